Source: an optimization exercise on an open RTL-to-GDS flow (aim: small area, a short achievable clock period and few clock cycles). Production flows keep margins and buffers that such runs may drop.
At most, simulation tests tie the RTL to the original design; equivalence was not proved.
Order is by start time. A run may have started before the one above it ended, and the first run may already hold edits.
The series may have gaps, and a smaller design here may also do less where the tests do not look.
No functional check of the RTL was part of runs 3 to 16.
No activity file was given, so power comes from the tool's default toggle rates.

$ cat flow/design.v
`timescale 1ns/100ps
`default_nettype none
module milestone(
	input logic Clock,
	input logic resetn,
	input logic [15:0] SRAM_read_data,
	input logic m1start,
	output logic [17:0] SRAM_address,
	output logic [15:0] SRAM_write_data,
	output logic SRAM_we_n,
	output logic m1end); 
typedef enum logic [6:0] {
	M1S_IDLE,
	li0, 
	li1,
	li2,
	li3,
	li4,
	li5,
	li6,
	li7,
	li8,
	li9,
	li10,
	li11,
	li12,
	li13,
	li14,
	li15,
	li16,
	li17,
	li18,
	li19,
	li20,
	li21,
	li22,
	li23,
	li24,
	li25,
	li26,
	li27,
	li28,
	li29,
	li30,
	li31,
	li32,
	li33,
	cc1,
	cc2,
	cc3,
	cc4,
	cc5,
	cc6,
	cc7,
	cc8,
	cc9,
	cc10,
	cc11,
	cc12,
	cc13,
	cc14,
	cc15,
	cc16,
	cc17,
	cc18,
	lo0,
	lo1,
	lo2,
	lo3,
	lo4,
	lo5,
	lo6,
	lo7,
	lo8,
	lo9,
	lo10,
	lo11,
	lo12,
	lo13,
	lo14,
	lo15,
	lo16,
	lo17,
	lo18,
	lo19,
	lo20,
	lo21,
	lo22,
	lo23,
	lo24,
	lo25,
	lo26,
	lo27,
	lo28,
	lo29,
	lo30
} milestone1_state_type;
milestone1_state_type m1state;
parameter uaddy= 18'd38400;
parameter yaddy=18'd0;
parameter vaddy=18'd57600;
parameter RGBaddy=18'd146944;
logic[31:0] upeven;
logic[31:0] upodd;
logic[31:0] ubufferodd;
logic[31:0] ubuffereven;
logic[31:0] vpeven;
logic[31:0] vpodd;
logic[31:0] vbufferodd;
logic[31:0] vbuffereven;
logic [7:0] un5;
logic [7:0] un3;
logic [7:0] un1;
logic [7:0] up1;
logic [7:0] up3;
logic [7:0] up5;
logic [7:0] vn5;
logic [7:0] vn3;
logic [7:0] vn1;
logic [7:0] vp1;
logic [7:0] vp3;
logic [7:0] vp5;
logic [31:0]ybuff[1:0];
logic [7:0]ubuff;
logic [7:0]vbuff;
logic [31:0] R; 
logic [31:0] G;
logic [31:0] B;
logic [31:0] Rbuff[0:1];  
logic [31:0] Gbuff[0:1];
logic [31:0] Bbuff[0:1];
logic [7:0] Rc[1:0]; 
logic [7:0] Bc[1:0];
logic [7:0] Gc[1:0];
logic [7:0] Rout[0:1];
logic [7:0] Bout[0:1];
logic [7:0] Gout[0:1];
logic signed [31:0] op1,op2,op3,op4,op5,op6;
logic signed [31:0] mult1,mult2,mult3;
logic signed [63:0] multlong1, multlong2, multlong3;
logic [17:0] ucounter;
logic [17:0] vcounter;
logic [17:0] ycounter;
logic [17:0] rgbcounter;
logic[17:0] colcounter;
logic [17:0] pixCount;
parameter signed jn5= 32'h15; 
parameter signed jn3= 32'hFFFFFFCC; 
parameter signed jn1= 32'h9F; 
parameter signed jp1= 32'h9F; 
parameter signed jp3= 32'hFFFFFFCC; 
parameter signed jp5= 32'h15; 
parameter signed a00=32'h129FC; 
parameter signed a02=32'h19893; 
parameter signed a11=32'hFFFF9BE8; 
parameter signed a12=32'hFFFF2FDF; 
parameter signed a21=32'h2049B; 
assign multlong1=$signed(op1)*$signed(op2);
assign mult1=multlong1[31:0];
assign multlong2=$signed(op3)*$signed(op4);
assign mult2=multlong2[31:0];
assign multlong3=$signed(op5)*$signed(op6);
assign mult3=multlong3[31:0];
always_comb begin
 Rc[0]=(Rbuff[0][31]==1'b1)?8'd0:((Rbuff[0][31:24]>=8'd1)?8'd255:Rbuff[0][23:16]);
 Bc[0]=(Bbuff[0][31]==1'b1)?8'd0:((Bbuff[0][31:24]>=8'd1)?8'd255:Bbuff[0][23:16]);
Gc[0]=(Gbuff[0][31]==1'b1)?8'd0:((Gbuff[0][31:24]>=8'd1)?8'd255:Gbuff[0][23:16]);
 Rc[1]=(Rbuff[1][31]==1'b1)?8'd0:((Rbuff[1][31:24]>=8'd1)?8'd255:Rbuff[1][23:16]);
 Bc[1]=(Bbuff[1][31]==1'b1)?8'd0:((Bbuff[1][31:24]>=8'd1)?8'd255:Bbuff[1][23:16]);
 Gc[1]=(Gbuff[1][31]==1'b1)?8'd0:((Gbuff[1][31:24]>=8'd1)?8'd255:Gbuff[1][23:16]);
end
always @(posedge Clock or negedge resetn) begin
	if(~resetn)begin
		SRAM_address<=18'd0;
		SRAM_write_data<=18'd0;
		SRAM_we_n<=1'b1;
		m1end<=1'b0;
		upeven<=32'd0;
		upodd<=32'd0;
      ubufferodd<=32'd0;
		ubuffereven<=32'd0;
		ucounter<=18'd0;
		vcounter<=18'd0;
		ycounter<=18'd0;
		vpeven<=32'd0;
		vpodd<=32'd0;
		vbufferodd<=32'd0;
		vbuffereven<=32'd0;
		pixCount<=18'd0;
		un5<=8'd0;
		un3<=8'd0;
		un1<=8'd0;
		up1<=8'd0;
		up3<=8'd0;
		up5<=8'd0;
		vn5<=8'd0;
		vn3<=8'd0;
		vn1<=8'd0;
		vp1<=8'd0;
		vp3<=8'd0;
		vp5<=8'd0;
		ybuff[0]<=32'd0;
		ybuff[1]<=32'd0;
		ubuff<=8'd0;
		vbuff<=8'd0;
		R<=32'd0;
		G<=32'd0;
		B<=32'd0;
		Rbuff[0]<=32'd0;
		Gbuff[0]<=32'd0;
		Bbuff[0]<=32'd0;
		Rbuff[1]<=32'd0;
		Gbuff[1]<=32'd0;
		Bbuff[1]<=32'd0;
		Rout[0]<=8'd0;
		Bout[0]<=8'd0;
		Gout[0]<=8'd0;
		Rout[1]<=8'd0;
		Bout[1]<=8'd0;
		Gout[1]<=8'd0;
		op1<=32'd0;
		op2<=32'd0;
		op3<=32'd0;
		op4<=32'd0;
		op5<=32'd0;
		op6<=32'd0;
		rgbcounter<=18'd0;
		colcounter<=18'd0;
		m1state<=M1S_IDLE;
	end else begin
		case(m1state)
			M1S_IDLE:begin
					if (m1start==1'b1) begin
					SRAM_address <= uaddy;
					ucounter<= 18'd0;
					m1state <= li0;
					SRAM_write_data<=18'd0;
					SRAM_we_n<=1'b1;
					m1end<=1'b0;
					upeven<=32'd0;
					upodd<=32'd0;
					ucounter<=18'd0;
					vcounter<=18'd0;
					ycounter<=18'd0;
					ubufferodd<=32'd0;
					ubuffereven<=32'd0;
					pixCount<=18'd0;
					vpeven<=32'd0;
					vpodd<=32'd0;
					vbufferodd<=32'd0;
					vbuffereven<=32'd0;
					un5<=8'd0;
					un3<=8'd0;
					un1<=8'd0;
					up1<=8'd0;
					up3<=8'd0;
					up5<=8'd0;
					vn5<=8'd0;
					vn3<=8'd0;
					vn1<=8'd0;
					vp1<=8'd0;
					vp3<=8'd0;
					vp5<=8'd0;
					ybuff[0]<=32'd0;
					ybuff[1]<=32'd0;
					ubuff<=8'd0;
					vbuff<=8'd0;
					R<=32'd0;
					G<=32'd0;
					B<=32'd0;
		Rbuff[0]<=32'd0;
		Gbuff[0]<=32'd0;
		Bbuff[0]<=32'd0;
		Rbuff[1]<=32'd0;
		Gbuff[1]<=32'd0;
		Bbuff[1]<=32'd0;
		Rout[0]<=8'd0;
		Bout[0]<=8'd0;
		Gout[0]<=8'd0;
		Rout[1]<=8'd0;
		Bout[1]<=8'd0;
		Gout[1]<=8'd0;					
					colcounter<=18'd0;
					op1<=32'd0;
					op2<=32'd0;
					op3<=32'd0;
					op4<=32'd0;
					op5<=32'd0;
					op6<=32'd0;
					rgbcounter<=18'd0;
					m1state <= li0;
					end
			end
			li0:begin
				SRAM_we_n <= 1'b1;
				SRAM_address <= vaddy+vcounter; 
				vcounter <= vcounter + 18'd1;
				ucounter<= ucounter + 18'd1;
				m1state <= li1;
			end
			li1:begin 
				SRAM_address <= uaddy + ucounter;  
				m1state <= li2;
			end 
			li2:begin
				un5<=SRAM_read_data[15:8]; 
				un3<=SRAM_read_data[15:8];
				un1<=SRAM_read_data[15:8];
				up1<=SRAM_read_data[15:8];
				up3<=SRAM_read_data[15:8];
				up5<=SRAM_read_data[7:0]; 
				upeven <= {24'd0,SRAM_read_data[15:8]};
				op1<= {24'd0,SRAM_read_data[15:8]}; 
				op2 <= jn5;
				SRAM_address <= vaddy + vcounter;
				vcounter <= vcounter + 18'd1;
				ucounter<= ucounter + 18'd1;
				m1state <= li3;
			end
			li3:begin
				vn5<=SRAM_read_data[15:8]; 
				vn3<=SRAM_read_data[15:8]; 
				vn1<=SRAM_read_data[15:8]; 
				vp1<=SRAM_read_data[15:8]; 
				vp3<=SRAM_read_data[15:8]; 
				vp5<=SRAM_read_data[7:0];
				vpeven <= {24'd0,SRAM_read_data[15:8]};
				ubuffereven <= upeven-32'd128;
				upodd <= mult1;  
				op1<= {24'd0,un3};
				op2 <= jn3;
				op3<= {24'd0,SRAM_read_data[15:8]}; 
				op4<=jn5;
				SRAM_address <= yaddy+ycounter;
				ycounter<= ycounter + 18'd1;
				m1state <= li4;				
			end
			li4:begin	
				upodd <= upodd+mult1;  
				vpodd<=mult2;  
				up1<=up5; 
				up3<=SRAM_read_data[15:8]; 
				up5<=SRAM_read_data[7:0]; 
				op1<= {24'd0,un1}; 
				op2 <= jn1;
				op3 <= {24'd0,vn3};
				op4 <= jn3;
				vbuffereven<=vpeven-32'd128;
				m1state <= li5;
			end
			li5:begin
				upodd <= upodd + mult1;  
				vpodd <= vpodd + mult2;  
				vp1<=vp5;
				vp3<=SRAM_read_data[15:8];
				vp5<=SRAM_read_data[7:0];
				op1<={24'd0,up1};
				op2<=jp1;
				op3<={24'd0,vn1};
				op4<=jn1;
				m1state <= li6;
			end
			li6:begin
				upodd <= upodd + mult1;  
				vpodd <= vpodd + mult2;  
				ybuff[0]<={24'd0,SRAM_read_data[15:8]} - 32'd16;
				ybuff[1]<={24'd0,SRAM_read_data[7:0]} - 32'd16;
				op1<={24'd0,up3};
				op2<=jp3;
				op3<={24'd0,vp1};
				op4<=jp1;
				m1state <= li7;
			end
			li7:begin
				upodd <= upodd + mult1;  
				vpodd <= vpodd + mult2;  
				op1<={24'd0,up5};
				op2<=jp5;
				op3<={24'd0,vp3};
				op4<=jp3;
				m1state <= li8;
			end
			li8:begin
				upodd <= ((upodd + mult1 + 32'd128)>>>8) - 32'd128;  
				vpodd <= vpodd + mult2;  
				op3<={24'd0,vp5};
				op4<=jp5;
				m1state <= li9;
			end
			li9:begin
				vpodd <= ((vpodd + mult2 + 32'd128)>>>8) - 32'd128;  
				ubufferodd <= upodd; 
				op1<=a00;
				op2<=ybuff[0];			
				op3<=a02; 
				op4<=vbuffereven;		
				op5<=a21; 
				op6<=ubuffereven;
				m1state <= li10;
			end
			li10:begin
			Rbuff[0]<=mult1+mult2;
			Bbuff[0]<=mult1+mult3;
			G<=mult1;
			op1<=a11;
			op2<=ubuffereven;				
			op3<=a12;
			op4<=vbuffereven;
			vbufferodd <= vpodd;
			SRAM_address <= uaddy + ucounter;  
			m1state <= li11;
			end
			li11:begin
				SRAM_address <= vaddy + vcounter;  
				vcounter<= vcounter + 18'd1;
				ucounter<= ucounter + 18'd1;
				Gbuff[0]<=G+mult1+mult2;
				Rout[0]<=Rc[0];
				Bout[0]<=Bc[0];
				un5 <= un3;
				un3 <= un1;
				un1 <= up1;
				up1<=up3;
				up3 <= up5;
				vn5 <= vn3;
				vn3 <= vn1;
				vn1 <= vp1;
				vp1 <= vp3;
				vp3<=vp5;
				op1<=a00;
		op2<=ybuff[1];
		op3<=a02; 
		op4<=vbufferodd;
		op5<=a21; 
		op6<=ubufferodd;
				m1state <= li12;
			end
			li12:begin
			Rbuff[1]<=mult1+mult2;
			Bbuff[1]<=mult1+mult3;
			G<=mult1;
			op1<=a11;
			op2<=ubufferodd;	
			op3<=a12;
			op4<=vbufferodd;
			Gout[0]<=Gc[0];
			SRAM_address <= yaddy + ycounter;
			ycounter <= ycounter + 18'd1;
			m1state <= li13;
			end
			li13:begin
				SRAM_we_n <= 18'b0;
			SRAM_address <= RGBaddy + rgbcounter;
			rgbcounter <= rgbcounter + 18'd1;
			SRAM_write_data <= {Rout[0],Gout[0]};
			op1 <= {24'd0,un5};
			op2 <= jn5;
			op3 <= {24'd0,un3};
			op4 <= jn3;
			op5 <= {24'd0,un1};
			op6 <= jn1;
			Rout[1]<=Rc[1];
			Bout[1]<=Bc[1];
			Gbuff[1]<=G+mult1+mult2;
			up5 <= SRAM_read_data[15:8];
			ubuff <= SRAM_read_data[7:0];
				m1state <= li14;				
			end
			li14:begin
			SRAM_we_n <= 18'b1;
			Gout[1]<=Gc[1];
			upodd<=mult1+mult2+mult3;
			ubuffereven<={24'd0,un1}-32'd128;
			vp5 <= SRAM_read_data[15:8];
			vbuff <= SRAM_read_data[7:0];
			op1 <= {24'd0,up5};
			op2 <= jp5;
			op3 <= {24'd0,up3};
			op4 <= jp3;
			op5 <= {24'd0,up1};
			op6 <= jp1;
				m1state <= li15;
			end
			li15:begin
			pixCount<=pixCount+18'd1;
			SRAM_we_n <= 18'b0;
			SRAM_address <= RGBaddy + rgbcounter; 
			rgbcounter <= rgbcounter + 18'd1;
			SRAM_write_data <= {Bout[0],Rout[1]};
			ubufferodd<=((upodd+mult1+mult2+mult3+ 32'd128)>>>8)-32'd128;
			ubuffereven<={24'd0,un1}-32'd128;
			ybuff[0] <= {24'd0,SRAM_read_data[15:8]}-32'd16;
			ybuff[1] <= {24'd0,SRAM_read_data[7:0]}-32'd16;
			op1 <= {24'd0,vn5};
			op2 <= jn5;
			op3 <= {24'd0,vn3};
			op4 <= jn3;
			op5 <= {24'd0,vn1};
			op6 <= jn1;
			vbuffereven<={24'd0,vn1}-32'd128;
			m1state <= li16;
			end
			li16:begin
			pixCount<=pixCount+18'd1;
			SRAM_address <= RGBaddy + rgbcounter; 
			rgbcounter <= rgbcounter + 18'd1;
			SRAM_write_data <= {Gout[1],Bout[1]};
				vpodd<=mult1+mult2+mult3;
			op1 <= {24'd0,vp5};
			op2 <= jp5;
			op3 <= {24'd0,vp3};
			op4 <= jp3;
			op5 <= {24'd0,vp1};
			op6 <= jp1;	
				m1state <= li17;
			end
			li17:begin
			SRAM_we_n <= 18'b1;
				vbufferodd<=((vpodd+mult1+mult2+mult3+ 32'd128)>>>8)-32'd128;
		op1<=a00;
		op2<=ybuff[0];			
		op3<=a02; 
		op4<=vbuffereven;		
		op5<=a21; 
		op6<=ubuffereven;	
				m1state <= li18;
			end
			li18:begin
				Rbuff[0]<=mult1+mult2;
		Bbuff[0]<=mult1+mult3;
		G<=mult1;
		op1<=a11;
		op2<=ubuffereven;				
		op3<=a12;
		op4<=vbuffereven;
				m1state <= li19;
			end
			li19:begin
				Gbuff[0]<=G+mult1+mult2;
		Rout[0]<=Rc[0];
		Bout[0]<=Bc[0];
		op1<=a00;
		op2<=ybuff[1];
		op3<=a02; 
		op4<=vbufferodd;
		op5<=a21; 
		op6<=ubufferodd;
				m1state <= li20;
			end
			li20:begin
				Rbuff[1]<=mult1+mult2;
			Bbuff[1]<=mult1+mult3;
			G<=mult1;
			op1<=a11;
				op2<=ubufferodd;
				op3<=a12;
				op4<=vbufferodd;
				Gout[0]<=Gc[0];
				m1state <= li21;
			end
			li21:begin
				SRAM_address <= yaddy + ycounter;
			ycounter <= ycounter + 18'd1;
			Rout[1]<=Rc[1];
			Bout[1]<=Bc[1];
			Gbuff[1]<=G+mult1+mult2;
			un5 <= un3;
				un3 <= un1;
				un1 <= up1;
				up1<=up3;
				up3 <= up5;
				up5<=ubuff;
				vn5 <= vn3;
				vn3 <= vn1;
				vn1 <= vp1;
				vp1 <= vp3;
				vp3<=vp5;
				vp5<=vbuff;
			m1state <= li22;		
			end
			li22:begin
					Gout[1]<=Gc[1];
		SRAM_we_n <= 18'b0;
			SRAM_address <= RGBaddy + rgbcounter;
			rgbcounter <= rgbcounter + 18'd1;
			SRAM_write_data <= {Rout[0],Gout[0]};
			op1 <= {24'd0,un5};
			op2 <= jn5;
			op3 <= {24'd0,un3};
			op4 <= jn3;
			op5 <= {24'd0,un1};
			op6 <= jn1;
			m1state <= li23;				
			end
			li23:begin
SRAM_address <= RGBaddy + rgbcounter; 
				rgbcounter <= rgbcounter + 18'd1;
			SRAM_write_data <= {Bout[0],Rout[1]};
			upodd<=mult1+mult2+mult3;
			op1 <= {24'd0,up5};
			op2 <= jp5;
			op3 <= {24'd0,up3};
			op4 <= jp3;
			op5 <= {24'd0,up1};
			op6 <= jp1;
			pixCount<=pixCount+18'd1;	
			m1state <= li24;				
			end
			li24:begin				
				SRAM_address <= RGBaddy + rgbcounter; 
				rgbcounter <= rgbcounter + 18'd1;
			SRAM_write_data <= {Gout[1],Bout[1]};
			ubufferodd<=((upodd+mult1+mult2+mult3+ 32'd128)>>>8)-32'd128;
			ubuffereven<={24'd0,un1}-32'd128;
			ybuff[0] <= {24'd0,SRAM_read_data[15:8]}-32'd16;
			ybuff[1] <= {24'd0,SRAM_read_data[7:0]}-32'd16;
			op1 <= {24'd0,vn5};
			op2 <= jn5;
			op3 <= {24'd0,vn3};
			op4 <= jn3;
			op5 <= {24'd0,vn1};
			op6 <= jn1;	
		vbuffereven<={24'd0,vn1}-32'd128;	
		pixCount<=pixCount+18'd1;
			m1state <= li25;			
			end	
			li25:begin
				SRAM_we_n <= 18'b1;
			vpodd<=mult1+mult2+mult3;
			op1 <= {24'd0,vp5};
			op2 <= jp5;
			op3 <= {24'd0,vp3};
			op4 <= jp3;
			op5 <= {24'd0,vp1};
			op6 <= jp1;			
			m1state <= li26;				
			end
			li26:begin
			op1<=a00;
		op2<=ybuff[0];			
		op3<=a02; 
		op4<=vbuffereven;		
		op5<=a21; 
		op6<=ubuffereven;
		vbufferodd<=((vpodd+mult1+mult2+mult3+ 32'd128)>>>8)-32'd128;
				m1state<=li27;
			end
			li27: begin
						un5 <= un3;
				un3 <= un1;
				un1 <= up1;
				up1<=up3;
				up3 <= up5;
				vn5 <= vn3;
				vn3 <= vn1;
				vn1 <= vp1;
				vp1 <= vp3;
				vp3<=vp5;
				Rbuff[0]<=mult1+mult2;
				Bbuff[0]<=mult1+mult3;
				G<=mult1;
				op1<=a11;
				op2<=ubuffereven;
				op3<=a12;
				op4<=vbuffereven;
				m1state<=li28;
			end
			li28: begin
			SRAM_we_n <= 1'b1;
			Gbuff[0]<=G+mult1+mult2;
			Rout[0]<=Rc[0];
			Bout[0]<=Bc[0];
			op1<=a00;
				op2<=ybuff[1];
				op3<=a02; 
				op4<=vbufferodd;
				op5<=a21; 
				op6<=ubufferodd;
			m1state<=li29;
			end
			li29: begin
								SRAM_address <= uaddy + ucounter;
			Rbuff[1]<=mult1+mult2;
			Bbuff[1]<=mult1+mult3;
			Gout[0]<=Gc[0];
			G<=mult1;
			op1<=a11;
				op2<=ubufferodd;
				op3<=a12;
				op4<=vbufferodd;
			m1state<=li30;
			end
			li30: begin
			SRAM_address <= vaddy + vcounter;
			vcounter <= vcounter + 18'd1;
			ucounter <= ucounter + 18'd1;
			Rout[1]<=Rc[1];
			Bout[1]<=Bc[1];
			Gbuff[1]<=G+mult1+mult2;
			m1state<=li31;
			end
			li31: begin
			SRAM_address <= yaddy + ycounter;
			ycounter <= ycounter + 18'd1;	
			Gout[1]<=Gc[1];
			m1state<=cc1;
			end
		cc1:begin
		SRAM_we_n <= 18'b0;
			SRAM_address <= RGBaddy + rgbcounter;
			rgbcounter <= rgbcounter + 18'd1;
			SRAM_write_data <= {Rout[0],Gout[0]};
			Gout[1]<=Gc[1];
			op1 <= {24'd0,un5};
			op2 <= jn5;
			op3 <= {24'd0,un3};
			op4 <= jn3;
			op5 <= {24'd0,un1};
			op6 <= jn1;
			up5 <= SRAM_read_data[15:8];
			ubuff <= SRAM_read_data[7:0];
			m1state<=cc2;
			end
		cc2:begin
				SRAM_address <= RGBaddy + rgbcounter; 
				rgbcounter <= rgbcounter + 18'd1;
			SRAM_write_data <= {Bout[0],Rout[1]};
			upodd<=mult1+mult2+mult3;
			ubuffereven<={24'd0,un1}-32'd128;
			vp5 <= SRAM_read_data[15:8];
			vbuff <= SRAM_read_data[7:0];
			op1 <= {24'd0,up5};
			pixCount<=pixCount+18'd1;
			op2 <= jp5;
			op3 <= {24'd0,up3};
			op4 <= jp3;
			op5 <= {24'd0,up1};
			op6 <= jp1;
			m1state<=cc3;
			end
		cc3:begin
		pixCount<=pixCount+18'd1;
				SRAM_address <= RGBaddy + rgbcounter; 
				rgbcounter <= rgbcounter + 18'd1;
			SRAM_write_data <= {Gout[1],Bout[1]};
			ubufferodd<=((upodd+mult1+mult2+mult3+ 32'd128)>>>8)-32'd128;
			ubuffereven<={24'd0,un1}-32'd128;
			ybuff[0] <= {24'd0,SRAM_read_data[15:8]}-32'd16;
			ybuff[1] <= {24'd0,SRAM_read_data[7:0]}-32'd16;
			op1 <= {24'd0,vn5};
			op2 <= jn5;
			op3 <= {24'd0,vn3};
			op4 <= jn3;
			op5 <= {24'd0,vn1};
			op6 <= jn1;
			vbuffereven<={24'd0,vn1}-32'd128;
		m1state<=cc4;
			end
		cc4:begin
		vpodd<=mult1+mult2+mult3;
		SRAM_we_n <= 18'b1;
			op1 <= {24'd0,vp5};
			op2 <= jp5;
			op3 <= {24'd0,vp3};
			op4 <= jp3;
			op5 <= {24'd0,vp1};
			op6 <= jp1;
		m1state<=cc5;	
				end
		cc5:begin
		vbufferodd<=((vpodd+mult1+mult2+mult3+ 32'd128)>>>8)-32'd128;
		op1<=a00;
		op2<=ybuff[0];			
		op3<=a02; 
		op4<=vbuffereven;		
		op5<=a21; 
		op6<=ubuffereven;
		m1state<=cc6;
			end
		cc6:begin
		Rbuff[0]<=mult1+mult2;
		Bbuff[0]<=mult1+mult3;
		G<=mult1;
		op1<=a11;
		op2<=ubuffereven;				
		op3<=a12;
		op4<=vbuffereven;
		m1state<=cc7;
				end
		cc7:begin
		Gbuff[0]<=G+mult1+mult2;
		Rout[0]<=Rc[0];
		Bout[0]<=Bc[0];
		op1<=a00;
		op2<=ybuff[1];
		op3<=a02; 
		op4<=vbufferodd;
		op5<=a21; 
		op6<=ubufferodd;
		m1state<=cc8;
			end
		cc8:begin
				SRAM_address <= yaddy + ycounter;
			ycounter <= ycounter + 18'd1;
			Rbuff[1]<=mult1+mult2;
			Bbuff[1]<=mult1+mult3;
			G<=mult1;
			op1<=a11;
				op2<=ubufferodd;
				op3<=a12;
				op4<=vbufferodd;
				Gout[0]<=Gc[0];
		m1state<=cc9;
			end
		cc9:begin
			Rout[1]<=Rc[1];
			Bout[1]<=Bc[1];
			Gbuff[1]<=G+mult1+mult2;
			un5 <= un3;
				un3 <= un1;
				un1 <= up1;
				up1<=up3;
				up3 <= up5;
				up5<=ubuff;
				vn5 <= vn3;
				vn3 <= vn1;
				vn1 <= vp1;
				vp1 <= vp3;
				vp3<=vp5;
				vp5<=vbuff;
		m1state<=cc10;
			end
		cc10:begin
		Gout[1]<=Gc[1];
		SRAM_we_n <= 18'b0;
			SRAM_address <= RGBaddy + rgbcounter;
			rgbcounter <= rgbcounter + 18'd1;
			SRAM_write_data <= {Rout[0],Gout[0]};
			op1 <= {24'd0,un5};
			op2 <= jn5;
			op3 <= {24'd0,un3};
			op4 <= jn3;
			op5 <= {24'd0,un1};
			op6 <= jn1;
		m1state<=cc11;
			end
		cc11:begin
		ybuff[0] <= {24'd0,SRAM_read_data[15:8]}-32'd16;
			ybuff[1] <= {24'd0,SRAM_read_data[7:0]}-32'd16;
		SRAM_address <= RGBaddy + rgbcounter; 
				rgbcounter <= rgbcounter + 18'd1;
			SRAM_write_data <= {Bout[0],Rout[1]};
			upodd<=mult1+mult2+mult3;
			op1 <= {24'd0,up5};
			op2 <= jp5;
			op3 <= {24'd0,up3};
			op4 <= jp3;
			op5 <= {24'd0,up1};
			op6 <= jp1;
			pixCount<=pixCount+18'd1;
		m1state<=cc12;
			end
		cc12:begin
		SRAM_address <= RGBaddy + rgbcounter; 
				rgbcounter <= rgbcounter + 18'd1;
			SRAM_write_data <= {Gout[1],Bout[1]};
			ubufferodd<=((upodd+mult1+mult2+mult3+ 32'd128)>>>8)-32'd128;
			ubuffereven<={24'd0,un1}-32'd128;
			op1 <= {24'd0,vn5};
			op2 <= jn5;
			op3 <= {24'd0,vn3};
			op4 <= jn3;
			op5 <= {24'd0,vn1};
			op6 <= jn1;	
		vbuffereven<={24'd0,vn1}-32'd128;	
		pixCount<=pixCount+18'd1;
		m1state<=cc13;
			end
		cc13:begin
			SRAM_we_n <= 18'b1;
			vpodd<=mult1+mult2+mult3;
			op1 <= {24'd0,vp5};
			op2 <= jp5;
			op3 <= {24'd0,vp3};
			op4 <= jp3;
			op5 <= {24'd0,vp1};
			op6 <= jp1;	
		m1state<=cc14;
			end
		cc14:begin
		op1<=a00;
		op2<=ybuff[0];			
		op3<=a02; 
		op4<=vbuffereven;		
		op5<=a21; 
		op6<=ubuffereven;
		vbufferodd<=((vpodd+mult1+mult2+mult3+ 32'd128)>>>8)-32'd128;
		m1state<=cc15;
			end
		cc15:begin
		Rbuff[0]<=mult1+mult2;
		Bbuff[0]<=mult1+mult3;
		G<=mult1;
		op1<=a11;
		op2<=ubuffereven;				
		op3<=a12;
		op4<=vbuffereven;
		m1state<=cc16;
			end
		cc16:begin
		if (pixCount!=312) begin
		SRAM_address <= uaddy + ucounter;
		end
		Gbuff[0]<=G+mult1+mult2;
		Rout[0]<=Rc[0];
		Bout[0]<=Bc[0];
		op1<=a00;
		op2<=ybuff[1];
		op3<=a02; 
		op4<=vbufferodd;
		op5<=a21; 
		op6<=ubufferodd;
		m1state<=cc17;
			end
		cc17:begin
		if (pixCount!=312) begin
		SRAM_address <= vaddy + vcounter;
		vcounter <= vcounter + 18'd1;	
		ucounter <= ucounter + 18'd1;	
		end
		Rbuff[1]<=mult1+mult2;
		Bbuff[1]<=mult1+mult3;
		Gout[0]<=Gc[0];
		G<=mult1;
		op1<=a11;
		op2<=ubufferodd;				
				op3<=a12;
				op4<=vbufferodd;
				un5 <= un3;
				un3 <= un1;
				un1 <= up1;
				up1<=up3;
				up3 <= up5;
				vn5 <= vn3;
				vn3 <= vn1;
				vn1 <= vp1;
				vp1 <= vp3;
				vp3<=vp5;
		m1state<=cc18;
			end
		cc18:begin
		SRAM_address <= yaddy + ycounter;
			ycounter <= ycounter + 18'd1;
			Rout[1]<=Rc[1];
			Bout[1]<=Bc[1];
			Gbuff[1]<=G+mult1+mult2;
		if (pixCount<312) begin
			m1state<=cc1;
		end else begin
		m1state<=lo0;
		end
			end		
		lo0:begin
			SRAM_we_n <= 18'b0;
			SRAM_address <= RGBaddy + rgbcounter;
			rgbcounter <= rgbcounter + 18'd1;
			SRAM_write_data <= {Rout[0],Gout[0]};
			Gout[1]<=Gc[1];
			op1 <= {24'd0,un5};
			op2 <= jn5;
			op3 <= {24'd0,un3};
			op4 <= jn3;
			op5 <= {24'd0,un1};
			op6 <= jn1;
			m1state<=lo1;
			end
		lo1:begin
			SRAM_address <= RGBaddy + rgbcounter; 
			rgbcounter <= rgbcounter + 18'd1;
			SRAM_write_data <= {Bout[0],Rout[1]};
			pixCount <= pixCount + 32'd1;
			upodd<=mult1+mult2+mult3;
			ubuffereven<={24'd0,un1}-32'd128;
			op1 <= {24'd0,up5};
			op2 <= jp5;
			op3 <= {24'd0,up3};
			op4 <= jp3;
			op5 <= {24'd0,up1};
			op6 <= jp1;
			m1state<=lo2;
			end
		lo2:begin
				SRAM_address <= RGBaddy + rgbcounter; 
				rgbcounter <= rgbcounter + 18'd1;
			SRAM_write_data <= {Gout[1],Bout[1]};
			pixCount <= pixCount + 32'd1;
			ubufferodd<=((upodd+mult1+mult2+mult3+ 32'd128)>>>8)-32'd128;
			ubuffereven<={24'd0,un1}-32'd128;
			ybuff[0] <= {24'd0,SRAM_read_data[15:8]}-32'd16;
			ybuff[1] <= {24'd0,SRAM_read_data[7:0]}-32'd16;
			op1 <= {24'd0,vn5};
			op2 <= jn5;
			op3 <= {24'd0,vn3};
			op4 <= jn3;
			op5 <= {24'd0,vn1};
			op6 <= jn1;
			vbuffereven<={24'd0,vn1}-32'd128;
		m1state<=lo3;
			end
		lo3:begin
		vpodd<=mult1+mult2+mult3;
		SRAM_we_n <= 18'b1;
			op1 <= {24'd0,vp5};
			op2 <= jp5;
			op3 <= {24'd0,vp3};
			op4 <= jp3;
			op5 <= {24'd0,vp1};
			op6 <= jp1;	
		m1state<=lo4;
				end
		lo4:begin
		vbufferodd<=((vpodd+mult1+mult2+mult3+ 32'd128)>>>8)-32'd128;
		op1<=a00;
		op2<=ybuff[0];			
		op3<=a02; 
		op4<=vbuffereven;		
		op5<=a21; 
		op6<=ubuffereven;
		m1state<=lo5;
			end
		lo5:begin
		Rbuff[0]<=mult1+mult2;
		Bbuff[0]<=mult1+mult3;
		G<=mult1;
		op1<=a11;
		op2<=ubuffereven;				
		op3<=a12;
		op4<=vbuffereven;
		m1state<=lo6;
				end
		lo6:begin
		Gbuff[0]<=G+mult1+mult2;
		Rout[0]<=Rc[0];
		Bout[0]<=Bc[0];
		op1<=a00;
		op2<=ybuff[1];
		op3<=a02; 
		op4<=vbufferodd;
		op5<=a21; 
		op6<=ubufferodd;
		m1state<=lo7;
			end
		lo7:begin
			Rbuff[1]<=mult1+mult2;
			Bbuff[1]<=mult1+mult3;
			Gout[0]<=Gc[0];
			G<=mult1;
			op1<=a11;
			op2<=ubufferodd;
			op3<=a12;
			op4<=vbufferodd;
			un5 <= un3;
			un3 <= un1;
			un1 <= up1;
			up1<=up3;
			up3 <= up5;
		m1state<=lo8;
			end
		lo8:begin
		SRAM_address <= yaddy + ycounter;
		ycounter <= ycounter + 18'd1;
			Rout[1]<=Rc[1];
			Bout[1]<=Bc[1];
			Gbuff[1]<=G+mult1+mult2; 
		m1state<=lo9;
			end
		lo9:begin
		Gout[1]<=Gc[1];
		SRAM_we_n <= 18'b0;
			SRAM_address <= RGBaddy + rgbcounter;
			rgbcounter <= rgbcounter + 18'd1;
			SRAM_write_data <= {Rout[0],Gout[0]};
			op1 <= {24'd0,un5};
			op2 <= jn5;
			op3 <= {24'd0,un3};
			op4 <= jn3;
			op5 <= {24'd0,un1};
			op6 <= jn1;
			vn5 <= vn3;
			vn3 <= vn1;
			vn1 <= vp1;
			vp1 <= vp3;
			vp3<=vp5;
		m1state<=lo10;
			end
		lo10:begin
		SRAM_address <= RGBaddy + rgbcounter; 
				rgbcounter <= rgbcounter + 18'd1;
			SRAM_write_data <= {Bout[0],Rout[1]};
			pixCount <= pixCount + 32'd1;
			upodd<=mult1+mult2+mult3;
			op1 <= {24'd0,up5};
			op2 <= jp5;
			op3 <= {24'd0,up3};
			op4 <= jp3;
			op5 <= {24'd0,up1};
			op6 <= jp1;
		m1state<=lo11;
			end
		lo11:begin
		SRAM_address <= RGBaddy + rgbcounter; 
				rgbcounter <= rgbcounter + 18'd1;
			SRAM_write_data <= {Gout[1],Bout[1]};
			pixCount <= pixCount + 32'd1;
			ubufferodd<=((upodd+mult1+mult2+mult3+ 32'd128)>>>8)-32'd128;
			ubuffereven<={24'd0,un1}-32'd128;
			ybuff[0] <= {24'd0,SRAM_read_data[15:8]}-32'd16;
			ybuff[1] <= {24'd0,SRAM_read_data[7:0]}-32'd16;
			op1 <= {24'd0,vn5};
			op2 <= jn5;
			op3 <= {24'd0,vn3};
			op4 <= jn3;
			op5 <= {24'd0,vn1};
			op6 <= jn1;	
		vbuffereven<={24'd0,vn1}-32'd128;	
		m1state<=lo12;
			end
		lo12:begin
				SRAM_we_n <= 18'b1;
			op1 <= {24'd0,vp5};
			op2 <= jp5;
			op3 <= {24'd0,vp3};
			op4 <= jp3;
			op5 <= {24'd0,vp1};
			op6 <= jp1;
			vpodd<=mult1+mult2+mult3;
		m1state<=lo13;
			end
		lo13:begin
				op1<=a00;
		op2<=ybuff[0];			
		op3<=a02; 
		op4<=vbuffereven;		
		op5<=a21; 
		op6<=ubuffereven;
		vbufferodd<=((vpodd+mult1+mult2+mult3+ 32'd128)>>>8)-32'd128;
		m1state<=lo14;
			end
		lo14:begin
		Rbuff[0]<=mult1+mult2;
		Bbuff[0]<=mult1+mult3;
		G<=mult1;
		op1<=a11;
		op2<=ubuffereven;				
		op3<=a12;
		op4<=vbuffereven;
		m1state<=lo15;
			end
		lo15:begin
		Gbuff[0]<=G+mult1+mult2;
		Rout[0]<=Rc[0];
		Bout[0]<=Bc[0];
		op1<=a00;
		op2<=ybuff[1];
		op3<=a02; 
		op4<=vbufferodd;
		op5<=a21; 
		op6<=ubufferodd;
		m1state<=lo16;
			end
		lo16:begin		
			Rbuff[1]<=mult1+mult2;
			Bbuff[1]<=mult1+mult3;
			Gout[0]<=Gc[0];
			G<=mult1;
			op1<=a11;
				op2<=ubufferodd;
				op3<=a12;
				op4<=vbufferodd;
		m1state<=lo17;
			end
		lo17:begin
		SRAM_address <= yaddy + ycounter;
			ycounter <= ycounter + 18'd1;
			Rout[1]<=Rc[1];
			Bout[1]<=Bc[1];
			Gbuff[1]<=G+mult1+mult2;
			un5 <= un3;
			un3 <= un1;
			un1 <= up1;
			up1 <= up3;
			up3 <= up5;
					vn5 <= vn3;
			vn3 <= vn1;
			vn1 <= vp1;
			vp1 <= vp3;
			vp3 <= vp5;
			m1state <= lo18;
			end
		lo18:begin
			SRAM_we_n <= 18'b0;
			SRAM_address <= RGBaddy + rgbcounter;
			rgbcounter <= rgbcounter + 18'd1;
			SRAM_write_data <= {Rout[0],Gout[0]};
			Gout[1]<=Gc[1];
			op1 <= {24'd0,un5};
			op2 <= jn5;
			op3 <= {24'd0,un3};
			op4 <= jn3;
			op5 <= {24'd0,un1};
			op6 <= jn1;
			m1state<=lo19;
			end
		lo19:begin
			SRAM_address <= RGBaddy + rgbcounter; 
			rgbcounter <= rgbcounter + 18'd1;
			SRAM_write_data <= {Bout[0],Rout[1]};
			pixCount <= pixCount + 32'd1;
			upodd<=mult1+mult2+mult3;
			ubuffereven<={24'd0,un1}-32'd128;
			op1 <= {24'd0,up5};
			op2 <= jp5;
			op3 <= {24'd0,up3};
			op4 <= jp3;
			op5 <= {24'd0,up1};
			op6 <= jp1;
			m1state<=lo20;
			end
		lo20:begin
				SRAM_address <= RGBaddy + rgbcounter; 
				rgbcounter <= rgbcounter + 18'd1;
			SRAM_write_data <= {Gout[1],Bout[1]};
			pixCount <= pixCount + 32'd1;
			ubufferodd<=((upodd+mult1+mult2+mult3+ 32'd128)>>>8)-32'd128;
			ubuffereven<={24'd0,un1}-32'd128;
			ybuff[0] <= {24'd0,SRAM_read_data[15:8]}-32'd16;
			ybuff[1] <= {24'd0,SRAM_read_data[7:0]}-32'd16;
			op1 <= {24'd0,vn5};
			op2 <= jn5;
			op3 <= {24'd0,vn3};
			op4 <= jn3;
			op5 <= {24'd0,vn1};
			op6 <= jn1;
			vbuffereven<={24'd0,vn1}-32'd128;
		m1state<=lo21;
			end
		lo21:begin
		vpodd<=mult1+mult2+mult3;
		SRAM_we_n <= 18'b1;
			op1 <= {24'd0,vp5};
			op2 <= jp5;
			op3 <= {24'd0,vp3};
			op4 <= jp3;
			op5 <= {24'd0,vp1};
			op6 <= jp1;
		m1state<=lo22;
				end
		lo22:begin
		vbufferodd<=((vpodd+mult1+mult2+mult3+ 32'd128)>>>8)-32'd128;
		op1<=a00;
		op2<=ybuff[0];			
		op3<=a02; 
		op4<=vbuffereven;		
		op5<=a21; 
		op6<=ubuffereven;
		m1state<=lo23;
			end
		lo23:begin
		Rbuff[0]<=mult1+mult2;
		Bbuff[0]<=mult1+mult3;
		G<=mult1;
		op1<=a11;
		op2<=ubuffereven;				
		op3<=a12;
		op4<=vbuffereven;
		m1state<=lo24;
				end
		lo24:begin
		Gbuff[0]<=G+mult1+mult2;
		Rout[0]<=Rc[0];
		Bout[0]<=Bc[0];
		op1<=a00;
		op2<=ybuff[1];
		op3<=a02; 
		op4<=vbufferodd;
		op5<=a21; 
		op6<=ubufferodd;
		m1state<=lo25;
			end
		lo25:begin
			Rbuff[1]<=mult1+mult2;
			Bbuff[1]<=mult1+mult3;
			Gout[0]<=Gc[0];
			G<=mult1;
			op1<=a11;
				op2<=ubufferodd;
				op3<=a12;
				op4<=vbufferodd;
		m1state<=lo26;
			end
		lo26:begin
			Rout[1]<=Rc[1];
			Bout[1]<=Bc[1];
			Gbuff[1]<=G+mult1+mult2;
			m1state<=lo27;	
			end
		lo27: begin
		Gout[1]<=Gc[1];
			SRAM_we_n <= 18'b0;
			SRAM_address <= RGBaddy + rgbcounter;
			rgbcounter <= rgbcounter + 18'd1;
			SRAM_write_data <= {Rout[0],Gout[0]};
			m1state<=lo28;
		end
		lo28:begin
		SRAM_address <= RGBaddy + rgbcounter;
			rgbcounter <= rgbcounter + 18'd1;
			SRAM_write_data <= {Bout[0],Rout[1]};
			pixCount <= pixCount + 32'd1;
			m1state<=lo29;
		end
				lo29:begin
		SRAM_address <= RGBaddy + rgbcounter;
			rgbcounter <= rgbcounter + 18'd1;
			SRAM_write_data <= {Gout[1],Bout[1]};
			pixCount <= pixCount + 32'd1;
			colcounter <= colcounter + 18'd1;
			m1state<=lo30;
		end
		lo30:begin
		SRAM_we_n <= 18'b1;
		if (colcounter<240) begin
			pixCount<=18'd0;
			SRAM_address <= uaddy+ucounter;
			vpodd<=32'd0;
			upodd<=32'd0;
				vpeven<=32'd0;
			upeven<=32'd0;
			ubuffereven<=32'd0;
			ubufferodd<=32'd0;
				vbuffereven<=32'd0;
			vbufferodd<=32'd0;
			G<=32'd0;
			m1state<=li0;
		end else begin
		m1state<=M1S_IDLE;
		m1end<=1'b1;
		end
		end
		endcase
end
end
endmodule
$ cat flow/run.sh
#!/bin/bash
# synth_recipe.tcl (not shown) runs the flow's synth.tcl, then flattens the netlist and writes it again
# the make line also repeats each setting of config.mk as NAME=value (left out here)
make -C /OpenROAD-flow-scripts/flow DESIGN_CONFIG=/design/flow/config.mk WORK_HOME=/design/flow/orfs CLKGATE_MAP_FILE= SYNTH_SCRIPT=/design/flow/synth_recipe.tcl finish
$ cat flow/config.mk
export PLATFORM = sky130hd
export DESIGN_NAME = milestone
export DESIGN_NICKNAME = milestone
export VERILOG_FILES = /design/flow/design.v
export SDC_FILE = /design/flow/constraint.sdc
export NUM_CORES = 4
export LEC_CHECK = 0
export CAP_MARGIN = 20
export CORE_MARGIN = 2
export CORE_UTILIZATION = 40
export SLEW_MARGIN = 20
$ cat flow/constraint.sdc
create_clock -name core_clock -period 13.0 [get_ports {Clock}]
set_input_delay 2.6000 -clock core_clock [delete_from_list [all_inputs] [get_ports {Clock}]]
set_output_delay 2.6000 -clock core_clock [all_outputs]
set_load 0.01 [all_outputs]
==> results of run 1 <==
==> registers in the layout, indices dropped and copies added, names as in the netlist, 32 cells and up <==
name        count
Rbuff          32
op4            32
vbufferodd     32
ubufferodd     32
op2            32
vpodd          32
op6            32
Bbuff          32
Gbuff          32
G              32
upodd          32
==> cells by family after synthesis <==
group / Yosys count / share of synthesized area, %
compound gates: 1813 / 14.4
buf+inv: 2010 / 8.57
flops: 744 / 21.1
fa+ha+maj: 1820 / 34.3
xor+xnor: 576 / 5.76
simple gates: 2874 / 15.5
mux: 23 / 0.284
==> worst max path at each step <==
stage	endpoint	slack (ns)	start
2_1_floorplan	ubufferodd[24]	1.59	op1[6]
5_1_grt	ubufferodd[24]	0.03	op1[6]
3_5_place_dp	ubufferodd[29]	0.48	op1[30]
3_3_place_gp	ubufferodd[29]	0.57	op1[6]
6_report	ubufferodd[24]	0.70	op2[2]
4_1_cts	ubufferodd[24]	0.44	op1[30]
==> final cells by class <==
cell class                 instances  area, um2  share of cell area [%]
multi-input combinational       7106      62200                    64.9
antenna                            2       5.00                 0.00522
clock inverter                    43        671                   0.699
tap                             2871       3590                    3.74
sequential                       744      18600                    19.4
timing repair buffer             297       2470                    2.57
clock buffer                     122       2560                    2.67
inverter                        1542       5790                    6.03
==> placed cells by master (no fill, tap or decap), drive strengths merged, types with 163 or more instances in the layout <==
cell type  synthesis  final
inv             1541   1542
nand2           1166   1166
fa               994    994
ha               826    826
dfrtp            743    743
nor2             453    453
and2             447    447
o21ai            411    411
a21oi            368    368
xnor2            345    345
nand3            278    278
buf               47    244
xor2             229    229
a221o            163    163
==> cell usage after synthesis (all sizes together), types with 42 or more instances <==
library cell | n | area, um2
nand4 | 63 | 409
o211ai | 47 | 363
inv | 1541 | 5780
nor2 | 453 | 1700
nor4 | 42 | 284
a221o | 163 | 1630
xnor2 | 345 | 3020
or3 | 60 | 380
and2 | 447 | 2800
a21o | 113 | 848
nand2 | 1166 | 4380
a21oi | 368 | 1850
and3 | 52 | 325
ha | 826 | 10300
nor2b | 62 | 388
nand2b | 55 | 344
a222oi | 115 | 1150
o31ai | 45 | 338
dfrtp | 743 | 18600
a22oi | 94 | 706
nor3 | 106 | 536
xor2 | 229 | 2010
nand3 | 278 | 1410
o21ai | 411 | 2060
buf | 47 | 189
fa | 994 | 19900
o21a | 64 | 480
a221oi | 66 | 578
clkbuf | 421 | 1580
==> per-layer routing <==
layer / up-vias / global-route usage (%) / part of all wire (%)
met5: - / 0 / 0.0043
met4: 2 / 10.6 / 4.5
met3: 623 / 5.10 / 8.0
met2: 2833 / 43.6 / 46
met1: 36600 / 36.7 / 42
li1: 32600 / - / -
==> critical path, delay by kind of cell, from the launching register on <==
family	cells	cell delay [ns]
adder cells (fa/ha/maj)	12	5.32
buffers and inverters	6	1.26
flip-flops	1	0.60
AO/OA/AOI/OAI	10	2.59
XOR/XNOR	5	1.53
AND/OR/NAND/NOR	3	0.94
==> metrics by stage <==
stage | worst slack (ns) | hold WS [ns] | util (%) | cell area (um2) | instances
final | 0.701 | 0.461 | 43.7 | 95900 | 12700
after global routing | 0.0289 | 0.484 | 43.7 | 95900 | 12700
after CTS | 0.443 | 0.456 | 43.7 | 95800 | 12700
after detailed placement | 0.475 | 0.458 | 42.2 | 92600 | 12600
after global placement | 0.573 | 0.450 | 42.2 | 92600 | 12600
after floorplan | 1.59 | 0.438 | - | 88100 | 9860
==> results.py, run 1 <==
metrics = {
    "critical_path": {
        "cp_common_cell": "fa_1",
        "rr_startpoint": "op2[2]",
        "required_ns": 13.66,
        "rr_worst_depth": 36,
        "r2r-end": "ubufferodd[24]",
        "r2r_slack_ns": 0.70,
        "worst-path-max-fanout": 12,
        "path_class": "flip-flop to flip-flop",
        "endpoint_kind": "flip-flop",
        "startpoint_type": "flip-flop",
        "cp_slowest_cell": "a2111oi_0",
        "crit_path_max_incr_delay_ns": 0.81,
        "arrival_ns": 12.96,
    },
    "timing": {
        "fin_crit_sh_pct": 94.6,
        "timing.slew.headroom_pct": 16.1,
        "setup_viol": 0,
        "fmax_ghz": 0.0813,
        "fin_skew_ns": 0.0947,
        "finalHoldViolations": 0,
        "grt_setup_unrepaired": "false",
        "finalWorstPathRequiredPeriod_ns": 12.30,
        "slew_viol_final": 0,
        "fin_setup_tns_ns": 0,
        "worst_slew_pin_slew_ns": 1.25,
    },
    "global_route": {
        "grt_pass1_wl_mm": 468,
        "grt_pass1_vias": 74000,
        "grt_max_degree": 178,
        "grt_usage_pct": 27.3,
        "grt_antenna_before_repair": 9,
        "grt_overflow": 0,
    },
    "floorplanning": {
        "coreArea_um2": 219000,
        "start_util_pct": 40.2,
        "core.rowCount": 172,
        "ioPinCount": 55,
        "die_x_um": 473,
        "die-area_um2": 224000,
        "die_h_um": 473,
    },
    "place": {
        "dp_hpwl_mm": 243,
        "place_congestion": 0.993,
        "portBuffers": 54,
    },
    "clocking": {
        "clk_latency_ns": 0.80,
        "cts_tree": "built",
        "cts-root-buf": "clkbuf_16",
        "cts_hold_buffers": 0,
        "path_clk_slew_ns": 0.08,
        "cts_max_level": 3,
        "cts_made_buffers": 91,
        "cts_sinks": 744,
        "cts.path.max_buffers": 3,
        "cts-resized-gates": 0,
        "post_cts_buffers": 0,
    },
    "detailed_routing": {
        "vias_per_cell": 5.71,
        "dr.first_iter.drc_count": 7054,
        "drtAntennaViolNets": 0,
        "firstDrtPassIters": 10,
        "dr_total_vias": 72600,
        "drc": 0,
        "drt_wl_total_mm": 305,
        "post_drt_wl_per_cell_um": 24.0,
    },
    "logic_synthesis": {
        "ys.flop_type": "dfrtp_1",
        "yosysSeqAreaShare_pct": 21.1,
        "synth_area_um2": 88100,
        "ys_warn_count": 11,
        "synthDistinctLibCells": 105,
        "synthArstFlopShare_pct": 100,
        "avgSynthCellArea_um2": 8.94,
        "synth_edf_count": 0,
        "synth_cells": 9860,
        "yosys_register_bits": 744,
    },
    "hold_path": {
        "hold_end": "vp5[4]",
        "hold_path_startpoint": "vbuff[4]",
        "holdPathStages": 2,
        "hold_class": "flip-flop to flip-flop",
    },
    "finish": {
        "num-fill-cells": 21300,
        "drive_gt1_share_pct": 5.16,
        "syn2layout_area_growth_pct": 8.84,
        "nets": 11600,
    },
    "run": {
        "cap_viol_max_count": 0,
    },
    "outcome": {
        "status": "no timing/DRC/antenna violations",
    },
}
Testbench counts, summed over its fixed seeds: cycles 1,043,283.
Power of run 1 is not shown: default switching activity piles up to over one toggle a cycle in this logic, so the estimate is an artifact.
==> run 2, diff against run 1 <==
==> flow/design.v (replaced) <==
`timescale 1ns/100ps
`default_nettype none
module milestone(
	input logic Clock,
	input logic resetn,
	input logic [15:0] SRAM_read_data,
	input logic m1start,
	output logic [17:0] SRAM_address,
	output logic [15:0] SRAM_write_data,
	output logic SRAM_we_n,
	output logic m1end);
localparam logic [17:0] RGB_BASE = 18'd146944;
logic        run;
logic [2:0]  ph;
logic signed [16:0] ycnt;    
logic [7:0]  col;            
logic [17:0] rgb_next;
logic [7:0]  wu [0:6];       
logic [7:0]  wv [0:6];       
logic [15:0] yw;             
logic signed [9:0] uo, vo;   
logic        uq, vq;         
logic signed [11:0] rs, gs, bs;  
logic        sqv, squ;        
logic [7:0]  b0h;            
logic [7:0] t0, t1, t2, t3, t4, t5;
logic [7:0] f [0:5];
always_comb begin
	for (int i = 0; i < 6; i++) f[i] = (ph == 3'd0) ? wu[i] : wv[i];
	t0 = f[0]; t1 = f[1]; t2 = f[2]; t3 = f[3]; t4 = f[4]; t5 = f[5];
	if (col == 8'd0) begin t0 = f[2]; t1 = f[2]; end
	if (col == 8'd1) t0 = f[1];
	if (col == 8'd157) t5 = f[4];
	if (col == 8'd158) begin t4 = f[3]; t5 = f[3]; end
	if (col == 8'd159) begin t3 = f[2]; t4 = f[2]; t5 = f[2]; end
end
logic [8:0] fa, fb, fc;
logic signed [17:0] fs;
assign fa = t0 + t5;
assign fb = t1 + t4;
assign fc = t2 + t3;
assign fs = $signed({9'd0, fa}) * 18'sd21 - $signed({9'd0, fb}) * 18'sd52
          + $signed({9'd0, fc}) * 18'sd159 + 18'sd128;
logic [7:0] cy;
logic signed [9:0] cu, cv;
logic cqu, cqv;
always_comb begin
	if (ph == 3'd1) begin
		cy = yw[15:8]; cu = {2'b00, wu[2]}; cv = {2'b00, wv[1]}; cqu = 1'b0; cqv = 1'b0;
	end else begin
		cy = yw[7:0]; cu = uo; cv = vo; cqu = uq; cqv = vq;
	end
end
logic signed [27:0] rsum, gsum, bsum;
logic signed [27:0] py;
assign py   = $signed({20'd0, cy}) * 28'sd76284;
assign rsum = py + cv * 28'sd104595 - 28'sd14608704;
assign gsum = py - cu * 28'sd25624 - cv * 28'sd53281 + 28'sd8879296;
assign bsum = py + cu * 28'sd132251 - 28'sd18148672;
function automatic logic [7:0] clip(input logic signed [11:0] s, input logic [7:0] k);
	logic [7:0] top;
	top = {{4{s[11]}}, s[11:8]} + k;
	if (top[7]) clip = 8'd0;
	else if (top[6:0] != 7'd0) clip = 8'd255;
	else clip = s[7:0];
endfunction
logic [7:0] cr, cg, cb;
assign cr = clip(rs, sqv ? 8'h93 : 8'h00);
assign cg = clip(gs, (squ ? 8'hE8 : 8'h00) + (sqv ? 8'hDF : 8'h00));
assign cb = clip(bs, squ ? 8'h9B : 8'h00);
always_ff @(posedge Clock or negedge resetn) begin
	if (~resetn) begin
		run <= 1'b0;
		SRAM_we_n <= 1'b1;
		m1end <= 1'b0;
	end else if (!run) begin
		if (m1start) begin
			run <= 1'b1;
			m1end <= 1'b0;
		end
	end else begin
		if (ph == 3'd2) SRAM_we_n <= (ycnt <= 17'sd0);
		if (ph == 3'd0) begin
			SRAM_we_n <= 1'b1;
			if (!SRAM_we_n && (&SRAM_address)) begin
				run <= 1'b0;
				m1end <= 1'b1;
			end
		end
	end
end
always_ff @(posedge Clock) begin
	if (!run) begin
		if (m1start) begin
			ph <= 3'd2;
			ycnt <= -17'sd4;
			col <= 8'd156;
			rgb_next <= RGB_BASE;
			SRAM_address <= 18'd57600;
		end
	end else begin
		ph <= (ph == 3'd4) ? 3'd0 : ph + 3'd1;
		case (ph)
			3'd0: begin
				SRAM_address <= {ycnt[16], ycnt};
				if (!SRAM_we_n) rgb_next <= SRAM_address + 18'd1;
				col <= (col == 8'd159) ? 8'd0 : col + 8'd1;
			end
			3'd1: SRAM_address <= {{2{ycnt[16]}}, ycnt[16:1]} + (ycnt[0] ? 18'd38402 : 18'd57602);
			3'd2: begin
				SRAM_address <= rgb_next;
				ycnt <= ycnt + 17'sd1;
			end
			default: SRAM_address <= SRAM_address + 18'd1;
		endcase
	end
end
always_ff @(posedge Clock) begin
	if (ph == 3'd0) begin
		uo <= fs[17:8];
		uq <= fs[17];
	end
	if (ph == 3'd2) begin
		vo <= fs[17:8];
		vq <= fs[17];
	end
	if (ph == 3'd3) yw <= SRAM_read_data;
	if (ph == 3'd4) begin
		if (!ycnt[0]) begin
			for (int i = 0; i < 5; i++) wu[i] <= wu[i+1];
			wu[5] <= SRAM_read_data[15:8];
			wu[6] <= SRAM_read_data[7:0];
			for (int i = 0; i < 6; i++) wv[i] <= wv[i+1];
		end else begin
			for (int i = 0; i < 6; i++) wu[i] <= wu[i+1];
			for (int i = 0; i < 5; i++) wv[i] <= wv[i+1];
			wv[5] <= SRAM_read_data[15:8];
			wv[6] <= SRAM_read_data[7:0];
		end
	end
	if (ph == 3'd1 || ph == 3'd2) begin
		rs <= rsum[27:16]; gs <= gsum[27:16]; bs <= bsum[27:16];
		sqv <= cqv; squ <= cqu;
	end
	case (ph)
		3'd2: begin SRAM_write_data <= {cr, cg}; b0h <= cb; end
		3'd3: SRAM_write_data <= {b0h, cr};
		3'd4: SRAM_write_data <= {cg, cb};
		default: ;
	endcase
end
endmodule
==> results.py, run 2 <==
metrics = {
    "outcome": {
        "status": "no timing/DRC/antenna violations",
    },
    "floorplanning": {
        "start_util_pct": 40.3,
        "core.rowCount": 102,
        "ioPinCount": 55,
        "coreArea_um2": 77300,
        "die-area_um2": 80100,
        "die_x_um": 283,
        "die_h_um": 283,
    },
    "critical_path": {
        "rr_startpoint": "ph[1]",
        "required_ns": 13.32,
        "arrival_ns": 10.73,
        "startpoint_type": "flip-flop",
        "worst-path-max-fanout": 21,
        "rr_worst_depth": 36,
        "r2r_slack_ns": 2.59,
        "path_class": "flip-flop to flip-flop",
        "crit_path_max_incr_delay_ns": 0.67,
        "crit_path_start": "ph[1]",
        "r2r-end": "rs[11]",
        "endpoint_kind": "flip-flop",
        "cp_common_cell": "inv_1",
        "cp_slowest_cell": "fa_1",
    },
    "finish": {
        "final_common_cell": "ha_1",
        "final_core_util_pct": 43.8,
        "drive_gt1_share_pct": 4.16,
        "syn2layout_area_growth_pct": 8.80,
        "layout_common_cells": "603 x ha_1, 598 x inv_1, 274 x edfxtp_1",
        "reg.largest.list": "wu: 56 flops, wv: 56 flops",
        "nets": 3930,
    },
    "logic_synthesis": {
        "synth_cells": 2992,
        "ys.flop_type": "edfxtp_1",
        "yosysTopAreaCell": "edfxtp_1",
        "synthTopCellsByArea": "edfxtp_1 26%, ha_1 24%, fa_1 16%",
        "yosysSeqAreaShare_pct": 26.7,
        "synth_edf_count": 274,
        "yosys-top-cells-count": "603 x ha_1, 600 x inv_1, 274 x edfxtp_1, 253 x fa_1, 196 x nand2_1",
        "ys_warn_count": 4,
        "yosys.area.top_type_share_pct": 26.4,
        "synth_area_um2": 31200,
        "synthArstFlopShare_pct": 1.08,
        "post-synth-top-count-cell": "ha_1",
        "avgSynthCellArea_um2": 10.4,
        "synthDistinctLibCells": 80,
        "yosys_register_bits": 277,
    },
    "timing": {
        "fin_setup_tns_ns": 0,
        "slew_viol_final": 0,
        "timing.slew.headroom_pct": 32.6,
        "finalWorstPathRequiredPeriod_ns": 10.41,
        "fmax_ghz": 0.0961,
        "fin_crit_sh_pct": 80.1,
        "fin_skew_ns": 0.0211,
        "setup_viol": 0,
        "worst_slew_pin_slew_ns": 1.01,
        "finalHoldViolations": 0,
        "grt_setup_unrepaired": "false",
    },
    "clocking": {
        "post_cts_buffers": 0,
        "path_clk_slew_ns": 0.07,
        "clk_latency_ns": 0.60,
        "cts_sinks": 277,
        "cts_made_buffers": 29,
        "cts_hold_buffers": 0,
        "cts_max_level": 1,
        "cts-root-buf": "clkbuf_16",
        "cts_tree": "built",
        "cts-resized-gates": 0,
        "cts.path.max_buffers": 3,
    },
    "global_route": {
        "grt_usage_pct": 18.7,
        "grt_max_degree": 52,
        "grt_antenna_before_repair": 4,
        "grt_pass1_wl_mm": 118,
        "grt_pass1_vias": 21200,
        "grt_overflow": 0,
    },
    "hold_path": {
        "hold_end": "wv[1][6]",
        "holdPathStages": 0,
        "hold_path_startpoint": "wv[2][6]",
        "hold_class": "flip-flop to flip-flop",
    },
    "detailed_routing": {
        "dr_total_vias": 20800,
        "drtAntennaViolNets": 0,
        "drc": 0,
        "drt_wl_total_mm": 74.4,
        "firstDrtPassIters": 5,
        "vias_per_cell": 5.06,
        "post_drt_wl_per_cell_um": 18.1,
        "dr.first_iter.drc_count": 1366,
    },
    "place": {
        "dp_hpwl_mm": 61.7,
        "place_congestion": 0.940,
        "portBuffers": 54,
    },
    "run": {
        "cap_viol_max_count": 0,
    },
}
run 2: cell count changes after synthesis, moves of 274 or more:
cell / previous run / this run
and2_1: 438 / 9
clkbuf_1: 421 / 34
dfrtp_1: 743 / 2
edfxtp_1: 0 / 274
fa_1: 994 / 253
inv_1: 1541 / 600
nand2_1: 1166 / 196
nor2_1: 453 / 141
o21ai_0: 382 / 52
run 2: kinds of logic after synthesis:
family | count (synthesis) | share of synthesized area [%]
adder cells (fa/ha/maj) | 856 | 40.5
flip-flops | 277 | 26.7
XOR/XNOR | 182 | 5.12
multiplexers | 74 | 3.08
buffers and inverters | 647 | 7.83
AND/OR/NAND/NOR | 524 | 7.59
AO/OA/AOI/OAI | 432 | 9.26
run 2: cell type report:
cell class              instances  area, um2
well taps                    1040       1300
fillers                      7438      43400
flip-flops and latches        277       8300
clock inverters                18        131
clock buffers                  35        748
inverters                     600       2250
repair buffers                 79        728
diodes                          1       2.50
multi-input cells            2068      20400
run 2: worst max path at each step:
| stage | slack, ns | depth (start not counted) | end |
|---|---|---|---|
| after floorplan | 3.44 | 38 | rs[11] |
| after global placement | 2.80 | 36 | rs[11] |
| after detailed placement | 2.60 | 36 | rs[11] |
| after CTS | 2.56 | 36 | rs[11] |
| after global routing | 1.87 | 36 | rs[11] |
| final | 2.59 | 36 | rs[11] |
run 2: metrics by stage:
| stage | hold slack (ns) | setup WS, ns | area, um2 | instances |
|---|---|---|---|---|
| CTS | 0.443 | 2.56 | 33900 | 4117 |
| global placement | 0.429 | 2.80 | 33000 | 4064 |
| floorplan | 0.421 | 3.44 | 31200 | 2992 |
| detailed placement | 0.433 | 2.60 | 33000 | 4064 |
| global route | 0.454 | 1.87 | 33900 | 4117 |
| finish | 0.442 | 2.59 | 33900 | 4118 |
run 2: metal layers:
layer / vias up / routed length (um) / part of all wire, % / track usage, %
met1: 10000 / 34300 / 46 / 25.4
met2: 381 / 34600 / 47 / 31.2
li1: 10300 / - / - / -
met4: 4 / 2350 / 3.2 / 5.45
met5: - / 26 / 0.035 / 0
met3: 120 / 3070 / 4.1 / 2.38
run 2: worst max-delay path: cells and delay by family, from the launching register on:
kind                     cells  cell delay (ns)
AO/OA/AOI/OAI                8             1.56
XOR/XNOR                     2             0.76
adder cells (fa/ha/maj)     12             5.13
buffers and inverters        9             0.79
flip-flops                   1             0.41
multiplexers                 1             0.31
AND/OR/NAND/NOR              4             1.15
Testbench counts for the RTL of run 2, summed over its fixed seeds: cycles 576,075.
Power of run 2 is left out for the same reason.
==> run 3, diff against run 2 <==
==> flow/design.v (replaced) <==
`timescale 1ns/100ps
`default_nettype none
module milestone(
	input logic Clock,
	input logic resetn,
	input logic [15:0] SRAM_read_data,
	input logic m1start,
	output logic [17:0] SRAM_address,
	output logic [15:0] SRAM_write_data,
	output logic SRAM_we_n,
	output logic m1end);
localparam logic [17:0] RGB_BASE = 18'd146944;
logic        run;
logic [4:0]  ph;             
logic signed [16:0] ycnt;    
logic [7:0]  col;            
logic [17:0] wa;             
logic        wr_ok;          
assign wr_ok = !ycnt[16] && (ycnt[15:1] != 15'd0);
logic [7:0]  wu [0:6];       
logic [7:0]  wv [0:6];       
logic [15:0] yw;             
logic [7:0] f [0:5];
logic [7:0] t0, t1, t2, t3, t4, t5;
logic e0, e1, e157, e158, e159;
assign e0 = (col == 8'd0);
assign e1 = (col == 8'd1);
assign e157 = (col == 8'd157);
assign e158 = (col == 8'd158);
assign e159 = (col == 8'd159);
always_comb begin
	for (int i = 0; i < 6; i++) f[i] = ph[0] ? wu[i] : wv[i];
	t0 = e0 ? f[2] : (e1 ? f[1] : f[0]);
	t1 = e0 ? f[2] : f[1];
	t2 = f[2];
	t3 = e159 ? f[2] : f[3];
	t4 = e159 ? f[2] : (e158 ? f[3] : f[4]);
	t5 = e159 ? f[2] : (e158 ? f[3] : (e157 ? f[4] : f[5]));
end
logic [8:0] fa, fb, fc;      
always_ff @(posedge Clock) begin
	fa <= t0 + t5;
	fb <= t1 + t4;
	fc <= t2 + t3;
end
logic [17:0] fsum;
wire f_1 = fa[7] ^ fa[5];
wire f_2 = fa[7] & fa[5];
wire f_3 = fa[8] ^ fa[6];
wire f_4 = fa[8] & fa[6];
wire f_5 = fa[5] ^ fa[3];
wire f_6 = fa[5] & fa[3];
wire f_7 = fa[6] ^ fa[4] ^ fa[2];
wire f_8 = (fa[6] & fa[4]) | (fa[6] & fa[2]) | (fa[4] & fa[2]);
wire f_9 = ~fb[4] ^ fb[2] ^ ~fb[0];
wire f_10 = (~fb[4] & fb[2]) | (~fb[4] & ~fb[0]) | (fb[2] & ~fb[0]);
wire f_11 = fa[3] ^ ~fb[5] ^ fb[3];
wire f_12 = (fa[3] & ~fb[5]) | (fa[3] & fb[3]) | (~fb[5] & fb[3]);
wire f_13 = ~fb[1] ^ ~fc[7] ^ fc[2];
wire f_14 = (~fb[1] & ~fc[7]) | (~fb[1] & fc[2]) | (~fc[7] & fc[2]);
wire f_15 = fc[0] ^ 1'b1;
wire f_16 = fc[0] & 1'b1;
wire f_17 = fa[4] ^ ~fb[6] ^ fb[4];
wire f_18 = (fa[4] & ~fb[6]) | (fa[4] & fb[4]) | (~fb[6] & fb[4]);
wire f_19 = ~fb[2] ^ ~fc[8] ^ fc[3];
wire f_20 = (~fb[2] & ~fc[8]) | (~fb[2] & fc[3]) | (~fc[8] & fc[3]);
wire f_21 = fc[1] ^ f_2 ^ f_3;
wire f_22 = (fc[1] & f_2) | (fc[1] & f_3) | (f_2 & f_3);
wire f_23 = fa[7] ^ fa[5] ^ ~fb[7];
wire f_24 = (fa[7] & fa[5]) | (fa[7] & ~fb[7]) | (fa[5] & ~fb[7]);
wire f_25 = fb[5] ^ ~fb[3] ^ fc[4];
wire f_26 = (fb[5] & ~fb[3]) | (fb[5] & fc[4]) | (~fb[3] & fc[4]);
wire f_27 = fc[2] ^ 1'b1 ^ f_4;
wire f_28 = (fc[2] & 1'b1) | (fc[2] & f_4) | (1'b1 & f_4);
wire f_29 = fa[8] ^ fa[6] ^ ~fb[8];
wire f_30 = (fa[8] & fa[6]) | (fa[8] & ~fb[8]) | (fa[6] & ~fb[8]);
wire f_31 = fb[6] ^ ~fb[4] ^ fc[5];
wire f_32 = (fb[6] & ~fb[4]) | (fb[6] & fc[5]) | (~fb[4] & fc[5]);
wire f_33 = fc[3] ^ 1'b1;
wire f_34 = fc[3] & 1'b1;
wire f_35 = fa[7] ^ fb[7] ^ ~fb[5];
wire f_36 = (fa[7] & fb[7]) | (fa[7] & ~fb[5]) | (fb[7] & ~fb[5]);
wire f_37 = fa[8] ^ fb[8];
wire f_38 = fa[8] & fb[8];
wire f_39 = fa[2] ^ fa[0];
wire f_40 = fa[2] & fa[0];
wire f_41 = fa[3] ^ fa[1];
wire f_42 = fa[3] & fa[1];
wire f_43 = fa[4] ^ fa[2] ^ fa[0];
wire f_44 = (fa[4] & fa[2]) | (fa[4] & fa[0]) | (fa[2] & fa[0]);
wire f_45 = ~fb[2] ^ fb[0];
wire f_46 = ~fb[2] & fb[0];
wire f_47 = fa[1] ^ ~fb[3] ^ fb[1];
wire f_48 = (fa[1] & ~fb[3]) | (fa[1] & fb[1]) | (~fb[3] & fb[1]);
wire f_49 = ~fc[5] ^ fc[0] ^ f_5;
wire f_50 = (~fc[5] & fc[0]) | (~fc[5] & f_5) | (fc[0] & f_5);
wire f_51 = ~fc[6] ^ fc[1] ^ 1'b1;
wire f_52 = (~fc[6] & fc[1]) | (~fc[6] & 1'b1) | (fc[1] & 1'b1);
wire f_53 = f_6 ^ f_7 ^ f_9;
wire f_54 = (f_6 & f_7) | (f_6 & f_9) | (f_7 & f_9);
wire f_55 = f_1 ^ f_8 ^ f_10;
wire f_56 = (f_1 & f_8) | (f_1 & f_10) | (f_8 & f_10);
wire f_57 = f_11 ^ f_13 ^ f_15;
wire f_58 = (f_11 & f_13) | (f_11 & f_15) | (f_13 & f_15);
wire f_59 = f_12 ^ f_14 ^ f_16;
wire f_60 = (f_12 & f_14) | (f_12 & f_16) | (f_14 & f_16);
wire f_61 = f_17 ^ f_19 ^ f_21;
wire f_62 = (f_17 & f_19) | (f_17 & f_21) | (f_19 & f_21);
wire f_63 = f_18 ^ f_20 ^ f_22;
wire f_64 = (f_18 & f_20) | (f_18 & f_22) | (f_20 & f_22);
wire f_65 = f_23 ^ f_25 ^ f_27;
wire f_66 = (f_23 & f_25) | (f_23 & f_27) | (f_25 & f_27);
wire f_67 = f_24 ^ f_26 ^ f_28;
wire f_68 = (f_24 & f_26) | (f_24 & f_28) | (f_26 & f_28);
wire f_69 = f_29 ^ f_31 ^ f_33;
wire f_70 = (f_29 & f_31) | (f_29 & f_33) | (f_31 & f_33);
wire f_71 = fc[6] ^ fc[4] ^ f_30;
wire f_72 = (fc[6] & fc[4]) | (fc[6] & f_30) | (fc[4] & f_30);
wire f_73 = f_32 ^ f_34 ^ f_35;
wire f_74 = (f_32 & f_34) | (f_32 & f_35) | (f_34 & f_35);
wire f_75 = ~fb[6] ^ fc[7] ^ fc[5];
wire f_76 = (~fb[6] & fc[7]) | (~fb[6] & fc[5]) | (fc[7] & fc[5]);
wire f_77 = 1'b1 ^ f_36 ^ f_37;
wire f_78 = (1'b1 & f_36) | (1'b1 & f_37) | (f_36 & f_37);
wire f_79 = ~fb[7] ^ fc[8] ^ fc[6];
wire f_80 = (~fb[7] & fc[8]) | (~fb[7] & fc[6]) | (fc[8] & fc[6]);
wire f_81 = 1'b1 ^ f_38;
wire f_82 = 1'b1 & f_38;
wire f_83 = ~fb[8] ^ fc[7];
wire f_84 = ~fb[8] & fc[7];
wire f_85 = ~fb[0] ^ ~fc[2];
wire f_86 = ~fb[0] & ~fc[2];
wire f_87 = ~fb[1] ^ ~fc[3] ^ f_40;
wire f_88 = (~fb[1] & ~fc[3]) | (~fb[1] & f_40) | (~fc[3] & f_40);
wire f_89 = ~fc[4] ^ f_42 ^ f_43;
wire f_90 = (~fc[4] & f_42) | (~fc[4] & f_43) | (f_42 & f_43);
wire f_91 = f_44 ^ f_46 ^ f_47;
wire f_92 = (f_44 & f_46) | (f_44 & f_47) | (f_46 & f_47);
wire f_93 = f_48 ^ f_50 ^ f_51;
wire f_94 = (f_48 & f_50) | (f_48 & f_51) | (f_50 & f_51);
wire f_95 = f_52 ^ f_54 ^ f_55;
wire f_96 = (f_52 & f_54) | (f_52 & f_55) | (f_54 & f_55);
wire f_97 = f_56 ^ f_58 ^ f_59;
wire f_98 = (f_56 & f_58) | (f_56 & f_59) | (f_58 & f_59);
wire f_99 = f_60 ^ f_62 ^ f_63;
wire f_100 = (f_60 & f_62) | (f_60 & f_63) | (f_62 & f_63);
wire f_101 = f_64 ^ f_66 ^ f_67;
wire f_102 = (f_64 & f_66) | (f_64 & f_67) | (f_66 & f_67);
wire f_103 = f_68 ^ f_70 ^ f_71;
wire f_104 = (f_68 & f_70) | (f_68 & f_71) | (f_70 & f_71);
wire f_105 = f_72 ^ f_74 ^ f_75;
wire f_106 = (f_72 & f_74) | (f_72 & f_75) | (f_74 & f_75);
wire f_107 = f_76 ^ f_78 ^ f_79;
wire f_108 = (f_76 & f_78) | (f_76 & f_79) | (f_78 & f_79);
wire f_109 = 1'b1 ^ f_80 ^ f_82;
wire f_110 = (1'b1 & f_80) | (1'b1 & f_82) | (f_80 & f_82);
wire f_111 = fa[0] ^ ~fc[0];
wire f_112 = fa[0] & ~fc[0];
wire f_113 = fa[1] ^ ~fc[1];
wire f_114 = fa[1] & ~fc[1];
wire f_115 = 1'b1 ^ f_39 ^ f_85;
wire f_116 = (1'b1 & f_39) | (1'b1 & f_85) | (f_39 & f_85);
wire f_117 = f_41 ^ f_86 ^ f_87;
wire f_118 = (f_41 & f_86) | (f_41 & f_87) | (f_86 & f_87);
wire f_119 = f_45 ^ f_88 ^ f_89;
wire f_120 = (f_45 & f_88) | (f_45 & f_89) | (f_88 & f_89);
wire f_121 = f_49 ^ f_90 ^ f_91;
wire f_122 = (f_49 & f_90) | (f_49 & f_91) | (f_90 & f_91);
wire f_123 = f_53 ^ f_92 ^ f_93;
wire f_124 = (f_53 & f_92) | (f_53 & f_93) | (f_92 & f_93);
wire f_125 = f_57 ^ f_94 ^ f_95;
wire f_126 = (f_57 & f_94) | (f_57 & f_95) | (f_94 & f_95);
wire f_127 = f_61 ^ f_96 ^ f_97;
wire f_128 = (f_61 & f_96) | (f_61 & f_97) | (f_96 & f_97);
wire f_129 = f_65 ^ f_98 ^ f_99;
wire f_130 = (f_65 & f_98) | (f_65 & f_99) | (f_98 & f_99);
wire f_131 = f_69 ^ f_100 ^ f_101;
wire f_132 = (f_69 & f_100) | (f_69 & f_101) | (f_100 & f_101);
wire f_133 = f_73 ^ f_102 ^ f_103;
wire f_134 = (f_73 & f_102) | (f_73 & f_103) | (f_102 & f_103);
wire f_135 = f_77 ^ f_104 ^ f_105;
wire f_136 = (f_77 & f_104) | (f_77 & f_105) | (f_104 & f_105);
wire f_137 = f_81 ^ f_106 ^ f_107;
wire f_138 = (f_81 & f_106) | (f_81 & f_107) | (f_106 & f_107);
wire f_139 = f_83 ^ f_108 ^ f_109;
wire f_140 = (f_83 & f_108) | (f_83 & f_109) | (f_108 & f_109);
wire f_141 = fc[8] ^ f_84 ^ f_110;
wire f_142 = (fc[8] & f_84) | (fc[8] & f_110) | (f_84 & f_110);
assign fsum = {1'b0, f_142, f_140, f_138, f_136, f_134, f_132, f_130, f_128, f_126, f_124, f_122, f_120, f_118, f_116, f_114, f_112, 1'b1} + {1'b0, 1'b0, f_141, f_139, f_137, f_135, f_133, f_131, f_129, f_127, f_125, f_123, f_121, f_119, f_117, f_115, f_113, f_111};
logic [9:0] fx;
logic       fq;
assign fx = fsum[17:8];
assign fq = ~(fsum[17] | fsum[16]);
logic [9:0] vo;
logic       vq;
logic [7:0] cy;              
logic [9:0] cu, cv;          
logic       cqu, cqv;        
logic [16+3:0] r_lo, g_lo, b_lo;
wire rl_1 = ~cy[7] ^ cy[0];
wire rl_2 = ~cy[7] & cy[0];
wire rl_3 = cy[4] ^ cy[2];
wire rl_4 = cy[4] & cy[2];
wire rl_5 = cy[5] ^ cy[3];
wire rl_6 = cy[5] & cy[3];
wire rl_7 = cy[6] ^ cy[4] ^ cy[2];
wire rl_8 = (cy[6] & cy[4]) | (cy[6] & cy[2]) | (cy[4] & cy[2]);
wire rl_9 = ~cy[4] ^ ~cv[6];
wire rl_10 = ~cy[4] & ~cv[6];
wire rl_11 = ~cy[5] ^ ~cv[7] ^ cv[5];
wire rl_12 = (~cy[5] & ~cv[7]) | (~cy[5] & cv[5]) | (~cv[7] & cv[5]);
wire rl_13 = cv[3] ^ cv[0];
wire rl_14 = cv[3] & cv[0];
wire rl_15 = ~cy[6] ^ ~cv[8] ^ cv[6];
wire rl_16 = (~cy[6] & ~cv[8]) | (~cy[6] & cv[6]) | (~cv[8] & cv[6]);
wire rl_17 = cv[4] ^ cv[1] ^ 1'b1;
wire rl_18 = (cv[4] & cv[1]) | (cv[4] & 1'b1) | (cv[1] & 1'b1);
wire rl_19 = ~cv[9] ^ cv[7] ^ cv[5];
wire rl_20 = (~cv[9] & cv[7]) | (~cv[9] & cv[5]) | (cv[7] & cv[5]);
wire rl_21 = cv[2] ^ 1'b1 ^ rl_1;
wire rl_22 = (cv[2] & 1'b1) | (cv[2] & rl_1) | (1'b1 & rl_1);
wire rl_23 = cy[1] ^ cv[8] ^ cv[6];
wire rl_24 = (cy[1] & cv[8]) | (cy[1] & cv[6]) | (cv[8] & cv[6]);
wire rl_25 = cv[3] ^ rl_2;
wire rl_26 = cv[3] & rl_2;
wire rl_27 = cy[2] ^ cy[0] ^ cv[9];
wire rl_28 = (cy[2] & cy[0]) | (cy[2] & cv[9]) | (cy[0] & cv[9]);
wire rl_29 = cv[7] ^ cv[4] ^ ~cv[0];
wire rl_30 = (cv[7] & cv[4]) | (cv[7] & ~cv[0]) | (cv[4] & ~cv[0]);
wire rl_31 = cy[3] ^ cy[1] ^ cv[8];
wire rl_32 = (cy[3] & cy[1]) | (cy[3] & cv[8]) | (cy[1] & cv[8]);
wire rl_33 = cv[5] ^ ~cv[1];
wire rl_34 = cv[5] & ~cv[1];
wire rl_35 = cy[0] ^ cv[9] ^ cv[6];
wire rl_36 = (cy[0] & cv[9]) | (cy[0] & cv[6]) | (cv[9] & cv[6]);
wire rl_37 = ~cv[2] ^ cv[0] ^ rl_3;
wire rl_38 = (~cv[2] & cv[0]) | (~cv[2] & rl_3) | (cv[0] & rl_3);
wire rl_39 = cy[1] ^ cv[7] ^ ~cv[3];
wire rl_40 = (cy[1] & cv[7]) | (cy[1] & ~cv[3]) | (cv[7] & ~cv[3]);
wire rl_41 = cv[1] ^ rl_4 ^ rl_5;
wire rl_42 = (cv[1] & rl_4) | (cv[1] & rl_5) | (rl_4 & rl_5);
wire rl_43 = cv[8] ^ ~cv[4] ^ cv[2];
wire rl_44 = (cv[8] & ~cv[4]) | (cv[8] & cv[2]) | (~cv[4] & cv[2]);
wire rl_45 = ~cv[0] ^ rl_6 ^ rl_7;
wire rl_46 = (~cv[0] & rl_6) | (~cv[0] & rl_7) | (rl_6 & rl_7);
wire rl_47 = ~cy[0] ^ ~cv[2];
wire rl_48 = ~cy[0] & ~cv[2];
wire rl_49 = ~cy[1] ^ ~cv[3];
wire rl_50 = ~cy[1] & ~cv[3];
wire rl_51 = ~cy[2] ^ ~cv[4] ^ cv[2];
wire rl_52 = (~cy[2] & ~cv[4]) | (~cy[2] & cv[2]) | (~cv[4] & cv[2]);
wire rl_53 = ~cy[3] ^ ~cv[5] ^ cv[3];
wire rl_54 = (~cy[3] & ~cv[5]) | (~cy[3] & cv[3]) | (~cv[5] & cv[3]);
wire rl_55 = cv[4] ^ cv[2] ^ 1'b1;
wire rl_56 = (cv[4] & cv[2]) | (cv[4] & 1'b1) | (cv[2] & 1'b1);
wire rl_57 = 1'b1 ^ rl_10 ^ rl_11;
wire rl_58 = (1'b1 & rl_10) | (1'b1 & rl_11) | (rl_10 & rl_11);
wire rl_59 = rl_12 ^ rl_14 ^ rl_15;
wire rl_60 = (rl_12 & rl_14) | (rl_12 & rl_15) | (rl_14 & rl_15);
wire rl_61 = rl_16 ^ rl_18 ^ rl_19;
wire rl_62 = (rl_16 & rl_18) | (rl_16 & rl_19) | (rl_18 & rl_19);
wire rl_63 = rl_20 ^ rl_22 ^ rl_23;
wire rl_64 = (rl_20 & rl_22) | (rl_20 & rl_23) | (rl_22 & rl_23);
wire rl_65 = rl_24 ^ rl_26 ^ rl_27;
wire rl_66 = (rl_24 & rl_26) | (rl_24 & rl_27) | (rl_26 & rl_27);
wire rl_67 = rl_28 ^ rl_30 ^ rl_31;
wire rl_68 = (rl_28 & rl_30) | (rl_28 & rl_31) | (rl_30 & rl_31);
wire rl_69 = rl_32 ^ rl_34 ^ rl_35;
wire rl_70 = (rl_32 & rl_34) | (rl_32 & rl_35) | (rl_34 & rl_35);
wire rl_71 = rl_36 ^ rl_38 ^ rl_39;
wire rl_72 = (rl_36 & rl_38) | (rl_36 & rl_39) | (rl_38 & rl_39);
wire rl_73 = rl_40 ^ rl_42 ^ rl_43;
wire rl_74 = (rl_40 & rl_42) | (rl_40 & rl_43) | (rl_42 & rl_43);
wire rl_75 = rl_8 ^ rl_44;
wire rl_76 = rl_8 & rl_44;
wire rl_77 = cv[0] ^ 1'b1;
wire rl_78 = cv[0] & 1'b1;
wire rl_79 = cv[1] ^ rl_48 ^ rl_49;
wire rl_80 = (cv[1] & rl_48) | (cv[1] & rl_49) | (rl_48 & rl_49);
wire rl_81 = cv[0] ^ rl_50 ^ rl_51;
wire rl_82 = (cv[0] & rl_50) | (cv[0] & rl_51) | (rl_50 & rl_51);
wire rl_83 = cv[1] ^ rl_52 ^ rl_53;
wire rl_84 = (cv[1] & rl_52) | (cv[1] & rl_53) | (rl_52 & rl_53);
wire rl_85 = rl_9 ^ rl_54 ^ rl_55;
wire rl_86 = (rl_9 & rl_54) | (rl_9 & rl_55) | (rl_54 & rl_55);
wire rl_87 = rl_13 ^ rl_56 ^ rl_57;
wire rl_88 = (rl_13 & rl_56) | (rl_13 & rl_57) | (rl_56 & rl_57);
wire rl_89 = rl_17 ^ rl_58 ^ rl_59;
wire rl_90 = (rl_17 & rl_58) | (rl_17 & rl_59) | (rl_58 & rl_59);
wire rl_91 = rl_21 ^ rl_60 ^ rl_61;
wire rl_92 = (rl_21 & rl_60) | (rl_21 & rl_61) | (rl_60 & rl_61);
wire rl_93 = rl_25 ^ rl_62 ^ rl_63;
wire rl_94 = (rl_25 & rl_62) | (rl_25 & rl_63) | (rl_62 & rl_63);
wire rl_95 = rl_29 ^ rl_64 ^ rl_65;
wire rl_96 = (rl_29 & rl_64) | (rl_29 & rl_65) | (rl_64 & rl_65);
wire rl_97 = rl_33 ^ rl_66 ^ rl_67;
wire rl_98 = (rl_33 & rl_66) | (rl_33 & rl_67) | (rl_66 & rl_67);
wire rl_99 = rl_37 ^ rl_68 ^ rl_69;
wire rl_100 = (rl_37 & rl_68) | (rl_37 & rl_69) | (rl_68 & rl_69);
wire rl_101 = rl_41 ^ rl_70 ^ rl_71;
wire rl_102 = (rl_41 & rl_70) | (rl_41 & rl_71) | (rl_70 & rl_71);
wire rl_103 = rl_45 ^ rl_72 ^ rl_73;
wire rl_104 = (rl_45 & rl_72) | (rl_45 & rl_73) | (rl_72 & rl_73);
wire rl_105 = rl_46 ^ rl_74 ^ rl_75;
wire rl_106 = (rl_46 & rl_74) | (rl_46 & rl_75) | (rl_74 & rl_75);
assign r_lo = {1'b0, 1'b0, rl_76, rl_104, rl_102, rl_100, rl_98, rl_96, rl_94, rl_92, rl_90, rl_88, rl_86, rl_84, rl_82, rl_80, rl_78, rl_47, ~cv[1], ~cv[0]} + {1'b0, 1'b0, rl_106, rl_105, rl_103, rl_101, rl_99, rl_97, rl_95, rl_93, rl_91, rl_89, rl_87, rl_85, rl_83, rl_81, rl_79, rl_77, 1'b0, 1'b1};
wire gl_1 = cy[5] ^ cy[3];
wire gl_2 = cy[5] & cy[3];
wire gl_3 = ~cy[7] ^ cy[0];
wire gl_4 = ~cy[7] & cy[0];
wire gl_5 = cy[3] ^ cy[1];
wire gl_6 = cy[3] & cy[1];
wire gl_7 = cy[4] ^ cy[2] ^ cy[0];
wire gl_8 = (cy[4] & cy[2]) | (cy[4] & cy[0]) | (cy[2] & cy[0]);
wire gl_9 = ~cu[8] ^ ~cu[3];
wire gl_10 = ~cu[8] & ~cu[3];
wire gl_11 = cy[1] ^ ~cu[9] ^ ~cu[4];
wire gl_12 = (cy[1] & ~cu[9]) | (cy[1] & ~cu[4]) | (~cu[9] & ~cu[4]);
wire gl_13 = cu[1] ^ ~cv[9] ^ ~cv[2];
wire gl_14 = (cu[1] & ~cv[9]) | (cu[1] & ~cv[2]) | (~cv[9] & ~cv[2]);
wire gl_15 = cv[0] ^ 1'b1;
wire gl_16 = cv[0] & 1'b1;
wire gl_17 = cy[6] ^ cy[4] ^ cy[2];
wire gl_18 = (cy[6] & cy[4]) | (cy[6] & cy[2]) | (cy[4] & cy[2]);
wire gl_19 = ~cu[5] ^ cu[2] ^ ~cu[0];
wire gl_20 = (~cu[5] & cu[2]) | (~cu[5] & ~cu[0]) | (cu[2] & ~cu[0]);
wire gl_21 = ~cv[3] ^ cv[1] ^ gl_2;
wire gl_22 = (~cv[3] & cv[1]) | (~cv[3] & gl_2) | (cv[1] & gl_2);
wire gl_23 = ~cy[3] ^ cu[2];
wire gl_24 = ~cy[3] & cu[2];
wire gl_25 = ~cy[4] ^ cu[3] ^ ~cu[1];
wire gl_26 = (~cy[4] & cu[3]) | (~cy[4] & ~cu[1]) | (cu[3] & ~cu[1]);
wire gl_27 = ~cy[5] ^ cu[4] ^ ~cu[2];
wire gl_28 = (~cy[5] & cu[4]) | (~cy[5] & ~cu[2]) | (cu[4] & ~cu[2]);
wire gl_29 = ~cy[6] ^ cu[5] ^ ~cu[3];
wire gl_30 = (~cy[6] & cu[5]) | (~cy[6] & ~cu[3]) | (cu[5] & ~cu[3]);
wire gl_31 = cu[6] ^ ~cu[4] ^ ~cv[9];
wire gl_32 = (cu[6] & ~cu[4]) | (cu[6] & ~cv[9]) | (~cu[4] & ~cv[9]);
wire gl_33 = ~cv[4] ^ 1'b1;
wire gl_34 = ~cv[4] & 1'b1;
wire gl_35 = cy[1] ^ cu[7] ^ ~cu[5];
wire gl_36 = (cy[1] & cu[7]) | (cy[1] & ~cu[5]) | (cu[7] & ~cu[5]);
wire gl_37 = ~cu[0] ^ ~cv[5] ^ gl_4;
wire gl_38 = (~cu[0] & ~cv[5]) | (~cu[0] & gl_4) | (~cv[5] & gl_4);
wire gl_39 = cy[2] ^ cy[0] ^ cu[8];
wire gl_40 = (cy[2] & cy[0]) | (cy[2] & cu[8]) | (cy[0] & cu[8]);
wire gl_41 = ~cu[6] ^ ~cu[1] ^ ~cv[6];
wire gl_42 = (~cu[6] & ~cu[1]) | (~cu[6] & ~cv[6]) | (~cu[1] & ~cv[6]);
wire gl_43 = cu[9] ^ ~cu[7] ^ ~cu[2];
wire gl_44 = (cu[9] & ~cu[7]) | (cu[9] & ~cu[2]) | (~cu[7] & ~cu[2]);
wire gl_45 = ~cv[7] ^ ~cv[0] ^ gl_5;
wire gl_46 = (~cv[7] & ~cv[0]) | (~cv[7] & gl_5) | (~cv[0] & gl_5);
wire gl_47 = cu[0] ^ ~cv[8] ^ ~cv[1];
wire gl_48 = (cu[0] & ~cv[8]) | (cu[0] & ~cv[1]) | (~cv[8] & ~cv[1]);
wire gl_49 = gl_6 ^ gl_7 ^ gl_9;
wire gl_50 = (gl_6 & gl_7) | (gl_6 & gl_9) | (gl_7 & gl_9);
wire gl_51 = gl_1 ^ gl_8 ^ gl_10;
wire gl_52 = (gl_1 & gl_8) | (gl_1 & gl_10) | (gl_8 & gl_10);
wire gl_53 = gl_11 ^ gl_13 ^ gl_15;
wire gl_54 = (gl_11 & gl_13) | (gl_11 & gl_15) | (gl_13 & gl_15);
wire gl_55 = gl_12 ^ gl_14 ^ gl_16;
wire gl_56 = (gl_12 & gl_14) | (gl_12 & gl_16) | (gl_14 & gl_16);
wire gl_57 = gl_17 ^ gl_19 ^ gl_21;
wire gl_58 = (gl_17 & gl_19) | (gl_17 & gl_21) | (gl_19 & gl_21);
wire gl_59 = gl_18 ^ gl_20;
wire gl_60 = gl_18 & gl_20;
wire gl_61 = ~cu[0] ^ ~cv[5];
wire gl_62 = ~cu[0] & ~cv[5];
wire gl_63 = ~cv[6] ^ ~cv[1] ^ gl_24;
wire gl_64 = (~cv[6] & ~cv[1]) | (~cv[6] & gl_24) | (~cv[1] & gl_24);
wire gl_65 = ~cv[7] ^ ~cv[2] ^ gl_26;
wire gl_66 = (~cv[7] & ~cv[2]) | (~cv[7] & gl_26) | (~cv[2] & gl_26);
wire gl_67 = ~cv[8] ^ ~cv[3] ^ gl_28;
wire gl_68 = (~cv[8] & ~cv[3]) | (~cv[8] & gl_28) | (~cv[3] & gl_28);
wire gl_69 = gl_3 ^ gl_30 ^ gl_31;
wire gl_70 = (gl_3 & gl_30) | (gl_3 & gl_31) | (gl_30 & gl_31);
wire gl_71 = gl_32 ^ gl_34 ^ gl_35;
wire gl_72 = (gl_32 & gl_34) | (gl_32 & gl_35) | (gl_34 & gl_35);
wire gl_73 = gl_36 ^ gl_38 ^ gl_39;
wire gl_74 = (gl_36 & gl_38) | (gl_36 & gl_39) | (gl_38 & gl_39);
wire gl_75 = gl_40 ^ gl_42 ^ gl_43;
wire gl_76 = (gl_40 & gl_42) | (gl_40 & gl_43) | (gl_42 & gl_43);
wire gl_77 = gl_44 ^ gl_46 ^ gl_47;
wire gl_78 = (gl_44 & gl_46) | (gl_44 & gl_47) | (gl_46 & gl_47);
wire gl_79 = gl_48 ^ gl_50 ^ gl_51;
wire gl_80 = (gl_48 & gl_50) | (gl_48 & gl_51) | (gl_50 & gl_51);
wire gl_81 = gl_52 ^ gl_54 ^ gl_55;
wire gl_82 = (gl_52 & gl_54) | (gl_52 & gl_55) | (gl_54 & gl_55);
wire gl_83 = gl_22 ^ gl_56 ^ gl_58;
wire gl_84 = (gl_22 & gl_56) | (gl_22 & gl_58) | (gl_56 & gl_58);
wire gl_85 = ~cy[0] ^ ~cv[2];
wire gl_86 = ~cy[0] & ~cv[2];
wire gl_87 = ~cy[1] ^ cu[0] ^ ~cv[3];
wire gl_88 = (~cy[1] & cu[0]) | (~cy[1] & ~cv[3]) | (cu[0] & ~cv[3]);
wire gl_89 = ~cy[2] ^ cu[1] ^ ~cv[4];
wire gl_90 = (~cy[2] & cu[1]) | (~cy[2] & ~cv[4]) | (cu[1] & ~cv[4]);
wire gl_91 = ~cv[0] ^ gl_23 ^ gl_61;
wire gl_92 = (~cv[0] & gl_23) | (~cv[0] & gl_61) | (gl_23 & gl_61);
wire gl_93 = gl_25 ^ gl_62 ^ gl_63;
wire gl_94 = (gl_25 & gl_62) | (gl_25 & gl_63) | (gl_62 & gl_63);
wire gl_95 = gl_27 ^ gl_64 ^ gl_65;
wire gl_96 = (gl_27 & gl_64) | (gl_27 & gl_65) | (gl_64 & gl_65);
wire gl_97 = gl_29 ^ gl_66 ^ gl_67;
wire gl_98 = (gl_29 & gl_66) | (gl_29 & gl_67) | (gl_66 & gl_67);
wire gl_99 = gl_33 ^ gl_68 ^ gl_69;
wire gl_100 = (gl_33 & gl_68) | (gl_33 & gl_69) | (gl_68 & gl_69);
wire gl_101 = gl_37 ^ gl_70 ^ gl_71;
wire gl_102 = (gl_37 & gl_70) | (gl_37 & gl_71) | (gl_70 & gl_71);
wire gl_103 = gl_41 ^ gl_72 ^ gl_73;
wire gl_104 = (gl_41 & gl_72) | (gl_41 & gl_73) | (gl_72 & gl_73);
wire gl_105 = gl_45 ^ gl_74 ^ gl_75;
wire gl_106 = (gl_45 & gl_74) | (gl_45 & gl_75) | (gl_74 & gl_75);
wire gl_107 = gl_49 ^ gl_76 ^ gl_77;
wire gl_108 = (gl_49 & gl_76) | (gl_49 & gl_77) | (gl_76 & gl_77);
wire gl_109 = gl_53 ^ gl_78 ^ gl_79;
wire gl_110 = (gl_53 & gl_78) | (gl_53 & gl_79) | (gl_78 & gl_79);
wire gl_111 = gl_57 ^ gl_80 ^ gl_81;
wire gl_112 = (gl_57 & gl_80) | (gl_57 & gl_81) | (gl_80 & gl_81);
wire gl_113 = gl_59 ^ gl_82 ^ gl_83;
wire gl_114 = (gl_59 & gl_82) | (gl_59 & gl_83) | (gl_82 & gl_83);
wire gl_115 = gl_60 ^ gl_84;
wire gl_116 = gl_60 & gl_84;
assign g_lo = {1'b0, gl_116, gl_114, gl_112, gl_110, gl_108, gl_106, gl_104, gl_102, gl_100, gl_98, gl_96, gl_94, gl_92, gl_90, gl_88, gl_86, 1'b1, ~cv[1], ~cv[0]} + {1'b0, 1'b0, gl_115, gl_113, gl_111, gl_109, gl_107, gl_105, gl_103, gl_101, gl_99, gl_97, gl_95, gl_93, gl_91, gl_89, gl_87, gl_85, 1'b0, 1'b1};
wire bl_1 = ~cy[7] ^ cy[0];
wire bl_2 = ~cy[7] & cy[0];
wire bl_3 = cy[1] ^ ~cu[8];
wire bl_4 = cy[1] & ~cu[8];
wire bl_5 = cy[2] ^ cy[0] ^ ~cu[9];
wire bl_6 = (cy[2] & cy[0]) | (cy[2] & ~cu[9]) | (cy[0] & ~cu[9]);
wire bl_7 = cy[3] ^ cy[1];
wire bl_8 = cy[3] & cy[1];
wire bl_9 = cy[4] ^ cy[2];
wire bl_10 = cy[4] & cy[2];
wire bl_11 = cy[5] ^ cy[3] ^ cy[1];
wire bl_12 = (cy[5] & cy[3]) | (cy[5] & cy[1]) | (cy[3] & cy[1]);
wire bl_13 = ~cy[4] ^ ~cu[6];
wire bl_14 = ~cy[4] & ~cu[6];
wire bl_15 = ~cy[5] ^ ~cu[7] ^ ~cu[5];
wire bl_16 = (~cy[5] & ~cu[7]) | (~cy[5] & ~cu[5]) | (~cu[7] & ~cu[5]);
wire bl_17 = cu[2] ^ cu[0];
wire bl_18 = cu[2] & cu[0];
wire bl_19 = ~cy[6] ^ ~cu[8] ^ ~cu[6];
wire bl_20 = (~cy[6] & ~cu[8]) | (~cy[6] & ~cu[6]) | (~cu[8] & ~cu[6]);
wire bl_21 = cu[3] ^ cu[1] ^ 1'b1;
wire bl_22 = (cu[3] & cu[1]) | (cu[3] & 1'b1) | (cu[1] & 1'b1);
wire bl_23 = ~cu[9] ^ ~cu[7] ^ cu[4];
wire bl_24 = (~cu[9] & ~cu[7]) | (~cu[9] & cu[4]) | (~cu[7] & cu[4]);
wire bl_25 = cu[2] ^ 1'b1 ^ bl_1;
wire bl_26 = (cu[2] & 1'b1) | (cu[2] & bl_1) | (1'b1 & bl_1);
wire bl_27 = cu[5] ^ cu[3] ^ cu[0];
wire bl_28 = (cu[5] & cu[3]) | (cu[5] & cu[0]) | (cu[3] & cu[0]);
wire bl_29 = 1'b1 ^ bl_2 ^ bl_3;
wire bl_30 = (1'b1 & bl_2) | (1'b1 & bl_3) | (bl_2 & bl_3);
wire bl_31 = cu[6] ^ cu[4] ^ cu[1];
wire bl_32 = (cu[6] & cu[4]) | (cu[6] & cu[1]) | (cu[4] & cu[1]);
wire bl_33 = 1'b1 ^ bl_4 ^ bl_5;
wire bl_34 = (1'b1 & bl_4) | (1'b1 & bl_5) | (bl_4 & bl_5);
wire bl_35 = cu[7] ^ cu[5] ^ cu[2];
wire bl_36 = (cu[7] & cu[5]) | (cu[7] & cu[2]) | (cu[5] & cu[2]);
wire bl_37 = 1'b1 ^ bl_6 ^ bl_7;
wire bl_38 = (1'b1 & bl_6) | (1'b1 & bl_7) | (bl_6 & bl_7);
wire bl_39 = cy[0] ^ cu[8] ^ cu[6];
wire bl_40 = (cy[0] & cu[8]) | (cy[0] & cu[6]) | (cu[8] & cu[6]);
wire bl_41 = cu[3] ^ bl_8 ^ bl_9;
wire bl_42 = (cu[3] & bl_8) | (cu[3] & bl_9) | (bl_8 & bl_9);
wire bl_43 = cu[9] ^ cu[7] ^ cu[4];
wire bl_44 = (cu[9] & cu[7]) | (cu[9] & cu[4]) | (cu[7] & cu[4]);
wire bl_45 = 1'b1 ^ bl_10 ^ bl_11;
wire bl_46 = (1'b1 & bl_10) | (1'b1 & bl_11) | (bl_10 & bl_11);
wire bl_47 = cy[6] ^ cy[4] ^ cy[2];
wire bl_48 = (cy[6] & cy[4]) | (cy[6] & cy[2]) | (cy[4] & cy[2]);
wire bl_49 = cu[8] ^ cu[5] ^ bl_12;
wire bl_50 = (cu[8] & cu[5]) | (cu[8] & bl_12) | (cu[5] & bl_12);
wire bl_51 = ~cy[1] ^ ~cu[3];
wire bl_52 = ~cy[1] & ~cu[3];
wire bl_53 = ~cy[2] ^ ~cu[4];
wire bl_54 = ~cy[2] & ~cu[4];
wire bl_55 = ~cy[3] ^ ~cu[5] ^ ~cu[3];
wire bl_56 = (~cy[3] & ~cu[5]) | (~cy[3] & ~cu[3]) | (~cu[5] & ~cu[3]);
wire bl_57 = ~cu[4] ^ cu[1] ^ 1'b1;
wire bl_58 = (~cu[4] & cu[1]) | (~cu[4] & 1'b1) | (cu[1] & 1'b1);
wire bl_59 = 1'b1 ^ bl_14 ^ bl_15;
wire bl_60 = (1'b1 & bl_14) | (1'b1 & bl_15) | (bl_14 & bl_15);
wire bl_61 = bl_16 ^ bl_18 ^ bl_19;
wire bl_62 = (bl_16 & bl_18) | (bl_16 & bl_19) | (bl_18 & bl_19);
wire bl_63 = bl_20 ^ bl_22 ^ bl_23;
wire bl_64 = (bl_20 & bl_22) | (bl_20 & bl_23) | (bl_22 & bl_23);
wire bl_65 = bl_24 ^ bl_26 ^ bl_27;
wire bl_66 = (bl_24 & bl_26) | (bl_24 & bl_27) | (bl_26 & bl_27);
wire bl_67 = bl_28 ^ bl_30 ^ bl_31;
wire bl_68 = (bl_28 & bl_30) | (bl_28 & bl_31) | (bl_30 & bl_31);
wire bl_69 = bl_32 ^ bl_34 ^ bl_35;
wire bl_70 = (bl_32 & bl_34) | (bl_32 & bl_35) | (bl_34 & bl_35);
wire bl_71 = bl_36 ^ bl_38 ^ bl_39;
wire bl_72 = (bl_36 & bl_38) | (bl_36 & bl_39) | (bl_38 & bl_39);
wire bl_73 = bl_40 ^ bl_42 ^ bl_43;
wire bl_74 = (bl_40 & bl_42) | (bl_40 & bl_43) | (bl_42 & bl_43);
wire bl_75 = bl_44 ^ bl_46 ^ bl_47;
wire bl_76 = (bl_44 & bl_46) | (bl_44 & bl_47) | (bl_46 & bl_47);
wire bl_77 = ~cy[0] ^ ~cu[2];
wire bl_78 = ~cy[0] & ~cu[2];
wire bl_79 = ~cu[1] ^ 1'b1 ^ bl_51;
wire bl_80 = (~cu[1] & 1'b1) | (~cu[1] & bl_51) | (1'b1 & bl_51);
wire bl_81 = ~cu[2] ^ bl_52 ^ bl_53;
wire bl_82 = (~cu[2] & bl_52) | (~cu[2] & bl_53) | (bl_52 & bl_53);
wire bl_83 = cu[0] ^ bl_54 ^ bl_55;
wire bl_84 = (cu[0] & bl_54) | (cu[0] & bl_55) | (bl_54 & bl_55);
wire bl_85 = bl_13 ^ bl_56 ^ bl_57;
wire bl_86 = (bl_13 & bl_56) | (bl_13 & bl_57) | (bl_56 & bl_57);
wire bl_87 = bl_17 ^ bl_58 ^ bl_59;
wire bl_88 = (bl_17 & bl_58) | (bl_17 & bl_59) | (bl_58 & bl_59);
wire bl_89 = bl_21 ^ bl_60 ^ bl_61;
wire bl_90 = (bl_21 & bl_60) | (bl_21 & bl_61) | (bl_60 & bl_61);
wire bl_91 = bl_25 ^ bl_62 ^ bl_63;
wire bl_92 = (bl_25 & bl_62) | (bl_25 & bl_63) | (bl_62 & bl_63);
wire bl_93 = bl_29 ^ bl_64 ^ bl_65;
wire bl_94 = (bl_29 & bl_64) | (bl_29 & bl_65) | (bl_64 & bl_65);
wire bl_95 = bl_33 ^ bl_66 ^ bl_67;
wire bl_96 = (bl_33 & bl_66) | (bl_33 & bl_67) | (bl_66 & bl_67);
wire bl_97 = bl_37 ^ bl_68 ^ bl_69;
wire bl_98 = (bl_37 & bl_68) | (bl_37 & bl_69) | (bl_68 & bl_69);
wire bl_99 = bl_41 ^ bl_70 ^ bl_71;
wire bl_100 = (bl_41 & bl_70) | (bl_41 & bl_71) | (bl_70 & bl_71);
wire bl_101 = bl_45 ^ bl_72 ^ bl_73;
wire bl_102 = (bl_45 & bl_72) | (bl_45 & bl_73) | (bl_72 & bl_73);
wire bl_103 = bl_49 ^ bl_74 ^ bl_75;
wire bl_104 = (bl_49 & bl_74) | (bl_49 & bl_75) | (bl_74 & bl_75);
wire bl_105 = bl_48 ^ bl_50 ^ bl_76;
wire bl_106 = (bl_48 & bl_50) | (bl_48 & bl_76) | (bl_50 & bl_76);
assign b_lo = {1'b0, 1'b0, bl_106, bl_104, bl_102, bl_100, bl_98, bl_96, bl_94, bl_92, bl_90, bl_88, bl_86, bl_84, bl_82, bl_80, bl_78, ~cu[0], ~cu[1], ~cu[0]} + {1'b0, 1'b0, 1'b0, bl_105, bl_103, bl_101, bl_99, bl_97, bl_95, bl_93, bl_91, bl_89, bl_87, bl_85, bl_83, bl_81, bl_79, bl_77, 1'b0, 1'b1};
logic [3:0] r_cy, g_cy, b_cy;
always_ff @(posedge Clock) begin
	r_cy <= r_lo[16+3:16];
	g_cy <= g_lo[16+3:16];
	b_cy <= b_lo[16+3:16];
end
logic [12-1:0] r_hi, g_hi, b_hi;
wire rh_1 = cy[7] ^ cy[5];
wire rh_2 = cy[7] & cy[5];
wire rh_3 = cy[3] ^ cy[0] ^ cv[9];
wire rh_4 = (cy[3] & cy[0]) | (cy[3] & cv[9]) | (cy[0] & cv[9]);
wire rh_5 = ~cv[5] ^ cv[3];
wire rh_6 = ~cv[5] & cv[3];
wire rh_7 = cy[6] ^ cy[4] ^ cy[1];
wire rh_8 = (cy[6] & cy[4]) | (cy[6] & cy[1]) | (cy[4] & cy[1]);
wire rh_9 = ~cv[6] ^ cv[4] ^ ~cv[2];
wire rh_10 = (~cv[6] & cv[4]) | (~cv[6] & ~cv[2]) | (cv[4] & ~cv[2]);
wire rh_11 = cv[0] ^ r_cy[1];
wire rh_12 = cv[0] & r_cy[1];
wire rh_13 = cy[7] ^ cy[5] ^ cy[2];
wire rh_14 = (cy[7] & cy[5]) | (cy[7] & cy[2]) | (cy[5] & cy[2]);
wire rh_15 = ~cv[7] ^ cv[5] ^ ~cv[3];
wire rh_16 = (~cv[7] & cv[5]) | (~cv[7] & ~cv[3]) | (cv[5] & ~cv[3]);
wire rh_17 = cv[1] ^ r_cy[2];
wire rh_18 = cv[1] & r_cy[2];
wire rh_19 = cy[6] ^ cy[3] ^ ~cv[8];
wire rh_20 = (cy[6] & cy[3]) | (cy[6] & ~cv[8]) | (cy[3] & ~cv[8]);
wire rh_21 = cv[6] ^ ~cv[4] ^ cv[2];
wire rh_22 = (cv[6] & ~cv[4]) | (cv[6] & cv[2]) | (~cv[4] & cv[2]);
wire rh_23 = 1'b1 ^ r_cy[3];
wire rh_24 = 1'b1 & r_cy[3];
wire rh_25 = cy[7] ^ cy[4] ^ ~cv[9];
wire rh_26 = (cy[7] & cy[4]) | (cy[7] & ~cv[9]) | (cy[4] & ~cv[9]);
wire rh_27 = cv[7] ^ ~cv[5];
wire rh_28 = cv[7] & ~cv[5];
wire rh_29 = cy[5] ^ cv[8];
wire rh_30 = cy[5] & cv[8];
wire rh_31 = ~cv[1] ^ 1'b1 ^ r_cy[0];
wire rh_32 = (~cv[1] & 1'b1) | (~cv[1] & r_cy[0]) | (1'b1 & r_cy[0]);
wire rh_33 = rh_2 ^ rh_4 ^ rh_6;
wire rh_34 = (rh_2 & rh_4) | (rh_2 & rh_6) | (rh_4 & rh_6);
wire rh_35 = rh_7 ^ rh_9;
wire rh_36 = rh_7 & rh_9;
wire rh_37 = rh_8 ^ rh_10 ^ rh_12;
wire rh_38 = (rh_8 & rh_10) | (rh_8 & rh_12) | (rh_10 & rh_12);
wire rh_39 = rh_13 ^ rh_15 ^ rh_17;
wire rh_40 = (rh_13 & rh_15) | (rh_13 & rh_17) | (rh_15 & rh_17);
wire rh_41 = rh_14 ^ rh_16 ^ rh_18;
wire rh_42 = (rh_14 & rh_16) | (rh_14 & rh_18) | (rh_16 & rh_18);
wire rh_43 = rh_19 ^ rh_21 ^ rh_23;
wire rh_44 = (rh_19 & rh_21) | (rh_19 & rh_23) | (rh_21 & rh_23);
wire rh_45 = cv[3] ^ rh_20 ^ rh_22;
wire rh_46 = (cv[3] & rh_20) | (cv[3] & rh_22) | (rh_20 & rh_22);
wire rh_47 = rh_24 ^ rh_25 ^ rh_27;
wire rh_48 = (rh_24 & rh_25) | (rh_24 & rh_27) | (rh_25 & rh_27);
wire rh_49 = ~cv[6] ^ cv[4] ^ 1'b1;
wire rh_50 = (~cv[6] & cv[4]) | (~cv[6] & 1'b1) | (cv[4] & 1'b1);
wire rh_51 = rh_26 ^ rh_28 ^ rh_29;
wire rh_52 = (rh_26 & rh_28) | (rh_26 & rh_29) | (rh_28 & rh_29);
wire rh_53 = cy[6] ^ cv[9] ^ ~cv[7];
wire rh_54 = (cy[6] & cv[9]) | (cy[6] & ~cv[7]) | (cv[9] & ~cv[7]);
wire rh_55 = cv[5] ^ 1'b1 ^ rh_30;
wire rh_56 = (cv[5] & 1'b1) | (cv[5] & rh_30) | (1'b1 & rh_30);
wire rh_57 = cy[7] ^ ~cv[8];
wire rh_58 = cy[7] & ~cv[8];
wire rh_59 = rh_1 ^ rh_3;
wire rh_60 = rh_1 & rh_3;
wire rh_61 = rh_11 ^ rh_32 ^ rh_33;
wire rh_62 = (rh_11 & rh_32) | (rh_11 & rh_33) | (rh_32 & rh_33);
wire rh_63 = rh_34 ^ rh_36 ^ rh_37;
wire rh_64 = (rh_34 & rh_36) | (rh_34 & rh_37) | (rh_36 & rh_37);
wire rh_65 = rh_38 ^ rh_40 ^ rh_41;
wire rh_66 = (rh_38 & rh_40) | (rh_38 & rh_41) | (rh_40 & rh_41);
wire rh_67 = rh_42 ^ rh_44 ^ rh_45;
wire rh_68 = (rh_42 & rh_44) | (rh_42 & rh_45) | (rh_44 & rh_45);
wire rh_69 = rh_46 ^ rh_48 ^ rh_49;
wire rh_70 = (rh_46 & rh_48) | (rh_46 & rh_49) | (rh_48 & rh_49);
wire rh_71 = rh_50 ^ rh_52 ^ rh_53;
wire rh_72 = (rh_50 & rh_52) | (rh_50 & rh_53) | (rh_52 & rh_53);
wire rh_73 = cv[6] ^ rh_54 ^ rh_56;
wire rh_74 = (cv[6] & rh_54) | (cv[6] & rh_56) | (rh_54 & rh_56);
wire rh_75 = ~cv[9] ^ cv[7] ^ 1'b1;
wire rh_76 = (~cv[9] & cv[7]) | (~cv[9] & 1'b1) | (cv[7] & 1'b1);
wire rh_77 = rh_5 ^ rh_31;
wire rh_78 = rh_5 & rh_31;
wire rh_79 = rh_35 ^ rh_60 ^ rh_61;
wire rh_80 = (rh_35 & rh_60) | (rh_35 & rh_61) | (rh_60 & rh_61);
wire rh_81 = rh_39 ^ rh_62 ^ rh_63;
wire rh_82 = (rh_39 & rh_62) | (rh_39 & rh_63) | (rh_62 & rh_63);
wire rh_83 = rh_43 ^ rh_64 ^ rh_65;
wire rh_84 = (rh_43 & rh_64) | (rh_43 & rh_65) | (rh_64 & rh_65);
wire rh_85 = rh_47 ^ rh_66 ^ rh_67;
wire rh_86 = (rh_47 & rh_66) | (rh_47 & rh_67) | (rh_66 & rh_67);
wire rh_87 = rh_51 ^ rh_68 ^ rh_69;
wire rh_88 = (rh_51 & rh_68) | (rh_51 & rh_69) | (rh_68 & rh_69);
wire rh_89 = rh_55 ^ rh_70 ^ rh_71;
wire rh_90 = (rh_55 & rh_70) | (rh_55 & rh_71) | (rh_70 & rh_71);
wire rh_91 = rh_57 ^ rh_72 ^ rh_73;
wire rh_92 = (rh_57 & rh_72) | (rh_57 & rh_73) | (rh_72 & rh_73);
wire rh_93 = rh_58 ^ rh_74 ^ rh_75;
wire rh_94 = (rh_58 & rh_74) | (rh_58 & rh_75) | (rh_74 & rh_75);
wire rh_95 = cv[8] ^ 1'b1 ^ rh_76;
wire rh_96 = (cv[8] & 1'b1) | (cv[8] & rh_76) | (1'b1 & rh_76);
assign r_hi = {1'b1, cv[9], rh_94, rh_92, rh_90, rh_88, rh_86, rh_84, rh_82, rh_80, rh_78, rh_59} + {1'b0, rh_96, rh_95, rh_93, rh_91, rh_89, rh_87, rh_85, rh_83, rh_81, rh_79, rh_77};
wire gh_1 = cy[7] ^ cy[5] ^ cy[3];
wire gh_2 = (cy[7] & cy[5]) | (cy[7] & cy[3]) | (cy[5] & cy[3]);
wire gh_3 = cy[6] ^ cy[4] ^ cy[1];
wire gh_4 = (cy[6] & cy[4]) | (cy[6] & cy[1]) | (cy[4] & cy[1]);
wire gh_5 = cy[7] ^ cy[5] ^ cy[2];
wire gh_6 = (cy[7] & cy[5]) | (cy[7] & cy[2]) | (cy[5] & cy[2]);
wire gh_7 = ~cu[8] ^ cu[5];
wire gh_8 = ~cu[8] & cu[5];
wire gh_9 = cy[6] ^ cy[3] ^ ~cu[9];
wire gh_10 = (cy[6] & cy[3]) | (cy[6] & ~cu[9]) | (cy[3] & ~cu[9]);
wire gh_11 = cu[6] ^ ~cu[4];
wire gh_12 = cu[6] & ~cu[4];
wire gh_13 = cy[0] ^ ~cu[6] ^ cu[3];
wire gh_14 = (cy[0] & ~cu[6]) | (cy[0] & cu[3]) | (~cu[6] & cu[3]);
wire gh_15 = ~cu[1] ^ ~cv[4];
wire gh_16 = ~cu[1] & ~cv[4];
wire gh_17 = ~cu[7] ^ cu[4] ^ ~cu[2];
wire gh_18 = (~cu[7] & cu[4]) | (~cu[7] & ~cu[2]) | (cu[4] & ~cu[2]);
wire gh_19 = ~cv[5] ^ cv[3] ^ ~cv[1];
wire gh_20 = (~cv[5] & cv[3]) | (~cv[5] & ~cv[1]) | (cv[3] & ~cv[1]);
wire gh_21 = g_cy[1] ^ gh_2;
wire gh_22 = g_cy[1] & gh_2;
wire gh_23 = ~cu[3] ^ ~cv[6] ^ cv[4];
wire gh_24 = (~cu[3] & ~cv[6]) | (~cu[3] & cv[4]) | (~cv[6] & cv[4]);
wire gh_25 = ~cv[2] ^ 1'b1 ^ g_cy[2];
wire gh_26 = (~cv[2] & 1'b1) | (~cv[2] & g_cy[2]) | (1'b1 & g_cy[2]);
wire gh_27 = gh_4 ^ gh_5 ^ gh_7;
wire gh_28 = (gh_4 & gh_5) | (gh_4 & gh_7) | (gh_5 & gh_7);
wire gh_29 = ~cv[7] ^ cv[5] ^ ~cv[3];
wire gh_30 = (~cv[7] & cv[5]) | (~cv[7] & ~cv[3]) | (cv[5] & ~cv[3]);
wire gh_31 = 1'b1 ^ g_cy[3] ^ gh_6;
wire gh_32 = (1'b1 & g_cy[3]) | (1'b1 & gh_6) | (g_cy[3] & gh_6);
wire gh_33 = gh_8 ^ gh_9 ^ gh_11;
wire gh_34 = (gh_8 & gh_9) | (gh_8 & gh_11) | (gh_9 & gh_11);
wire gh_35 = cy[7] ^ cy[4] ^ cu[7];
wire gh_36 = (cy[7] & cy[4]) | (cy[7] & cu[7]) | (cy[4] & cu[7]);
wire gh_37 = ~cu[5] ^ ~cv[8] ^ cv[6];
wire gh_38 = (~cu[5] & ~cv[8]) | (~cu[5] & cv[6]) | (~cv[8] & cv[6]);
wire gh_39 = ~cv[4] ^ gh_10 ^ gh_12;
wire gh_40 = (~cv[4] & gh_10) | (~cv[4] & gh_12) | (gh_10 & gh_12);
wire gh_41 = cy[5] ^ cu[8] ^ ~cu[6];
wire gh_42 = (cy[5] & cu[8]) | (cy[5] & ~cu[6]) | (cu[8] & ~cu[6]);
wire gh_43 = ~cv[9] ^ cv[7] ^ ~cv[5];
wire gh_44 = (~cv[9] & cv[7]) | (~cv[9] & ~cv[5]) | (cv[7] & ~cv[5]);
wire gh_45 = cy[6] ^ cu[9] ^ ~cu[7];
wire gh_46 = (cy[6] & cu[9]) | (cy[6] & ~cu[7]) | (cu[9] & ~cu[7]);
wire gh_47 = cv[2] ^ ~cv[0] ^ g_cy[0];
wire gh_48 = (cv[2] & ~cv[0]) | (cv[2] & g_cy[0]) | (~cv[0] & g_cy[0]);
wire gh_49 = gh_3 ^ gh_14 ^ gh_16;
wire gh_50 = (gh_3 & gh_14) | (gh_3 & gh_16) | (gh_14 & gh_16);
wire gh_51 = gh_17 ^ gh_19;
wire gh_52 = gh_17 & gh_19;
wire gh_53 = gh_18 ^ gh_20 ^ gh_22;
wire gh_54 = (gh_18 & gh_20) | (gh_18 & gh_22) | (gh_20 & gh_22);
wire gh_55 = gh_23 ^ gh_25 ^ gh_27;
wire gh_56 = (gh_23 & gh_25) | (gh_23 & gh_27) | (gh_25 & gh_27);
wire gh_57 = gh_24 ^ gh_26 ^ gh_28;
wire gh_58 = (gh_24 & gh_26) | (gh_24 & gh_28) | (gh_26 & gh_28);
wire gh_59 = gh_29 ^ gh_31 ^ gh_33;
wire gh_60 = (gh_29 & gh_31) | (gh_29 & gh_33) | (gh_31 & gh_33);
wire gh_61 = gh_30 ^ gh_32 ^ gh_34;
wire gh_62 = (gh_30 & gh_32) | (gh_30 & gh_34) | (gh_32 & gh_34);
wire gh_63 = gh_35 ^ gh_37 ^ gh_39;
wire gh_64 = (gh_35 & gh_37) | (gh_35 & gh_39) | (gh_37 & gh_39);
wire gh_65 = 1'b1 ^ gh_36 ^ gh_38;
wire gh_66 = (1'b1 & gh_36) | (1'b1 & gh_38) | (gh_36 & gh_38);
wire gh_67 = gh_40 ^ gh_41 ^ gh_43;
wire gh_68 = (gh_40 & gh_41) | (gh_40 & gh_43) | (gh_41 & gh_43);
wire gh_69 = cv[8] ^ ~cv[6] ^ 1'b1;
wire gh_70 = (cv[8] & ~cv[6]) | (cv[8] & 1'b1) | (~cv[6] & 1'b1);
wire gh_71 = gh_42 ^ gh_44 ^ gh_45;
wire gh_72 = (gh_42 & gh_44) | (gh_42 & gh_45) | (gh_44 & gh_45);
wire gh_73 = cy[7] ^ ~cu[8] ^ cv[9];
wire gh_74 = (cy[7] & ~cu[8]) | (cy[7] & cv[9]) | (~cu[8] & cv[9]);
wire gh_75 = ~cv[7] ^ gh_46;
wire gh_76 = ~cv[7] & gh_46;
wire gh_77 = ~cu[9] ^ ~cv[8];
wire gh_78 = ~cu[9] & ~cv[8];
wire gh_79 = gh_1 ^ gh_13;
wire gh_80 = gh_1 & gh_13;
wire gh_81 = gh_21 ^ gh_48 ^ gh_49;
wire gh_82 = (gh_21 & gh_48) | (gh_21 & gh_49) | (gh_48 & gh_49);
wire gh_83 = gh_50 ^ gh_52 ^ gh_53;
wire gh_84 = (gh_50 & gh_52) | (gh_50 & gh_53) | (gh_52 & gh_53);
wire gh_85 = gh_54 ^ gh_56 ^ gh_57;
wire gh_86 = (gh_54 & gh_56) | (gh_54 & gh_57) | (gh_56 & gh_57);
wire gh_87 = gh_58 ^ gh_60 ^ gh_61;
wire gh_88 = (gh_58 & gh_60) | (gh_58 & gh_61) | (gh_60 & gh_61);
wire gh_89 = gh_62 ^ gh_64 ^ gh_65;
wire gh_90 = (gh_62 & gh_64) | (gh_62 & gh_65) | (gh_64 & gh_65);
wire gh_91 = gh_66 ^ gh_68 ^ gh_69;
wire gh_92 = (gh_66 & gh_68) | (gh_66 & gh_69) | (gh_68 & gh_69);
wire gh_93 = gh_70 ^ gh_72 ^ gh_73;
wire gh_94 = (gh_70 & gh_72) | (gh_70 & gh_73) | (gh_72 & gh_73);
wire gh_95 = 1'b1 ^ gh_74 ^ gh_76;
wire gh_96 = (1'b1 & gh_74) | (1'b1 & gh_76) | (gh_74 & gh_76);
wire gh_97 = ~cv[9] ^ 1'b1;
wire gh_98 = ~cv[9] & 1'b1;
wire gh_99 = gh_15 ^ gh_47;
wire gh_100 = gh_15 & gh_47;
wire gh_101 = gh_51 ^ gh_80 ^ gh_81;
wire gh_102 = (gh_51 & gh_80) | (gh_51 & gh_81) | (gh_80 & gh_81);
wire gh_103 = gh_55 ^ gh_82 ^ gh_83;
wire gh_104 = (gh_55 & gh_82) | (gh_55 & gh_83) | (gh_82 & gh_83);
wire gh_105 = gh_59 ^ gh_84 ^ gh_85;
wire gh_106 = (gh_59 & gh_84) | (gh_59 & gh_85) | (gh_84 & gh_85);
wire gh_107 = gh_63 ^ gh_86 ^ gh_87;
wire gh_108 = (gh_63 & gh_86) | (gh_63 & gh_87) | (gh_86 & gh_87);
wire gh_109 = gh_67 ^ gh_88 ^ gh_89;
wire gh_110 = (gh_67 & gh_88) | (gh_67 & gh_89) | (gh_88 & gh_89);
wire gh_111 = gh_71 ^ gh_90 ^ gh_91;
wire gh_112 = (gh_71 & gh_90) | (gh_71 & gh_91) | (gh_90 & gh_91);
wire gh_113 = gh_75 ^ gh_92 ^ gh_93;
wire gh_114 = (gh_75 & gh_92) | (gh_75 & gh_93) | (gh_92 & gh_93);
wire gh_115 = gh_77 ^ gh_94 ^ gh_95;
wire gh_116 = (gh_77 & gh_94) | (gh_77 & gh_95) | (gh_94 & gh_95);
wire gh_117 = gh_78 ^ gh_96 ^ gh_97;
wire gh_118 = (gh_78 & gh_96) | (gh_78 & gh_97) | (gh_96 & gh_97);
assign g_hi = {1'b1, gh_98, gh_116, gh_114, gh_112, gh_110, gh_108, gh_106, gh_104, gh_102, gh_100, gh_79} + {1'b0, gh_118, gh_117, gh_115, gh_113, gh_111, gh_109, gh_107, gh_105, gh_103, gh_101, gh_99};
wire bh_1 = cy[7] ^ cy[5];
wire bh_2 = cy[7] & cy[5];
wire bh_3 = cy[6] ^ cy[4] ^ cy[1];
wire bh_4 = (cy[6] & cy[4]) | (cy[6] & cy[1]) | (cy[4] & cy[1]);
wire bh_5 = cy[7] ^ cy[5] ^ cy[2];
wire bh_6 = (cy[7] & cy[5]) | (cy[7] & cy[2]) | (cy[5] & cy[2]);
wire bh_7 = cy[3] ^ cy[0] ^ cu[9];
wire bh_8 = (cy[3] & cy[0]) | (cy[3] & cu[9]) | (cy[0] & cu[9]);
wire bh_9 = cu[7] ^ cu[0] ^ 1'b1;
wire bh_10 = (cu[7] & cu[0]) | (cu[7] & 1'b1) | (cu[0] & 1'b1);
wire bh_11 = b_cy[1] ^ bh_2;
wire bh_12 = b_cy[1] & bh_2;
wire bh_13 = cu[8] ^ cu[1] ^ 1'b1;
wire bh_14 = (cu[8] & cu[1]) | (cu[8] & 1'b1) | (cu[1] & 1'b1);
wire bh_15 = b_cy[2] ^ bh_4 ^ bh_5;
wire bh_16 = (b_cy[2] & bh_4) | (b_cy[2] & bh_5) | (bh_4 & bh_5);
wire bh_17 = cy[6] ^ cy[3] ^ cu[9];
wire bh_18 = (cy[6] & cy[3]) | (cy[6] & cu[9]) | (cy[3] & cu[9]);
wire bh_19 = cu[2] ^ b_cy[3] ^ bh_6;
wire bh_20 = (cu[2] & b_cy[3]) | (cu[2] & bh_6) | (b_cy[3] & bh_6);
wire bh_21 = cy[7] ^ cy[4];
wire bh_22 = cy[7] & cy[4];
wire bh_23 = cu[6] ^ b_cy[0];
wire bh_24 = cu[6] & b_cy[0];
wire bh_25 = bh_3 ^ bh_8 ^ bh_9;
wire bh_26 = (bh_3 & bh_8) | (bh_3 & bh_9) | (bh_8 & bh_9);
wire bh_27 = bh_10 ^ bh_12 ^ bh_13;
wire bh_28 = (bh_10 & bh_12) | (bh_10 & bh_13) | (bh_12 & bh_13);
wire bh_29 = bh_14 ^ bh_16 ^ bh_17;
wire bh_30 = (bh_14 & bh_16) | (bh_14 & bh_17) | (bh_16 & bh_17);
wire bh_31 = cu[3] ^ bh_18 ^ bh_20;
wire bh_32 = (cu[3] & bh_18) | (cu[3] & bh_20) | (bh_18 & bh_20);
wire bh_33 = cy[5] ^ cu[4] ^ 1'b1;
wire bh_34 = (cy[5] & cu[4]) | (cy[5] & 1'b1) | (cu[4] & 1'b1);
wire bh_35 = cy[6] ^ cu[5];
wire bh_36 = cy[6] & cu[5];
wire bh_37 = cy[7] ^ cu[6];
wire bh_38 = cy[7] & cu[6];
wire bh_39 = bh_1 ^ bh_7;
wire bh_40 = bh_1 & bh_7;
wire bh_41 = bh_11 ^ bh_24 ^ bh_25;
wire bh_42 = (bh_11 & bh_24) | (bh_11 & bh_25) | (bh_24 & bh_25);
wire bh_43 = bh_15 ^ bh_26 ^ bh_27;
wire bh_44 = (bh_15 & bh_26) | (bh_15 & bh_27) | (bh_26 & bh_27);
wire bh_45 = bh_19 ^ bh_28 ^ bh_29;
wire bh_46 = (bh_19 & bh_28) | (bh_19 & bh_29) | (bh_28 & bh_29);
wire bh_47 = bh_21 ^ bh_30 ^ bh_31;
wire bh_48 = (bh_21 & bh_30) | (bh_21 & bh_31) | (bh_30 & bh_31);
wire bh_49 = bh_22 ^ bh_32 ^ bh_33;
wire bh_50 = (bh_22 & bh_32) | (bh_22 & bh_33) | (bh_32 & bh_33);
wire bh_51 = 1'b1 ^ bh_34 ^ bh_35;
wire bh_52 = (1'b1 & bh_34) | (1'b1 & bh_35) | (bh_34 & bh_35);
wire bh_53 = 1'b1 ^ bh_36 ^ bh_37;
wire bh_54 = (1'b1 & bh_36) | (1'b1 & bh_37) | (bh_36 & bh_37);
wire bh_55 = cu[7] ^ bh_38;
wire bh_56 = cu[7] & bh_38;
assign b_hi = {1'b1, cu[9], cu[8], bh_54, bh_52, bh_50, bh_48, bh_46, bh_44, bh_42, bh_40, bh_23} + {1'b0, 1'b1, bh_56, bh_55, bh_53, bh_51, bh_49, bh_47, bh_45, bh_43, bh_41, bh_39};
logic [11:0] rs, gs, bs;     
logic        squ, sqv;
always_ff @(posedge Clock) begin
	rs <= r_hi[27-16:16-16];
	gs <= g_hi[27-16:16-16];
	bs <= b_hi[27-16:16-16];
	squ <= cqu;
	sqv <= cqv;
end
function automatic logic [7:0] clip(input logic [11:0] s, input logic [7:0] k);
	logic [7:0] top;
	top = {{4{s[11]}}, s[11:8]} + k;
	if (top[7]) clip = 8'd0;
	else if (top[6:0] != 7'd0) clip = 8'd255;
	else clip = s[7:0];
endfunction
logic [7:0] cr, cg, cb;
assign cr = clip(rs, sqv ? 8'h93 : 8'h00);
assign cg = clip(gs, (squ ? 8'hE8 : 8'h00) + (sqv ? 8'hDF : 8'h00));
assign cb = clip(bs, squ ? 8'h9B : 8'h00);
logic [7:0] b0h;             
always_ff @(posedge Clock or negedge resetn) begin
	if (~resetn) begin
		run <= 1'b0;
		SRAM_we_n <= 1'b1;
		m1end <= 1'b0;
	end else if (!run) begin
		if (m1start) begin
			run <= 1'b1;
			m1end <= 1'b0;
		end
	end else begin
		if (ph[2] || ph[4]) SRAM_we_n <= !wr_ok;
		if (ph[1] || ph[3]) SRAM_we_n <= 1'b1;
		if (ph[1] && !SRAM_we_n && (&SRAM_address)) begin
			run <= 1'b0;
			m1end <= 1'b1;
		end
	end
end
always_ff @(posedge Clock) begin
	if (!run) begin
		if (m1start) begin
			ph <= 5'b00100;
			ycnt <= -17'sd3;
			col <= 8'd156;
			wa <= RGB_BASE;
			SRAM_address <= 18'd57600;
		end
	end else begin
		ph <= {ph[3:0], ph[4]};
		if (ph[0]) col <= (col == 8'd159) ? 8'd0 : col + 8'd1;
		if (ph[4]) ycnt <= ycnt + 17'sd1;
		if (((ph[2] || ph[4]) && wr_ok) || (ph[0] && !SRAM_we_n)) wa <= wa + 18'd1;
		if (ph[0] || ph[2] || ph[4]) SRAM_address <= wa;
		if (ph[1]) SRAM_address <= {{2{ycnt[16]}}, ycnt[16:1]} + (ycnt[0] ? 18'd57602 : 18'd38401);
		if (ph[3]) SRAM_address <= {ycnt[16], ycnt};
	end
end
always_ff @(posedge Clock) begin
	if (ph[1]) yw <= SRAM_read_data;
	if (ph[4]) begin
		if (!ycnt[0]) begin
			for (int i = 0; i < 5; i++) wu[i] <= wu[i+1];
			wu[5] <= SRAM_read_data[15:8];
			wu[6] <= SRAM_read_data[7:0];
			for (int i = 0; i < 6; i++) wv[i] <= wv[i+1];
		end else begin
			for (int i = 0; i < 6; i++) wu[i] <= wu[i+1];
			for (int i = 0; i < 5; i++) wv[i] <= wv[i+1];
			wv[5] <= SRAM_read_data[15:8];
			wv[6] <= SRAM_read_data[7:0];
		end
	end
	if (ph[3]) begin
		vo <= fx;
		vq <= fq;
	end
	if (ph[4]) begin
		cy <= yw[15:8];
		cu <= {2'b01, wu[3]};
		cv <= {2'b01, wv[2]};
		cqu <= 1'b0;
		cqv <= 1'b0;
	end
	if (ph[1]) begin
		cy <= yw[7:0];
		cu <= fx;
		cv <= vo;
		cqu <= fq;
		cqv <= vq;
	end
	if (ph[2]) b0h <= cb;
	if (ph[2]) SRAM_write_data <= {cr, cg};
	else if (ph[4]) SRAM_write_data <= {b0h, cr};
	else SRAM_write_data <= {cg, cb};
end
endmodule
==> results.py, run 3 <==
metrics = {
    "outcome": {
        "status": "no timing/DRC/antenna violations",
    },
    "detailed_routing": {
        "drc": 0,
        "post_drt_wl_per_cell_um": 18.6,
        "dr.first_iter.drc_count": 1153,
        "firstDrtPassIters": 8,
        "drt_wl_total_mm": 60.5,
        "dr_total_vias": 16400,
        "vias_per_cell": 5.04,
        "drtAntennaViolNets": 0,
    },
    "run": {
        "cap_viol_max_count": 0,
    },
    "clocking": {
        "cts_hold_buffers": 0,
        "cts_made_buffers": 40,
        "cts-resized-gates": 0,
        "path_clk_slew_ns": 0.06,
        "post_cts_buffers": 0,
        "cts.path.max_buffers": 3,
        "cts-root-buf": "clkbuf_16",
        "cts_max_level": 2,
        "cts_tree": "built",
        "clk_latency_ns": 0.59,
        "cts_sinks": 337,
    },
    "finish": {
        "syn2layout_area_growth_pct": 11.1,
        "multi_input_area_um2": 14400,
        "layout_common_cells": "522 x inv_1, 261 x fa_1, 253 x ha_1",
        "nets": 2905,
        "finalNonFillerCells": 3250,
        "antennaDiodeCount": 0,
        "drive_gt1_share_pct": 7.07,
        "reg.largest.list": "wu: 56 flops, wv: 56 flops",
        "final_common_cell": "inv_1",
        "seqCellArea_um2": 9200,
        "num-fill-cells": 5899,
    },
    "timing": {
        "finalWorstPathRequiredPeriod_ns": 5.26,
        "worst_slew_pin_slew_ns": 1.01,
        "timing.slew.headroom_pct": 32.5,
        "slew_viol_final": 0,
        "finalHoldViolations": 0,
        "setup_viol": 0,
        "grt_setup_unrepaired": "false",
        "fmax_ghz": 0.190,
        "fin_skew_ns": 0.0321,
        "fin_crit_sh_pct": 40.5,
        "fin_setup_tns_ns": 0,
    },
    "logic_synthesis": {
        "yosysTopAreaCell": "edfxtp_1",
        "synth_mux_area_share_pct": 4.53,
        "post-synth-top-count-cell": "inv_1",
        "synthDistinctLibCells": 75,
        "synth-simple-area-share_pct": 7.05,
        "yosys_register_bits": 337,
        "synthXorXnorAreaFrac_pct": 3.44,
        "yosys-top-cells-count": "522 x inv_1, 261 x fa_1, 253 x ha_1, 243 x edfxtp_1, 125 x nand2_1",
        "synth_top_family_by_area": "adder cells",
        "synth_area_um2": 25700,
        "synth_cells": 2313,
        "yosys.area.top_type_share_pct": 28.4,
        "synth_adder_area_share_pct": 32.7,
        "synth_compound_area_share_pct": 8.14,
        "synthTopCellsByArea": "edfxtp_1 28%, fa_1 20%, ha_1 12%",
        "synthArstFlopShare_pct": 0.890,
        "yosysSeqAreaShare_pct": 35.8,
        "synth_edf_count": 243,
        "ys.flop_type": "edfxtp_1",
        "ys_warn_count": 4,
        "avgSynthCellArea_um2": 11.1,
    },
    "floorplanning": {
        "die_x_um": 257,
        "start_util_pct": 40.6,
        "coreArea_um2": 63300,
        "die-area_um2": 66300,
        "die_h_um": 257,
        "ioPinCount": 55,
        "core.rowCount": 92,
    },
    "critical_path": {
        "crit_chain": "inv_1, fa_1, fa_1, inv_1, fa_1, fa_1, fa_1, a21o_1, a21oi_1, o21ai_0, a2111o_1, a31o_2, a21oi_1, xnor2_1",
        "worst-path-max-fanout": 9,
        "required_ns": 13.49,
        "cp_slowest_cell": "edfxtp_1",
        "crit_path_max_incr_delay_ns": 0.72,
        "cp_common_cell": "fa_1",
        "endpoint_kind": "flip-flop",
        "arrival_ns": 5.75,
        "path_class": "flip-flop to flip-flop",
        "path_buf_inv": 2,
        "startpoint_type": "flip-flop",
        "crit_family": "adder cells",
    },
    "place": {
        "portBuffers": 54,
        "place_congestion": 0.929,
        "dp_cells": 3176,
        "dp_hpwl_mm": 48.2,
    },
    "global_route": {
        "grt_overflow": 0,
        "grt_pass1_vias": 17900,
        "grt_pass1_wl_mm": 97.6,
        "grt_max_degree": 83,
        "grt_antenna_before_repair": 1,
        "grt_usage_pct": 18.8,
    },
    "hold_path": {
        "hold_class": "flip-flop to flip-flop",
    },
}
[run 3: cell count changes in the layout (fill, tap and decap cells not counted), sizes merged, moves of 55 or more]
cell	delta
a21oi	-66
dfxtp	+91
ha	-350
inv	-79
nand2	-71
nor2	-55
[run 3: path summary, 6_finish.rpt]
check                      startpoint   endpoint  slack [ns]  depth (start not counted)
setup reg to reg                cy[1]     gs[10]        7.74                         14
max in group asynchronous      resetn  SRAM_we_n       10.57                          1
hold reg to reg                   cqv        sqv        0.35                          0
hold / removal                    cqv        sqv        0.35                          0
min in group asynchronous      resetn        run        2.21                          1
setup / recovery                cy[1]     gs[10]        7.74                         14
[run 3: logic make-up (layout without fill, tap and decap cells)]
logic type | after synthesis | count (layout)
buffers and inverters | 569 | 660
adders and majority gates | 515 | 515
and+or+nand+nor | 378 | 378
DFF | 337 | 337
AOI/OAI and AO/OA | 317 | 317
xor gates and xnor gates | 101 | 101
muxes | 96 | 96
[run 3: worst register-to-register path, delay by kind of cell, from the launching register on]
kind	cells	cell delay (ns)
adder cells (fa/ha/maj)	5	2.62
XOR/XNOR	1	0.13
flip-flops	1	0.72
buffers and inverters	2	0.32
AO/OA/AOI/OAI	6	1.39
[run 3: through the flow]
step                      setup slack, ns  instance area [um2]  utilization [%]  hold WS, ns
final                                7.74                28600             45.1        0.351
after detailed placement             7.74                27200             42.9        0.345
after floorplan                      8.13                25700                -        0.323
after CTS                            7.70                28600             45.1        0.358
after global placement               7.77                27200             42.9        0.327
after global routing                 7.37                28600             45.1        0.365
[run 3: per-layer routing]
metal  vias to the layer above  track usage (%)  part of all wire [%]
met5                         -                0                     0
met3                       121             2.30                   3.8
met4                         0             7.42                   4.1
li1                       7762                -                     -
met1                      8165             23.9                    43
met2                       338             32.4                    49
[run 3: layout make-up]
type | count | share of cell area [%]
clock buffer | 47 | 3.63
tap | 846 | 3.71
sequential | 337 | 32.2
inverter | 522 | 6.86
clock inverter | 27 | 1.18
multi-input combinational | 1407 | 50.3
timing repair buffer | 64 | 2.16
Power of run 3 is left out for the same reason.
==> run 4, diff against run 3 <==
==> flow/design.v (replaced) <==
`timescale 1ns/100ps
`default_nettype none
module milestone(
	input logic Clock,
	input logic resetn,
	input logic [15:0] SRAM_read_data,
	input logic m1start,
	output logic [17:0] SRAM_address,
	output logic [15:0] SRAM_write_data,
	output logic SRAM_we_n,
	output logic m1end);
localparam logic [17:0] RGB_BASE = 18'd146944;
logic        run;
logic [4:0]  ph;             
logic signed [16:0] ycnt;    
logic [7:0]  col;            
logic [17:0] wa;             
logic        wr_ok;          
logic        wpend;          
assign wr_ok = !ycnt[16] && (ycnt[15:1] != 15'd0);
logic [7:0]  wu [0:6];       
logic [7:0]  wv [0:7];       
logic [15:0] yw;             
logic [7:0] f [0:5];
logic [7:0] t0, t1, t2, t3, t4, t5;
logic e0, e1, e157, e158, e159;
assign e0 = (col == 8'd0);
assign e1 = (col == 8'd1);
assign e157 = (col == 8'd157);
assign e158 = (col == 8'd158);
assign e159 = (col == 8'd159);
always_comb begin
	for (int i = 0; i < 6; i++) f[i] = ph[0] ? wu[i] : wv[i];
	t0 = e0 ? f[2] : (e1 ? f[1] : f[0]);
	t1 = e0 ? f[2] : f[1];
	t2 = f[2];
	t3 = e159 ? f[2] : f[3];
	t4 = e159 ? f[2] : (e158 ? f[3] : f[4]);
	t5 = e159 ? f[2] : (e158 ? f[3] : (e157 ? f[4] : f[5]));
end
logic [9:0] fd1, fd2;        
logic [8:0] fc;
always_ff @(posedge Clock) begin
	fd1 <= {2'b00, t0} + {2'b00, t5} - {2'b00, t1} - {2'b00, t4};
	fd2 <= {2'b00, t2} + {2'b00, t3} - {2'b00, t1} - {2'b00, t4};
	fc  <= {1'b0, t2} + {1'b0, t3};
end
logic [17:0] fsum;
wire f_1 = fd1[8] ^ fd1[6];
wire f_2 = fd1[8] & fd1[6];
wire f_3 = fd1[7] ^ fd1[5];
wire f_4 = fd1[7] & fd1[5];
wire f_5 = fd1[5] ^ fd1[3];
wire f_6 = fd1[5] & fd1[3];
wire f_7 = fd1[6] ^ fd1[4] ^ fd1[2];
wire f_8 = (fd1[6] & fd1[4]) | (fd1[6] & fd1[2]) | (fd1[4] & fd1[2]);
wire f_9 = fd1[5] ^ fd1[3] ^ fd2[2];
wire f_10 = (fd1[5] & fd1[3]) | (fd1[5] & fd2[2]) | (fd1[3] & fd2[2]);
wire f_11 = fd1[7] ^ fd2[7];
wire f_12 = fd1[7] | fd2[7];
wire f_13 = fd1[7] ^ f_1 ^ fd1[4];
wire f_14 = (fd1[7] & f_1) | (fd1[7] & fd1[4]) | (f_1 & fd1[4]);
wire f_15 = ~fd2[8];
wire f_16 = fd2[3] ^ fc[1] ^ f_15;
wire f_17 = (fd2[3] & fc[1]) | (fd2[3] & f_15) | (fc[1] & f_15);
wire f_18 = f_2 ^ f_3 ^ fd2[9];
wire f_19 = (f_2 & f_3) | (f_2 & fd2[9]) | (f_3 & fd2[9]);
wire f_20 = ~fd1[9];
wire f_21 = fd2[4] ^ fc[2] ^ f_20;
wire f_22 = (fd2[4] & fc[2]) | (fd2[4] & f_20) | (fc[2] & f_20);
wire f_23 = f_4 ^ fd1[8];
wire f_24 = f_4 | fd1[8];
wire f_25 = fd1[6] ^ fd2[5] ^ fc[3];
wire f_26 = (fd1[6] & fd2[5]) | (fd1[6] & fc[3]) | (fd2[5] & fc[3]);
wire f_27 = fd1[7] ^ fd2[6] ^ fc[4];
wire f_28 = (fd1[7] & fd2[6]) | (fd1[7] & fc[4]) | (fd2[6] & fc[4]);
wire f_29 = fd1[4] ^ fd1[2];
wire f_30 = fd1[4] & fd1[2];
wire f_31 = f_5 ^ fd1[1] ^ fd2[0];
wire f_32 = (f_5 & fd1[1]) | (f_5 & fd2[0]) | (fd1[1] & fd2[0]);
wire f_33 = f_6 ^ f_7 ^ fd2[1];
wire f_34 = (f_6 & f_7) | (f_6 & fd2[1]) | (f_7 & fd2[1]);
wire f_35 = f_8 ^ f_9 ^ f_11;
wire f_36 = (f_8 & f_9) | (f_8 & f_11) | (f_9 & f_11);
wire f_37 = f_10 ^ f_13 ^ f_16;
wire f_38 = (f_10 & f_13) | (f_10 & f_16) | (f_13 & f_16);
wire f_39 = f_14 ^ f_17 ^ f_18;
wire f_40 = (f_14 & f_17) | (f_14 & f_18) | (f_17 & f_18);
wire f_41 = f_19 ^ f_22 ^ f_25;
wire f_42 = (f_19 & f_22) | (f_19 & f_25) | (f_22 & f_25);
wire f_43 = f_24 ^ f_26 ^ f_27;
wire f_44 = (f_24 & f_26) | (f_24 & f_27) | (f_26 & f_27);
wire f_45 = f_28 ^ fd2[7] ^ fc[5];
wire f_46 = (f_28 & fd2[7]) | (f_28 & fc[5]) | (fd2[7] & fc[5]);
wire f_47 = fd1[8] ^ fd2[8] ^ fc[6];
wire f_48 = (fd1[8] & fd2[8]) | (fd1[8] & fc[6]) | (fd2[8] & fc[6]);
wire f_49 = fd1[1] ^ fd2[1];
wire f_50 = fd1[1] & ~fd2[1];
wire f_51 = ~fd2[2];
wire f_52 = fd1[2] ^ fd1[0] ^ f_51;
wire f_53 = (fd1[2] & fd1[0]) | (fd1[2] & f_51) | (fd1[0] & f_51);
wire f_54 = ~fd2[3];
wire f_55 = fd1[3] ^ fd1[1] ^ f_54;
wire f_56 = (fd1[3] & fd1[1]) | (fd1[3] & f_54) | (fd1[1] & f_54);
wire f_57 = ~fd2[4];
wire f_58 = f_29 ^ fd1[0] ^ f_57;
wire f_59 = (f_29 & fd1[0]) | (f_29 & f_57) | (fd1[0] & f_57);
wire f_60 = ~fd2[5];
wire f_61 = f_30 ^ f_31 ^ f_60;
wire f_62 = (f_30 & f_31) | (f_30 & f_60) | (f_31 & f_60);
wire f_63 = ~fd2[6];
wire f_64 = f_32 ^ f_33 ^ f_63;
wire f_65 = (f_32 & f_33) | (f_32 & f_63) | (f_33 & f_63);
wire f_66 = f_34 ^ f_35 ^ fc[0];
wire f_67 = (f_34 & f_35) | (f_34 & fc[0]) | (f_35 & fc[0]);
wire f_68 = ~f_12;
wire f_69 = f_36 ^ f_37 ^ f_68;
wire f_70 = (f_36 & f_37) | (f_36 & f_68) | (f_37 & f_68);
wire f_71 = f_38 ^ f_39 ^ f_21;
wire f_72 = (f_38 & f_39) | (f_38 & f_21) | (f_39 & f_21);
wire f_73 = ~f_23;
wire f_74 = f_40 ^ f_41 ^ f_73;
wire f_75 = (f_40 & f_41) | (f_40 & f_73) | (f_41 & f_73);
wire f_76 = ~fd1[9];
wire f_77 = f_42 ^ f_43 ^ f_76;
wire f_78 = (f_42 & f_43) | (f_42 & f_76) | (f_43 & f_76);
wire f_79 = ~fd1[8];
wire f_80 = f_44 ^ f_45 ^ f_79;
wire f_81 = (f_44 & f_45) | (f_44 & f_79) | (f_45 & f_79);
wire f_82 = ~fd1[9];
wire f_83 = f_46 ^ f_47 ^ f_82;
wire f_84 = (f_46 & f_47) | (f_46 & f_82) | (f_47 & f_82);
wire f_85 = ~fd2[9];
wire f_86 = f_48 ^ fc[7] ^ f_85;
wire f_87 = (f_48 & fc[7]) | (f_48 & f_85) | (fc[7] & f_85);
assign fsum = {1'b0, fc[8], f_87, f_84, f_81, f_78, f_75, f_72, f_70, f_67, f_65, f_62, f_59, f_56, f_53, f_50, fd1[0], ~fd1[0]} + {1'b0, 1'b0, ~fc[8], f_86, f_83, f_80, f_77, f_74, f_71, f_69, f_66, f_64, f_61, f_58, f_55, f_52, ~f_49, ~fd2[0]};
logic [9:0] uo, vo;
logic       uq, vq;
always_ff @(posedge Clock) begin
	if (ph[1]) begin
		uo <= fsum[17:8];
		uq <= ~(fsum[17] | fsum[16]);
	end
	if (ph[3]) begin
		vo <= fsum[17:8];
		vq <= ~(fsum[17] | fsum[16]);
	end
end
logic [7:0]  ysel;
logic [22:0] ymul;           
assign ysel = ph[0] ? yw[15:8] : yw[7:0];
wire y_1 = ysel[5] ^ ysel[3];
wire y_2 = ysel[5] | ysel[3];
wire y_3 = ysel[6] ^ ysel[4];
wire y_4 = ysel[6] | ysel[4];
wire y_5 = ysel[5] ^ ysel[3] ^ ysel[0];
wire y_6 = (ysel[5] & ysel[3]) | (ysel[5] & ysel[0]) | (ysel[3] & ysel[0]);
wire y_7 = ysel[7] ^ ysel[4] ^ ysel[1];
wire y_8 = (ysel[7] & ysel[4]) | (ysel[7] & ysel[1]) | (ysel[4] & ysel[1]);
wire y_9 = ysel[6] ^ ysel[5] ^ ysel[2];
wire y_10 = (ysel[6] & ysel[5]) | (ysel[6] & ysel[2]) | (ysel[5] & ysel[2]);
wire y_11 = ysel[7] ^ ysel[6];
wire y_12 = ysel[7] | ysel[6];
wire y_13 = ysel[3] ^ ysel[1];
wire y_14 = ysel[3] | ysel[1];
wire y_15 = ~ysel[4];
wire y_16 = ysel[2] ^ ysel[0] ^ y_15;
wire y_17 = (ysel[2] & ysel[0]) | (ysel[2] & y_15) | (ysel[0] & y_15);
wire y_18 = ~y_1;
wire y_19 = ysel[4] ^ ysel[1] ^ y_18;
wire y_20 = (ysel[4] & ysel[1]) | (ysel[4] & y_18) | (ysel[1] & y_18);
wire y_21 = ~y_3;
wire y_22 = y_2 ^ ysel[2] ^ y_21;
wire y_23 = (y_2 & ysel[2]) | (y_2 & y_21) | (ysel[2] & y_21);
wire y_24 = ~ysel[7];
wire y_25 = y_4 ^ y_5 ^ y_24;
wire y_26 = (y_4 & y_5) | (y_4 & y_24) | (y_5 & y_24);
wire y_27 = ~ysel[6];
wire y_28 = y_6 ^ y_7 ^ y_27;
wire y_29 = (y_6 & y_7) | (y_6 & y_27) | (y_7 & y_27);
wire y_30 = ~ysel[7];
wire y_31 = y_8 ^ y_9 ^ y_30;
wire y_32 = (y_8 & y_9) | (y_8 & y_30) | (y_9 & y_30);
wire y_33 = ~y_11;
wire y_34 = y_10 ^ ysel[3] ^ y_33;
wire y_35 = (y_10 & ysel[3]) | (y_10 & y_33) | (ysel[3] & y_33);
wire y_36 = ~ysel[7];
wire y_37 = y_12 ^ ysel[4] ^ y_36;
wire y_38 = (y_12 & ysel[4]) | (y_12 & y_36) | (ysel[4] & y_36);
wire y_39 = ysel[7] ^ ysel[5];
wire y_40 = ysel[7] | ysel[5];
assign ymul = {ysel[7], ysel[6], y_40, y_38, y_35, y_32, y_29, y_26, y_23, y_20, y_17, y_14, ysel[2], ~ysel[2], ysel[1], ~ysel[7], ~ysel[6], ~ysel[5], ~ysel[4], ~ysel[3], ~ysel[2], ~ysel[1], ~ysel[0]} + {1'b1, ~ysel[7], ~ysel[6], ~y_39, y_37, y_34, y_31, y_28, y_25, y_22, y_19, y_16, ~y_13, ysel[0], 1'b1, ysel[0], 1'b0, 1'b0, 1'b0, 1'b0, 1'b0, 1'b0, 1'b1};
logic [22:0] cy;
logic [9:0]  cu, cv;         
logic        cqu, cqv;       
logic [12+3:0] r_lo, g_lo, b_lo;
wire rl_1 = cy[5] ^ cv[5];
wire rl_2 = cy[5] | cv[5];
wire rl_3 = cv[3] ^ cv[0];
wire rl_4 = cv[3] & cv[0];
wire rl_5 = cy[6] ^ cv[6];
wire rl_6 = cy[6] | cv[6];
wire rl_7 = ~cv[8];
wire rl_8 = cv[4] ^ cv[1] ^ rl_7;
wire rl_9 = (cv[4] & cv[1]) | (cv[4] & rl_7) | (cv[1] & rl_7);
wire rl_10 = cy[7] ^ cv[7];
wire rl_11 = cy[7] | cv[7];
wire rl_12 = ~cv[9];
wire rl_13 = cv[5] ^ cv[2] ^ rl_12;
wire rl_14 = (cv[5] & cv[2]) | (cv[5] & rl_12) | (cv[2] & rl_12);
wire rl_15 = cy[8] ^ cv[8];
wire rl_16 = cy[8] | cv[8];
wire rl_17 = cv[6] ^ cv[3];
wire rl_18 = cv[6] & cv[3];
wire rl_19 = cy[9] ^ cv[9] ^ cv[7];
wire rl_20 = (cy[9] & cv[9]) | (cy[9] & cv[7]) | (cv[9] & cv[7]);
wire rl_21 = cv[4] ^ cv[0];
wire rl_22 = cv[4] & ~cv[0];
wire rl_23 = cy[2] ^ cv[2];
wire rl_24 = cy[2] & cv[2];
wire rl_25 = cy[3] ^ cv[3] ^ cv[1];
wire rl_26 = (cy[3] & cv[3]) | (cy[3] & cv[1]) | (cv[3] & cv[1]);
wire rl_27 = ~cy[4];
wire rl_28 = cv[4] ^ cv[2] ^ rl_27;
wire rl_29 = (cv[4] & cv[2]) | (cv[4] & rl_27) | (cv[2] & rl_27);
wire rl_30 = ~rl_1;
wire rl_31 = cy[4] ^ rl_3 ^ rl_30;
wire rl_32 = (cy[4] & rl_3) | (cy[4] & rl_30) | (rl_3 & rl_30);
wire rl_33 = rl_2 ^ rl_4 ^ rl_8;
wire rl_34 = (rl_2 & rl_4) | (rl_2 & rl_8) | (rl_4 & rl_8);
wire rl_35 = rl_6 ^ rl_9 ^ rl_13;
wire rl_36 = (rl_6 & rl_9) | (rl_6 & rl_13) | (rl_9 & rl_13);
wire rl_37 = rl_11 ^ rl_14 ^ rl_17;
wire rl_38 = (rl_11 & rl_14) | (rl_11 & rl_17) | (rl_14 & rl_17);
wire rl_39 = rl_16 ^ rl_18 ^ rl_19;
wire rl_40 = (rl_16 & rl_18) | (rl_16 & rl_19) | (rl_18 & rl_19);
wire rl_41 = cy[0] ^ cv[0];
wire rl_42 = cy[0] & cv[0];
wire rl_43 = ~cv[3];
wire rl_44 = cy[1] ^ cv[1] ^ rl_43;
wire rl_45 = (cy[1] & cv[1]) | (cy[1] & rl_43) | (cv[1] & rl_43);
wire rl_46 = ~cv[4];
wire rl_47 = rl_23 ^ cv[0] ^ rl_46;
wire rl_48 = (rl_23 & cv[0]) | (rl_23 & rl_46) | (cv[0] & rl_46);
wire rl_49 = ~cv[5];
wire rl_50 = rl_24 ^ rl_25 ^ rl_49;
wire rl_51 = (rl_24 & rl_25) | (rl_24 & rl_49) | (rl_25 & rl_49);
wire rl_52 = ~cv[6];
wire rl_53 = rl_26 ^ rl_28 ^ rl_52;
wire rl_54 = (rl_26 & rl_28) | (rl_26 & rl_52) | (rl_28 & rl_52);
wire rl_55 = ~cv[7];
wire rl_56 = rl_29 ^ rl_31 ^ rl_55;
wire rl_57 = (rl_29 & rl_31) | (rl_29 & rl_55) | (rl_31 & rl_55);
wire rl_58 = ~rl_5;
wire rl_59 = rl_32 ^ rl_33 ^ rl_58;
wire rl_60 = (rl_32 & rl_33) | (rl_32 & rl_58) | (rl_33 & rl_58);
wire rl_61 = ~rl_10;
wire rl_62 = rl_34 ^ rl_35 ^ rl_61;
wire rl_63 = (rl_34 & rl_35) | (rl_34 & rl_61) | (rl_35 & rl_61);
wire rl_64 = ~rl_15;
wire rl_65 = rl_36 ^ rl_37 ^ rl_64;
wire rl_66 = (rl_36 & rl_37) | (rl_36 & rl_64) | (rl_37 & rl_64);
wire rl_67 = ~rl_21;
wire rl_68 = rl_38 ^ rl_39 ^ rl_67;
wire rl_69 = (rl_38 & rl_39) | (rl_38 & rl_67) | (rl_39 & rl_67);
wire rl_70 = rl_40 ^ rl_20 ^ rl_22;
wire rl_71 = (rl_40 & rl_20) | (rl_40 & rl_22) | (rl_20 & rl_22);
assign r_lo = {1'b0, 1'b0, rl_71, rl_69, rl_66, rl_63, rl_60, rl_57, rl_54, rl_51, rl_48, rl_45, rl_42, rl_41, ~cv[1], ~cv[0]} + {1'b0, 1'b0, 1'b0, rl_70, rl_68, rl_65, rl_62, rl_59, rl_56, rl_53, rl_50, rl_47, rl_44, ~cv[2], 1'b0, 1'b1};
wire gl_1 = cy[3] ^ cu[2];
wire gl_2 = cy[3] & cu[2];
wire gl_3 = cu[1] ^ cv[6] ^ cv[1];
wire gl_4 = (cu[1] & cv[6]) | (cu[1] & cv[1]) | (cv[6] & cv[1]);
wire gl_5 = cu[2] ^ cv[7] ^ cv[2];
wire gl_6 = (cu[2] & cv[7]) | (cu[2] & cv[2]) | (cv[7] & cv[2]);
wire gl_7 = cu[3] ^ cv[8] ^ cv[3];
wire gl_8 = (cu[3] & cv[8]) | (cu[3] & cv[3]) | (cv[8] & cv[3]);
wire gl_9 = cu[4] ^ cv[9];
wire gl_10 = cu[4] & cv[9];
wire gl_11 = cy[7] ^ cu[6];
wire gl_12 = cy[7] & cu[6];
wire gl_13 = cu[5] ^ cu[0];
wire gl_14 = cu[5] & cu[0];
wire gl_15 = ~cv[5];
wire gl_16 = cy[8] ^ cu[7] ^ gl_15;
wire gl_17 = (cy[8] & cu[7]) | (cy[8] & gl_15) | (cu[7] & gl_15);
wire gl_18 = cu[6] ^ cu[1] ^ cv[6];
wire gl_19 = (cu[6] & cu[1]) | (cu[6] & cv[6]) | (cu[1] & cv[6]);
wire gl_20 = cy[9] ^ cu[8];
wire gl_21 = cy[9] & cu[8];
wire gl_22 = cu[0] ^ cv[5];
wire gl_23 = cu[0] | cv[5];
wire gl_24 = gl_2 ^ cy[4] ^ cu[3];
wire gl_25 = (gl_2 & cy[4]) | (gl_2 & cu[3]) | (cy[4] & cu[3]);
wire gl_26 = ~gl_4;
wire gl_27 = cy[5] ^ cu[4] ^ gl_26;
wire gl_28 = (cy[5] & cu[4]) | (cy[5] & gl_26) | (cu[4] & gl_26);
wire gl_29 = ~gl_6;
wire gl_30 = cy[6] ^ cu[5] ^ gl_29;
wire gl_31 = (cy[6] & cu[5]) | (cy[6] & gl_29) | (cu[5] & gl_29);
wire gl_32 = gl_8 ^ gl_9 ^ cv[4];
wire gl_33 = (gl_8 & gl_9) | (gl_8 & cv[4]) | (gl_9 & cv[4]);
wire gl_34 = ~gl_10;
wire gl_35 = gl_12 ^ gl_16 ^ gl_34;
wire gl_36 = (gl_12 & gl_16) | (gl_12 & gl_34) | (gl_16 & gl_34);
wire gl_37 = ~gl_14;
wire gl_38 = gl_17 ^ gl_20 ^ gl_37;
wire gl_39 = (gl_17 & gl_20) | (gl_17 & gl_37) | (gl_20 & gl_37);
wire gl_40 = cy[1] ^ cu[0];
wire gl_41 = cy[1] & cu[0];
wire gl_42 = ~cv[4];
wire gl_43 = cy[2] ^ cu[1] ^ gl_42;
wire gl_44 = (cy[2] & cu[1]) | (cy[2] & gl_42) | (cu[1] & gl_42);
wire gl_45 = ~cv[0];
wire gl_46 = gl_22 ^ gl_1 ^ gl_45;
wire gl_47 = (gl_22 & gl_1) | (gl_22 & gl_45) | (gl_1 & gl_45);
wire gl_48 = ~gl_24;
wire gl_49 = gl_23 ^ gl_3 ^ gl_48;
wire gl_50 = (gl_23 & gl_3) | (gl_23 & gl_48) | (gl_3 & gl_48);
wire gl_51 = ~gl_5;
wire gl_52 = gl_25 ^ gl_27 ^ gl_51;
wire gl_53 = (gl_25 & gl_27) | (gl_25 & gl_51) | (gl_27 & gl_51);
wire gl_54 = ~gl_7;
wire gl_55 = gl_28 ^ gl_30 ^ gl_54;
wire gl_56 = (gl_28 & gl_30) | (gl_28 & gl_54) | (gl_30 & gl_54);
wire gl_57 = ~gl_32;
wire gl_58 = gl_31 ^ gl_11 ^ gl_57;
wire gl_59 = (gl_31 & gl_11) | (gl_31 & gl_57) | (gl_11 & gl_57);
wire gl_60 = ~gl_35;
wire gl_61 = gl_33 ^ gl_13 ^ gl_60;
wire gl_62 = (gl_33 & gl_13) | (gl_33 & gl_60) | (gl_13 & gl_60);
wire gl_63 = ~gl_18;
wire gl_64 = gl_36 ^ gl_38 ^ gl_63;
wire gl_65 = (gl_36 & gl_38) | (gl_36 & gl_63) | (gl_38 & gl_63);
wire gl_66 = ~gl_19;
wire gl_67 = gl_39 ^ gl_21 ^ gl_66;
wire gl_68 = (gl_39 & gl_21) | (gl_39 & gl_66) | (gl_21 & gl_66);
assign g_lo = {1'b0, 1'b0, gl_68, gl_65, ~gl_62, gl_59, gl_56, gl_53, ~gl_50, gl_47, gl_44, gl_41, gl_40, cy[0], ~cv[1], ~cv[0]} + {1'b0, 1'b0, 1'b0, gl_67, gl_64, ~gl_61, gl_58, gl_55, gl_52, ~gl_49, gl_46, gl_43, ~cv[3], ~cv[2], 1'b0, 1'b1};
wire bl_1 = cu[7] ^ cu[5];
wire bl_2 = cu[7] & cu[5];
wire bl_3 = cy[5] ^ cu[2];
wire bl_4 = cy[5] & cu[2];
wire bl_5 = cu[8] ^ cu[6];
wire bl_6 = cu[8] & cu[6];
wire bl_7 = cy[6] ^ cu[3] ^ cu[1];
wire bl_8 = (cy[6] & cu[3]) | (cy[6] & cu[1]) | (cu[3] & cu[1]);
wire bl_9 = cu[9] ^ cu[7];
wire bl_10 = cu[9] & cu[7];
wire bl_11 = cy[7] ^ cu[4] ^ cu[2];
wire bl_12 = (cy[7] & cu[4]) | (cy[7] & cu[2]) | (cu[4] & cu[2]);
wire bl_13 = cy[8] ^ cu[5] ^ cu[3];
wire bl_14 = (cy[8] & cu[5]) | (cy[8] & cu[3]) | (cu[5] & cu[3]);
wire bl_15 = cu[0] ^ cu[8];
wire bl_16 = cu[0] & ~cu[8];
wire bl_17 = cy[9] ^ cu[6] ^ cu[4];
wire bl_18 = (cy[9] & cu[6]) | (cy[9] & cu[4]) | (cu[6] & cu[4]);
wire bl_19 = cu[1] ^ cu[9];
wire bl_20 = cu[1] & ~cu[9];
wire bl_21 = cu[3] ^ cu[1];
wire bl_22 = cu[3] | cu[1];
wire bl_23 = cu[4] ^ cu[2];
wire bl_24 = cu[4] | cu[2];
wire bl_25 = ~cu[5];
wire bl_26 = cy[3] ^ cu[0] ^ bl_25;
wire bl_27 = (cy[3] & cu[0]) | (cy[3] & bl_25) | (cu[0] & bl_25);
wire bl_28 = cy[4] ^ cu[6] ^ cu[4];
wire bl_29 = (cy[4] & cu[6]) | (cy[4] & cu[4]) | (cu[6] & cu[4]);
wire bl_30 = cy[4] ^ bl_3 ^ cu[0];
wire bl_31 = (cy[4] & bl_3) | (cy[4] & cu[0]) | (bl_3 & cu[0]);
wire bl_32 = ~bl_2;
wire bl_33 = bl_4 ^ bl_7 ^ bl_32;
wire bl_34 = (bl_4 & bl_7) | (bl_4 & bl_32) | (bl_7 & bl_32);
wire bl_35 = ~bl_6;
wire bl_36 = bl_8 ^ bl_11 ^ bl_35;
wire bl_37 = (bl_8 & bl_11) | (bl_8 & bl_35) | (bl_11 & bl_35);
wire bl_38 = ~bl_10;
wire bl_39 = bl_12 ^ bl_13 ^ bl_38;
wire bl_40 = (bl_12 & bl_13) | (bl_12 & bl_38) | (bl_13 & bl_38);
wire bl_41 = bl_14 ^ bl_16 ^ bl_17;
wire bl_42 = (bl_14 & bl_16) | (bl_14 & bl_17) | (bl_16 & bl_17);
wire bl_43 = cy[0] ^ cu[2];
wire bl_44 = cy[0] | cu[2];
wire bl_45 = cy[0] ^ bl_21 ^ cy[1];
wire bl_46 = (cy[0] & bl_21) | (cy[0] & cy[1]) | (bl_21 & cy[1]);
wire bl_47 = ~bl_22;
wire bl_48 = bl_23 ^ cy[2] ^ bl_47;
wire bl_49 = (bl_23 & cy[2]) | (bl_23 & bl_47) | (cy[2] & bl_47);
wire bl_50 = ~bl_26;
wire bl_51 = bl_24 ^ cu[3] ^ bl_50;
wire bl_52 = (bl_24 & cu[3]) | (bl_24 & bl_50) | (cu[3] & bl_50);
wire bl_53 = ~bl_28;
wire bl_54 = bl_27 ^ cu[1] ^ bl_53;
wire bl_55 = (bl_27 & cu[1]) | (bl_27 & bl_53) | (cu[1] & bl_53);
wire bl_56 = ~bl_30;
wire bl_57 = bl_29 ^ bl_1 ^ bl_56;
wire bl_58 = (bl_29 & bl_1) | (bl_29 & bl_56) | (bl_1 & bl_56);
wire bl_59 = ~bl_5;
wire bl_60 = bl_31 ^ bl_33 ^ bl_59;
wire bl_61 = (bl_31 & bl_33) | (bl_31 & bl_59) | (bl_33 & bl_59);
wire bl_62 = ~bl_9;
wire bl_63 = bl_34 ^ bl_36 ^ bl_62;
wire bl_64 = (bl_34 & bl_36) | (bl_34 & bl_62) | (bl_36 & bl_62);
wire bl_65 = ~bl_15;
wire bl_66 = bl_37 ^ bl_39 ^ bl_65;
wire bl_67 = (bl_37 & bl_39) | (bl_37 & bl_65) | (bl_39 & bl_65);
wire bl_68 = ~bl_19;
wire bl_69 = bl_40 ^ bl_41 ^ bl_68;
wire bl_70 = (bl_40 & bl_41) | (bl_40 & bl_68) | (bl_41 & bl_68);
wire bl_71 = bl_42 ^ bl_18 ^ bl_20;
wire bl_72 = (bl_42 & bl_18) | (bl_42 & bl_20) | (bl_18 & bl_20);
assign b_lo = {1'b0, 1'b0, bl_72, bl_70, bl_67, bl_64, bl_61, ~bl_58, bl_55, ~bl_52, bl_49, bl_46, ~bl_44, bl_43, ~cu[1], ~cu[0]} + {1'b0, 1'b0, 1'b0, bl_71, bl_69, bl_66, bl_63, bl_60, ~bl_57, bl_54, ~bl_51, bl_48, bl_45, ~cu[0], 1'b0, 1'b1};
logic [3:0] r_cy, g_cy, b_cy;
always_ff @(posedge Clock) begin
	r_cy <= r_lo[12+3:12];
	g_cy <= g_lo[12+3:12];
	b_cy <= b_lo[12+3:12];
end
logic r_hc, g_hc, b_hc;
logic [11:0] r_ha, r_hb, g_ha, g_hb, b_ha, b_hb;
wire rh_1 = cy[10] ^ cv[8];
wire rh_2 = cy[10] & cv[8];
wire rh_3 = cy[11] ^ cv[9] ^ cv[6];
wire rh_4 = (cy[11] & cv[9]) | (cy[11] & cv[6]) | (cv[9] & cv[6]);
wire rh_5 = cv[0] ^ r_cy[1];
wire rh_6 = cv[0] & r_cy[1];
wire rh_7 = cy[12] ^ cv[7] ^ cv[1];
wire rh_8 = (cy[12] & cv[7]) | (cy[12] & cv[1]) | (cv[7] & cv[1]);
wire rh_9 = r_cy[2] ^ cv[3];
wire rh_10 = r_cy[2] & ~cv[3];
wire rh_11 = cy[13] ^ cv[8] ^ cv[2];
wire rh_12 = (cy[13] & cv[8]) | (cy[13] & cv[2]) | (cv[8] & cv[2]);
wire rh_13 = ~r_cy[3];
wire rh_14 = cv[4] ^ cv[0] ^ rh_13;
wire rh_15 = (cv[4] & cv[0]) | (cv[4] & rh_13) | (cv[0] & rh_13);
wire rh_16 = cv[5] ^ cv[1];
wire rh_17 = cv[5] & cv[1];
wire rh_18 = cy[14] ^ cv[9] ^ cv[3];
wire rh_19 = (cy[14] & cv[9]) | (cy[14] & cv[3]) | (cv[9] & cv[3]);
wire rh_20 = cy[15] ^ cv[4] ^ cv[0];
wire rh_21 = (cy[15] & cv[4]) | (cy[15] & cv[0]) | (cv[4] & cv[0]);
wire rh_22 = cv[6] ^ cv[2];
wire rh_23 = cv[6] | cv[2];
wire rh_24 = cy[16] ^ cv[5] ^ cv[1];
wire rh_25 = (cy[16] & cv[5]) | (cy[16] & cv[1]) | (cv[5] & cv[1]);
wire rh_26 = cv[7] ^ cv[3];
wire rh_27 = cv[7] | cv[3];
wire rh_28 = cv[8] ^ cv[4];
wire rh_29 = cv[8] & cv[4];
wire rh_30 = cy[17] ^ cv[6] ^ cv[2];
wire rh_31 = (cy[17] & cv[6]) | (cy[17] & cv[2]) | (cv[6] & cv[2]);
wire rh_32 = cy[18] ^ cv[7] ^ cv[3];
wire rh_33 = (cy[18] & cv[7]) | (cy[18] & cv[3]) | (cv[7] & cv[3]);
wire rh_34 = cv[9] ^ cv[5];
wire rh_35 = cv[9] | cv[5];
wire rh_36 = cy[19] ^ cv[8];
wire rh_37 = cy[19] | cv[8];
wire rh_38 = cv[4] ^ cv[6];
wire rh_39 = cv[4] & ~cv[6];
wire rh_40 = cy[20] ^ cv[9];
wire rh_41 = cy[20] | cv[9];
wire rh_42 = cv[5] ^ cv[7];
wire rh_43 = cv[5] & ~cv[7];
wire rh_44 = cy[21] ^ cv[6];
wire rh_45 = cy[21] & cv[6];
wire rh_46 = rh_1 ^ cv[5];
wire rh_47 = rh_1 & cv[5];
wire rh_48 = rh_2 ^ rh_3 ^ rh_5;
wire rh_49 = (rh_2 & rh_3) | (rh_2 & rh_5) | (rh_3 & rh_5);
wire rh_50 = rh_4 ^ rh_6 ^ rh_7;
wire rh_51 = (rh_4 & rh_6) | (rh_4 & rh_7) | (rh_6 & rh_7);
wire rh_52 = rh_8 ^ rh_10 ^ rh_11;
wire rh_53 = (rh_8 & rh_10) | (rh_8 & rh_11) | (rh_10 & rh_11);
wire rh_54 = ~rh_15;
wire rh_55 = rh_12 ^ rh_18 ^ rh_54;
wire rh_56 = (rh_12 & rh_18) | (rh_12 & rh_54) | (rh_18 & rh_54);
wire rh_57 = rh_19 ^ rh_20 ^ rh_22;
wire rh_58 = (rh_19 & rh_20) | (rh_19 & rh_22) | (rh_20 & rh_22);
wire rh_59 = rh_21 ^ rh_24 ^ rh_26;
wire rh_60 = (rh_21 & rh_24) | (rh_21 & rh_26) | (rh_24 & rh_26);
wire rh_61 = ~rh_27;
wire rh_62 = rh_25 ^ rh_30 ^ rh_61;
wire rh_63 = (rh_25 & rh_30) | (rh_25 & rh_61) | (rh_30 & rh_61);
wire rh_64 = rh_31 ^ rh_32 ^ rh_34;
wire rh_65 = (rh_31 & rh_32) | (rh_31 & rh_34) | (rh_32 & rh_34);
wire rh_66 = rh_35 ^ rh_36 ^ rh_38;
wire rh_67 = (rh_35 & rh_36) | (rh_35 & rh_38) | (rh_36 & rh_38);
wire rh_68 = ~rh_40;
wire rh_69 = rh_37 ^ rh_39 ^ rh_68;
wire rh_70 = (rh_37 & rh_39) | (rh_37 & rh_68) | (rh_39 & rh_68);
wire rh_71 = rh_41 ^ rh_43 ^ rh_44;
wire rh_72 = (rh_41 & rh_43) | (rh_41 & rh_44) | (rh_43 & rh_44);
wire rh_73 = ~cy[22];
wire rh_74 = rh_45 ^ cv[7] ^ rh_73;
wire rh_75 = (rh_45 & cv[7]) | (rh_45 & rh_73) | (cv[7] & rh_73);
wire rh_76 = rh_46 ^ r_cy[0];
wire rh_77 = rh_46 & r_cy[0];
wire rh_78 = ~cv[2];
wire rh_79 = rh_47 ^ rh_48 ^ rh_78;
wire rh_80 = (rh_47 & rh_48) | (rh_47 & rh_78) | (rh_48 & rh_78);
wire rh_81 = ~rh_9;
wire rh_82 = rh_49 ^ rh_50 ^ rh_81;
wire rh_83 = (rh_49 & rh_50) | (rh_49 & rh_81) | (rh_50 & rh_81);
wire rh_84 = ~rh_14;
wire rh_85 = rh_51 ^ rh_52 ^ rh_84;
wire rh_86 = (rh_51 & rh_52) | (rh_51 & rh_84) | (rh_52 & rh_84);
wire rh_87 = ~rh_16;
wire rh_88 = rh_53 ^ rh_55 ^ rh_87;
wire rh_89 = (rh_53 & rh_55) | (rh_53 & rh_87) | (rh_55 & rh_87);
wire rh_90 = ~rh_17;
wire rh_91 = rh_56 ^ rh_57 ^ rh_90;
wire rh_92 = (rh_56 & rh_57) | (rh_56 & rh_90) | (rh_57 & rh_90);
wire rh_93 = ~rh_23;
wire rh_94 = rh_58 ^ rh_59 ^ rh_93;
wire rh_95 = (rh_58 & rh_59) | (rh_58 & rh_93) | (rh_59 & rh_93);
wire rh_96 = ~rh_28;
wire rh_97 = rh_60 ^ rh_62 ^ rh_96;
wire rh_98 = (rh_60 & rh_62) | (rh_60 & rh_96) | (rh_62 & rh_96);
wire rh_99 = ~rh_29;
wire rh_100 = rh_63 ^ rh_64 ^ rh_99;
wire rh_101 = (rh_63 & rh_64) | (rh_63 & rh_99) | (rh_64 & rh_99);
wire rh_102 = ~rh_66;
wire rh_103 = rh_65 ^ rh_33 ^ rh_102;
wire rh_104 = (rh_65 & rh_33) | (rh_65 & rh_102) | (rh_33 & rh_102);
wire rh_105 = ~rh_69;
wire rh_106 = rh_67 ^ rh_42 ^ rh_105;
wire rh_107 = (rh_67 & rh_42) | (rh_67 & rh_105) | (rh_42 & rh_105);
wire rh_108 = ~cv[8];
wire rh_109 = rh_70 ^ rh_71 ^ rh_108;
wire rh_110 = (rh_70 & rh_71) | (rh_70 & rh_108) | (rh_71 & rh_108);
wire rh_111 = ~cv[9];
wire rh_112 = rh_72 ^ rh_74 ^ rh_111;
wire rh_113 = (rh_72 & rh_74) | (rh_72 & rh_111) | (rh_74 & rh_111);
wire rh_114 = ~cy[22];
wire rh_115 = rh_75 ^ cv[8] ^ rh_114;
wire rh_116 = (rh_75 & cv[8]) | (rh_75 & rh_114) | (cv[8] & rh_114);
wire rh_117 = cy[22] ^ cv[9];
wire rh_118 = cy[22] & cv[9];
wire [4:0] r_hl = {1'b0, rh_83, rh_80, rh_77, rh_76} + {1'b0, rh_85, rh_82, rh_79, ~cv[1]};
assign r_hc = r_hl[4];
assign r_ha = {rh_118, rh_116, rh_113, rh_110, ~rh_107, rh_104, rh_101, rh_98, rh_95, rh_92, rh_89, rh_86};
assign r_hb = {1'b1, rh_117, rh_115, rh_112, rh_109, ~rh_106, rh_103, rh_100, rh_97, rh_94, rh_91, rh_88};
wire gh_1 = cy[10] ^ cu[9];
wire gh_2 = cy[10] & cu[9];
wire gh_3 = cu[8] ^ cu[3] ^ cv[8];
wire gh_4 = (cu[8] & cu[3]) | (cu[8] & cv[8]) | (cu[3] & cv[8]);
wire gh_5 = cu[9] ^ cu[4];
wire gh_6 = cu[9] & cu[4];
wire gh_7 = cy[12] ^ cu[1] ^ cv[0];
wire gh_8 = (cy[12] & cu[1]) | (cy[12] & cv[0]) | (cu[1] & cv[0]);
wire gh_9 = cy[13] ^ cu[2] ^ cv[1];
wire gh_10 = (cy[13] & cu[2]) | (cy[13] & cv[1]) | (cu[2] & cv[1]);
wire gh_11 = cu[5] ^ cu[0];
wire gh_12 = cu[5] | cu[0];
wire gh_13 = cu[6] ^ cu[1] ^ cv[4];
wire gh_14 = (cu[6] & cu[1]) | (cu[6] & cv[4]) | (cu[1] & cv[4]);
wire gh_15 = cy[14] ^ cu[3];
wire gh_16 = cy[14] & cu[3];
wire gh_17 = cu[7] ^ cu[2] ^ cv[5];
wire gh_18 = (cu[7] & cu[2]) | (cu[7] & cv[5]) | (cu[2] & cv[5]);
wire gh_19 = cy[15] ^ cu[4];
wire gh_20 = cy[15] & cu[4];
wire gh_21 = cu[8] ^ cu[3];
wire gh_22 = cu[8] & cu[3];
wire gh_23 = cy[16] ^ cu[5] ^ cv[4];
wire gh_24 = (cy[16] & cu[5]) | (cy[16] & cv[4]) | (cu[5] & cv[4]);
wire gh_25 = cu[9] ^ cu[4];
wire gh_26 = cu[9] & cu[4];
wire gh_27 = cy[17] ^ cu[6] ^ cv[5];
wire gh_28 = (cy[17] & cu[6]) | (cy[17] & cv[5]) | (cu[6] & cv[5]);
wire gh_29 = cu[5] ^ cv[8] ^ cv[4];
wire gh_30 = (cu[5] & cv[8]) | (cu[5] & cv[4]) | (cv[8] & cv[4]);
wire gh_31 = cu[6] ^ cv[9];
wire gh_32 = cu[6] & cv[9];
wire gh_33 = cu[7] ^ cu[2] ^ cv[7];
wire gh_34 = (cu[7] & cu[2]) | (cu[7] & cv[7]) | (cu[2] & cv[7]);
wire gh_35 = gh_2 ^ cy[11] ^ cu[0];
wire gh_36 = (gh_2 & cy[11]) | (gh_2 & cu[0]) | (cy[11] & cu[0]);
wire gh_37 = gh_3 ^ cv[1];
wire gh_38 = gh_3 | cv[1];
wire gh_39 = gh_4 ^ gh_5 ^ cv[9];
wire gh_40 = (gh_4 & gh_5) | (gh_4 & cv[9]) | (gh_5 & cv[9]);
wire gh_41 = ~cv[2];
wire gh_42 = gh_7 ^ g_cy[2] ^ gh_41;
wire gh_43 = (gh_7 & g_cy[2]) | (gh_7 & gh_41) | (g_cy[2] & gh_41);
wire gh_44 = gh_8 ^ gh_9 ^ gh_11;
wire gh_45 = (gh_8 & gh_9) | (gh_8 & gh_11) | (gh_9 & gh_11);
wire gh_46 = ~g_cy[3];
wire gh_47 = gh_6 ^ cv[3] ^ gh_46;
wire gh_48 = (gh_6 & cv[3]) | (gh_6 & gh_46) | (cv[3] & gh_46);
wire gh_49 = gh_12 ^ gh_13 ^ cv[0];
wire gh_50 = (gh_12 & gh_13) | (gh_12 & cv[0]) | (gh_13 & cv[0]);
wire gh_51 = gh_10 ^ gh_15 ^ cv[2];
wire gh_52 = (gh_10 & gh_15) | (gh_10 & cv[2]) | (gh_15 & cv[2]);
wire gh_53 = gh_14 ^ gh_17 ^ cv[1];
wire gh_54 = (gh_14 & gh_17) | (gh_14 & cv[1]) | (gh_17 & cv[1]);
wire gh_55 = gh_16 ^ gh_19 ^ cv[3];
wire gh_56 = (gh_16 & gh_19) | (gh_16 & cv[3]) | (gh_19 & cv[3]);
wire gh_57 = gh_18 ^ gh_21 ^ cv[6];
wire gh_58 = (gh_18 & gh_21) | (gh_18 & cv[6]) | (gh_21 & cv[6]);
wire gh_59 = ~cv[2];
wire gh_60 = gh_20 ^ gh_23 ^ gh_59;
wire gh_61 = (gh_20 & gh_23) | (gh_20 & gh_59) | (gh_23 & gh_59);
wire gh_62 = gh_22 ^ gh_25 ^ cv[7];
wire gh_63 = (gh_22 & gh_25) | (gh_22 & cv[7]) | (gh_25 & cv[7]);
wire gh_64 = ~cv[3];
wire gh_65 = gh_24 ^ gh_27 ^ gh_64;
wire gh_66 = (gh_24 & gh_27) | (gh_24 & gh_64) | (gh_27 & gh_64);
wire gh_67 = gh_28 ^ cy[18] ^ cu[7];
wire gh_68 = (gh_28 & cy[18]) | (gh_28 & cu[7]) | (cy[18] & cu[7]);
wire gh_69 = ~cv[6];
wire gh_70 = gh_26 ^ gh_29 ^ gh_69;
wire gh_71 = (gh_26 & gh_29) | (gh_26 & gh_69) | (gh_29 & gh_69);
wire gh_72 = gh_30 ^ gh_31 ^ cv[5];
wire gh_73 = (gh_30 & gh_31) | (gh_30 & cv[5]) | (gh_31 & cv[5]);
wire gh_74 = cy[19] ^ cu[8] ^ cv[7];
wire gh_75 = (cy[19] & cu[8]) | (cy[19] & cv[7]) | (cu[8] & cv[7]);
wire gh_76 = gh_32 ^ cy[20] ^ cu[7];
wire gh_77 = (gh_32 & cy[20]) | (gh_32 & cu[7]) | (cy[20] & cu[7]);
wire gh_78 = ~cv[6];
wire gh_79 = cu[9] ^ cv[8] ^ gh_78;
wire gh_80 = (cu[9] & cv[8]) | (cu[9] & gh_78) | (cv[8] & gh_78);
wire gh_81 = cy[20] ^ cy[21] ^ cv[9];
wire gh_82 = (cy[20] & cy[21]) | (cy[20] & cv[9]) | (cy[21] & cv[9]);
wire gh_83 = cu[8] ^ cv[7];
wire gh_84 = cu[8] | cv[7];
wire gh_85 = cu[9] ^ cv[8];
wire gh_86 = cu[9] & cv[8];
wire gh_87 = gh_1 ^ g_cy[0];
wire gh_88 = gh_1 & g_cy[0];
wire gh_89 = gh_35 ^ gh_37 ^ g_cy[1];
wire gh_90 = (gh_35 & gh_37) | (gh_35 & g_cy[1]) | (gh_37 & g_cy[1]);
wire gh_91 = ~gh_38;
wire gh_92 = gh_36 ^ gh_42 ^ gh_91;
wire gh_93 = (gh_36 & gh_42) | (gh_36 & gh_91) | (gh_42 & gh_91);
wire gh_94 = ~gh_40;
wire gh_95 = gh_43 ^ gh_44 ^ gh_94;
wire gh_96 = (gh_43 & gh_44) | (gh_43 & gh_94) | (gh_44 & gh_94);
wire gh_97 = ~gh_48;
wire gh_98 = gh_45 ^ gh_51 ^ gh_97;
wire gh_99 = (gh_45 & gh_51) | (gh_45 & gh_97) | (gh_51 & gh_97);
wire gh_100 = ~gh_50;
wire gh_101 = gh_52 ^ gh_55 ^ gh_100;
wire gh_102 = (gh_52 & gh_55) | (gh_52 & gh_100) | (gh_55 & gh_100);
wire gh_103 = ~gh_54;
wire gh_104 = gh_56 ^ gh_60 ^ gh_103;
wire gh_105 = (gh_56 & gh_60) | (gh_56 & gh_103) | (gh_60 & gh_103);
wire gh_106 = ~gh_58;
wire gh_107 = gh_61 ^ gh_65 ^ gh_106;
wire gh_108 = (gh_61 & gh_65) | (gh_61 & gh_106) | (gh_65 & gh_106);
wire gh_109 = ~gh_63;
wire gh_110 = gh_66 ^ gh_67 ^ gh_109;
wire gh_111 = (gh_66 & gh_67) | (gh_66 & gh_109) | (gh_67 & gh_109);
wire gh_112 = ~gh_71;
wire gh_113 = gh_68 ^ gh_74 ^ gh_112;
wire gh_114 = (gh_68 & gh_74) | (gh_68 & gh_112) | (gh_74 & gh_112);
wire gh_115 = ~gh_73;
wire gh_116 = gh_75 ^ gh_79 ^ gh_115;
wire gh_117 = (gh_75 & gh_79) | (gh_75 & gh_115) | (gh_79 & gh_115);
wire gh_118 = gh_80 ^ gh_81 ^ gh_83;
wire gh_119 = (gh_80 & gh_81) | (gh_80 & gh_83) | (gh_81 & gh_83);
wire gh_120 = ~gh_84;
wire gh_121 = gh_82 ^ cy[22] ^ gh_120;
wire gh_122 = (gh_82 & cy[22]) | (gh_82 & gh_120) | (cy[22] & gh_120);
wire gh_123 = gh_33 ^ cv[0];
wire gh_124 = gh_33 | cv[0];
wire gh_125 = ~gh_34;
wire gh_126 = gh_88 ^ gh_89 ^ gh_125;
wire gh_127 = (gh_88 & gh_89) | (gh_88 & gh_125) | (gh_89 & gh_125);
wire gh_128 = ~gh_39;
wire gh_129 = gh_90 ^ gh_92 ^ gh_128;
wire gh_130 = (gh_90 & gh_92) | (gh_90 & gh_128) | (gh_92 & gh_128);
wire gh_131 = ~gh_47;
wire gh_132 = gh_93 ^ gh_95 ^ gh_131;
wire gh_133 = (gh_93 & gh_95) | (gh_93 & gh_131) | (gh_95 & gh_131);
wire gh_134 = ~gh_49;
wire gh_135 = gh_96 ^ gh_98 ^ gh_134;
wire gh_136 = (gh_96 & gh_98) | (gh_96 & gh_134) | (gh_98 & gh_134);
wire gh_137 = ~gh_53;
wire gh_138 = gh_99 ^ gh_101 ^ gh_137;
wire gh_139 = (gh_99 & gh_101) | (gh_99 & gh_137) | (gh_101 & gh_137);
wire gh_140 = ~gh_57;
wire gh_141 = gh_102 ^ gh_104 ^ gh_140;
wire gh_142 = (gh_102 & gh_104) | (gh_102 & gh_140) | (gh_104 & gh_140);
wire gh_143 = ~gh_62;
wire gh_144 = gh_105 ^ gh_107 ^ gh_143;
wire gh_145 = (gh_105 & gh_107) | (gh_105 & gh_143) | (gh_107 & gh_143);
wire gh_146 = ~gh_70;
wire gh_147 = gh_108 ^ gh_110 ^ gh_146;
wire gh_148 = (gh_108 & gh_110) | (gh_108 & gh_146) | (gh_110 & gh_146);
wire gh_149 = ~gh_72;
wire gh_150 = gh_111 ^ gh_113 ^ gh_149;
wire gh_151 = (gh_111 & gh_113) | (gh_111 & gh_149) | (gh_113 & gh_149);
wire gh_152 = ~gh_76;
wire gh_153 = gh_114 ^ gh_116 ^ gh_152;
wire gh_154 = (gh_114 & gh_116) | (gh_114 & gh_152) | (gh_116 & gh_152);
wire gh_155 = ~gh_77;
wire gh_156 = gh_117 ^ gh_118 ^ gh_155;
wire gh_157 = (gh_117 & gh_118) | (gh_117 & gh_155) | (gh_118 & gh_155);
wire gh_158 = ~gh_85;
wire gh_159 = gh_119 ^ gh_121 ^ gh_158;
wire gh_160 = (gh_119 & gh_121) | (gh_119 & gh_158) | (gh_121 & gh_158);
wire gh_161 = ~cv[9];
wire gh_162 = gh_122 ^ gh_86 ^ gh_161;
wire gh_163 = (gh_122 & gh_86) | (gh_122 & gh_161) | (gh_86 & gh_161);
wire [4:0] g_hl = {1'b0, gh_130, gh_127, ~gh_124, gh_123} + {1'b0, gh_132, gh_129, gh_126, gh_87};
assign g_hc = g_hl[4];
assign g_ha = {1'b1, gh_163, gh_160, gh_157, gh_154, gh_151, gh_148, gh_145, gh_142, gh_139, gh_136, gh_133};
assign g_hb = {1'b0, ~gh_86, gh_162, gh_159, gh_156, gh_153, gh_150, gh_147, gh_144, gh_141, gh_138, gh_135};
wire bh_1 = cy[10] ^ cu[7];
wire bh_2 = cy[10] & cu[7];
wire bh_3 = cy[11] ^ cu[8];
wire bh_4 = cy[11] | cu[8];
wire bh_5 = cu[6] ^ cu[3];
wire bh_6 = cu[6] & cu[3];
wire bh_7 = cy[12] ^ cu[9];
wire bh_8 = cy[12] | cu[9];
wire bh_9 = cu[7] ^ cu[4] ^ b_cy[2];
wire bh_10 = (cu[7] & cu[4]) | (cu[7] & b_cy[2]) | (cu[4] & b_cy[2]);
wire bh_11 = cy[13] ^ cu[8] ^ cu[5];
wire bh_12 = (cy[13] & cu[8]) | (cy[13] & cu[5]) | (cu[8] & cu[5]);
wire bh_13 = bh_1 ^ cu[5];
wire bh_14 = bh_1 & cu[5];
wire bh_15 = bh_2 ^ bh_5 ^ b_cy[1];
wire bh_16 = (bh_2 & bh_5) | (bh_2 & b_cy[1]) | (bh_5 & b_cy[1]);
wire bh_17 = bh_4 ^ bh_6 ^ bh_9;
wire bh_18 = (bh_4 & bh_6) | (bh_4 & bh_9) | (bh_6 & bh_9);
wire bh_19 = bh_8 ^ bh_10 ^ bh_11;
wire bh_20 = (bh_8 & bh_10) | (bh_8 & bh_11) | (bh_10 & bh_11);
wire bh_21 = bh_12 ^ cy[14] ^ cu[9];
wire bh_22 = (bh_12 & cy[14]) | (bh_12 & cu[9]) | (cy[14] & cu[9]);
wire bh_23 = cy[15] ^ cu[7];
wire bh_24 = cy[15] | cu[7];
wire bh_25 = cy[16] ^ cu[8];
wire bh_26 = cy[16] | cu[8];
wire bh_27 = cy[17] ^ cu[9];
wire bh_28 = cy[17] & cu[9];
wire bh_29 = bh_13 ^ cu[2];
wire bh_30 = bh_13 & cu[2];
wire bh_31 = ~bh_3;
wire bh_32 = bh_14 ^ bh_15 ^ bh_31;
wire bh_33 = (bh_14 & bh_15) | (bh_14 & bh_31) | (bh_15 & bh_31);
wire bh_34 = ~bh_7;
wire bh_35 = bh_16 ^ bh_17 ^ bh_34;
wire bh_36 = (bh_16 & bh_17) | (bh_16 & bh_34) | (bh_17 & bh_34);
wire bh_37 = bh_18 ^ bh_19 ^ b_cy[3];
wire bh_38 = (bh_18 & bh_19) | (bh_18 & b_cy[3]) | (bh_19 & b_cy[3]);
wire bh_39 = bh_20 ^ bh_21 ^ cu[6];
wire bh_40 = (bh_20 & bh_21) | (bh_20 & cu[6]) | (bh_21 & cu[6]);
wire bh_41 = ~bh_23;
wire bh_42 = bh_22 ^ cu[0] ^ bh_41;
wire bh_43 = (bh_22 & cu[0]) | (bh_22 & bh_41) | (cu[0] & bh_41);
wire bh_44 = ~bh_25;
wire bh_45 = bh_24 ^ cu[1] ^ bh_44;
wire bh_46 = (bh_24 & cu[1]) | (bh_24 & bh_44) | (cu[1] & bh_44);
wire bh_47 = bh_26 ^ bh_27 ^ cu[2];
wire bh_48 = (bh_26 & bh_27) | (bh_26 & cu[2]) | (bh_27 & cu[2]);
wire bh_49 = bh_28 ^ cy[18] ^ cu[3];
wire bh_50 = (bh_28 & cy[18]) | (bh_28 & cu[3]) | (cy[18] & cu[3]);
wire bh_51 = cy[19] ^ cu[4];
wire bh_52 = cy[19] | cu[4];
wire bh_53 = cy[20] ^ cu[5];
wire bh_54 = cy[20] | cu[5];
wire bh_55 = cy[21] ^ cu[6];
wire bh_56 = cy[21] | cu[6];
wire bh_57 = cy[22] ^ cu[7];
wire bh_58 = cy[22] & cu[7];
wire [4:0] b_hl = {1'b0, bh_36, bh_33, bh_30, bh_29} + {1'b0, bh_37, bh_35, bh_32, b_cy[0]};
assign b_hc = b_hl[4];
assign b_ha = {1'b1, cu[9], bh_58, bh_56, bh_54, bh_52, bh_50, bh_48, bh_46, bh_43, bh_40, bh_38};
assign b_hb = {1'b0, 1'b1, cu[8], bh_57, ~bh_55, ~bh_53, ~bh_51, bh_49, bh_47, bh_45, bh_42, bh_39};
logic [11:0] ra, rb, ga, gb, ba, bb;   
logic        rc, gc, bc;
logic        squ, sqv;
always_ff @(posedge Clock) begin
	ra <= r_ha; rb <= r_hb; rc <= r_hc;
	ga <= g_ha; gb <= g_hb; gc <= g_hc;
	ba <= b_ha; bb <= b_hb; bc <= b_hc;
	squ <= cqu;
	sqv <= cqv;
end
function automatic logic [7:0] clip(input logic [11:0] s, input logic [7:0] k);
	logic [7:0] top;
	top = {{4{s[11]}}, s[11:8]} + k;
	if (top[7]) clip = 8'd0;
	else if (top[6:0] != 7'd0) clip = 8'd255;
	else clip = s[7:0];
endfunction
logic [11:0] rs, gs, bs;
assign rs = ra + rb + {11'd0, rc};
assign gs = ga + gb + {11'd0, gc};
assign bs = ba + bb + {11'd0, bc};
logic [7:0] cr, cg, cb;
assign cr = clip(rs, sqv ? 8'h93 : 8'h00);
assign cg = clip(gs, (squ ? 8'hE8 : 8'h00) + (sqv ? 8'hDF : 8'h00));
assign cb = clip(bs, squ ? 8'h9B : 8'h00);
logic [7:0] b0h;             
always_ff @(posedge Clock or negedge resetn) begin
	if (~resetn) begin
		run <= 1'b0;
		SRAM_we_n <= 1'b1;
		m1end <= 1'b0;
	end else if (!run) begin
		if (m1start) begin
			run <= 1'b1;
			m1end <= 1'b0;
		end
	end else begin
		if (ph[3]) SRAM_we_n <= !wr_ok;
		if (ph[0] || ph[1]) SRAM_we_n <= !wpend;
		if (ph[2] || ph[4]) SRAM_we_n <= 1'b1;
		if (ph[2] && !SRAM_we_n && (&SRAM_address)) begin
			run <= 1'b0;
			m1end <= 1'b1;
		end
	end
end
always_ff @(posedge Clock) begin
	if (!run) begin
		if (m1start) begin
			ph <= 5'b01000;
			ycnt <= -17'sd4;
			col <= 8'd155;
			wa <= RGB_BASE;
			wpend <= 1'b0;
			SRAM_address <= 18'd57600;
		end
	end else begin
		ph <= {ph[3:0], ph[4]};
		if (ph[0]) col <= (col == 8'd159) ? 8'd0 : col + 8'd1;
		if (ph[4]) ycnt <= ycnt + 17'sd1;
		if (ph[3]) wpend <= wr_ok;
		if ((ph[3] && wr_ok) || ((ph[0] || ph[1]) && wpend)) wa <= wa + 18'd1;
		if (ph[0] || ph[1] || ph[3]) SRAM_address <= wa;
		if (ph[2]) SRAM_address <= {{2{ycnt[16]}}, ycnt[16:1]} + (ycnt[0] ? 18'd38402 : 18'd57602);
		if (ph[4]) SRAM_address <= {ycnt[16], ycnt};
	end
end
always_ff @(posedge Clock) begin
	if (ph[2]) yw <= SRAM_read_data;
	if (ph[0]) begin
		if (!ycnt[0]) begin
			for (int i = 0; i < 5; i++) wu[i] <= wu[i+1];
			wu[5] <= SRAM_read_data[15:8];
			wu[6] <= SRAM_read_data[7:0];
			for (int i = 0; i < 7; i++) wv[i] <= wv[i+1];
		end else begin
			for (int i = 0; i < 6; i++) wu[i] <= wu[i+1];
			for (int i = 0; i < 6; i++) wv[i] <= wv[i+1];
			wv[6] <= SRAM_read_data[15:8];
			wv[7] <= SRAM_read_data[7:0];
		end
	end
	if (ph[0]) begin
		cy <= ymul;
		cu <= {2'b01, wu[2]};
		cv <= {2'b01, wv[2]};
		cqu <= 1'b0;
		cqv <= 1'b0;
	end
	if (ph[2]) begin
		cy <= ymul;
		cu <= uo;
		cv <= vo;
		cqu <= uq;
		cqv <= vq;
	end
	if (ph[3]) b0h <= cb;
	if (ph[3]) SRAM_write_data <= {cr, cg};
	else if (ph[0]) SRAM_write_data <= {b0h, cr};
	else SRAM_write_data <= {cg, cb};
end
endmodule
==> results.py, run 4 <==
metrics = {
    "outcome": {
        "status": "no timing/DRC/antenna violations",
    },
    "finish": {
        "final_common_cell": "inv_1",
        "stdcell_area_um2": 30800,
        "top_register": "wv",
        "num-fill-cells": 6316,
        "layout_common_cells": "411 x inv_1, 278 x edfxtp_1, 246 x ha_1",
        "seqCellArea_um2": 10900,
        "final_core_util_pct": 44.9,
        "drive_gt1_share_pct": 6.39,
        "nets": 2976,
        "antennaDiodeCount": 0,
        "reg.largest.list": "wv: 64 flops, wu: 56 flops, cy: 23 flops",
        "multi_input_area_um2": 14900,
        "syn2layout_area_growth_pct": 11.5,
        "largest_reg_flops": 64,
    },
    "logic_synthesis": {
        "synthArstFlopShare_pct": 0.739,
        "synthTopCellsByArea": "edfxtp_1 30%, fa_1 18%, ha_1 11%",
        "yosys_register_bits": 406,
        "synth_compound_area_share_pct": 9.17,
        "synth_mux_area_share_pct": 4.39,
        "synth-simple-area-share_pct": 8.22,
        "synth_edf_count": 278,
        "synthXorXnorAreaFrac_pct": 3.43,
        "ys_warn_count": 4,
        "synth_area_um2": 27600,
        "yosys.area.top_type_share_pct": 30.3,
        "synthDistinctLibCells": 74,
        "yosysTopAreaCell": "edfxtp_1",
        "avgSynthCellArea_um2": 11.5,
        "yosysSeqAreaShare_pct": 39.6,
        "synth_adder_area_share_pct": 28.9,
        "synth_top_family_by_area": "adder cells",
        "post-synth-top-count-cell": "inv_1",
        "synth_cells": 2403,
        "ys.flop_type": "edfxtp_1",
        "yosys-top-cells-count": "411 x inv_1, 278 x edfxtp_1, 246 x ha_1, 244 x fa_1, 125 x dfxtp_1",
    },
    "global_route": {
        "grt_use_met3_pct": 2.80,
        "grt_overflow": 0,
        "grt_use_met2_pct": 30.9,
        "grt_pass1_wl_mm": 99.3,
        "busiest_layer": "met2",
        "grt_antenna_before_repair": 0,
        "grt_usage_pct": 17.8,
        "grt_max_degree": 182,
        "use_met1_pct": 22.8,
        "grt_pass1_vias": 18400,
    },
    "detailed_routing": {
        "dr_total_vias": 17400,
        "firstDrtPassIters": 5,
        "post_drt_wl_per_cell_um": 18.2,
        "drc": 0,
        "vias_per_cell": 5.14,
        "dr.first_iter.drc_count": 1026,
        "drt_wl_total_mm": 61.6,
        "drtAntennaViolNets": 0,
    },
    "floorplanning": {
        "die-area_um2": 71000,
        "die_x_um": 267,
        "ioPinCount": 55,
        "die_h_um": 267,
        "core.rowCount": 96,
        "coreArea_um2": 68500,
        "start_util_pct": 40.3,
    },
    "clocking": {
        "cts_sinks": 406,
        "cts_tree": "built",
        "cts-resized-gates": 0,
        "path_clk_slew_ns": 0.06,
        "clk_latency_ns": 0.59,
        "post_cts_buffers": 0,
        "cts_made_buffers": 46,
        "cts-root-buf": "clkbuf_16",
        "cts_hold_buffers": 0,
        "cts.path.max_buffers": 3,
        "cts_max_level": 2,
    },
    "critical_path": {
        "worst-path-max-fanout": 12,
        "crit_family": "compound AO/OA/AOI/OAI gates",
        "required_ns": 13.45,
        "path_buf_inv": 1,
        "path_class": "flip-flop to flip-flop",
        "crit_path_max_incr_delay_ns": 0.56,
        "arrival_ns": 5.83,
        "endpoint_kind": "flip-flop",
        "cp_slowest_cell": "a2111o_1",
        "crit_chain": "fa_1, fa_1, a211oi_1, nor2_1, o311ai_0, a21oi_1, o21ai_0, nand2b_1, a21oi_1, xnor2_1, ha_1, inv_1, fa_1, nor2b_1, o21a_1, mux2_2, a21oi_1, a2111o_1, or2_2, a22oi_1, o22ai_1",
        "startpoint_type": "flip-flop",
    },
    "timing": {
        "fin_crit_sh_pct": 41.4,
        "fin_setup_tns_ns": 0,
        "fin_skew_ns": 0.0320,
        "worst_slew_pin_slew_ns": 0.991,
        "grt_setup_unrepaired": "false",
        "setup_viol": 0,
        "finalWorstPathRequiredPeriod_ns": 5.39,
        "slew_viol_final": 0,
        "finalHoldViolations": 0,
        "fmax_ghz": 0.186,
        "timing.slew.headroom_pct": 33.9,
    },
    "place": {
        "place_area_um2": 29100,
        "portBuffers": 54,
        "dp_hpwl_mm": 47.6,
        "place_congestion": 0.868,
    },
    "hold_path": {
        "hold_class": "flip-flop to flip-flop",
    },
    "run": {
        "cap_viol_max_count": 0,
    },
}
[run 4: changes by cell type after synthesis, moves of 24 or more]
cell / delta
inv_1: -111
a211oi_1: +24
dfxtp_1: +34
nand2_1: -25
nor2_1: +26
edfxtp_1: +35
[run 4: layout make-up]
| class | count | area share, % |
|---|---|---|
| multi-input combinational | 1536 | 48.6 |
| sequential | 406 | 35.5 |
| inverter | 411 | 5.02 |
| clock buffer | 63 | 4.12 |
| tap | 882 | 3.59 |
| timing repair buffer | 66 | 2.09 |
| clock inverter | 22 | 1.09 |
[run 4: logic make-up (layout without fill, tap and decap cells)]
kind of cell	after synthesis	in the layout
XOR/XNOR	108	108
multiplexers	98	98
buffers and inverters	461	562
AO/OA/AOI/OAI	386	386
AND/OR/NAND/NOR	454	454
adder cells (fa/ha/maj)	490	490
flip-flops	406	406
[run 4: worst paths after layout]
kind                            startpoint                  to  slack (ns)  depth (start not counted)
worst max-delay path                 ga[0]  SRAM_write_data[9]        7.61                         21
worst max register to register       ga[0]  SRAM_write_data[9]        7.61                         21
min in group asynchronous           resetn                 run        2.19                          1
max in group asynchronous           resetn           SRAM_we_n       10.60                          1
worst min register to register         cqv                 sqv        0.35                          0
worst min-delay path                   cqv                 sqv        0.35                          0
[run 4: routing by layer]
metal	wire, um	vias up
li1	-	8369
met3	2590	98
met5	0	-
met1	27300	8612
met2	30000	327
met4	1620	0
[run 4: stage by stage]
stage / hold slack (ns) / setup WS, ns / instances
global route: 0.357 / 7.17 / 3386
global placement: 0.331 / 7.77 / 3301
finish: 0.354 / 7.61 / 3386
CTS: 0.352 / 7.62 / 3386
floorplan: 0.323 / 6.06 / 2403
detailed placement: 0.340 / 7.65 / 3301
Power of run 4 is left out for the same reason.
==> run 5: too many edits to list; what changed since run 4 <==
flow/design.v: 871 -> 998 lines; modules unchanged: 0
  milestone: edited, 869 -> 996 lines, shown in part
==> module milestone, changes in run 5, first 51 of 1723 lines <==
@@ -14,10 +14,9 @@
 logic [7:0]  col;            
 logic [17:0] wa;             
 logic        wr_ok;          
-logic        wpend;          
 assign wr_ok = !ycnt[16] && (ycnt[15:1] != 15'd0);
 logic [7:0]  wu [0:6];       
-logic [7:0]  wv [0:7];       
+logic [7:0]  wv [0:6];       
 logic [15:0] yw;             
 logic [7:0] f [0:5];
 logic [7:0] t0, t1, t2, t3, t4, t5;
@@ -36,742 +35,873 @@
 	t4 = e159 ? f[2] : (e158 ? f[3] : f[4]);
 	t5 = e159 ? f[2] : (e158 ? f[3] : (e157 ? f[4] : f[5]));
 end
-logic [9:0] fd1, fd2;        
-logic [8:0] fc;
+logic [8:0] fa, fb, fc;      
 always_ff @(posedge Clock) begin
-	fd1 <= {2'b00, t0} + {2'b00, t5} - {2'b00, t1} - {2'b00, t4};
-	fd2 <= {2'b00, t2} + {2'b00, t3} - {2'b00, t1} - {2'b00, t4};
-	fc  <= {1'b0, t2} + {1'b0, t3};
+	fa <= t0 + t5;
+	fb <= t1 + t4;
+	fc <= t2 + t3;
 end
 logic [17:0] fsum;
-wire f_1 = fd1[8] ^ fd1[6];
-wire f_2 = fd1[8] & fd1[6];
-wire f_3 = fd1[7] ^ fd1[5];
-wire f_4 = fd1[7] & fd1[5];
-wire f_5 = fd1[5] ^ fd1[3];
-wire f_6 = fd1[5] & fd1[3];
-wire f_7 = fd1[6] ^ fd1[4] ^ fd1[2];
-wire f_8 = (fd1[6] & fd1[4]) | (fd1[6] & fd1[2]) | (fd1[4] & fd1[2]);
-wire f_9 = fd1[5] ^ fd1[3] ^ fd2[2];
-wire f_10 = (fd1[5] & fd1[3]) | (fd1[5] & fd2[2]) | (fd1[3] & fd2[2]);
-wire f_11 = fd1[7] ^ fd2[7];
-wire f_12 = fd1[7] | fd2[7];
-wire f_13 = fd1[7] ^ f_1 ^ fd1[4];
-wire f_14 = (fd1[7] & f_1) | (fd1[7] & fd1[4]) | (f_1 & fd1[4]);
-wire f_15 = ~fd2[8];
-wire f_16 = fd2[3] ^ fc[1] ^ f_15;
-wire f_17 = (fd2[3] & fc[1]) | (fd2[3] & f_15) | (fc[1] & f_15);
-wire f_18 = f_2 ^ f_3 ^ fd2[9];
-wire f_19 = (f_2 & f_3) | (f_2 & fd2[9]) | (f_3 & fd2[9]);
-wire f_20 = ~fd1[9];
-wire f_21 = fd2[4] ^ fc[2] ^ f_20;
-wire f_22 = (fd2[4] & fc[2]) | (fd2[4] & f_20) | (fc[2] & f_20);
-wire f_23 = f_4 ^ fd1[8];
removed: flow/run.sh
==> flow/flow/run.sh (new file) <==
#!/bin/bash
# The standard layout (standard.sh), with ORFS's repair_timing asked
# to leave more setup slack (SETUP_SLACK_MARGIN) than the clock period needs.
# The design is still laid out and signed off at the design's clock period.
set -euo pipefail
MARGIN=${MARGIN:-9}
sed "s/\"\\\${@:-finish}\"/SETUP_SLACK_MARGIN=$MARGIN \"\${@:-finish}\"/" standard.sh > standard_margin.sh
grep -q "SETUP_SLACK_MARGIN=$MARGIN" standard_margin.sh
bash standard_margin.sh > flow_make.log 2>&1
==> flow/standard.sh (new file) <==
#!/bin/bash
# synth_recipe.tcl (not shown) runs the flow's synth.tcl, then flattens the netlist and writes it again
# the make line also repeats each setting of config.mk as NAME=value (left out here)
make -C /OpenROAD-flow-scripts/flow DESIGN_CONFIG=/design/flow/config.mk WORK_HOME=/design/flow/orfs CLKGATE_MAP_FILE= SYNTH_SCRIPT=/design/flow/synth_recipe.tcl "${@:-finish}"
==> results.py, run 5 <==
metrics = {
    "outcome": {
        "status": "no timing/DRC/antenna violations",
    },
    "detailed_routing": {
        "met2WireLength_mm": 30.1,
        "drc": 0,
        "drtAntennaViolNets": 0,
        "route.met3.wl_mm": 3.66,
        "drt_wl_total_mm": 64.3,
        "dr.first_iter.drc_count": 1250,
        "highest_layer": "met4",
        "dr_total_vias": 16800,
        "vias_per_cell": 5.16,
        "firstDrtPassIters": 7,
        "post_drt_wl_per_cell_um": 19.7,
        "drt-met1-wl_mm": 28.6,
    },
    "timing": {
        "timing.slew.headroom_pct": 34.0,
        "fin_skew_ns": 0.0299,
        "fin_crit_sh_pct": 34.4,
        "finalHoldViolations": 0,
        "grt_setup_unrepaired": "true",
        "setup_viol": 0,
        "slew_viol_final": 0,
        "fin_ws_ns": 8.53,
        "fmax_ghz": 0.224,
        "worst_slew_pin_slew_ns": 0.990,
        "finalWorstPathRequiredPeriod_ns": 4.47,
        "fin_setup_tns_ns": 0,
    },
    "hold_path": {
        "hold_class": "flip-flop to flip-flop",
    },
    "critical_path": {
        "startpoint_type": "flip-flop",
        "endpoint_kind": "flip-flop",
        "worst-path-max-fanout": 4,
        "path_class": "flip-flop to flip-flop",
        "arrival_ns": 4.90,
        "required_ns": 13.43,
    },
    "floorplanning": {
        "ioPinCount": 55,
        "die_x_um": 256,
        "die_h_um": 256,
        "coreArea_um2": 63000,
        "core.rowCount": 92,
        "start_util_pct": 40.5,
        "die-area_um2": 65700,
    },
    "global_route": {
        "grt_antenna_before_repair": 1,
        "grt_usage_pct": 19.7,
        "grt_pass1_wl_mm": 101,
        "grt_pass1_vias": 17800,
        "grt_overflow": 0,
        "grt_max_degree": 72,
    },
    "place": {
        "place_congestion": 0.882,
        "dp_hpwl_mm": 47.7,
        "portBuffers": 54,
        "place_ws_ns": 7.91,
    },
    "logic_synthesis": {
        "yosys-top-cells-count": "354 x inv_1, 285 x fa_1, 243 x edfxtp_1, 225 x ha_1, 121 x nand2_1",
        "ys.flop_type": "edfxtp_1",
        "post-synth-top-count-cell": "inv_1",
        "yosysSeqAreaShare_pct": 36.1,
        "synth_edf_count": 243,
        "yosysTopAreaCell": "edfxtp_1",
        "synth_cells": 2207,
        "yosys.area.top_type_share_pct": 28.6,
        "synthDistinctLibCells": 67,
        "synth_area_um2": 25500,
        "avgSynthCellArea_um2": 11.5,
        "yosys_register_bits": 337,
        "synthTopCellsByArea": "edfxtp_1 29%, fa_1 22%, ha_1 11%",
        "ys_warn_count": 4,
        "synthArstFlopShare_pct": 0.890,
    },
    "clocking": {
        "cts.path.max_buffers": 3,
        "cts-root-buf": "clkbuf_16",
        "cts_tree": "built",
        "path_clk_slew_ns": 0.06,
        "cts_sinks": 337,
        "cts_hold_buffers": 0,
        "cts_made_buffers": 39,
        "cts_max_level": 2,
        "clk_latency_ns": 0.57,
    },
    "finish": {
        "layout_common_cells": "327 x inv_1, 276 x fa_1, 243 x edfxtp_1",
        "drive_gt1_share_pct": 16.6,
        "reg.largest.list": "wu: 56 flops, wv: 56 flops",
        "syn2layout_area_growth_pct": 18.2,
        "antennaDiodeCount": 0,
        "nets": 2909,
        "final_common_cell": "inv_1",
    },
    "run": {
        "cap_viol_max_count": 0,
    },
}
## run 5: final timing paths
path / start / endpoint / slack [ns] / cells past startpoint
max in group asynchronous: resetn / SRAM_we_n / 10.54 / 1
hold reg to reg: cqv / sqv / 0.34 / 0
setup reg to reg: cy[7] / rs[9] / 8.53 / 16
min in group asynchronous: resetn / m1end / 2.23 / 1
setup / recovery: cy[7] / rs[9] / 8.53 / 16
hold / removal: cqv / sqv / 0.34 / 0
## run 5: cell families (layout without fill, tap and decap cells)
logic type	after synthesis	after routing	synth area share (%)
and+or+nand+nor	420	420	8.27
buffers and inverters	406	609	6.05
xor gates and xnor gates	91	91	3.13
AOI/OAI and AO/OA	353	353	8.77
adders and majority gates	510	510	33.4
DFF	337	337	36.1
muxes	90	90	4.24
## run 5: critical path, stage by stage, from the launching register on
cell,delay [ns]
edfxtp_1,0.50
clkinvlp_4,0.19
buf_6,0.15
fa_1,0.51
inv_2,0.04
fa_1,0.51
inv_1,0.05
fa_1,0.47
inv_1,0.05
fa_1,0.46
ha_1,0.29
a21o_1,0.17
a21oi_2,0.14
nor2b_1,0.07
o31a_1,0.28
o31a_1,0.33
xor2_1,0.14
## run 5: layer usage
metal / track usage, % / up-vias
li1: - / 7885
met1: 26.6 / 8302
met2: 32.5 / 483
met3: 3.49 / 127
met4: 6.01 / 0
met5: 0 / -
## run 5: stage by stage
stage	instance area (um2)	utilization [%]	hold slack (ns)	std cells
2_1_floorplan	25700	-	0.323	2207
3_3_place_gp	27100	43.1	0.328	3067
3_5_place_dp	27100	43.1	0.330	3068
4_1_cts	29700	47.1	0.345	3232
5_1_grt	30100	47.8	0.357	3256
6_report	30100	47.8	0.342	3256
## run 5: timing repair
action,in CTS,in global routing
endpoints found under the setup margin,101,60
resized for setup,149,56
setup buffers,93,24
pin swaps,49,66
## run 5: cell type report
| cell class | count | area [um2] |
|---|---|---|
| flip-flops and latches | 337 | 9210 |
| inverters | 354 | 1370 |
| fillers | 5574 | 32900 |
| clock buffers | 48 | 1150 |
| repair buffers | 184 | 1640 |
| multi-input cells | 1464 | 15400 |
| well taps | 846 | 1060 |
| clock inverters | 23 | 263 |
Power of run 5 is left out for the same reason.
==> run 6, diff against run 5 <==
==> flow/design.v (replaced) <==
`timescale 1ns/100ps
`default_nettype none
module milestone(
	input logic Clock,
	input logic resetn,
	input logic [15:0] SRAM_read_data,
	input logic m1start,
	output logic [17:0] SRAM_address,
	output logic [15:0] SRAM_write_data,
	output logic SRAM_we_n,
	output logic m1end);
localparam logic [17:0] RGB_BASE = 18'd146944;
logic        run;
logic [4:0]  ph;             
logic signed [16:0] ycnt;    
logic [7:0]  col;            
logic [17:0] wa;             
logic        wr_ok;          
logic        wpend;          
always_ff @(posedge Clock) wr_ok <= !ycnt[16] && (ycnt[15:1] != 15'd0);
logic [7:0]  wu [0:6];       
logic [7:0]  wv [0:7];       
logic [15:0] yw;             
logic [7:0] f [0:5];
logic [7:0] t0, t1, t2, t3, t4, t5;
logic e0, e1, e157, e158, e159;   
logic fsel;                        
always_ff @(posedge Clock) begin
	e0 <= (col == 8'd0);
	e1 <= (col == 8'd1);
	e157 <= (col == 8'd157);
	e158 <= (col == 8'd158);
	e159 <= (col == 8'd159);
	fsel <= ph[4];
end
always_comb begin
	for (int i = 0; i < 6; i++) f[i] = fsel ? wu[i] : wv[i];
	t0 = e0 ? f[2] : (e1 ? f[1] : f[0]);
	t1 = e0 ? f[2] : f[1];
	t2 = f[2];
	t3 = e159 ? f[2] : f[3];
	t4 = e159 ? f[2] : (e158 ? f[3] : f[4]);
	t5 = e159 ? f[2] : (e158 ? f[3] : (e157 ? f[4] : f[5]));
end
logic [9:0] fd1, fd2;        
logic [8:0] fc;
always_ff @(posedge Clock) begin
	fd1 <= {2'b00, t0} + {2'b00, t5} - {2'b00, t1} - {2'b00, t4};
	fd2 <= {2'b00, t2} + {2'b00, t3} - {2'b00, t1} - {2'b00, t4};
	fc  <= {1'b0, t2} + {1'b0, t3};
end
logic [17:0] fsum;
wire f_1_s, f_1_c;
ha2 u_f_1 (.a(fd1[8]), .b(fd1[6]), .s(f_1_s), .co(f_1_c));
wire f_2_s, f_2_c;
ha2 u_f_2 (.a(fd1[7]), .b(fd1[5]), .s(f_2_s), .co(f_2_c));
wire f_3_s, f_3_c;
ha2 u_f_3 (.a(fd1[5]), .b(fd1[3]), .s(f_3_s), .co(f_3_c));
wire f_4_s, f_4_c;
fa3 u_f_4 (.a(fd1[6]), .b(fd1[4]), .c(fd1[2]), .s(f_4_s), .co(f_4_c));
wire f_5_s, f_5_c;
fa3 u_f_5 (.a(fd1[5]), .b(fd1[3]), .c(fd2[2]), .s(f_5_s), .co(f_5_c));
wire f_6 = fd1[7] ^ fd2[7];
wire f_7 = fd1[7] | fd2[7];
wire f_8_s, f_8_c;
fa3 u_f_8 (.a(fd1[7]), .b(f_1_s), .c(fd1[4]), .s(f_8_s), .co(f_8_c));
wire f_9 = ~fd2[8];
wire f_10_s, f_10_c;
fa3 u_f_10 (.a(fd2[3]), .b(fc[1]), .c(f_9), .s(f_10_s), .co(f_10_c));
wire f_11_s, f_11_c;
fa3 u_f_11 (.a(f_1_c), .b(f_2_s), .c(fd2[9]), .s(f_11_s), .co(f_11_c));
wire f_12 = ~fd1[9];
wire f_13_s, f_13_c;
fa3 u_f_13 (.a(fd2[4]), .b(fc[2]), .c(f_12), .s(f_13_s), .co(f_13_c));
wire f_14 = f_2_c ^ fd1[8];
wire f_15 = f_2_c | fd1[8];
wire f_16_s, f_16_c;
fa3 u_f_16 (.a(fd1[6]), .b(fd2[5]), .c(fc[3]), .s(f_16_s), .co(f_16_c));
wire f_17_s, f_17_c;
fa3 u_f_17 (.a(fd1[7]), .b(fd2[6]), .c(fc[4]), .s(f_17_s), .co(f_17_c));
wire f_18_s, f_18_c;
ha2 u_f_18 (.a(fd1[4]), .b(fd1[2]), .s(f_18_s), .co(f_18_c));
wire f_19_s, f_19_c;
fa3 u_f_19 (.a(f_3_s), .b(fd1[1]), .c(fd2[0]), .s(f_19_s), .co(f_19_c));
wire f_20_s, f_20_c;
fa3 u_f_20 (.a(f_3_c), .b(f_4_s), .c(fd2[1]), .s(f_20_s), .co(f_20_c));
wire f_21_s, f_21_c;
fa3 u_f_21 (.a(f_4_c), .b(f_5_s), .c(f_6), .s(f_21_s), .co(f_21_c));
wire f_22_s, f_22_c;
fa3 u_f_22 (.a(f_5_c), .b(f_8_s), .c(f_10_s), .s(f_22_s), .co(f_22_c));
wire f_23_s, f_23_c;
fa3 u_f_23 (.a(f_8_c), .b(f_10_c), .c(f_11_s), .s(f_23_s), .co(f_23_c));
wire f_24_s, f_24_c;
fa3 u_f_24 (.a(f_11_c), .b(f_13_c), .c(f_16_s), .s(f_24_s), .co(f_24_c));
wire f_25_s, f_25_c;
fa3 u_f_25 (.a(f_15), .b(f_16_c), .c(f_17_s), .s(f_25_s), .co(f_25_c));
wire f_26_s, f_26_c;
fa3 u_f_26 (.a(f_17_c), .b(fd2[7]), .c(fc[5]), .s(f_26_s), .co(f_26_c));
wire f_27_s, f_27_c;
fa3 u_f_27 (.a(fd1[8]), .b(fd2[8]), .c(fc[6]), .s(f_27_s), .co(f_27_c));
wire f_28 = fd1[1] ^ fd2[1];
wire f_29 = fd1[1] & ~fd2[1];
wire f_30 = ~fd2[2];
wire f_31_s, f_31_c;
fa3 u_f_31 (.a(fd1[2]), .b(fd1[0]), .c(f_30), .s(f_31_s), .co(f_31_c));
wire f_32 = ~fd2[3];
wire f_33_s, f_33_c;
fa3 u_f_33 (.a(fd1[3]), .b(fd1[1]), .c(f_32), .s(f_33_s), .co(f_33_c));
wire f_34 = ~fd2[4];
wire f_35_s, f_35_c;
fa3 u_f_35 (.a(f_18_s), .b(fd1[0]), .c(f_34), .s(f_35_s), .co(f_35_c));
wire f_36 = ~fd2[5];
wire f_37_s, f_37_c;
fa3 u_f_37 (.a(f_18_c), .b(f_19_s), .c(f_36), .s(f_37_s), .co(f_37_c));
wire f_38 = ~fd2[6];
wire f_39_s, f_39_c;
fa3 u_f_39 (.a(f_19_c), .b(f_20_s), .c(f_38), .s(f_39_s), .co(f_39_c));
wire f_40_s, f_40_c;
fa3 u_f_40 (.a(f_20_c), .b(f_21_s), .c(fc[0]), .s(f_40_s), .co(f_40_c));
wire f_41 = ~f_7;
wire f_42_s, f_42_c;
fa3 u_f_42 (.a(f_21_c), .b(f_22_s), .c(f_41), .s(f_42_s), .co(f_42_c));
wire f_43_s, f_43_c;
fa3 u_f_43 (.a(f_22_c), .b(f_23_s), .c(f_13_s), .s(f_43_s), .co(f_43_c));
wire f_44 = ~f_14;
wire f_45_s, f_45_c;
fa3 u_f_45 (.a(f_23_c), .b(f_24_s), .c(f_44), .s(f_45_s), .co(f_45_c));
wire f_46 = ~fd1[9];
wire f_47_s, f_47_c;
fa3 u_f_47 (.a(f_24_c), .b(f_25_s), .c(f_46), .s(f_47_s), .co(f_47_c));
wire f_48 = ~fd1[8];
wire f_49_s, f_49_c;
fa3 u_f_49 (.a(f_25_c), .b(f_26_s), .c(f_48), .s(f_49_s), .co(f_49_c));
wire f_50 = ~fd1[9];
wire f_51_s, f_51_c;
fa3 u_f_51 (.a(f_26_c), .b(f_27_s), .c(f_50), .s(f_51_s), .co(f_51_c));
wire f_52 = ~fd2[9];
wire f_53_s, f_53_c;
fa3 u_f_53 (.a(f_27_c), .b(fc[7]), .c(f_52), .s(f_53_s), .co(f_53_c));
assign fsum = {1'b0, fc[8], f_53_c, f_51_c, f_49_c, f_47_c, f_45_c, f_43_c, f_42_c, f_40_c, f_39_c, f_37_c, f_35_c, f_33_c, f_31_c, f_29, fd1[0], ~fd1[0]} + {1'b0, 1'b0, ~fc[8], f_53_s, f_51_s, f_49_s, f_47_s, f_45_s, f_43_s, f_42_s, f_40_s, f_39_s, f_37_s, f_35_s, f_33_s, f_31_s, ~f_28, ~fd2[0]};
logic [9:0] uo, vo;
logic       uq, vq;
always_ff @(posedge Clock) begin
	if (ph[1]) begin
		uo <= fsum[17:8];
		uq <= ~(fsum[17] | fsum[16]);
	end
	if (ph[3]) begin
		vo <= fsum[17:8];
		vq <= ~(fsum[17] | fsum[16]);
	end
end
logic [7:0]  ysel;
logic [22:0] ymul;           
logic yhi;                   
always_ff @(posedge Clock) yhi <= ph[4];
assign ysel = yhi ? yw[15:8] : yw[7:0];
wire y_1 = ysel[5] ^ ysel[3];
wire y_2 = ysel[5] | ysel[3];
wire y_3 = ysel[6] ^ ysel[4];
wire y_4 = ysel[6] | ysel[4];
wire y_5_s, y_5_c;
fa3 u_y_5 (.a(ysel[5]), .b(ysel[3]), .c(ysel[0]), .s(y_5_s), .co(y_5_c));
wire y_6_s, y_6_c;
fa3 u_y_6 (.a(ysel[7]), .b(ysel[4]), .c(ysel[1]), .s(y_6_s), .co(y_6_c));
wire y_7_s, y_7_c;
fa3 u_y_7 (.a(ysel[6]), .b(ysel[5]), .c(ysel[2]), .s(y_7_s), .co(y_7_c));
wire y_8 = ysel[7] ^ ysel[6];
wire y_9 = ysel[7] | ysel[6];
wire y_10 = ysel[3] ^ ysel[1];
wire y_11 = ysel[3] | ysel[1];
wire y_12 = ~ysel[4];
wire y_13_s, y_13_c;
fa3 u_y_13 (.a(ysel[2]), .b(ysel[0]), .c(y_12), .s(y_13_s), .co(y_13_c));
wire y_14 = ~y_1;
wire y_15_s, y_15_c;
fa3 u_y_15 (.a(ysel[4]), .b(ysel[1]), .c(y_14), .s(y_15_s), .co(y_15_c));
wire y_16 = ~y_3;
wire y_17_s, y_17_c;
fa3 u_y_17 (.a(y_2), .b(ysel[2]), .c(y_16), .s(y_17_s), .co(y_17_c));
wire y_18 = ~ysel[7];
wire y_19_s, y_19_c;
fa3 u_y_19 (.a(y_4), .b(y_5_s), .c(y_18), .s(y_19_s), .co(y_19_c));
wire y_20 = ~ysel[6];
wire y_21_s, y_21_c;
fa3 u_y_21 (.a(y_5_c), .b(y_6_s), .c(y_20), .s(y_21_s), .co(y_21_c));
wire y_22 = ~ysel[7];
wire y_23_s, y_23_c;
fa3 u_y_23 (.a(y_6_c), .b(y_7_s), .c(y_22), .s(y_23_s), .co(y_23_c));
wire y_24 = ~y_8;
wire y_25_s, y_25_c;
fa3 u_y_25 (.a(y_7_c), .b(ysel[3]), .c(y_24), .s(y_25_s), .co(y_25_c));
wire y_26 = ~ysel[7];
wire y_27_s, y_27_c;
fa3 u_y_27 (.a(y_9), .b(ysel[4]), .c(y_26), .s(y_27_s), .co(y_27_c));
wire y_28 = ysel[7] ^ ysel[5];
wire y_29 = ysel[7] | ysel[5];
assign ymul = {ysel[7], ysel[6], y_29, y_27_c, y_25_c, y_23_c, y_21_c, y_19_c, y_17_c, y_15_c, y_13_c, y_11, ysel[2], ~ysel[2], ysel[1], ~ysel[7], ~ysel[6], ~ysel[5], ~ysel[4], ~ysel[3], ~ysel[2], ~ysel[1], ~ysel[0]} + {1'b1, ~ysel[7], ~ysel[6], ~y_28, y_27_s, y_25_s, y_23_s, y_21_s, y_19_s, y_17_s, y_15_s, y_13_s, ~y_10, ysel[0], 1'b1, ysel[0], 1'b0, 1'b0, 1'b0, 1'b0, 1'b0, 1'b0, 1'b1};
logic [22:0] cy;
logic [9:0]  cu, cv;         
logic        cqu, cqv;       
logic [16+3:0] r_lo, g_lo, b_lo;
wire rl_1 = cy[5] ^ cv[5];
wire rl_2 = cy[5] | cv[5];
wire rl_3_s, rl_3_c;
ha2 u_rl_3 (.a(cv[3]), .b(cv[0]), .s(rl_3_s), .co(rl_3_c));
wire rl_4 = cy[6] ^ cv[6];
wire rl_5 = cy[6] | cv[6];
wire rl_6 = ~cv[8];
wire rl_7_s, rl_7_c;
fa3 u_rl_7 (.a(cv[4]), .b(cv[1]), .c(rl_6), .s(rl_7_s), .co(rl_7_c));
wire rl_8 = cy[7] ^ cv[7];
wire rl_9 = cy[7] | cv[7];
wire rl_10 = ~cv[9];
wire rl_11_s, rl_11_c;
fa3 u_rl_11 (.a(cv[5]), .b(cv[2]), .c(rl_10), .s(rl_11_s), .co(rl_11_c));
wire rl_12 = cy[8] ^ cv[8];
wire rl_13 = cy[8] | cv[8];
wire rl_14_s, rl_14_c;
ha2 u_rl_14 (.a(cv[6]), .b(cv[3]), .s(rl_14_s), .co(rl_14_c));
wire rl_15_s, rl_15_c;
fa3 u_rl_15 (.a(cy[9]), .b(cv[9]), .c(cv[7]), .s(rl_15_s), .co(rl_15_c));
wire rl_16 = cv[4] ^ cv[0];
wire rl_17 = cv[4] & ~cv[0];
wire rl_18_s, rl_18_c;
fa3 u_rl_18 (.a(cy[10]), .b(cv[8]), .c(cv[5]), .s(rl_18_s), .co(rl_18_c));
wire rl_19_s, rl_19_c;
fa3 u_rl_19 (.a(cy[11]), .b(cv[9]), .c(cv[6]), .s(rl_19_s), .co(rl_19_c));
wire rl_20_s, rl_20_c;
ha2 u_rl_20 (.a(cy[12]), .b(cv[7]), .s(rl_20_s), .co(rl_20_c));
wire rl_21_s, rl_21_c;
fa3 u_rl_21 (.a(cy[13]), .b(cv[8]), .c(cv[2]), .s(rl_21_s), .co(rl_21_c));
wire rl_22_s, rl_22_c;
ha2 u_rl_22 (.a(cy[2]), .b(cv[2]), .s(rl_22_s), .co(rl_22_c));
wire rl_23_s, rl_23_c;
fa3 u_rl_23 (.a(cy[3]), .b(cv[3]), .c(cv[1]), .s(rl_23_s), .co(rl_23_c));
wire rl_24 = ~cy[4];
wire rl_25_s, rl_25_c;
fa3 u_rl_25 (.a(cv[4]), .b(cv[2]), .c(rl_24), .s(rl_25_s), .co(rl_25_c));
wire rl_26 = ~rl_1;
wire rl_27_s, rl_27_c;
fa3 u_rl_27 (.a(cy[4]), .b(rl_3_s), .c(rl_26), .s(rl_27_s), .co(rl_27_c));
wire rl_28_s, rl_28_c;
fa3 u_rl_28 (.a(rl_2), .b(rl_3_c), .c(rl_7_s), .s(rl_28_s), .co(rl_28_c));
wire rl_29_s, rl_29_c;
fa3 u_rl_29 (.a(rl_5), .b(rl_7_c), .c(rl_11_s), .s(rl_29_s), .co(rl_29_c));
wire rl_30_s, rl_30_c;
fa3 u_rl_30 (.a(rl_9), .b(rl_11_c), .c(rl_14_s), .s(rl_30_s), .co(rl_30_c));
wire rl_31_s, rl_31_c;
fa3 u_rl_31 (.a(rl_13), .b(rl_14_c), .c(rl_15_s), .s(rl_31_s), .co(rl_31_c));
wire rl_32_s, rl_32_c;
fa3 u_rl_32 (.a(rl_15_c), .b(rl_17), .c(rl_18_s), .s(rl_32_s), .co(rl_32_c));
wire rl_33_s, rl_33_c;
fa3 u_rl_33 (.a(rl_18_c), .b(rl_19_s), .c(cv[0]), .s(rl_33_s), .co(rl_33_c));
wire rl_34_s, rl_34_c;
fa3 u_rl_34 (.a(rl_19_c), .b(rl_20_s), .c(cv[1]), .s(rl_34_s), .co(rl_34_c));
wire rl_35 = ~cv[4];
wire rl_36_s, rl_36_c;
fa3 u_rl_36 (.a(rl_20_c), .b(rl_21_s), .c(rl_35), .s(rl_36_s), .co(rl_36_c));
wire rl_37_s, rl_37_c;
ha2 u_rl_37 (.a(cy[0]), .b(cv[0]), .s(rl_37_s), .co(rl_37_c));
wire rl_38 = ~cv[3];
wire rl_39_s, rl_39_c;
fa3 u_rl_39 (.a(cy[1]), .b(cv[1]), .c(rl_38), .s(rl_39_s), .co(rl_39_c));
wire rl_40 = ~cv[4];
wire rl_41_s, rl_41_c;
fa3 u_rl_41 (.a(rl_22_s), .b(cv[0]), .c(rl_40), .s(rl_41_s), .co(rl_41_c));
wire rl_42 = ~cv[5];
wire rl_43_s, rl_43_c;
fa3 u_rl_43 (.a(rl_22_c), .b(rl_23_s), .c(rl_42), .s(rl_43_s), .co(rl_43_c));
wire rl_44 = ~cv[6];
wire rl_45_s, rl_45_c;
fa3 u_rl_45 (.a(rl_23_c), .b(rl_25_s), .c(rl_44), .s(rl_45_s), .co(rl_45_c));
wire rl_46 = ~cv[7];
wire rl_47_s, rl_47_c;
fa3 u_rl_47 (.a(rl_25_c), .b(rl_27_s), .c(rl_46), .s(rl_47_s), .co(rl_47_c));
wire rl_48 = ~rl_4;
wire rl_49_s, rl_49_c;
fa3 u_rl_49 (.a(rl_27_c), .b(rl_28_s), .c(rl_48), .s(rl_49_s), .co(rl_49_c));
wire rl_50 = ~rl_8;
wire rl_51_s, rl_51_c;
fa3 u_rl_51 (.a(rl_28_c), .b(rl_29_s), .c(rl_50), .s(rl_51_s), .co(rl_51_c));
wire rl_52 = ~rl_12;
wire rl_53_s, rl_53_c;
fa3 u_rl_53 (.a(rl_29_c), .b(rl_30_s), .c(rl_52), .s(rl_53_s), .co(rl_53_c));
wire rl_54 = ~rl_16;
wire rl_55_s, rl_55_c;
fa3 u_rl_55 (.a(rl_30_c), .b(rl_31_s), .c(rl_54), .s(rl_55_s), .co(rl_55_c));
wire rl_56 = ~cv[1];
wire rl_57_s, rl_57_c;
fa3 u_rl_57 (.a(rl_31_c), .b(rl_32_s), .c(rl_56), .s(rl_57_s), .co(rl_57_c));
wire rl_58 = ~cv[2];
wire rl_59_s, rl_59_c;
fa3 u_rl_59 (.a(rl_32_c), .b(rl_33_s), .c(rl_58), .s(rl_59_s), .co(rl_59_c));
wire rl_60 = ~cv[3];
wire rl_61_s, rl_61_c;
fa3 u_rl_61 (.a(rl_33_c), .b(rl_34_s), .c(rl_60), .s(rl_61_s), .co(rl_61_c));
wire rl_62 = ~cv[0];
wire rl_63_s, rl_63_c;
fa3 u_rl_63 (.a(rl_34_c), .b(rl_36_s), .c(rl_62), .s(rl_63_s), .co(rl_63_c));
wire rl_64_s, rl_64_c;
ha2 u_rl_64 (.a(rl_36_c), .b(rl_21_c), .s(rl_64_s), .co(rl_64_c));
assign r_lo = {1'b0, 1'b0, rl_64_c, rl_63_c, rl_61_c, rl_59_c, rl_57_c, rl_55_c, rl_53_c, rl_51_c, rl_49_c, rl_47_c, rl_45_c, rl_43_c, rl_41_c, rl_39_c, rl_37_c, rl_37_s, ~cv[1], ~cv[0]} + {1'b0, 1'b0, 1'b0, rl_64_s, rl_63_s, rl_61_s, rl_59_s, rl_57_s, rl_55_s, rl_53_s, rl_51_s, rl_49_s, rl_47_s, rl_45_s, rl_43_s, rl_41_s, rl_39_s, ~cv[2], 1'b0, 1'b1};
wire gl_1 = cu[9] ^ cu[4];
wire gl_2 = cu[9] & cu[4];
wire gl_3_s, gl_3_c;
ha2 u_gl_3 (.a(cy[13]), .b(cu[2]), .s(gl_3_s), .co(gl_3_c));
wire gl_4_s, gl_4_c;
ha2 u_gl_4 (.a(cy[3]), .b(cu[2]), .s(gl_4_s), .co(gl_4_c));
wire gl_5_s, gl_5_c;
fa3 u_gl_5 (.a(cu[1]), .b(cv[6]), .c(cv[1]), .s(gl_5_s), .co(gl_5_c));
wire gl_6_s, gl_6_c;
fa3 u_gl_6 (.a(cu[2]), .b(cv[7]), .c(cv[2]), .s(gl_6_s), .co(gl_6_c));
wire gl_7_s, gl_7_c;
fa3 u_gl_7 (.a(cu[3]), .b(cv[8]), .c(cv[3]), .s(gl_7_s), .co(gl_7_c));
wire gl_8 = cu[4] ^ cv[9];
wire gl_9 = cu[4] & cv[9];
wire gl_10_s, gl_10_c;
ha2 u_gl_10 (.a(cy[7]), .b(cu[6]), .s(gl_10_s), .co(gl_10_c));
wire gl_11 = cu[5] ^ cu[0];
wire gl_12 = cu[5] & cu[0];
wire gl_13 = ~cv[5];
wire gl_14_s, gl_14_c;
fa3 u_gl_14 (.a(cy[8]), .b(cu[7]), .c(gl_13), .s(gl_14_s), .co(gl_14_c));
wire gl_15_s, gl_15_c;
fa3 u_gl_15 (.a(cu[6]), .b(cu[1]), .c(cv[6]), .s(gl_15_s), .co(gl_15_c));
wire gl_16_s, gl_16_c;
ha2 u_gl_16 (.a(cy[9]), .b(cu[8]), .s(gl_16_s), .co(gl_16_c));
wire gl_17_s, gl_17_c;
fa3 u_gl_17 (.a(cu[7]), .b(cu[2]), .c(cv[7]), .s(gl_17_s), .co(gl_17_c));
wire gl_18 = ~cv[0];
wire gl_19_s, gl_19_c;
fa3 u_gl_19 (.a(cy[10]), .b(cu[9]), .c(gl_18), .s(gl_19_s), .co(gl_19_c));
wire gl_20_s, gl_20_c;
fa3 u_gl_20 (.a(cu[8]), .b(cu[3]), .c(cv[8]), .s(gl_20_s), .co(gl_20_c));
wire gl_21 = ~cv[1];
wire gl_22_s, gl_22_c;
fa3 u_gl_22 (.a(cy[11]), .b(cu[0]), .c(gl_21), .s(gl_22_s), .co(gl_22_c));
wire gl_23_s, gl_23_c;
fa3 u_gl_23 (.a(gl_1), .b(cv[9]), .c(cv[2]), .s(gl_23_s), .co(gl_23_c));
wire gl_24_s, gl_24_c;
fa3 u_gl_24 (.a(cy[12]), .b(cu[1]), .c(cv[0]), .s(gl_24_s), .co(gl_24_c));
wire gl_25_s, gl_25_c;
fa3 u_gl_25 (.a(gl_2), .b(cu[5]), .c(cu[0]), .s(gl_25_s), .co(gl_25_c));
wire gl_26 = ~cv[3];
wire gl_27_s, gl_27_c;
fa3 u_gl_27 (.a(gl_3_s), .b(cv[1]), .c(gl_26), .s(gl_27_s), .co(gl_27_c));
wire gl_28 = cu[0] ^ cv[5];
wire gl_29 = cu[0] | cv[5];
wire gl_30_s, gl_30_c;
fa3 u_gl_30 (.a(gl_4_c), .b(cy[4]), .c(cu[3]), .s(gl_30_s), .co(gl_30_c));
wire gl_31 = ~gl_5_c;
wire gl_32_s, gl_32_c;
fa3 u_gl_32 (.a(cy[5]), .b(cu[4]), .c(gl_31), .s(gl_32_s), .co(gl_32_c));
wire gl_33 = ~gl_6_c;
wire gl_34_s, gl_34_c;
fa3 u_gl_34 (.a(cy[6]), .b(cu[5]), .c(gl_33), .s(gl_34_s), .co(gl_34_c));
wire gl_35_s, gl_35_c;
fa3 u_gl_35 (.a(gl_7_c), .b(gl_8), .c(cv[4]), .s(gl_35_s), .co(gl_35_c));
wire gl_36 = ~gl_9;
wire gl_37_s, gl_37_c;
fa3 u_gl_37 (.a(gl_10_c), .b(gl_14_s), .c(gl_36), .s(gl_37_s), .co(gl_37_c));
wire gl_38 = ~gl_12;
wire gl_39_s, gl_39_c;
fa3 u_gl_39 (.a(gl_14_c), .b(gl_16_s), .c(gl_38), .s(gl_39_s), .co(gl_39_c));
wire gl_40 = ~gl_15_c;
wire gl_41_s, gl_41_c;
fa3 u_gl_41 (.a(gl_16_c), .b(gl_19_s), .c(gl_40), .s(gl_41_s), .co(gl_41_c));
wire gl_42 = ~gl_17_c;
wire gl_43_s, gl_43_c;
fa3 u_gl_43 (.a(gl_19_c), .b(gl_22_s), .c(gl_42), .s(gl_43_s), .co(gl_43_c));
wire gl_44 = ~gl_20_c;
wire gl_45_s, gl_45_c;
fa3 u_gl_45 (.a(gl_22_c), .b(gl_24_s), .c(gl_44), .s(gl_45_s), .co(gl_45_c));
wire gl_46 = ~gl_23_c;
wire gl_47_s, gl_47_c;
fa3 u_gl_47 (.a(gl_24_c), .b(gl_27_s), .c(gl_46), .s(gl_47_s), .co(gl_47_c));
wire gl_48_s, gl_48_c;
ha2 u_gl_48 (.a(gl_27_c), .b(gl_3_c), .s(gl_48_s), .co(gl_48_c));
wire gl_49_s, gl_49_c;
ha2 u_gl_49 (.a(cy[1]), .b(cu[0]), .s(gl_49_s), .co(gl_49_c));
wire gl_50 = ~cv[4];
wire gl_51_s, gl_51_c;
fa3 u_gl_51 (.a(cy[2]), .b(cu[1]), .c(gl_50), .s(gl_51_s), .co(gl_51_c));
wire gl_52 = ~cv[0];
wire gl_53_s, gl_53_c;
fa3 u_gl_53 (.a(gl_28), .b(gl_4_s), .c(gl_52), .s(gl_53_s), .co(gl_53_c));
wire gl_54 = ~gl_30_s;
wire gl_55_s, gl_55_c;
fa3 u_gl_55 (.a(gl_29), .b(gl_5_s), .c(gl_54), .s(gl_55_s), .co(gl_55_c));
wire gl_56 = ~gl_6_s;
wire gl_57_s, gl_57_c;
fa3 u_gl_57 (.a(gl_30_c), .b(gl_32_s), .c(gl_56), .s(gl_57_s), .co(gl_57_c));
wire gl_58 = ~gl_7_s;
wire gl_59_s, gl_59_c;
fa3 u_gl_59 (.a(gl_32_c), .b(gl_34_s), .c(gl_58), .s(gl_59_s), .co(gl_59_c));
wire gl_60 = ~gl_35_s;
wire gl_61_s, gl_61_c;
fa3 u_gl_61 (.a(gl_34_c), .b(gl_10_s), .c(gl_60), .s(gl_61_s), .co(gl_61_c));
wire gl_62 = ~gl_37_s;
wire gl_63_s, gl_63_c;
fa3 u_gl_63 (.a(gl_35_c), .b(gl_11), .c(gl_62), .s(gl_63_s), .co(gl_63_c));
wire gl_64 = ~gl_15_s;
wire gl_65_s, gl_65_c;
fa3 u_gl_65 (.a(gl_37_c), .b(gl_39_s), .c(gl_64), .s(gl_65_s), .co(gl_65_c));
wire gl_66 = ~gl_17_s;
wire gl_67_s, gl_67_c;
fa3 u_gl_67 (.a(gl_39_c), .b(gl_41_s), .c(gl_66), .s(gl_67_s), .co(gl_67_c));
wire gl_68 = ~gl_20_s;
wire gl_69_s, gl_69_c;
fa3 u_gl_69 (.a(gl_41_c), .b(gl_43_s), .c(gl_68), .s(gl_69_s), .co(gl_69_c));
wire gl_70 = ~gl_23_s;
wire gl_71_s, gl_71_c;
fa3 u_gl_71 (.a(gl_43_c), .b(gl_45_s), .c(gl_70), .s(gl_71_s), .co(gl_71_c));
wire gl_72 = ~gl_25_s;
wire gl_73_s, gl_73_c;
fa3 u_gl_73 (.a(gl_45_c), .b(gl_47_s), .c(gl_72), .s(gl_73_s), .co(gl_73_c));
wire gl_74 = ~gl_25_c;
wire gl_75_s, gl_75_c;
fa3 u_gl_75 (.a(gl_47_c), .b(gl_48_s), .c(gl_74), .s(gl_75_s), .co(gl_75_c));
assign g_lo = {1'b0, 1'b0, gl_75_c, gl_73_c, gl_71_c, gl_69_c, gl_67_c, gl_65_c, ~gl_63_c, gl_61_c, gl_59_c, gl_57_c, ~gl_55_c, gl_53_c, gl_51_c, gl_49_c, gl_49_s, cy[0], ~cv[1], ~cv[0]} + {1'b0, 1'b0, gl_48_c, gl_75_s, gl_73_s, gl_71_s, gl_69_s, gl_67_s, gl_65_s, ~gl_63_s, gl_61_s, gl_59_s, gl_57_s, ~gl_55_s, gl_53_s, gl_51_s, ~cv[3], ~cv[2], 1'b0, 1'b1};
wire bl_1 = cu[7] ^ cu[5];
wire bl_2 = cu[7] & cu[5];
wire bl_3_s, bl_3_c;
ha2 u_bl_3 (.a(cy[5]), .b(cu[2]), .s(bl_3_s), .co(bl_3_c));
wire bl_4 = cu[8] ^ cu[6];
wire bl_5 = cu[8] & cu[6];
wire bl_6_s, bl_6_c;
fa3 u_bl_6 (.a(cy[6]), .b(cu[3]), .c(cu[1]), .s(bl_6_s), .co(bl_6_c));
wire bl_7 = cu[9] ^ cu[7];
wire bl_8 = cu[9] & cu[7];
wire bl_9_s, bl_9_c;
fa3 u_bl_9 (.a(cy[7]), .b(cu[4]), .c(cu[2]), .s(bl_9_s), .co(bl_9_c));
wire bl_10_s, bl_10_c;
fa3 u_bl_10 (.a(cy[8]), .b(cu[5]), .c(cu[3]), .s(bl_10_s), .co(bl_10_c));
wire bl_11 = cu[0] ^ cu[8];
wire bl_12 = cu[0] & ~cu[8];
wire bl_13_s, bl_13_c;
fa3 u_bl_13 (.a(cy[9]), .b(cu[6]), .c(cu[4]), .s(bl_13_s), .co(bl_13_c));
wire bl_14 = cu[1] ^ cu[9];
wire bl_15 = cu[1] & ~cu[9];
wire bl_16_s, bl_16_c;
fa3 u_bl_16 (.a(cy[10]), .b(cu[7]), .c(cu[5]), .s(bl_16_s), .co(bl_16_c));
wire bl_17 = cy[11] ^ cu[8];
wire bl_18 = cy[11] | cu[8];
wire bl_19 = cy[12] ^ cu[9];
wire bl_20 = cy[12] | cu[9];
wire bl_21 = cu[3] ^ cu[1];
wire bl_22 = cu[3] | cu[1];
wire bl_23 = cu[4] ^ cu[2];
wire bl_24 = cu[4] | cu[2];
wire bl_25 = ~cu[5];
wire bl_26_s, bl_26_c;
fa3 u_bl_26 (.a(cy[3]), .b(cu[0]), .c(bl_25), .s(bl_26_s), .co(bl_26_c));
wire bl_27_s, bl_27_c;
fa3 u_bl_27 (.a(cy[4]), .b(cu[6]), .c(cu[4]), .s(bl_27_s), .co(bl_27_c));
wire bl_28_s, bl_28_c;
fa3 u_bl_28 (.a(cy[4]), .b(bl_3_s), .c(cu[0]), .s(bl_28_s), .co(bl_28_c));
wire bl_29 = ~bl_2;
wire bl_30_s, bl_30_c;
fa3 u_bl_30 (.a(bl_3_c), .b(bl_6_s), .c(bl_29), .s(bl_30_s), .co(bl_30_c));
wire bl_31 = ~bl_5;
wire bl_32_s, bl_32_c;
fa3 u_bl_32 (.a(bl_6_c), .b(bl_9_s), .c(bl_31), .s(bl_32_s), .co(bl_32_c));
wire bl_33 = ~bl_8;
wire bl_34_s, bl_34_c;
fa3 u_bl_34 (.a(bl_9_c), .b(bl_10_s), .c(bl_33), .s(bl_34_s), .co(bl_34_c));
wire bl_35_s, bl_35_c;
fa3 u_bl_35 (.a(bl_10_c), .b(bl_12), .c(bl_13_s), .s(bl_35_s), .co(bl_35_c));
wire bl_36_s, bl_36_c;
fa3 u_bl_36 (.a(bl_13_c), .b(bl_15), .c(bl_16_s), .s(bl_36_s), .co(bl_36_c));
wire bl_37_s, bl_37_c;
fa3 u_bl_37 (.a(bl_16_c), .b(cu[6]), .c(cu[3]), .s(bl_37_s), .co(bl_37_c));
wire bl_38_s, bl_38_c;
fa3 u_bl_38 (.a(bl_18), .b(cu[7]), .c(cu[4]), .s(bl_38_s), .co(bl_38_c));
wire bl_39_s, bl_39_c;
fa3 u_bl_39 (.a(bl_20), .b(cy[13]), .c(cu[8]), .s(bl_39_s), .co(bl_39_c));
wire bl_40 = cy[0] ^ cu[2];
wire bl_41 = cy[0] | cu[2];
wire bl_42_s, bl_42_c;
fa3 u_bl_42 (.a(cy[0]), .b(bl_21), .c(cy[1]), .s(bl_42_s), .co(bl_42_c));
wire bl_43 = ~bl_22;
wire bl_44_s, bl_44_c;
fa3 u_bl_44 (.a(bl_23), .b(cy[2]), .c(bl_43), .s(bl_44_s), .co(bl_44_c));
wire bl_45 = ~bl_26_s;
wire bl_46_s, bl_46_c;
fa3 u_bl_46 (.a(bl_24), .b(cu[3]), .c(bl_45), .s(bl_46_s), .co(bl_46_c));
wire bl_47 = ~bl_27_s;
wire bl_48_s, bl_48_c;
fa3 u_bl_48 (.a(bl_26_c), .b(cu[1]), .c(bl_47), .s(bl_48_s), .co(bl_48_c));
wire bl_49 = ~bl_28_s;
wire bl_50_s, bl_50_c;
fa3 u_bl_50 (.a(bl_27_c), .b(bl_1), .c(bl_49), .s(bl_50_s), .co(bl_50_c));
wire bl_51 = ~bl_4;
wire bl_52_s, bl_52_c;
fa3 u_bl_52 (.a(bl_28_c), .b(bl_30_s), .c(bl_51), .s(bl_52_s), .co(bl_52_c));
wire bl_53 = ~bl_7;
wire bl_54_s, bl_54_c;
fa3 u_bl_54 (.a(bl_30_c), .b(bl_32_s), .c(bl_53), .s(bl_54_s), .co(bl_54_c));
wire bl_55 = ~bl_11;
wire bl_56_s, bl_56_c;
fa3 u_bl_56 (.a(bl_32_c), .b(bl_34_s), .c(bl_55), .s(bl_56_s), .co(bl_56_c));
wire bl_57 = ~bl_14;
wire bl_58_s, bl_58_c;
fa3 u_bl_58 (.a(bl_34_c), .b(bl_35_s), .c(bl_57), .s(bl_58_s), .co(bl_58_c));
wire bl_59_s, bl_59_c;
fa3 u_bl_59 (.a(bl_35_c), .b(bl_36_s), .c(cu[2]), .s(bl_59_s), .co(bl_59_c));
wire bl_60 = ~bl_17;
wire bl_61_s, bl_61_c;
fa3 u_bl_61 (.a(bl_36_c), .b(bl_37_s), .c(bl_60), .s(bl_61_s), .co(bl_61_c));
wire bl_62 = ~bl_19;
wire bl_63_s, bl_63_c;
fa3 u_bl_63 (.a(bl_37_c), .b(bl_38_s), .c(bl_62), .s(bl_63_s), .co(bl_63_c));
wire bl_64_s, bl_64_c;
fa3 u_bl_64 (.a(bl_38_c), .b(bl_39_s), .c(cu[5]), .s(bl_64_s), .co(bl_64_c));
assign b_lo = {1'b0, 1'b0, 1'b0, bl_64_c, bl_63_c, bl_61_c, bl_59_c, bl_58_c, bl_56_c, bl_54_c, bl_52_c, ~bl_50_c, bl_48_c, ~bl_46_c, bl_44_c, bl_42_c, ~bl_41, bl_40, ~cu[1], ~cu[0]} + {1'b0, 1'b0, 1'b0, bl_39_c, bl_64_s, bl_63_s, bl_61_s, bl_59_s, bl_58_s, bl_56_s, bl_54_s, bl_52_s, ~bl_50_s, bl_48_s, ~bl_46_s, bl_44_s, bl_42_s, ~cu[0], 1'b0, 1'b1};
logic [3:0] r_cy, g_cy, b_cy;
always_ff @(posedge Clock) begin
	r_cy <= r_lo[16+3:16];
	g_cy <= g_lo[16+3:16];
	b_cy <= b_lo[16+3:16];
end
logic [11:0] r_ha, r_hb, g_ha, g_hb, b_ha, b_hb;
wire rh_1_s, rh_1_c;
ha2 u_rh_1 (.a(cy[15]), .b(cv[4]), .s(rh_1_s), .co(rh_1_c));
wire rh_2_s, rh_2_c;
ha2 u_rh_2 (.a(cy[16]), .b(cv[5]), .s(rh_2_s), .co(rh_2_c));
wire rh_3 = cv[8] ^ cv[4];
wire rh_4 = cv[8] & cv[4];
wire rh_5_s, rh_5_c;
fa3 u_rh_5 (.a(cy[14]), .b(cv[5]), .c(cv[1]), .s(rh_5_s), .co(rh_5_c));
wire rh_6_s, rh_6_c;
fa3 u_rh_6 (.a(cy[14]), .b(rh_1_s), .c(cv[0]), .s(rh_6_s), .co(rh_6_c));
wire rh_7 = cv[6] ^ cv[2];
wire rh_8 = cv[6] | cv[2];
wire rh_9_s, rh_9_c;
fa3 u_rh_9 (.a(rh_1_c), .b(rh_2_s), .c(cv[1]), .s(rh_9_s), .co(rh_9_c));
wire rh_10 = ~r_cy[2];
wire rh_11_s, rh_11_c;
fa3 u_rh_11 (.a(cv[7]), .b(cv[3]), .c(rh_10), .s(rh_11_s), .co(rh_11_c));
wire rh_12_s, rh_12_c;
fa3 u_rh_12 (.a(rh_2_c), .b(cy[17]), .c(cv[6]), .s(rh_12_s), .co(rh_12_c));
wire rh_13 = ~rh_3;
wire rh_14_s, rh_14_c;
fa3 u_rh_14 (.a(cv[2]), .b(r_cy[3]), .c(rh_13), .s(rh_14_s), .co(rh_14_c));
wire rh_15_s, rh_15_c;
fa3 u_rh_15 (.a(rh_4), .b(cv[9]), .c(cv[5]), .s(rh_15_s), .co(rh_15_c));
wire rh_16_s, rh_16_c;
fa3 u_rh_16 (.a(cy[18]), .b(cv[7]), .c(cv[3]), .s(rh_16_s), .co(rh_16_c));
wire rh_17 = cy[19] ^ cv[8];
wire rh_18 = cy[19] | cv[8];
wire rh_19 = cv[4] ^ cv[6];
wire rh_20 = cv[4] & ~cv[6];
wire rh_21 = cy[20] ^ cv[9];
wire rh_22 = cy[20] | cv[9];
wire rh_23 = cv[5] ^ cv[7];
wire rh_24 = cv[5] & ~cv[7];
wire rh_25_s, rh_25_c;
ha2 u_rh_25 (.a(cy[21]), .b(cv[6]), .s(rh_25_s), .co(rh_25_c));
wire rh_26_s, rh_26_c;
ha2 u_rh_26 (.a(cv[9]), .b(cv[3]), .s(rh_26_s), .co(rh_26_c));
wire rh_27_s, rh_27_c;
fa3 u_rh_27 (.a(rh_6_s), .b(rh_7), .c(r_cy[1]), .s(rh_27_s), .co(rh_27_c));
wire rh_28 = ~rh_8;
wire rh_29_s, rh_29_c;
fa3 u_rh_29 (.a(rh_6_c), .b(rh_9_s), .c(rh_28), .s(rh_29_s), .co(rh_29_c));
wire rh_30_s, rh_30_c;
fa3 u_rh_30 (.a(rh_9_c), .b(rh_12_s), .c(rh_14_s), .s(rh_30_s), .co(rh_30_c));
wire rh_31_s, rh_31_c;
fa3 u_rh_31 (.a(rh_12_c), .b(rh_14_c), .c(rh_16_s), .s(rh_31_s), .co(rh_31_c));
wire rh_32_s, rh_32_c;
fa3 u_rh_32 (.a(rh_15_c), .b(rh_17), .c(rh_19), .s(rh_32_s), .co(rh_32_c));
wire rh_33 = ~rh_21;
wire rh_34_s, rh_34_c;
fa3 u_rh_34 (.a(rh_18), .b(rh_20), .c(rh_33), .s(rh_34_s), .co(rh_34_c));
wire rh_35_s, rh_35_c;
fa3 u_rh_35 (.a(rh_22), .b(rh_24), .c(rh_25_s), .s(rh_35_s), .co(rh_35_c));
wire rh_36 = ~cy[22];
wire rh_37_s, rh_37_c;
fa3 u_rh_37 (.a(rh_25_c), .b(cv[7]), .c(rh_36), .s(rh_37_s), .co(rh_37_c));
wire rh_38_s, rh_38_c;
ha2 u_rh_38 (.a(rh_26_s), .b(r_cy[0]), .s(rh_38_s), .co(rh_38_c));
wire rh_39 = ~rh_5_c;
wire rh_40_s, rh_40_c;
fa3 u_rh_40 (.a(rh_26_c), .b(rh_27_s), .c(rh_39), .s(rh_40_s), .co(rh_40_c));
wire rh_41 = ~rh_11_s;
wire rh_42_s, rh_42_c;
fa3 u_rh_42 (.a(rh_27_c), .b(rh_29_s), .c(rh_41), .s(rh_42_s), .co(rh_42_c));
wire rh_43 = ~rh_11_c;
wire rh_44_s, rh_44_c;
fa3 u_rh_44 (.a(rh_29_c), .b(rh_30_s), .c(rh_43), .s(rh_44_s), .co(rh_44_c));
wire rh_45 = ~rh_15_s;
wire rh_46_s, rh_46_c;
fa3 u_rh_46 (.a(rh_30_c), .b(rh_31_s), .c(rh_45), .s(rh_46_s), .co(rh_46_c));
wire rh_47 = ~rh_32_s;
wire rh_48_s, rh_48_c;
fa3 u_rh_48 (.a(rh_31_c), .b(rh_16_c), .c(rh_47), .s(rh_48_s), .co(rh_48_c));
wire rh_49 = ~rh_34_s;
wire rh_50_s, rh_50_c;
fa3 u_rh_50 (.a(rh_32_c), .b(rh_23), .c(rh_49), .s(rh_50_s), .co(rh_50_c));
wire rh_51 = ~cv[8];
wire rh_52_s, rh_52_c;
fa3 u_rh_52 (.a(rh_34_c), .b(rh_35_s), .c(rh_51), .s(rh_52_s), .co(rh_52_c));
wire rh_53 = ~cv[9];
wire rh_54_s, rh_54_c;
fa3 u_rh_54 (.a(rh_35_c), .b(rh_37_s), .c(rh_53), .s(rh_54_s), .co(rh_54_c));
wire rh_55 = ~cy[22];
wire rh_56_s, rh_56_c;
fa3 u_rh_56 (.a(rh_37_c), .b(cv[8]), .c(rh_55), .s(rh_56_s), .co(rh_56_c));
wire rh_57_s, rh_57_c;
ha2 u_rh_57 (.a(cy[22]), .b(cv[9]), .s(rh_57_s), .co(rh_57_c));
assign r_ha = {rh_57_c, rh_56_c, rh_54_c, rh_52_c, ~rh_50_c, rh_48_c, rh_46_c, rh_44_c, rh_42_c, rh_40_c, rh_38_c, rh_38_s};
assign r_hb = {1'b1, rh_57_s, rh_56_s, rh_54_s, rh_52_s, ~rh_50_s, rh_48_s, rh_46_s, rh_44_s, rh_42_s, rh_40_s, ~rh_5_s};
wire gh_1_s, gh_1_c;
fa3 u_gh_1 (.a(cu[6]), .b(cu[1]), .c(cv[4]), .s(gh_1_s), .co(gh_1_c));
wire gh_2_s, gh_2_c;
fa3 u_gh_2 (.a(cu[7]), .b(cu[2]), .c(cv[5]), .s(gh_2_s), .co(gh_2_c));
wire gh_3_s, gh_3_c;
ha2 u_gh_3 (.a(cy[15]), .b(cu[4]), .s(gh_3_s), .co(gh_3_c));
wire gh_4 = cu[8] ^ cu[3];
wire gh_5 = cu[8] & cu[3];
wire gh_6_s, gh_6_c;
fa3 u_gh_6 (.a(cy[16]), .b(cu[5]), .c(cv[4]), .s(gh_6_s), .co(gh_6_c));
wire gh_7 = cv[6] ^ cv[2];
wire gh_8 = cv[6] | cv[2];
wire gh_9 = cu[9] ^ cu[4];
wire gh_10 = cu[9] & cu[4];
wire gh_11_s, gh_11_c;
fa3 u_gh_11 (.a(cy[17]), .b(cu[6]), .c(cv[5]), .s(gh_11_s), .co(gh_11_c));
wire gh_12 = ~g_cy[3];
wire gh_13_s, gh_13_c;
fa3 u_gh_13 (.a(cv[7]), .b(cv[3]), .c(gh_12), .s(gh_13_s), .co(gh_13_c));
wire gh_14_s, gh_14_c;
fa3 u_gh_14 (.a(cu[5]), .b(cv[8]), .c(cv[4]), .s(gh_14_s), .co(gh_14_c));
wire gh_15_s, gh_15_c;
ha2 u_gh_15 (.a(cy[18]), .b(cu[7]), .s(gh_15_s), .co(gh_15_c));
wire gh_16 = cu[6] ^ cv[9];
wire gh_17 = cu[6] & cv[9];
wire gh_18_s, gh_18_c;
ha2 u_gh_18 (.a(cy[19]), .b(cu[8]), .s(gh_18_s), .co(gh_18_c));
wire gh_19 = cu[7] ^ cv[6];
wire gh_20 = cu[7] & cv[6];
wire gh_21_s, gh_21_c;
fa3 u_gh_21 (.a(cy[14]), .b(cu[3]), .c(cv[2]), .s(gh_21_s), .co(gh_21_c));
wire gh_22_s, gh_22_c;
fa3 u_gh_22 (.a(gh_1_c), .b(gh_2_s), .c(cv[1]), .s(gh_22_s), .co(gh_22_c));
wire gh_23_s, gh_23_c;
ha2 u_gh_23 (.a(gh_3_s), .b(cv[3]), .s(gh_23_s), .co(gh_23_c));
wire gh_24_s, gh_24_c;
fa3 u_gh_24 (.a(gh_3_c), .b(gh_6_s), .c(gh_7), .s(gh_24_s), .co(gh_24_c));
wire gh_25 = ~g_cy[2];
wire gh_26_s, gh_26_c;
fa3 u_gh_26 (.a(gh_2_c), .b(gh_4), .c(gh_25), .s(gh_26_s), .co(gh_26_c));
wire gh_27_s, gh_27_c;
fa3 u_gh_27 (.a(gh_5), .b(gh_8), .c(gh_9), .s(gh_27_s), .co(gh_27_c));
wire gh_28 = ~gh_13_s;
wire gh_29_s, gh_29_c;
fa3 u_gh_29 (.a(gh_6_c), .b(gh_11_s), .c(gh_28), .s(gh_29_s), .co(gh_29_c));
wire gh_30_s, gh_30_c;
fa3 u_gh_30 (.a(gh_10), .b(gh_13_c), .c(gh_14_s), .s(gh_30_s), .co(gh_30_c));
wire gh_31_s, gh_31_c;
fa3 u_gh_31 (.a(gh_11_c), .b(gh_15_s), .c(cv[6]), .s(gh_31_s), .co(gh_31_c));
wire gh_32_s, gh_32_c;
fa3 u_gh_32 (.a(gh_14_c), .b(gh_16), .c(cv[5]), .s(gh_32_s), .co(gh_32_c));
wire gh_33_s, gh_33_c;
fa3 u_gh_33 (.a(gh_15_c), .b(gh_18_s), .c(cv[7]), .s(gh_33_s), .co(gh_33_c));
wire gh_34_s, gh_34_c;
fa3 u_gh_34 (.a(gh_18_c), .b(cy[20]), .c(cu[9]), .s(gh_34_s), .co(gh_34_c));
wire gh_35 = ~cv[8];
wire gh_36_s, gh_36_c;
fa3 u_gh_36 (.a(gh_17), .b(gh_19), .c(gh_35), .s(gh_36_s), .co(gh_36_c));
wire gh_37_s, gh_37_c;
fa3 u_gh_37 (.a(gh_20), .b(cu[8]), .c(cv[7]), .s(gh_37_s), .co(gh_37_c));
wire gh_38_s, gh_38_c;
ha2 u_gh_38 (.a(cy[21]), .b(cv[9]), .s(gh_38_s), .co(gh_38_c));
wire gh_39 = cu[9] ^ cv[8];
wire gh_40 = cu[9] & cv[8];
wire gh_41_s, gh_41_c;
ha2 u_gh_41 (.a(gh_21_s), .b(g_cy[0]), .s(gh_41_s), .co(gh_41_c));
wire gh_42_s, gh_42_c;
fa3 u_gh_42 (.a(gh_21_c), .b(gh_23_s), .c(g_cy[1]), .s(gh_42_s), .co(gh_42_c));
wire gh_43 = ~gh_22_c;
wire gh_44_s, gh_44_c;
fa3 u_gh_44 (.a(gh_23_c), .b(gh_24_s), .c(gh_43), .s(gh_44_s), .co(gh_44_c));
wire gh_45 = ~gh_26_c;
wire gh_46_s, gh_46_c;
fa3 u_gh_46 (.a(gh_24_c), .b(gh_29_s), .c(gh_45), .s(gh_46_s), .co(gh_46_c));
wire gh_47 = ~gh_27_c;
wire gh_48_s, gh_48_c;
fa3 u_gh_48 (.a(gh_29_c), .b(gh_31_s), .c(gh_47), .s(gh_48_s), .co(gh_48_c));
wire gh_49 = ~gh_30_c;
wire gh_50_s, gh_50_c;
fa3 u_gh_50 (.a(gh_31_c), .b(gh_33_s), .c(gh_49), .s(gh_50_s), .co(gh_50_c));
wire gh_51 = ~gh_32_c;
wire gh_52_s, gh_52_c;
fa3 u_gh_52 (.a(gh_33_c), .b(gh_34_s), .c(gh_51), .s(gh_52_s), .co(gh_52_c));
wire gh_53 = ~gh_36_c;
wire gh_54_s, gh_54_c;
fa3 u_gh_54 (.a(gh_34_c), .b(gh_38_s), .c(gh_53), .s(gh_54_s), .co(gh_54_c));
wire gh_55 = ~gh_37_c;
wire gh_56_s, gh_56_c;
fa3 u_gh_56 (.a(gh_38_c), .b(cy[22]), .c(gh_55), .s(gh_56_s), .co(gh_56_c));
wire gh_57 = gh_1_s ^ cv[0];
wire gh_58 = gh_1_s | cv[0];
wire gh_59 = ~gh_22_s;
wire gh_60_s, gh_60_c;
fa3 u_gh_60 (.a(gh_41_c), .b(gh_42_s), .c(gh_59), .s(gh_60_s), .co(gh_60_c));
wire gh_61 = ~gh_26_s;
wire gh_62_s, gh_62_c;
fa3 u_gh_62 (.a(gh_42_c), .b(gh_44_s), .c(gh_61), .s(gh_62_s), .co(gh_62_c));
wire gh_63 = ~gh_27_s;
wire gh_64_s, gh_64_c;
fa3 u_gh_64 (.a(gh_44_c), .b(gh_46_s), .c(gh_63), .s(gh_64_s), .co(gh_64_c));
wire gh_65 = ~gh_30_s;
wire gh_66_s, gh_66_c;
fa3 u_gh_66 (.a(gh_46_c), .b(gh_48_s), .c(gh_65), .s(gh_66_s), .co(gh_66_c));
wire gh_67 = ~gh_32_s;
wire gh_68_s, gh_68_c;
fa3 u_gh_68 (.a(gh_48_c), .b(gh_50_s), .c(gh_67), .s(gh_68_s), .co(gh_68_c));
wire gh_69 = ~gh_36_s;
wire gh_70_s, gh_70_c;
fa3 u_gh_70 (.a(gh_50_c), .b(gh_52_s), .c(gh_69), .s(gh_70_s), .co(gh_70_c));
wire gh_71 = ~gh_37_s;
wire gh_72_s, gh_72_c;
fa3 u_gh_72 (.a(gh_52_c), .b(gh_54_s), .c(gh_71), .s(gh_72_s), .co(gh_72_c));
wire gh_73 = ~gh_39;
wire gh_74_s, gh_74_c;
fa3 u_gh_74 (.a(gh_54_c), .b(gh_56_s), .c(gh_73), .s(gh_74_s), .co(gh_74_c));
wire gh_75 = ~cv[9];
wire gh_76_s, gh_76_c;
fa3 u_gh_76 (.a(gh_56_c), .b(gh_40), .c(gh_75), .s(gh_76_s), .co(gh_76_c));
assign g_ha = {1'b1, gh_76_c, gh_74_c, gh_72_c, gh_70_c, gh_68_c, gh_66_c, gh_64_c, gh_62_c, gh_60_c, ~gh_58, gh_57};
assign g_hb = {1'b0, ~gh_40, gh_76_s, gh_74_s, gh_72_s, gh_70_s, gh_68_s, gh_66_s, gh_64_s, gh_62_s, gh_60_s, gh_41_s};
wire bh_1 = cy[16] ^ cu[8];
wire bh_2 = cy[16] | cu[8];
wire bh_3_s, bh_3_c;
ha2 u_bh_3 (.a(cy[17]), .b(cu[9]), .s(bh_3_s), .co(bh_3_c));
wire bh_4_s, bh_4_c;
ha2 u_bh_4 (.a(cy[14]), .b(cu[9]), .s(bh_4_s), .co(bh_4_c));
wire bh_5_s, bh_5_c;
fa3 u_bh_5 (.a(cu[7]), .b(cu[0]), .c(b_cy[1]), .s(bh_5_s), .co(bh_5_c));
wire bh_6_s, bh_6_c;
fa3 u_bh_6 (.a(cy[15]), .b(cu[1]), .c(b_cy[2]), .s(bh_6_s), .co(bh_6_c));
wire bh_7_s, bh_7_c;
fa3 u_bh_7 (.a(bh_2), .b(bh_3_s), .c(cu[2]), .s(bh_7_s), .co(bh_7_c));
wire bh_8_s, bh_8_c;
ha2 u_bh_8 (.a(bh_3_c), .b(cy[18]), .s(bh_8_s), .co(bh_8_c));
wire bh_9_s, bh_9_c;
ha2 u_bh_9 (.a(bh_4_s), .b(cu[6]), .s(bh_9_s), .co(bh_9_c));
wire bh_10 = ~cy[15];
wire bh_11_s, bh_11_c;
fa3 u_bh_11 (.a(bh_4_c), .b(bh_5_s), .c(bh_10), .s(bh_11_s), .co(bh_11_c));
wire bh_12 = ~bh_1;
wire bh_13_s, bh_13_c;
fa3 u_bh_13 (.a(bh_5_c), .b(bh_6_s), .c(bh_12), .s(bh_13_s), .co(bh_13_c));
wire bh_14_s, bh_14_c;
fa3 u_bh_14 (.a(bh_6_c), .b(bh_7_s), .c(b_cy[3]), .s(bh_14_s), .co(bh_14_c));
wire bh_15_s, bh_15_c;
fa3 u_bh_15 (.a(bh_7_c), .b(bh_8_s), .c(cu[3]), .s(bh_15_s), .co(bh_15_c));
wire bh_16 = ~cy[19];
wire bh_17_s, bh_17_c;
fa3 u_bh_17 (.a(bh_8_c), .b(cu[4]), .c(bh_16), .s(bh_17_s), .co(bh_17_c));
wire bh_18 = ~cy[20];
wire bh_19_s, bh_19_c;
fa3 u_bh_19 (.a(cy[19]), .b(cu[5]), .c(bh_18), .s(bh_19_s), .co(bh_19_c));
wire bh_20 = ~cy[21];
wire bh_21_s, bh_21_c;
fa3 u_bh_21 (.a(cy[20]), .b(cu[6]), .c(bh_20), .s(bh_21_s), .co(bh_21_c));
wire bh_22_s, bh_22_c;
fa3 u_bh_22 (.a(cy[21]), .b(cy[22]), .c(cu[7]), .s(bh_22_s), .co(bh_22_c));
assign b_ha = {1'b1, cu[9], bh_22_c, bh_21_c, bh_19_c, bh_17_c, bh_15_c, bh_14_c, bh_13_c, bh_11_c, bh_9_c, bh_9_s};
assign b_hb = {1'b0, 1'b1, cu[8], bh_22_s, bh_21_s, bh_19_s, bh_17_s, bh_15_s, bh_14_s, bh_13_s, bh_11_s, b_cy[0]};
logic [11:0] ra, rb, ga, gb, ba, bb;   
logic        squ, sqv;
always_ff @(posedge Clock) begin
	ra <= r_ha; rb <= r_hb;
	ga <= g_ha; gb <= g_hb;
	ba <= b_ha; bb <= b_hb;
	squ <= cqu;
	sqv <= cqv;
end
function automatic logic [7:0] clip(input logic [11:0] s, input logic wrapped);
	if (wrapped || s[11]) clip = 8'd0;
	else if (s[10:8] != 3'd0) clip = 8'd255;
	else clip = s[7:0];
endfunction
logic [11:0] rs, gs, bs;
assign rs = ra + rb;
assign gs = ga + gb;
assign bs = ba + bb;
logic [7:0] cr, cg, cb;
assign cr = clip(rs, sqv);
assign cg = clip(gs, squ | sqv);
assign cb = clip(bs, squ);
logic [7:0] b0h;             
always_ff @(posedge Clock or negedge resetn) begin
	if (~resetn) begin
		run <= 1'b0;
		SRAM_we_n <= 1'b1;
		m1end <= 1'b0;
	end else if (!run) begin
		if (m1start) begin
			run <= 1'b1;
			m1end <= 1'b0;
		end
	end else begin
		if (ph[3]) SRAM_we_n <= !wr_ok;
		if (ph[0] || ph[1]) SRAM_we_n <= !wpend;
		if (ph[2] || ph[4]) SRAM_we_n <= 1'b1;
		if (ph[2] && !SRAM_we_n && (&SRAM_address)) begin
			run <= 1'b0;
			m1end <= 1'b1;
		end
	end
end
always_ff @(posedge Clock) begin
	if (!run) begin
		if (m1start) begin
			ph <= 5'b01000;
			ycnt <= -17'sd4;
			col <= 8'd155;
			wa <= RGB_BASE;
			wpend <= 1'b0;
			SRAM_address <= 18'd57600;
		end
	end else begin
		ph <= {ph[3:0], ph[4]};
		if (ph[0]) col <= (col == 8'd159) ? 8'd0 : col + 8'd1;
		if (ph[4]) ycnt <= ycnt + 17'sd1;
		if (ph[3]) wpend <= wr_ok;
		if ((ph[3] && wr_ok) || ((ph[0] || ph[1]) && wpend)) wa <= wa + 18'd1;
		if (ph[0] || ph[1] || ph[3]) SRAM_address <= wa;
		if (ph[2]) SRAM_address <= {{2{ycnt[16]}}, ycnt[16:1]} + (ycnt[0] ? 18'd38402 : 18'd57602);
		if (ph[4]) SRAM_address <= {ycnt[16], ycnt};
	end
end
always_ff @(posedge Clock) begin
	if (ph[2]) yw <= SRAM_read_data;
	if (ph[0]) begin
		if (!ycnt[0]) begin
			for (int i = 0; i < 5; i++) wu[i] <= wu[i+1];
			wu[5] <= SRAM_read_data[15:8];
			wu[6] <= SRAM_read_data[7:0];
			for (int i = 0; i < 7; i++) wv[i] <= wv[i+1];
		end else begin
			for (int i = 0; i < 6; i++) wu[i] <= wu[i+1];
			for (int i = 0; i < 6; i++) wv[i] <= wv[i+1];
			wv[6] <= SRAM_read_data[15:8];
			wv[7] <= SRAM_read_data[7:0];
		end
	end
	if (ph[0]) begin
		cy <= ymul;
		cu <= {2'b01, wu[2]};
		cv <= {2'b01, wv[2]};
		cqu <= 1'b0;
		cqv <= 1'b0;
	end
	if (ph[2]) begin
		cy <= ymul;
		cu <= uo;
		cv <= vo;
		cqu <= uq;
		cqv <= vq;
	end
	if (ph[3]) b0h <= cb;
	if (ph[3]) SRAM_write_data <= {cr, cg};
	else if (ph[0]) SRAM_write_data <= {b0h, cr};
	else SRAM_write_data <= {cg, cb};
end
endmodule
module fa3(input logic a, input logic b, input logic c, output logic s, output logic co);
assign s = a ^ b ^ c;
assign co = (a & b) | (a & c) | (b & c);
endmodule
module ha2(input logic a, input logic b, output logic s, output logic co);
assign s = a ^ b;
assign co = a & b;
endmodule
==> flow/run.sh (new file) <==
#!/bin/bash
# synth_recipe.tcl (not shown) runs the flow's synth.tcl, then flattens the netlist and writes it again
# the make line also repeats each setting of config.mk as NAME=value (left out here)
make -C /OpenROAD-flow-scripts/flow DESIGN_CONFIG=/design/flow/config.mk WORK_HOME=/design/flow/orfs CLKGATE_MAP_FILE= SYNTH_SCRIPT=/design/flow/synth_recipe.tcl finish
--- a/flow/config.mk
+++ b/flow/config.mk
@@ -9,3 +9,4 @@
 export CORE_MARGIN = 2
 export CORE_UTILIZATION = 40
 export SLEW_MARGIN = 20
+export SYNTH_HIERARCHICAL = 1
removed: flow/flow/run.sh
removed: flow/standard.sh
==> results.py, run 6 <==
metrics = {
    "outcome": {
        "status": "no timing/DRC/antenna violations",
    },
    "logic_synthesis": {
        "avgSynthCellArea_um2": 12.2,
        "yosysSeqAreaShare_pct": 41.6,
        "synth_area_um2": 26400,
        "synthArstFlopShare_pct": 0.733,
        "ys_warn_count": 10,
        "yosys-top-cells-count": "278 x edfxtp_1, 266 x inv_1, 244 x fa_1, 221 x ha_1, 128 x dfxtp_1",
        "yosys.area.top_type_share_pct": 31.6,
        "yosys_register_bits": 409,
        "ys.flop_type": "edfxtp_1",
        "post-synth-top-count-cell": "edfxtp_1",
        "synthDistinctLibCells": 77,
        "synth_edf_count": 278,
        "synth_cells": 2171,
        "synthTopCellsByArea": "edfxtp_1 32%, fa_1 18%, ha_1 10%",
        "yosysTopAreaCell": "edfxtp_1",
    },
    "detailed_routing": {
        "vias_per_cell": 5.13,
        "firstDrtPassIters": 5,
        "drtAntennaViolNets": 0,
        "post_drt_wl_per_cell_um": 18.4,
        "drt_wl_total_mm": 57.7,
        "dr_total_vias": 16100,
        "drc": 0,
        "dr.first_iter.drc_count": 945,
    },
    "timing": {
        "setup_viol": 0,
        "finalHoldViolations": 0,
        "fin_setup_tns_ns": 0,
        "slew_viol_final": 0,
        "fin_crit_sh_pct": 40.0,
        "worst_slew_pin_slew_ns": 1.03,
        "finalWorstPathRequiredPeriod_ns": 5.19,
        "grt_setup_unrepaired": "false",
        "fin_skew_ns": 0.0222,
        "timing.slew.headroom_pct": 31.0,
        "fmax_ghz": 0.193,
    },
    "critical_path": {
        "crit_chain": "buf_4, mux2_2, or2_2, o21ai_0, nor2_1, a21oi_1, fa_1, inv_1, fa_1, inv_1, ha_1, inv_1, fa_1, nor2b_1, o21ai_0, a21boi_0, o21ai_0, nand2b_1, a21o_1, a21oi_1, xnor2_1",
        "cp_slowest_cell": "dfxtp_4",
        "required_ns": 13.46,
        "crit_path_start": "fsel",
        "endpoint_kind": "flip-flop",
        "arrival_ns": 5.66,
        "rr_startpoint": "fsel",
        "crit_path_max_incr_delay_ns": 0.71,
        "startpoint_type": "flip-flop",
        "worst-path-max-fanout": 37,
        "path_class": "flip-flop to flip-flop",
    },
    "run": {
        "cap_viol_max_count": 0,
    },
    "floorplanning": {
        "ioPinCount": 55,
        "core.rowCount": 94,
        "die-area_um2": 68200,
        "coreArea_um2": 65600,
        "die_h_um": 261,
        "die_x_um": 261,
        "start_util_pct": 40.3,
    },
    "hold_path": {
        "hold_path_startpoint": "b_cy[0]",
        "hold_class": "flip-flop to flip-flop",
    },
    "global_route": {
        "grt_antenna_before_repair": 0,
        "grt_usage_pct": 17.4,
        "grt_overflow": 0,
        "grt_pass1_vias": 16700,
        "grt_max_degree": 75,
        "grt_pass1_wl_mm": 92.5,
    },
    "place": {
        "portBuffers": 54,
        "dp_hpwl_mm": 44.1,
        "place_congestion": 0.866,
    },
    "finish": {
        "drive_gt1_share_pct": 7.43,
        "reg.largest.list": "wv: 64 flops, wu: 56 flops, cy: 23 flops",
        "final_core_util_pct": 45.0,
        "syn2layout_area_growth_pct": 11.7,
        "antennaDiodeCount": 0,
        "final_common_cell": "edfxtp_1",
        "layout_common_cells": "278 x edfxtp_1, 266 x inv_1, 244 x fa_1",
        "nets": 2723,
        "top_register": "wv",
        "largest_reg_flops": 64,
    },
    "clocking": {
        "cts-resized-gates": 0,
        "clk_latency_ns": 0.59,
        "cts_hold_buffers": 0,
        "cts_tree": "built",
        "cts.path.max_buffers": 3,
        "cts_made_buffers": 46,
        "cts_sinks": 409,
        "cts_max_level": 2,
        "cts-root-buf": "clkbuf_16",
        "post_cts_buffers": 0,
        "path_clk_slew_ns": 0.06,
    },
}
run 6: logic make-up after synthesis:
| family | after synthesis | share of synthesized area [%] |
|---|---|---|
| other | 2 | 0.0284 |
| and+or+nand+nor | 402 | 7.63 |
| buffers and inverters | 321 | 4.60 |
| adders and majority gates | 465 | 28.9 |
| AOI/OAI and AO/OA | 371 | 9.24 |
| muxes | 92 | 4.40 |
| DFF | 409 | 41.6 |
| xor gates and xnor gates | 109 | 3.61 |
run 6: metrics by stage:
stage | cells | hold slack (ns) | setup slack [ns] | cell area (um2)
detailed placement | 3055 | 0.312 | 7.81 | 28000
global route | 3140 | 0.342 | 7.34 | 29500
floorplan | 2173 | 0.310 | 8.36 | 26400
finish | 3140 | 0.325 | 7.81 | 29500
CTS | 3140 | 0.325 | 7.79 | 29500
global placement | 3055 | 0.317 | 7.94 | 28000
run 6: worst paths after layout:
| path | to | cells after the start | slack [ns] |
|---|---|---|---|
| worst max-delay path | fd1[8] | 21 | 7.81 |
| worst min-delay path | bb[0] | 0 | 0.33 |
| worst max register to register | fd1[8] | 21 | 7.81 |
| worst min register to register | bb[0] | 0 | 0.33 |
| max in group asynchronous | SRAM_we_n | 1 | 10.57 |
| min in group asynchronous | m1end | 1 | 2.21 |
run 6: worst max-delay path: cells and delay by family (launching register included):
kind            cells  cell delay, ns
fa+ha+maj           4            1.40
compound gates      7            1.02
buf+inv             4            0.78
flops               1            0.71
simple gates        4            0.58
mux                 1            0.40
xor+xnor            1            0.14
run 6: per-module statistics from Yosys, one instance, submodules excluded:
| module | times used | cells inside | flip-flops and latches |
|---|---|---|---|
| ha2 | 33 | 1 | 0 |
| milestone | 1 | 1930 | 409 |
| fa3 | 208 | 1 | 0 |
run 6: final cells by class:
class,instances,area [um2]
Clock inverter,30,305
Timing Repair Buffer,70,661
Tap cell,864,1080
Multi-Input combinational cell,1443,14300
Fill cell,6008,36100
Sequential cell,409,11000
Inverter,269,1010
Clock buffer,55,1210
run 6: metal layers:
metal | GRT usage [%] | share of wire, % | vias to the layer above
met5 | 0 | 0 | -
li1 | - | - | 7720
met1 | 23.8 | 46 | 8000
met2 | 29.4 | 48 | 298
met3 | 2.19 | 4.0 | 75
met4 | 4.50 | 2.0 | 0
Power of run 6 is left out for the same reason.
==> run 7, diff against run 6 <==
--- a/flow/design.v
+++ b/flow/design.v
@@ -24,8 +24,9 @@
 logic [7:0] f [0:5];
 logic [7:0] t0, t1, t2, t3, t4, t5;
 logic e0, e1, e157, e158, e159;   
-logic fsel;                        
+logic fsel, fseln;                 
 always_ff @(posedge Clock) begin
+	fseln <= ~ph[4];
 	e0 <= (col == 8'd0);
 	e1 <= (col == 8'd1);
 	e157 <= (col == 8'd157);
@@ -34,7 +35,8 @@
 	fsel <= ph[4];
 end
 always_comb begin
-	for (int i = 0; i < 6; i++) f[i] = fsel ? wu[i] : wv[i];
+	for (int i = 0; i < 3; i++) f[i] = fsel ? wu[i] : wv[i];
+	for (int i = 3; i < 6; i++) f[i] = fseln ? wv[i] : wu[i];
 	t0 = e0 ? f[2] : (e1 ? f[1] : f[0]);
 	t1 = e0 ? f[2] : f[1];
 	t2 = f[2];
@@ -42,109 +44,180 @@
 	t4 = e159 ? f[2] : (e158 ? f[3] : f[4]);
 	t5 = e159 ? f[2] : (e158 ? f[3] : (e157 ? f[4] : f[5]));
 end
-logic [9:0] fd1, fd2;        
-logic [8:0] fc;
+logic [8:0] fa, fb, fc;      
 always_ff @(posedge Clock) begin
-	fd1 <= {2'b00, t0} + {2'b00, t5} - {2'b00, t1} - {2'b00, t4};
-	fd2 <= {2'b00, t2} + {2'b00, t3} - {2'b00, t1} - {2'b00, t4};
-	fc  <= {1'b0, t2} + {1'b0, t3};
+	fa <= {1'b0, t0} + {1'b0, t5};
+	fb <= {1'b0, t1} + {1'b0, t4};
+	fc <= {1'b0, t2} + {1'b0, t3};
 end
 logic [17:0] fsum;
 wire f_1_s, f_1_c;
-ha2 u_f_1 (.a(fd1[8]), .b(fd1[6]), .s(f_1_s), .co(f_1_c));
+ha2 u_f_1 (.a(fa[8]), .b(fa[6]), .s(f_1_s), .co(f_1_c));
 wire f_2_s, f_2_c;
-ha2 u_f_2 (.a(fd1[7]), .b(fd1[5]), .s(f_2_s), .co(f_2_c));
-wire f_3_s, f_3_c;
-ha2 u_f_3 (.a(fd1[5]), .b(fd1[3]), .s(f_3_s), .co(f_3_c));
-wire f_4_s, f_4_c;
-fa3 u_f_4 (.a(fd1[6]), .b(fd1[4]), .c(fd1[2]), .s(f_4_s), .co(f_4_c));
+ha2 u_f_2 (.a(fa[5]), .b(fa[3]), .s(f_2_s), .co(f_2_c));
+wire f_3 = fb[4] ^ fb[0];
+wire f_4 = fb[4] & fb[0];
 wire f_5_s, f_5_c;
-fa3 u_f_5 (.a(fd1[5]), .b(fd1[3]), .c(fd2[2]), .s(f_5_s), .co(f_5_c));
-wire f_6 = fd1[7] ^ fd2[7];
-wire f_7 = fd1[7] | fd2[7];
+fa3 u_f_5 (.a(fa[6]), .b(fa[4]), .c(fa[2]), .s(f_5_s), .co(f_5_c));
+wire f_6_s, f_6_c;
+fa3 u_f_6 (.a(fa[5]), .b(fa[3]), .c(fb[3]), .s(f_6_s), .co(f_6_c));
+wire f_7_s, f_7_c;
+fa3 u_f_7 (.a(fa[7]), .b(fb[5]), .c(fb[1]), .s(f_7_s), .co(f_7_c));
 wire f_8_s, f_8_c;
-fa3 u_f_8 (.a(fd1[7]), .b(f_1_s), .c(fd1[4]), .s(f_8_s), .co(f_8_c));
-wire f_9 = ~fd2[8];
+ha2 u_f_8 (.a(fc[2]), .b(fc[0]), .s(f_8_s), .co(f_8_c));
+wire f_9_s, f_9_c;
+fa3 u_f_9 (.a(fa[7]), .b(f_1_s), .c(fa[4]), .s(f_9_s), .co(f_9_c));
 wire f_10_s, f_10_c;
-fa3 u_f_10 (.a(fd2[3]), .b(fc[1]), .c(f_9), .s(f_10_s), .co(f_10_c));
+fa3 u_f_10 (.a(fb[6]), .b(fb[2]), .c(fc[8]), .s(f_10_s), .co(f_10_c));
 wire f_11_s, f_11_c;
-fa3 u_f_11 (.a(f_1_c), .b(f_2_s), .c(fd2[9]), .s(f_11_s), .co(f_11_c));
-wire f_12 = ~fd1[9];
-wire f_13_s, f_13_c;
-fa3 u_f_13 (.a(fd2[4]), .b(fc[2]), .c(f_12), .s(f_13_s), .co(f_13_c));
-wire f_14 = f_2_c ^ fd1[8];
-wire f_15 = f_2_c | fd1[8];
-wire f_16_s, f_16_c;
-fa3 u_f_16 (.a(fd1[6]), .b(fd2[5]), .c(fc[3]), .s(f_16_s), .co(f_16_c));
-wire f_17_s, f_17_c;
-fa3 u_f_17 (.a(fd1[7]), .b(fd2[6]), .c(fc[4]), .s(f_17_s), .co(f_17_c));
+fa3 u_f_11 (.a(fb[4]), .b(fc[3]), .c(fc[1]), .s(f_11_s), .co(f_11_c));
+wire f_12 = fb[7] ^ fb[3];
+wire f_13 = fb[7] & fb[3];
+wire f_14_s, f_14_c;
+fa3 u_f_14 (.a(f_1_c), .b(fa[7]), .c(fa[5]), .s(f_14_s), .co(f_14_c));
+wire f_15_s, f_15_c;
+fa3 u_f_15 (.a(fb[5]), .b(fc[4]), .c(fc[2]), .s(f_15_s), .co(f_15_c));
+wire f_16 = fb[8] ^ fb[4];
+wire f_17 = fb[8] & fb[4];
 wire f_18_s, f_18_c;
-ha2 u_f_18 (.a(fd1[4]), .b(fd1[2]), .s(f_18_s), .co(f_18_c));
+fa3 u_f_18 (.a(fa[8]), .b(fa[6]), .c(fb[6]), .s(f_18_s), .co(f_18_c));
 wire f_19_s, f_19_c;
-fa3 u_f_19 (.a(f_3_s), .b(fd1[1]), .c(fd2[0]), .s(f_19_s), .co(f_19_c));
+ha2 u_f_19 (.a(fc[5]), .b(fc[3]), .s(f_19_s), .co(f_19_c));
 wire f_20_s, f_20_c;
-fa3 u_f_20 (.a(f_3_c), .b(f_4_s), .c(fd2[1]), .s(f_20_s), .co(f_20_c));
+fa3 u_f_20 (.a(fa[7]), .b(fb[7]), .c(fc[6]), .s(f_20_s), .co(f_20_c));
 wire f_21_s, f_21_c;
-fa3 u_f_21 (.a(f_4_c), .b(f_5_s), .c(f_6), .s(f_21_s), .co(f_21_c));
+ha2 u_f_21 (.a(fa[3]), .b(fa[1]), .s(f_21_s), .co(f_21_c));
 wire f_22_s, f_22_c;
-fa3 u_f_22 (.a(f_5_c), .b(f_8_s), .c(f_10_s), .s(f_22_s), .co(f_22_c));
-wire f_23_s, f_23_c;
-fa3 u_f_23 (.a(f_8_c), .b(f_10_c), .c(f_11_s), .s(f_23_s), .co(f_23_c));
-wire f_24_s, f_24_c;
-fa3 u_f_24 (.a(f_11_c), .b(f_13_c), .c(f_16_s), .s(f_24_s), .co(f_24_c));
+fa3 u_f_22 (.a(fa[4]), .b(fa[2]), .c(fa[0]), .s(f_22_s), .co(f_22_c));
+wire f_23 = fb[2] ^ fc[4];
+wire f_24 = fb[2] | fc[4];
 wire f_25_s, f_25_c;
-fa3 u_f_25 (.a(f_15), .b(f_16_c), .c(f_17_s), .s(f_25_s), .co(f_25_c));
-wire f_26_s, f_26_c;
-fa3 u_f_26 (.a(f_17_c), .b(fd2[7]), .c(fc[5]), .s(f_26_s), .co(f_26_c));
+fa3 u_f_25 (.a(f_2_s), .b(fa[1]), .c(fb[1]), .s(f_25_s), .co(f_25_c));
+wire f_26 = ~fc[0];
 wire f_27_s, f_27_c;
-fa3 u_f_27 (.a(fd1[8]), .b(fd2[8]), .c(fc[6]), .s(f_27_s), .co(f_27_c));
-wire f_28 = fd1[1] ^ fd2[1];
-wire f_29 = fd1[1] & ~fd2[1];
-wire f_30 = ~fd2[2];
+fa3 u_f_27 (.a(fb[3]), .b(fc[5]), .c(f_26), .s(f_27_s), .co(f_27_c));
+wire f_28_s, f_28_c;
+fa3 u_f_28 (.a(f_2_c), .b(f_5_s), .c(fb[2]), .s(f_28_s), .co(f_28_c));
+wire f_29 = ~fc[1];
+wire f_30_s, f_30_c;
+fa3 u_f_30 (.a(f_3), .b(fc[6]), .c(f_29), .s(f_30_s), .co(f_30_c));
 wire f_31_s, f_31_c;
-fa3 u_f_31 (.a(fd1[2]), .b(fd1[0]), .c(f_30), .s(f_31_s), .co(f_31_c));
-wire f_32 = ~fd2[3];
+fa3 u_f_31 (.a(f_4), .b(f_7_s), .c(fc[7]), .s(f_31_s), .co(f_31_c));
+wire f_32_s, f_32_c;
+fa3 u_f_32 (.a(f_5_c), .b(f_6_s), .c(f_8_s), .s(f_32_s), .co(f_32_c));
 wire f_33_s, f_33_c;
-fa3 u_f_33 (.a(fd1[3]), .b(fd1[1]), .c(f_32), .s(f_33_s), .co(f_33_c));
-wire f_34 = ~fd2[4];
+fa3 u_f_33 (.a(f_6_c), .b(f_8_c), .c(f_9_s), .s(f_33_s), .co(f_33_c));
+wire f_34 = ~f_11_s;
 wire f_35_s, f_35_c;
-fa3 u_f_35 (.a(f_18_s), .b(fd1[0]), .c(f_34), .s(f_35_s), .co(f_35_c));
-wire f_36 = ~fd2[5];
-wire f_37_s, f_37_c;
-fa3 u_f_37 (.a(f_18_c), .b(f_19_s), .c(f_36), .s(f_37_s), .co(f_37_c));
-wire f_38 = ~fd2[6];
+fa3 u_f_35 (.a(f_7_c), .b(f_10_s), .c(f_34), .s(f_35_s), .co(f_35_c));
+wire f_36_s, f_36_c;
+fa3 u_f_36 (.a(f_9_c), .b(f_11_c), .c(f_14_s), .s(f_36_s), .co(f_36_c));
+wire f_37 = ~f_15_s;
+wire f_38_s, f_38_c;
+fa3 u_f_38 (.a(f_10_c), .b(f_12), .c(f_37), .s(f_38_s), .co(f_38_c));
 wire f_39_s, f_39_c;
-fa3 u_f_39 (.a(f_19_c), .b(f_20_s), .c(f_38), .s(f_39_s), .co(f_39_c));
-wire f_40_s, f_40_c;
-fa3 u_f_40 (.a(f_20_c), .b(f_21_s), .c(fc[0]), .s(f_40_s), .co(f_40_c));
-wire f_41 = ~f_7;
+fa3 u_f_39 (.a(f_14_c), .b(f_15_c), .c(f_18_s), .s(f_39_s), .co(f_39_c));
+wire f_40 = ~f_19_s;
+wire f_41_s, f_41_c;
+fa3 u_f_41 (.a(f_13), .b(f_16), .c(f_40), .s(f_41_s), .co(f_41_c));
 wire f_42_s, f_42_c;
-fa3 u_f_42 (.a(f_21_c), .b(f_22_s), .c(f_41), .s(f_42_s), .co(f_42_c));
-wire f_43_s, f_43_c;
-fa3 u_f_43 (.a(f_22_c), .b(f_23_s), .c(f_13_s), .s(f_43_s), .co(f_43_c));
-wire f_44 = ~f_14;
+fa3 u_f_42 (.a(f_18_c), .b(f_19_c), .c(f_20_s), .s(f_42_s), .co(f_42_c));
+wire f_43 = ~fc[4];
+wire f_44_s, f_44_c;
+fa3 u_f_44 (.a(f_17), .b(fb[5]), .c(f_43), .s(f_44_s), .co(f_44_c));
 wire f_45_s, f_45_c;
-fa3 u_f_45 (.a(f_23_c), .b(f_24_s), .c(f_44), .s(f_45_s), .co(f_45_c));
-wire f_46 = ~fd1[9];
+fa3 u_f_45 (.a(f_20_c), .b(fb[8]), .c(fc[7]), .s(f_45_s), .co(f_45_c));
+wire f_46 = ~fc[5];
 wire f_47_s, f_47_c;
-fa3 u_f_47 (.a(f_24_c), .b(f_25_s), .c(f_46), .s(f_47_s), .co(f_47_c));
-wire f_48 = ~fd1[8];
-wire f_49_s, f_49_c;
-fa3 u_f_49 (.a(f_25_c), .b(f_26_s), .c(f_48), .s(f_49_s), .co(f_49_c));
-wire f_50 = ~fd1[9];
-wire f_51_s, f_51_c;
-fa3 u_f_51 (.a(f_26_c), .b(f_27_s), .c(f_50), .s(f_51_s), .co(f_51_c));
-wire f_52 = ~fd2[9];
-wire f_53_s, f_53_c;
-fa3 u_f_53 (.a(f_27_c), .b(fc[7]), .c(f_52), .s(f_53_s), .co(f_53_c));
-assign fsum = {1'b0, fc[8], f_53_c, f_51_c, f_49_c, f_47_c, f_45_c, f_43_c, f_42_c, f_40_c, f_39_c, f_37_c, f_35_c, f_33_c, f_31_c, f_29, fd1[0], ~fd1[0]} + {1'b0, 1'b0, ~fc[8], f_53_s, f_51_s, f_49_s, f_47_s, f_45_s, f_43_s, f_42_s, f_40_s, f_39_s, f_37_s, f_35_s, f_33_s, f_31_s, ~f_28, ~fd2[0]};
+fa3 u_f_47 (.a(fa[8]), .b(fb[6]), .c(f_46), .s(f_47_s), .co(f_47_c));
+wire f_48 = fa[8] ^ fc[8];
+wire f_49 = fa[8] | fc[8];
+wire f_50 = fc[6] ^ fb[7];
+wire f_51 = fc[6] & ~fb[7];
+wire f_52 = fa[2] ^ fb[0];
+wire f_53 = fa[2] | fb[0];
+wire f_54 = ~fb[1];
+wire f_55_s, f_55_c;
+fa3 u_f_55 (.a(fa[2]), .b(f_21_s), .c(f_54), .s(f_55_s), .co(f_55_c));
+wire f_56_s, f_56_c;
+fa3 u_f_56 (.a(f_21_c), .b(f_22_s), .c(f_23), .s(f_56_s), .co(f_56_c));
+wire f_57 = ~f_24;
+wire f_58_s, f_58_c;
+fa3 u_f_58 (.a(f_22_c), .b(f_25_s), .c(f_57), .s(f_58_s), .co(f_58_c));
+wire f_59 = ~f_27_c;
+wire f_60_s, f_60_c;
+fa3 u_f_60 (.a(f_25_c), .b(f_28_s), .c(f_59), .s(f_60_s), .co(f_60_c));
+wire f_61 = ~f_30_c;
+wire f_62_s, f_62_c;
+fa3 u_f_62 (.a(f_28_c), .b(f_32_s), .c(f_61), .s(f_62_s), .co(f_62_c));
+wire f_63 = ~f_31_c;
+wire f_64_s, f_64_c;
+fa3 u_f_64 (.a(f_32_c), .b(f_33_s), .c(f_63), .s(f_64_s), .co(f_64_c));
+wire f_65 = ~f_35_c;
+wire f_66_s, f_66_c;
+fa3 u_f_66 (.a(f_33_c), .b(f_36_s), .c(f_65), .s(f_66_s), .co(f_66_c));
+wire f_67 = ~f_38_c;
+wire f_68_s, f_68_c;
+fa3 u_f_68 (.a(f_36_c), .b(f_39_s), .c(f_67), .s(f_68_s), .co(f_68_c));
+wire f_69 = ~f_41_c;
+wire f_70_s, f_70_c;
+fa3 u_f_70 (.a(f_39_c), .b(f_42_s), .c(f_69), .s(f_70_s), .co(f_70_c));
+wire f_71 = ~f_44_c;
+wire f_72_s, f_72_c;
+fa3 u_f_72 (.a(f_42_c), .b(f_45_s), .c(f_71), .s(f_72_s), .co(f_72_c));
+wire f_73_s, f_73_c;
+fa3 u_f_73 (.a(f_47_c), .b(f_48), .c(f_50), .s(f_73_s), .co(f_73_c));
+wire f_74_s, f_74_c;
+fa3 u_f_74 (.a(f_49), .b(f_51), .c(fb[8]), .s(f_74_s), .co(f_74_c));
+wire f_75 = fa[1] ^ fc[1];
+wire f_76 = fa[1] & ~fc[1];
+wire f_77 = ~fc[2];
+wire f_78_s, f_78_c;
+fa3 u_f_78 (.a(f_52), .b(fa[0]), .c(f_77), .s(f_78_s), .co(f_78_c));
+wire f_79 = ~f_55_s;
+wire f_80_s, f_80_c;
+fa3 u_f_80 (.a(f_53), .b(fc[3]), .c(f_79), .s(f_80_s), .co(f_80_c));
+wire f_81_s, f_81_c;
+fa3 u_f_81 (.a(f_55_c), .b(f_56_s), .c(fb[0]), .s(f_81_s), .co(f_81_c));
+wire f_82 = ~f_27_s;
+wire f_83_s, f_83_c;
+fa3 u_f_83 (.a(f_56_c), .b(f_58_s), .c(f_82), .s(f_83_s), .co(f_83_c));
+wire f_84 = ~f_30_s;
+wire f_85_s, f_85_c;
+fa3 u_f_85 (.a(f_58_c), .b(f_60_s), .c(f_84), .s(f_85_s), .co(f_85_c));
+wire f_86 = ~f_31_s;
+wire f_87_s, f_87_c;
+fa3 u_f_87 (.a(f_60_c), .b(f_62_s), .c(f_86), .s(f_87_s), .co(f_87_c));
+wire f_88 = ~f_35_s;
+wire f_89_s, f_89_c;
+fa3 u_f_89 (.a(f_62_c), .b(f_64_s), .c(f_88), .s(f_89_s), .co(f_89_c));
+wire f_90 = ~f_38_s;
+wire f_91_s, f_91_c;
+fa3 u_f_91 (.a(f_64_c), .b(f_66_s), .c(f_90), .s(f_91_s), .co(f_91_c));
+wire f_92 = ~f_41_s;
+wire f_93_s, f_93_c;
+fa3 u_f_93 (.a(f_66_c), .b(f_68_s), .c(f_92), .s(f_93_s), .co(f_93_c));
+wire f_94 = ~f_44_s;
+wire f_95_s, f_95_c;
+fa3 u_f_95 (.a(f_68_c), .b(f_70_s), .c(f_94), .s(f_95_s), .co(f_95_c));
+wire f_96 = ~f_47_s;
+wire f_97_s, f_97_c;
+fa3 u_f_97 (.a(f_70_c), .b(f_72_s), .c(f_96), .s(f_97_s), .co(f_97_c));
+wire f_98 = ~f_73_s;
+wire f_99_s, f_99_c;
+fa3 u_f_99 (.a(f_72_c), .b(f_45_c), .c(f_98), .s(f_99_s), .co(f_99_c));
+wire f_100 = ~f_73_c;
+wire f_101_s, f_101_c;
+fa3 u_f_101 (.a(f_74_s), .b(fc[7]), .c(f_100), .s(f_101_s), .co(f_101_c));
+wire f_102 = ~fb[8];
+wire f_103_s, f_103_c;
+fa3 u_f_103 (.a(f_74_c), .b(fc[8]), .c(f_102), .s(f_103_s), .co(f_103_c));
+assign fsum = {1'b0, f_103_c, f_101_c, f_99_c, f_97_c, f_95_c, f_93_c, f_91_c, f_89_c, f_87_c, f_85_c, f_83_c, f_81_c, ~f_80_c, f_78_c, f_76, fa[0], ~fa[0]} + {1'b0, 1'b0, f_103_s, f_101_s, f_99_s, f_97_s, f_95_s, f_93_s, f_91_s, f_89_s, f_87_s, f_85_s, f_83_s, f_81_s, ~f_80_s, f_78_s, ~f_75, ~fc[0]};
 logic [9:0] uo, vo;
 logic       uq, vq;
 always_ff @(posedge Clock) begin
-	if (ph[1]) begin
-		uo <= fsum[17:8];
-		uq <= ~(fsum[17] | fsum[16]);
-	end
+	uo <= fsum[17:8];            
+	uq <= ~(fsum[17] | fsum[16]);
 	if (ph[3]) begin
 		vo <= fsum[17:8];
 		vq <= ~(fsum[17] | fsum[16]);
@@ -152,9 +225,7 @@
 end
 logic [7:0]  ysel;
 logic [22:0] ymul;           
-logic yhi;                   
-always_ff @(posedge Clock) yhi <= ph[4];
-assign ysel = yhi ? yw[15:8] : yw[7:0];
+assign ysel = yw[15:8];      
 wire y_1 = ysel[5] ^ ysel[3];
 wire y_2 = ysel[5] | ysel[3];
 wire y_3 = ysel[6] ^ ysel[4];
@@ -815,27 +886,26 @@
 end
 always_ff @(posedge Clock) begin
 	if (!run) begin
-		if (m1start) begin
-			ph <= 5'b01000;
-			ycnt <= -17'sd4;
-			col <= 8'd155;
-			wa <= RGB_BASE;
-			wpend <= 1'b0;
-			SRAM_address <= 18'd57600;
-		end
+		ph <= 5'b01000;
+		ycnt <= -17'sd4;
+		col <= 8'd155;
+		wa <= RGB_BASE;
+		wpend <= 1'b0;
+		SRAM_address <= 18'd57600;
 	end else begin
 		ph <= {ph[3:0], ph[4]};
-		if (ph[0]) col <= (col == 8'd159) ? 8'd0 : col + 8'd1;
-		if (ph[4]) ycnt <= ycnt + 17'sd1;
+		col <= (ph[0] && col == 8'd159) ? 8'd0 : col + {7'd0, ph[0]};
+		ycnt <= ycnt + {16'd0, ph[4]};
 		if (ph[3]) wpend <= wr_ok;
-		if ((ph[3] && wr_ok) || ((ph[0] || ph[1]) && wpend)) wa <= wa + 18'd1;
-		if (ph[0] || ph[1] || ph[3]) SRAM_address <= wa;
+		wa <= wa + {17'd0, (ph[3] && wr_ok) || ((ph[0] || ph[1]) && wpend)};
 		if (ph[2]) SRAM_address <= {{2{ycnt[16]}}, ycnt[16:1]} + (ycnt[0] ? 18'd38402 : 18'd57602);
-		if (ph[4]) SRAM_address <= {ycnt[16], ycnt};
+		else if (ph[4]) SRAM_address <= {ycnt[16], ycnt};
+		else SRAM_address <= wa;
 	end
 end
 always_ff @(posedge Clock) begin
 	if (ph[2]) yw <= SRAM_read_data;
+	if (ph[0]) yw[15:8] <= yw[7:0];
 	if (ph[0]) begin
 		if (!ycnt[0]) begin
 			for (int i = 0; i < 5; i++) wu[i] <= wu[i+1];
==> results.py, run 7 <==
metrics = {
    "outcome": {
        "status": "no timing/DRC/antenna violations",
    },
    "global_route": {
        "grt_max_degree": 83,
        "grt_antenna_before_repair": 2,
        "grt_pass1_wl_mm": 93.6,
        "grt_usage_pct": 18.1,
        "grt_overflow": 0,
        "grt_pass1_vias": 16700,
    },
    "timing": {
        "worst_slew_pin_slew_ns": 1.04,
        "fin_crit_sh_pct": 35.2,
        "finalWorstPathRequiredPeriod_ns": 4.58,
        "fmax_ghz": 0.218,
        "fin_skew_ns": 0.0316,
        "slew_viol_final": 0,
        "fin_setup_tns_ns": 0,
        "setup_viol": 0,
        "grt_setup_unrepaired": "false",
        "finalHoldViolations": 0,
        "timing.slew.headroom_pct": 30.4,
    },
    "clocking": {
        "path_clk_slew_ns": 0.06,
        "cts_made_buffers": 45,
        "cts.path.max_buffers": 3,
        "cts-resized-gates": 0,
        "cts-root-buf": "clkbuf_16",
        "post_cts_buffers": 0,
        "cts_hold_buffers": 0,
        "clk_latency_ns": 0.59,
        "cts_tree": "built",
        "cts_max_level": 2,
        "cts_sinks": 408,
    },
    "place": {
        "place_congestion": 0.871,
        "dp_hpwl_mm": 45.5,
        "place_area_um2": 27100,
        "portBuffers": 54,
    },
    "logic_synthesis": {
        "ys_warn_count": 10,
        "yosys-top-cells-count": "241 x inv_1, 237 x fa_1, 223 x ha_1, 205 x dfxtp_1, 200 x edfxtp_1",
        "yosysSeqAreaShare_pct": 39.8,
        "synth_edf_count": 200,
        "ys.flop_type": "dfxtp_1",
        "synthTopCellsByArea": "edfxtp_1 23%, fa_1 19%, dfxtp_1 16%",
        "yosys.area.top_type_share_pct": 23.5,
        "synth_area_um2": 25600,
        "synthArstFlopShare_pct": 0.735,
        "yosysTopAreaCell": "edfxtp_1",
        "synthDistinctLibCells": 77,
        "synth_cells": 2173,
        "post-synth-top-count-cell": "inv_1",
        "avgSynthCellArea_um2": 11.8,
        "yosys_register_bits": 408,
    },
    "detailed_routing": {
        "post_drt_wl_per_cell_um": 18.9,
        "vias_per_cell": 5.23,
        "drtAntennaViolNets": 0,
        "firstDrtPassIters": 4,
        "drt_wl_total_mm": 58.8,
        "dr_total_vias": 16300,
        "dr.first_iter.drc_count": 1149,
        "drc": 0,
    },
    "finish": {
        "final_common_cell": "inv_1",
        "top_register": "wv",
        "antennaDiodeCount": 0,
        "largest_reg_flops": 64,
        "stdcell_area_um2": 28600,
        "reg.largest.list": "wv: 64 flops, wu: 56 flops, cy: 23 flops",
        "nets": 2711,
        "syn2layout_area_growth_pct": 11.7,
        "drive_gt1_share_pct": 7.40,
        "layout_common_cells": "241 x inv_1, 237 x fa_1, 223 x ha_1",
    },
    "floorplanning": {
        "die_h_um": 257,
        "start_util_pct": 40.5,
        "core.rowCount": 92,
        "coreArea_um2": 63200,
        "die-area_um2": 66000,
        "ioPinCount": 55,
        "die_x_um": 257,
    },
    "critical_path": {
        "cp_slowest_cell": "fa_1",
        "worst-path-max-fanout": 4,
        "endpoint_kind": "flip-flop",
        "startpoint_type": "flip-flop",
        "arrival_ns": 4.89,
        "crit_chain": "ha_1, fa_1, fa_1, fa_1, fa_1, ha_1, and2_0, o21ai_0, a31oi_1, a21oi_1, o21bai_1, and2_1",
        "cp_common_cell": "fa_1",
        "required_ns": 13.31,
        "crit_path_max_incr_delay_ns": 0.55,
        "rr_worst_depth": 12,
        "path_class": "flip-flop to flip-flop",
    },
    "power": {
        "worst_ir_drop_vdd_mv": 0.108,
        "power.total_w": 0.00494,
        "p_per_area_nw_per_um2": 173,
        "p_leak_nw": 11.7,
    },
    "hold_path": {
        "holdPathStages": 0,
        "hold_class": "flip-flop to flip-flop",
    },
    "run": {
        "cap_viol_max_count": 0,
    },
}
-- run 7: cell types whose count changed after synthesis, moves of 9 or more --
cell | previous run | this run
a211oi_1 | 26 | 38
and2_1 | 41 | 16
dfxtp_1 | 128 | 205
edfxtp_1 | 278 | 200
inv_1 | 266 | 241
nand3_1 | 32 | 50
nand4_1 | 13 | 22
o21a_1 | 28 | 11
o21ai_1 | 1 | 15
o31ai_1 | 5 | 20
xnor2_1 | 65 | 56
-- run 7: metrics by stage --
step / hold WS, ns / util (%) / cells / setup WS [ns]
after floorplan: 0.310 / - / 2175 / 8.56
after global placement: 0.327 / 42.8 / 3030 / 8.53
after detailed placement: 0.328 / 42.8 / 3031 / 8.45
after CTS: 0.343 / 45.2 / 3115 / 8.42
after global routing: 0.349 / 45.2 / 3115 / 8.17
final: 0.336 / 45.2 / 3115 / 8.42
-- run 7: where the power goes --
group | total, W | internal (W) | switching [W] | leakage (nW)
registers | 0.00166 | 0.00152 | 0.000141 | 3.65
clock network | 0.00126 | 0.000738 | 0.000526 | 0.736
logic | 0.00202 | 0.000955 | 0.00106 | 7.29
total | 0.00494 | 0.00321 | 0.00173 | 11.7
-- run 7: cell type report --
cell class                 count  area [um2]
fill                        5715       34600
multi-input combinational   1468       14300
sequential                   408       10200
clock buffer                  58        1280
tap                          846        1060
inverter                     244         916
timing repair buffer          65         623
clock inverter                26         214
-- run 7: cell families after synthesis --
family	count (synthesis)	synth area share [%]
other cells	2	0.0294
flops	408	39.8
xor+xnor	102	3.49
buf+inv	299	4.44
simple gates	417	8.18
fa+ha+maj	460	29.5
compound gates	384	9.66
mux	101	4.93
-- run 7: path summary, 6_finish.rpt --
check	start	to	slack [ns]
max in group asynchronous	resetn	SRAM_we_n	10.56
max	fa[8]	vo[9]	8.42
max reg2reg	fa[8]	vo[9]	8.42
min	b_cy[0]	bb[0]	0.34
min in group asynchronous	resetn	run	2.21
min reg2reg	b_cy[0]	bb[0]	0.34
-- run 7: Yosys stat by module (local to each module, per instance) --
module | flip-flops and latches | area, um2 | times used | cells
ha2 | 0 | 12.5 | 34 | 1
fa3 | 0 | 20.0 | 231 | 1
milestone | 408 | 20500 | 1 | 1908
-- run 7: critical path, delay by kind of cell, from the launching register on --
family                   cells  cell delay (ns)
adder cells (fa/ha/maj)      6             2.57
AO/OA/AOI/OAI                4             0.92
flip-flops                   1             0.44
AND/OR/NAND/NOR              2             0.36
-- run 7: per-layer routing --
layer | vias up | track usage [%] | part of all wire, %
met5 | - | 0 | 0
met4 | 0 | 4.80 | 2.1
met3 | 77 | 3.42 | 5.8
met2 | 385 | 28.2 | 45
met1 | 8097 | 25.9 | 47
li1 | 7748 | - | -
==> run 8, diff against run 7 <==
==> flow/flow/run.sh (new file) <==
#!/bin/bash
# The standard layout (standard.sh), with ORFS's repair_timing asked
# to leave more setup slack (SETUP_SLACK_MARGIN) than the clock period needs.
# The design is still laid out and signed off at the design's clock period.
set -euo pipefail
MARGIN=${MARGIN:-9}
sed "s/\"\\\${@:-finish}\"/SETUP_SLACK_MARGIN=$MARGIN \"\${@:-finish}\"/" standard.sh > standard_margin.sh
grep -q "SETUP_SLACK_MARGIN=$MARGIN" standard_margin.sh
bash standard_margin.sh > flow_make.log 2>&1
==> flow/standard.sh (new file) <==
#!/bin/bash
# synth_recipe.tcl (not shown) runs the flow's synth.tcl, then flattens the netlist and writes it again
# the make line also repeats each setting of config.mk as NAME=value (left out here)
make -C /OpenROAD-flow-scripts/flow DESIGN_CONFIG=/design/flow/config.mk WORK_HOME=/design/flow/orfs CLKGATE_MAP_FILE= SYNTH_SCRIPT=/design/flow/synth_recipe.tcl "${@:-finish}"
removed: flow/run.sh
==> results.py, run 8 <==
metrics = {
    "place": {
        "portBuffers": 54,
        "dp_hpwl_mm": 46.1,
        "place_congestion": 0.867,
        "place_area_um2": 27100,
    },
    "finish": {
        "reg.largest.list": "wv: 64 flops, wu: 56 flops, cy: 23 flops",
        "final_common_cell": "inv_1",
        "nets": 2769,
        "syn2layout_area_growth_pct": 14.3,
        "layout_common_cells": "240 x inv_1, 235 x fa_1, 216 x ha_1",
        "largest_reg_flops": 64,
        "drive_gt1_share_pct": 11.2,
        "stdcell_area_um2": 29200,
        "antennaDiodeCount": 0,
        "top_register": "wv",
    },
    "critical_path": {
        "arrival_ns": 4.48,
        "required_ns": 13.33,
        "path_class": "flip-flop to flip-flop",
        "endpoint_kind": "flip-flop",
        "worst-path-max-fanout": 4,
        "startpoint_type": "flip-flop",
    },
    "logic_synthesis": {
        "yosysSeqAreaShare_pct": 39.8,
        "synthTopCellsByArea": "edfxtp_1 23%, fa_1 19%, dfxtp_1 16%",
        "synth_cells": 2173,
        "yosysTopAreaCell": "edfxtp_1",
        "post-synth-top-count-cell": "inv_1",
        "yosys_register_bits": 408,
        "synthArstFlopShare_pct": 0.735,
        "yosys.area.top_type_share_pct": 23.5,
        "synthDistinctLibCells": 77,
        "avgSynthCellArea_um2": 11.8,
        "yosys-top-cells-count": "241 x inv_1, 237 x fa_1, 223 x ha_1, 205 x dfxtp_1, 200 x edfxtp_1",
        "synth_area_um2": 25600,
        "ys.flop_type": "dfxtp_1",
        "ys_warn_count": 10,
        "synth_edf_count": 200,
    },
    "timing": {
        "timing.slew.headroom_pct": 32.7,
        "setup_viol": 0,
        "finalHoldViolations": 0,
        "fmax_ghz": 0.241,
        "finalWorstPathRequiredPeriod_ns": 4.15,
        "slew_viol_final": 0,
        "worst_slew_pin_slew_ns": 1.01,
        "fin_hold_ws_ns": 0.324,
        "fin_skew_ns": 0.0155,
        "fin_setup_tns_ns": 0,
        "grt_setup_unrepaired": "true",
        "fin_crit_sh_pct": 31.9,
    },
    "detailed_routing": {
        "drc": 0,
        "drt_wl_total_mm": 60.5,
        "dr_total_vias": 16500,
        "post_drt_wl_per_cell_um": 19.1,
        "dr.first_iter.drc_count": 1024,
        "drtAntennaViolNets": 0,
        "firstDrtPassIters": 5,
        "vias_per_cell": 5.20,
    },
    "global_route": {
        "grt_pass1_vias": 17100,
        "grt_pass1_wl_mm": 96.2,
        "grt_overflow": 0,
        "grt_max_degree": 79,
        "grt_usage_pct": 18.6,
        "grt_antenna_before_repair": 0,
    },
    "clocking": {
        "cts_max_level": 2,
        "path_clk_slew_ns": 0.06,
        "cts_sinks": 408,
        "clk_latency_ns": 0.60,
        "cts-root-buf": "clkbuf_16",
        "cts_tree": "built",
        "cts_made_buffers": 45,
        "cts_hold_buffers": 0,
        "cts.path.max_buffers": 3,
    },
    "floorplanning": {
        "die_h_um": 257,
        "ioPinCount": 55,
        "die_x_um": 257,
        "core.rowCount": 92,
        "die-area_um2": 66000,
        "start_util_pct": 40.5,
        "coreArea_um2": 63200,
    },
    "outcome": {
        "status": "no timing/DRC/antenna violations",
    },
    "power": {
        "p_per_area_nw_per_um2": 177,
        "worst_ir_drop_vdd_mv": 0.131,
        "power.total_w": 0.00517,
        "p_leak_nw": 12.1,
    },
    "run": {
        "cap_viol_max_count": 0,
    },
    "hold_path": {
        "hold_class": "flip-flop to flip-flop",
    },
}
==> run 8: cell counts after synthesis <==
Identical to the previous run, type by type.
==> run 8: worst max-delay path: stages, from the launching register on <==
cell	delay, ns
dfxtp_4	0.36
fa_1	0.57
fa_1	0.45
fa_1	0.49
fa_1	0.52
ha_4	0.31
nand4_1	0.09
a21o_1	0.20
a21o_4	0.23
a311oi_2	0.31
o21a_1	0.17
nor2_1	0.05
xnor2_1	0.14
==> run 8: repair_timing <==
item,in CTS,in global routing
pin swaps,22,15
buffers inserted,42,15
gates resized for setup,57,22
setup endpoints to repair,57,24
==> run 8: logic make-up after synthesis <==
logic type / synth area share [%]
mux: 4.93
compound gates: 9.66
simple gates: 8.18
other cells: 0.0294
flops: 39.8
buf+inv: 4.44
fa+ha+maj: 29.5
xor+xnor: 3.49
==> run 8: path summary, 6_finish.rpt <==
check | from | to | slack (ns) | cells after the start
max | fa[2] | vo[6] | 8.85 | 12
min | b_cy[0] | bb[0] | 0.32 | 0
max reg2reg | fa[2] | vo[6] | 8.85 | 12
min reg2reg | b_cy[0] | bb[0] | 0.32 | 0
max in group asynchronous | resetn | SRAM_we_n | 10.59 | 1
min in group asynchronous | resetn | m1end | 2.19 | 1
==> run 8: final cells by class <==
| type | count | area, um2 |
|---|---|---|
| repair buffers | 123 | 1030 |
| inverters | 244 | 920 |
| flip-flops and latches | 408 | 10200 |
| clock inverters | 23 | 269 |
| clock buffers | 60 | 1280 |
| multi-input cells | 1468 | 14500 |
| well taps | 846 | 1060 |
| fillers | 5709 | 34000 |
==> run 8: metrics by stage <==
stage | utilization [%] | setup WS (ns) | std cells
floorplan | - | 9.00 | 2175
global placement | 42.9 | 8.75 | 3031
detailed placement | 42.9 | 8.62 | 3031
CTS | 45.9 | 8.84 | 3156
global route | 46.3 | 8.70 | 3172
finish | 46.3 | 8.85 | 3172
==> run 8: where the power goes <==
group | switching (W) | internal, W | leakage, nW
Sequential | 0.0000776 | 0.00151 | 3.66
Clock | 0.000542 | 0.000764 | 0.751
Combinational | 0.00119 | 0.00108 | 7.66
Total | 0.00181 | 0.00336 | 12.1
==> run 8: modules after synthesis, one instance, submodules excluded <==
module	cells	area, um2	copies in the design
fa3	1	20.0	231
ha2	1	12.5	34
milestone	1908	20500	1
==> run 8: metal layers <==
| metal | share of wire (%) | global-route usage, % | up-vias |
|---|---|---|---|
| li1 | - | - | 7867 |
| met1 | 43 | 24.2 | 8216 |
| met2 | 51 | 32.7 | 311 |
| met3 | 3.5 | 2.78 | 93 |
| met4 | 2.4 | 4.65 | 0 |
| met5 | 0 | 0 | - |
==> run 9, diff against run 8 <==
==> flow/flow/run.sh (replaced) <==
#!/bin/bash
# The standard layout (standard.sh), with ORFS's repair_timing asked
# to leave more setup slack (SETUP_SLACK_MARGIN) than the clock period needs.
# The design is still laid out and signed off at the design's clock period.
set -euo pipefail
MARGIN=${MARGIN:-11}
sed "s/\"\\\${@:-finish}\"/SETUP_SLACK_MARGIN=$MARGIN \"\${@:-finish}\"/" standard.sh > standard_margin.sh
grep -q "SETUP_SLACK_MARGIN=$MARGIN" standard_margin.sh
bash standard_margin.sh > flow_make.log 2>&1
==> results.py, run 9 <==
metrics = {
    "detailed_routing": {
        "drc": 0,
        "drt_wl_total_mm": 68.9,
        "post_drt_wl_per_cell_um": 20.6,
        "firstDrtPassIters": 5,
        "vias_per_cell": 5.28,
        "dr.first_iter.drc_count": 998,
        "drtAntennaViolNets": 0,
        "dr_total_vias": 17700,
    },
    "finish": {
        "layout_common_cells": "205 x inv_1, 200 x edfxtp_1, 177 x fa_1",
        "largest_reg_flops": 64,
        "final_common_cell": "inv_1",
        "num-fill-cells": 5171,
        "top_register": "wv",
        "drive_gt1_share_pct": 35.0,
        "syn2layout_area_growth_pct": 31.5,
        "antennaDiodeCount": 0,
        "nets": 2944,
        "reg.largest.list": "wv: 64 flops, wu: 56 flops, cy: 23 flops",
    },
    "logic_synthesis": {
        "ys.flop_type": "dfxtp_1",
        "ys_warn_count": 10,
        "yosys-top-cells-count": "241 x inv_1, 237 x fa_1, 223 x ha_1, 205 x dfxtp_1, 200 x edfxtp_1",
        "yosys_register_bits": 408,
        "synthTopCellsByArea": "edfxtp_1 23%, fa_1 19%, dfxtp_1 16%",
        "post-synth-top-count-cell": "inv_1",
        "synthArstFlopShare_pct": 0.735,
        "avgSynthCellArea_um2": 11.8,
        "synth_edf_count": 200,
        "yosysTopAreaCell": "edfxtp_1",
        "synth_area_um2": 25600,
        "yosysSeqAreaShare_pct": 39.8,
        "synth_cells": 2173,
        "synthDistinctLibCells": 77,
        "yosys.area.top_type_share_pct": 23.5,
    },
    "global_route": {
        "grt_antenna_before_repair": 0,
        "grt_pass1_wl_mm": 105,
        "grt_pass1_vias": 18400,
        "grt_usage_pct": 20.5,
        "grt_overflow": 0,
        "grt_max_degree": 67,
    },
    "floorplanning": {
        "die_h_um": 257,
        "ioPinCount": 55,
        "die_x_um": 257,
        "core.rowCount": 92,
        "die-area_um2": 66000,
        "start_util_pct": 40.5,
        "coreArea_um2": 63200,
    },
    "power": {
        "p_seq_share_pct": 26.7,
        "net-switching-power_w": 0.00215,
        "p_comb_share_pct": 48.4,
        "p_int_w": 0.00384,
        "p_leak_nw": 13.6,
        "power.total_w": 0.00599,
        "worst_ir_drop_vdd_mv": 0.142,
        "p_per_area_nw_per_um2": 178,
        "switching_share_pct": 35.9,
        "p_clk_share_pct": 25.0,
    },
    "place": {
        "dp_hpwl_mm": 46.9,
        "portBuffers": 54,
        "place_congestion": 0.873,
    },
    "clocking": {
        "clk_latency_ns": 0.61,
        "cts.path.max_buffers": 3,
        "cts_tree": "built",
        "cts_hold_buffers": 0,
        "cts_sinks": 408,
        "cts_max_level": 2,
        "path_clk_slew_ns": 0.06,
        "cts_made_buffers": 48,
        "cts-root-buf": "clkbuf_16",
    },
    "timing": {
        "setup_viol": 0,
        "fin_skew_ns": 0.0388,
        "fin_crit_sh_pct": 31.7,
        "finalHoldViolations": 0,
        "slew_viol_final": 0,
        "fin_setup_tns_ns": 0,
        "grt_setup_unrepaired": "true",
        "fin_hold_ws_ns": 0.330,
        "timing.slew.headroom_pct": 32.3,
        "finalWorstPathRequiredPeriod_ns": 4.13,
        "worst_slew_pin_slew_ns": 1.02,
        "fmax_ghz": 0.242,
    },
    "critical_path": {
        "required_ns": 13.38,
        "arrival_ns": 4.51,
        "endpoint_kind": "flip-flop",
        "startpoint_type": "flip-flop",
        "worst-path-max-fanout": 4,
        "r2r_slack_ns": 8.87,
        "path_class": "flip-flop to flip-flop",
    },
    "hold_path": {
        "hold_class": "flip-flop to flip-flop",
    },
    "run": {
        "cap_viol_max_count": 0,
    },
    "outcome": {
        "status": "no timing/DRC/antenna violations",
    },
}
## run 9: cell counts after synthesis
No cell type changed its count.
## run 9: logic make-up (layout without fill, tap and decap cells)
| family | count (synthesis) | after routing | synth area share (%) |
|---|---|---|---|
| AO/OA/AOI/OAI | 384 | 386 | 9.66 |
| flip-flops | 408 | 408 | 39.8 |
| buffers and inverters | 299 | 625 | 4.44 |
| other | 2 | 4 | 0.0294 |
| adder cells (fa/ha/maj) | 460 | 460 | 29.5 |
| AND/OR/NAND/NOR | 417 | 418 | 8.18 |
| multiplexers | 101 | 101 | 4.93 |
| XOR/XNOR | 102 | 103 | 3.49 |
## run 9: worst paths after layout
kind | startpoint | end | depth (start not counted)
min in group asynchronous | resetn | m1end | 1
worst max register to register | fa[8] | vo[2] | 13
max in group asynchronous | resetn | SRAM_we_n | 1
worst min-delay path | cqv | sqv | 0
worst max-delay path | fa[8] | vo[2] | 13
worst min register to register | cqv | sqv | 0
## run 9: per-layer routing
| metal | global-route usage (%) | wire length, um |
|---|---|---|
| met1 | 27.4 | 29700 |
| met2 | 34.8 | 34000 |
| met3 | 2.78 | 3270 |
| met4 | 5.93 | 1880 |
| met5 | 0 | 0 |
## run 9: power by group through the flow
stage	sequential, W	combinational (W)	clock, W
after floorplan	0.00164	0.00161	0
after global placement	0.00168	0.00216	0
after detailed placement	0.00168	0.00223	0
after CTS	0.00161	0.00265	0.00153
after global routing	0.00161	0.00321	0.00157
final	0.00160	0.00290	0.00149
## run 9: repair_timing
action / in CTS / in global routing
gates cloned: 5 / 2
setup endpoints to repair: 364 / 225
setup buffers: 165 / 60
resized for setup: 580 / 150
endpoints found under the hold margin: 0 / 0
pin swaps: 150 / 118
## run 9: final cells by class
class,count,area (um2),area share (%)
Multi-Input combinational cell,1472,16600,49.4
Sequential cell,408,10300,30.6
Tap cell,846,1060,3.15
Inverter,244,971,2.89
Timing Repair Buffer,291,2910,8.65
Clock inverter,30,464,1.38
Clock buffer,60,1310,3.89
## run 9: metrics by stage
step                      utilization [%]  std cells  setup WS [ns]  area (um2)
after global placement               44.0       3029           8.87       27800
after detailed placement             44.0       3029           8.72       27800
final                                53.2       3351           8.87       33600
after CTS                            51.3       3289           8.94       32400
after global routing                 53.2       3351           8.77       33600
after floorplan                         -       2175           9.09       26500
## run 9: per-module statistics from Yosys, one instance, submodules excluded
| module | flops+latches | cells inside |
|---|---|---|
| milestone | 408 | 1908 |
| fa3 | 0 | 1 |
| ha2 | 0 | 1 |
## run 9: critical path, stage by stage, from the launching register on
cell and delay [ns]:
dfxtp_4 0.36, ha_4 0.24, fa_2 0.54, fa_1 0.43, fa_1 0.51, fa_1 0.45, ha_4 0.33, nand3_2 0.07
a21o_1 0.22, buf_4 0.16, buf_6 0.10, nand2_1 0.14, nor2_2 0.07, xnor2_2 0.29
==> run 10, diff against run 9 <==
==> flow/flow/run.sh (replaced) <==
#!/bin/bash
# The standard layout (standard.sh), with ORFS's repair_timing asked
# to leave more setup slack (SETUP_SLACK_MARGIN) than the clock period needs.
# The design is still laid out and signed off at the design's clock period.
set -euo pipefail
MARGIN=${MARGIN:-9}
sed "s/\"\\\${@:-finish}\"/SETUP_SLACK_MARGIN=$MARGIN \"\${@:-finish}\"/" standard.sh > standard_margin.sh
grep -q "SETUP_SLACK_MARGIN=$MARGIN" standard_margin.sh
bash standard_margin.sh > flow_make.log 2>&1
--- a/flow/config.mk
+++ b/flow/config.mk
@@ -7,6 +7,6 @@
 export LEC_CHECK = 0
 export CAP_MARGIN = 20
 export CORE_MARGIN = 2
-export CORE_UTILIZATION = 40
+export CORE_UTILIZATION = 55
 export SLEW_MARGIN = 20
 export SYNTH_HIERARCHICAL = 1
==> results.py, run 10 <==
metrics = {
    "outcome": {
        "status": "no timing/DRC/antenna violations",
    },
    "floorplanning": {
        "start_util_pct": 55.3,
        "die-area_um2": 48300,
        "die_x_um": 220,
        "die_h_um": 220,
        "coreArea_um2": 46300,
        "core.rowCount": 79,
        "ioPinCount": 55,
    },
    "critical_path": {
        "required_ns": 13.33,
        "cp_common_cell": "fa_1",
        "rr_worst_depth": 12,
        "r2r_slack_ns": 8.92,
        "crit_path_max_incr_delay_ns": 0.56,
        "r2r-end": "vo[8]",
        "startpoint_type": "flip-flop",
        "crit_path_start": "fa[6]",
        "crit_family": "adder cells",
        "endpoint_kind": "flip-flop",
        "path_class": "flip-flop to flip-flop",
        "crit_chain": "ha_4, fa_1, fa_2, fa_1, fa_1, ha_4, and2_4, o21ai_4, a31oi_4, a21oi_2, o21bai_2, xor2_1",
        "worst-path-max-fanout": 4,
        "cp_slowest_cell": "fa_1",
        "path_buf_inv": 0,
        "arrival_ns": 4.41,
        "rr_startpoint": "fa[6]",
    },
    "timing": {
        "finalWorstPathRequiredPeriod_ns": 4.08,
        "setup_viol": 0,
        "worst_slew_pin_slew_ns": 1.00,
        "fmax_ghz": 0.245,
        "fin_skew_ns": 0.0156,
        "fin_hold_ws_ns": 0.327,
        "timing.slew.headroom_pct": 32.4,
        "grt_setup_unrepaired": "true",
        "fin_crit_sh_pct": 31.4,
        "finalHoldViolations": 0,
        "slew_viol_final": 0,
        "fin_setup_tns_ns": 0,
    },
    "detailed_routing": {
        "dr_total_vias": 16600,
        "drt-met1-wl_mm": 29.2,
        "post_drt_wl_per_cell_um": 20.8,
        "drt_wl_total_mm": 61.1,
        "vias_per_cell": 5.66,
        "drtAntennaViolNets": 0,
        "firstDrtPassIters": 5,
        "route.met3.wl_mm": 3.15,
        "dr.first_iter.drc_count": 1325,
        "met2WireLength_mm": 27.6,
        "drc": 0,
        "highest_layer": "met4",
    },
    "finish": {
        "reg.largest.list": "wv: 64 flops, wu: 56 flops, cy: 23 flops",
        "nets": 2765,
        "layout_common_cells": "239 x inv_1, 233 x fa_1, 216 x ha_1",
        "largest_reg_flops": 64,
        "top_register": "wv",
        "final_common_cell": "inv_1",
        "drive_gt1_share_pct": 11.2,
        "num-fill-cells": 3672,
        "antennaDiodeCount": 0,
        "syn2layout_area_growth_pct": 13.0,
    },
    "logic_synthesis": {
        "avgSynthCellArea_um2": 11.8,
        "synth_cells": 2173,
        "yosysTopAreaCell": "edfxtp_1",
        "yosysSeqAreaShare_pct": 39.8,
        "ys_warn_count": 10,
        "post-synth-top-count-cell": "inv_1",
        "ys.flop_type": "dfxtp_1",
        "synth_area_um2": 25600,
        "yosys-top-cells-count": "241 x inv_1, 237 x fa_1, 223 x ha_1, 205 x dfxtp_1, 200 x edfxtp_1",
        "synthArstFlopShare_pct": 0.735,
        "synthDistinctLibCells": 77,
        "synthTopCellsByArea": "edfxtp_1 23%, fa_1 19%, dfxtp_1 16%",
        "yosys.area.top_type_share_pct": 23.5,
        "synth_edf_count": 200,
        "yosys_register_bits": 408,
    },
    "global_route": {
        "grt_antenna_before_repair": 2,
        "grt_usage_pct": 25.9,
        "grt_overflow": 0,
        "grt_pass1_vias": 16600,
        "grt_max_degree": 65,
        "grt_pass1_wl_mm": 94.6,
    },
    "clocking": {
        "cts_tree": "built",
        "clk_latency_ns": 0.59,
        "cts_hold_buffers": 0,
        "cts_made_buffers": 45,
        "path_clk_slew_ns": 0.06,
        "cts-root-buf": "clkbuf_16",
        "cts_max_level": 2,
        "cts.path.max_buffers": 3,
        "cts_sinks": 408,
    },
    "power": {
        "p_per_area_nw_per_um2": 179,
        "p_leak_nw": 12.1,
        "worst_ir_drop_vdd_mv": 0.270,
    },
    "place": {
        "place_congestion": 0.863,
        "dp_hpwl_mm": 46.3,
        "portBuffers": 54,
    },
    "hold_path": {
        "hold_path_startpoint": "b_cy[0]",
        "hold_end": "bb[0]",
        "holdPathStages": 0,
        "hold_class": "flip-flop to flip-flop",
    },
    "run": {
        "cap_viol_max_count": 0,
    },
}
==> run 10: modules after synthesis (local to each module, per instance) <==
module	flops+latches	cells inside
ha2	0	1
milestone	408	1908
fa3	0	1
==> run 10: routing by layer <==
layer / vias up / GRT usage, %
met5: - / 0
met4: 0 / 6.00
met3: 67 / 3.44
met2: 433 / 39.8
met1: 8217 / 39.3
li1: 7864 / -
==> run 10: worst max path at each step <==
stage	cells past startpoint	to
final	12	vo[8]
after global routing	12	vo[8]
after CTS	11	vo[8]
after detailed placement	12	r_cy[1]
after global placement	12	r_cy[1]
after floorplan	12	vo[9]
==> run 10: logic make-up after synthesis <==
kind of cell               after synthesis  share of synthesized area (%)
other                                    2                         0.0294
adders and majority gates              460                           29.5
muxes                                  101                           4.93
DFF                                    408                           39.8
buffers and inverters                  299                           4.44
AOI/OAI and AO/OA                      384                           9.66
and+or+nand+nor                        417                           8.18
xor gates and xnor gates               102                           3.49
==> run 10: through the flow <==
step	utilization [%]	total power (W)	area (um2)	setup WS, ns	std cells
2_1_floorplan	-	0.00314	25600	9.00	2175
3_3_place_gp	57.9	0.00367	26800	8.69	2790
3_5_place_dp	57.9	0.00372	26800	8.65	2790
4_1_cts	61.7	0.00508	28500	8.93	2904
5_1_grt	62.5	0.00561	28900	8.81	2929
6_report	62.5	0.00519	28900	8.92	2929
==> run 10: what timing repair did <==
action | in CTS | in global routing
resized for setup | 51 | 30
endpoints found under the setup margin | 56 | 22
buffers inserted | 31 | 25
endpoints found under the hold margin | 0 | 0
pin swaps | 20 | 3
==> run 10: area by class of cell <==
cell class	instances	area [um2]	share of cell area (%)
multi-input combinational	1468	14500	50.2
sequential	408	10200	35.3
clock buffer	59	1290	4.45
timing repair buffer	119	997	3.45
inverter	244	916	3.17
tap	607	759	2.63
clock inverter	24	229	0.792
==> run 10: power by group <==
group / switching [W] / leakage, nW / total [W] / internal, W
combinational: 0.00121 / 7.65 / 0.00229 / 0.00108
sequential: 0.0000850 / 3.66 / 0.00160 / 0.00152
clock: 0.000550 / 0.756 / 0.00130 / 0.000750
==> run 11, diff against run 10 <==
--- a/flow/design.v
+++ b/flow/design.v
@@ -45,88 +45,87 @@
 	t5 = e159 ? f[2] : (e158 ? f[3] : (e157 ? f[4] : f[5]));
 end
 logic [8:0] fa, fb, fc;      
-always_ff @(posedge Clock) begin
+always_ff @(posedge Clock) begin   
 	fa <= {1'b0, t0} + {1'b0, t5};
 	fb <= {1'b0, t1} + {1'b0, t4};
-	fc <= {1'b0, t2} + {1'b0, t3};
+	fc <= {1'b0, t2} + {1'b0, t3} + 9'd1;
 end
 logic [17:0] fsum;
-wire f_1_s, f_1_c;
-ha2 u_f_1 (.a(fa[8]), .b(fa[6]), .s(f_1_s), .co(f_1_c));
-wire f_2_s, f_2_c;
-ha2 u_f_2 (.a(fa[5]), .b(fa[3]), .s(f_2_s), .co(f_2_c));
-wire f_3 = fb[4] ^ fb[0];
-wire f_4 = fb[4] & fb[0];
+wire f_1 = fb[3] ^ fc[5];
+wire f_2 = fb[3] & fc[5];
+wire f_3_s, f_3_c;
+fa3 u_f_3 (.a(fa[6]), .b(fa[4]), .c(fa[2]), .s(f_3_s), .co(f_3_c));
+wire f_4_s, f_4_c;
+ha2 u_f_4 (.a(fb[2]), .b(fc[1]), .s(f_4_s), .co(f_4_c));
 wire f_5_s, f_5_c;
-fa3 u_f_5 (.a(fa[6]), .b(fa[4]), .c(fa[2]), .s(f_5_s), .co(f_5_c));
+fa3 u_f_5 (.a(fa[7]), .b(fa[5]), .c(fa[3]), .s(f_5_s), .co(f_5_c));
 wire f_6_s, f_6_c;
-fa3 u_f_6 (.a(fa[5]), .b(fa[3]), .c(fb[3]), .s(f_6_s), .co(f_6_c));
+fa3 u_f_6 (.a(fb[5]), .b(fb[1]), .c(fc[7]), .s(f_6_s), .co(f_6_c));
 wire f_7_s, f_7_c;
-fa3 u_f_7 (.a(fa[7]), .b(fb[5]), .c(fb[1]), .s(f_7_s), .co(f_7_c));
+ha2 u_f_7 (.a(fb[3]), .b(fc[2]), .s(f_7_s), .co(f_7_c));
 wire f_8_s, f_8_c;
-ha2 u_f_8 (.a(fc[2]), .b(fc[0]), .s(f_8_s), .co(f_8_c));
+fa3 u_f_8 (.a(fa[8]), .b(fa[6]), .c(fa[4]), .s(f_8_s), .co(f_8_c));
 wire f_9_s, f_9_c;
-fa3 u_f_9 (.a(fa[7]), .b(f_1_s), .c(fa[4]), .s(f_9_s), .co(f_9_c));
+fa3 u_f_9 (.a(fb[6]), .b(fb[2]), .c(fc[8]), .s(f_9_s), .co(f_9_c));
 wire f_10_s, f_10_c;
-fa3 u_f_10 (.a(fb[6]), .b(fb[2]), .c(fc[8]), .s(f_10_s), .co(f_10_c));
-wire f_11_s, f_11_c;
-fa3 u_f_11 (.a(fb[4]), .b(fc[3]), .c(fc[1]), .s(f_11_s), .co(f_11_c));
-wire f_12 = fb[7] ^ fb[3];
-wire f_13 = fb[7] & fb[3];
+fa3 u_f_10 (.a(fb[4]), .b(fc[3]), .c(fc[1]), .s(f_10_s), .co(f_10_c));
+wire f_11 = fb[7] ^ fb[3];
+wire f_12 = fb[7] & fb[3];
+wire f_13_s, f_13_c;
+fa3 u_f_13 (.a(fa[7]), .b(fa[5]), .c(fb[5]), .s(f_13_s), .co(f_13_c));
 wire f_14_s, f_14_c;
-fa3 u_f_14 (.a(f_1_c), .b(fa[7]), .c(fa[5]), .s(f_14_s), .co(f_14_c));
-wire f_15_s, f_15_c;
-fa3 u_f_15 (.a(fb[5]), .b(fc[4]), .c(fc[2]), .s(f_15_s), .co(f_15_c));
-wire f_16 = fb[8] ^ fb[4];
-wire f_17 = fb[8] & fb[4];
+ha2 u_f_14 (.a(fc[4]), .b(fc[2]), .s(f_14_s), .co(f_14_c));
+wire f_15 = fb[8] ^ fb[4];
+wire f_16 = fb[8] & fb[4];
+wire f_17_s, f_17_c;
+fa3 u_f_17 (.a(fa[8]), .b(fa[6]), .c(fb[6]), .s(f_17_s), .co(f_17_c));
 wire f_18_s, f_18_c;
-fa3 u_f_18 (.a(fa[8]), .b(fa[6]), .c(fb[6]), .s(f_18_s), .co(f_18_c));
+ha2 u_f_18 (.a(fc[5]), .b(fc[3]), .s(f_18_s), .co(f_18_c));
 wire f_19_s, f_19_c;
-ha2 u_f_19 (.a(fc[5]), .b(fc[3]), .s(f_19_s), .co(f_19_c));
+fa3 u_f_19 (.a(fa[7]), .b(fb[7]), .c(fc[6]), .s(f_19_s), .co(f_19_c));
 wire f_20_s, f_20_c;
-fa3 u_f_20 (.a(fa[7]), .b(fb[7]), .c(fc[6]), .s(f_20_s), .co(f_20_c));
+ha2 u_f_20 (.a(fa[3]), .b(fa[1]), .s(f_20_s), .co(f_20_c));
 wire f_21_s, f_21_c;
-ha2 u_f_21 (.a(fa[3]), .b(fa[1]), .s(f_21_s), .co(f_21_c));
-wire f_22_s, f_22_c;
-fa3 u_f_22 (.a(fa[4]), .b(fa[2]), .c(fa[0]), .s(f_22_s), .co(f_22_c));
-wire f_23 = fb[2] ^ fc[4];
-wire f_24 = fb[2] | fc[4];
-wire f_25_s, f_25_c;
-fa3 u_f_25 (.a(f_2_s), .b(fa[1]), .c(fb[1]), .s(f_25_s), .co(f_25_c));
-wire f_26 = ~fc[0];
+fa3 u_f_21 (.a(fa[4]), .b(fa[2]), .c(fa[0]), .s(f_21_s), .co(f_21_c));
+wire f_22 = fb[2] ^ fc[4];
+wire f_23 = fb[2] | fc[4];
+wire f_24_s, f_24_c;
+fa3 u_f_24 (.a(fa[5]), .b(fa[3]), .c(fa[1]), .s(f_24_s), .co(f_24_c));
+wire f_25 = ~f_1;
+wire f_26_s, f_26_c;
+fa3 u_f_26 (.a(fb[1]), .b(fc[0]), .c(f_25), .s(f_26_s), .co(f_26_c));
 wire f_27_s, f_27_c;
-fa3 u_f_27 (.a(fb[3]), .b(fc[5]), .c(f_26), .s(f_27_s), .co(f_27_c));
-wire f_28_s, f_28_c;
-fa3 u_f_28 (.a(f_2_c), .b(f_5_s), .c(fb[2]), .s(f_28_s), .co(f_28_c));
-wire f_29 = ~fc[1];
+fa3 u_f_27 (.a(f_2), .b(fb[4]), .c(fb[0]), .s(f_27_s), .co(f_27_c));
+wire f_28 = ~fc[6];
+wire f_29_s, f_29_c;
+fa3 u_f_29 (.a(f_3_s), .b(f_4_s), .c(f_28), .s(f_29_s), .co(f_29_c));
 wire f_30_s, f_30_c;
-fa3 u_f_30 (.a(f_3), .b(fc[6]), .c(f_29), .s(f_30_s), .co(f_30_c));
-wire f_31_s, f_31_c;
-fa3 u_f_31 (.a(f_4), .b(f_7_s), .c(fc[7]), .s(f_31_s), .co(f_31_c));
+fa3 u_f_30 (.a(f_3_c), .b(f_4_c), .c(f_5_s), .s(f_30_s), .co(f_30_c));
+wire f_31 = ~f_6_s;
 wire f_32_s, f_32_c;
-fa3 u_f_32 (.a(f_5_c), .b(f_6_s), .c(f_8_s), .s(f_32_s), .co(f_32_c));
+fa3 u_f_32 (.a(f_7_s), .b(fc[0]), .c(f_31), .s(f_32_s), .co(f_32_c));
 wire f_33_s, f_33_c;
-fa3 u_f_33 (.a(f_6_c), .b(f_8_c), .c(f_9_s), .s(f_33_s), .co(f_33_c));
-wire f_34 = ~f_11_s;
+fa3 u_f_33 (.a(f_5_c), .b(f_7_c), .c(f_8_s), .s(f_33_s), .co(f_33_c));
+wire f_34 = ~f_10_s;
 wire f_35_s, f_35_c;
-fa3 u_f_35 (.a(f_7_c), .b(f_10_s), .c(f_34), .s(f_35_s), .co(f_35_c));
+fa3 u_f_35 (.a(f_6_c), .b(f_9_s), .c(f_34), .s(f_35_s), .co(f_35_c));
 wire f_36_s, f_36_c;
-fa3 u_f_36 (.a(f_9_c), .b(f_11_c), .c(f_14_s), .s(f_36_s), .co(f_36_c));
-wire f_37 = ~f_15_s;
+fa3 u_f_36 (.a(f_8_c), .b(f_10_c), .c(f_13_s), .s(f_36_s), .co(f_36_c));
+wire f_37 = ~f_14_s;
 wire f_38_s, f_38_c;
-fa3 u_f_38 (.a(f_10_c), .b(f_12), .c(f_37), .s(f_38_s), .co(f_38_c));
+fa3 u_f_38 (.a(f_9_c), .b(f_11), .c(f_37), .s(f_38_s), .co(f_38_c));
 wire f_39_s, f_39_c;
-fa3 u_f_39 (.a(f_14_c), .b(f_15_c), .c(f_18_s), .s(f_39_s), .co(f_39_c));
-wire f_40 = ~f_19_s;
+fa3 u_f_39 (.a(f_13_c), .b(f_14_c), .c(f_17_s), .s(f_39_s), .co(f_39_c));
+wire f_40 = ~f_18_s;
 wire f_41_s, f_41_c;
-fa3 u_f_41 (.a(f_13), .b(f_16), .c(f_40), .s(f_41_s), .co(f_41_c));
+fa3 u_f_41 (.a(f_12), .b(f_15), .c(f_40), .s(f_41_s), .co(f_41_c));
 wire f_42_s, f_42_c;
-fa3 u_f_42 (.a(f_18_c), .b(f_19_c), .c(f_20_s), .s(f_42_s), .co(f_42_c));
+fa3 u_f_42 (.a(f_17_c), .b(f_18_c), .c(f_19_s), .s(f_42_s), .co(f_42_c));
 wire f_43 = ~fc[4];
 wire f_44_s, f_44_c;
-fa3 u_f_44 (.a(f_17), .b(fb[5]), .c(f_43), .s(f_44_s), .co(f_44_c));
+fa3 u_f_44 (.a(f_16), .b(fb[5]), .c(f_43), .s(f_44_s), .co(f_44_c));
 wire f_45_s, f_45_c;
-fa3 u_f_45 (.a(f_20_c), .b(fb[8]), .c(fc[7]), .s(f_45_s), .co(f_45_c));
+fa3 u_f_45 (.a(f_19_c), .b(fb[8]), .c(fc[7]), .s(f_45_s), .co(f_45_c));
 wire f_46 = ~fc[5];
 wire f_47_s, f_47_c;
 fa3 u_f_47 (.a(fa[8]), .b(fb[6]), .c(f_46), .s(f_47_s), .co(f_47_c));
@@ -138,81 +137,75 @@
 wire f_53 = fa[2] | fb[0];
 wire f_54 = ~fb[1];
 wire f_55_s, f_55_c;
-fa3 u_f_55 (.a(fa[2]), .b(f_21_s), .c(f_54), .s(f_55_s), .co(f_55_c));
+fa3 u_f_55 (.a(fa[2]), .b(f_20_s), .c(f_54), .s(f_55_s), .co(f_55_c));
 wire f_56_s, f_56_c;
-fa3 u_f_56 (.a(f_21_c), .b(f_22_s), .c(f_23), .s(f_56_s), .co(f_56_c));
-wire f_57 = ~f_24;
+fa3 u_f_56 (.a(f_20_c), .b(f_21_s), .c(f_22), .s(f_56_s), .co(f_56_c));
+wire f_57_s, f_57_c;
+fa3 u_f_57 (.a(f_21_c), .b(f_24_s), .c(f_26_s), .s(f_57_s), .co(f_57_c));
 wire f_58_s, f_58_c;
-fa3 u_f_58 (.a(f_22_c), .b(f_25_s), .c(f_57), .s(f_58_s), .co(f_58_c));
-wire f_59 = ~f_27_c;
+fa3 u_f_58 (.a(f_24_c), .b(f_26_c), .c(f_29_s), .s(f_58_s), .co(f_58_c));
+wire f_59_s, f_59_c;
+fa3 u_f_59 (.a(f_29_c), .b(f_30_s), .c(f_32_s), .s(f_59_s), .co(f_59_c));
 wire f_60_s, f_60_c;
-fa3 u_f_60 (.a(f_25_c), .b(f_28_s), .c(f_59), .s(f_60_s), .co(f_60_c));
-wire f_61 = ~f_30_c;
+fa3 u_f_60 (.a(f_30_c), .b(f_32_c), .c(f_33_s), .s(f_60_s), .co(f_60_c));
+wire f_61 = ~f_35_c;
 wire f_62_s, f_62_c;
-fa3 u_f_62 (.a(f_28_c), .b(f_32_s), .c(f_61), .s(f_62_s), .co(f_62_c));
-wire f_63 = ~f_31_c;
+fa3 u_f_62 (.a(f_33_c), .b(f_36_s), .c(f_61), .s(f_62_s), .co(f_62_c));
+wire f_63 = ~f_38_c;
 wire f_64_s, f_64_c;
-fa3 u_f_64 (.a(f_32_c), .b(f_33_s), .c(f_63), .s(f_64_s), .co(f_64_c));
-wire f_65 = ~f_35_c;
+fa3 u_f_64 (.a(f_36_c), .b(f_39_s), .c(f_63), .s(f_64_s), .co(f_64_c));
+wire f_65 = ~f_41_c;
 wire f_66_s, f_66_c;
-fa3 u_f_66 (.a(f_33_c), .b(f_36_s), .c(f_65), .s(f_66_s), .co(f_66_c));
-wire f_67 = ~f_38_c;
+fa3 u_f_66 (.a(f_39_c), .b(f_42_s), .c(f_65), .s(f_66_s), .co(f_66_c));
+wire f_67 = ~f_44_c;
 wire f_68_s, f_68_c;
-fa3 u_f_68 (.a(f_36_c), .b(f_39_s), .c(f_67), .s(f_68_s), .co(f_68_c));
-wire f_69 = ~f_41_c;
+fa3 u_f_68 (.a(f_42_c), .b(f_45_s), .c(f_67), .s(f_68_s), .co(f_68_c));
+wire f_69_s, f_69_c;
+fa3 u_f_69 (.a(f_47_c), .b(f_48), .c(f_50), .s(f_69_s), .co(f_69_c));
 wire f_70_s, f_70_c;
-fa3 u_f_70 (.a(f_39_c), .b(f_42_s), .c(f_69), .s(f_70_s), .co(f_70_c));
-wire f_71 = ~f_44_c;
+fa3 u_f_70 (.a(f_49), .b(f_51), .c(fb[8]), .s(f_70_s), .co(f_70_c));
+wire f_71 = ~fc[2];
 wire f_72_s, f_72_c;
-fa3 u_f_72 (.a(f_42_c), .b(f_45_s), .c(f_71), .s(f_72_s), .co(f_72_c));
-wire f_73_s, f_73_c;
-fa3 u_f_73 (.a(f_47_c), .b(f_48), .c(f_50), .s(f_73_s), .co(f_73_c));
+fa3 u_f_72 (.a(f_52), .b(fa[0]), .c(f_71), .s(f_72_s), .co(f_72_c));
+wire f_73 = ~f_55_s;
 wire f_74_s, f_74_c;
-fa3 u_f_74 (.a(f_49), .b(f_51), .c(fb[8]), .s(f_74_s), .co(f_74_c));
-wire f_75 = fa[1] ^ fc[1];
-wire f_76 = fa[1] & ~fc[1];
-wire f_77 = ~fc[2];
-wire f_78_s, f_78_c;
-fa3 u_f_78 (.a(f_52), .b(fa[0]), .c(f_77), .s(f_78_s), .co(f_78_c));
-wire f_79 = ~f_55_s;
-wire f_80_s, f_80_c;
-fa3 u_f_80 (.a(f_53), .b(fc[3]), .c(f_79), .s(f_80_s), .co(f_80_c));
+fa3 u_f_74 (.a(f_53), .b(fc[3]), .c(f_73), .s(f_74_s), .co(f_74_c));
+wire f_75_s, f_75_c;
+fa3 u_f_75 (.a(f_55_c), .b(f_56_s), .c(fb[0]), .s(f_75_s), .co(f_75_c));
+wire f_76 = ~f_23;
+wire f_77_s, f_77_c;
+fa3 u_f_77 (.a(f_56_c), .b(f_57_s), .c(f_76), .s(f_77_s), .co(f_77_c));
+wire f_78 = ~f_27_s;
+wire f_79_s, f_79_c;
+fa3 u_f_79 (.a(f_57_c), .b(f_58_s), .c(f_78), .s(f_79_s), .co(f_79_c));
+wire f_80 = ~f_27_c;
 wire f_81_s, f_81_c;
-fa3 u_f_81 (.a(f_55_c), .b(f_56_s), .c(fb[0]), .s(f_81_s), .co(f_81_c));
-wire f_82 = ~f_27_s;
+fa3 u_f_81 (.a(f_58_c), .b(f_59_s), .c(f_80), .s(f_81_s), .co(f_81_c));
+wire f_82 = ~f_35_s;
 wire f_83_s, f_83_c;
-fa3 u_f_83 (.a(f_56_c), .b(f_58_s), .c(f_82), .s(f_83_s), .co(f_83_c));
-wire f_84 = ~f_30_s;
+fa3 u_f_83 (.a(f_59_c), .b(f_60_s), .c(f_82), .s(f_83_s), .co(f_83_c));
+wire f_84 = ~f_38_s;
 wire f_85_s, f_85_c;
-fa3 u_f_85 (.a(f_58_c), .b(f_60_s), .c(f_84), .s(f_85_s), .co(f_85_c));
-wire f_86 = ~f_31_s;
+fa3 u_f_85 (.a(f_60_c), .b(f_62_s), .c(f_84), .s(f_85_s), .co(f_85_c));
+wire f_86 = ~f_41_s;
 wire f_87_s, f_87_c;
-fa3 u_f_87 (.a(f_60_c), .b(f_62_s), .c(f_86), .s(f_87_s), .co(f_87_c));
-wire f_88 = ~f_35_s;
+fa3 u_f_87 (.a(f_62_c), .b(f_64_s), .c(f_86), .s(f_87_s), .co(f_87_c));
+wire f_88 = ~f_44_s;
 wire f_89_s, f_89_c;
-fa3 u_f_89 (.a(f_62_c), .b(f_64_s), .c(f_88), .s(f_89_s), .co(f_89_c));
-wire f_90 = ~f_38_s;
+fa3 u_f_89 (.a(f_64_c), .b(f_66_s), .c(f_88), .s(f_89_s), .co(f_89_c));
+wire f_90 = ~f_47_s;
 wire f_91_s, f_91_c;
-fa3 u_f_91 (.a(f_64_c), .b(f_66_s), .c(f_90), .s(f_91_s), .co(f_91_c));
-wire f_92 = ~f_41_s;
+fa3 u_f_91 (.a(f_66_c), .b(f_68_s), .c(f_90), .s(f_91_s), .co(f_91_c));
+wire f_92 = ~f_69_s;
 wire f_93_s, f_93_c;
-fa3 u_f_93 (.a(f_66_c), .b(f_68_s), .c(f_92), .s(f_93_s), .co(f_93_c));
-wire f_94 = ~f_44_s;
+fa3 u_f_93 (.a(f_68_c), .b(f_45_c), .c(f_92), .s(f_93_s), .co(f_93_c));
+wire f_94 = ~f_69_c;
 wire f_95_s, f_95_c;
-fa3 u_f_95 (.a(f_68_c), .b(f_70_s), .c(f_94), .s(f_95_s), .co(f_95_c));
-wire f_96 = ~f_47_s;
+fa3 u_f_95 (.a(f_70_s), .b(fc[7]), .c(f_94), .s(f_95_s), .co(f_95_c));
+wire f_96 = ~fb[8];
 wire f_97_s, f_97_c;
-fa3 u_f_97 (.a(f_70_c), .b(f_72_s), .c(f_96), .s(f_97_s), .co(f_97_c));
-wire f_98 = ~f_73_s;
-wire f_99_s, f_99_c;
-fa3 u_f_99 (.a(f_72_c), .b(f_45_c), .c(f_98), .s(f_99_s), .co(f_99_c));
-wire f_100 = ~f_73_c;
-wire f_101_s, f_101_c;
-fa3 u_f_101 (.a(f_74_s), .b(fc[7]), .c(f_100), .s(f_101_s), .co(f_101_c));
-wire f_102 = ~fb[8];
-wire f_103_s, f_103_c;
-fa3 u_f_103 (.a(f_74_c), .b(fc[8]), .c(f_102), .s(f_103_s), .co(f_103_c));
-assign fsum = {1'b0, f_103_c, f_101_c, f_99_c, f_97_c, f_95_c, f_93_c, f_91_c, f_89_c, f_87_c, f_85_c, f_83_c, f_81_c, ~f_80_c, f_78_c, f_76, fa[0], ~fa[0]} + {1'b0, 1'b0, f_103_s, f_101_s, f_99_s, f_97_s, f_95_s, f_93_s, f_91_s, f_89_s, f_87_s, f_85_s, f_83_s, f_81_s, ~f_80_s, f_78_s, ~f_75, ~fc[0]};
+fa3 u_f_97 (.a(f_70_c), .b(fc[8]), .c(f_96), .s(f_97_s), .co(f_97_c));
+assign fsum = {1'b0, f_97_c, f_95_c, f_93_c, f_91_c, f_89_c, f_87_c, f_85_c, f_83_c, f_81_c, f_79_c, f_77_c, f_75_c, ~f_74_c, f_72_c, fa[1], ~fa[1], fa[0]} + {1'b0, 1'b0, f_97_s, f_95_s, f_93_s, f_91_s, f_89_s, f_87_s, f_85_s, f_83_s, f_81_s, f_79_s, f_77_s, f_75_s, ~f_74_s, f_72_s, ~fc[1], ~fc[0]};
 logic [9:0] uo, vo;
 logic       uq, vq;
 always_ff @(posedge Clock) begin
==> results.py, run 11 <==
metrics = {
    "hold_path": {
        "hold_path_startpoint": "cqu",
        "hold_end": "squ",
        "hold_class": "flip-flop to flip-flop",
        "holdPathStages": 0,
    },
    "global_route": {
        "grt_overflow": 0,
        "grt_pass1_vias": 16700,
        "grt_usage_pct": 25.4,
        "grt_max_degree": 62,
        "grt_antenna_before_repair": 0,
        "grt_pass1_wl_mm": 92.5,
    },
    "place": {
        "portBuffers": 54,
        "dp_hpwl_mm": 44.7,
        "dp_cells": 2759,
        "place_congestion": 0.892,
        "place_area_um2": 26700,
    },
    "critical_path": {
        "cp_common_cell": "fa_1",
        "rr_worst_depth": 14,
        "cp_slowest_cell": "fa_1",
        "crit_chain": "fa_1, inv_1, fa_1, fa_1, fa_1, ha_4, and4_4, and3_4, a221oi_4, a2111oi_4, o21a_1, o21ai_4, a211oi_4, xor2_1",
        "worst-path-max-fanout": 3,
        "arrival_ns": 4.74,
        "rr_startpoint": "fb[5]",
        "startpoint_type": "flip-flop",
        "path_class": "flip-flop to flip-flop",
        "r2r_slack_ns": 8.58,
        "crit_path_max_incr_delay_ns": 0.54,
        "r2r-end": "vo[8]",
        "endpoint_kind": "flip-flop",
        "required_ns": 13.32,
    },
    "floorplanning": {
        "die_x_um": 219,
        "ioPinCount": 55,
        "core.rowCount": 78,
        "start_util_pct": 55.9,
        "die_h_um": 219,
        "coreArea_um2": 45500,
        "die-area_um2": 48000,
    },
    "clocking": {
        "cts_tree": "built",
        "cts.path.max_buffers": 3,
        "cts_max_level": 2,
        "clk_latency_ns": 0.58,
        "cts_made_buffers": 45,
        "path_clk_slew_ns": 0.06,
        "cts-root-buf": "clkbuf_16",
        "cts_sinks": 408,
    },
    "logic_synthesis": {
        "post-synth-top-count-cell": "inv_1",
        "avgSynthCellArea_um2": 11.9,
        "synth_edf_count": 200,
        "synthDistinctLibCells": 75,
        "yosysSeqAreaShare_pct": 40.0,
        "yosysTopAreaCell": "edfxtp_1",
        "synthArstFlopShare_pct": 0.735,
        "ys.flop_type": "dfxtp_1",
        "synth_area_um2": 25400,
        "yosys_register_bits": 408,
        "synth_cells": 2137,
        "yosys-top-cells-count": "240 x inv_1, 236 x fa_1, 222 x ha_1, 205 x dfxtp_1, 200 x edfxtp_1",
        "yosys.area.top_type_share_pct": 23.6,
        "synthTopCellsByArea": "edfxtp_1 24%, fa_1 19%, dfxtp_1 16%",
        "ys_warn_count": 10,
    },
    "finish": {
        "syn2layout_area_growth_pct": 13.1,
        "final_common_cell": "inv_1",
        "top_register": "wv",
        "drive_gt1_share_pct": 11.9,
        "antennaDiodeCount": 0,
        "largest_reg_flops": 64,
        "nets": 2737,
        "reg.largest.list": "wv: 64 flops, wu: 56 flops, cy: 23 flops",
        "stdcell_area_um2": 28800,
        "num-fill-cells": 3658,
        "finalNonFillerCells": 2897,
        "layout_common_cells": "236 x inv_1, 234 x fa_1, 219 x ha_1",
    },
    "detailed_routing": {
        "drc": 0,
        "dr_total_vias": 16000,
        "dr.first_iter.drc_count": 844,
        "post_drt_wl_per_cell_um": 20.2,
        "vias_per_cell": 5.51,
        "drt_wl_total_mm": 58.5,
        "firstDrtPassIters": 5,
        "drtAntennaViolNets": 0,
    },
    "timing": {
        "finalHoldViolations": 0,
        "fin_skew_ns": 0.0177,
        "timing.slew.headroom_pct": 32.5,
        "setup_viol": 0,
        "fmax_ghz": 0.226,
        "finalWorstPathRequiredPeriod_ns": 4.42,
        "worst_slew_pin_slew_ns": 1.00,
        "fin_crit_sh_pct": 34.0,
        "fin_setup_tns_ns": 0,
        "slew_viol_final": 0,
        "grt_setup_unrepaired": "true",
    },
    "outcome": {
        "status": "no timing/DRC/antenna violations",
    },
    "run": {
        "cap_viol_max_count": 0,
    },
}
## run 11: critical path, delay by kind of cell (launching register included)
kind / cells / cell delay (ns)
adders and majority gates: 5 / 2.28
buffers and inverters: 1 / 0.05
DFF: 1 / 0.34
AOI/OAI and AO/OA: 5 / 0.98
and+or+nand+nor: 2 / 0.42
xor gates and xnor gates: 1 / 0.12
## run 11: cell families (layout without fill, tap and decap cells)
logic type	after synthesis	count (layout)	share of synthesized area, %
adder cells (fa/ha/maj)	458	458	29.5
other	2	4	0.0295
flip-flops	408	408	40.0
buffers and inverters	290	448	4.40
AND/OR/NAND/NOR	400	400	7.91
XOR/XNOR	104	104	3.61
multiplexers	97	97	4.49
AO/OA/AOI/OAI	378	378	10.0
## run 11: final cells by class
| type | instances | area [um2] | area share [%] |
|---|---|---|---|
| inverter | 241 | 916 | 3.18 |
| tap | 600 | 751 | 2.61 |
| clock inverter | 18 | 179 | 0.622 |
| multi-input combinational | 1441 | 14300 | 49.7 |
| sequential | 408 | 10200 | 35.5 |
| timing repair buffer | 123 | 1060 | 3.69 |
| clock buffer | 66 | 1350 | 4.69 |
## run 11: per-layer routing
metal	GRT usage (%)	up-vias	wire [um]
met5	0	-	0
met3	3.20	77	1770
met1	32.3	7924	25300
met2	45.3	278	29800
li1	-	7691	-
met4	7.48	0	1660
## run 11: modules after synthesis, one instance, submodules excluded
module / cells / flops+latches / times used / cell area [um2]
fa3: 1 / 0 / 230 / 20.0
ha2: 1 / 0 / 34 / 12.5
milestone: 1873 / 408 / 1 / 20400
## run 11: how the worst max path moves through the flow
stage / startpoint / to / depth (start not counted)
floorplan: fb[5] / vo[8] / 14
global placement: fa[5] / vo[8] / 13
detailed placement: fa[5] / vo[8] / 13
CTS: fb[5] / vo[8] / 14
global route: fb[5] / vo[8] / 14
finish: fb[5] / vo[8] / 14
## run 11: timing repair
| item | 4_1_cts | 5_1_grt |
|---|---|---|
| setup buffers | 37 | 17 |
| hold buffers | 0 | 0 |
| pin swaps | 16 | 8 |
| setup endpoints to repair | 61 | 26 |
| resized for setup | 59 | 22 |
## run 11: metrics by stage
| step | hold slack [ns] | util, % | setup slack [ns] |
|---|---|---|---|
| 2_1_floorplan | 0.310 | - | 8.74 |
| 3_3_place_gp | 0.327 | 58.6 | 8.54 |
| 3_5_place_dp | 0.327 | 58.6 | 8.35 |
| 4_1_cts | 0.341 | 62.7 | 8.44 |
| 5_1_grt | 0.363 | 63.2 | 8.43 |
| 6_report | 0.339 | 63.2 | 8.58 |
Power of run 11 is not shown: default switching activity piles up to over one toggle a cycle in this logic, so the estimate is an artifact.
==> run 12, diff against run 11 <==
--- a/flow/config.mk
+++ b/flow/config.mk
@@ -7,6 +7,6 @@
 export LEC_CHECK = 0
 export CAP_MARGIN = 20
 export CORE_MARGIN = 2
-export CORE_UTILIZATION = 55
+export CORE_UTILIZATION = 70
 export SLEW_MARGIN = 20
 export SYNTH_HIERARCHICAL = 1
==> results.py, run 12 <==
metrics = {
    "critical_path": {
        "path_class": "flip-flop to flip-flop",
        "startpoint_type": "flip-flop",
        "worst-path-max-fanout": 3,
        "required_ns": 13.33,
        "endpoint_kind": "flip-flop",
        "arrival_ns": 4.79,
    },
    "place": {
        "place_congestion": 0.900,
        "portBuffers": 54,
        "dp_hpwl_mm": 42.3,
        "place_ws_ns": 8.41,
    },
    "clocking": {
        "cts.path.max_buffers": 3,
        "cts_tree": "built",
        "cts_made_buffers": 44,
        "cts_sinks": 408,
        "path_clk_slew_ns": 0.07,
        "cts_max_level": 2,
        "clk_latency_ns": 0.59,
        "cts-root-buf": "clkbuf_16",
    },
    "logic_synthesis": {
        "synth_mux_area_share_pct": 4.49,
        "yosysTopAreaCell": "edfxtp_1",
        "yosys_register_bits": 408,
        "avgSynthCellArea_um2": 11.9,
        "synth_compound_area_share_pct": 10.0,
        "synth_area_um2": 25400,
        "post-synth-top-count-cell": "inv_1",
        "synthDistinctLibCells": 75,
        "synthArstFlopShare_pct": 0.735,
        "synth-simple-area-share_pct": 7.91,
        "synth_cells": 2137,
        "synth_edf_count": 200,
        "yosys-top-cells-count": "240 x inv_1, 236 x fa_1, 222 x ha_1, 205 x dfxtp_1, 200 x edfxtp_1",
        "ys.flop_type": "dfxtp_1",
        "yosys.area.top_type_share_pct": 23.6,
        "synthTopCellsByArea": "edfxtp_1 24%, fa_1 19%, dfxtp_1 16%",
        "synth_top_family_by_area": "adder cells",
        "synth_adder_area_share_pct": 29.5,
        "synthXorXnorAreaFrac_pct": 3.61,
        "ys_warn_count": 10,
        "yosysSeqAreaShare_pct": 40.0,
    },
    "finish": {
        "seqCellArea_um2": 10200,
        "final_common_cell": "inv_1",
        "multi_input_area_um2": 14300,
        "largest_reg_flops": 64,
        "drive_gt1_share_pct": 11.7,
        "top_register": "wv",
        "nets": 2729,
        "layout_common_cells": "238 x inv_1, 232 x fa_1, 219 x ha_1",
        "num-fill-cells": 2132,
        "reg.largest.list": "wv: 64 flops, wu: 56 flops, cy: 23 flops",
        "syn2layout_area_growth_pct": 12.3,
    },
    "floorplanning": {
        "start_util_pct": 71.4,
        "die-area_um2": 37900,
        "ioPinCount": 55,
        "die_x_um": 195,
        "coreArea_um2": 35700,
        "core.rowCount": 69,
        "die_h_um": 195,
    },
    "run": {
        "cap_viol_max_count": 0,
    },
    "global_route": {
        "grt_pass1_wl_mm": 92.7,
        "grt_pass1_vias": 17300,
        "grt_overflow": 0,
        "grt_max_degree": 83,
        "grt_usage_pct": 31.9,
        "grt_antenna_before_repair": 0,
    },
    "detailed_routing": {
        "drtAntennaViolNets": 0,
        "firstDrtPassIters": 5,
        "post_drt_wl_per_cell_um": 21.3,
        "drc": 0,
        "drt_wl_total_mm": 58.5,
        "vias_per_cell": 6.05,
        "dr_total_vias": 16600,
        "dr.first_iter.drc_count": 1272,
    },
    "timing": {
        "fin_setup_tns_ns": 0,
        "slew_viol_final": 0,
        "fmax_ghz": 0.224,
        "setup_viol": 0,
        "grt_setup_unrepaired": "true",
        "fin_ws_ns": 8.54,
        "finalWorstPathRequiredPeriod_ns": 4.46,
        "fin_hold_ws_ns": 0.351,
        "fin_crit_sh_pct": 34.3,
        "timing.slew.headroom_pct": 32.0,
        "worst_slew_pin_slew_ns": 1.02,
        "finalHoldViolations": 0,
        "fin_skew_ns": 0.0183,
    },
    "outcome": {
        "status": "no timing/DRC/antenna violations",
    },
    "hold_path": {
        "hold_class": "flip-flop to flip-flop",
    },
}
==> run 12: cell counts after synthesis <==
Identical to the previous run, type by type.
==> run 12: what timing repair did <==
action | CTS | global route
pin swaps | 14 | 19
setup buffers | 44 | 7
endpoints found under the setup margin | 63 | 23
resized for setup | 62 | 22
hold buffers | 0 | 0
endpoints found under the hold margin | 0 | 0
==> run 12: kinds of logic (layout without fill, tap and decap cells) <==
logic type	Yosys count	in the layout
fa+ha+maj	458	458
flops	408	408
simple gates	400	400
compound gates	378	378
buf+inv	290	439
xor+xnor	104	104
mux	97	97
other cells	2	5
==> run 12: final timing paths <==
kind                        endpoint  slack [ns]    start  cells after the start
max                            vo[9]        8.54    fb[5]                     14
min in group asynchronous      m1end        2.20   resetn                      1
max in group asynchronous  SRAM_we_n       10.58   resetn                      1
max reg2reg                    vo[9]        8.54    fb[5]                     14
min reg2reg                    bb[0]        0.35  b_cy[0]                      0
min                            bb[0]        0.35  b_cy[0]                      0
==> run 12: metal layers <==
metal	up-vias	wire (um)	GRT usage, %
li1	7656	-	-
met1	8307	25100	43.3
met2	567	27700	51.8
met3	107	4040	6.80
met4	0	1640	10.1
met5	-	0	0
==> run 12: area by class of cell <==
cell class	count	area share, %
Clock buffer	64	4.55
Timing Repair Buffer	116	3.46
Sequential cell	408	35.8
Multi-Input combinational cell	1441	50.2
Antenna cell	1	0.00876
Inverter	241	3.17
Clock inverter	18	0.837
Tap cell	461	2.02
==> run 12: modules after synthesis, one instance, submodules excluded <==
| module | area [um2] | flops+latches | times used |
|---|---|---|---|
| milestone | 20400 | 408 | 1 |
| fa3 | 20.0 | 0 | 230 |
| ha2 | 12.5 | 0 | 34 |
==> run 12: worst max-delay path, stage by stage (launching register included) <==
cell and delay (ns):
dfxtp_4 0.35, fa_1 0.52, inv_1 0.05, fa_1 0.49
fa_1 0.44, fa_1 0.54, ha_4 0.21, a21oi_1 0.18
o21ai_2 0.12, a221oi_4 0.41, a2111oi_4 0.13, o21a_1 0.24
o21ai_2 0.20, a211oi_2 0.12, and2_1 0.19
==> run 12: metrics by stage <==
step	cell area (um2)	util [%]	std cells
detailed placement	26500	74.2	2616
CTS	28400	79.7	2742
finish	28600	80.1	2750
global placement	26500	74.2	2616
floorplan	25500	-	2139
global route	28600	80.1	2749
Power of run 12 is left out for the same reason.
## Run 13: large edit since run 12, in outline
flow/design.v: 942 -> 960 lines; modules unchanged: 2
  milestone: edited, 932 -> 950 lines, shown in part
==> module milestone, changes in run 13, first 50 of 1073 lines <==
@@ -24,13 +24,13 @@
 logic e0, e1, e157, e158, e159;   
 logic fsel, fseln;                 
 always_ff @(posedge Clock) begin
-	fseln <= ~ph[4];
+	fseln <= ~ph[3];
 	e0 <= (col == 8'd0);
 	e1 <= (col == 8'd1);
 	e157 <= (col == 8'd157);
 	e158 <= (col == 8'd158);
 	e159 <= (col == 8'd159);
-	fsel <= ph[4];
+	fsel <= ph[3];
 end
 always_comb begin
 	for (int i = 0; i < 3; i++) f[i] = fsel ? wu[i] : wv[i];
@@ -48,7 +48,8 @@
 	fb <= {1'b0, t1} + {1'b0, t4};
 	fc <= {1'b0, t2} + {1'b0, t3} + 9'd1;
 end
-logic [17:0] fsum;
+logic [9:0] f_a, f_b;
+logic       f_c;
 wire f_1 = fb[3] ^ fc[5];
 wire f_2 = fb[3] & fc[5];
 wire f_3_s, f_3_c;
@@ -203,15 +204,27 @@
 wire f_96 = ~fb[8];
 wire f_97_s, f_97_c;
 fa3 u_f_97 (.a(f_70_c), .b(fc[8]), .c(f_96), .s(f_97_s), .co(f_97_c));
-assign fsum = {1'b0, f_97_c, f_95_c, f_93_c, f_91_c, f_89_c, f_87_c, f_85_c, f_83_c, f_81_c, f_79_c, f_77_c, f_75_c, ~f_74_c, f_72_c, fa[1], ~fa[1], fa[0]} + {1'b0, 1'b0, f_97_s, f_95_s, f_93_s, f_91_s, f_89_s, f_87_s, f_85_s, f_83_s, f_81_s, f_79_s, f_77_s, f_75_s, ~f_74_s, f_72_s, ~fc[1], ~fc[0]};
+wire [8:0] f_lo = {1'b0, f_79_c, f_77_c, f_75_c, ~f_74_c, f_72_c, fa[1], ~fa[1], fa[0]} + {1'b0, f_81_s, f_79_s, f_77_s, f_75_s, ~f_74_s, f_72_s, ~fc[1], ~fc[0]};
+assign f_c = f_lo[8];
+assign f_a = {1'b0, f_97_c, f_95_c, f_93_c, f_91_c, f_89_c, f_87_c, f_85_c, f_83_c, f_81_c};
+assign f_b = {1'b0, 1'b0, f_97_s, f_95_s, f_93_s, f_91_s, f_89_s, f_87_s, f_85_s, f_83_s};
+logic [9:0] fra, frb;
+logic       frc;
+always_ff @(posedge Clock) begin
+	fra <= f_a;
+	frb <= f_b;
+	frc <= f_c;
+end
+logic [9:0] fx;
+assign fx = fra + frb + {9'd0, frc};
 logic [9:0] uo, vo;
 logic       uq, vq;
 always_ff @(posedge Clock) begin
-	uo <= fsum[17:8];            
-	uq <= ~(fsum[17] | fsum[16]);
-	if (ph[3]) begin
--- a/flow/config.mk
+++ b/flow/config.mk
@@ -7,6 +7,6 @@
 export LEC_CHECK = 0
 export CAP_MARGIN = 20
 export CORE_MARGIN = 2
-export CORE_UTILIZATION = 70
+export CORE_UTILIZATION = 55
 export SLEW_MARGIN = 20
 export SYNTH_HIERARCHICAL = 1
==> results.py, run 13 <==
metrics = {
    "timing": {
        "fmax_ghz": 0.254,
        "fin_setup_tns_ns": 0,
        "fin_skew_ns": 0.0294,
        "setup_viol": 0,
        "worst_slew_pin_slew_ns": 0.817,
        "slew_viol_final": 0,
        "fin_crit_sh_pct": 30.2,
        "timing.slew.headroom_pct": 45.0,
        "grt_setup_unrepaired": "false",
        "fin_ws_ns": 9.07,
        "finalHoldViolations": 0,
        "finalWorstPathRequiredPeriod_ns": 3.93,
    },
    "clocking": {
        "cts_sinks": 430,
        "cts_max_level": 2,
        "cts_tree": "built",
        "cts_made_buffers": 47,
        "cts.path.max_buffers": 3,
        "cts-root-buf": "clkbuf_16",
        "path_clk_slew_ns": 0.06,
        "clk_latency_ns": 0.60,
        "cts_hold_buffers": 0,
    },
    "floorplanning": {
        "die-area_um2": 48600,
        "core.rowCount": 79,
        "die_x_um": 220,
        "coreArea_um2": 46400,
        "start_util_pct": 55.5,
        "ioPinCount": 55,
        "die_h_um": 220,
    },
    "logic_synthesis": {
        "yosys_register_bits": 430,
        "synthTopCellsByArea": "edfxtp_1 23%, fa_1 18%, dfxtp_1 18%",
        "synth_area_um2": 25700,
        "yosysSeqAreaShare_pct": 41.3,
        "yosys-top-cells-count": "248 x inv_1, 236 x fa_1, 227 x dfxtp_1, 218 x ha_1, 200 x edfxtp_1",
        "yosys.area.top_type_share_pct": 23.3,
        "avgSynthCellArea_um2": 12.0,
        "synthDistinctLibCells": 75,
        "post-synth-top-count-cell": "inv_1",
        "synth_edf_count": 200,
        "ys_warn_count": 10,
        "synth_cells": 2140,
        "ys.flop_type": "dfxtp_1",
        "yosysTopAreaCell": "edfxtp_1",
        "synthArstFlopShare_pct": 0.698,
    },
    "place": {
        "place_ws_ns": 9.20,
        "dp_hpwl_mm": 47.4,
        "portBuffers": 54,
        "place_congestion": 0.916,
    },
    "global_route": {
        "grt_usage_pct": 26.0,
        "grt_pass1_vias": 16700,
        "grt_pass1_wl_mm": 94.5,
        "grt_antenna_before_repair": 1,
        "grt_overflow": 0,
        "grt_max_degree": 61,
    },
    "finish": {
        "top_register": "wv",
        "reg.largest.list": "wv: 64 flops, wu: 56 flops, cy: 23 flops",
        "drive_gt1_share_pct": 8.34,
        "largest_reg_flops": 64,
        "final_common_cell": "inv_1",
        "layout_common_cells": "248 x inv_1, 236 x fa_1, 223 x dfxtp_1",
        "antennaDiodeCount": 0,
        "nets": 2687,
        "syn2layout_area_growth_pct": 11.2,
    },
    "critical_path": {
        "path_class": "flip-flop to output pin",
        "required_ns": 10.40,
        "startpoint_type": "flip-flop",
        "arrival_ns": 1.33,
        "endpoint_kind": "output pin",
        "crit_path_start": "we",
        "worst-path-max-fanout": 2,
        "rr_startpoint": "cv[9]",
    },
    "detailed_routing": {
        "vias_per_cell": 5.56,
        "drtAntennaViolNets": 0,
        "firstDrtPassIters": 5,
        "drt_wl_total_mm": 60.4,
        "post_drt_wl_per_cell_um": 21.1,
        "drc": 0,
        "dr_total_vias": 15900,
        "dr.first_iter.drc_count": 742,
    },
    "run": {
        "cap_viol_max_count": 0,
    },
    "outcome": {
        "status": "no timing/DRC/antenna violations",
    },
    "hold_path": {
        "hold_path_startpoint": "cqu",
        "hold_class": "flip-flop to flip-flop",
    },
}
-- run 13: final timing paths --
path / slack (ns) / depth (start not counted) / endpoint
worst min register to register: 0.35 / 0 / squ
max in group asynchronous: 10.67 / 1 / m1end
min in group asynchronous: 2.18 / 1 / run
worst min-delay path: 0.35 / 0 / squ
worst max-delay path: 9.07 / 2 / SRAM_we_n
worst max register to register: 9.25 / 11 / r_cy[1]
-- run 13: cells by family after synthesis --
family | after synthesis | share of synthesized area [%]
and+or+nand+nor | 381 | 7.42
xor gates and xnor gates | 109 | 3.71
AOI/OAI and AO/OA | 367 | 9.47
buffers and inverters | 301 | 4.42
DFF | 430 | 41.3
adders and majority gates | 454 | 28.9
muxes | 96 | 4.74
other | 2 | 0.0292
-- run 13: metal layers --
metal  vias to the layer above  global-route usage, %  part of all wire (%)
met5                         -                      0                 0.030
met4                         2                   11.7                   4.6
met3                       118                   4.03                   3.6
met2                       298                   45.7                    51
met1                      7900                   31.7                    41
li1                       7579                      -                     -
-- run 13: layout make-up --
| class | instances | area, um2 |
|---|---|---|
| flip-flops and latches | 430 | 10600 |
| inverters | 250 | 938 |
| clock inverters | 22 | 238 |
| multi-input cells | 1410 | 14000 |
| well taps | 607 | 759 |
| fillers | 3779 | 17700 |
| repair buffers | 75 | 654 |
| clock buffers | 66 | 1430 |
-- run 13: metrics by stage --
stage	hold slack, ns	utilization, %	cells	cell area, um2
2_1_floorplan	0.323	-	2141	25800
3_3_place_gp	0.329	58.1	2763	26900
3_5_place_dp	0.337	58.1	2763	26900
4_1_cts	0.347	61.6	2851	28600
5_1_grt	0.363	61.8	2860	28600
6_report	0.346	61.8	2860	28600
-- run 13: critical path, cell delays in order, from the launching register on --
cell	delay (ns)
dfrtp_1	0.40
inv_1	0.10
clkdlybuf4s15_1	0.24
-- run 13: Yosys stat by module (local to each module, per instance) --
module     cells inside  copies in the design  flip-flops and latches
ha2                   1                    30                       0
milestone          1882                     1                     430
fa3                   1                   228                       0
-- run 13: repair_timing --
action / CTS / global route
gates cloned: 0 / 0
setup endpoints to repair: 36 / 5
setup buffers: 0 / 9
resized for setup: 36 / 1
endpoints found under the hold margin: 0 / 0
Power of run 13 is not shown: the default activity estimate is doubtful for this run.
==> run 14, diff against run 13 <==
--- a/flow/config.mk
+++ b/flow/config.mk
@@ -8,5 +8,6 @@
 export CAP_MARGIN = 20
 export CORE_MARGIN = 2
 export CORE_UTILIZATION = 55
+export CTS_BUF_LIST = sky130_fd_sc_hd__clkbuf_4 sky130_fd_sc_hd__clkbuf_8
 export SLEW_MARGIN = 20
 export SYNTH_HIERARCHICAL = 1
==> results.py, run 14 <==
metrics = {
    "outcome": {
        "status": "no timing/DRC/antenna violations",
    },
    "clocking": {
        "cts_made_buffers": 74,
        "cts-root-buf": "clkbuf_8",
        "cts_max_level": 3,
        "cts_tree": "built",
        "clk_latency_ns": 0.67,
        "cts_hold_buffers": 0,
        "cts.path.max_buffers": 3,
        "cts_sinks": 430,
        "path_clk_slew_ns": 0.06,
    },
    "timing": {
        "worst_slew_pin_slew_ns": 0.870,
        "fin_skew_ns": 0.0391,
        "grt_setup_unrepaired": "false",
        "fmax_ghz": 0.257,
        "fin_crit_sh_pct": 30.0,
        "finalHoldViolations": 0,
        "slew_viol_final": 0,
        "timing.slew.headroom_pct": 41.9,
        "setup_viol": 0,
        "fin_hold_ws_ns": 0.343,
        "finalWorstPathRequiredPeriod_ns": 3.90,
        "fin_setup_tns_ns": 0,
    },
    "finish": {
        "final_core_util_pct": 61.9,
        "final_common_cell": "inv_1",
        "drive_gt1_share_pct": 10.7,
        "largest_reg_flops": 64,
        "top_register": "wv",
        "nets": 2714,
        "reg.largest.list": "wv: 64 flops, wu: 56 flops, cy: 23 flops",
        "syn2layout_area_growth_pct": 11.4,
        "antennaDiodeCount": 0,
        "finalNonFillerCells": 2909,
        "layout_common_cells": "248 x inv_1, 236 x fa_1, 223 x dfxtp_1",
    },
    "detailed_routing": {
        "post_drt_wl_per_cell_um": 20.8,
        "dr_total_vias": 16100,
        "dr.first_iter.drc_count": 799,
        "drc": 0,
        "firstDrtPassIters": 5,
        "drtAntennaViolNets": 0,
        "vias_per_cell": 5.54,
        "drt_wl_total_mm": 60.6,
    },
    "global_route": {
        "grt_pass1_wl_mm": 95.3,
        "grt_antenna_before_repair": 0,
        "grt_usage_pct": 26.2,
        "grt_max_degree": 61,
        "grt_pass1_vias": 17000,
        "grt_overflow": 0,
    },
    "critical_path": {
        "path_buf_inv": 1,
        "arrival_ns": 1.30,
        "crit_family": "flip-flops",
        "worst-path-max-fanout": 2,
        "path_class": "flip-flop to output pin",
        "rr_worst_depth": 11,
        "crit_chain": "dlygate4sd2_1",
        "required_ns": 10.40,
        "r2r_slack_ns": 9.22,
        "crit_path_start": "SRAM_address[7]",
        "cp_slowest_cell": "dfxtp_1",
        "startpoint_type": "flip-flop",
        "r2r-end": "r_cy[1]",
        "crit_path_max_incr_delay_ns": 0.35,
        "rr_startpoint": "cv[9]",
        "endpoint_kind": "output pin",
    },
    "hold_path": {
        "hold_end": "squ",
        "hold_class": "flip-flop to flip-flop",
        "hold_path_startpoint": "cqu",
        "holdPathStages": 0,
    },
    "logic_synthesis": {
        "synth_cells": 2140,
        "synth_edf_count": 200,
        "ys.flop_type": "dfxtp_1",
        "post-synth-top-count-cell": "inv_1",
        "ys_warn_count": 10,
        "synthDistinctLibCells": 75,
        "synthArstFlopShare_pct": 0.698,
        "avgSynthCellArea_um2": 12.0,
        "synth_area_um2": 25700,
        "yosys.area.top_type_share_pct": 23.3,
        "yosysSeqAreaShare_pct": 41.3,
        "synthTopCellsByArea": "edfxtp_1 23%, fa_1 18%, dfxtp_1 18%",
        "yosysTopAreaCell": "edfxtp_1",
        "yosys_register_bits": 430,
        "yosys-top-cells-count": "248 x inv_1, 236 x fa_1, 227 x dfxtp_1, 218 x ha_1, 200 x edfxtp_1",
    },
    "floorplanning": {
        "ioPinCount": 55,
        "start_util_pct": 55.5,
        "die_x_um": 220,
        "core.rowCount": 79,
        "die_h_um": 220,
        "coreArea_um2": 46400,
        "die-area_um2": 48600,
    },
    "place": {
        "portBuffers": 54,
        "dp_hpwl_mm": 47.4,
        "place_congestion": 0.916,
        "dp_cells": 2763,
    },
    "run": {
        "cap_viol_max_count": 0,
    },
}
==> run 14: modules after synthesis, one instance, submodules excluded <==
module     cell area [um2]  cells  flip-flops and latches  times used
ha2                   12.5      1                       0          30
fa3                   20.0      1                       0         228
milestone            20800   1882                     430           1
==> run 14: repair_timing <==
| item | CTS | global route |
|---|---|---|
| setup buffers | 0 | 9 |
| setup endpoints to repair | 36 | 6 |
| resized for setup | 36 | 3 |
==> run 14: kinds of logic (layout without fill, tap and decap cells) <==
| family | count (synthesis) | count (layout) | synth area share (%) |
|---|---|---|---|
| mux | 96 | 96 | 4.74 |
| other cells | 2 | 3 | 0.0292 |
| fa+ha+maj | 454 | 454 | 28.9 |
| flops | 430 | 430 | 41.3 |
| simple gates | 381 | 381 | 7.42 |
| compound gates | 367 | 367 | 9.47 |
| xor+xnor | 109 | 109 | 3.71 |
| buf+inv | 301 | 462 | 4.42 |
==> run 14: through the flow <==
| stage | worst slack, ns | area (um2) |
|---|---|---|
| CTS | 8.90 | 28600 |
| finish | 9.10 | 28700 |
| global placement | 9.27 | 26900 |
| global route | 9.01 | 28700 |
| detailed placement | 9.20 | 26900 |
| floorplan | 9.55 | 25800 |
==> run 14: how the worst max path moves through the flow <==
stage | cells after the start | slack [ns] | to
2_1_floorplan | 16 | 9.55 | fa[8]
3_3_place_gp | 13 | 9.27 | g_cy[1]
3_5_place_dp | 13 | 9.20 | g_cy[1]
4_1_cts | 2 | 8.90 | SRAM_we_n
5_1_grt | 1 | 9.01 | SRAM_write_data[8]
6_report | 1 | 9.10 | SRAM_address[7]
==> run 14: cell type report <==
cell class / instances / area, um2
Clock inverter: 22 / 292
Tap cell: 607 / 759
Clock buffer: 115 / 1430
Timing Repair Buffer: 75 / 651
Inverter: 250 / 938
Fill cell: 3797 / 17700
Multi-Input combinational cell: 1410 / 14000
Sequential cell: 430 / 10600
==> run 14: per-layer routing <==
layer  up-vias  part of all wire [%]  GRT usage [%]
li1       7651                     -              -
met1      8060                    42           31.8
met2       293                    52           47.0
met3       110                   3.1           4.12
met4         0                   3.4           9.87
met5         -                     0              0
Power of run 14 is not shown: the default activity estimate is doubtful for this run.
==> run 15, diff against run 14 <==
--- a/flow/config.mk
+++ b/flow/config.mk
@@ -8,6 +8,6 @@
 export CAP_MARGIN = 20
 export CORE_MARGIN = 2
 export CORE_UTILIZATION = 55
-export CTS_BUF_LIST = sky130_fd_sc_hd__clkbuf_4 sky130_fd_sc_hd__clkbuf_8
+export CTS_BUF_LIST = sky130_fd_sc_hd__clkbuf_8
 export SLEW_MARGIN = 20
 export SYNTH_HIERARCHICAL = 1
==> results.py, run 15 <==
metrics = {
    "detailed_routing": {
        "dr_total_vias": 16100,
        "post_drt_wl_per_cell_um": 20.8,
        "drc": 0,
        "drtAntennaViolNets": 0,
        "dr.first_iter.drc_count": 819,
        "drt_wl_total_mm": 60.5,
        "firstDrtPassIters": 5,
        "vias_per_cell": 5.53,
    },
    "critical_path": {
        "arrival_ns": 1.30,
        "path_class": "flip-flop to output pin",
        "startpoint_type": "flip-flop",
        "endpoint_kind": "output pin",
        "rr_worst_depth": 11,
        "required_ns": 10.40,
        "worst-path-max-fanout": 2,
    },
    "clocking": {
        "cts.path.max_buffers": 3,
        "cts_sinks": 430,
        "cts_max_level": 3,
        "clk_latency_ns": 0.67,
        "cts-root-buf": "clkbuf_8",
        "path_clk_slew_ns": 0.06,
        "cts_hold_buffers": 0,
        "cts_tree": "built",
        "cts_made_buffers": 74,
    },
    "logic_synthesis": {
        "avgSynthCellArea_um2": 12.0,
        "yosys_register_bits": 430,
        "post-synth-top-count-cell": "inv_1",
        "ys.flop_type": "dfxtp_1",
        "synthTopCellsByArea": "edfxtp_1 23%, fa_1 18%, dfxtp_1 18%",
        "yosysSeqAreaShare_pct": 41.3,
        "ys_warn_count": 10,
        "synth_cells": 2140,
        "yosysTopAreaCell": "edfxtp_1",
        "synthDistinctLibCells": 75,
        "yosys.area.top_type_share_pct": 23.3,
        "synth_edf_count": 200,
        "yosys-top-cells-count": "248 x inv_1, 236 x fa_1, 227 x dfxtp_1, 218 x ha_1, 200 x edfxtp_1",
        "synthArstFlopShare_pct": 0.698,
        "synth_area_um2": 25700,
    },
    "floorplanning": {
        "ioPinCount": 55,
        "die-area_um2": 48600,
        "die_h_um": 220,
        "die_x_um": 220,
        "coreArea_um2": 46400,
        "start_util_pct": 55.5,
        "core.rowCount": 79,
    },
    "global_route": {
        "grt_usage_pct": 26.2,
        "grt_antenna_before_repair": 0,
        "grt_pass1_vias": 17000,
        "grt_overflow": 0,
        "grt_max_degree": 61,
        "grt_pass1_wl_mm": 95.3,
    },
    "finish": {
        "syn2layout_area_growth_pct": 11.1,
        "nets": 2714,
        "reg.largest.list": "wv: 64 flops, wu: 56 flops, cy: 23 flops",
        "layout_common_cells": "273 x inv_1, 236 x fa_1, 223 x dfxtp_1",
        "antennaDiodeCount": 0,
        "final_common_cell": "inv_1",
        "largest_reg_flops": 64,
        "num-fill-cells": 3822,
        "top_register": "wv",
        "drive_gt1_share_pct": 9.64,
    },
    "place": {
        "portBuffers": 54,
        "place_congestion": 0.916,
        "dp_hpwl_mm": 47.4,
    },
    "timing": {
        "fin_crit_sh_pct": 30.0,
        "slew_viol_final": 0,
        "grt_setup_unrepaired": "false",
        "timing.slew.headroom_pct": 41.9,
        "finalHoldViolations": 0,
        "fin_setup_tns_ns": 0,
        "finalWorstPathRequiredPeriod_ns": 3.90,
        "fin_skew_ns": 0.0386,
        "fmax_ghz": 0.256,
        "worst_slew_pin_slew_ns": 0.869,
        "setup_viol": 0,
    },
    "hold_path": {
        "hold_class": "flip-flop to flip-flop",
        "holdPathStages": 0,
    },
    "outcome": {
        "status": "no timing/DRC/antenna violations",
    },
    "run": {
        "cap_viol_max_count": 0,
    },
}
run 15: through the flow:
stage,util [%],std cells,cell area (um2),worst slack [ns],hold slack (ns)
5_1_grt,61.7,2909,28600,9.01,0.364
3_3_place_gp,58.1,2763,26900,9.27,0.329
6_report,61.7,2909,28600,9.10,0.343
4_1_cts,61.5,2900,28500,8.89,0.351
2_1_floorplan,-,2141,25800,9.55,0.323
3_5_place_dp,58.1,2763,26900,9.20,0.337
run 15: logic make-up (layout without fill, tap and decap cells):
group | count (synthesis) | after routing | share of synthesized area, %
compound gates | 367 | 367 | 9.47
other cells | 2 | 3 | 0.0292
fa+ha+maj | 454 | 454 | 28.9
simple gates | 381 | 381 | 7.42
flops | 430 | 430 | 41.3
buf+inv | 301 | 462 | 4.42
mux | 96 | 96 | 4.74
xor+xnor | 109 | 109 | 3.71
run 15: path summary, 6_finish.rpt:
check,start,to,slack [ns]
worst min register to register,cqu,squ,0.34
worst max register to register,cv[9],r_cy[1],9.22
max in group asynchronous,resetn,we,10.73
worst min-delay path,cqu,squ,0.34
min in group asynchronous,resetn,m1end,2.11
worst max-delay path,we,SRAM_we_n,9.10
run 15: Yosys stat by module, one instance, submodules excluded:
module,cells,flip-flops and latches
milestone,1882,430
fa3,1,0
ha2,1,0
run 15: layer usage:
| layer | GRT usage, % | wire length (um) | share of wire (%) |
|---|---|---|---|
| met3 | 4.07 | 2050 | 3.4 |
| met1 | 31.8 | 25000 | 41 |
| met5 | 0 | 0 | 0 |
| met4 | 9.98 | 2160 | 3.6 |
| met2 | 47.1 | 31300 | 52 |
run 15: final cells by class:
class | instances | area [um2] | share of cell area (%)
Multi-Input combinational cell | 1410 | 14000 | 48.9
Sequential cell | 430 | 10600 | 37.2
Clock buffer | 90 | 1240 | 4.33
Inverter | 250 | 938 | 3.28
Tap cell | 607 | 759 | 2.66
Timing Repair Buffer | 75 | 651 | 2.28
Clock inverter | 47 | 385 | 1.35
run 15: what timing repair did:
item                                    CTS  global route
pin swaps                                 0             0
endpoints found under the setup margin   36             6
setup buffers                             0             9
resized for setup                        36             3
run 15: worst max-delay path, stage by stage (launching register included):
cell and delay (ns):
dfrtp_1 0.41, inv_1 0.10, clkbuf_2 0.14
Power of run 15 is not shown: the default activity estimate is doubtful for this run.
==> run 16: too many edits to list; what changed since run 15 <==
flow/design.v: 960 -> 914 lines; modules unchanged: 2
  milestone: edited, 950 -> 904 lines, shown in part
==> module milestone, changes in run 16, first 49 of 903 lines <==
@@ -24,13 +24,13 @@
 logic e0, e1, e157, e158, e159;   
 logic fsel, fseln;                 
 always_ff @(posedge Clock) begin
-	fseln <= ~ph[3];
+	fseln <= ~ph[4];
 	e0 <= (col == 8'd0);
 	e1 <= (col == 8'd1);
 	e157 <= (col == 8'd157);
 	e158 <= (col == 8'd158);
 	e159 <= (col == 8'd159);
-	fsel <= ph[3];
+	fsel <= ph[4];
 end
 always_comb begin
 	for (int i = 0; i < 3; i++) f[i] = fsel ? wu[i] : wv[i];
@@ -50,164 +50,160 @@
 end
 logic [9:0] f_a, f_b;
 logic       f_c;
-wire f_1 = fb[3] ^ fc[5];
-wire f_2 = fb[3] & fc[5];
+wire f_1_s, f_1_c;
+fa3 u_f_1 (.a(fb[3]), .b(fb[1]), .c(fb[0]), .s(f_1_s), .co(f_1_c));
+wire f_2_s, f_2_c;
+ha2 u_f_2 (.a(fa[5]), .b(fa[3]), .s(f_2_s), .co(f_2_c));
 wire f_3_s, f_3_c;
-fa3 u_f_3 (.a(fa[6]), .b(fa[4]), .c(fa[2]), .s(f_3_s), .co(f_3_c));
+fa3 u_f_3 (.a(fb[4]), .b(fb[2]), .c(fb[1]), .s(f_3_s), .co(f_3_c));
 wire f_4_s, f_4_c;
-ha2 u_f_4 (.a(fb[2]), .b(fc[1]), .s(f_4_s), .co(f_4_c));
+fa3 u_f_4 (.a(fa[6]), .b(fa[4]), .c(fa[2]), .s(f_4_s), .co(f_4_c));
 wire f_5_s, f_5_c;
 fa3 u_f_5 (.a(fa[7]), .b(fa[5]), .c(fa[3]), .s(f_5_s), .co(f_5_c));
 wire f_6_s, f_6_c;
-fa3 u_f_6 (.a(fb[5]), .b(fb[1]), .c(fc[7]), .s(f_6_s), .co(f_6_c));
+fa3 u_f_6 (.a(fb[5]), .b(fb[3]), .c(fb[2]), .s(f_6_s), .co(f_6_c));
 wire f_7_s, f_7_c;
-ha2 u_f_7 (.a(fb[3]), .b(fc[2]), .s(f_7_s), .co(f_7_c));
+ha2 u_f_7 (.a(fc[2]), .b(fc[0]), .s(f_7_s), .co(f_7_c));
 wire f_8_s, f_8_c;
 fa3 u_f_8 (.a(fa[8]), .b(fa[6]), .c(fa[4]), .s(f_8_s), .co(f_8_c));
 wire f_9_s, f_9_c;
-fa3 u_f_9 (.a(fb[6]), .b(fb[2]), .c(fc[8]), .s(f_9_s), .co(f_9_c));
-wire f_10_s, f_10_c;
-fa3 u_f_10 (.a(fb[4]), .b(fc[3]), .c(fc[1]), .s(f_10_s), .co(f_10_c));
-wire f_11 = fb[7] ^ fb[3];
-wire f_12 = fb[7] & fb[3];
-wire f_13_s, f_13_c;
==> flow/flow/run.sh (replaced) <==
#!/bin/bash
set -euo pipefail
MARGIN=${MARGIN:-9.3}
sed "s/\"\\\${@:-finish}\"/SETUP_SLACK_MARGIN=$MARGIN \"\${@:-finish}\"/" standard.sh > standard_margin.sh
grep -q "SETUP_SLACK_MARGIN=$MARGIN" standard_margin.sh
bash standard_margin.sh > flow_make.log 2>&1
--- a/flow/config.mk
+++ b/flow/config.mk
@@ -8,6 +8,8 @@
 export CAP_MARGIN = 20
 export CORE_MARGIN = 2
 export CORE_UTILIZATION = 55
-export CTS_BUF_LIST = sky130_fd_sc_hd__clkbuf_8
+export CTS_CLUSTER_DIAMETER = 100
+export CTS_CLUSTER_SIZE = 25
+export PLACE_DENSITY = 0.75
 export SLEW_MARGIN = 20
 export SYNTH_HIERARCHICAL = 1
==> results.py, run 16 <==
metrics = {
    "finish": {
        "largest_reg_flops": 64,
        "syn2layout_area_growth_pct": 8.20,
        "drive_gt1_share_pct": 11.3,
        "final_common_cell": "inv_1",
        "num-fill-cells": 3641,
        "reg.largest.list": "wv: 64 flops, wu: 56 flops, cy: 23 flops",
        "layout_common_cells": "240 x inv_1, 235 x fa_1, 207 x ha_1",
        "nets": 2632,
        "top_register": "wv",
        "antennaDiodeCount": 0,
    },
    "floorplanning": {
        "die_x_um": 219,
        "coreArea_um2": 45500,
        "die_h_um": 219,
        "die-area_um2": 47900,
        "start_util_pct": 55.8,
        "core.rowCount": 78,
        "ioPinCount": 55,
    },
    "clocking": {
        "path_clk_slew_ns": 0.10,
        "cts.path.max_buffers": 3,
        "clk_latency_ns": 0.56,
        "cts_max_level": 1,
        "cts_tree": "built",
        "cts_hold_buffers": 0,
        "cts_made_buffers": 21,
        "cts_sinks": 416,
        "cts-root-buf": "clkbuf_16",
    },
    "logic_synthesis": {
        "yosys.area.top_type_share_pct": 23.7,
        "avgSynthCellArea_um2": 12.1,
        "synthArstFlopShare_pct": 0.721,
        "yosysSeqAreaShare_pct": 40.7,
        "synth_cells": 2090,
        "post-synth-top-count-cell": "inv_1",
        "ys_warn_count": 10,
        "ys.flop_type": "dfxtp_1",
        "synth_edf_count": 200,
        "synth_area_um2": 25400,
        "synthTopCellsByArea": "edfxtp_1 24%, fa_1 19%, dfxtp_1 17%",
        "yosys-top-cells-count": "242 x inv_1, 236 x fa_1, 213 x dfxtp_1, 208 x ha_1, 200 x edfxtp_1",
        "yosysTopAreaCell": "edfxtp_1",
        "synthDistinctLibCells": 84,
        "yosys_register_bits": 416,
    },
    "detailed_routing": {
        "drtAntennaViolNets": 0,
        "drt_wl_total_mm": 55.4,
        "firstDrtPassIters": 5,
        "dr.first_iter.drc_count": 1002,
        "vias_per_cell": 5.63,
        "dr_total_vias": 15700,
        "drc": 0,
        "post_drt_wl_per_cell_um": 19.9,
    },
    "critical_path": {
        "arrival_ns": 4.27,
        "cp_common_cell": "fa_1",
        "r2r_slack_ns": 9.18,
        "path_buf_inv": 0,
        "rr_worst_depth": 11,
        "crit_chain": "fa_1, fa_1, fa_1, ha_4, a21o_1, a21o_1, a21oi_2, or4b_4, a31oi_4, o21bai_1, xor2_1",
        "cp_slowest_cell": "fa_1",
        "worst-path-max-fanout": 4,
        "required_ns": 13.45,
        "startpoint_type": "flip-flop",
        "endpoint_kind": "flip-flop",
        "path_class": "flip-flop to flip-flop",
        "cp.depth": 11,
        "crit_family": "adder cells",
        "crit_path_max_incr_delay_ns": 0.61,
    },
    "global_route": {
        "grt_usage_pct": 24.1,
        "grt_pass1_vias": 16600,
        "grt_antenna_before_repair": 0,
        "grt_max_degree": 79,
        "grt_overflow": 0,
        "grt_pass1_wl_mm": 89.6,
    },
    "place": {
        "place_congestion": 0.918,
        "portBuffers": 54,
        "dp_hpwl_mm": 42.5,
    },
    "outcome": {
        "status": "no timing/DRC/antenna violations",
    },
    "timing": {
        "timing.slew.headroom_pct": 32.6,
        "grt_setup_unrepaired": "true",
        "fin_setup_tns_ns": 0,
        "setup_viol": 0,
        "fin_crit_sh_pct": 29.4,
        "finalHoldViolations": 0,
        "worst_slew_pin_slew_ns": 1.01,
        "finalWorstPathRequiredPeriod_ns": 3.82,
        "fmax_ghz": 0.262,
        "slew_viol_final": 0,
        "fin_skew_ns": 0.0239,
    },
    "run": {
        "cap_viol_max_count": 0,
    },
    "hold_path": {
        "holdPathStages": 0,
        "hold_class": "flip-flop to flip-flop",
    },
}
==> run 16: cell count changes after synthesis, moves of 10 or more <==
cell | before | now
nor4_1 | 17 | 7
a21o_1 | 21 | 34
mux2i_1 | 32 | 44
nand3_1 | 28 | 42
ha_1 | 218 | 208
nor2_1 | 79 | 55
nor3_1 | 16 | 30
dfxtp_1 | 227 | 213
a21oi_1 | 93 | 82
a211oi_1 | 38 | 15
==> run 16: repair_timing <==
item,in CTS,in global routing
setup buffers,36,2
endpoints found under the setup margin,45,11
resized for setup,180,10
pin swaps,6,16
hold endpoints to repair,0,0
==> run 16: path summary, 6_finish.rpt <==
kind | startpoint | end
min in group asynchronous | resetn | run
max reg2reg | cv[9] | r_cy[1]
min | cqu | squ
max in group asynchronous | resetn | m1end
min reg2reg | cqu | squ
max | cv[9] | r_cy[1]
==> run 16: final cells by class <==
| type | count | area, um2 | share of cell area [%] |
|---|---|---|---|
| clock buffer | 34 | 584 | 2.13 |
| clock inverter | 3 | 41.3 | 0.150 |
| inverter | 242 | 908 | 3.31 |
| multi-input combinational | 1384 | 14000 | 51.1 |
| sequential | 416 | 10400 | 37.8 |
| tap | 600 | 751 | 2.73 |
| timing repair buffer | 104 | 761 | 2.77 |
==> run 16: cells by family after synthesis <==
logic type	count (synthesis)	synth area share (%)
and+or+nand+nor	368	7.51
adders and majority gates	444	28.9
xor gates and xnor gates	109	3.76
DFF	416	40.7
buffers and inverters	292	4.40
AOI/OAI and AO/OA	347	9.21
other	1	0.0148
muxes	113	5.50
==> run 16: through the flow <==
stage          cell area, um2  cells  hold slack (ns)  util [%]  setup slack, ns
3_3_place_gp            26600   2708            0.330      58.5             8.80
4_1_cts                 27400   2781            0.358      60.3             9.17
6_report                27500   2783            0.356      60.4             9.18
2_1_floorplan           25400   2092            0.323         -             9.10
3_5_place_dp            26600   2708            0.330      58.5             8.73
5_1_grt                 27500   2783            0.364      60.4             9.03
==> run 16: layer usage <==
layer	share of wire, %	vias up	wire length, um	track usage, %
met3	4.5	129	2490	3.26
met5	0	-	0	0
li1	-	7411	-	-
met2	49	394	27200	42.0
met4	4.2	0	2330	9.28
met1	42	7748	23400	30.7
==> run 16: modules after synthesis (local to each module, per instance) <==
| module | area [um2] | cells inside | times used |
|---|---|---|---|
| milestone | 20400 | 1830 | 1 |
| fa3 | 20.0 | 1 | 228 |
| ha2 | 12.5 | 1 | 32 |
Power of run 16 is not shown: the default activity estimate is doubtful for this run.

==> afterwards: timing with drivers on the ports <==
No port has a modelled driver above. Below, the same layouts with a new extraction and two added sets of constraints. Step 1: set_driving_cell puts a clkbuf_16 on Clock and a buf_2 on each other input, an assumption about the parent block. Step 2 moves the port delays by t, midway between the first and last clock arrival at a register: inputs arrive t later, outputs are due t later. That takes back most of the time a late clock gives input paths. Slacks: no drivers / after step 1 / after step 2; pairs: no drivers / after step 1.
run | t (ns) | setup WS [ns] | clock arrival spread, ns | worst data-port slew with drivers (ns) | pins driven straight from the clock port
run 1 | 0.832 | 0.701 / 0.701 / 0.701 | 0.095 / 0.096 | 0.06 | 1
run 2 | 0.643 | 2.590 / 2.590 / 2.590 | 0.021 / 0.021 | 0.05 | 1
run 3 | 0.635 | 7.741 / 7.741 / 7.741 | 0.033 / 0.033 | 0.04 | 1
run 4 | 0.641 | 7.612 / 7.612 / 7.612 | 0.035 / 0.034 | 0.04 | 1
run 5 | 0.616 | 8.530 / 8.530 / 8.530 | 0.030 / 0.030 | 0.08 | 1
run 6 | 0.637 | 7.806 / 7.806 / 7.806 | 0.023 / 0.023 | 0.05 | 1
run 7 | 0.628 | 8.422 / 8.422 / 8.422 | 0.032 / 0.032 | 0.04 | 1
run 8 | 0.651 | 8.850 / 8.850 / 8.850 | 0.018 / 0.017 | 0.03 | 1
run 9 | 0.657 | 8.874 / 8.874 / 8.874 | 0.041 / 0.041 | 0.06 | 1
run 10 | 0.639 | 8.918 / 8.918 / 8.918 | 0.018 / 0.017 | 0.05 | 1
run 11 | 0.629 | 8.578 / 8.578 / 8.578 | 0.019 / 0.019 | 0.04 | 1
run 12 | 0.641 | 8.544 / 8.544 / 8.544 | 0.020 / 0.020 | 0.04 | 1
run 13 | 0.645 | 9.069 / 9.011 / 9.247 | 0.031 / 0.030 | 0.05 | 1
run 14 | 0.708 | 9.103 / 9.048 / 9.216 | 0.039 / 0.039 | 0.05 | 1
run 15 | 0.710 | 9.099 / 9.044 / 9.217 | 0.039 / 0.039 | 0.05 | 1
run 16 | 0.607 | 9.181 / 9.181 / 9.181 | 0.031 / 0.031 | 0.03 | 1
After both steps every run listed still meets setup and hold.
